Context: an optimization exercise on an open-source flow, tuned for small area and a short achievable clock period. The choices shown serve that exercise and are no tape-out recipe. At most, simulation tests tie the RTL to the original design; equivalence was not proved. Runs are listed by start time; runs that overlapped did not see each other's results, and the first one shown may already differ from the original design. Some runs may be left out. An edit can pass the tests and still lose a function that they never use. Only the layout flow was run in runs 8, 10, 13, 16 and 20; the RTL was not checked for function there. Power and IR drop assume default switching activity.

--- config.mk ---
export PLATFORM = sky130hd
export DESIGN_NAME = adder
export DESIGN_NICKNAME = adder
export VERILOG_FILES = /design/flow/design.v
export SDC_FILE = /design/flow/constraint.sdc
export NUM_CORES = 4
export LEC_CHECK = 0
export CAP_MARGIN = 20
export CORE_AREA = 10 10 550 550
export DIE_AREA = 0 0 560 560
export SLEW_MARGIN = 20
--- constraint.sdc ---
create_clock -name core_clock -period 10.0 [get_ports {clk}]
set_input_delay 2.0000 -clock core_clock [delete_from_list [all_inputs] [get_ports {clk}]]
set_output_delay 2.0000 -clock core_clock [all_outputs]
set_load 0.01 [all_outputs]
--- design.v ---
module adder #(
    parameter N = 512,                           
    parameter p = 512'h65b48e8f740f89bffc8ab0d15e3e4c4ab42d083aedc88c425afbfcc69322c9cda7aac6c567f35507516730cc1f0b4f25c2721bf457aca8351b81b90533c6c87b,  
    parameter word_size = 32,
    parameter chunks = N/word_size
    ) (
    input clk,
    input rst,
    input c_in,
    input wire [N-1:0] X, Y,
    output wire [N:0] Z,
    output reg done
);
reg state;
reg [N-1:0] sum;
integer i;
reg [word_size:0] sum_partials0 [0:chunks-1];
reg [word_size:0] sum_partials1 [0:chunks-1];
reg [chunks-1:0] carry;
assign Z[N-1:0] = sum[N-1:0];
assign Z[N] = carry[chunks-1];
always@ (posedge clk) begin
    if (rst) begin
        state <= 1'b0;
	done <= 1'b0;
    end
    else begin
        if (state) begin
            done <= 1'b1;
        end
        else begin
            for (i = 0; i < chunks; i = i + 1) begin
                sum_partials0[i] <= X[32*i + 31 -: 32] + Y[32*i + 31 -: 32];
		sum_partials1[i] <= X[32*i + 31 -: 32] + Y[32*i + 31 -: 32] + 1'b1;
            end
            state <= 1'b1;
        end
    end
end
always@(*) begin
    begin
            for (i = 0; i < chunks; i = i + 1) begin
                if (i==0) begin
			if (c_in) begin
				sum[31:0] = sum_partials1[0][31:0];
                    		carry [0] = sum_partials1[0][32];
			end
			else begin
                    		sum[31:0] = sum_partials0[0][31:0];
                    		carry [0] = sum_partials0[0][32];
			end
                end
                else begin
                    if (carry [i-1]) begin
                        carry [i] = sum_partials1[i][32];
                        sum[(i+1)*word_size-1 -: word_size] = sum_partials1[i][31:0];
                    end
                    else begin
                        carry [i] = sum_partials0[i][32];
                        sum[(i+1)*word_size-1 -: word_size] = sum_partials0[i][31:0];
                    end
                end
            end
    end
end
endmodule
--- run.sh ---
#!/bin/bash
# synth_recipe.tcl (not shown) runs the flow's synth.tcl, then flattens the netlist and writes it again
# the make line also repeats each setting of config.mk as NAME=value (left out here)
make -C /OpenROAD-flow-scripts/flow DESIGN_CONFIG=/design/flow/config.mk WORK_HOME=/design/flow/orfs CLKGATE_MAP_FILE= SYNTH_SCRIPT=/design/flow/synth_recipe.tcl finish
==> results of run 1 <==
## power groups by stage
| stage | clock network, W | logic (W) | registers [W] |
|---|---|---|---|
| floorplan | 0 | 0.00308 | 0.00577 |
| global placement | 0 | 0.00549 | 0.00583 |
| detailed placement | 0 | 0.00556 | 0.00582 |
| CTS | 0.00547 | 0.00559 | 0.00573 |
| global route | 0.00562 | 0.00600 | 0.00575 |
| finish | 0.00534 | 0.00559 | 0.00573 |
## metrics by stage
stage	setup WS [ns]	power, W	utilization [%]	instances
final	1.20	0.0167	34.6	12900
after global routing	0.909	0.0174	34.5	12900
after CTS	1.02	0.0168	34.5	12800
after global placement	1.08	0.0113	32.8	12600
after detailed placement	1.04	0.0114	32.8	12600
after floorplan	-7.99	0.00885	-	7216
## flip-flops by register name, indices dropped and copies added, names as in the netlist
name	cells
done	1
state	1
sum_partials0	528
sum_partials1	528
## routing by layer
metal | part of all wire, % | GRT usage, %
met2 | 48 | 37.0
met3 | 7.3 | 5.12
met4 | 6.2 | 11.9
met5 | 0.048 | 0
met1 | 38 | 25.0
## cells by family (layout without fill, tap and decap cells)
| group | Yosys count | in the layout | share of synthesized area [%] |
|---|---|---|---|
| muxes | 447 | 447 | 6.71 |
| AOI/OAI and AO/OA | 1641 | 1641 | 14.6 |
| adders and majority gates | 544 | 544 | 9.23 |
| DFF | 1058 | 1058 | 42.3 |
| and+or+nand+nor | 2163 | 2163 | 14.3 |
| buffers and inverters | 471 | 2157 | 2.40 |
| other | 0 | 118 | 0 |
| xor gates and xnor gates | 892 | 892 | 10.4 |
## worst reg2reg max path: cells and delay by family (launching register included)
kind / cells / cell delay, ns
DFF: 1 / 0.33
and+or+nand+nor: 1 / 0.48
buffers and inverters: 2 / 1.72
## cells in the final DEF, fill, tap and decap left out, types with 21 or more instances in the layout
master and instances:
a211oi_1 86, a21o_1 271, a21oi_1 443, a311o_1 38, a31oi_1 54, and2_1 67
and3_1 114, and4_1 34, buf_4 75, bufinv_16 21, clkbuf_16 143, clkdlybuf4s50_1 1518
diode_2 118, edfxtp_1 1056, ha_1 528, inv_1 306, mux2_1 64, mux2_2 359
nand2_1 662, nand2b_1 117, nand3_1 248, nand4_1 139, nor2_1 370, nor2b_1 62
nor3_1 150, nor4_1 42, o211ai_1 51, o21a_1 94, o21ai_0 231, o21bai_1 80
o31ai_1 27, or2_2 26, or3_1 26, xnor2_1 606, xor2_1 285
## final timing paths
kind,startpoint,endpoint,slack [ns],depth (start not counted)
setup / recovery,c_in,Z[434],1.20,16
hold / removal,done,done,0.49,2
setup reg to reg,state,sum_partials0[1][21],7.03,3
hold reg to reg,done,done,0.49,2
## cell type report
class	instances	area, µm²
fillers	29200	190000
multi-input cells	5687	41700
flip-flops and latches	1058	31800
repair buffers	1601	15900
well taps	3900	4880
clock buffers	162	3650
inverters	306	1150
clock inverters	88	1110
diodes	118	295
==> results.txt, run 1 <==
instance count of the mapped netlist=just over 7,000; number of storage elements in the synthesis netlist=1,058; total CTS buffers=140; Final TNS setup=0 ns; placement row count=198; worst-skew pair later-pin latency=0.84 ns; Hold Vio Cnt, Final=0; most instantiated cells after synthesis=edfxtp_1 (1,056), nand2_1 (663), xnor2_1 (606); top flip-flop cell by instance count after synthesis=edfxtp_1; switching share of power=33.3%; layout cells sized above 1=8.39%; run status=no timing/DRC/antenna violations; share of the clock period used by the worst path after layout=88.0%; count leader, synth=edfxtp_1; async set-reset flop share out of synthesis=0%; remaining routing DRC violations=0; warnings from Yosys=3; critical path endpoint category=output port; maximum operating frequency=about 110 MHz; Crit Path Max Fanout=34; core area=291,000 µm²; highest cell delay on the worst timing path=approximately 0.51 ns; startpoint-to-endpoint class of the critical path=in -> out; highest ir drop seen on vdd=0.123 mV; cell area after synthesis=75,100 µm²; half-perimeter wire length after detailed placement=305,000 µm; setup repair after global routing missed its margin=no; Hold Worst Slack=around 0.49 ns; die extent in x=560 µm; Pins Over Slew Limit=0; class of the most critical hold timing path=reg -> reg; Required @ worst endpoint=8.00 ns; ratio of total power to cell area=roughly 170 nW/µm²; effective utilization at floorplan=around 26%; Post-synth EDFFs=1,056; worst path buffer plus inverter count=4; clock-pin slew on the worst setup and hold paths=~0.060 ns; largest net degree at the start of global routing=~150; sequential element share of the synthesized area=42.3%; clock tree from TritonCTS=done; minimum period implied by the final worst setup slack=8.80 ns; Via-to-Cell Ratio=5.09; internal power summed over all cells=0.0111 W; post-synthesis to final-layout area growth=33.7%; DIE AREA=314,000 µm²; global-route wire length before repair=496,000 µm; number of port buffers=1,540; highest-delay cell along the critical path=clkdlybuf4s50_1; global router's overall resource usage=21.7%; total of endpoints with negative setup slack in the final report=0; total routed wirelength=between 300,000 and 400,000 µm; max-cap viol count=0; post-detailed-route count of antenna-violating nets=0; number of top-level pins=1,541; share of total power in the clock network=32.0%; Flop pwr share=34.4%; ordered cell list for the critical path=buf_2 > mux2i_4 > buf_4 > nand4_1 > nand3_1 > o221a_1 > nor2_1 > nand2_2 > mux2i_4 > mux2_2 > nor2_4 > mux2i_4 > mux2i_4 > buf_4 > mux2_1 > clkdlybuf4s50_1; Slew @ Worst Pin=~1.2 ns; kind of launch point of the worst setup path=input pin; Sink Count=1,058; area share of the leading cell type in the synthesized netlist=a little over two fifths; number of iterations in the first detailed-routing pass=7; arrival time reported for the critical path endpoint=6.80 ns; count of routing violations after the opening detailed-route iteration=5,636; routed wirelength normalized by instance count=28.0 µm; number of antenna violations at the first check in global routing=between 100 and 150; via count of the first global-routing pass=64,600; post-route cell area=100,000 µm²; dominant cell type by area after synthesis=edfxtp_1; worst clock skew=0.0402 ns; # resized after CTS=0; Post-CTS Setup Repair Bufs=0; area post-placement=around 95,000 µm²; cell type with the highest occurrence count on the critical path=mux2i_4; total congestion overflow=0; root cell of the clock tree=clkbuf_16; Unique masters post-synth=102; layout net count=10,400; leakage dissipation=37.6 nW; leading post-synthesis cells by cell area=edfxtp_1 (42%), ha_1 (8.8%), xnor2_1 (7.1%); crit-path leading delay family=multiplexers; routability cong.=0.990; Psw=about 0.0056 W; maximum level of the CTS H-tree=4; number of hold-repair buffers added at the cts stage=0; Mapped Nets=8,787; Comb pwr share=between 30% and 40%; Chip Height=560 µm; post-synthesis average cell area=10.4 µm²; maximum clock insertion buffer count=4; via count=65,700; normalized max-slew margin=20.3%
==> run 2, diff against run 1 <==
==> design.v (replaced) <==
module adder #(
    parameter N = 512,
    parameter p = 512'h65b48e8f740f89bffc8ab0d15e3e4c4ab42d083aedc88c425afbfcc69322c9cda7aac6c567f35507516730cc1f0b4f25c2721bf457aca8351b81b90533c6c87b,
    parameter word_size = 32,
    parameter chunks = N/word_size
    ) (
    input clk,
    input rst,
    input c_in,
    input wire [N-1:0] X, Y,
    output wire [N:0] Z,
    output reg done
);
reg state;
reg [511:0] bs;    
reg [255:0] bg;    
reg cr;           
reg [512:0] zr;
assign Z = zr;
always @(posedge clk) begin
    if (rst) begin
        state <= 1'b0;
        done <= 1'b0;
    end else begin
        state <= 1'b1;
        done <= state;
    end
end
integer i;
always @(posedge clk) begin
    cr <= c_in;
    for (i = 0; i < 256; i = i + 1)
        {bg[i], bs[2*i +: 2]} <= {1'b0, X[2*i +: 2]} + {1'b0, Y[2*i +: 2]};
end
wire [255:0] bp;
genvar j;
generate for (j = 0; j < 256; j = j + 1) begin : gp
    assign bp[j] = &bs[2*j +: 2];
end endgenerate
wire g0c = bg[0] | (bp[0] & cr);
wire pg1;
wire pg2;
wire pp2;
wire pg3;
wire pp3;
wire pg4;
wire pp4;
wire pg5;
wire pp5;
wire pg6;
wire pp6;
wire pg7;
wire pp7;
wire pg8;
wire pp8;
wire pg9;
wire pp9;
wire pg10;
wire pp10;
wire pg11;
wire pp11;
wire pg12;
wire pp12;
wire pg13;
wire pp13;
wire pg14;
wire pp14;
wire pg15;
wire pp15;
wire pg16;
wire pp16;
wire pg17;
wire pp17;
wire pg18;
wire pp18;
wire pg19;
wire pp19;
wire pg20;
wire pp20;
wire pg21;
wire pp21;
wire pg22;
wire pp22;
wire pg23;
wire pp23;
wire pg24;
wire pp24;
wire pg25;
wire pp25;
wire pg26;
wire pp26;
wire pg27;
wire pp27;
wire pg28;
wire pp28;
wire pg29;
wire pp29;
wire pg30;
wire pp30;
wire pg31;
wire pp31;
wire pg32;
wire pp32;
wire pg33;
wire pp33;
wire pg34;
wire pp34;
wire pg35;
wire pp35;
wire pg36;
wire pp36;
wire pg37;
wire pp37;
wire pg38;
wire pp38;
wire pg39;
wire pp39;
wire pg40;
wire pp40;
wire pg41;
wire pp41;
wire pg42;
wire pp42;
wire pg43;
wire pp43;
wire pg44;
wire pp44;
wire pg45;
wire pp45;
wire pg46;
wire pp46;
wire pg47;
wire pp47;
wire pg48;
wire pp48;
wire pg49;
wire pp49;
wire pg50;
wire pp50;
wire pg51;
wire pp51;
wire pg52;
wire pp52;
wire pg53;
wire pp53;
wire pg54;
wire pp54;
wire pg55;
wire pp55;
wire pg56;
wire pp56;
wire pg57;
wire pp57;
wire pg58;
wire pp58;
wire pg59;
wire pp59;
wire pg60;
wire pp60;
wire pg61;
wire pp61;
wire pg62;
wire pp62;
wire pg63;
wire pp63;
wire pg64;
wire pp64;
wire pg65;
wire pp65;
wire pg66;
wire pp66;
wire pg67;
wire pp67;
wire pg68;
wire pp68;
wire pg69;
wire pp69;
wire pg70;
wire pp70;
wire pg71;
wire pp71;
wire pg72;
wire pp72;
wire pg73;
wire pp73;
wire pg74;
wire pp74;
wire pg75;
wire pp75;
wire pg76;
wire pp76;
wire pg77;
wire pp77;
wire pg78;
wire pp78;
wire pg79;
wire pp79;
wire pg80;
wire pp80;
wire pg81;
wire pp81;
wire pg82;
wire pp82;
wire pg83;
wire pp83;
wire pg84;
wire pp84;
wire pg85;
wire pp85;
wire pg86;
wire pp86;
wire pg87;
wire pp87;
wire pg88;
wire pp88;
wire pg89;
wire pp89;
wire pg90;
wire pp90;
wire pg91;
wire pp91;
wire pg92;
wire pp92;
wire pg93;
wire pp93;
wire pg94;
wire pp94;
wire pg95;
wire pp95;
wire pg96;
wire pp96;
wire pg97;
wire pp97;
wire pg98;
wire pp98;
wire pg99;
wire pp99;
wire pg100;
wire pp100;
wire pg101;
wire pp101;
wire pg102;
wire pp102;
wire pg103;
wire pp103;
wire pg104;
wire pp104;
wire pg105;
wire pp105;
wire pg106;
wire pp106;
wire pg107;
wire pp107;
wire pg108;
wire pp108;
wire pg109;
wire pp109;
wire pg110;
wire pp110;
wire pg111;
wire pp111;
wire pg112;
wire pp112;
wire pg113;
wire pp113;
wire pg114;
wire pp114;
wire pg115;
wire pp115;
wire pg116;
wire pp116;
wire pg117;
wire pp117;
wire pg118;
wire pp118;
wire pg119;
wire pp119;
wire pg120;
wire pp120;
wire pg121;
wire pp121;
wire pg122;
wire pp122;
wire pg123;
wire pp123;
wire pg124;
wire pp124;
wire pg125;
wire pp125;
wire pg126;
wire pp126;
wire pg127;
wire pp127;
wire pg128;
wire pp128;
wire pg129;
wire pg130;
wire pp130;
wire pg131;
wire pp131;
wire pg132;
wire pp132;
wire pg133;
wire pp133;
wire pg134;
wire pp134;
wire pg135;
wire pp135;
wire pg136;
wire pp136;
wire pg137;
wire pp137;
wire pg138;
wire pp138;
wire pg139;
wire pp139;
wire pg140;
wire pp140;
wire pg141;
wire pp141;
wire pg142;
wire pp142;
wire pg143;
wire pp143;
wire pg144;
wire pp144;
wire pg145;
wire pp145;
wire pg146;
wire pp146;
wire pg147;
wire pp147;
wire pg148;
wire pp148;
wire pg149;
wire pp149;
wire pg150;
wire pp150;
wire pg151;
wire pp151;
wire pg152;
wire pp152;
wire pg153;
wire pp153;
wire pg154;
wire pp154;
wire pg155;
wire pp155;
wire pg156;
wire pp156;
wire pg157;
wire pp157;
wire pg158;
wire pp158;
wire pg159;
wire pp159;
wire pg160;
wire pp160;
wire pg161;
wire pp161;
wire pg162;
wire pp162;
wire pg163;
wire pp163;
wire pg164;
wire pp164;
wire pg165;
wire pp165;
wire pg166;
wire pp166;
wire pg167;
wire pp167;
wire pg168;
wire pp168;
wire pg169;
wire pp169;
wire pg170;
wire pp170;
wire pg171;
wire pp171;
wire pg172;
wire pp172;
wire pg173;
wire pp173;
wire pg174;
wire pp174;
wire pg175;
wire pp175;
wire pg176;
wire pp176;
wire pg177;
wire pp177;
wire pg178;
wire pp178;
wire pg179;
wire pp179;
wire pg180;
wire pp180;
wire pg181;
wire pp181;
wire pg182;
wire pp182;
wire pg183;
wire pp183;
wire pg184;
wire pp184;
wire pg185;
wire pp185;
wire pg186;
wire pp186;
wire pg187;
wire pp187;
wire pg188;
wire pp188;
wire pg189;
wire pp189;
wire pg190;
wire pp190;
wire pg191;
wire pp191;
wire pg192;
wire pp192;
wire pg193;
wire pg194;
wire pp194;
wire pg195;
wire pp195;
wire pg196;
wire pp196;
wire pg197;
wire pp197;
wire pg198;
wire pp198;
wire pg199;
wire pp199;
wire pg200;
wire pp200;
wire pg201;
wire pp201;
wire pg202;
wire pp202;
wire pg203;
wire pp203;
wire pg204;
wire pp204;
wire pg205;
wire pp205;
wire pg206;
wire pp206;
wire pg207;
wire pp207;
wire pg208;
wire pp208;
wire pg209;
wire pp209;
wire pg210;
wire pp210;
wire pg211;
wire pp211;
wire pg212;
wire pp212;
wire pg213;
wire pp213;
wire pg214;
wire pp214;
wire pg215;
wire pp215;
wire pg216;
wire pp216;
wire pg217;
wire pp217;
wire pg218;
wire pp218;
wire pg219;
wire pp219;
wire pg220;
wire pp220;
wire pg221;
wire pp221;
wire pg222;
wire pp222;
wire pg223;
wire pp223;
wire pg224;
wire pp224;
wire pg225;
wire pg226;
wire pp226;
wire pg227;
wire pp227;
wire pg228;
wire pp228;
wire pg229;
wire pp229;
wire pg230;
wire pp230;
wire pg231;
wire pp231;
wire pg232;
wire pp232;
wire pg233;
wire pp233;
wire pg234;
wire pp234;
wire pg235;
wire pp235;
wire pg236;
wire pp236;
wire pg237;
wire pp237;
wire pg238;
wire pp238;
wire pg239;
wire pp239;
wire pg240;
wire pp240;
wire pg241;
wire pg242;
wire pp242;
wire pg243;
wire pp243;
wire pg244;
wire pp244;
wire pg245;
wire pp245;
wire pg246;
wire pp246;
wire pg247;
wire pp247;
wire pg248;
wire pp248;
wire pg249;
wire pg250;
wire pp250;
wire pg251;
wire pp251;
wire pg252;
wire pp252;
wire pg253;
wire pg254;
wire pp254;
wire pg255;
wire pg256;
wire pg257;
wire pg258;
wire pg259;
wire pg260;
wire pg261;
wire pg262;
wire pg263;
wire pg264;
wire pg265;
wire pg266;
wire pg267;
wire pg268;
wire pg269;
wire pg270;
wire pg271;
wire pg272;
wire pg273;
wire pg274;
wire pg275;
wire pg276;
wire pg277;
wire pg278;
wire pg279;
wire pg280;
wire pg281;
wire pg282;
wire pg283;
wire pg284;
wire pg285;
wire pg286;
wire pg287;
wire pg288;
wire pg289;
wire pg290;
wire pg291;
wire pg292;
wire pg293;
wire pg294;
wire pg295;
wire pg296;
wire pg297;
wire pg298;
wire pg299;
wire pg300;
wire pg301;
wire pg302;
wire pg303;
wire pg304;
wire pg305;
wire pg306;
wire pg307;
wire pg308;
wire pg309;
wire pg310;
wire pg311;
wire pg312;
wire pg313;
wire pg314;
wire pg315;
wire pg316;
wire pg317;
wire pg318;
wire pg319;
wire pg320;
wire pg321;
wire pg322;
wire pg323;
wire pg324;
wire pg325;
wire pg326;
wire pg327;
wire pg328;
wire pg329;
wire pg330;
wire pg331;
wire pg332;
wire pg333;
wire pg334;
wire pg335;
wire pg336;
wire pg337;
wire pg338;
wire pg339;
wire pg340;
wire pg341;
wire pg342;
wire pg343;
wire pg344;
wire pg345;
wire pg346;
wire pg347;
wire pg348;
wire pg349;
wire pg350;
wire pg351;
wire pg352;
wire pg353;
wire pg354;
wire pg355;
wire pg356;
wire pg357;
wire pg358;
wire pg359;
wire pg360;
wire pg361;
wire pg362;
wire pg363;
wire pg364;
wire pg365;
wire pg366;
wire pg367;
wire pg368;
wire pg369;
wire pg370;
wire pg371;
wire pg372;
wire pg373;
wire pg374;
wire pg375;
wire pg376;
wire pg377;
wire pg378;
wire pg379;
wire pg380;
wire pg381;
wire pg382;
wire pg383;
wire pg384;
wire pg385;
wire pg386;
wire pg387;
wire pg388;
wire pg389;
wire pg390;
wire pg391;
wire pg392;
wire pg393;
wire pg394;
wire pg395;
wire pg396;
wire pg397;
wire pg398;
wire pg399;
wire pg400;
wire pg401;
wire pg402;
wire pg403;
wire pg404;
wire pg405;
wire pg406;
wire pg407;
wire pg408;
wire pg409;
wire pg410;
wire pg411;
wire pg412;
wire pg413;
wire pg414;
wire pg415;
wire pg416;
wire pg417;
wire pg418;
wire pg419;
wire pg420;
wire pg421;
wire pg422;
wire pg423;
wire pg424;
wire pg425;
wire pg426;
wire pg427;
wire pg428;
wire pg429;
wire pg430;
wire pg431;
wire pg432;
wire pg433;
wire pg434;
wire pg435;
wire pg436;
wire pg437;
wire pg438;
wire pg439;
wire pg440;
wire pg441;
wire pg442;
wire pg443;
wire pg444;
wire pg445;
wire pg446;
wire pg447;
wire pg448;
wire pg449;
wire pg450;
wire pg451;
wire pg452;
wire pg453;
wire pg454;
wire pg455;
wire pg456;
wire pg457;
wire pg458;
wire pg459;
wire pg460;
wire pg461;
wire pg462;
wire pg463;
wire pg464;
wire pg465;
wire pg466;
wire pg467;
wire pg468;
wire pg469;
wire pg470;
wire pg471;
wire pg472;
wire pg473;
wire pg474;
wire pg475;
wire pg476;
wire pg477;
wire pg478;
wire pg479;
wire pg480;
wire pg481;
wire pg482;
wire pg483;
wire pg484;
wire pg485;
wire pg486;
wire pg487;
wire pg488;
wire pg489;
wire pg490;
wire pg491;
wire pg492;
wire pg493;
wire pg494;
wire pg495;
wire pg496;
wire pg497;
wire pg498;
wire pg499;
wire pg500;
wire pg501;
wire pg502;
assign pg1 = bg[1] | (bp[1] & g0c);
assign pg2 = bg[3] | (bp[3] & bg[2]);
assign pp2 = bp[3] & bp[2];
assign pg3 = bg[5] | (bp[5] & bg[4]);
assign pp3 = bp[5] & bp[4];
assign pg4 = bg[7] | (bp[7] & bg[6]);
assign pp4 = bp[7] & bp[6];
assign pg5 = bg[9] | (bp[9] & bg[8]);
assign pp5 = bp[9] & bp[8];
assign pg6 = bg[11] | (bp[11] & bg[10]);
assign pp6 = bp[11] & bp[10];
assign pg7 = bg[13] | (bp[13] & bg[12]);
assign pp7 = bp[13] & bp[12];
assign pg8 = bg[15] | (bp[15] & bg[14]);
assign pp8 = bp[15] & bp[14];
assign pg9 = bg[17] | (bp[17] & bg[16]);
assign pp9 = bp[17] & bp[16];
assign pg10 = bg[19] | (bp[19] & bg[18]);
assign pp10 = bp[19] & bp[18];
assign pg11 = bg[21] | (bp[21] & bg[20]);
assign pp11 = bp[21] & bp[20];
assign pg12 = bg[23] | (bp[23] & bg[22]);
assign pp12 = bp[23] & bp[22];
assign pg13 = bg[25] | (bp[25] & bg[24]);
assign pp13 = bp[25] & bp[24];
assign pg14 = bg[27] | (bp[27] & bg[26]);
assign pp14 = bp[27] & bp[26];
assign pg15 = bg[29] | (bp[29] & bg[28]);
assign pp15 = bp[29] & bp[28];
assign pg16 = bg[31] | (bp[31] & bg[30]);
assign pp16 = bp[31] & bp[30];
assign pg17 = bg[33] | (bp[33] & bg[32]);
assign pp17 = bp[33] & bp[32];
assign pg18 = bg[35] | (bp[35] & bg[34]);
assign pp18 = bp[35] & bp[34];
assign pg19 = bg[37] | (bp[37] & bg[36]);
assign pp19 = bp[37] & bp[36];
assign pg20 = bg[39] | (bp[39] & bg[38]);
assign pp20 = bp[39] & bp[38];
assign pg21 = bg[41] | (bp[41] & bg[40]);
assign pp21 = bp[41] & bp[40];
assign pg22 = bg[43] | (bp[43] & bg[42]);
assign pp22 = bp[43] & bp[42];
assign pg23 = bg[45] | (bp[45] & bg[44]);
assign pp23 = bp[45] & bp[44];
assign pg24 = bg[47] | (bp[47] & bg[46]);
assign pp24 = bp[47] & bp[46];
assign pg25 = bg[49] | (bp[49] & bg[48]);
assign pp25 = bp[49] & bp[48];
assign pg26 = bg[51] | (bp[51] & bg[50]);
assign pp26 = bp[51] & bp[50];
assign pg27 = bg[53] | (bp[53] & bg[52]);
assign pp27 = bp[53] & bp[52];
assign pg28 = bg[55] | (bp[55] & bg[54]);
assign pp28 = bp[55] & bp[54];
assign pg29 = bg[57] | (bp[57] & bg[56]);
assign pp29 = bp[57] & bp[56];
assign pg30 = bg[59] | (bp[59] & bg[58]);
assign pp30 = bp[59] & bp[58];
assign pg31 = bg[61] | (bp[61] & bg[60]);
assign pp31 = bp[61] & bp[60];
assign pg32 = bg[63] | (bp[63] & bg[62]);
assign pp32 = bp[63] & bp[62];
assign pg33 = bg[65] | (bp[65] & bg[64]);
assign pp33 = bp[65] & bp[64];
assign pg34 = bg[67] | (bp[67] & bg[66]);
assign pp34 = bp[67] & bp[66];
assign pg35 = bg[69] | (bp[69] & bg[68]);
assign pp35 = bp[69] & bp[68];
assign pg36 = bg[71] | (bp[71] & bg[70]);
assign pp36 = bp[71] & bp[70];
assign pg37 = bg[73] | (bp[73] & bg[72]);
assign pp37 = bp[73] & bp[72];
assign pg38 = bg[75] | (bp[75] & bg[74]);
assign pp38 = bp[75] & bp[74];
assign pg39 = bg[77] | (bp[77] & bg[76]);
assign pp39 = bp[77] & bp[76];
assign pg40 = bg[79] | (bp[79] & bg[78]);
assign pp40 = bp[79] & bp[78];
assign pg41 = bg[81] | (bp[81] & bg[80]);
assign pp41 = bp[81] & bp[80];
assign pg42 = bg[83] | (bp[83] & bg[82]);
assign pp42 = bp[83] & bp[82];
assign pg43 = bg[85] | (bp[85] & bg[84]);
assign pp43 = bp[85] & bp[84];
assign pg44 = bg[87] | (bp[87] & bg[86]);
assign pp44 = bp[87] & bp[86];
assign pg45 = bg[89] | (bp[89] & bg[88]);
assign pp45 = bp[89] & bp[88];
assign pg46 = bg[91] | (bp[91] & bg[90]);
assign pp46 = bp[91] & bp[90];
assign pg47 = bg[93] | (bp[93] & bg[92]);
assign pp47 = bp[93] & bp[92];
assign pg48 = bg[95] | (bp[95] & bg[94]);
assign pp48 = bp[95] & bp[94];
assign pg49 = bg[97] | (bp[97] & bg[96]);
assign pp49 = bp[97] & bp[96];
assign pg50 = bg[99] | (bp[99] & bg[98]);
assign pp50 = bp[99] & bp[98];
assign pg51 = bg[101] | (bp[101] & bg[100]);
assign pp51 = bp[101] & bp[100];
assign pg52 = bg[103] | (bp[103] & bg[102]);
assign pp52 = bp[103] & bp[102];
assign pg53 = bg[105] | (bp[105] & bg[104]);
assign pp53 = bp[105] & bp[104];
assign pg54 = bg[107] | (bp[107] & bg[106]);
assign pp54 = bp[107] & bp[106];
assign pg55 = bg[109] | (bp[109] & bg[108]);
assign pp55 = bp[109] & bp[108];
assign pg56 = bg[111] | (bp[111] & bg[110]);
assign pp56 = bp[111] & bp[110];
assign pg57 = bg[113] | (bp[113] & bg[112]);
assign pp57 = bp[113] & bp[112];
assign pg58 = bg[115] | (bp[115] & bg[114]);
assign pp58 = bp[115] & bp[114];
assign pg59 = bg[117] | (bp[117] & bg[116]);
assign pp59 = bp[117] & bp[116];
assign pg60 = bg[119] | (bp[119] & bg[118]);
assign pp60 = bp[119] & bp[118];
assign pg61 = bg[121] | (bp[121] & bg[120]);
assign pp61 = bp[121] & bp[120];
assign pg62 = bg[123] | (bp[123] & bg[122]);
assign pp62 = bp[123] & bp[122];
assign pg63 = bg[125] | (bp[125] & bg[124]);
assign pp63 = bp[125] & bp[124];
assign pg64 = bg[127] | (bp[127] & bg[126]);
assign pp64 = bp[127] & bp[126];
assign pg65 = bg[129] | (bp[129] & bg[128]);
assign pp65 = bp[129] & bp[128];
assign pg66 = bg[131] | (bp[131] & bg[130]);
assign pp66 = bp[131] & bp[130];
assign pg67 = bg[133] | (bp[133] & bg[132]);
assign pp67 = bp[133] & bp[132];
assign pg68 = bg[135] | (bp[135] & bg[134]);
assign pp68 = bp[135] & bp[134];
assign pg69 = bg[137] | (bp[137] & bg[136]);
assign pp69 = bp[137] & bp[136];
assign pg70 = bg[139] | (bp[139] & bg[138]);
assign pp70 = bp[139] & bp[138];
assign pg71 = bg[141] | (bp[141] & bg[140]);
assign pp71 = bp[141] & bp[140];
assign pg72 = bg[143] | (bp[143] & bg[142]);
assign pp72 = bp[143] & bp[142];
assign pg73 = bg[145] | (bp[145] & bg[144]);
assign pp73 = bp[145] & bp[144];
assign pg74 = bg[147] | (bp[147] & bg[146]);
assign pp74 = bp[147] & bp[146];
assign pg75 = bg[149] | (bp[149] & bg[148]);
assign pp75 = bp[149] & bp[148];
assign pg76 = bg[151] | (bp[151] & bg[150]);
assign pp76 = bp[151] & bp[150];
assign pg77 = bg[153] | (bp[153] & bg[152]);
assign pp77 = bp[153] & bp[152];
assign pg78 = bg[155] | (bp[155] & bg[154]);
assign pp78 = bp[155] & bp[154];
assign pg79 = bg[157] | (bp[157] & bg[156]);
assign pp79 = bp[157] & bp[156];
assign pg80 = bg[159] | (bp[159] & bg[158]);
assign pp80 = bp[159] & bp[158];
assign pg81 = bg[161] | (bp[161] & bg[160]);
assign pp81 = bp[161] & bp[160];
assign pg82 = bg[163] | (bp[163] & bg[162]);
assign pp82 = bp[163] & bp[162];
assign pg83 = bg[165] | (bp[165] & bg[164]);
assign pp83 = bp[165] & bp[164];
assign pg84 = bg[167] | (bp[167] & bg[166]);
assign pp84 = bp[167] & bp[166];
assign pg85 = bg[169] | (bp[169] & bg[168]);
assign pp85 = bp[169] & bp[168];
assign pg86 = bg[171] | (bp[171] & bg[170]);
assign pp86 = bp[171] & bp[170];
assign pg87 = bg[173] | (bp[173] & bg[172]);
assign pp87 = bp[173] & bp[172];
assign pg88 = bg[175] | (bp[175] & bg[174]);
assign pp88 = bp[175] & bp[174];
assign pg89 = bg[177] | (bp[177] & bg[176]);
assign pp89 = bp[177] & bp[176];
assign pg90 = bg[179] | (bp[179] & bg[178]);
assign pp90 = bp[179] & bp[178];
assign pg91 = bg[181] | (bp[181] & bg[180]);
assign pp91 = bp[181] & bp[180];
assign pg92 = bg[183] | (bp[183] & bg[182]);
assign pp92 = bp[183] & bp[182];
assign pg93 = bg[185] | (bp[185] & bg[184]);
assign pp93 = bp[185] & bp[184];
assign pg94 = bg[187] | (bp[187] & bg[186]);
assign pp94 = bp[187] & bp[186];
assign pg95 = bg[189] | (bp[189] & bg[188]);
assign pp95 = bp[189] & bp[188];
assign pg96 = bg[191] | (bp[191] & bg[190]);
assign pp96 = bp[191] & bp[190];
assign pg97 = bg[193] | (bp[193] & bg[192]);
assign pp97 = bp[193] & bp[192];
assign pg98 = bg[195] | (bp[195] & bg[194]);
assign pp98 = bp[195] & bp[194];
assign pg99 = bg[197] | (bp[197] & bg[196]);
assign pp99 = bp[197] & bp[196];
assign pg100 = bg[199] | (bp[199] & bg[198]);
assign pp100 = bp[199] & bp[198];
assign pg101 = bg[201] | (bp[201] & bg[200]);
assign pp101 = bp[201] & bp[200];
assign pg102 = bg[203] | (bp[203] & bg[202]);
assign pp102 = bp[203] & bp[202];
assign pg103 = bg[205] | (bp[205] & bg[204]);
assign pp103 = bp[205] & bp[204];
assign pg104 = bg[207] | (bp[207] & bg[206]);
assign pp104 = bp[207] & bp[206];
assign pg105 = bg[209] | (bp[209] & bg[208]);
assign pp105 = bp[209] & bp[208];
assign pg106 = bg[211] | (bp[211] & bg[210]);
assign pp106 = bp[211] & bp[210];
assign pg107 = bg[213] | (bp[213] & bg[212]);
assign pp107 = bp[213] & bp[212];
assign pg108 = bg[215] | (bp[215] & bg[214]);
assign pp108 = bp[215] & bp[214];
assign pg109 = bg[217] | (bp[217] & bg[216]);
assign pp109 = bp[217] & bp[216];
assign pg110 = bg[219] | (bp[219] & bg[218]);
assign pp110 = bp[219] & bp[218];
assign pg111 = bg[221] | (bp[221] & bg[220]);
assign pp111 = bp[221] & bp[220];
assign pg112 = bg[223] | (bp[223] & bg[222]);
assign pp112 = bp[223] & bp[222];
assign pg113 = bg[225] | (bp[225] & bg[224]);
assign pp113 = bp[225] & bp[224];
assign pg114 = bg[227] | (bp[227] & bg[226]);
assign pp114 = bp[227] & bp[226];
assign pg115 = bg[229] | (bp[229] & bg[228]);
assign pp115 = bp[229] & bp[228];
assign pg116 = bg[231] | (bp[231] & bg[230]);
assign pp116 = bp[231] & bp[230];
assign pg117 = bg[233] | (bp[233] & bg[232]);
assign pp117 = bp[233] & bp[232];
assign pg118 = bg[235] | (bp[235] & bg[234]);
assign pp118 = bp[235] & bp[234];
assign pg119 = bg[237] | (bp[237] & bg[236]);
assign pp119 = bp[237] & bp[236];
assign pg120 = bg[239] | (bp[239] & bg[238]);
assign pp120 = bp[239] & bp[238];
assign pg121 = bg[241] | (bp[241] & bg[240]);
assign pp121 = bp[241] & bp[240];
assign pg122 = bg[243] | (bp[243] & bg[242]);
assign pp122 = bp[243] & bp[242];
assign pg123 = bg[245] | (bp[245] & bg[244]);
assign pp123 = bp[245] & bp[244];
assign pg124 = bg[247] | (bp[247] & bg[246]);
assign pp124 = bp[247] & bp[246];
assign pg125 = bg[249] | (bp[249] & bg[248]);
assign pp125 = bp[249] & bp[248];
assign pg126 = bg[251] | (bp[251] & bg[250]);
assign pp126 = bp[251] & bp[250];
assign pg127 = bg[253] | (bp[253] & bg[252]);
assign pp127 = bp[253] & bp[252];
assign pg128 = bg[255] | (bp[255] & bg[254]);
assign pp128 = bp[255] & bp[254];
assign pg129 = pg2 | (pp2 & pg1);
assign pg130 = pg4 | (pp4 & pg3);
assign pp130 = pp4 & pp3;
assign pg131 = pg6 | (pp6 & pg5);
assign pp131 = pp6 & pp5;
assign pg132 = pg8 | (pp8 & pg7);
assign pp132 = pp8 & pp7;
assign pg133 = pg10 | (pp10 & pg9);
assign pp133 = pp10 & pp9;
assign pg134 = pg12 | (pp12 & pg11);
assign pp134 = pp12 & pp11;
assign pg135 = pg14 | (pp14 & pg13);
assign pp135 = pp14 & pp13;
assign pg136 = pg16 | (pp16 & pg15);
assign pp136 = pp16 & pp15;
assign pg137 = pg18 | (pp18 & pg17);
assign pp137 = pp18 & pp17;
assign pg138 = pg20 | (pp20 & pg19);
assign pp138 = pp20 & pp19;
assign pg139 = pg22 | (pp22 & pg21);
assign pp139 = pp22 & pp21;
assign pg140 = pg24 | (pp24 & pg23);
assign pp140 = pp24 & pp23;
assign pg141 = pg26 | (pp26 & pg25);
assign pp141 = pp26 & pp25;
assign pg142 = pg28 | (pp28 & pg27);
assign pp142 = pp28 & pp27;
assign pg143 = pg30 | (pp30 & pg29);
assign pp143 = pp30 & pp29;
assign pg144 = pg32 | (pp32 & pg31);
assign pp144 = pp32 & pp31;
assign pg145 = pg34 | (pp34 & pg33);
assign pp145 = pp34 & pp33;
assign pg146 = pg36 | (pp36 & pg35);
assign pp146 = pp36 & pp35;
assign pg147 = pg38 | (pp38 & pg37);
assign pp147 = pp38 & pp37;
assign pg148 = pg40 | (pp40 & pg39);
assign pp148 = pp40 & pp39;
assign pg149 = pg42 | (pp42 & pg41);
assign pp149 = pp42 & pp41;
assign pg150 = pg44 | (pp44 & pg43);
assign pp150 = pp44 & pp43;
assign pg151 = pg46 | (pp46 & pg45);
assign pp151 = pp46 & pp45;
assign pg152 = pg48 | (pp48 & pg47);
assign pp152 = pp48 & pp47;
assign pg153 = pg50 | (pp50 & pg49);
assign pp153 = pp50 & pp49;
assign pg154 = pg52 | (pp52 & pg51);
assign pp154 = pp52 & pp51;
assign pg155 = pg54 | (pp54 & pg53);
assign pp155 = pp54 & pp53;
assign pg156 = pg56 | (pp56 & pg55);
assign pp156 = pp56 & pp55;
assign pg157 = pg58 | (pp58 & pg57);
assign pp157 = pp58 & pp57;
assign pg158 = pg60 | (pp60 & pg59);
assign pp158 = pp60 & pp59;
assign pg159 = pg62 | (pp62 & pg61);
assign pp159 = pp62 & pp61;
assign pg160 = pg64 | (pp64 & pg63);
assign pp160 = pp64 & pp63;
assign pg161 = pg66 | (pp66 & pg65);
assign pp161 = pp66 & pp65;
assign pg162 = pg68 | (pp68 & pg67);
assign pp162 = pp68 & pp67;
assign pg163 = pg70 | (pp70 & pg69);
assign pp163 = pp70 & pp69;
assign pg164 = pg72 | (pp72 & pg71);
assign pp164 = pp72 & pp71;
assign pg165 = pg74 | (pp74 & pg73);
assign pp165 = pp74 & pp73;
assign pg166 = pg76 | (pp76 & pg75);
assign pp166 = pp76 & pp75;
assign pg167 = pg78 | (pp78 & pg77);
assign pp167 = pp78 & pp77;
assign pg168 = pg80 | (pp80 & pg79);
assign pp168 = pp80 & pp79;
assign pg169 = pg82 | (pp82 & pg81);
assign pp169 = pp82 & pp81;
assign pg170 = pg84 | (pp84 & pg83);
assign pp170 = pp84 & pp83;
assign pg171 = pg86 | (pp86 & pg85);
assign pp171 = pp86 & pp85;
assign pg172 = pg88 | (pp88 & pg87);
assign pp172 = pp88 & pp87;
assign pg173 = pg90 | (pp90 & pg89);
assign pp173 = pp90 & pp89;
assign pg174 = pg92 | (pp92 & pg91);
assign pp174 = pp92 & pp91;
assign pg175 = pg94 | (pp94 & pg93);
assign pp175 = pp94 & pp93;
assign pg176 = pg96 | (pp96 & pg95);
assign pp176 = pp96 & pp95;
assign pg177 = pg98 | (pp98 & pg97);
assign pp177 = pp98 & pp97;
assign pg178 = pg100 | (pp100 & pg99);
assign pp178 = pp100 & pp99;
assign pg179 = pg102 | (pp102 & pg101);
assign pp179 = pp102 & pp101;
assign pg180 = pg104 | (pp104 & pg103);
assign pp180 = pp104 & pp103;
assign pg181 = pg106 | (pp106 & pg105);
assign pp181 = pp106 & pp105;
assign pg182 = pg108 | (pp108 & pg107);
assign pp182 = pp108 & pp107;
assign pg183 = pg110 | (pp110 & pg109);
assign pp183 = pp110 & pp109;
assign pg184 = pg112 | (pp112 & pg111);
assign pp184 = pp112 & pp111;
assign pg185 = pg114 | (pp114 & pg113);
assign pp185 = pp114 & pp113;
assign pg186 = pg116 | (pp116 & pg115);
assign pp186 = pp116 & pp115;
assign pg187 = pg118 | (pp118 & pg117);
assign pp187 = pp118 & pp117;
assign pg188 = pg120 | (pp120 & pg119);
assign pp188 = pp120 & pp119;
assign pg189 = pg122 | (pp122 & pg121);
assign pp189 = pp122 & pp121;
assign pg190 = pg124 | (pp124 & pg123);
assign pp190 = pp124 & pp123;
assign pg191 = pg126 | (pp126 & pg125);
assign pp191 = pp126 & pp125;
assign pg192 = pg128 | (pp128 & pg127);
assign pp192 = pp128 & pp127;
assign pg193 = pg130 | (pp130 & pg129);
assign pg194 = pg132 | (pp132 & pg131);
assign pp194 = pp132 & pp131;
assign pg195 = pg134 | (pp134 & pg133);
assign pp195 = pp134 & pp133;
assign pg196 = pg136 | (pp136 & pg135);
assign pp196 = pp136 & pp135;
assign pg197 = pg138 | (pp138 & pg137);
assign pp197 = pp138 & pp137;
assign pg198 = pg140 | (pp140 & pg139);
assign pp198 = pp140 & pp139;
assign pg199 = pg142 | (pp142 & pg141);
assign pp199 = pp142 & pp141;
assign pg200 = pg144 | (pp144 & pg143);
assign pp200 = pp144 & pp143;
assign pg201 = pg146 | (pp146 & pg145);
assign pp201 = pp146 & pp145;
assign pg202 = pg148 | (pp148 & pg147);
assign pp202 = pp148 & pp147;
assign pg203 = pg150 | (pp150 & pg149);
assign pp203 = pp150 & pp149;
assign pg204 = pg152 | (pp152 & pg151);
assign pp204 = pp152 & pp151;
assign pg205 = pg154 | (pp154 & pg153);
assign pp205 = pp154 & pp153;
assign pg206 = pg156 | (pp156 & pg155);
assign pp206 = pp156 & pp155;
assign pg207 = pg158 | (pp158 & pg157);
assign pp207 = pp158 & pp157;
assign pg208 = pg160 | (pp160 & pg159);
assign pp208 = pp160 & pp159;
assign pg209 = pg162 | (pp162 & pg161);
assign pp209 = pp162 & pp161;
assign pg210 = pg164 | (pp164 & pg163);
assign pp210 = pp164 & pp163;
assign pg211 = pg166 | (pp166 & pg165);
assign pp211 = pp166 & pp165;
assign pg212 = pg168 | (pp168 & pg167);
assign pp212 = pp168 & pp167;
assign pg213 = pg170 | (pp170 & pg169);
assign pp213 = pp170 & pp169;
assign pg214 = pg172 | (pp172 & pg171);
assign pp214 = pp172 & pp171;
assign pg215 = pg174 | (pp174 & pg173);
assign pp215 = pp174 & pp173;
assign pg216 = pg176 | (pp176 & pg175);
assign pp216 = pp176 & pp175;
assign pg217 = pg178 | (pp178 & pg177);
assign pp217 = pp178 & pp177;
assign pg218 = pg180 | (pp180 & pg179);
assign pp218 = pp180 & pp179;
assign pg219 = pg182 | (pp182 & pg181);
assign pp219 = pp182 & pp181;
assign pg220 = pg184 | (pp184 & pg183);
assign pp220 = pp184 & pp183;
assign pg221 = pg186 | (pp186 & pg185);
assign pp221 = pp186 & pp185;
assign pg222 = pg188 | (pp188 & pg187);
assign pp222 = pp188 & pp187;
assign pg223 = pg190 | (pp190 & pg189);
assign pp223 = pp190 & pp189;
assign pg224 = pg192 | (pp192 & pg191);
assign pp224 = pp192 & pp191;
assign pg225 = pg194 | (pp194 & pg193);
assign pg226 = pg196 | (pp196 & pg195);
assign pp226 = pp196 & pp195;
assign pg227 = pg198 | (pp198 & pg197);
assign pp227 = pp198 & pp197;
assign pg228 = pg200 | (pp200 & pg199);
assign pp228 = pp200 & pp199;
assign pg229 = pg202 | (pp202 & pg201);
assign pp229 = pp202 & pp201;
assign pg230 = pg204 | (pp204 & pg203);
assign pp230 = pp204 & pp203;
assign pg231 = pg206 | (pp206 & pg205);
assign pp231 = pp206 & pp205;
assign pg232 = pg208 | (pp208 & pg207);
assign pp232 = pp208 & pp207;
assign pg233 = pg210 | (pp210 & pg209);
assign pp233 = pp210 & pp209;
assign pg234 = pg212 | (pp212 & pg211);
assign pp234 = pp212 & pp211;
assign pg235 = pg214 | (pp214 & pg213);
assign pp235 = pp214 & pp213;
assign pg236 = pg216 | (pp216 & pg215);
assign pp236 = pp216 & pp215;
assign pg237 = pg218 | (pp218 & pg217);
assign pp237 = pp218 & pp217;
assign pg238 = pg220 | (pp220 & pg219);
assign pp238 = pp220 & pp219;
assign pg239 = pg222 | (pp222 & pg221);
assign pp239 = pp222 & pp221;
assign pg240 = pg224 | (pp224 & pg223);
assign pp240 = pp224 & pp223;
assign pg241 = pg226 | (pp226 & pg225);
assign pg242 = pg228 | (pp228 & pg227);
assign pp242 = pp228 & pp227;
assign pg243 = pg230 | (pp230 & pg229);
assign pp243 = pp230 & pp229;
assign pg244 = pg232 | (pp232 & pg231);
assign pp244 = pp232 & pp231;
assign pg245 = pg234 | (pp234 & pg233);
assign pp245 = pp234 & pp233;
assign pg246 = pg236 | (pp236 & pg235);
assign pp246 = pp236 & pp235;
assign pg247 = pg238 | (pp238 & pg237);
assign pp247 = pp238 & pp237;
assign pg248 = pg240 | (pp240 & pg239);
assign pp248 = pp240 & pp239;
assign pg249 = pg242 | (pp242 & pg241);
assign pg250 = pg244 | (pp244 & pg243);
assign pp250 = pp244 & pp243;
assign pg251 = pg246 | (pp246 & pg245);
assign pp251 = pp246 & pp245;
assign pg252 = pg248 | (pp248 & pg247);
assign pp252 = pp248 & pp247;
assign pg253 = pg250 | (pp250 & pg249);
assign pg254 = pg252 | (pp252 & pg251);
assign pp254 = pp252 & pp251;
assign pg255 = pg254 | (pp254 & pg253);
assign pg256 = pg251 | (pp251 & pg253);
assign pg257 = pg243 | (pp243 & pg249);
assign pg258 = pg245 | (pp245 & pg253);
assign pg259 = pg247 | (pp247 & pg256);
assign pg260 = pg227 | (pp227 & pg241);
assign pg261 = pg229 | (pp229 & pg249);
assign pg262 = pg231 | (pp231 & pg257);
assign pg263 = pg233 | (pp233 & pg253);
assign pg264 = pg235 | (pp235 & pg258);
assign pg265 = pg237 | (pp237 & pg256);
assign pg266 = pg239 | (pp239 & pg259);
assign pg267 = pg195 | (pp195 & pg225);
assign pg268 = pg197 | (pp197 & pg241);
assign pg269 = pg199 | (pp199 & pg260);
assign pg270 = pg201 | (pp201 & pg249);
assign pg271 = pg203 | (pp203 & pg261);
assign pg272 = pg205 | (pp205 & pg257);
assign pg273 = pg207 | (pp207 & pg262);
assign pg274 = pg209 | (pp209 & pg253);
assign pg275 = pg211 | (pp211 & pg263);
assign pg276 = pg213 | (pp213 & pg258);
assign pg277 = pg215 | (pp215 & pg264);
assign pg278 = pg217 | (pp217 & pg256);
assign pg279 = pg219 | (pp219 & pg265);
assign pg280 = pg221 | (pp221 & pg259);
assign pg281 = pg223 | (pp223 & pg266);
assign pg282 = pg131 | (pp131 & pg193);
assign pg283 = pg133 | (pp133 & pg225);
assign pg284 = pg135 | (pp135 & pg267);
assign pg285 = pg137 | (pp137 & pg241);
assign pg286 = pg139 | (pp139 & pg268);
assign pg287 = pg141 | (pp141 & pg260);
assign pg288 = pg143 | (pp143 & pg269);
assign pg289 = pg145 | (pp145 & pg249);
assign pg290 = pg147 | (pp147 & pg270);
assign pg291 = pg149 | (pp149 & pg261);
assign pg292 = pg151 | (pp151 & pg271);
assign pg293 = pg153 | (pp153 & pg257);
assign pg294 = pg155 | (pp155 & pg272);
assign pg295 = pg157 | (pp157 & pg262);
assign pg296 = pg159 | (pp159 & pg273);
assign pg297 = pg161 | (pp161 & pg253);
assign pg298 = pg163 | (pp163 & pg274);
assign pg299 = pg165 | (pp165 & pg263);
assign pg300 = pg167 | (pp167 & pg275);
assign pg301 = pg169 | (pp169 & pg258);
assign pg302 = pg171 | (pp171 & pg276);
assign pg303 = pg173 | (pp173 & pg264);
assign pg304 = pg175 | (pp175 & pg277);
assign pg305 = pg177 | (pp177 & pg256);
assign pg306 = pg179 | (pp179 & pg278);
assign pg307 = pg181 | (pp181 & pg265);
assign pg308 = pg183 | (pp183 & pg279);
assign pg309 = pg185 | (pp185 & pg259);
assign pg310 = pg187 | (pp187 & pg280);
assign pg311 = pg189 | (pp189 & pg266);
assign pg312 = pg191 | (pp191 & pg281);
assign pg313 = pg3 | (pp3 & pg129);
assign pg314 = pg5 | (pp5 & pg193);
assign pg315 = pg7 | (pp7 & pg282);
assign pg316 = pg9 | (pp9 & pg225);
assign pg317 = pg11 | (pp11 & pg283);
assign pg318 = pg13 | (pp13 & pg267);
assign pg319 = pg15 | (pp15 & pg284);
assign pg320 = pg17 | (pp17 & pg241);
assign pg321 = pg19 | (pp19 & pg285);
assign pg322 = pg21 | (pp21 & pg268);
assign pg323 = pg23 | (pp23 & pg286);
assign pg324 = pg25 | (pp25 & pg260);
assign pg325 = pg27 | (pp27 & pg287);
assign pg326 = pg29 | (pp29 & pg269);
assign pg327 = pg31 | (pp31 & pg288);
assign pg328 = pg33 | (pp33 & pg249);
assign pg329 = pg35 | (pp35 & pg289);
assign pg330 = pg37 | (pp37 & pg270);
assign pg331 = pg39 | (pp39 & pg290);
assign pg332 = pg41 | (pp41 & pg261);
assign pg333 = pg43 | (pp43 & pg291);
assign pg334 = pg45 | (pp45 & pg271);
assign pg335 = pg47 | (pp47 & pg292);
assign pg336 = pg49 | (pp49 & pg257);
assign pg337 = pg51 | (pp51 & pg293);
assign pg338 = pg53 | (pp53 & pg272);
assign pg339 = pg55 | (pp55 & pg294);
assign pg340 = pg57 | (pp57 & pg262);
assign pg341 = pg59 | (pp59 & pg295);
assign pg342 = pg61 | (pp61 & pg273);
assign pg343 = pg63 | (pp63 & pg296);
assign pg344 = pg65 | (pp65 & pg253);
assign pg345 = pg67 | (pp67 & pg297);
assign pg346 = pg69 | (pp69 & pg274);
assign pg347 = pg71 | (pp71 & pg298);
assign pg348 = pg73 | (pp73 & pg263);
assign pg349 = pg75 | (pp75 & pg299);
assign pg350 = pg77 | (pp77 & pg275);
assign pg351 = pg79 | (pp79 & pg300);
assign pg352 = pg81 | (pp81 & pg258);
assign pg353 = pg83 | (pp83 & pg301);
assign pg354 = pg85 | (pp85 & pg276);
assign pg355 = pg87 | (pp87 & pg302);
assign pg356 = pg89 | (pp89 & pg264);
assign pg357 = pg91 | (pp91 & pg303);
assign pg358 = pg93 | (pp93 & pg277);
assign pg359 = pg95 | (pp95 & pg304);
assign pg360 = pg97 | (pp97 & pg256);
assign pg361 = pg99 | (pp99 & pg305);
assign pg362 = pg101 | (pp101 & pg278);
assign pg363 = pg103 | (pp103 & pg306);
assign pg364 = pg105 | (pp105 & pg265);
assign pg365 = pg107 | (pp107 & pg307);
assign pg366 = pg109 | (pp109 & pg279);
assign pg367 = pg111 | (pp111 & pg308);
assign pg368 = pg113 | (pp113 & pg259);
assign pg369 = pg115 | (pp115 & pg309);
assign pg370 = pg117 | (pp117 & pg280);
assign pg371 = pg119 | (pp119 & pg310);
assign pg372 = pg121 | (pp121 & pg266);
assign pg373 = pg123 | (pp123 & pg311);
assign pg374 = pg125 | (pp125 & pg281);
assign pg375 = pg127 | (pp127 & pg312);
assign pg376 = bg[2] | (bp[2] & pg1);
assign pg377 = bg[4] | (bp[4] & pg129);
assign pg378 = bg[6] | (bp[6] & pg313);
assign pg379 = bg[8] | (bp[8] & pg193);
assign pg380 = bg[10] | (bp[10] & pg314);
assign pg381 = bg[12] | (bp[12] & pg282);
assign pg382 = bg[14] | (bp[14] & pg315);
assign pg383 = bg[16] | (bp[16] & pg225);
assign pg384 = bg[18] | (bp[18] & pg316);
assign pg385 = bg[20] | (bp[20] & pg283);
assign pg386 = bg[22] | (bp[22] & pg317);
assign pg387 = bg[24] | (bp[24] & pg267);
assign pg388 = bg[26] | (bp[26] & pg318);
assign pg389 = bg[28] | (bp[28] & pg284);
assign pg390 = bg[30] | (bp[30] & pg319);
assign pg391 = bg[32] | (bp[32] & pg241);
assign pg392 = bg[34] | (bp[34] & pg320);
assign pg393 = bg[36] | (bp[36] & pg285);
assign pg394 = bg[38] | (bp[38] & pg321);
assign pg395 = bg[40] | (bp[40] & pg268);
assign pg396 = bg[42] | (bp[42] & pg322);
assign pg397 = bg[44] | (bp[44] & pg286);
assign pg398 = bg[46] | (bp[46] & pg323);
assign pg399 = bg[48] | (bp[48] & pg260);
assign pg400 = bg[50] | (bp[50] & pg324);
assign pg401 = bg[52] | (bp[52] & pg287);
assign pg402 = bg[54] | (bp[54] & pg325);
assign pg403 = bg[56] | (bp[56] & pg269);
assign pg404 = bg[58] | (bp[58] & pg326);
assign pg405 = bg[60] | (bp[60] & pg288);
assign pg406 = bg[62] | (bp[62] & pg327);
assign pg407 = bg[64] | (bp[64] & pg249);
assign pg408 = bg[66] | (bp[66] & pg328);
assign pg409 = bg[68] | (bp[68] & pg289);
assign pg410 = bg[70] | (bp[70] & pg329);
assign pg411 = bg[72] | (bp[72] & pg270);
assign pg412 = bg[74] | (bp[74] & pg330);
assign pg413 = bg[76] | (bp[76] & pg290);
assign pg414 = bg[78] | (bp[78] & pg331);
assign pg415 = bg[80] | (bp[80] & pg261);
assign pg416 = bg[82] | (bp[82] & pg332);
assign pg417 = bg[84] | (bp[84] & pg291);
assign pg418 = bg[86] | (bp[86] & pg333);
assign pg419 = bg[88] | (bp[88] & pg271);
assign pg420 = bg[90] | (bp[90] & pg334);
assign pg421 = bg[92] | (bp[92] & pg292);
assign pg422 = bg[94] | (bp[94] & pg335);
assign pg423 = bg[96] | (bp[96] & pg257);
assign pg424 = bg[98] | (bp[98] & pg336);
assign pg425 = bg[100] | (bp[100] & pg293);
assign pg426 = bg[102] | (bp[102] & pg337);
assign pg427 = bg[104] | (bp[104] & pg272);
assign pg428 = bg[106] | (bp[106] & pg338);
assign pg429 = bg[108] | (bp[108] & pg294);
assign pg430 = bg[110] | (bp[110] & pg339);
assign pg431 = bg[112] | (bp[112] & pg262);
assign pg432 = bg[114] | (bp[114] & pg340);
assign pg433 = bg[116] | (bp[116] & pg295);
assign pg434 = bg[118] | (bp[118] & pg341);
assign pg435 = bg[120] | (bp[120] & pg273);
assign pg436 = bg[122] | (bp[122] & pg342);
assign pg437 = bg[124] | (bp[124] & pg296);
assign pg438 = bg[126] | (bp[126] & pg343);
assign pg439 = bg[128] | (bp[128] & pg253);
assign pg440 = bg[130] | (bp[130] & pg344);
assign pg441 = bg[132] | (bp[132] & pg297);
assign pg442 = bg[134] | (bp[134] & pg345);
assign pg443 = bg[136] | (bp[136] & pg274);
assign pg444 = bg[138] | (bp[138] & pg346);
assign pg445 = bg[140] | (bp[140] & pg298);
assign pg446 = bg[142] | (bp[142] & pg347);
assign pg447 = bg[144] | (bp[144] & pg263);
assign pg448 = bg[146] | (bp[146] & pg348);
assign pg449 = bg[148] | (bp[148] & pg299);
assign pg450 = bg[150] | (bp[150] & pg349);
assign pg451 = bg[152] | (bp[152] & pg275);
assign pg452 = bg[154] | (bp[154] & pg350);
assign pg453 = bg[156] | (bp[156] & pg300);
assign pg454 = bg[158] | (bp[158] & pg351);
assign pg455 = bg[160] | (bp[160] & pg258);
assign pg456 = bg[162] | (bp[162] & pg352);
assign pg457 = bg[164] | (bp[164] & pg301);
assign pg458 = bg[166] | (bp[166] & pg353);
assign pg459 = bg[168] | (bp[168] & pg276);
assign pg460 = bg[170] | (bp[170] & pg354);
assign pg461 = bg[172] | (bp[172] & pg302);
assign pg462 = bg[174] | (bp[174] & pg355);
assign pg463 = bg[176] | (bp[176] & pg264);
assign pg464 = bg[178] | (bp[178] & pg356);
assign pg465 = bg[180] | (bp[180] & pg303);
assign pg466 = bg[182] | (bp[182] & pg357);
assign pg467 = bg[184] | (bp[184] & pg277);
assign pg468 = bg[186] | (bp[186] & pg358);
assign pg469 = bg[188] | (bp[188] & pg304);
assign pg470 = bg[190] | (bp[190] & pg359);
assign pg471 = bg[192] | (bp[192] & pg256);
assign pg472 = bg[194] | (bp[194] & pg360);
assign pg473 = bg[196] | (bp[196] & pg305);
assign pg474 = bg[198] | (bp[198] & pg361);
assign pg475 = bg[200] | (bp[200] & pg278);
assign pg476 = bg[202] | (bp[202] & pg362);
assign pg477 = bg[204] | (bp[204] & pg306);
assign pg478 = bg[206] | (bp[206] & pg363);
assign pg479 = bg[208] | (bp[208] & pg265);
assign pg480 = bg[210] | (bp[210] & pg364);
assign pg481 = bg[212] | (bp[212] & pg307);
assign pg482 = bg[214] | (bp[214] & pg365);
assign pg483 = bg[216] | (bp[216] & pg279);
assign pg484 = bg[218] | (bp[218] & pg366);
assign pg485 = bg[220] | (bp[220] & pg308);
assign pg486 = bg[222] | (bp[222] & pg367);
assign pg487 = bg[224] | (bp[224] & pg259);
assign pg488 = bg[226] | (bp[226] & pg368);
assign pg489 = bg[228] | (bp[228] & pg309);
assign pg490 = bg[230] | (bp[230] & pg369);
assign pg491 = bg[232] | (bp[232] & pg280);
assign pg492 = bg[234] | (bp[234] & pg370);
assign pg493 = bg[236] | (bp[236] & pg310);
assign pg494 = bg[238] | (bp[238] & pg371);
assign pg495 = bg[240] | (bp[240] & pg266);
assign pg496 = bg[242] | (bp[242] & pg372);
assign pg497 = bg[244] | (bp[244] & pg311);
assign pg498 = bg[246] | (bp[246] & pg373);
assign pg499 = bg[248] | (bp[248] & pg281);
assign pg500 = bg[250] | (bp[250] & pg374);
assign pg501 = bg[252] | (bp[252] & pg312);
assign pg502 = bg[254] | (bp[254] & pg375);
wire [256:0] bc;
assign bc[0] = cr;
assign bc[1] = g0c;
assign bc[2] = pg1;
assign bc[3] = pg376;
assign bc[4] = pg129;
assign bc[5] = pg377;
assign bc[6] = pg313;
assign bc[7] = pg378;
assign bc[8] = pg193;
assign bc[9] = pg379;
assign bc[10] = pg314;
assign bc[11] = pg380;
assign bc[12] = pg282;
assign bc[13] = pg381;
assign bc[14] = pg315;
assign bc[15] = pg382;
assign bc[16] = pg225;
assign bc[17] = pg383;
assign bc[18] = pg316;
assign bc[19] = pg384;
assign bc[20] = pg283;
assign bc[21] = pg385;
assign bc[22] = pg317;
assign bc[23] = pg386;
assign bc[24] = pg267;
assign bc[25] = pg387;
assign bc[26] = pg318;
assign bc[27] = pg388;
assign bc[28] = pg284;
assign bc[29] = pg389;
assign bc[30] = pg319;
assign bc[31] = pg390;
assign bc[32] = pg241;
assign bc[33] = pg391;
assign bc[34] = pg320;
assign bc[35] = pg392;
assign bc[36] = pg285;
assign bc[37] = pg393;
assign bc[38] = pg321;
assign bc[39] = pg394;
assign bc[40] = pg268;
assign bc[41] = pg395;
assign bc[42] = pg322;
assign bc[43] = pg396;
assign bc[44] = pg286;
assign bc[45] = pg397;
assign bc[46] = pg323;
assign bc[47] = pg398;
assign bc[48] = pg260;
assign bc[49] = pg399;
assign bc[50] = pg324;
assign bc[51] = pg400;
assign bc[52] = pg287;
assign bc[53] = pg401;
assign bc[54] = pg325;
assign bc[55] = pg402;
assign bc[56] = pg269;
assign bc[57] = pg403;
assign bc[58] = pg326;
assign bc[59] = pg404;
assign bc[60] = pg288;
assign bc[61] = pg405;
assign bc[62] = pg327;
assign bc[63] = pg406;
assign bc[64] = pg249;
assign bc[65] = pg407;
assign bc[66] = pg328;
assign bc[67] = pg408;
assign bc[68] = pg289;
assign bc[69] = pg409;
assign bc[70] = pg329;
assign bc[71] = pg410;
assign bc[72] = pg270;
assign bc[73] = pg411;
assign bc[74] = pg330;
assign bc[75] = pg412;
assign bc[76] = pg290;
assign bc[77] = pg413;
assign bc[78] = pg331;
assign bc[79] = pg414;
assign bc[80] = pg261;
assign bc[81] = pg415;
assign bc[82] = pg332;
assign bc[83] = pg416;
assign bc[84] = pg291;
assign bc[85] = pg417;
assign bc[86] = pg333;
assign bc[87] = pg418;
assign bc[88] = pg271;
assign bc[89] = pg419;
assign bc[90] = pg334;
assign bc[91] = pg420;
assign bc[92] = pg292;
assign bc[93] = pg421;
assign bc[94] = pg335;
assign bc[95] = pg422;
assign bc[96] = pg257;
assign bc[97] = pg423;
assign bc[98] = pg336;
assign bc[99] = pg424;
assign bc[100] = pg293;
assign bc[101] = pg425;
assign bc[102] = pg337;
assign bc[103] = pg426;
assign bc[104] = pg272;
assign bc[105] = pg427;
assign bc[106] = pg338;
assign bc[107] = pg428;
assign bc[108] = pg294;
assign bc[109] = pg429;
assign bc[110] = pg339;
assign bc[111] = pg430;
assign bc[112] = pg262;
assign bc[113] = pg431;
assign bc[114] = pg340;
assign bc[115] = pg432;
assign bc[116] = pg295;
assign bc[117] = pg433;
assign bc[118] = pg341;
assign bc[119] = pg434;
assign bc[120] = pg273;
assign bc[121] = pg435;
assign bc[122] = pg342;
assign bc[123] = pg436;
assign bc[124] = pg296;
assign bc[125] = pg437;
assign bc[126] = pg343;
assign bc[127] = pg438;
assign bc[128] = pg253;
assign bc[129] = pg439;
assign bc[130] = pg344;
assign bc[131] = pg440;
assign bc[132] = pg297;
assign bc[133] = pg441;
assign bc[134] = pg345;
assign bc[135] = pg442;
assign bc[136] = pg274;
assign bc[137] = pg443;
assign bc[138] = pg346;
assign bc[139] = pg444;
assign bc[140] = pg298;
assign bc[141] = pg445;
assign bc[142] = pg347;
assign bc[143] = pg446;
assign bc[144] = pg263;
assign bc[145] = pg447;
assign bc[146] = pg348;
assign bc[147] = pg448;
assign bc[148] = pg299;
assign bc[149] = pg449;
assign bc[150] = pg349;
assign bc[151] = pg450;
assign bc[152] = pg275;
assign bc[153] = pg451;
assign bc[154] = pg350;
assign bc[155] = pg452;
assign bc[156] = pg300;
assign bc[157] = pg453;
assign bc[158] = pg351;
assign bc[159] = pg454;
assign bc[160] = pg258;
assign bc[161] = pg455;
assign bc[162] = pg352;
assign bc[163] = pg456;
assign bc[164] = pg301;
assign bc[165] = pg457;
assign bc[166] = pg353;
assign bc[167] = pg458;
assign bc[168] = pg276;
assign bc[169] = pg459;
assign bc[170] = pg354;
assign bc[171] = pg460;
assign bc[172] = pg302;
assign bc[173] = pg461;
assign bc[174] = pg355;
assign bc[175] = pg462;
assign bc[176] = pg264;
assign bc[177] = pg463;
assign bc[178] = pg356;
assign bc[179] = pg464;
assign bc[180] = pg303;
assign bc[181] = pg465;
assign bc[182] = pg357;
assign bc[183] = pg466;
assign bc[184] = pg277;
assign bc[185] = pg467;
assign bc[186] = pg358;
assign bc[187] = pg468;
assign bc[188] = pg304;
assign bc[189] = pg469;
assign bc[190] = pg359;
assign bc[191] = pg470;
assign bc[192] = pg256;
assign bc[193] = pg471;
assign bc[194] = pg360;
assign bc[195] = pg472;
assign bc[196] = pg305;
assign bc[197] = pg473;
assign bc[198] = pg361;
assign bc[199] = pg474;
assign bc[200] = pg278;
assign bc[201] = pg475;
assign bc[202] = pg362;
assign bc[203] = pg476;
assign bc[204] = pg306;
assign bc[205] = pg477;
assign bc[206] = pg363;
assign bc[207] = pg478;
assign bc[208] = pg265;
assign bc[209] = pg479;
assign bc[210] = pg364;
assign bc[211] = pg480;
assign bc[212] = pg307;
assign bc[213] = pg481;
assign bc[214] = pg365;
assign bc[215] = pg482;
assign bc[216] = pg279;
assign bc[217] = pg483;
assign bc[218] = pg366;
assign bc[219] = pg484;
assign bc[220] = pg308;
assign bc[221] = pg485;
assign bc[222] = pg367;
assign bc[223] = pg486;
assign bc[224] = pg259;
assign bc[225] = pg487;
assign bc[226] = pg368;
assign bc[227] = pg488;
assign bc[228] = pg309;
assign bc[229] = pg489;
assign bc[230] = pg369;
assign bc[231] = pg490;
assign bc[232] = pg280;
assign bc[233] = pg491;
assign bc[234] = pg370;
assign bc[235] = pg492;
assign bc[236] = pg310;
assign bc[237] = pg493;
assign bc[238] = pg371;
assign bc[239] = pg494;
assign bc[240] = pg266;
assign bc[241] = pg495;
assign bc[242] = pg372;
assign bc[243] = pg496;
assign bc[244] = pg311;
assign bc[245] = pg497;
assign bc[246] = pg373;
assign bc[247] = pg498;
assign bc[248] = pg281;
assign bc[249] = pg499;
assign bc[250] = pg374;
assign bc[251] = pg500;
assign bc[252] = pg312;
assign bc[253] = pg501;
assign bc[254] = pg375;
assign bc[255] = pg502;
assign bc[256] = pg255;
always @(posedge clk) begin
    if (!done) begin
        for (i = 0; i < 256; i = i + 1)
            zr[2*i +: 2] <= bs[2*i +: 2] + bc[i];
        zr[512] <= bc[256];
    end
end
endmodule
--- a/config.mk
+++ b/config.mk
@@ -8,4 +8,4 @@
 export CAP_MARGIN = 20
-export CORE_AREA = 10 10 550 550
-export DIE_AREA = 0 0 560 560
+export CORE_MARGIN = 2
+export CORE_UTILIZATION = 50
 export SLEW_MARGIN = 20
==> run 2 against run 1 <==
Effect of this change:
- the flow now stops in I/O pin placement (3_2_place_iop)
- synthesized area shrank 32%
- synthesized cell count shrank 54%
==> results.txt, run 2 <==
Unique masters post-synth=76 (-25%); placement row count=116 (-41%); warnings from Yosys=1 (-2); Post-synth EDFFs=513 (-51%); Mapped Nets=5,110 (-42%); die extent in x=323 µm (-42%); run status=did not finish; async set-reset flop share out of synthesis=0% (unchanged); top flip-flop cell by instance count after synthesis=dfxtp_1; area share of the leading cell type in the synthesized netlist=30.4% (-12 points); most instantiated cells after synthesis=dfxtp_1 (771), edfxtp_1 (513), ha_1 (512); Stop Error=[ERROR PPL-0024] Number of IO pins (1541) exceeds maximum number of available positions (1164). Increase the die perimeter from 1290.36um to 2095.76um.; number of storage elements in the synthesis netlist=1,284 (+21%); dominant cell type by area after synthesis=dfxtp_1; post-synthesis average cell area=15.3 µm² (+47%); count leader, synth=dfxtp_1; cell area after synthesis=50,700 µm² (-32%); leading post-synthesis cells by cell area=dfxtp_1 (30%), edfxtp_1 (30%), ha_1 (13%); effective utilization at floorplan=50.6% (+25 points); last flow stage reached=I/O pin placement (3_2_place_iop); sequential element share of the synthesized area=60.8% (+18 points); Chip Height=323 µm (-42%); instance count of the mapped netlist=3,315 (-54%)
[run 2: cell count changes after synthesis, sizes merged, moves of 245 or more]
cell | before | now
xnor2 | 606 | 0
a21oi | 443 | 59
dfxtp | 2 | 771
inv | 306 | 61
nand2 | 664 | 150
a21o | 271 | 14
nor2 | 374 | 69
edfxtp | 1056 | 513
mux2 | 424 | 0
[run 2: kinds of logic after synthesis]
| family | after synthesis | synth area share (%) |
|---|---|---|
| AOI/OAI and AO/OA | 491 | 7.15 |
| buffers and inverters | 61 | 0.451 |
| adders and majority gates | 768 | 22.7 |
| xor gates and xnor gates | 256 | 4.42 |
| DFF | 1284 | 60.8 |
| and+or+nand+nor | 455 | 4.49 |
==> run 3, diff against run 2 <==
--- a/config.mk
+++ b/config.mk
@@ -7,2 +7,3 @@
 export LEC_CHECK = 0
+export ABC_CLOCK_PERIOD_IN_PS = 3000
 export CAP_MARGIN = 20
==> run 3 against run 2 <==
Effect of this change:
- synthesized area unchanged
- the run again fails in I/O pin placement (3_2_place_iop)
- synthesized cell count unchanged
==> results.txt, run 3 <==
run status=did not finish; last flow stage reached=I/O pin placement (3_2_place_iop); Stop Error=[ERROR PPL-0024] Number of IO pins (1541) exceeds maximum number of available positions (1164). Increase the die perimeter from 1290.36um to 2095.76um.; area share of the leading cell type in the synthesized netlist=30.4% (unchanged); portion of netlist area occupied by mux cells=0% (unchanged); compound-gate portion of the synthesized area=7.15% (unchanged); top flip-flop cell by instance count after synthesis=dfxtp_1; number of storage elements in the synthesis netlist=1,284 (unchanged); die extent in x=323 µm (unchanged); async set-reset flop share out of synthesis=0% (unchanged); effective utilization at floorplan=50.6% (unchanged); warnings from Yosys=1 (unchanged); Mapped Nets=5,110 (unchanged); Post-synth EDFFs=513 (unchanged); cell area after synthesis=50,700 µm² (unchanged); instance count of the mapped netlist=3,315 (unchanged); post-synthesis average cell area=15.3 µm² (unchanged); count leader, synth=dfxtp_1; sequential element share of the synthesized area=60.8% (unchanged); dominant cell type by area after synthesis=dfxtp_1; largest family of logic cells by synthesized area=adder cells; xor/xnor cell area share of the yosys netlist=4.42% (unchanged); most instantiated cells after synthesis=dfxtp_1 (771), edfxtp_1 (513), ha_1 (512); leading post-synthesis cells by cell area=dfxtp_1 (30%), edfxtp_1 (30%), ha_1 (13%); placement row count=116 (unchanged); post-synthesis adder-cell area fraction=22.7% (unchanged); area share of and/or/nand/nor cells after synthesis=4.49% (unchanged); Unique masters post-synth=76 (unchanged); Chip Height=323 µm (unchanged)
## run 3: cell counts after synthesis
No cell type changed its count.
## run 3: cell families after synthesis
family	count (synthesis)
buffers and inverters	61
xor gates and xnor gates	256
adders and majority gates	768
DFF	1284
AOI/OAI and AO/OA	491
and+or+nand+nor	455
==> run 4, diff against run 3 <==
--- a/config.mk
+++ b/config.mk
@@ -7,6 +7,5 @@
 export LEC_CHECK = 0
-export ABC_CLOCK_PERIOD_IN_PS = 3000
 export CAP_MARGIN = 20
-export CORE_MARGIN = 2
-export CORE_UTILIZATION = 50
+export CORE_AREA = 10 10 530 530
+export DIE_AREA = 0 0 540 540
 export SLEW_MARGIN = 20
==> run 4 against run 3 <==
Effect of this change:
- now clean on timing, DRC and antenna
- synthesized cell count stayed put
- synthesized area stayed put
==> results.txt, run 4 <==
core area=269,000 µm²; placement row count=190 (+64%); post-synthesis to final-layout area growth=49.9%; startpoint-to-endpoint class of the critical path=reg -> reg; Final Power=0.0165 W; Slew @ Worst Pin=~1.1 ns; Pins Over Slew Limit=0; normalized max-slew margin=27.6%; async set-reset flop share out of synthesis=0% (unchanged); setup repair after global routing missed its margin=no; maximum operating frequency=194 MHz; highest ir drop seen on vdd=0.116 mV; half-perimeter wire length after detailed placement=251,000 µm; flip-flop count of the largest register after layout=513; Crit Path Max Fanout=4; Flop pwr share=42.8%; remaining routing DRC violations=0; Sink Count=1,284; Setup WS pre-CTS=4.76 ns; DIE AREA=292,000 µm²; number of port buffers=1,540; area post-placement=70,800 µm²; max-cap viol count=0; total congestion overflow=0; register with the most flip-flops=zr; number of top-level pins=1,541; kind of launch point of the worst setup path=register; # resized after CTS=0; class of the most critical hold timing path=reg -> reg; most instantiated cells after synthesis=dfxtp_1 (771), edfxtp_1 (513), ha_1 (512); number of iterations in the first detailed-routing pass=5; layout net count=6,829; post-detailed-route count of antenna-violating nets=0; switching share of power=30.2%; top flip-flop cell by instance count after synthesis=dfxtp_1; Chip Height=540 µm (+67%); clock-pin slew on the worst setup and hold paths=0.07 ns; post-synthesis average cell area=15.3 µm² (unchanged); internal power summed over all cells=about 0.011 W; Final TNS setup=0 ns; Mapped Nets=5,110 (unchanged); share of total power in the clock network=35.2%; routability cong.=~0.99; Post-CTS Setup Repair Bufs=0; leading post-synthesis cells by cell area=dfxtp_1 (30%), edfxtp_1 (30%), ha_1 (13%); Comb pwr share=22.0%; Required @ worst endpoint=10.56 ns; routed wirelength normalized by instance count=32.6 µm; Unique masters post-synth=76 (unchanged); global-route wire length before repair=about 370,000 µm; number of antenna violations at the first check in global routing=125; effective utilization at floorplan=18.9% (-32 points); layout cells sized above 1=under 10%; Post-synth EDFFs=513 (unchanged); commonest non-fill, non-tap cell in the layout=clkdlybuf4s50_1; area share of the leading cell type in the synthesized netlist=30.4% (unchanged); number of cells on the worst reg-to-reg path=13; root cell of the clock tree=clkbuf_16; via count of the first global-routing pass=38,200; minimum period implied by the final worst setup slack=approximately 5.2 ns; total CTS buffers=159; via count=35,400; maximum level of the CTS H-tree=4; worst clock skew=around 0.07 ns; hold path cells=1; instance count of the mapped netlist=3,315 (unchanged); cell area after synthesis=50,700 µm² (unchanged); leakage dissipation=30.0 nW; number of storage elements in the synthesis netlist=1,284 (unchanged); count leader, synth=dfxtp_1; number of hold-repair buffers added at the cts stage=0; ratio of total power to cell area=216 nW/µm²; total of endpoints with negative setup slack in the final report=0; minimum setup slack in the final design=4.83 ns; Psw=roughly 0.0050 W; sequential element share of the synthesized area=60.8% (unchanged); warnings from Yosys=1 (unchanged); critical path endpoint category=register; maximum clock insertion buffer count=4; clock tree from TritonCTS=done; global router's overall resource usage=a little under a fifth; Via-to-Cell Ratio=4.06; share of the clock period used by the worst path after layout=51.7%; post-route cell area=76,100 µm²; most frequent cells in the layout=clkdlybuf4s50_1 (1,540), dfxtp_1 (771), edfxtp_1 (513); die extent in x=540 µm (+67%); arrival time reported for the critical path endpoint=5.72 ns; count of routing violations after the opening detailed-route iteration=2,475; Hold Worst Slack=~0.45 ns; worst-skew pair later-pin latency=between 0.8 and 0.9 ns; dominant cell type by area after synthesis=dfxtp_1; Hold Vio Cnt, Final=0; total routed wirelength=285,000 µm; run status=no timing/DRC/antenna violations; largest net degree at the start of global routing=148
run 4: cell counts after synthesis:
No cell type changed its count.
run 4: cell families (layout without fill, tap and decap cells):
| group | Yosys count | in the layout | share of synthesized area (%) |
|---|---|---|---|
| flops | 1284 | 1284 | 60.8 |
| fa+ha+maj | 768 | 768 | 22.7 |
| compound gates | 491 | 491 | 7.15 |
| simple gates | 455 | 455 | 4.49 |
| xor+xnor | 256 | 256 | 4.42 |
| buf+inv | 61 | 1901 | 0.451 |
| other cells | 0 | 25 | 0 |
run 4: worst paths after layout:
check | startpoint | to | slack, ns
worst max-delay path | bs[69] | zr[174] | 4.83
worst min-delay path | state | done | 0.45
worst max register to register | bs[69] | zr[174] | 4.83
worst min register to register | state | done | 0.45
run 4: worst max-delay path: stages, from the launching register on:
cell and delay (ns):
dfxtp_1 0.44, nand2_1 0.13, nor3_1 0.72, nand3_1 0.37, nor4_1 0.36, nand4_1 0.31, a211oi_2 0.79, nor2_1 0.21
o21bai_2 0.48, a21oi_1 0.24, o21bai_1 0.25, a31o_2 0.21, a31o_2 0.16, ha_1 0.22
run 4: area by class of cell:
| class | count | area [µm²] |
|---|---|---|
| Inverter | 61 | 233 |
| Clock inverter | 72 | 654 |
| Antenna cell | 25 | 62.6 |
| Multi-Input combinational cell | 1970 | 19700 |
| Tap cell | 3552 | 4440 |
| Fill cell | 27100 | 193000 |
| Sequential cell | 1284 | 30800 |
| Timing Repair Buffer | 1558 | 15600 |
| Clock buffer | 210 | 4550 |
run 4: stage by stage:
step                      utilization [%]  std cells
after CTS                            28.3       8707
after detailed placement             26.4       8425
after floorplan                         -       3315
final                                28.3       8732
after global routing                 28.3       8718
after global placement               26.4       8425
run 4: metal layers:
layer | track usage [%] | vias up | part of all wire (%)
met5 | 0 | - | 0.072
met4 | 4.91 | 34 | 3.1
met3 | 6.91 | 378 | 8.9
met2 | 32.4 | 1660 | 48
met1 | 21.8 | 17600 | 40
li1 | - | 15800 | -
run 4: power by group through the flow:
stage / logic (W) / registers (W) / clock network, W
2_1_floorplan: 0.000766 / 0.00714 / 0
3_5_place_dp: 0.00371 / 0.00713 / 0
6_report: 0.00362 / 0.00704 / 0.00579
4_1_cts: 0.00374 / 0.00704 / 0.00596
5_1_grt: 0.00386 / 0.00711 / 0.00615
3_3_place_gp: 0.00372 / 0.00713 / 0
==> run 5, diff against run 4 <==
--- a/config.mk
+++ b/config.mk
@@ -7,2 +7,3 @@
 export LEC_CHECK = 0
+export ABC_CLOCK_PERIOD_IN_PS = 3000
 export CAP_MARGIN = 20
==> run 5 against run 4 <==
Effect of this change:
- still clean
- setup slack unchanged
- die area unchanged
- register-to-register slack about the same
- final area unchanged
- global-route usage unchanged
- count of clock-buffer cells in the layout unchanged
- first-iteration DRC count unchanged
- power unchanged
- utilization unchanged
- clock skew unchanged
- critical path type unchanged
- critical endpoint unchanged
==> results.txt, run 5 <==
layout net count=6,829 (unchanged); setup repair after global routing missed its margin=no; launch instance of the worst min-delay path=state; maximum operating frequency=194 MHz (unchanged); startpoint-to-endpoint class of the critical path=reg -> reg; effective utilization at floorplan=18.9% (unchanged); run status=no timing/DRC/antenna violations; worst clock skew=0.0702 ns (unchanged); placement row count=190 (unchanged); highest-delay cell along the critical path=a211oi_2; Hold Worst Slack=0.455 ns (unchanged); Crit Reg-Reg Startpoint=bs[69]; number of port buffers=1,540 (unchanged); root cell of the clock tree=clkbuf_16; crit-path leading delay family=compound AO/OA/AOI/OAI gates; share of the clock period used by the worst path after layout=51.7% (unchanged); highest ir drop seen on vdd=0.116 mV (unchanged); DIE AREA=292,000 µm² (unchanged); leading post-synthesis cells by cell area=dfxtp_1 (30%), edfxtp_1 (30%), ha_1 (13%); critical path endpoint category=register; Post-synth EDFFs=513 (unchanged); routed wirelength normalized by instance count=32.6 µm (unchanged); layout cells sized above 1=8.23% (unchanged); routability cong.=0.987 (unchanged); count of routing violations after the opening detailed-route iteration=2,475 (unchanged); via count of the first global-routing pass=38,200 (unchanged); normalized max-slew margin=27.6% (unchanged); max-cap viol count=0 (unchanged); count leader, synth=dfxtp_1; Via-to-Cell Ratio=4.06 (unchanged); total of endpoints with negative setup slack in the final report=0 (unchanged); minimum period implied by the final worst setup slack=5.17 ns (unchanged); number of antenna violations at the first check in global routing=125 (unchanged); largest net degree at the start of global routing=148 (unchanged); Pins Over Slew Limit=0 (unchanged); worst path buffer plus inverter count=0 (unchanged); Mapped Nets=5,110 (unchanged); kind of launch point of the worst setup path=register; cell area after synthesis=50,700 µm² (unchanged); total CTS buffers=159 (unchanged); commonest non-fill, non-tap cell in the layout=clkdlybuf4s50_1; Crit Path Max Fanout=4 (unchanged); warnings from Yosys=1 (unchanged); number of hold-repair buffers added at the cts stage=0 (unchanged); post-synthesis average cell area=15.3 µm² (unchanged); post-synthesis to final-layout area growth=49.9% (unchanged); worst setup path startpoint=bs[69]; ordered cell list for the critical path=nand2_1 > nor3_1 > nand3_1 > nor4_1 > nand4_1 > a211oi_2 > nor2_1 > o21bai_2 > a21oi_1 > o21bai_1 > a31o_2 > a31o_2 > ha_1; global-route wire length before repair=369,000 µm (unchanged); post-detailed-route count of antenna-violating nets=0 (unchanged); number of top-level pins=1,541 (unchanged); cell type with the highest occurrence count on the critical path=a31o_2; flip-flop count of the largest register after layout=513 (unchanged); core area=269,000 µm² (unchanged); register with the most flip-flops=zr; Unique masters post-synth=76 (unchanged); area share of the leading cell type in the synthesized netlist=30.4% (unchanged); most instantiated cells after synthesis=dfxtp_1 (771), edfxtp_1 (513), ha_1 (512); maximum level of the CTS H-tree=4 (unchanged); async set-reset flop share out of synthesis=0% (unchanged); remaining routing DRC violations=0 (unchanged); class of the most critical hold timing path=reg -> reg; Final TNS setup=0 ns (unchanged); number of iterations in the first detailed-routing pass=5 (unchanged); leakage dissipation=30.0 nW (unchanged); sequential element share of the synthesized area=60.8% (unchanged); # resized after CTS=0 (unchanged); most frequent cells in the layout=clkdlybuf4s50_1 (1,540), dfxtp_1 (771), edfxtp_1 (513); Slew @ Worst Pin=1.09 ns (unchanged); Setup WS pre-CTS=4.76 ns (unchanged); half-perimeter wire length after detailed placement=251,000 µm (unchanged); clock tree from TritonCTS=done; Hold Vio Cnt, Final=0 (unchanged); dominant cell type by area after synthesis=dfxtp_1; instance count of the mapped netlist=3,315 (unchanged); Final Power=0.0165 W (unchanged); top flip-flop cell by instance count after synthesis=dfxtp_1; maximum clock insertion buffer count=4 (unchanged); Sink Count=1,284 (unchanged); arrival time reported for the critical path endpoint=5.72 ns (about the same); minimum setup slack in the final design=4.83 ns (unchanged); total congestion overflow=0 (unchanged); Chip Height=540 µm (unchanged); clock-pin slew on the worst setup and hold paths=0.07 ns (about the same); global router's overall resource usage=18.7% (unchanged); via count=35,400 (unchanged); worst-skew pair later-pin latency=0.83 ns (about the same); Layout Utilization=28.3% (unchanged); die extent in x=540 µm (unchanged); highest cell delay on the worst timing path=0.79 ns (about the same); number of storage elements in the synthesis netlist=1,284 (unchanged); Required @ worst endpoint=10.56 ns (about the same); total routed wirelength=285,000 µm (unchanged); Post-CTS Setup Repair Bufs=0 (unchanged); ratio of total power to cell area=216 nW/µm² (unchanged)
-- run 5: kinds of logic (layout without fill, tap and decap cells) --
| kind of cell | Yosys count | after routing | synth area share, % |
|---|---|---|---|
| AOI/OAI and AO/OA | 491 | 491 | 7.15 |
| other | 0 | 25 | 0 |
| DFF | 1284 | 1284 | 60.8 |
| xor gates and xnor gates | 256 | 256 | 4.42 |
| adders and majority gates | 768 | 768 | 22.7 |
| and+or+nand+nor | 455 | 455 | 4.49 |
| buffers and inverters | 61 | 1901 | 0.451 |
-- run 5: worst paths after layout --
check	slack, ns	endpoint	cells past startpoint
max	4.83	zr[174]	13
min	0.45	done	1
max reg2reg	4.83	zr[174]	13
min reg2reg	0.45	done	1
-- run 5: area by class of cell --
type / instances / area (µm²)
fill: 27100 / 193000
sequential: 1284 / 30800
multi-input combinational: 1970 / 19700
timing repair buffer: 1558 / 15600
clock buffer: 210 / 4550
tap: 3552 / 4440
clock inverter: 72 / 654
inverter: 61 / 233
antenna: 25 / 62.6
-- run 5: worst reg2reg max path, stage by stage, from the launching register on --
cell and delay [ns]:
dfxtp_1 0.44, nand2_1 0.13, nor3_1 0.72, nand3_1 0.37
nor4_1 0.36, nand4_1 0.31, a211oi_2 0.79, nor2_1 0.22
o21bai_2 0.48, a21oi_1 0.25, o21bai_1 0.25, a31o_2 0.21
a31o_2 0.16, ha_1 0.22
-- run 5: metrics by stage --
step | area [µm²] | cells
floorplan | 50800 | 3315
finish | 76100 | 8732
detailed placement | 70800 | 8425
CTS | 76000 | 8707
global placement | 70800 | 8425
global route | 76000 | 8718
-- run 5: metal layers --
metal	vias to the layer above	share of wire (%)	GRT usage, %
met1	17600	40	21.8
met5	-	0.072	0
li1	15800	-	-
met2	1660	48	32.4
met4	34	3.1	4.91
met3	378	8.9	6.91
-- run 5: where the power goes --
group,internal (W),switching (W),total (W)
combinational,0.00165,0.00198,0.00362
sequential,0.00643,0.000613,0.00704
clock,0.00340,0.00239,0.00579
==> run 6, diff against run 5 <==
==> flow/run.sh (new file) <==
#!/bin/bash
set -euo pipefail
MARGIN=${MARGIN:-6.5}
bash standard.sh \
  "BUFFER_PORTS_ARGS=-buffer_cell sky130_fd_sc_hd__buf_2" \
  "SETUP_SLACK_MARGIN=$MARGIN" \
  finish > standard.log 2>&1
==> standard.sh (new file) <==
#!/bin/bash
# synth_recipe.tcl (not shown) runs the flow's synth.tcl, then flattens the netlist and writes it again
# the make line also repeats each setting of config.mk as NAME=value (left out here)
make -C /OpenROAD-flow-scripts/flow DESIGN_CONFIG=/design/flow/config.mk WORK_HOME=/design/flow/orfs CLKGATE_MAP_FILE= SYNTH_SCRIPT=/design/flow/synth_recipe.tcl "${@:-finish}"
--- a/config.mk
+++ b/config.mk
@@ -7,3 +7,2 @@
 export LEC_CHECK = 0
-export ABC_CLOCK_PERIOD_IN_PS = 3000
 export CAP_MARGIN = 20
removed: run.sh
==> run 6 against run 5 <==
Effect of this change:
- still clean
- die area unchanged
- setup slack better by 1.0 ns
- clock skew increased by 0.012 ns
- power rose by 2.2%
- count of clock-buffer cells in the layout grew 11
- routed wire length up 2.1%
- sequential power is 1% higher
- first-iteration DRC count grew 1.3%
- final area down 0.16%
- clock power is 3.6% higher
- highest routed layer unchanged
==> results.txt, run 6 <==
post-synthesis to final-layout area growth=49.6%; kind of launch point of the worst setup path=register; number of hold-repair buffers added at the cts stage=0 (unchanged); commonest non-fill, non-tap cell in the layout=buf_2; normalized max-slew margin=26.8% (-0.82 points); total routed wirelength=291,000 µm (+2.1%); area share of the leading cell type in the synthesized netlist=30.4% (unchanged); number of iterations in the first detailed-routing pass=5 (unchanged); cell type with the highest occurrence count on the critical path=buf_12; minimum setup slack in the final design=5.84 ns (+1.01 ns); area of combinational cells with multiple inputs=24,300 µm² (+23%); share of total power in the clock network=35.7% (+0.5 points); Flop pwr share=42.5% (-0.3 points); DIE AREA=292,000 µm² (unchanged); met2 Resource Use GR=32.2% (-0.12 points); maximum clock insertion buffer count=4 (unchanged); switching share of power=31.5% (+1.3 points); half-perimeter wire length after detailed placement=251,000 µm (about the same); highest-delay cell along the critical path=a221o_2; warnings from Yosys=1 (unchanged); Slew @ Worst Pin=1.09 ns (+0.00387 ns); minimum period implied by the final worst setup slack=4.16 ns (-1.01 ns); number of cells on the worst reg-to-reg path=19 (+6); effective utilization at floorplan=18.9% (unchanged); highest ir drop seen on vdd=0.112 mV (-4.1%); total CTS buffers=160 (+0.63%); register with the most flip-flops=zr; most frequent cells in the layout=buf_2 (1,379), dfxtp_1 (740), edfxtp_1 (513); worst reg2reg endpoint=zr[383]; share of the clock period used by the worst path after layout=41.6% (-10 points); gr busiest metal=met2; Psw=0.00530 W (+6.6%); setup slack of the worst register-to-register path=5.84 ns (+1.01 ns); worst clock skew=0.0824 ns (+0.0122 ns); Final Power=0.0168 W (+2.2%); met1 Usage GRT=22.2% (+0.33 points); via count=37,000 (+4.3%); internal power summed over all cells=0.0115 W (+0.25%); flip-flop count of the largest register after layout=513 (unchanged); count leader, synth=dfxtp_1; total congestion overflow=0 (unchanged); worst setup path startpoint=bg[80]; placement row count=190 (unchanged); dominant cell type by area after synthesis=dfxtp_1; post-synthesis average cell area=15.3 µm² (unchanged); leading post-synthesis cells by cell area=dfxtp_1 (30%), edfxtp_1 (30%), ha_1 (13%); number of top-level pins=1,541 (unchanged); async set-reset flop share out of synthesis=0% (unchanged); Via-to-Cell Ratio=4.14 (+2.0%); instance count of the mapped netlist=3,315 (unchanged); Mapped Nets=5,110 (unchanged); worst-skew pair later-pin latency=0.84 ns (about the same); arrival time reported for the critical path endpoint=4.67 ns (-1.05 ns); Hold Vio Cnt, Final=0 (unchanged); Unique masters post-synth=76 (unchanged); ratio of total power to cell area=221 nW/µm² (+2.3%); Comb pwr share=21.8% (-0.2 points); capturing element of the worst setup path=zr[383]; leakage dissipation=32.0 nW (+6.8%); Final TNS setup=0 ns (unchanged); largest net degree at the start of global routing=104 (-30%); routed wirelength normalized by instance count=32.6 µm (-0.20%); count of routing violations after the opening detailed-route iteration=2,507 (+1.3%); global-route wire length before repair=375,000 µm (+1.7%); setup repair after global routing missed its margin=yes; Sink Count=1,284 (unchanged); number of port buffers=1,540 (unchanged); clock tree from TritonCTS=done; maximum operating frequency=241 MHz (+24%); die extent in x=540 µm (unchanged); highest cell delay on the worst timing path=0.39 ns (-0.40 ns); cell area after synthesis=50,700 µm² (unchanged); routability cong.=1.03 (+4.2%); maximum level of the CTS H-tree=4 (unchanged); core area=269,000 µm² (unchanged); ordered cell list for the critical path=a311oi_4 > o31ai_4 > a21oi_2 > o21ai_2 > a2111oi_4 > buf_6 > o21ai_2 > a221o_2 > buf_12 > o21ai_4 > buf_12 > and2_4 > buf_12 > inv_12 > a31oi_4 > o211ai_1 > a41o_1 > ha_4 > xor2_1; layout cells sized above 1=48.8% (+41 points); Post-synth EDFFs=513 (unchanged); root cell of the clock tree=clkbuf_16; post-detailed-route count of antenna-violating nets=0 (unchanged); Crit Path Max Fanout=5 (+1); total of endpoints with negative setup slack in the final report=0 (unchanged); run status=no timing/DRC/antenna violations; met3 GRT Util=6.76% (-0.15 points); max-cap viol count=0 (unchanged); startpoint-to-endpoint class of the critical path=reg -> reg; number of storage elements in the synthesis netlist=1,284 (unchanged); total of fill cells in the finished design=27,400 (+0.78%); Chip Height=540 µm (unchanged); class of the most critical hold timing path=reg -> reg; Setup WS pre-CTS=4.75 ns (-0.00588 ns); layout net count=7,008 (+2.6%); register area=30,900 µm² (+0.16%); sequential element share of the synthesized area=60.8% (unchanged); Required @ worst endpoint=10.52 ns (-0.04 ns); Pins Over Slew Limit=0 (unchanged); clock-pin slew on the worst setup and hold paths=0.06 ns (about the same); via count of the first global-routing pass=39,500 (+3.4%); top flip-flop cell by instance count after synthesis=dfxtp_1; remaining routing DRC violations=0 (unchanged); Crit Reg-Reg Startpoint=bg[80]; most instantiated cells after synthesis=dfxtp_1 (771), edfxtp_1 (513), ha_1 (512); number of antenna violations at the first check in global routing=130 (+4.0%); global router's overall resource usage=18.9% (+0.20 points); critical path endpoint category=register
[run 6: cell count changes in the layout (fill, tap and decap cells not counted), sizes merged]
| cell | before | now |
|---|---|---|
| buf | 18 | 1733 |
| clkdlybuf4s50 | 1540 | 0 |
| diode | 25 | 49 |
| clkinv | 49 | 34 |
| clkbuf | 210 | 224 |
| bufinv | 7 | 10 |
| inv | 75 | 78 |
| clkinvlp | 2 | 3 |
[run 6: worst min path at each step]
stage / startpoint / endpoint / slack [ns] / cells past startpoint
CTS: state / done / 0.44 / 1
global route: state / done / 0.46 / 1
global placement: state / done / 0.42 / 1
detailed placement: state / done / 0.42 / 1
floorplan: state / done / 0.41 / 1
finish: state / done / 0.44 / 1
[run 6: area by class of cell]
| cell class | count | area share (%) |
|---|---|---|
| antenna | 49 | 0.161 |
| timing repair buffer | 1736 | 13.9 |
| clock inverter | 64 | 0.936 |
| multi-input combinational | 1970 | 32.0 |
| sequential | 1284 | 40.7 |
| inverter | 61 | 0.349 |
| tap | 3552 | 5.85 |
| clock buffer | 221 | 6.17 |
[run 6: per-stage QoR]
step	util, %	hold WS (ns)	area, µm²	cells
2_1_floorplan	-	0.414	50800	3315
3_3_place_gp	23.5	0.421	63100	8425
3_5_place_dp	23.5	0.424	63100	8425
4_1_cts	27.1	0.435	72900	8811
5_1_grt	28.3	0.457	75900	8918
6_report	28.3	0.435	75900	8937
[run 6: power groups by stage]
stage / logic (W) / registers [W] / clock network [W]
floorplan: 0.000766 / 0.00714 / 0
detailed placement: 0.00309 / 0.00713 / 0
global route: 0.00393 / 0.00723 / 0.00637
finish: 0.00367 / 0.00714 / 0.00600
CTS: 0.00352 / 0.00711 / 0.00616
global placement: 0.00309 / 0.00714 / 0
[run 6: cells by family after synthesis]
| logic type | Yosys count | synth area share [%] |
|---|---|---|
| AO/OA/AOI/OAI | 491 | 7.15 |
| XOR/XNOR | 256 | 4.42 |
| adder cells (fa/ha/maj) | 768 | 22.7 |
| buffers and inverters | 61 | 0.451 |
| flip-flops | 1284 | 60.8 |
| AND/OR/NAND/NOR | 455 | 4.49 |
[run 6: worst max-delay path: cells and delay by family, from the launching register on]
kind	cells	cell delay, ns
AO/OA/AOI/OAI	11	2.43
buffers and inverters	5	0.63
flip-flops	1	0.33
AND/OR/NAND/NOR	1	0.19
adder cells (fa/ha/maj)	1	0.16
XOR/XNOR	1	0.14
[run 6: routing by layer]
metal / share of wire [%] / wire length [µm]
met3: 9.0 / 26200
met1: 39 / 114000
met2: 48 / 140000
met4: 3.8 / 11000
met5: 0.11 / 307
[run 6: what timing repair did]
| item | 4_1_cts | 5_1_grt |
|---|---|---|
| setup endpoints to repair | 604 | 493 |
| pin swaps | 157 | 164 |
| endpoints found under the hold margin | 0 | 0 |
| setup buffers | 101 | 77 |
| resized for setup | 722 | 409 |
==> run 7, diff against run 6 <==
==> run.sh (new file) <==
#!/bin/bash
# synth_recipe.tcl (not shown) runs the flow's synth.tcl, then flattens the netlist and writes it again
# the make line also repeats each setting of config.mk as NAME=value (left out here)
make -C /OpenROAD-flow-scripts/flow DESIGN_CONFIG=/design/flow/config.mk WORK_HOME=/design/flow/orfs CLKGATE_MAP_FILE= SYNTH_SCRIPT=/design/flow/synth_recipe.tcl finish
--- a/config.mk
+++ b/config.mk
@@ -10,2 +10,3 @@
 export DIE_AREA = 0 0 540 540
+export SETUP_SLACK_MARGIN = 5
 export SLEW_MARGIN = 20
removed: flow/run.sh
removed: standard.sh
==> run 7 against run 6 <==
Effect of this change:
- sequential power fell by 2%
- register-to-register slack lost 0.49 ns
- sequential cell count is the same
- setup slack got worse by 0.49 ns
- final area rose by 0.24%
- cell count down 2.3%
- fmax is 11% lower
- combinational power barely moved
- count of clock-buffer cells in the layout decreased by 13
- largest cell class unchanged
- still clean on timing, DRC and antenna
- worst hold slack better by 0.0058 ns
==> results.txt, run 7 <==
layout cells sized above 1=8.33% (-40 points); total CTS buffers=160 (unchanged); setup repair after global routing missed its margin=no; Required @ worst endpoint=10.57 ns (+0.05 ns); cell area after synthesis=50,700 µm² (unchanged); critical path endpoint category=register; DIE AREA=292,000 µm² (unchanged); dominant cell type by area after synthesis=dfxtp_1; Final TNS setup=0 ns (unchanged); count leader, synth=dfxtp_1; register with the most flip-flops=zr; startpoint-to-endpoint class of the critical path=reg -> reg; leading post-synthesis cells by cell area=dfxtp_1 (30%), edfxtp_1 (30%), ha_1 (13%); post-detailed-route count of antenna-violating nets=0 (unchanged); Sink Count=1,284 (unchanged); most frequent cells in the layout=clkdlybuf4s50_1 (1,540), dfxtp_1 (770), edfxtp_1 (513); flip-flop count of the largest register after layout=513 (unchanged); Slew @ Worst Pin=1.25 ns (+0.161 ns); clock tree from TritonCTS=done; launch instance of the worst min-delay path=state; worst clock skew=0.0624 ns (-0.0200 ns); number of storage elements in the synthesis netlist=1,284 (unchanged); layout net count=6,830 (-2.5%); hold path cells=1 (unchanged); via count of the first global-routing pass=38,300 (-2.9%); commonest non-fill, non-tap cell in the layout=clkdlybuf4s50_1; clock-pin slew on the worst setup and hold paths=0.06 ns (about the same); remaining routing DRC violations=0 (unchanged); maximum clock insertion buffer count=4 (unchanged); Mapped Nets=5,110 (unchanged); total routed wirelength=287,000 µm (-1.3%); total of fill cells in the finished design=27,100 (-1.0%); Via-to-Cell Ratio=4.07 (-1.7%); half-perimeter wire length after detailed placement=252,000 µm (+0.55%); number of top-level pins=1,541 (unchanged); effective utilization at floorplan=18.9% (unchanged); routed wirelength normalized by instance count=32.9 µm (+0.97%); async set-reset flop share out of synthesis=0% (unchanged); share of the clock period used by the worst path after layout=46.5% (+4.9 points); register area=30,800 µm² (-0.15%); top flip-flop cell by instance count after synthesis=dfxtp_1; Hold Vio Cnt, Final=0 (unchanged); number of cells on the worst reg-to-reg path=12 (-7); instance count of the mapped netlist=3,315 (unchanged); area of combinational cells with multiple inputs=19,800 µm² (-19%); total of endpoints with negative setup slack in the final report=0 (unchanged); via count=35,500 (-3.9%); total congestion overflow=0 (unchanged); Hold Path End=done; root cell of the clock tree=clkbuf_16; maximum operating frequency=215 MHz (-11%); Hold Worst Slack=0.441 ns (+0.00581 ns); run status=no timing/DRC/antenna violations; Crit Path Max Fanout=7 (+2); number of port buffers=1,540 (unchanged); worst-skew pair later-pin latency=0.83 ns (about the same); number of iterations in the first detailed-routing pass=5 (unchanged); number of hold-repair buffers added at the cts stage=0 (unchanged); ordered cell list for the critical path=nand4_1 > nor4_1 > inv_1 > o21bai_1 > a41oi_2 > or2_1 > a21o_1 > o31ai_4 > a21o_2 > a21oi_1 > o311ai_1 > ha_1; warnings from Yosys=1 (unchanged); post-synthesis to final-layout area growth=50.0%; class of the most critical hold timing path=reg -> reg; highest ir drop seen on vdd=0.0979 mV (-12%); core area=269,000 µm² (unchanged); setup slack of the worst register-to-register path=5.35 ns (-0.49 ns); normalized max-slew margin=16.6% (-10 points); max-cap viol count=0 (unchanged); Chip Height=540 µm (unchanged); count of routing violations after the opening detailed-route iteration=2,295 (-8.5%); global-route wire length before repair=372,000 µm (-0.83%); Unique masters post-synth=76 (unchanged); largest net degree at the start of global routing=137 (+32%); sequential element share of the synthesized area=60.8% (unchanged); highest-delay cell along the critical path=nor4_1; kind of launch point of the worst setup path=register; highest cell delay on the worst timing path=0.79 ns (+0.40 ns); Pins Over Slew Limit=0 (unchanged); worst reg2reg endpoint=zr[494]; most instantiated cells after synthesis=dfxtp_1 (771), edfxtp_1 (513), ha_1 (512); global router's overall resource usage=18.9% (-0.043 points); die extent in x=540 µm (unchanged); post-synthesis average cell area=15.3 µm² (unchanged); routability cong.=0.945 (-8.1%); ratio of total power to cell area=217 nW/µm² (-2.2%); Crit Reg-Reg Startpoint=bs[279]; leakage dissipation=30.0 nW (-6.4%); minimum period implied by the final worst setup slack=4.65 ns (+0.490 ns); number of antenna violations at the first check in global routing=118 (-9.2%); placement row count=190 (unchanged); Post-synth EDFFs=513 (unchanged); arrival time reported for the critical path endpoint=5.22 ns (+0.55 ns); maximum level of the CTS H-tree=4 (unchanged); area share of the leading cell type in the synthesized netlist=30.4% (unchanged)
run 7: cell counts after synthesis:
Identical to the previous run, type by type.
run 7: per-layer routing:
metal	part of all wire (%)	global-route usage, %	up-vias
li1	-	-	15800
met1	40	22.4	17700
met2	48	32.4	1657
met3	8.2	6.08	415
met4	3.7	5.97	48
met5	0.12	0	-
run 7: report_power, final:
| group | switching, W | total [W] | internal, W |
|---|---|---|---|
| combinational | 0.00199 | 0.00364 | 0.00165 |
| sequential | 0.000602 | 0.00703 | 0.00643 |
| clock | 0.00242 | 0.00581 | 0.00339 |
run 7: worst max-delay path by stage:
stage	startpoint	to	slack, ns	cells after the start
2_1_floorplan	done	zr[0]	1.56	1
5_1_grt	bs[107]	zr[429]	5.06	14
3_3_place_gp	bs[91]	zr[429]	4.79	14
4_1_cts	bs[181]	zr[429]	5.00	12
6_report	bs[279]	zr[494]	5.35	12
3_5_place_dp	bs[90]	zr[429]	4.77	14
run 7: through the flow:
| step | total power, W | instance area [µm²] | util (%) | std cells | worst slack, ns |
|---|---|---|---|---|---|
| 3_3_place_gp | 0.0109 | 70800 | 26.3 | 8421 | 4.79 |
| 6_report | 0.0165 | 76100 | 28.3 | 8734 | 5.35 |
| 2_1_floorplan | 0.00791 | 50800 | - | 3315 | 1.56 |
| 5_1_grt | 0.0172 | 76100 | 28.3 | 8717 | 5.06 |
| 4_1_cts | 0.0168 | 76000 | 28.3 | 8709 | 5.00 |
| 3_5_place_dp | 0.0109 | 70800 | 26.3 | 8421 | 4.77 |
run 7: logic make-up (layout without fill, tap and decap cells):
group	Yosys count	in the layout	share of synthesized area [%]
XOR/XNOR	256	256	4.42
AND/OR/NAND/NOR	455	455	4.49
flip-flops	1284	1284	60.8
buffers and inverters	61	1905	0.451
AO/OA/AOI/OAI	491	491	7.15
other	0	23	0
adder cells (fa/ha/maj)	768	768	22.7
run 7: worst max-delay path, delay by kind of cell (launching register included):
| kind | cells | cell delay, ns |
|---|---|---|
| buffers and inverters | 1 | 0.29 |
| AOI/OAI and AO/OA | 7 | 1.98 |
| adders and majority gates | 1 | 0.29 |
| DFF | 1 | 0.38 |
| and+or+nand+nor | 3 | 1.46 |
run 7: repair_timing:
action,in CTS,in global routing
hold endpoints to repair,0,0
setup endpoints to repair,42,18
resized for setup,6,5
setup buffers,2,2
pin swaps,0,1
run 7: final cells by class:
type,instances,area share [%]
Clock buffer,208,5.89
Multi-Input combinational cell,1970,26.0
Antenna cell,23,0.0756
Clock inverter,78,0.948
Tap cell,3552,5.84
Sequential cell,1284,40.5
Timing Repair Buffer,1558,20.5
Inverter,61,0.306
==> run 8: too many edits to list; what changed since run 7 <==
design.v: 1804 -> 1737 lines; modules unchanged: 0
  adder: edited, 1804 -> 1737 lines, shown in part
==> module adder, changes in run 8, first 92 of 1964 lines <==
@@ -15,3 +15,3 @@
 reg [511:0] bs;    
-reg [255:0] bg;    
+reg [127:0] bg;    
 reg cr;           
@@ -29,11 +29,25 @@
 integer i;
+wire [511:0] ic;    
+wire [511:0] isum;
+wire [127:0] icout;
+genvar b;
+generate for (b = 0; b < 512; b = b + 1) begin : ib
+    if (b % 4 == 0) begin
+        assign isum[b] = X[b] ^ Y[b];
+        assign ic[b] = X[b] & Y[b];
+    end else begin
+        assign isum[b] = X[b] ^ Y[b] ^ ic[b-1];
+        assign ic[b] = (X[b] & Y[b]) | (ic[b-1] & (X[b] ^ Y[b]));
+    end
+    if (b % 4 == 3) assign icout[b/4] = ic[b];
+end endgenerate
 always @(posedge clk) begin
     cr <= c_in;
-    for (i = 0; i < 256; i = i + 1)
-        {bg[i], bs[2*i +: 2]} <= {1'b0, X[2*i +: 2]} + {1'b0, Y[2*i +: 2]};
+    bs <= isum;
+    bg <= icout;
 end
-wire [255:0] bp;
+wire [127:0] bp;
 genvar j;
-generate for (j = 0; j < 256; j = j + 1) begin : gp
-    assign bp[j] = &bs[2*j +: 2];
+generate for (j = 0; j < 128; j = j + 1) begin : gp
+    assign bp[j] = &bs[4*j +: 4];
 end endgenerate
@@ -168,3 +182,2 @@
 wire pg65;
-wire pp65;
 wire pg66;
@@ -294,3 +307,2 @@
 wire pg128;
-wire pp128;
 wire pg129;
@@ -417,7 +429,4 @@
 wire pg190;
-wire pp190;
 wire pg191;
-wire pp191;
 wire pg192;
-wire pp192;
 wire pg193;
@@ -486,2 +495,3 @@
 wire pg225;
+wire pp225;
 wire pg226;
@@ -517,2 +527,3 @@
 wire pg241;
+wire pp241;
 wire pg242;
@@ -532,11 +543,8 @@
 wire pg249;
+wire pp249;
 wire pg250;
-wire pp250;
 wire pg251;
-wire pp251;
 wire pg252;
-wire pp252;
 wire pg253;
 wire pg254;
-wire pp254;
 wire pg255;
@@ -545,49 +553,97 @@
 wire pg258;
+wire pp258;
 wire pg259;
+wire pp259;
 wire pg260;
+wire pp260;
 wire pg261;
+wire pp261;
 wire pg262;
+wire pp262;
 wire pg263;
+wire pp263;
 wire pg264;
+wire pp264;
 wire pg265;
+wire pp265;
 wire pg266;
+wire pp266;
removed: run.sh
==> flow/run.sh (new file) <==
#!/bin/bash
set -euo pipefail
MARGIN=${MARGIN:-6.3}
bash standard.sh \
  "BUFFER_PORTS_ARGS=-buffer_cell sky130_fd_sc_hd__buf_2" \
  "SETUP_SLACK_MARGIN=$MARGIN" \
  finish > standard.log 2>&1
==> standard.sh (new file) <==
#!/bin/bash
# synth_recipe.tcl (not shown) runs the flow's synth.tcl, then flattens the netlist and writes it again
# the make line also repeats each setting of config.mk as NAME=value (left out here)
make -C /OpenROAD-flow-scripts/flow DESIGN_CONFIG=/design/flow/config.mk WORK_HOME=/design/flow/orfs CLKGATE_MAP_FILE= SYNTH_SCRIPT=/design/flow/synth_recipe.tcl "${@:-finish}"
--- a/config.mk
+++ b/config.mk
@@ -7,2 +7,3 @@
 export LEC_CHECK = 0
+export ABC_AREA = 1
 export CAP_MARGIN = 20
@@ -10,3 +11,2 @@
 export DIE_AREA = 0 0 540 540
-export SETUP_SLACK_MARGIN = 5
 export SLEW_MARGIN = 20
==> run 8 against run 7 <==
Effect of this change:
- largest cell class unchanged
- non-clock buffer count down 12
- worst hold slack worse by 0.042 ns
- synthesized cell count up 60%
- sequential share of layout area down 2.1 points
- first-iteration DRC count down 7.3%
==> results.txt, run 8 <==
Layout Utilization=27.4% (-0.93 points); worst-skew pair later-pin latency=0.84 ns (about the same); via count=40,400 (+14%); Mapped Nets=7,230 (+41%); number of top-level pins=1,541 (unchanged); dominant cell type by area after synthesis=edfxtp_1; critical path endpoint category=output port; routability cong.=0.976 (+3.3%); total of fill cells in the finished design=28,600 (+5.7%); share of the clock period used by the worst path after layout=35.3% (-11 points); normalized max-slew margin=31.6% (+15 points); routed wirelength normalized by instance count=26.8 µm (-18%); Via-to-Cell Ratio=3.77 (-7.4%); placement row count=190 (unchanged); layout net count=8,925 (+31%); minimum period implied by the final worst setup slack=3.53 ns (-1.12 ns); startpoint-to-endpoint class of the critical path=reg -> out; total of endpoints with negative setup slack in the final report=0 (unchanged); Unique masters post-synth=38 (-50%); post-detailed-route count of antenna-violating nets=0 (unchanged); count leader, synth=inv_1; max-cap viol count=0 (unchanged); flip-flop count of the largest register after layout=513 (unchanged); Chip Height=540 µm (unchanged); post-synthesis to final-layout area growth=30.7%; total CTS buffers=147 (-8.1%); ratio of total power to cell area=204 nW/µm² (-5.9%); highest ir drop seen on vdd=0.109 mV (+11%); post-route cell area=73,600 µm² (-3.3%); arrival time reported for the critical path endpoint=1.53 ns (-3.69 ns); cell area after synthesis=56,300 µm² (+11%); Pins Over Slew Limit=0 (unchanged); global-route wire length before repair=376,000 µm (+0.94%); async set-reset flop share out of synthesis=0% (unchanged); run status=no timing/DRC/antenna violations; remaining routing DRC violations=0 (unchanged); post-synthesis average cell area=10.6 µm² (-31%); total routed wirelength=288,000 µm (+0.13%); highest cell delay on the worst timing path=0.42 ns (-0.37 ns); Crit Path Max Fanout=1 (-6); maximum clock insertion buffer count=4 (unchanged); Hold Vio Cnt, Final=0 (unchanged); setup repair after global routing missed its margin=yes; count of routing violations after the opening detailed-route iteration=2,127 (-7.3%); area post-placement=68,600 µm² (-3.1%); clock-pin slew on the worst setup and hold paths=0.06 ns (about the same); number of antenna violations at the first check in global routing=121 (+2.5%); number of port buffers=1,540 (unchanged); half-perimeter wire length after detailed placement=259,000 µm (+2.6%); die extent in x=540 µm (unchanged); layout cells sized above 1=29.0% (+21 points); setup slack of the worst register-to-register path=6.52 ns (+1.17 ns); maximum operating frequency=283 MHz (+32%); root cell of the clock tree=clkbuf_16; sequential element share of the synthesized area=50.2% (-11 points); register with the most flip-flops=zr; ordered cell list for the critical path=buf_2; Post-synth EDFFs=513 (unchanged); number of iterations in the first detailed-routing pass=5 (unchanged); Final TNS setup=0 ns (unchanged); leakage dissipation=38.6 nW (+29%); maximum level of the CTS H-tree=4 (unchanged); effective utilization at floorplan=21.0% (+2.1 points); number of hold-repair buffers added at the cts stage=0 (unchanged); Required @ worst endpoint=8.00 ns (-2.57 ns); leading post-synthesis cells by cell area=edfxtp_1 (27%), dfxtp_1 (23%), fa_1 (14%); clock tree from TritonCTS=done; number of storage elements in the synthesis netlist=1,156 (-10%); most frequent cells in the layout=inv_1 (1,649), buf_2 (1,540), nand2_1 (883); Sink Count=1,156 (-10%); Slew @ Worst Pin=1.03 ns (-0.225 ns); highest-delay cell along the critical path=edfxtp_1; top flip-flop cell by instance count after synthesis=dfxtp_1; kind of launch point of the worst setup path=register; largest net degree at the start of global routing=137 (unchanged); total congestion overflow=0 (unchanged); warnings from Yosys=1 (unchanged); DIE AREA=292,000 µm² (unchanged); instance count of the mapped netlist=5,307 (+60%); core area=269,000 µm² (unchanged); class of the most critical hold timing path=reg -> reg; worst path buffer plus inverter count=1 (unchanged); most instantiated cells after synthesis=inv_1 (1,650), nand2_1 (900), dfxtp_1 (643); commonest non-fill, non-tap cell in the layout=inv_1; Final Power=0.0150 W (-8.9%); via count of the first global-routing pass=42,800 (+12%); crit-path leading delay family=flip-flops; area share of the leading cell type in the synthesized netlist=27.3% (-3.1 points); worst clock skew=0.116 ns (+0.0533 ns); global router's overall resource usage=19.0% (+0.12 points)
## run 8: what timing repair did
item / in CTS / in global routing
buffers inserted: 0 / 1
resized for setup: 15 / 25
pin swaps: 0 / 1
endpoints found under the setup margin: 25 / 43
## run 8: path summary, 6_finish.rpt
path / end / depth (start not counted) / startpoint
hold reg to reg: done / 2 / state
setup / recovery: Z[174] / 1 / zr[174]
setup reg to reg: zr[435] / 18 / bs[212]
hold / removal: done / 2 / state
## run 8: layout make-up
type | instances | area (µm²) | share of cell area, %
diodes | 53 | 133 | 0.180
clock buffers | 195 | 4160 | 5.64
clock inverters | 65 | 636 | 0.863
inverters | 1717 | 6450 | 8.76
multi-input cells | 2434 | 21800 | 29.5
flip-flops and latches | 1156 | 28300 | 38.4
well taps | 3552 | 4440 | 6.03
repair buffers | 1546 | 7790 | 10.6
## run 8: cell families after synthesis
kind of cell	Yosys count	synth area share, %
flops	1156	50.2
buf+inv	1717	11.4
simple gates	1309	10.2
xor+xnor	128	1.99
compound gates	101	1.12
fa+ha+maj	896	25.0
## run 8: metal layers
metal  up-vias  track usage (%)  wire length [µm]
met5         -                0               165
met4        26             5.28              9330
met3       392             6.42             23900
met2      1493             33.2            139000
met1     19400             22.1            115000
li1      19100                -                 -
## run 8: power breakdown
part	internal, W	switching [W]	leakage (nW)
clock	0.00315	0.00217	2.37
sequential	0.00596	0.000436	10.7
combinational	0.00108	0.00222	25.6
## run 8: per-stage QoR
| step | worst slack (ns) | hold WS (ns) | instances |
|---|---|---|---|
| after floorplan | 1.56 | 0.381 | 5307 |
| after global placement | 5.88 | 0.387 | 10400 |
| after detailed placement | 5.90 | 0.394 | 10400 |
| after CTS | 6.32 | 0.403 | 10700 |
| after global routing | 6.29 | 0.429 | 10700 |
| final | 6.47 | 0.399 | 10700 |
==> run 9, diff against run 8 <==
==> design.v: back to that of run 2 <==
==> run 9 against run 8 <==
Effect of this change:
- still clean on timing, DRC and antenna
- cell count decreased by 15%
- final area decreased by 5.8%
- clock skew decreased by 0.063 ns
- power increased by 3.4%
- non-clock buffer count increased by 31
- worst hold slack got worse by 0.0015 ns
- synthesized cell count decreased by 32%
- clock power increased by 8.5%
- critical path type is now reg -> reg
==> results.txt, run 9 <==
Required @ worst endpoint=10.47 ns (+2.47 ns); count leader, synth=dfxtp_1; top sig layer=met5; maximum clock insertion buffer count=4 (unchanged); routability cong.=1.02 (+4.2%); global-route wire length before repair=345,000 µm (-8.1%); max-cap viol count=0 (unchanged); Sink Count=1,284 (+11%); maximum operating frequency=274 MHz (-3.4%); area post-placement=63,300 µm² (-7.6%); die extent in x=540 µm (unchanged); clock tree from TritonCTS=done; highest ir drop seen on vdd=0.108 mV (-0.77%); cell type with the highest occurrence count on the critical path=nand2_4; instance count of the mapped netlist=3,588 (-32%); Crit Reg-Reg Startpoint=bs[0]; leading post-synthesis cells by cell area=dfxtp_1 (30%), edfxtp_1 (30%), ha_1 (13%); capturing element of the worst setup path=zr[259]; maximum level of the CTS H-tree=4 (unchanged); routed wirelength normalized by instance count=29.2 µm (+8.8%); effective utilization at floorplan=19.0% (-2.0 points); total congestion overflow=0 (unchanged); area share of the leading cell type in the synthesized netlist=30.2% (+2.9 points); startpoint-to-endpoint class of the critical path=reg -> reg; via count=36,300 (-10%); number of cells on the worst reg-to-reg path=22 (+4); top flip-flop cell by instance count after synthesis=dfxtp_1; Slew @ Worst Pin=1.07 ns (+0.0437 ns); setup slack of the worst register-to-register path=6.35 ns (-0.17 ns); total CTS buffers=155 (+5.4%); most frequent cells in the layout=buf_2 (1,536), dfxtp_1 (766), edfxtp_1 (513); placement row count=190 (unchanged); ratio of total power to cell area=224 nW/µm² (+9.7%); Via-to-Cell Ratio=4.00 (+6.2%); share of the clock period used by the worst path after layout=36.5% (+1.3 points); arrival time reported for the critical path endpoint=4.12 ns (+2.59 ns); worst-skew pair later-pin latency=0.82 ns (-0.02 ns); commonest non-fill, non-tap cell in the layout=buf_2; Mapped Nets=5,383 (-26%); Post-synth EDFFs=513 (unchanged); clock-pin slew on the worst setup and hold paths=0.06 ns (about the same); layout net count=7,117 (-20%); DIE AREA=292,000 µm² (unchanged); Final TNS setup=0 ns (unchanged); number of antenna violations at the first check in global routing=209 (+73%); warnings from Yosys=1 (unchanged); number of iterations in the first detailed-routing pass=5 (unchanged); worst reg2reg endpoint=zr[259]; Pins Over Slew Limit=0 (unchanged); worst clock skew=0.0527 ns (-0.0630 ns); critical path endpoint category=register; sequential element share of the synthesized area=60.4% (+10 points); ordered cell list for the critical path=nand3_2 > nand2_2 > nand2_2 > nand2_4 > nand2_4 > nand2_4 > nand2_4 > nand2_8 > nand2_4 > nand2_8 > nand2_4 > nand2_8 > nand2_4 > nand2_8 > nand2_4 > nand2_8 > buf_4 > buf_4 > nand3_1 > nand2_1 > ha_1 > xor2_1; number of hold-repair buffers added at the cts stage=0 (unchanged); highest-delay cell along the critical path=xor2_1; Hold Vio Cnt, Final=0 (unchanged); root cell of the clock tree=clkbuf_16; highest cell delay on the worst timing path=0.78 ns (+0.36 ns); number of top-level pins=1,541 (unchanged); cell area after synthesis=51,100 µm² (-9.3%); via count of the first global-routing pass=37,900 (-12%); post-synthesis average cell area=14.2 µm² (+34%); layout cells sized above 1=37.2% (+8.2 points); met1 wire length=107,000 µm (-6.5%); largest net degree at the start of global routing=128 (-6.6%); global router's overall resource usage=17.3% (-1.7 points); number of port buffers=1,540 (unchanged); total of endpoints with negative setup slack in the final report=0 (unchanged); wire length on met3=29,500 µm (+23%); setup repair after global routing missed its margin=yes; post-detailed-route count of antenna-violating nets=0 (unchanged); half-perimeter wire length after detailed placement=232,000 µm (-10%); dominant cell type by area after synthesis=dfxtp_1; Chip Height=540 µm (unchanged); metal2 WL=121,000 µm (-13%); leakage dissipation=31.8 nW (-18%); post-synthesis to final-layout area growth=35.8%; count of routing violations after the opening detailed-route iteration=2,661 (+25%); kind of launch point of the worst setup path=register; normalized max-slew margin=28.4% (-3.2 points); remaining routing DRC violations=0 (unchanged); worst setup path startpoint=bs[0]; post-route cell area=69,400 µm² (-5.8%); Final Power=0.0155 W (+3.4%); async set-reset flop share out of synthesis=0% (unchanged); flip-flop count of the largest register after layout=513 (unchanged); total routed wirelength=265,000 µm (-7.9%); run status=no timing/DRC/antenna violations; most instantiated cells after synthesis=dfxtp_1 (771), edfxtp_1 (513), ha_1 (512); Crit Path Max Fanout=5 (+4); register with the most flip-flops=zr; minimum period implied by the final worst setup slack=3.65 ns (+0.125 ns); core area=269,000 µm² (unchanged); Unique masters post-synth=43 (+13%); number of storage elements in the synthesis netlist=1,284 (+11%); class of the most critical hold timing path=reg -> reg
[run 9: cell count changes after synthesis, moves of 57 or more]
| cell | before | now |
|---|---|---|
| nor2_1 | 188 | 88 |
| nand3_1 | 10 | 106 |
| nor2_2 | 57 | 0 |
| a31o_2 | 0 | 86 |
| nand4_1 | 17 | 74 |
| inv_1 | 1650 | 256 |
| dfxtp_1 | 643 | 771 |
| inv_2 | 65 | 5 |
| fa_1 | 384 | 256 |
| xor2_1 | 128 | 256 |
| nand2_1 | 900 | 365 |
[run 9: how the worst min path moves through the flow]
stage	start	to	slack, ns	cells after the start
final	state	done	0.40	2
after CTS	state	done	0.40	2
after detailed placement	state	done	0.39	2
after global routing	state	done	0.40	2
after floorplan	state	done	0.38	2
after global placement	state	done	0.39	2
[run 9: metal layers]
layer / GRT usage [%] / vias to the layer above
met5: 0 / -
met4: 3.88 / 76
met3: 7.11 / 434
met2: 28.2 / 1918
met1: 21.5 / 17800
li1: - / 16000
[run 9: cell type report]
cell class,instances,area [µm²]
sequential,1284,30800
timing repair buffer,1577,8060
fill,28100,199000
multi-input combinational,2043,19800
clock buffer,227,4580
tap,3552,4440
clock inverter,53,547
antenna,76,190
inverter,261,983
[run 9: repair_timing]
item | CTS | global route
setup buffers | 13 | 17
setup endpoints to repair | 310 | 144
pin swaps | 11 | 28
gates cloned | 0 | 0
resized for setup | 49 | 63
[run 9: logic make-up (layout without fill, tap and decap cells)]
| logic type | count (synthesis) | after routing | synth area share, % |
|---|---|---|---|
| adders and majority gates | 768 | 768 | 22.6 |
| AOI/OAI and AO/OA | 312 | 312 | 4.34 |
| other | 0 | 76 | 0 |
| DFF | 1284 | 1284 | 60.4 |
| buffers and inverters | 261 | 2118 | 1.92 |
| and+or+nand+nor | 707 | 707 | 6.43 |
| xor gates and xnor gates | 256 | 256 | 4.39 |
[run 9: per-stage QoR]
step           hold slack (ns)  std cells  utilization, %  setup WS [ns]
6_report                 0.397       9073            25.8           6.35
5_1_grt                  0.401       9024            25.8           6.23
4_1_cts                  0.397       8980            25.6           6.25
3_5_place_dp             0.388       8687            23.6           5.16
3_3_place_gp             0.385       8687            23.6           4.79
2_1_floorplan            0.381       3588               -           1.56
[run 9: report_power, final]
part / internal [W] / total [W] / switching [W] / leakage (nW)
logic: 0.00101 / 0.00277 / 0.00177 / 17.5
clock network: 0.00336 / 0.00576 / 0.00240 / 2.51
registers: 0.00643 / 0.00700 / 0.000572 / 11.7
[run 9: critical path, delay by kind of cell, from the launching register on]
family        cells  cell delay, ns
xor+xnor          1            0.78
buf+inv           2            0.31
simple gates     18            1.62
fa+ha+maj         1            0.15
flops             1            0.34
==> run 10, diff against run 9 <==
==> design.v: back to that of run 8 <==
==> flow/run.sh (replaced) <==
#!/bin/bash
set -euo pipefail
MARGIN=${MARGIN:-6.5}
bash standard.sh \
  "BUFFER_PORTS_ARGS=-buffer_cell sky130_fd_sc_hd__buf_1" \
  "SETUP_SLACK_MARGIN=$MARGIN" \
  finish > standard.log 2>&1
--- a/config.mk
+++ b/config.mk
@@ -10,2 +10,4 @@
 export CORE_AREA = 10 10 530 530
+export CTS_CLUSTER_DIAMETER = 80
+export CTS_CLUSTER_SIZE = 30
 export DIE_AREA = 0 0 540 540
==> run 10 against run 9 <==
Effect of this change:
- utilization grew 0.48 points
- sequential share of layout area shrank 4.4 points
- global-route usage grew 1.4 points
- largest power group unchanged
- combinational power grew 16%
- setup slack gained 0.17 ns
- highest routed layer unchanged
- synthesized area grew 10%
- critical path depth shrank 21
- critical path type is now reg -> out
==> results.txt, run 10 <==
clock-pin slew on the worst setup and hold paths=0.12 ns (+0.06 ns); most frequent cells in the layout=inv_1 (1,648), buf_1 (1,331), nand2_1 (861); Sink Count=1,156 (-10%); routability cong.=0.972 (-4.5%); kind of launch point of the worst setup path=register; Slew @ Worst Pin=1.07 ns (-0.000560 ns); Final TNS setup=0 ns (unchanged); core area=269,000 µm² (unchanged); Post-synth EDFFs=513 (unchanged); dominant cell type by area after synthesis=edfxtp_1; Setup WS pre-CTS=5.96 ns (+0.806 ns); via count=39,900 (+9.9%); maximum operating frequency=287 MHz (+4.8%); minimum period implied by the final worst setup slack=3.49 ns (-0.169 ns); max-cap viol count=0 (unchanged); die extent in x=540 µm (unchanged); setup repair after global routing missed its margin=yes; number of iterations in the first detailed-routing pass=5 (unchanged); worst clock skew=0.0685 ns (+0.0158 ns); class of the most critical hold timing path=reg -> reg; post-detailed-route count of antenna-violating nets=0 (unchanged); total routed wirelength=284,000 µm (+7.3%); commonest non-fill, non-tap cell in the layout=inv_1; layout cells sized above 1=10.0% (-27 points); effective utilization at floorplan=21.0% (+2.0 points); highest-delay cell along the critical path=edfxtp_1; layout net count=8,865 (+25%); run status=no timing/DRC/antenna violations; highest ir drop seen on vdd=0.120 mV (+11%); Via-to-Cell Ratio=3.76 (-6.0%); Crit Reg-Reg Startpoint=bs[122]; number of antenna violations at the first check in global routing=102 (-51%); leakage dissipation=34.2 nW (+7.6%); top flip-flop cell by instance count after synthesis=dfxtp_1; Crit Path Max Fanout=1 (-4); Pins Over Slew Limit=0 (unchanged); total CTS buffers=83 (-46%); placement row count=190 (unchanged); worst path buffer plus inverter count=1 (-1); number of port buffers=1,540 (unchanged); leading post-synthesis cells by cell area=edfxtp_1 (27%), dfxtp_1 (23%), fa_1 (14%); ordered cell list for the critical path=clkbuf_2; area share of the leading cell type in the synthesized netlist=27.3% (-2.9 points); clock tree from TritonCTS=done; Chip Height=540 µm (unchanged); Mapped Nets=7,230 (+34%); post-synthesis average cell area=10.6 µm² (-25%); async set-reset flop share out of synthesis=0% (unchanged); most instantiated cells after synthesis=inv_1 (1,650), nand2_1 (900), dfxtp_1 (643); startpoint-to-endpoint class of the critical path=reg -> out; maximum clock insertion buffer count=3 (-1); global router's overall resource usage=18.8% (+1.4 points); number of top-level pins=1,541 (unchanged); total congestion overflow=0 (unchanged); worst-skew pair later-pin latency=0.77 ns (-0.05 ns); cell area after synthesis=56,300 µm² (+10%); number of hold-repair buffers added at the cts stage=0 (unchanged); total of endpoints with negative setup slack in the final report=0 (unchanged); Hold Vio Cnt, Final=0 (unchanged); DIE AREA=292,000 µm² (unchanged); half-perimeter wire length after detailed placement=257,000 µm (+11%); global-route wire length before repair=369,000 µm (+7.0%); minimum setup slack in the final design=6.51 ns (+0.169 ns); arrival time reported for the critical path endpoint=1.49 ns (-2.63 ns); via count of the first global-routing pass=41,800 (+10%); flip-flop count of the largest register after layout=513 (unchanged); instance count of the mapped netlist=5,307 (+48%); remaining routing DRC violations=0 (unchanged); highest cell delay on the worst timing path=0.52 ns (-0.26 ns); Required @ worst endpoint=8.00 ns (-2.47 ns); maximum level of the CTS H-tree=3 (-1); number of storage elements in the synthesis netlist=1,156 (-10%); worst setup path startpoint=zr[91]; share of the clock period used by the worst path after layout=34.9% (-1.7 points); count leader, synth=inv_1; register with the most flip-flops=zr; warnings from Yosys=1 (unchanged); normalized max-slew margin=28.7% (+0.28 points); largest net degree at the start of global routing=121 (-5.5%); launch instance of the worst min-delay path=state; routed wirelength normalized by instance count=26.8 µm (-8.2%); ratio of total power to cell area=192 nW/µm² (-14%); Unique masters post-synth=38 (-12%); count of routing violations after the opening detailed-route iteration=2,606 (-2.1%); post-synthesis to final-layout area growth=25.4%; root cell of the clock tree=clkbuf_16; sequential element share of the synthesized area=50.2% (-10 points); critical path endpoint category=output port; crit-path leading delay family=flip-flops
-- run 10: layout make-up --
class,instances,area [µm²]
repair buffers,1550,6220
clock inverters,63,1010
fillers,29000,198000
flip-flops and latches,1156,28300
multi-input cells,2434,22000
clock buffers,91,2190
well taps,3552,4440
diodes,46,115
inverters,1717,6450
-- run 10: worst paths after layout --
check / slack (ns) / to / depth (start not counted)
max: 6.51 / Z[91] / 1
min: 0.40 / done / 2
max reg2reg: 6.68 / zr[310] / 15
min reg2reg: 0.40 / done / 2
-- run 10: cell families (layout without fill, tap and decap cells) --
logic type | count (synthesis) | in the layout | synth area share, %
buffers and inverters | 1717 | 3421 | 11.4
and+or+nand+nor | 1309 | 1309 | 10.2
DFF | 1156 | 1156 | 50.2
adders and majority gates | 896 | 896 | 25.0
xor gates and xnor gates | 128 | 128 | 1.99
AOI/OAI and AO/OA | 101 | 101 | 1.12
other | 0 | 46 | 0
-- run 10: stage by stage --
stage                     cells  cell area (µm²)  utilization [%]  hold WS (ns)  total power (W)
after floorplan            5307            56300                -         0.381          0.00759
after detailed placement  10400            66700             24.8         0.396          0.00973
after global placement    10400            66700             24.8         0.385          0.00973
after global routing      10600            70600             26.3         0.432           0.0143
after CTS                 10600            70400             26.2         0.409           0.0138
final                     10600            70700             26.3         0.404           0.0136
-- run 10: repair_timing --
action                                  4_1_cts  5_1_grt
setup buffers                                 3        1
endpoints found under the setup margin      295       59
pin swaps                                     2        2
gates resized for setup                     267       60
-- run 10: metal layers --
layer | vias up | global-route usage (%) | part of all wire, %
met3 | 305 | 7.09 | 9.5
met4 | 20 | 5.66 | 3.4
met1 | 19100 | 21.6 | 39
met5 | - | 0 | 0.049
met2 | 1515 | 32.4 | 48
li1 | 18900 | - | -
-- run 10: power by group --
group	total, W	leakage (nW)	internal [W]	switching [W]
clock	0.00397	1.53	0.00181	0.00216
sequential	0.00641	10.7	0.00595	0.000454
combinational	0.00320	22.0	0.000968	0.00223
total	0.0136	34.2	0.00873	0.00484
==> run 11, diff against run 10 <==
==> design.v: back to that of run 2 <==
==> run 11 against run 10 <==
Effect of this change:
- clock power rose by 3%
- sequential power rose by 9.8%
- critical path depth rose by 25
- sequential cell count rose by 128
- largest power group unchanged
- highest routed layer unchanged
==> results.txt, run 11 <==
leakage dissipation=27.7 nW (-19%); total routed wirelength=263,000 µm (-7.4%); async set-reset flop share out of synthesis=0% (unchanged); cell area after synthesis=51,100 µm² (-9.3%); dominant cell type by area after synthesis=dfxtp_1; top flip-flop cell by instance count after synthesis=dfxtp_1; worst-skew pair later-pin latency=0.76 ns (about the same); post-route cell area=68,400 µm² (-3.2%); total congestion overflow=0 (unchanged); Required @ worst endpoint=10.49 ns (+2.49 ns); Crit Path Max Fanout=4 (+3); run status=no timing/DRC/antenna violations; placement row count=190 (unchanged); DIE AREA=292,000 µm² (unchanged); class of the most critical hold timing path=reg -> reg; met1 wire length=107,000 µm (-3.1%); core area=269,000 µm² (unchanged); clock-pin slew on the worst setup and hold paths=0.11 ns (about the same); number of iterations in the first detailed-routing pass=5 (unchanged); normalized max-slew margin=36.3% (+7.5 points); Post-synth EDFFs=513 (unchanged); warnings from Yosys=1 (unchanged); half-perimeter wire length after detailed placement=231,000 µm (-10%); register with the most flip-flops=zr; remaining routing DRC violations=0 (unchanged); routed wirelength normalized by instance count=29.3 µm (+9.3%); highest ir drop seen on vdd=0.110 mV (-8.2%); count of routing violations after the opening detailed-route iteration=2,784 (+6.8%); most frequent cells in the layout=buf_1 (1,363), dfxtp_1 (758), edfxtp_1 (513); number of antenna violations at the first check in global routing=156 (+53%); Slew @ Worst Pin=0.956 ns (-0.113 ns); worst clock skew=0.0825 ns (+0.0140 ns); count leader, synth=dfxtp_1; layout cells sized above 1=15.4% (+5.4 points); commonest non-fill, non-tap cell in the layout=buf_1; metal2 WL=119,000 µm (-13%); layout net count=7,110 (-20%); global-route wire length before repair=342,000 µm (-7.3%); post-synthesis average cell area=14.2 µm² (+34%); post-detailed-route count of antenna-violating nets=0 (unchanged); total CTS buffers=82 (-1.2%); maximum level of the CTS H-tree=3 (unchanged); routability cong.=0.998 (+2.7%); number of port buffers=1,540 (unchanged); number of storage elements in the synthesis netlist=1,284 (+11%); effective utilization at floorplan=19.0% (-2.0 points); post-synthesis to final-layout area growth=33.8%; Layout Utilization=25.5% (-0.85 points); critical path endpoint category=register; Hold Vio Cnt, Final=0 (unchanged); flip-flop count of the largest register after layout=513 (unchanged); startpoint-to-endpoint class of the critical path=reg -> reg; kind of launch point of the worst setup path=register; Pins Over Slew Limit=0 (unchanged); area share of the leading cell type in the synthesized netlist=30.2% (+2.9 points); via count of the first global-routing pass=37,300 (-11%); Mapped Nets=5,383 (-26%); wire length on met3=28,100 µm (+4.2%); minimum period implied by the final worst setup slack=3.72 ns (+0.231 ns); total of endpoints with negative setup slack in the final report=0 (unchanged); Final TNS setup=0 ns (unchanged); maximum operating frequency=269 MHz (-6.2%); Chip Height=540 µm (unchanged); top sig layer=met5; sequential element share of the synthesized area=60.4% (+10 points); Via-to-Cell Ratio=4.03 (+7.1%); most instantiated cells after synthesis=dfxtp_1 (771), edfxtp_1 (513), ha_1 (512); number of hold-repair buffers added at the cts stage=0 (unchanged); arrival time reported for the critical path endpoint=4.20 ns (+2.71 ns); setup repair after global routing missed its margin=yes; Unique masters post-synth=43 (+13%); share of the clock period used by the worst path after layout=37.2% (+2.3 points); global router's overall resource usage=17.2% (-1.6 points); instance count of the mapped netlist=3,588 (-32%); Sink Count=1,284 (+11%); clock tree from TritonCTS=done; max-cap viol count=0 (unchanged); via count=36,200 (-9.2%); leading post-synthesis cells by cell area=dfxtp_1 (30%), edfxtp_1 (30%), ha_1 (13%); root cell of the clock tree=clkbuf_16; area post-placement=61,400 µm² (-7.9%); largest net degree at the start of global routing=119 (-1.7%); maximum clock insertion buffer count=3 (unchanged); number of top-level pins=1,541 (unchanged); ratio of total power to cell area=205 nW/µm² (+6.7%); die extent in x=540 µm (unchanged)
-- run 11: cell type report --
type,count,area [µm²]
multi-input cells,2043,21300
diodes,51,128
well taps,3552,4440
clock inverters,64,1040
flip-flops and latches,1284,30900
repair buffers,1643,7420
clock buffers,90,2180
inverters,261,996
fillers,28200,200000
-- run 11: worst paths after layout --
| kind | start | end | slack (ns) | cells after the start |
|---|---|---|---|---|
| worst max-delay path | bs[150] | zr[503] | 6.28 | 26 |
| worst min-delay path | state | done | 0.40 | 2 |
| worst max register to register | bs[150] | zr[503] | 6.28 | 26 |
| worst min register to register | state | done | 0.40 | 2 |
-- run 11: what timing repair did --
action | CTS | global route
setup buffers | 58 | 36
pin swaps | 45 | 67
gates resized for setup | 471 | 281
endpoints found under the setup margin | 511 | 303
-- run 11: power breakdown --
group          internal (W)  leakage [nW]  switching, W
Clock               0.00181          1.53       0.00229
Combinational       0.00105          14.4       0.00181
Sequential          0.00642          11.7      0.000623
Total               0.00928          27.7       0.00472
-- run 11: critical path, stage by stage (launching register included) --
cell and delay (ns):
dfxtp_2 0.35, nand2_2 0.08, nor2_1 0.04, or2_1 0.22
a21oi_2 0.14, nor2_1 0.07, nor3_2 0.26, nand2_1 0.11
nand2_2 0.12, nand2_8 0.12, a21oi_4 0.22, nand2_8 0.11
nand2_4 0.10, nand2_8 0.11, nand2_4 0.13, nand2_8 0.07
nand2_4 0.12, nand2_8 0.07, nand2_4 0.09, nand2_4 0.08
buf_6 0.17, inv_4 0.06, o21bai_4 0.07, nand3_2 0.07
nand2_2 0.07, ha_4 0.15, xor2_1 0.14
-- run 11: logic make-up after synthesis --
group | after synthesis | share of synthesized area (%)
AOI/OAI and AO/OA | 312 | 4.34
xor gates and xnor gates | 256 | 4.39
adders and majority gates | 768 | 22.6
buffers and inverters | 261 | 1.92
DFF | 1284 | 60.4
and+or+nand+nor | 707 | 6.43
-- run 11: through the flow --
stage	power, W	setup slack [ns]	instances	hold slack [ns]
floorplan	0.00789	1.56	3588	0.381
global placement	0.00966	4.83	8689	0.387
detailed placement	0.00968	5.20	8689	0.386
CTS	0.0140	6.25	8901	0.400
global route	0.0146	6.07	8945	0.424
finish	0.0140	6.28	8988	0.402
-- run 11: metal layers --
metal | track usage, % | vias to the layer above
met5 | 0 | -
li1 | - | 15900
met4 | 4.53 | 78
met3 | 7.14 | 351
met1 | 21.2 | 18000
met2 | 27.5 | 1859
==> run 12, diff against run 11 <==
==> design.v (replaced) <==
module adder #(
    parameter N = 512,
    parameter p = 512'h65b48e8f740f89bffc8ab0d15e3e4c4ab42d083aedc88c425afbfcc69322c9cda7aac6c567f35507516730cc1f0b4f25c2721bf457aca8351b81b90533c6c87b,
    parameter word_size = 32,
    parameter chunks = N/word_size
    ) (
    input clk,
    input rst,
    input c_in,
    input wire [N-1:0] X, Y,
    output wire [N:0] Z,
    output reg done
);
reg state;
reg [511:0] bs;    
reg [127:0] bg;    
reg cr;           
reg [512:0] zr;
assign Z = zr;
always @(posedge clk) begin
    if (rst) begin
        state <= 1'b0;
        done <= 1'b0;
    end else begin
        state <= 1'b1;
        done <= state;
    end
end
integer i;
wire [511:0] ic;    
wire [511:0] isum;
wire [127:0] icout;
genvar b;
generate for (b = 0; b < 512; b = b + 1) begin : ib
    if (b % 4 == 0) begin
        assign isum[b] = X[b] ^ Y[b];
        assign ic[b] = X[b] & Y[b];
    end else begin
        adder_fa fa (.a(X[b]), .b(Y[b]), .ci(ic[b-1]), .s(isum[b]), .co(ic[b]));
    end
    if (b % 4 == 3) assign icout[b/4] = ic[b];
end endgenerate
always @(posedge clk) begin
    cr <= c_in;
    bs <= isum;
    bg <= icout;
end
wire [127:0] bp;
genvar j;
generate for (j = 0; j < 128; j = j + 1) begin : gp
    assign bp[j] = &bs[4*j +: 4];
end endgenerate
wire g0c = bg[0] | (bp[0] & cr);
wire pg1;
wire pg2;
wire pp2;
wire pg3;
wire pp3;
wire pg4;
wire pp4;
wire pg5;
wire pp5;
wire pg6;
wire pp6;
wire pg7;
wire pp7;
wire pg8;
wire pp8;
wire pg9;
wire pp9;
wire pg10;
wire pp10;
wire pg11;
wire pp11;
wire pg12;
wire pp12;
wire pg13;
wire pp13;
wire pg14;
wire pp14;
wire pg15;
wire pp15;
wire pg16;
wire pp16;
wire pg17;
wire pp17;
wire pg18;
wire pp18;
wire pg19;
wire pp19;
wire pg20;
wire pp20;
wire pg21;
wire pp21;
wire pg22;
wire pp22;
wire pg23;
wire pp23;
wire pg24;
wire pp24;
wire pg25;
wire pp25;
wire pg26;
wire pp26;
wire pg27;
wire pp27;
wire pg28;
wire pp28;
wire pg29;
wire pp29;
wire pg30;
wire pp30;
wire pg31;
wire pp31;
wire pg32;
wire pp32;
wire pg33;
wire pp33;
wire pg34;
wire pp34;
wire pg35;
wire pp35;
wire pg36;
wire pp36;
wire pg37;
wire pp37;
wire pg38;
wire pp38;
wire pg39;
wire pp39;
wire pg40;
wire pp40;
wire pg41;
wire pp41;
wire pg42;
wire pp42;
wire pg43;
wire pp43;
wire pg44;
wire pp44;
wire pg45;
wire pp45;
wire pg46;
wire pp46;
wire pg47;
wire pp47;
wire pg48;
wire pp48;
wire pg49;
wire pp49;
wire pg50;
wire pp50;
wire pg51;
wire pp51;
wire pg52;
wire pp52;
wire pg53;
wire pp53;
wire pg54;
wire pp54;
wire pg55;
wire pp55;
wire pg56;
wire pp56;
wire pg57;
wire pp57;
wire pg58;
wire pp58;
wire pg59;
wire pp59;
wire pg60;
wire pp60;
wire pg61;
wire pp61;
wire pg62;
wire pp62;
wire pg63;
wire pp63;
wire pg64;
wire pp64;
wire pg65;
wire pg66;
wire pp66;
wire pg67;
wire pp67;
wire pg68;
wire pp68;
wire pg69;
wire pp69;
wire pg70;
wire pp70;
wire pg71;
wire pp71;
wire pg72;
wire pp72;
wire pg73;
wire pp73;
wire pg74;
wire pp74;
wire pg75;
wire pp75;
wire pg76;
wire pp76;
wire pg77;
wire pp77;
wire pg78;
wire pp78;
wire pg79;
wire pp79;
wire pg80;
wire pp80;
wire pg81;
wire pp81;
wire pg82;
wire pp82;
wire pg83;
wire pp83;
wire pg84;
wire pp84;
wire pg85;
wire pp85;
wire pg86;
wire pp86;
wire pg87;
wire pp87;
wire pg88;
wire pp88;
wire pg89;
wire pp89;
wire pg90;
wire pp90;
wire pg91;
wire pp91;
wire pg92;
wire pp92;
wire pg93;
wire pp93;
wire pg94;
wire pp94;
wire pg95;
wire pp95;
wire pg96;
wire pp96;
wire pg97;
wire pp97;
wire pg98;
wire pp98;
wire pg99;
wire pp99;
wire pg100;
wire pp100;
wire pg101;
wire pp101;
wire pg102;
wire pp102;
wire pg103;
wire pp103;
wire pg104;
wire pp104;
wire pg105;
wire pp105;
wire pg106;
wire pp106;
wire pg107;
wire pp107;
wire pg108;
wire pp108;
wire pg109;
wire pp109;
wire pg110;
wire pp110;
wire pg111;
wire pp111;
wire pg112;
wire pp112;
wire pg113;
wire pp113;
wire pg114;
wire pp114;
wire pg115;
wire pp115;
wire pg116;
wire pp116;
wire pg117;
wire pp117;
wire pg118;
wire pp118;
wire pg119;
wire pp119;
wire pg120;
wire pp120;
wire pg121;
wire pp121;
wire pg122;
wire pp122;
wire pg123;
wire pp123;
wire pg124;
wire pp124;
wire pg125;
wire pp125;
wire pg126;
wire pp126;
wire pg127;
wire pp127;
wire pg128;
wire pg129;
wire pg130;
wire pp130;
wire pg131;
wire pp131;
wire pg132;
wire pp132;
wire pg133;
wire pp133;
wire pg134;
wire pp134;
wire pg135;
wire pp135;
wire pg136;
wire pp136;
wire pg137;
wire pp137;
wire pg138;
wire pp138;
wire pg139;
wire pp139;
wire pg140;
wire pp140;
wire pg141;
wire pp141;
wire pg142;
wire pp142;
wire pg143;
wire pp143;
wire pg144;
wire pp144;
wire pg145;
wire pp145;
wire pg146;
wire pp146;
wire pg147;
wire pp147;
wire pg148;
wire pp148;
wire pg149;
wire pp149;
wire pg150;
wire pp150;
wire pg151;
wire pp151;
wire pg152;
wire pp152;
wire pg153;
wire pp153;
wire pg154;
wire pp154;
wire pg155;
wire pp155;
wire pg156;
wire pp156;
wire pg157;
wire pp157;
wire pg158;
wire pp158;
wire pg159;
wire pp159;
wire pg160;
wire pp160;
wire pg161;
wire pp161;
wire pg162;
wire pp162;
wire pg163;
wire pp163;
wire pg164;
wire pp164;
wire pg165;
wire pp165;
wire pg166;
wire pp166;
wire pg167;
wire pp167;
wire pg168;
wire pp168;
wire pg169;
wire pp169;
wire pg170;
wire pp170;
wire pg171;
wire pp171;
wire pg172;
wire pp172;
wire pg173;
wire pp173;
wire pg174;
wire pp174;
wire pg175;
wire pp175;
wire pg176;
wire pp176;
wire pg177;
wire pp177;
wire pg178;
wire pp178;
wire pg179;
wire pp179;
wire pg180;
wire pp180;
wire pg181;
wire pp181;
wire pg182;
wire pp182;
wire pg183;
wire pp183;
wire pg184;
wire pp184;
wire pg185;
wire pp185;
wire pg186;
wire pp186;
wire pg187;
wire pp187;
wire pg188;
wire pp188;
wire pg189;
wire pp189;
wire pg190;
wire pg191;
wire pg192;
wire pg193;
wire pg194;
wire pp194;
wire pg195;
wire pp195;
wire pg196;
wire pp196;
wire pg197;
wire pp197;
wire pg198;
wire pp198;
wire pg199;
wire pp199;
wire pg200;
wire pp200;
wire pg201;
wire pp201;
wire pg202;
wire pp202;
wire pg203;
wire pp203;
wire pg204;
wire pp204;
wire pg205;
wire pp205;
wire pg206;
wire pp206;
wire pg207;
wire pp207;
wire pg208;
wire pp208;
wire pg209;
wire pp209;
wire pg210;
wire pp210;
wire pg211;
wire pp211;
wire pg212;
wire pp212;
wire pg213;
wire pp213;
wire pg214;
wire pp214;
wire pg215;
wire pp215;
wire pg216;
wire pp216;
wire pg217;
wire pp217;
wire pg218;
wire pp218;
wire pg219;
wire pp219;
wire pg220;
wire pp220;
wire pg221;
wire pp221;
wire pg222;
wire pp222;
wire pg223;
wire pp223;
wire pg224;
wire pp224;
wire pg225;
wire pp225;
wire pg226;
wire pp226;
wire pg227;
wire pp227;
wire pg228;
wire pp228;
wire pg229;
wire pp229;
wire pg230;
wire pp230;
wire pg231;
wire pp231;
wire pg232;
wire pp232;
wire pg233;
wire pp233;
wire pg234;
wire pp234;
wire pg235;
wire pp235;
wire pg236;
wire pp236;
wire pg237;
wire pp237;
wire pg238;
wire pp238;
wire pg239;
wire pp239;
wire pg240;
wire pp240;
wire pg241;
wire pp241;
wire pg242;
wire pp242;
wire pg243;
wire pp243;
wire pg244;
wire pp244;
wire pg245;
wire pp245;
wire pg246;
wire pp246;
wire pg247;
wire pp247;
wire pg248;
wire pp248;
wire pg249;
wire pp249;
wire pg250;
wire pg251;
wire pg252;
wire pg253;
wire pg254;
wire pg255;
wire pg256;
wire pg257;
wire pg258;
wire pp258;
wire pg259;
wire pp259;
wire pg260;
wire pp260;
wire pg261;
wire pp261;
wire pg262;
wire pp262;
wire pg263;
wire pp263;
wire pg264;
wire pp264;
wire pg265;
wire pp265;
wire pg266;
wire pp266;
wire pg267;
wire pp267;
wire pg268;
wire pp268;
wire pg269;
wire pp269;
wire pg270;
wire pp270;
wire pg271;
wire pp271;
wire pg272;
wire pp272;
wire pg273;
wire pp273;
wire pg274;
wire pp274;
wire pg275;
wire pp275;
wire pg276;
wire pp276;
wire pg277;
wire pp277;
wire pg278;
wire pp278;
wire pg279;
wire pp279;
wire pg280;
wire pp280;
wire pg281;
wire pp281;
wire pg282;
wire pp282;
wire pg283;
wire pp283;
wire pg284;
wire pp284;
wire pg285;
wire pp285;
wire pg286;
wire pp286;
wire pg287;
wire pp287;
wire pg288;
wire pp288;
wire pg289;
wire pp289;
wire pg290;
wire pp290;
wire pg291;
wire pp291;
wire pg292;
wire pp292;
wire pg293;
wire pp293;
wire pg294;
wire pp294;
wire pg295;
wire pp295;
wire pg296;
wire pp296;
wire pg297;
wire pp297;
wire pg298;
wire pp298;
wire pg299;
wire pp299;
wire pg300;
wire pp300;
wire pg301;
wire pp301;
wire pg302;
wire pp302;
wire pg303;
wire pp303;
wire pg304;
wire pp304;
wire pg305;
wire pp305;
wire pg306;
wire pg307;
wire pg308;
wire pg309;
wire pg310;
wire pg311;
wire pg312;
wire pg313;
wire pg314;
wire pg315;
wire pg316;
wire pg317;
wire pg318;
wire pg319;
wire pg320;
wire pg321;
wire pg322;
wire pp322;
wire pg323;
wire pp323;
wire pg324;
wire pp324;
wire pg325;
wire pp325;
wire pg326;
wire pp326;
wire pg327;
wire pp327;
wire pg328;
wire pp328;
wire pg329;
wire pp329;
wire pg330;
wire pp330;
wire pg331;
wire pp331;
wire pg332;
wire pp332;
wire pg333;
wire pp333;
wire pg334;
wire pp334;
wire pg335;
wire pp335;
wire pg336;
wire pp336;
wire pg337;
wire pp337;
wire pg338;
wire pp338;
wire pg339;
wire pp339;
wire pg340;
wire pp340;
wire pg341;
wire pp341;
wire pg342;
wire pp342;
wire pg343;
wire pp343;
wire pg344;
wire pp344;
wire pg345;
wire pp345;
wire pg346;
wire pp346;
wire pg347;
wire pp347;
wire pg348;
wire pp348;
wire pg349;
wire pp349;
wire pg350;
wire pp350;
wire pg351;
wire pp351;
wire pg352;
wire pp352;
wire pg353;
wire pp353;
wire pg354;
wire pg355;
wire pg356;
wire pg357;
wire pg358;
wire pg359;
wire pg360;
wire pg361;
wire pg362;
wire pg363;
wire pg364;
wire pg365;
wire pg366;
wire pg367;
wire pg368;
wire pg369;
wire pg370;
wire pg371;
wire pg372;
wire pg373;
wire pg374;
wire pg375;
wire pg376;
wire pg377;
wire pg378;
wire pg379;
wire pg380;
wire pg381;
wire pg382;
wire pg383;
wire pg384;
wire pg385;
wire pg386;
wire pg387;
wire pg388;
wire pg389;
wire pg390;
wire pg391;
wire pg392;
wire pg393;
wire pg394;
wire pg395;
wire pg396;
wire pg397;
wire pg398;
wire pg399;
wire pg400;
wire pg401;
wire pg402;
wire pg403;
wire pg404;
wire pg405;
wire pg406;
wire pg407;
wire pg408;
wire pg409;
wire pg410;
wire pg411;
wire pg412;
wire pg413;
wire pg414;
wire pg415;
wire pg416;
wire pg417;
wire pg418;
wire pg419;
wire pg420;
wire pg421;
wire pg422;
wire pg423;
wire pg424;
wire pg425;
wire pg426;
wire pg427;
wire pg428;
wire pg429;
wire pg430;
wire pg431;
wire pg432;
wire pg433;
wire pg434;
wire pg435;
wire pg436;
wire pg437;
wire pg438;
wire pg439;
wire pg440;
wire pg441;
wire pg442;
wire pg443;
wire pg444;
wire pg445;
wire pg446;
wire pg447;
wire pg448;
assign pg1 = bg[1] | (bp[1] & g0c);
assign pg2 = bg[3] | (bp[3] & bg[2]);
assign pp2 = bp[3] & bp[2];
assign pg3 = bg[5] | (bp[5] & bg[4]);
assign pp3 = bp[5] & bp[4];
assign pg4 = bg[7] | (bp[7] & bg[6]);
assign pp4 = bp[7] & bp[6];
assign pg5 = bg[9] | (bp[9] & bg[8]);
assign pp5 = bp[9] & bp[8];
assign pg6 = bg[11] | (bp[11] & bg[10]);
assign pp6 = bp[11] & bp[10];
assign pg7 = bg[13] | (bp[13] & bg[12]);
assign pp7 = bp[13] & bp[12];
assign pg8 = bg[15] | (bp[15] & bg[14]);
assign pp8 = bp[15] & bp[14];
assign pg9 = bg[17] | (bp[17] & bg[16]);
assign pp9 = bp[17] & bp[16];
assign pg10 = bg[19] | (bp[19] & bg[18]);
assign pp10 = bp[19] & bp[18];
assign pg11 = bg[21] | (bp[21] & bg[20]);
assign pp11 = bp[21] & bp[20];
assign pg12 = bg[23] | (bp[23] & bg[22]);
assign pp12 = bp[23] & bp[22];
assign pg13 = bg[25] | (bp[25] & bg[24]);
assign pp13 = bp[25] & bp[24];
assign pg14 = bg[27] | (bp[27] & bg[26]);
assign pp14 = bp[27] & bp[26];
assign pg15 = bg[29] | (bp[29] & bg[28]);
assign pp15 = bp[29] & bp[28];
assign pg16 = bg[31] | (bp[31] & bg[30]);
assign pp16 = bp[31] & bp[30];
assign pg17 = bg[33] | (bp[33] & bg[32]);
assign pp17 = bp[33] & bp[32];
assign pg18 = bg[35] | (bp[35] & bg[34]);
assign pp18 = bp[35] & bp[34];
assign pg19 = bg[37] | (bp[37] & bg[36]);
assign pp19 = bp[37] & bp[36];
assign pg20 = bg[39] | (bp[39] & bg[38]);
assign pp20 = bp[39] & bp[38];
assign pg21 = bg[41] | (bp[41] & bg[40]);
assign pp21 = bp[41] & bp[40];
assign pg22 = bg[43] | (bp[43] & bg[42]);
assign pp22 = bp[43] & bp[42];
assign pg23 = bg[45] | (bp[45] & bg[44]);
assign pp23 = bp[45] & bp[44];
assign pg24 = bg[47] | (bp[47] & bg[46]);
assign pp24 = bp[47] & bp[46];
assign pg25 = bg[49] | (bp[49] & bg[48]);
assign pp25 = bp[49] & bp[48];
assign pg26 = bg[51] | (bp[51] & bg[50]);
assign pp26 = bp[51] & bp[50];
assign pg27 = bg[53] | (bp[53] & bg[52]);
assign pp27 = bp[53] & bp[52];
assign pg28 = bg[55] | (bp[55] & bg[54]);
assign pp28 = bp[55] & bp[54];
assign pg29 = bg[57] | (bp[57] & bg[56]);
assign pp29 = bp[57] & bp[56];
assign pg30 = bg[59] | (bp[59] & bg[58]);
assign pp30 = bp[59] & bp[58];
assign pg31 = bg[61] | (bp[61] & bg[60]);
assign pp31 = bp[61] & bp[60];
assign pg32 = bg[63] | (bp[63] & bg[62]);
assign pp32 = bp[63] & bp[62];
assign pg33 = bg[65] | (bp[65] & bg[64]);
assign pp33 = bp[65] & bp[64];
assign pg34 = bg[67] | (bp[67] & bg[66]);
assign pp34 = bp[67] & bp[66];
assign pg35 = bg[69] | (bp[69] & bg[68]);
assign pp35 = bp[69] & bp[68];
assign pg36 = bg[71] | (bp[71] & bg[70]);
assign pp36 = bp[71] & bp[70];
assign pg37 = bg[73] | (bp[73] & bg[72]);
assign pp37 = bp[73] & bp[72];
assign pg38 = bg[75] | (bp[75] & bg[74]);
assign pp38 = bp[75] & bp[74];
assign pg39 = bg[77] | (bp[77] & bg[76]);
assign pp39 = bp[77] & bp[76];
assign pg40 = bg[79] | (bp[79] & bg[78]);
assign pp40 = bp[79] & bp[78];
assign pg41 = bg[81] | (bp[81] & bg[80]);
assign pp41 = bp[81] & bp[80];
assign pg42 = bg[83] | (bp[83] & bg[82]);
assign pp42 = bp[83] & bp[82];
assign pg43 = bg[85] | (bp[85] & bg[84]);
assign pp43 = bp[85] & bp[84];
assign pg44 = bg[87] | (bp[87] & bg[86]);
assign pp44 = bp[87] & bp[86];
assign pg45 = bg[89] | (bp[89] & bg[88]);
assign pp45 = bp[89] & bp[88];
assign pg46 = bg[91] | (bp[91] & bg[90]);
assign pp46 = bp[91] & bp[90];
assign pg47 = bg[93] | (bp[93] & bg[92]);
assign pp47 = bp[93] & bp[92];
assign pg48 = bg[95] | (bp[95] & bg[94]);
assign pp48 = bp[95] & bp[94];
assign pg49 = bg[97] | (bp[97] & bg[96]);
assign pp49 = bp[97] & bp[96];
assign pg50 = bg[99] | (bp[99] & bg[98]);
assign pp50 = bp[99] & bp[98];
assign pg51 = bg[101] | (bp[101] & bg[100]);
assign pp51 = bp[101] & bp[100];
assign pg52 = bg[103] | (bp[103] & bg[102]);
assign pp52 = bp[103] & bp[102];
assign pg53 = bg[105] | (bp[105] & bg[104]);
assign pp53 = bp[105] & bp[104];
assign pg54 = bg[107] | (bp[107] & bg[106]);
assign pp54 = bp[107] & bp[106];
assign pg55 = bg[109] | (bp[109] & bg[108]);
assign pp55 = bp[109] & bp[108];
assign pg56 = bg[111] | (bp[111] & bg[110]);
assign pp56 = bp[111] & bp[110];
assign pg57 = bg[113] | (bp[113] & bg[112]);
assign pp57 = bp[113] & bp[112];
assign pg58 = bg[115] | (bp[115] & bg[114]);
assign pp58 = bp[115] & bp[114];
assign pg59 = bg[117] | (bp[117] & bg[116]);
assign pp59 = bp[117] & bp[116];
assign pg60 = bg[119] | (bp[119] & bg[118]);
assign pp60 = bp[119] & bp[118];
assign pg61 = bg[121] | (bp[121] & bg[120]);
assign pp61 = bp[121] & bp[120];
assign pg62 = bg[123] | (bp[123] & bg[122]);
assign pp62 = bp[123] & bp[122];
assign pg63 = bg[125] | (bp[125] & bg[124]);
assign pp63 = bp[125] & bp[124];
assign pg64 = bg[127] | (bp[127] & bg[126]);
assign pp64 = bp[127] & bp[126];
assign pg65 = pg2 | (pp2 & pg1);
assign pg66 = pg3 | (pp3 & pg2);
assign pp66 = pp3 & pp2;
assign pg67 = pg4 | (pp4 & pg3);
assign pp67 = pp4 & pp3;
assign pg68 = pg5 | (pp5 & pg4);
assign pp68 = pp5 & pp4;
assign pg69 = pg6 | (pp6 & pg5);
assign pp69 = pp6 & pp5;
assign pg70 = pg7 | (pp7 & pg6);
assign pp70 = pp7 & pp6;
assign pg71 = pg8 | (pp8 & pg7);
assign pp71 = pp8 & pp7;
assign pg72 = pg9 | (pp9 & pg8);
assign pp72 = pp9 & pp8;
assign pg73 = pg10 | (pp10 & pg9);
assign pp73 = pp10 & pp9;
assign pg74 = pg11 | (pp11 & pg10);
assign pp74 = pp11 & pp10;
assign pg75 = pg12 | (pp12 & pg11);
assign pp75 = pp12 & pp11;
assign pg76 = pg13 | (pp13 & pg12);
assign pp76 = pp13 & pp12;
assign pg77 = pg14 | (pp14 & pg13);
assign pp77 = pp14 & pp13;
assign pg78 = pg15 | (pp15 & pg14);
assign pp78 = pp15 & pp14;
assign pg79 = pg16 | (pp16 & pg15);
assign pp79 = pp16 & pp15;
assign pg80 = pg17 | (pp17 & pg16);
assign pp80 = pp17 & pp16;
assign pg81 = pg18 | (pp18 & pg17);
assign pp81 = pp18 & pp17;
assign pg82 = pg19 | (pp19 & pg18);
assign pp82 = pp19 & pp18;
assign pg83 = pg20 | (pp20 & pg19);
assign pp83 = pp20 & pp19;
assign pg84 = pg21 | (pp21 & pg20);
assign pp84 = pp21 & pp20;
assign pg85 = pg22 | (pp22 & pg21);
assign pp85 = pp22 & pp21;
assign pg86 = pg23 | (pp23 & pg22);
assign pp86 = pp23 & pp22;
assign pg87 = pg24 | (pp24 & pg23);
assign pp87 = pp24 & pp23;
assign pg88 = pg25 | (pp25 & pg24);
assign pp88 = pp25 & pp24;
assign pg89 = pg26 | (pp26 & pg25);
assign pp89 = pp26 & pp25;
assign pg90 = pg27 | (pp27 & pg26);
assign pp90 = pp27 & pp26;
assign pg91 = pg28 | (pp28 & pg27);
assign pp91 = pp28 & pp27;
assign pg92 = pg29 | (pp29 & pg28);
assign pp92 = pp29 & pp28;
assign pg93 = pg30 | (pp30 & pg29);
assign pp93 = pp30 & pp29;
assign pg94 = pg31 | (pp31 & pg30);
assign pp94 = pp31 & pp30;
assign pg95 = pg32 | (pp32 & pg31);
assign pp95 = pp32 & pp31;
assign pg96 = pg33 | (pp33 & pg32);
assign pp96 = pp33 & pp32;
assign pg97 = pg34 | (pp34 & pg33);
assign pp97 = pp34 & pp33;
assign pg98 = pg35 | (pp35 & pg34);
assign pp98 = pp35 & pp34;
assign pg99 = pg36 | (pp36 & pg35);
assign pp99 = pp36 & pp35;
assign pg100 = pg37 | (pp37 & pg36);
assign pp100 = pp37 & pp36;
assign pg101 = pg38 | (pp38 & pg37);
assign pp101 = pp38 & pp37;
assign pg102 = pg39 | (pp39 & pg38);
assign pp102 = pp39 & pp38;
assign pg103 = pg40 | (pp40 & pg39);
assign pp103 = pp40 & pp39;
assign pg104 = pg41 | (pp41 & pg40);
assign pp104 = pp41 & pp40;
assign pg105 = pg42 | (pp42 & pg41);
assign pp105 = pp42 & pp41;
assign pg106 = pg43 | (pp43 & pg42);
assign pp106 = pp43 & pp42;
assign pg107 = pg44 | (pp44 & pg43);
assign pp107 = pp44 & pp43;
assign pg108 = pg45 | (pp45 & pg44);
assign pp108 = pp45 & pp44;
assign pg109 = pg46 | (pp46 & pg45);
assign pp109 = pp46 & pp45;
assign pg110 = pg47 | (pp47 & pg46);
assign pp110 = pp47 & pp46;
assign pg111 = pg48 | (pp48 & pg47);
assign pp111 = pp48 & pp47;
assign pg112 = pg49 | (pp49 & pg48);
assign pp112 = pp49 & pp48;
assign pg113 = pg50 | (pp50 & pg49);
assign pp113 = pp50 & pp49;
assign pg114 = pg51 | (pp51 & pg50);
assign pp114 = pp51 & pp50;
assign pg115 = pg52 | (pp52 & pg51);
assign pp115 = pp52 & pp51;
assign pg116 = pg53 | (pp53 & pg52);
assign pp116 = pp53 & pp52;
assign pg117 = pg54 | (pp54 & pg53);
assign pp117 = pp54 & pp53;
assign pg118 = pg55 | (pp55 & pg54);
assign pp118 = pp55 & pp54;
assign pg119 = pg56 | (pp56 & pg55);
assign pp119 = pp56 & pp55;
assign pg120 = pg57 | (pp57 & pg56);
assign pp120 = pp57 & pp56;
assign pg121 = pg58 | (pp58 & pg57);
assign pp121 = pp58 & pp57;
assign pg122 = pg59 | (pp59 & pg58);
assign pp122 = pp59 & pp58;
assign pg123 = pg60 | (pp60 & pg59);
assign pp123 = pp60 & pp59;
assign pg124 = pg61 | (pp61 & pg60);
assign pp124 = pp61 & pp60;
assign pg125 = pg62 | (pp62 & pg61);
assign pp125 = pp62 & pp61;
assign pg126 = pg63 | (pp63 & pg62);
assign pp126 = pp63 & pp62;
assign pg127 = pg64 | (pp64 & pg63);
assign pp127 = pp64 & pp63;
assign pg128 = pg66 | (pp66 & pg1);
assign pg129 = pg67 | (pp67 & pg65);
assign pg130 = pg68 | (pp68 & pg66);
assign pp130 = pp68 & pp66;
assign pg131 = pg69 | (pp69 & pg67);
assign pp131 = pp69 & pp67;
assign pg132 = pg70 | (pp70 & pg68);
assign pp132 = pp70 & pp68;
assign pg133 = pg71 | (pp71 & pg69);
assign pp133 = pp71 & pp69;
assign pg134 = pg72 | (pp72 & pg70);
assign pp134 = pp72 & pp70;
assign pg135 = pg73 | (pp73 & pg71);
assign pp135 = pp73 & pp71;
assign pg136 = pg74 | (pp74 & pg72);
assign pp136 = pp74 & pp72;
assign pg137 = pg75 | (pp75 & pg73);
assign pp137 = pp75 & pp73;
assign pg138 = pg76 | (pp76 & pg74);
assign pp138 = pp76 & pp74;
assign pg139 = pg77 | (pp77 & pg75);
assign pp139 = pp77 & pp75;
assign pg140 = pg78 | (pp78 & pg76);
assign pp140 = pp78 & pp76;
assign pg141 = pg79 | (pp79 & pg77);
assign pp141 = pp79 & pp77;
assign pg142 = pg80 | (pp80 & pg78);
assign pp142 = pp80 & pp78;
assign pg143 = pg81 | (pp81 & pg79);
assign pp143 = pp81 & pp79;
assign pg144 = pg82 | (pp82 & pg80);
assign pp144 = pp82 & pp80;
assign pg145 = pg83 | (pp83 & pg81);
assign pp145 = pp83 & pp81;
assign pg146 = pg84 | (pp84 & pg82);
assign pp146 = pp84 & pp82;
assign pg147 = pg85 | (pp85 & pg83);
assign pp147 = pp85 & pp83;
assign pg148 = pg86 | (pp86 & pg84);
assign pp148 = pp86 & pp84;
assign pg149 = pg87 | (pp87 & pg85);
assign pp149 = pp87 & pp85;
assign pg150 = pg88 | (pp88 & pg86);
assign pp150 = pp88 & pp86;
assign pg151 = pg89 | (pp89 & pg87);
assign pp151 = pp89 & pp87;
assign pg152 = pg90 | (pp90 & pg88);
assign pp152 = pp90 & pp88;
assign pg153 = pg91 | (pp91 & pg89);
assign pp153 = pp91 & pp89;
assign pg154 = pg92 | (pp92 & pg90);
assign pp154 = pp92 & pp90;
assign pg155 = pg93 | (pp93 & pg91);
assign pp155 = pp93 & pp91;
assign pg156 = pg94 | (pp94 & pg92);
assign pp156 = pp94 & pp92;
assign pg157 = pg95 | (pp95 & pg93);
assign pp157 = pp95 & pp93;
assign pg158 = pg96 | (pp96 & pg94);
assign pp158 = pp96 & pp94;
assign pg159 = pg97 | (pp97 & pg95);
assign pp159 = pp97 & pp95;
assign pg160 = pg98 | (pp98 & pg96);
assign pp160 = pp98 & pp96;
assign pg161 = pg99 | (pp99 & pg97);
assign pp161 = pp99 & pp97;
assign pg162 = pg100 | (pp100 & pg98);
assign pp162 = pp100 & pp98;
assign pg163 = pg101 | (pp101 & pg99);
assign pp163 = pp101 & pp99;
assign pg164 = pg102 | (pp102 & pg100);
assign pp164 = pp102 & pp100;
assign pg165 = pg103 | (pp103 & pg101);
assign pp165 = pp103 & pp101;
assign pg166 = pg104 | (pp104 & pg102);
assign pp166 = pp104 & pp102;
assign pg167 = pg105 | (pp105 & pg103);
assign pp167 = pp105 & pp103;
assign pg168 = pg106 | (pp106 & pg104);
assign pp168 = pp106 & pp104;
assign pg169 = pg107 | (pp107 & pg105);
assign pp169 = pp107 & pp105;
assign pg170 = pg108 | (pp108 & pg106);
assign pp170 = pp108 & pp106;
assign pg171 = pg109 | (pp109 & pg107);
assign pp171 = pp109 & pp107;
assign pg172 = pg110 | (pp110 & pg108);
assign pp172 = pp110 & pp108;
assign pg173 = pg111 | (pp111 & pg109);
assign pp173 = pp111 & pp109;
assign pg174 = pg112 | (pp112 & pg110);
assign pp174 = pp112 & pp110;
assign pg175 = pg113 | (pp113 & pg111);
assign pp175 = pp113 & pp111;
assign pg176 = pg114 | (pp114 & pg112);
assign pp176 = pp114 & pp112;
assign pg177 = pg115 | (pp115 & pg113);
assign pp177 = pp115 & pp113;
assign pg178 = pg116 | (pp116 & pg114);
assign pp178 = pp116 & pp114;
assign pg179 = pg117 | (pp117 & pg115);
assign pp179 = pp117 & pp115;
assign pg180 = pg118 | (pp118 & pg116);
assign pp180 = pp118 & pp116;
assign pg181 = pg119 | (pp119 & pg117);
assign pp181 = pp119 & pp117;
assign pg182 = pg120 | (pp120 & pg118);
assign pp182 = pp120 & pp118;
assign pg183 = pg121 | (pp121 & pg119);
assign pp183 = pp121 & pp119;
assign pg184 = pg122 | (pp122 & pg120);
assign pp184 = pp122 & pp120;
assign pg185 = pg123 | (pp123 & pg121);
assign pp185 = pp123 & pp121;
assign pg186 = pg124 | (pp124 & pg122);
assign pp186 = pp124 & pp122;
assign pg187 = pg125 | (pp125 & pg123);
assign pp187 = pp125 & pp123;
assign pg188 = pg126 | (pp126 & pg124);
assign pp188 = pp126 & pp124;
assign pg189 = pg127 | (pp127 & pg125);
assign pp189 = pp127 & pp125;
assign pg190 = pg130 | (pp130 & pg1);
assign pg191 = pg131 | (pp131 & pg65);
assign pg192 = pg132 | (pp132 & pg128);
assign pg193 = pg133 | (pp133 & pg129);
assign pg194 = pg134 | (pp134 & pg130);
assign pp194 = pp134 & pp130;
assign pg195 = pg135 | (pp135 & pg131);
assign pp195 = pp135 & pp131;
assign pg196 = pg136 | (pp136 & pg132);
assign pp196 = pp136 & pp132;
assign pg197 = pg137 | (pp137 & pg133);
assign pp197 = pp137 & pp133;
assign pg198 = pg138 | (pp138 & pg134);
assign pp198 = pp138 & pp134;
assign pg199 = pg139 | (pp139 & pg135);
assign pp199 = pp139 & pp135;
assign pg200 = pg140 | (pp140 & pg136);
assign pp200 = pp140 & pp136;
assign pg201 = pg141 | (pp141 & pg137);
assign pp201 = pp141 & pp137;
assign pg202 = pg142 | (pp142 & pg138);
assign pp202 = pp142 & pp138;
assign pg203 = pg143 | (pp143 & pg139);
assign pp203 = pp143 & pp139;
assign pg204 = pg144 | (pp144 & pg140);
assign pp204 = pp144 & pp140;
assign pg205 = pg145 | (pp145 & pg141);
assign pp205 = pp145 & pp141;
assign pg206 = pg146 | (pp146 & pg142);
assign pp206 = pp146 & pp142;
assign pg207 = pg147 | (pp147 & pg143);
assign pp207 = pp147 & pp143;
assign pg208 = pg148 | (pp148 & pg144);
assign pp208 = pp148 & pp144;
assign pg209 = pg149 | (pp149 & pg145);
assign pp209 = pp149 & pp145;
assign pg210 = pg150 | (pp150 & pg146);
assign pp210 = pp150 & pp146;
assign pg211 = pg151 | (pp151 & pg147);
assign pp211 = pp151 & pp147;
assign pg212 = pg152 | (pp152 & pg148);
assign pp212 = pp152 & pp148;
assign pg213 = pg153 | (pp153 & pg149);
assign pp213 = pp153 & pp149;
assign pg214 = pg154 | (pp154 & pg150);
assign pp214 = pp154 & pp150;
assign pg215 = pg155 | (pp155 & pg151);
assign pp215 = pp155 & pp151;
assign pg216 = pg156 | (pp156 & pg152);
assign pp216 = pp156 & pp152;
assign pg217 = pg157 | (pp157 & pg153);
assign pp217 = pp157 & pp153;
assign pg218 = pg158 | (pp158 & pg154);
assign pp218 = pp158 & pp154;
assign pg219 = pg159 | (pp159 & pg155);
assign pp219 = pp159 & pp155;
assign pg220 = pg160 | (pp160 & pg156);
assign pp220 = pp160 & pp156;
assign pg221 = pg161 | (pp161 & pg157);
assign pp221 = pp161 & pp157;
assign pg222 = pg162 | (pp162 & pg158);
assign pp222 = pp162 & pp158;
assign pg223 = pg163 | (pp163 & pg159);
assign pp223 = pp163 & pp159;
assign pg224 = pg164 | (pp164 & pg160);
assign pp224 = pp164 & pp160;
assign pg225 = pg165 | (pp165 & pg161);
assign pp225 = pp165 & pp161;
assign pg226 = pg166 | (pp166 & pg162);
assign pp226 = pp166 & pp162;
assign pg227 = pg167 | (pp167 & pg163);
assign pp227 = pp167 & pp163;
assign pg228 = pg168 | (pp168 & pg164);
assign pp228 = pp168 & pp164;
assign pg229 = pg169 | (pp169 & pg165);
assign pp229 = pp169 & pp165;
assign pg230 = pg170 | (pp170 & pg166);
assign pp230 = pp170 & pp166;
assign pg231 = pg171 | (pp171 & pg167);
assign pp231 = pp171 & pp167;
assign pg232 = pg172 | (pp172 & pg168);
assign pp232 = pp172 & pp168;
assign pg233 = pg173 | (pp173 & pg169);
assign pp233 = pp173 & pp169;
assign pg234 = pg174 | (pp174 & pg170);
assign pp234 = pp174 & pp170;
assign pg235 = pg175 | (pp175 & pg171);
assign pp235 = pp175 & pp171;
assign pg236 = pg176 | (pp176 & pg172);
assign pp236 = pp176 & pp172;
assign pg237 = pg177 | (pp177 & pg173);
assign pp237 = pp177 & pp173;
assign pg238 = pg178 | (pp178 & pg174);
assign pp238 = pp178 & pp174;
assign pg239 = pg179 | (pp179 & pg175);
assign pp239 = pp179 & pp175;
assign pg240 = pg180 | (pp180 & pg176);
assign pp240 = pp180 & pp176;
assign pg241 = pg181 | (pp181 & pg177);
assign pp241 = pp181 & pp177;
assign pg242 = pg182 | (pp182 & pg178);
assign pp242 = pp182 & pp178;
assign pg243 = pg183 | (pp183 & pg179);
assign pp243 = pp183 & pp179;
assign pg244 = pg184 | (pp184 & pg180);
assign pp244 = pp184 & pp180;
assign pg245 = pg185 | (pp185 & pg181);
assign pp245 = pp185 & pp181;
assign pg246 = pg186 | (pp186 & pg182);
assign pp246 = pp186 & pp182;
assign pg247 = pg187 | (pp187 & pg183);
assign pp247 = pp187 & pp183;
assign pg248 = pg188 | (pp188 & pg184);
assign pp248 = pp188 & pp184;
assign pg249 = pg189 | (pp189 & pg185);
assign pp249 = pp189 & pp185;
assign pg250 = pg194 | (pp194 & pg1);
assign pg251 = pg195 | (pp195 & pg65);
assign pg252 = pg196 | (pp196 & pg128);
assign pg253 = pg197 | (pp197 & pg129);
assign pg254 = pg198 | (pp198 & pg190);
assign pg255 = pg199 | (pp199 & pg191);
assign pg256 = pg200 | (pp200 & pg192);
assign pg257 = pg201 | (pp201 & pg193);
assign pg258 = pg202 | (pp202 & pg194);
assign pp258 = pp202 & pp194;
assign pg259 = pg203 | (pp203 & pg195);
assign pp259 = pp203 & pp195;
assign pg260 = pg204 | (pp204 & pg196);
assign pp260 = pp204 & pp196;
assign pg261 = pg205 | (pp205 & pg197);
assign pp261 = pp205 & pp197;
assign pg262 = pg206 | (pp206 & pg198);
assign pp262 = pp206 & pp198;
assign pg263 = pg207 | (pp207 & pg199);
assign pp263 = pp207 & pp199;
assign pg264 = pg208 | (pp208 & pg200);
assign pp264 = pp208 & pp200;
assign pg265 = pg209 | (pp209 & pg201);
assign pp265 = pp209 & pp201;
assign pg266 = pg210 | (pp210 & pg202);
assign pp266 = pp210 & pp202;
assign pg267 = pg211 | (pp211 & pg203);
assign pp267 = pp211 & pp203;
assign pg268 = pg212 | (pp212 & pg204);
assign pp268 = pp212 & pp204;
assign pg269 = pg213 | (pp213 & pg205);
assign pp269 = pp213 & pp205;
assign pg270 = pg214 | (pp214 & pg206);
assign pp270 = pp214 & pp206;
assign pg271 = pg215 | (pp215 & pg207);
assign pp271 = pp215 & pp207;
assign pg272 = pg216 | (pp216 & pg208);
assign pp272 = pp216 & pp208;
assign pg273 = pg217 | (pp217 & pg209);
assign pp273 = pp217 & pp209;
assign pg274 = pg218 | (pp218 & pg210);
assign pp274 = pp218 & pp210;
assign pg275 = pg219 | (pp219 & pg211);
assign pp275 = pp219 & pp211;
assign pg276 = pg220 | (pp220 & pg212);
assign pp276 = pp220 & pp212;
assign pg277 = pg221 | (pp221 & pg213);
assign pp277 = pp221 & pp213;
assign pg278 = pg222 | (pp222 & pg214);
assign pp278 = pp222 & pp214;
assign pg279 = pg223 | (pp223 & pg215);
assign pp279 = pp223 & pp215;
assign pg280 = pg224 | (pp224 & pg216);
assign pp280 = pp224 & pp216;
assign pg281 = pg225 | (pp225 & pg217);
assign pp281 = pp225 & pp217;
assign pg282 = pg226 | (pp226 & pg218);
assign pp282 = pp226 & pp218;
assign pg283 = pg227 | (pp227 & pg219);
assign pp283 = pp227 & pp219;
assign pg284 = pg228 | (pp228 & pg220);
assign pp284 = pp228 & pp220;
assign pg285 = pg229 | (pp229 & pg221);
assign pp285 = pp229 & pp221;
assign pg286 = pg230 | (pp230 & pg222);
assign pp286 = pp230 & pp222;
assign pg287 = pg231 | (pp231 & pg223);
assign pp287 = pp231 & pp223;
assign pg288 = pg232 | (pp232 & pg224);
assign pp288 = pp232 & pp224;
assign pg289 = pg233 | (pp233 & pg225);
assign pp289 = pp233 & pp225;
assign pg290 = pg234 | (pp234 & pg226);
assign pp290 = pp234 & pp226;
assign pg291 = pg235 | (pp235 & pg227);
assign pp291 = pp235 & pp227;
assign pg292 = pg236 | (pp236 & pg228);
assign pp292 = pp236 & pp228;
assign pg293 = pg237 | (pp237 & pg229);
assign pp293 = pp237 & pp229;
assign pg294 = pg238 | (pp238 & pg230);
assign pp294 = pp238 & pp230;
assign pg295 = pg239 | (pp239 & pg231);
assign pp295 = pp239 & pp231;
assign pg296 = pg240 | (pp240 & pg232);
assign pp296 = pp240 & pp232;
assign pg297 = pg241 | (pp241 & pg233);
assign pp297 = pp241 & pp233;
assign pg298 = pg242 | (pp242 & pg234);
assign pp298 = pp242 & pp234;
assign pg299 = pg243 | (pp243 & pg235);
assign pp299 = pp243 & pp235;
assign pg300 = pg244 | (pp244 & pg236);
assign pp300 = pp244 & pp236;
assign pg301 = pg245 | (pp245 & pg237);
assign pp301 = pp245 & pp237;
assign pg302 = pg246 | (pp246 & pg238);
assign pp302 = pp246 & pp238;
assign pg303 = pg247 | (pp247 & pg239);
assign pp303 = pp247 & pp239;
assign pg304 = pg248 | (pp248 & pg240);
assign pp304 = pp248 & pp240;
assign pg305 = pg249 | (pp249 & pg241);
assign pp305 = pp249 & pp241;
assign pg306 = pg258 | (pp258 & pg1);
assign pg307 = pg259 | (pp259 & pg65);
assign pg308 = pg260 | (pp260 & pg128);
assign pg309 = pg261 | (pp261 & pg129);
assign pg310 = pg262 | (pp262 & pg190);
assign pg311 = pg263 | (pp263 & pg191);
assign pg312 = pg264 | (pp264 & pg192);
assign pg313 = pg265 | (pp265 & pg193);
assign pg314 = pg266 | (pp266 & pg250);
assign pg315 = pg267 | (pp267 & pg251);
assign pg316 = pg268 | (pp268 & pg252);
assign pg317 = pg269 | (pp269 & pg253);
assign pg318 = pg270 | (pp270 & pg254);
assign pg319 = pg271 | (pp271 & pg255);
assign pg320 = pg272 | (pp272 & pg256);
assign pg321 = pg273 | (pp273 & pg257);
assign pg322 = pg274 | (pp274 & pg258);
assign pp322 = pp274 & pp258;
assign pg323 = pg275 | (pp275 & pg259);
assign pp323 = pp275 & pp259;
assign pg324 = pg276 | (pp276 & pg260);
assign pp324 = pp276 & pp260;
assign pg325 = pg277 | (pp277 & pg261);
assign pp325 = pp277 & pp261;
assign pg326 = pg278 | (pp278 & pg262);
assign pp326 = pp278 & pp262;
assign pg327 = pg279 | (pp279 & pg263);
assign pp327 = pp279 & pp263;
assign pg328 = pg280 | (pp280 & pg264);
assign pp328 = pp280 & pp264;
assign pg329 = pg281 | (pp281 & pg265);
assign pp329 = pp281 & pp265;
assign pg330 = pg282 | (pp282 & pg266);
assign pp330 = pp282 & pp266;
assign pg331 = pg283 | (pp283 & pg267);
assign pp331 = pp283 & pp267;
assign pg332 = pg284 | (pp284 & pg268);
assign pp332 = pp284 & pp268;
assign pg333 = pg285 | (pp285 & pg269);
assign pp333 = pp285 & pp269;
assign pg334 = pg286 | (pp286 & pg270);
assign pp334 = pp286 & pp270;
assign pg335 = pg287 | (pp287 & pg271);
assign pp335 = pp287 & pp271;
assign pg336 = pg288 | (pp288 & pg272);
assign pp336 = pp288 & pp272;
assign pg337 = pg289 | (pp289 & pg273);
assign pp337 = pp289 & pp273;
assign pg338 = pg290 | (pp290 & pg274);
assign pp338 = pp290 & pp274;
assign pg339 = pg291 | (pp291 & pg275);
assign pp339 = pp291 & pp275;
assign pg340 = pg292 | (pp292 & pg276);
assign pp340 = pp292 & pp276;
assign pg341 = pg293 | (pp293 & pg277);
assign pp341 = pp293 & pp277;
assign pg342 = pg294 | (pp294 & pg278);
assign pp342 = pp294 & pp278;
assign pg343 = pg295 | (pp295 & pg279);
assign pp343 = pp295 & pp279;
assign pg344 = pg296 | (pp296 & pg280);
assign pp344 = pp296 & pp280;
assign pg345 = pg297 | (pp297 & pg281);
assign pp345 = pp297 & pp281;
assign pg346 = pg298 | (pp298 & pg282);
assign pp346 = pp298 & pp282;
assign pg347 = pg299 | (pp299 & pg283);
assign pp347 = pp299 & pp283;
assign pg348 = pg300 | (pp300 & pg284);
assign pp348 = pp300 & pp284;
assign pg349 = pg301 | (pp301 & pg285);
assign pp349 = pp301 & pp285;
assign pg350 = pg302 | (pp302 & pg286);
assign pp350 = pp302 & pp286;
assign pg351 = pg303 | (pp303 & pg287);
assign pp351 = pp303 & pp287;
assign pg352 = pg304 | (pp304 & pg288);
assign pp352 = pp304 & pp288;
assign pg353 = pg305 | (pp305 & pg289);
assign pp353 = pp305 & pp289;
assign pg354 = pg322 | (pp322 & pg1);
assign pg355 = pg323 | (pp323 & pg65);
assign pg356 = pg324 | (pp324 & pg128);
assign pg357 = pg325 | (pp325 & pg129);
assign pg358 = pg326 | (pp326 & pg190);
assign pg359 = pg327 | (pp327 & pg191);
assign pg360 = pg328 | (pp328 & pg192);
assign pg361 = pg329 | (pp329 & pg193);
assign pg362 = pg330 | (pp330 & pg250);
assign pg363 = pg331 | (pp331 & pg251);
assign pg364 = pg332 | (pp332 & pg252);
assign pg365 = pg333 | (pp333 & pg253);
assign pg366 = pg334 | (pp334 & pg254);
assign pg367 = pg335 | (pp335 & pg255);
assign pg368 = pg336 | (pp336 & pg256);
assign pg369 = pg337 | (pp337 & pg257);
assign pg370 = pg338 | (pp338 & pg306);
assign pg371 = pg339 | (pp339 & pg307);
assign pg372 = pg340 | (pp340 & pg308);
assign pg373 = pg341 | (pp341 & pg309);
assign pg374 = pg342 | (pp342 & pg310);
assign pg375 = pg343 | (pp343 & pg311);
assign pg376 = pg344 | (pp344 & pg312);
assign pg377 = pg345 | (pp345 & pg313);
assign pg378 = pg346 | (pp346 & pg314);
assign pg379 = pg347 | (pp347 & pg315);
assign pg380 = pg348 | (pp348 & pg316);
assign pg381 = pg349 | (pp349 & pg317);
assign pg382 = pg350 | (pp350 & pg318);
assign pg383 = pg351 | (pp351 & pg319);
assign pg384 = pg352 | (pp352 & pg320);
assign pg385 = pg353 | (pp353 & pg321);
assign pg386 = bg[2] | (bp[2] & pg1);
assign pg387 = bg[4] | (bp[4] & pg65);
assign pg388 = bg[6] | (bp[6] & pg128);
assign pg389 = bg[8] | (bp[8] & pg129);
assign pg390 = bg[10] | (bp[10] & pg190);
assign pg391 = bg[12] | (bp[12] & pg191);
assign pg392 = bg[14] | (bp[14] & pg192);
assign pg393 = bg[16] | (bp[16] & pg193);
assign pg394 = bg[18] | (bp[18] & pg250);
assign pg395 = bg[20] | (bp[20] & pg251);
assign pg396 = bg[22] | (bp[22] & pg252);
assign pg397 = bg[24] | (bp[24] & pg253);
assign pg398 = bg[26] | (bp[26] & pg254);
assign pg399 = bg[28] | (bp[28] & pg255);
assign pg400 = bg[30] | (bp[30] & pg256);
assign pg401 = bg[32] | (bp[32] & pg257);
assign pg402 = bg[34] | (bp[34] & pg306);
assign pg403 = bg[36] | (bp[36] & pg307);
assign pg404 = bg[38] | (bp[38] & pg308);
assign pg405 = bg[40] | (bp[40] & pg309);
assign pg406 = bg[42] | (bp[42] & pg310);
assign pg407 = bg[44] | (bp[44] & pg311);
assign pg408 = bg[46] | (bp[46] & pg312);
assign pg409 = bg[48] | (bp[48] & pg313);
assign pg410 = bg[50] | (bp[50] & pg314);
assign pg411 = bg[52] | (bp[52] & pg315);
assign pg412 = bg[54] | (bp[54] & pg316);
assign pg413 = bg[56] | (bp[56] & pg317);
assign pg414 = bg[58] | (bp[58] & pg318);
assign pg415 = bg[60] | (bp[60] & pg319);
assign pg416 = bg[62] | (bp[62] & pg320);
assign pg417 = bg[64] | (bp[64] & pg321);
assign pg418 = bg[66] | (bp[66] & pg354);
assign pg419 = bg[68] | (bp[68] & pg355);
assign pg420 = bg[70] | (bp[70] & pg356);
assign pg421 = bg[72] | (bp[72] & pg357);
assign pg422 = bg[74] | (bp[74] & pg358);
assign pg423 = bg[76] | (bp[76] & pg359);
assign pg424 = bg[78] | (bp[78] & pg360);
assign pg425 = bg[80] | (bp[80] & pg361);
assign pg426 = bg[82] | (bp[82] & pg362);
assign pg427 = bg[84] | (bp[84] & pg363);
assign pg428 = bg[86] | (bp[86] & pg364);
assign pg429 = bg[88] | (bp[88] & pg365);
assign pg430 = bg[90] | (bp[90] & pg366);
assign pg431 = bg[92] | (bp[92] & pg367);
assign pg432 = bg[94] | (bp[94] & pg368);
assign pg433 = bg[96] | (bp[96] & pg369);
assign pg434 = bg[98] | (bp[98] & pg370);
assign pg435 = bg[100] | (bp[100] & pg371);
assign pg436 = bg[102] | (bp[102] & pg372);
assign pg437 = bg[104] | (bp[104] & pg373);
assign pg438 = bg[106] | (bp[106] & pg374);
assign pg439 = bg[108] | (bp[108] & pg375);
assign pg440 = bg[110] | (bp[110] & pg376);
assign pg441 = bg[112] | (bp[112] & pg377);
assign pg442 = bg[114] | (bp[114] & pg378);
assign pg443 = bg[116] | (bp[116] & pg379);
assign pg444 = bg[118] | (bp[118] & pg380);
assign pg445 = bg[120] | (bp[120] & pg381);
assign pg446 = bg[122] | (bp[122] & pg382);
assign pg447 = bg[124] | (bp[124] & pg383);
assign pg448 = bg[126] | (bp[126] & pg384);
wire [128:0] bc;
assign bc[0] = cr;
assign bc[1] = g0c;
assign bc[2] = pg1;
assign bc[3] = pg386;
assign bc[4] = pg65;
assign bc[5] = pg387;
assign bc[6] = pg128;
assign bc[7] = pg388;
assign bc[8] = pg129;
assign bc[9] = pg389;
assign bc[10] = pg190;
assign bc[11] = pg390;
assign bc[12] = pg191;
assign bc[13] = pg391;
assign bc[14] = pg192;
assign bc[15] = pg392;
assign bc[16] = pg193;
assign bc[17] = pg393;
assign bc[18] = pg250;
assign bc[19] = pg394;
assign bc[20] = pg251;
assign bc[21] = pg395;
assign bc[22] = pg252;
assign bc[23] = pg396;
assign bc[24] = pg253;
assign bc[25] = pg397;
assign bc[26] = pg254;
assign bc[27] = pg398;
assign bc[28] = pg255;
assign bc[29] = pg399;
assign bc[30] = pg256;
assign bc[31] = pg400;
assign bc[32] = pg257;
assign bc[33] = pg401;
assign bc[34] = pg306;
assign bc[35] = pg402;
assign bc[36] = pg307;
assign bc[37] = pg403;
assign bc[38] = pg308;
assign bc[39] = pg404;
assign bc[40] = pg309;
assign bc[41] = pg405;
assign bc[42] = pg310;
assign bc[43] = pg406;
assign bc[44] = pg311;
assign bc[45] = pg407;
assign bc[46] = pg312;
assign bc[47] = pg408;
assign bc[48] = pg313;
assign bc[49] = pg409;
assign bc[50] = pg314;
assign bc[51] = pg410;
assign bc[52] = pg315;
assign bc[53] = pg411;
assign bc[54] = pg316;
assign bc[55] = pg412;
assign bc[56] = pg317;
assign bc[57] = pg413;
assign bc[58] = pg318;
assign bc[59] = pg414;
assign bc[60] = pg319;
assign bc[61] = pg415;
assign bc[62] = pg320;
assign bc[63] = pg416;
assign bc[64] = pg321;
assign bc[65] = pg417;
assign bc[66] = pg354;
assign bc[67] = pg418;
assign bc[68] = pg355;
assign bc[69] = pg419;
assign bc[70] = pg356;
assign bc[71] = pg420;
assign bc[72] = pg357;
assign bc[73] = pg421;
assign bc[74] = pg358;
assign bc[75] = pg422;
assign bc[76] = pg359;
assign bc[77] = pg423;
assign bc[78] = pg360;
assign bc[79] = pg424;
assign bc[80] = pg361;
assign bc[81] = pg425;
assign bc[82] = pg362;
assign bc[83] = pg426;
assign bc[84] = pg363;
assign bc[85] = pg427;
assign bc[86] = pg364;
assign bc[87] = pg428;
assign bc[88] = pg365;
assign bc[89] = pg429;
assign bc[90] = pg366;
assign bc[91] = pg430;
assign bc[92] = pg367;
assign bc[93] = pg431;
assign bc[94] = pg368;
assign bc[95] = pg432;
assign bc[96] = pg369;
assign bc[97] = pg433;
assign bc[98] = pg370;
assign bc[99] = pg434;
assign bc[100] = pg371;
assign bc[101] = pg435;
assign bc[102] = pg372;
assign bc[103] = pg436;
assign bc[104] = pg373;
assign bc[105] = pg437;
assign bc[106] = pg374;
assign bc[107] = pg438;
assign bc[108] = pg375;
assign bc[109] = pg439;
assign bc[110] = pg376;
assign bc[111] = pg440;
assign bc[112] = pg377;
assign bc[113] = pg441;
assign bc[114] = pg378;
assign bc[115] = pg442;
assign bc[116] = pg379;
assign bc[117] = pg443;
assign bc[118] = pg380;
assign bc[119] = pg444;
assign bc[120] = pg381;
assign bc[121] = pg445;
assign bc[122] = pg382;
assign bc[123] = pg446;
assign bc[124] = pg383;
assign bc[125] = pg447;
assign bc[126] = pg384;
assign bc[127] = pg448;
assign bc[128] = pg385;
wire [511:0] zsum;
generate for (b = 0; b < 512; b = b + 1) begin : ob
    if (b % 4 == 0) assign zsum[b] = bs[b] ^ bc[b/4];
    else assign zsum[b] = bs[b] ^ (bc[b/4] & (&bs[b-1:b-(b%4)]));
end endgenerate
always @(posedge clk) begin
    if (!done) zr <= {bc[128], zsum};
end
endmodule
module adder_fa (input a, input b, input ci, output s, output co);
assign {co, s} = a + b + ci;
endmodule
--- a/config.mk
+++ b/config.mk
@@ -14 +14,3 @@
 export SLEW_MARGIN = 20
+export SYNTH_HIERARCHICAL = 1
+export SYNTH_MINIMUM_KEEP_SIZE = 0
==> run 12 against run 11 <==
Effect of this change:
- still clean on timing, DRC and antenna
- sequential share of layout area down 3.6 points
- global-route usage up 1.5 points
- combinational power rose by 9.4%
- cell count grew 13%
- setup slack better by 0.13 ns
- utilization fell by 0.11 points
- via count rose by 11%
- die area did not move
- register-to-register slack improved by 0.13 ns
- non-clock buffer count decreased by 96
- power decreased by 3.5%
- critical endpoint is now zr[386]
- largest cell class unchanged
==> results.txt, run 12 <==
run status=no timing/DRC/antenna violations; Unique masters post-synth=41 (-4.7%); via count=40,000 (+11%); async set-reset flop share out of synthesis=0% (unchanged); Required @ worst endpoint=10.48 ns (about the same); total routed wirelength=284,000 µm (+7.7%); crit-path leading delay family=simple AND/OR/NAND/NOR gates; number of port buffers=1,540 (unchanged); area share of the leading cell type in the synthesized netlist=28.5% (-1.7 points); Hold Vio Cnt, Final=0 (unchanged); ratio of total power to cell area=198 nW/µm² (-3.1%); global router's overall resource usage=18.7% (+1.5 points); arrival time reported for the critical path endpoint=4.06 ns (-0.14 ns); worst path buffer plus inverter count=0 (-2); number of iterations in the first detailed-routing pass=5 (unchanged); Setup WS pre-CTS=5.74 ns (+0.539 ns); kind of launch point of the worst setup path=register; number of storage elements in the synthesis netlist=1,156 (-10%); met1 Usage GRT=22.7% (+1.5 points); effective utilization at floorplan=20.1% (+1.1 points); cell area after synthesis=54,000 µm² (+5.6%); warnings from Yosys=7 (+6); routed wirelength normalized by instance count=27.9 µm (-4.6%); dominant cell type by area after synthesis=edfxtp_1; count leader, synth=nand2_1; most instantiated cells after synthesis=nand2_1 (1,146), dfxtp_1 (643), inv_1 (628); Final TNS setup=0 ns (unchanged); clock-pin slew on the worst setup and hold paths=0.10 ns (about the same); maximum operating frequency=279 MHz (+3.7%); normalized max-slew margin=30.9% (-5.4 points); Placed Instances=9,941 (+14%); post-route cell area=68,100 µm² (-0.44%); top flip-flop cell by instance count after synthesis=dfxtp_1; post-detailed-route count of antenna-violating nets=0 (unchanged); leading post-synthesis cells by cell area=edfxtp_1 (29%), dfxtp_1 (24%), fa_1 (14%); Slew @ Worst Pin=1.04 ns (+0.0811 ns); worst-skew pair later-pin latency=0.76 ns (about the same); met2 Resource Use GR=29.5% (+2.0 points); setup repair after global routing missed its margin=yes; worst clock skew=0.0676 ns (-0.0149 ns); die extent in x=540 µm (unchanged); Post-CTS Setup Repair Bufs=0 (-100%); cell type with the highest occurrence count on the critical path=nand2_1; highest ir drop seen on vdd=0.119 mV (+8.8%); total CTS buffers=82 (unchanged); most frequent cells in the layout=buf_1 (1,363), nand2_1 (1,136), dfxtp_1 (642); number of top-level pins=1,541 (unchanged); minimum period implied by the final worst setup slack=3.58 ns (-0.134 ns); area post-placement=64,300 µm² (+4.6%); maximum level of the CTS H-tree=3 (unchanged); total of fill cells in the finished design=28,800 (+2.0%); Post-synth EDFFs=513 (unchanged); core area=269,000 µm² (unchanged); largest net degree at the start of global routing=140 (+18%); ordered cell list for the critical path=nand2_1 > nor2_1 > nand2_1 > nor2_4 > nand2_2 > nor2_4 > nand2_1 > nor2_1 > nand2_2 > nand2_2 > nand2_1 > xnor2_1; count of routing violations after the opening detailed-route iteration=2,921 (+4.9%); share of the clock period used by the worst path after layout=35.8% (-1.3 points); remaining routing DRC violations=0 (unchanged); critical path endpoint category=register; class of the most critical hold timing path=reg -> reg; Chip Height=540 µm (unchanged); post-synthesis average cell area=11.1 µm² (-22%); flip-flop count of the largest register after layout=513 (unchanged); Crit Path Max Fanout=4 (unchanged); Pins Over Slew Limit=0 (unchanged); instance count of the mapped netlist=4,842 (+35%); total of endpoints with negative setup slack in the final report=0 (unchanged); DIE AREA=292,000 µm² (unchanged); routability cong.=0.979 (-1.9%); post-synthesis to final-layout area growth=26.2%; half-perimeter wire length after detailed placement=255,000 µm (+10%); minimum setup slack in the final design=6.42 ns (+0.134 ns); clock tree from TritonCTS=done; highest cell delay on the worst timing path=0.48 ns (+0.13 ns); layout cells sized above 1=12.4% (-3.0 points); met3 GRT Util=7.19% (+0.055 points); total congestion overflow=0 (unchanged); commonest non-fill, non-tap cell in the layout=buf_1; max-cap viol count=0 (unchanged); placement row count=190 (unchanged); root cell of the clock tree=clkbuf_16; Via-to-Cell Ratio=3.94 (-2.1%); Final Power=0.0135 W (-3.5%); number of antenna violations at the first check in global routing=142 (-9.0%); layout net count=8,140 (+14%); global-route wire length before repair=367,000 µm (+7.3%); highest-delay cell along the critical path=xnor2_1; Mapped Nets=6,509 (+21%); maximum clock insertion buffer count=3 (unchanged); sequential element share of the synthesized area=52.4% (-8.0 points); Sink Count=1,156 (-10%); leakage dissipation=28.8 nW (+4.1%); post-layout instance count excluding filler cells=10,100 (+13%); startpoint-to-endpoint class of the critical path=reg -> reg; setup slack of the worst register-to-register path=6.42 ns (+0.13 ns); register with the most flip-flops=zr; gr busiest metal=met2; via count of the first global-routing pass=41,000 (+9.7%)
## run 12: cell types whose count changed in the layout (fill, tap and decap cells not counted), moves of 74 or more
cell and delta:
nor2_1 +172, buf_2 +74, nand2_2 +95, ha_1 -171
dfxtp_1 -116, fa_1 +128, inv_2 +76, inv_1 +382
nand2_1 +814, a21oi_1 +81, buf_6 -105, nor2_2 +92
## run 12: final timing paths
kind | startpoint | to | cells after the start
hold reg to reg | state | done | 2
setup / recovery | bs[221] | zr[386] | 12
setup reg to reg | bs[221] | zr[386] | 12
hold / removal | state | done | 2
## run 12: tightest hold or removal path, cell delays in order (launching register included)
cell and delay [ns]:
dfxtp_1 0.30, inv_1 0.04, nor2_1 0.03
## run 12: cells by family (layout without fill, tap and decap cells)
group / Yosys count / count (layout) / share of synthesized area, %
adder cells (fa/ha/maj): 640 / 640 / 20.2
AO/OA/AOI/OAI: 168 / 168 / 1.94
AND/OR/NAND/NOR: 1931 / 1931 / 16.8
XOR/XNOR: 226 / 226 / 3.67
flip-flops: 1156 / 1156 / 52.4
other: 0 / 50 / 0
buffers and inverters: 721 / 2422 / 5.02
## run 12: per-layer routing
| metal | vias to the layer above | share of wire (%) |
|---|---|---|
| met5 | - | 0.11 |
| met2 | 1803 | 44 |
| met3 | 398 | 10 |
| li1 | 18500 | - |
| met4 | 50 | 4.6 |
| met1 | 19300 | 41 |
## run 12: repair_timing
item / 4_1_cts / 5_1_grt
hold buffers: 0 / 0
gates resized for setup: 208 / 18
pin swaps: 0 / 2
setup endpoints to repair: 354 / 42
hold endpoints to repair: 0 / 0
## run 12: through the flow
stage	utilization [%]	hold slack, ns
floorplan	-	0.381
global route	25.3	0.416
global placement	23.9	0.385
CTS	25.3	0.403
finish	25.3	0.399
detailed placement	23.9	0.391
## run 12: area by class of cell
| cell class | count | area [µm²] | share of cell area [%] |
|---|---|---|---|
| repair buffers | 1547 | 6100 | 8.97 |
| well taps | 3552 | 4440 | 6.53 |
| diodes | 50 | 125 | 0.184 |
| multi-input cells | 2965 | 23100 | 34.0 |
| clock buffers | 89 | 2110 | 3.10 |
| flip-flops and latches | 1156 | 28300 | 41.5 |
| clock inverters | 65 | 1180 | 1.74 |
| inverters | 721 | 2710 | 3.98 |
## run 12: report_power, final
group	switching [W]	internal (W)	total [W]
sequential	0.000485	0.00593	0.00641
combinational	0.00219	0.000937	0.00313
clock	0.00220	0.00177	0.00397
## run 12: per-module statistics from Yosys (local to each module, per instance)
| module | flops+latches | area [µm²] | cells inside | copies in the design |
|---|---|---|---|---|
| adder_fa | 0 | 20.0 | 1 | 384 |
| adder | 1156 | 46300 | 4458 | 1 |
==> run 13, diff against run 12 <==
--- a/design.v
+++ b/design.v
@@ -38,3 +38,4 @@
     end else begin
-        adder_fa fa (.a(X[b]), .b(Y[b]), .ci(ic[b-1]), .s(isum[b]), .co(ic[b]));
+        assign isum[b] = X[b] ^ Y[b] ^ ic[b-1];
+        assign ic[b] = (X[b] & Y[b]) | (ic[b-1] & (X[b] ^ Y[b]));
     end
@@ -1721,6 +1722,12 @@
 assign bc[128] = pg385;
+wire [511:0] oc;
 wire [511:0] zsum;
 generate for (b = 0; b < 512; b = b + 1) begin : ob
-    if (b % 4 == 0) assign zsum[b] = bs[b] ^ bc[b/4];
-    else assign zsum[b] = bs[b] ^ (bc[b/4] & (&bs[b-1:b-(b%4)]));
+    if (b % 4 == 0) begin
+        assign zsum[b] = bs[b] ^ bc[b/4];
+        assign oc[b] = bs[b] & bc[b/4];
+    end else begin
+        assign zsum[b] = bs[b] ^ oc[b-1];
+        assign oc[b] = bs[b] & oc[b-1];
+    end
 end endgenerate
@@ -1730,4 +1737 @@
 endmodule
-module adder_fa (input a, input b, input ci, output s, output co);
-assign {co, s} = a + b + ci;
-endmodule
==> flow/run.sh (replaced) <==
#!/bin/bash
# Own layout flow: the standard flow with the standard synthesis unchanged, and
#  - port buffers made from plain buffers (buf_1, resized later as timing needs) instead of the
#    default delay buffer,
#  - pins allowed on every routing track of the die's edge, so that the die can be small,
set -euo pipefail
MARGIN=${MARGIN:-6.5}
bash standard.sh \
  "BUFFER_PORTS_ARGS=-buffer_cell sky130_fd_sc_hd__buf_1" \
  "PLACE_PINS_ARGS=-min_distance 1 -min_distance_in_tracks" \
  "SETUP_SLACK_MARGIN=$MARGIN" \
  finish > standard.log 2>&1
--- a/config.mk
+++ b/config.mk
@@ -9,8 +9,6 @@
 export CAP_MARGIN = 20
-export CORE_AREA = 10 10 530 530
+export CORE_AREA = 10 10 370 370
 export CTS_CLUSTER_DIAMETER = 80
 export CTS_CLUSTER_SIZE = 30
-export DIE_AREA = 0 0 540 540
+export DIE_AREA = 0 0 380 380
 export SLEW_MARGIN = 20
-export SYNTH_HIERARCHICAL = 1
-export SYNTH_MINIMUM_KEEP_SIZE = 0
==> run 13 against run 12 <==
Effect of this change:
- still clean on timing, DRC and antenna
- synthesized cell count is 9.6% higher
- fmax increased by 3.0%
- non-clock buffer count fell by 2
- setup slack gained 0.10 ns
- routed wire length decreased by 31%
- final area is 2.2% lower
- synthesized area grew 4.4%
- utilization rose by 26 points
- highest routed layer unchanged
==> results.txt, run 13 <==
Crit Path Max Fanout=1 (-3); highest-delay cell along the critical path=edfxtp_1; register with the most flip-flops=zr; top sig layer=met5; Comb pwr share=22.4% (-0.8 points); worst-skew pair later-pin latency=0.71 ns (-0.05 ns); leakage dissipation=33.0 nW (+15%); maximum level of the CTS H-tree=2 (-1); normalized max-slew margin=32.6% (+1.7 points); post-synthesis average cell area=10.6 µm² (-4.7%); minimum period implied by the final worst setup slack=3.48 ns (-0.103 ns); met1 wire length=76,700 µm (-34%); metal2 WL=88,700 µm (-30%); setup repair after global routing missed its margin=yes; switching share of power=32.9% (-3.2 points); DIE AREA=144,000 µm² (-50%); largest net degree at the start of global routing=166 (+19%); commonest non-fill, non-tap cell in the layout=inv_1; core area=129,000 µm² (-52%); ratio of total power to cell area=182 nW/µm² (-8.3%); arrival time reported for the critical path endpoint=1.48 ns (-2.58 ns); highest cell delay on the worst timing path=0.47 ns (about the same); routability cong.=0.991 (+1.2%); clock-pin slew on the worst setup and hold paths=0.11 ns (about the same); share of total power in the clock network=25.0% (-4.4 points); number of iterations in the first detailed-routing pass=7 (+2); top flip-flop cell by instance count after synthesis=dfxtp_1; startpoint-to-endpoint class of the critical path=reg -> out; flip-flop count of the largest register after layout=513 (unchanged); highest ir drop seen on vdd=0.140 mV (+18%); global router's overall resource usage=26.5% (+7.8 points); effective utilization at floorplan=43.6% (+24 points); maximum clock insertion buffer count=3 (unchanged); class of the most critical hold timing path=reg -> reg; number of antenna violations at the first check in global routing=34 (-76%); dominant cell type by area after synthesis=edfxtp_1; total of endpoints with negative setup slack in the final report=0 (unchanged); clock tree from TritonCTS=done; internal power summed over all cells=0.00813 W (-5.8%); Chip Height=380 µm (-30%); die extent in x=380 µm (-30%); Mapped Nets=7,230 (+11%); # resized after CTS=0 (-100%); wire length on met3=16,800 µm (-41%); Required @ worst endpoint=8.00 ns (-2.48 ns); global-route wire length before repair=279,000 µm (-24%); routed wirelength normalized by instance count=22.6 µm (-19%); half-perimeter wire length after detailed placement=174,000 µm (-32%); remaining routing DRC violations=0 (unchanged); number of hold-repair buffers added at the cts stage=0 (unchanged); most frequent cells in the layout=inv_1 (1,649), buf_1 (1,538), nand2_1 (900); ordered cell list for the critical path=buf_1; setup slack of the worst register-to-register path=6.67 ns (+0.25 ns); leading post-synthesis cells by cell area=edfxtp_1 (27%), dfxtp_1 (23%), fa_1 (14%); most instantiated cells after synthesis=inv_1 (1,650), nand2_1 (900), dfxtp_1 (643); cell area after synthesis=56,300 µm² (+4.4%); Flop pwr share=52.6% (+5.1 points); Psw=0.00399 W (-18%); number of top-level pins=1,541 (unchanged); Hold Vio Cnt, Final=0 (unchanged); Slew @ Worst Pin=1.01 ns (-0.0260 ns); critical path endpoint category=output port; worst path buffer plus inverter count=1 (+1); total CTS buffers=58 (-29%); Via-to-Cell Ratio=4.55 (+15%); Final Power=0.0121 W (-10%); total routed wirelength=197,000 µm (-31%); warnings from Yosys=1 (-6); instance count of the mapped netlist=5,307 (+9.6%); Final TNS setup=0 ns (unchanged); share of the clock period used by the worst path after layout=34.8% (-1.0 points); number of storage elements in the synthesis netlist=1,156 (unchanged); Post-CTS Setup Repair Bufs=0 (unchanged); sequential element share of the synthesized area=50.2% (-2.2 points); total congestion overflow=0 (unchanged); async set-reset flop share out of synthesis=0% (unchanged); count leader, synth=inv_1; area share of the leading cell type in the synthesized netlist=27.3% (-1.2 points); via count of the first global-routing pass=41,900 (+2.2%); max-cap viol count=0 (unchanged); layout net count=8,835 (+8.5%); worst clock skew=0.0428 ns (-0.0248 ns); run status=no timing/DRC/antenna violations; number of port buffers=1,540 (unchanged); post-synthesis to final-layout area growth=18.2%; placement row count=132 (-31%); crit-path leading delay family=flip-flops; count of routing violations after the opening detailed-route iteration=2,226 (-24%); kind of launch point of the worst setup path=register; layout cells sized above 1=5.20% (-7.2 points); via count=39,700 (-0.78%); Unique masters post-synth=38 (-7.3%); root cell of the clock tree=clkbuf_16; post-detailed-route count of antenna-violating nets=0 (unchanged); Post-synth EDFFs=513 (unchanged); Sink Count=1,156 (unchanged); maximum operating frequency=287 MHz (+3.0%); Pins Over Slew Limit=0 (unchanged)
[run 13: cell types whose count changed after synthesis, sizes merged, moves of 63 or more]
cell	previous run	this run
nor2	389	273
a21oi	113	50
ha	256	512
xor2	191	128
nand2	1314	972
inv	714	1715
nand3	139	28
[run 13: layout make-up]
class / instances / area (µm²)
multi-input cells: 2434 / 21600
well taps: 1742 / 2180
diodes: 18 / 45.0
repair buffers: 1545 / 5850
flip-flops and latches: 1156 / 28300
clock buffers: 75 / 1640
fillers: 12100 / 62500
inverters: 1717 / 6450
clock inverters: 35 / 531
[run 13: worst min-delay path, cell delays in order (launching register included)]
cell,delay (ns)
dfxtp_1,0.30
inv_1,0.04
nor2_1,0.03
[run 13: per-layer routing]
metal / vias up / global-route usage [%]
met2: 1722 / 42.1
li1: 18800 / -
met4: 28 / 16.5
met3: 497 / 8.26
met1: 18700 / 31.1
met5: - / 0
[run 13: metrics by stage]
step | setup slack (ns) | cell area, µm² | util, % | instances | hold slack [ns]
6_report | 6.52 | 66600 | 51.6 | 8722 | 0.402
2_1_floorplan | 1.56 | 56300 | - | 5307 | 0.381
3_3_place_gp | 6.29 | 64400 | 49.8 | 8594 | 0.384
4_1_cts | 6.51 | 66500 | 51.5 | 8704 | 0.404
3_5_place_dp | 6.33 | 64400 | 49.8 | 8594 | 0.391
5_1_grt | 6.46 | 66600 | 51.6 | 8713 | 0.418
[run 13: path summary, 6_finish.rpt]
| path | startpoint | endpoint | cells past startpoint |
|---|---|---|---|
| setup reg to reg | done | zr[411] | 4 |
| setup / recovery | zr[311] | Z[311] | 1 |
| hold reg to reg | state | done | 2 |
| hold / removal | state | done | 2 |
[run 13: kinds of logic (layout without fill, tap and decap cells)]
kind of cell	Yosys count	count (layout)	synth area share, %
AOI/OAI and AO/OA	101	101	1.12
xor gates and xnor gates	128	128	1.99
adders and majority gates	896	896	25.0
buffers and inverters	1717	3372	11.4
DFF	1156	1156	50.2
other	0	18	0
and+or+nand+nor	1309	1309	10.2
[run 13: power groups by stage]
stage          Combinational (W)  Clock, W  Sequential (W)
5_1_grt                  0.00298   0.00326         0.00645
4_1_cts                  0.00273   0.00310         0.00637
3_3_place_gp             0.00268         0         0.00646
2_1_floorplan           0.000964         0         0.00663
3_5_place_dp             0.00271         0         0.00647
6_report                 0.00272   0.00303         0.00637
==> run 14, diff against run 13 <==
--- a/design.v
+++ b/design.v
@@ -38,4 +38,3 @@
     end else begin
-        assign isum[b] = X[b] ^ Y[b] ^ ic[b-1];
-        assign ic[b] = (X[b] & Y[b]) | (ic[b-1] & (X[b] ^ Y[b]));
+        adder_fa fa (.a(X[b]), .b(Y[b]), .ci(ic[b-1]), .s(isum[b]), .co(ic[b]));
     end
@@ -1722,12 +1721,6 @@
 assign bc[128] = pg385;
-wire [511:0] oc;
 wire [511:0] zsum;
 generate for (b = 0; b < 512; b = b + 1) begin : ob
-    if (b % 4 == 0) begin
-        assign zsum[b] = bs[b] ^ bc[b/4];
-        assign oc[b] = bs[b] & bc[b/4];
-    end else begin
-        assign zsum[b] = bs[b] ^ oc[b-1];
-        assign oc[b] = bs[b] & oc[b-1];
-    end
+    if (b % 4 == 0) assign zsum[b] = bs[b] ^ bc[b/4];
+    else assign zsum[b] = bs[b] ^ (bc[b/4] & (&bs[b-1:b-(b%4)]));
 end endgenerate
@@ -1737 +1730,4 @@
 endmodule
+module adder_fa (input a, input b, input ci, output s, output co);
+assign {co, s} = a + b + ci;
+endmodule
--- a/flow/run.sh
+++ b/flow/run.sh
@@ -6,3 +6,3 @@
 set -euo pipefail
-MARGIN=${MARGIN:-6.5}
+MARGIN=${MARGIN:-6.8}
 bash standard.sh \
--- a/config.mk
+++ b/config.mk
@@ -14 +14,3 @@
 export SLEW_MARGIN = 20
+export SYNTH_HIERARCHICAL = 1
+export SYNTH_MINIMUM_KEEP_SIZE = 0
==> run 14 against run 13 <==
Effect of this change:
- fmax grew 3.1%
- sequential cell count is the same
- critical path depth is the same
- sequential power is essentially flat
- routed wire length shrank 0.68%
- combinational power grew 19%
- via count shrank 0.79%
- cell count shrank 5.3%
- setup slack gained 0.10 ns
- power grew 6.8%
- synthesized cell count shrank 8.8%
- clock power grew 8.9%
- critical path type unchanged
- largest cell class unchanged
==> results.txt, run 14 <==
root cell of the clock tree=clkbuf_16; post-synthesis to final-layout area growth=24.3%; Crit Reg-Reg Startpoint=bs[65]; share of total power in the clock network=25.5% (+0.5 points); class of the most critical hold timing path=reg -> reg; max-cap viol count=0 (unchanged); layout net count=8,121 (-8.1%); routability cong.=0.957 (-3.4%); post-layout instance count excluding filler cells=8,260 (-5.3%); setup slack of the worst register-to-register path=6.97 ns (+0.30 ns); total congestion overflow=0 (unchanged); Setup WS pre-CTS=6.19 ns (-0.136 ns); setup repair after global routing missed its margin=yes; number of hold-repair buffers added at the cts stage=0 (unchanged); effective utilization at floorplan=41.8% (-1.8 points); count of routing violations after the opening detailed-route iteration=2,516 (+13%); minimum setup slack in the final design=6.63 ns (+0.104 ns); Hold Vio Cnt, Final=0 (unchanged); area post-placement=62,300 µm² (-3.2%); global router's overall resource usage=26.3% (-0.16 points); most frequent cells in the layout=nand2_1 (1,145), buf_1 (1,027), dfxtp_1 (642); core area=129,000 µm² (unchanged); Flop pwr share=49.5% (-3.1 points); capturing element of the worst setup path=Z[323]; Post-synth EDFFs=513 (unchanged); register with the most flip-flops=zr; half-perimeter wire length after detailed placement=169,000 µm (-2.8%); highest cell delay on the worst timing path=0.52 ns (+0.05 ns); critical path endpoint category=output port; Hold Worst Slack=0.402 ns (-0.000108 ns); post-detailed-route count of antenna-violating nets=0 (unchanged); global-route wire length before repair=276,000 µm (-0.89%); post-synthesis average cell area=11.1 µm² (+5.0%); highest ir drop seen on vdd=0.120 mV (-14%); flip-flop count of the largest register after layout=513 (unchanged); Chip Height=380 µm (unchanged); ordered cell list for the critical path=buf_6; leading post-synthesis cells by cell area=edfxtp_1 (29%), dfxtp_1 (24%), fa_1 (14%); arrival time reported for the critical path endpoint=1.37 ns (-0.11 ns); highest-delay cell along the critical path=edfxtp_1; worst clock skew=0.0427 ns (-0.000123 ns); ratio of total power to cell area=193 nW/µm² (+6.0%); total CTS buffers=66 (+14%); cell area after synthesis=54,000 µm² (-4.2%); instance count of the mapped netlist=4,842 (-8.8%); Crit Path Max Fanout=1 (unchanged); total of endpoints with negative setup slack in the final report=0 (unchanged); placement row count=132 (unchanged); maximum operating frequency=296 MHz (+3.1%); Mapped Nets=6,509 (-10%); dominant cell type by area after synthesis=edfxtp_1; leakage dissipation=29.8 nW (-9.7%); logic depth of the worst path, buffers included=1 (unchanged); count leader, synth=nand2_1; remaining routing DRC violations=0 (unchanged); clock tree from TritonCTS=done; area share of the leading cell type in the synthesized netlist=28.5% (+1.2 points); Sink Count=1,156 (unchanged); commonest non-fill, non-tap cell in the layout=nand2_1; maximum clock insertion buffer count=3 (unchanged); Via-to-Cell Ratio=4.77 (+4.8%); async set-reset flop share out of synthesis=0% (unchanged); worst path buffer plus inverter count=1 (unchanged); number of iterations in the first detailed-routing pass=6 (-1); top flip-flop cell by instance count after synthesis=dfxtp_1; run status=no timing/DRC/antenna violations; largest net degree at the start of global routing=166 (unchanged); startpoint-to-endpoint class of the critical path=reg -> out; total of fill cells in the finished design=11,700 (-3.0%); crit-path leading delay family=flip-flops; switching share of power=33.0% (+0.098 points); share of the clock period used by the worst path after layout=33.7% (-1.0 points); minimum period implied by the final worst setup slack=3.37 ns (-0.104 ns); Placed Instances=8,128 (-5.4%); worst-skew pair later-pin latency=0.68 ns (-0.03 ns); worst reg2reg endpoint=zr[333]; number of top-level pins=1,541 (unchanged); sequential element share of the synthesized area=52.4% (+2.2 points); total routed wirelength=195,000 µm (-0.68%); worst setup path startpoint=zr[323]; post-route cell area=67,100 µm² (+0.71%); Pins Over Slew Limit=0 (unchanged); die extent in x=380 µm (unchanged); Psw=0.00427 W (+7.1%); via count of the first global-routing pass=41,300 (-1.3%); area of combinational cells with multiple inputs=23,400 µm² (+8.0%); most instantiated cells after synthesis=nand2_1 (1,146), dfxtp_1 (643), inv_1 (628); Final TNS setup=0 ns (unchanged); number of port buffers=1,540 (unchanged); register area=28,300 µm² (unchanged); number of storage elements in the synthesis netlist=1,156 (unchanged); routed wirelength normalized by instance count=23.7 µm (+4.9%); number of antenna violations at the first check in global routing=23 (-32%); maximum level of the CTS H-tree=3 (+1); DIE AREA=144,000 µm² (unchanged); warnings from Yosys=7 (+6); via count=39,400 (-0.79%); normalized max-slew margin=30.3% (-2.3 points); number of cells on the worst reg-to-reg path=16 (+12); Unique masters post-synth=41 (+7.9%); Required @ worst endpoint=8.00 ns (about the same); internal power summed over all cells=0.00867 W (+6.6%); Comb pwr share=25.0% (+2.6 points); clock-pin slew on the worst setup and hold paths=0.11 ns (about the same); kind of launch point of the worst setup path=register; layout cells sized above 1=17.7% (+13 points); Slew @ Worst Pin=1.05 ns (+0.0346 ns)
run 14: cell types whose count changed after synthesis, moves of 65 or more:
cell	delta
nand3_1	+97
inv_1	-1022
nand2_2	+65
ha_1	-256
nand2_1	+246
nor2_1	+69
run 14: worst min-delay path, delay by kind of cell, from the launching register on:
| kind | cells | cell delay, ns |
|---|---|---|
| buf+inv | 1 | 0.04 |
| flops | 1 | 0.31 |
| simple gates | 1 | 0.03 |
run 14: cell type report:
class,count,area share (%)
Sequential cell,1156,42.2
Multi-Input combinational cell,2965,34.8
Timing Repair Buffer,1544,12.0
Inverter,721,4.04
Tap cell,1742,3.25
Clock buffer,69,2.51
Clock inverter,50,1.17
Antenna cell,13,0.0485
run 14: what timing repair did:
action / CTS / global route
gates cloned: 0 / 0
endpoints found under the hold margin: 0 / 0
gates resized for setup: 772 / 250
buffers inserted: 0 / 0
endpoints found under the setup margin: 656 / 523
run 14: modules after synthesis (local to each module, per instance):
module | cells | flops+latches | area (µm²) | copies in the design
adder_fa | 1 | 0 | 20.0 | 384
adder | 4458 | 1156 | 46300 | 1
run 14: cells by family (layout without fill, tap and decap cells):
| kind of cell | after synthesis | count (layout) | share of synthesized area (%) |
|---|---|---|---|
| DFF | 1156 | 1156 | 52.4 |
| xor gates and xnor gates | 226 | 226 | 3.67 |
| adders and majority gates | 640 | 640 | 20.2 |
| other | 0 | 13 | 0 |
| AOI/OAI and AO/OA | 168 | 168 | 1.94 |
| buffers and inverters | 721 | 2384 | 5.02 |
| and+or+nand+nor | 1931 | 1931 | 16.8 |
run 14: per-stage QoR:
stage          util, %  total power (W)
2_1_floorplan        -          0.00770
3_3_place_gp      48.3          0.00924
3_5_place_dp      48.3          0.00929
4_1_cts           51.4           0.0129
5_1_grt           51.9           0.0135
6_report          51.9           0.0129
run 14: worst min-delay path by stage:
stage               slack (ns)  endpoint  start  depth (start not counted)
finish                    0.40      done  state                          2
global route              0.44      done  state                          2
CTS                       0.41      done  state                          2
detailed placement        0.39      done  state                          2
global placement          0.39      done  state                          2
floorplan                 0.38      done  state                          2
run 14: routing by layer:
| metal | GRT usage [%] | vias to the layer above | share of wire [%] |
|---|---|---|---|
| li1 | - | 18400 | - |
| met1 | 30.7 | 18500 | 38 |
| met2 | 40.1 | 1875 | 44 |
| met3 | 8.92 | 570 | 9.2 |
| met4 | 19.6 | 14 | 8.6 |
| met5 | 0.0661 | - | 0.042 |
run 14: power groups by stage:
| stage | registers [W] | clock network [W] | logic [W] |
|---|---|---|---|
| detailed placement | 0.00646 | 0 | 0.00283 |
| finish | 0.00640 | 0.00330 | 0.00323 |
| global route | 0.00649 | 0.00355 | 0.00347 |
| CTS | 0.00638 | 0.00338 | 0.00312 |
| global placement | 0.00644 | 0 | 0.00280 |
| floorplan | 0.00661 | 0 | 0.00109 |
==> run 15, diff against run 14 <==
--- a/flow/run.sh
+++ b/flow/run.sh
@@ -6,3 +6,3 @@
 set -euo pipefail
-MARGIN=${MARGIN:-6.8}
+MARGIN=${MARGIN:-7.0}
 bash standard.sh \
@@ -11,2 +11,3 @@
   "SETUP_SLACK_MARGIN=$MARGIN" \
+  "CTS_ARGS=-sink_clustering_enable -repair_clock_nets -sink_clustering_size 30 -sink_clustering_max_diameter 80 -dont_use_dummy_load" \
   finish > standard.log 2>&1
==> run 15 against run 14 <==
Effect of this change:
- global-route usage increased by 0.12 points
- critical endpoint is now Z[325]
- first-iteration DRC count increased by 4.4%
- register-to-register slack improved by 0.19 ns
- highest routed layer unchanged
- cell count decreased by 0.62%
- utilization decreased by 0.30 points
==> results.txt, run 15 <==
run status=no timing/DRC/antenna violations; post-synthesis average cell area=11.1 µm² (unchanged); Layout Utilization=51.6% (-0.30 points); core area=129,000 µm² (unchanged); highest-delay cell along the critical path=edfxtp_1; clock tree from TritonCTS=done; number of antenna violations at the first check in global routing=25 (+8.7%); post-synthesis to final-layout area growth=23.6%; DIE AREA=144,000 µm² (unchanged); Hold Worst Slack=0.396 ns (-0.00634 ns); Via-to-Cell Ratio=4.77 (about the same); minimum period implied by the final worst setup slack=3.35 ns (-0.0257 ns); count of routing violations after the opening detailed-route iteration=2,627 (+4.4%); count leader, synth=nand2_1; share of the clock period used by the worst path after layout=33.5% (-0.26 points); via count of the first global-routing pass=41,100 (-0.52%); leakage dissipation=29.5 nW (-1.3%); crit-path leading delay family=flip-flops; largest net degree at the start of global routing=166 (unchanged); highest ir drop seen on vdd=0.105 mV (-13%); Pins Over Slew Limit=0 (unchanged); top flip-flop cell by instance count after synthesis=dfxtp_1; root cell of the clock tree=clkbuf_16; flip-flop count of the largest register after layout=513 (unchanged); kind of launch point of the worst setup path=register; internal power summed over all cells=0.00841 W (-2.9%); register with the most flip-flops=zr; switching share of power=31.9% (-1.1 points); async set-reset flop share out of synthesis=0% (unchanged); via count=39,200 (-0.54%); Crit Path Max Fanout=1 (unchanged); global router's overall resource usage=26.4% (+0.12 points); worst path buffer plus inverter count=1 (unchanged); total of endpoints with negative setup slack in the final report=0 (unchanged); maximum operating frequency=299 MHz (+0.77%); Chip Height=380 µm (unchanged); Slew @ Worst Pin=1.02 ns (-0.0221 ns); global-route wire length before repair=277,000 µm (+0.14%); sequential element share of the synthesized area=52.4% (unchanged); max-cap viol count=0 (unchanged); Post-synth EDFFs=513 (unchanged); setup repair after global routing missed its margin=yes; Final Power=0.0124 W (-4.5%); maximum level of the CTS H-tree=3 (unchanged); Hold Vio Cnt, Final=0 (unchanged); warnings from Yosys=7 (unchanged); total congestion overflow=0 (unchanged); commonest non-fill, non-tap cell in the layout=nand2_1; die extent in x=380 µm (unchanged); ratio of total power to cell area=185 nW/µm² (-4.0%); post-detailed-route count of antenna-violating nets=0 (unchanged); routability cong.=0.957 (unchanged); Unique masters post-synth=41 (unchanged); class of the most critical hold timing path=reg -> reg; cell area after synthesis=54,000 µm² (unchanged); number of top-level pins=1,541 (unchanged); half-perimeter wire length after detailed placement=169,000 µm (unchanged); most frequent cells in the layout=nand2_1 (1,136), buf_1 (1,026), dfxtp_1 (641); number of port buffers=1,540 (unchanged); instance count of the mapped netlist=4,842 (unchanged); ordered cell list for the critical path=clkbuf_2; highest cell delay on the worst timing path=0.52 ns (about the same); startpoint-to-endpoint class of the critical path=reg -> out; normalized max-slew margin=31.8% (+1.5 points); routed wirelength normalized by instance count=24.0 µm (+1.3%); number of storage elements in the synthesis netlist=1,156 (unchanged); clock-pin slew on the worst setup and hold paths=0.11 ns (about the same); leading post-synthesis cells by cell area=edfxtp_1 (29%), dfxtp_1 (24%), fa_1 (14%); Sink Count=1,156 (unchanged); share of total power in the clock network=21.7% (-3.8 points); Required @ worst endpoint=8.00 ns (about the same); total CTS buffers=66 (unchanged); worst-skew pair later-pin latency=0.67 ns (about the same); Final TNS setup=0 ns (unchanged); dominant cell type by area after synthesis=edfxtp_1; effective utilization at floorplan=41.8% (unchanged); Psw=0.00394 W (-7.8%); arrival time reported for the critical path endpoint=1.35 ns (-0.02 ns); placement row count=132 (unchanged); area share of the leading cell type in the synthesized netlist=28.5% (unchanged); worst clock skew=0.0809 ns (+0.0382 ns); remaining routing DRC violations=0 (unchanged); Flop pwr share=51.8% (+2.3 points); layout cells sized above 1=18.7% (+1.0 points); number of iterations in the first detailed-routing pass=5 (-1); critical path endpoint category=output port; Mapped Nets=6,509 (unchanged); Comb pwr share=26.5% (+1.5 points); most instantiated cells after synthesis=nand2_1 (1,146), dfxtp_1 (643), inv_1 (628); maximum clock insertion buffer count=3 (unchanged); total routed wirelength=197,000 µm (+0.64%); layout net count=8,126 (+0.062%)
run 15: metal layers:
metal	wire (µm)	global-route usage, %	vias up
met5	210	0.430	-
met4	16700	19.1	20
met3	18300	8.65	552
met2	85800	40.4	1878
met1	75600	31.1	18400
li1	-	-	18400
run 15: timing repair:
action / 4_1_cts / 5_1_grt
endpoints found under the setup margin: 696 / 658
gates cloned: 1 / 0
pin swaps: 11 / 31
setup buffers: 0 / 4
hold buffers: 0 / 0
resized for setup: 809 / 332
run 15: final timing paths:
check / startpoint / end / slack (ns) / depth (start not counted)
worst max-delay path: zr[325] / Z[325] / 6.65 / 1
worst min register to register: state / done / 0.40 / 2
worst max register to register: bs[213] / zr[380] / 7.16 / 16
worst min-delay path: state / done / 0.40 / 2
run 15: Yosys stat by module (local to each module, per instance):
module | cells | flops+latches | cell area, µm² | times used
adder_fa | 1 | 0 | 20.0 | 384
adder | 4458 | 1156 | 46300 | 1
run 15: kinds of logic after synthesis:
group | after synthesis | share of synthesized area, %
adders and majority gates | 640 | 20.2
and+or+nand+nor | 1931 | 16.8
AOI/OAI and AO/OA | 168 | 1.94
DFF | 1156 | 52.4
buffers and inverters | 721 | 5.02
xor gates and xnor gates | 226 | 3.67
run 15: area by class of cell:
class                           instances  area, µm²
Timing Repair Buffer                 1549       8100
Fill cell                           11800      62500
Multi-Input combinational cell       2965      23700
Antenna cell                           10       25.0
Clock buffer                           66       1650
Tap cell                             1742       2180
Inverter                              721       2710
Sequential cell                      1156      28300
run 15: power by group through the flow:
stage                     clock network [W]  registers (W)  logic, W
after CTS                           0.00276        0.00639   0.00313
after global routing                0.00291        0.00649   0.00350
after floorplan                           0        0.00661   0.00109
after global placement                    0        0.00644   0.00280
final                               0.00268        0.00640   0.00327
after detailed placement                  0        0.00646   0.00283
run 15: through the flow:
step	cells	setup WS (ns)	area [µm²]
after CTS	8195	6.58	65700
after floorplan	4842	1.56	54300
after global routing	8206	6.61	66700
after detailed placement	8128	6.19	62300
after global placement	8128	6.22	62300
final	8209	6.65	66700
==> run 16, diff against run 15 <==
==> design.v (replaced) <==
module adder #(
    parameter N = 512,
    parameter p = 512'h65b48e8f740f89bffc8ab0d15e3e4c4ab42d083aedc88c425afbfcc69322c9cda7aac6c567f35507516730cc1f0b4f25c2721bf457aca8351b81b90533c6c87b,
    parameter word_size = 32,
    parameter chunks = N/word_size
    ) (
    input clk,
    input rst,
    input c_in,
    input wire [N-1:0] X, Y,
    output wire [N:0] Z,
    output reg done
);
reg state;
reg [511:0] bs;    
reg [127:0] bg;    
reg cr;           
reg [512:0] zr;
assign Z = zr;
always @(posedge clk) begin
    if (rst) begin
        state <= 1'b0;
        done <= 1'b0;
    end else begin
        state <= 1'b1;
        done <= state;
    end
end
integer i;
wire [511:0] ic;    
wire [511:0] isum;
wire [127:0] icout;
genvar b;
generate for (b = 0; b < 512; b = b + 1) begin : ib
    if (b % 4 == 0) begin
        assign isum[b] = X[b] ^ Y[b];
        assign ic[b] = X[b] & Y[b];
    end else begin
        adder_fa fa (.a(X[b]), .b(Y[b]), .ci(ic[b-1]), .s(isum[b]), .co(ic[b]));
    end
    if (b % 4 == 3) assign icout[b/4] = ic[b];
end endgenerate
always @(posedge clk) begin
    cr <= c_in;
    bs <= isum;
    bg <= icout;
end
wire [127:0] bp;
genvar j;
generate for (j = 0; j < 128; j = j + 1) begin : gp
    assign bp[j] = &bs[4*j +: 4];
end endgenerate
wire g0c = bg[0] | (bp[0] & cr);
wire pg1;
wire pg2;
wire pp2;
wire pg3;
wire pp3;
wire pg4;
wire pp4;
wire pg5;
wire pp5;
wire pg6;
wire pp6;
wire pg7;
wire pp7;
wire pg8;
wire pp8;
wire pg9;
wire pp9;
wire pg10;
wire pp10;
wire pg11;
wire pp11;
wire pg12;
wire pp12;
wire pg13;
wire pp13;
wire pg14;
wire pp14;
wire pg15;
wire pp15;
wire pg16;
wire pp16;
wire pg17;
wire pp17;
wire pg18;
wire pp18;
wire pg19;
wire pp19;
wire pg20;
wire pp20;
wire pg21;
wire pp21;
wire pg22;
wire pp22;
wire pg23;
wire pp23;
wire pg24;
wire pp24;
wire pg25;
wire pp25;
wire pg26;
wire pp26;
wire pg27;
wire pp27;
wire pg28;
wire pp28;
wire pg29;
wire pp29;
wire pg30;
wire pp30;
wire pg31;
wire pp31;
wire pg32;
wire pp32;
wire pg33;
wire pp33;
wire pg34;
wire pp34;
wire pg35;
wire pp35;
wire pg36;
wire pp36;
wire pg37;
wire pp37;
wire pg38;
wire pp38;
wire pg39;
wire pp39;
wire pg40;
wire pp40;
wire pg41;
wire pp41;
wire pg42;
wire pp42;
wire pg43;
wire pp43;
wire pg44;
wire pp44;
wire pg45;
wire pp45;
wire pg46;
wire pp46;
wire pg47;
wire pp47;
wire pg48;
wire pp48;
wire pg49;
wire pp49;
wire pg50;
wire pp50;
wire pg51;
wire pp51;
wire pg52;
wire pp52;
wire pg53;
wire pp53;
wire pg54;
wire pp54;
wire pg55;
wire pp55;
wire pg56;
wire pp56;
wire pg57;
wire pp57;
wire pg58;
wire pp58;
wire pg59;
wire pp59;
wire pg60;
wire pp60;
wire pg61;
wire pp61;
wire pg62;
wire pp62;
wire pg63;
wire pp63;
wire pg64;
wire pp64;
wire pg65;
wire pg66;
wire pg67;
wire pp67;
wire pg68;
wire pp68;
wire pg69;
wire pp69;
wire pg70;
wire pp70;
wire pg71;
wire pp71;
wire pg72;
wire pp72;
wire pg73;
wire pp73;
wire pg74;
wire pp74;
wire pg75;
wire pp75;
wire pg76;
wire pp76;
wire pg77;
wire pp77;
wire pg78;
wire pp78;
wire pg79;
wire pp79;
wire pg80;
wire pp80;
wire pg81;
wire pp81;
wire pg82;
wire pp82;
wire pg83;
wire pp83;
wire pg84;
wire pp84;
wire pg85;
wire pp85;
wire pg86;
wire pp86;
wire pg87;
wire pp87;
wire pg88;
wire pp88;
wire pg89;
wire pp89;
wire pg90;
wire pp90;
wire pg91;
wire pp91;
wire pg92;
wire pp92;
wire pg93;
wire pp93;
wire pg94;
wire pp94;
wire pg95;
wire pp95;
wire pg96;
wire pp96;
wire pg97;
wire pp97;
wire pg98;
wire pp98;
wire pg99;
wire pp99;
wire pg100;
wire pp100;
wire pg101;
wire pp101;
wire pg102;
wire pp102;
wire pg103;
wire pp103;
wire pg104;
wire pp104;
wire pg105;
wire pp105;
wire pg106;
wire pp106;
wire pg107;
wire pp107;
wire pg108;
wire pp108;
wire pg109;
wire pp109;
wire pg110;
wire pp110;
wire pg111;
wire pp111;
wire pg112;
wire pp112;
wire pg113;
wire pp113;
wire pg114;
wire pp114;
wire pg115;
wire pp115;
wire pg116;
wire pp116;
wire pg117;
wire pp117;
wire pg118;
wire pp118;
wire pg119;
wire pp119;
wire pg120;
wire pp120;
wire pg121;
wire pp121;
wire pg122;
wire pp122;
wire pg123;
wire pp123;
wire pg124;
wire pp124;
wire pg125;
wire pp125;
wire pg126;
wire pp126;
wire pg127;
wire pp127;
wire pg128;
wire pp128;
wire pg129;
wire pg130;
wire pg131;
wire pg132;
wire pg133;
wire pp133;
wire pg134;
wire pp134;
wire pg135;
wire pp135;
wire pg136;
wire pp136;
wire pg137;
wire pp137;
wire pg138;
wire pp138;
wire pg139;
wire pp139;
wire pg140;
wire pp140;
wire pg141;
wire pp141;
wire pg142;
wire pp142;
wire pg143;
wire pp143;
wire pg144;
wire pp144;
wire pg145;
wire pp145;
wire pg146;
wire pp146;
wire pg147;
wire pp147;
wire pg148;
wire pp148;
wire pg149;
wire pp149;
wire pg150;
wire pp150;
wire pg151;
wire pp151;
wire pg152;
wire pp152;
wire pg153;
wire pp153;
wire pg154;
wire pp154;
wire pg155;
wire pp155;
wire pg156;
wire pp156;
wire pg157;
wire pp157;
wire pg158;
wire pp158;
wire pg159;
wire pp159;
wire pg160;
wire pp160;
wire pg161;
wire pp161;
wire pg162;
wire pp162;
wire pg163;
wire pp163;
wire pg164;
wire pp164;
wire pg165;
wire pp165;
wire pg166;
wire pp166;
wire pg167;
wire pp167;
wire pg168;
wire pp168;
wire pg169;
wire pp169;
wire pg170;
wire pp170;
wire pg171;
wire pp171;
wire pg172;
wire pp172;
wire pg173;
wire pp173;
wire pg174;
wire pp174;
wire pg175;
wire pp175;
wire pg176;
wire pp176;
wire pg177;
wire pp177;
wire pg178;
wire pp178;
wire pg179;
wire pp179;
wire pg180;
wire pp180;
wire pg181;
wire pp181;
wire pg182;
wire pp182;
wire pg183;
wire pp183;
wire pg184;
wire pp184;
wire pg185;
wire pp185;
wire pg186;
wire pp186;
wire pg187;
wire pp187;
wire pg188;
wire pp188;
wire pg189;
wire pp189;
wire pg190;
wire pp190;
wire pg191;
wire pp191;
wire pg192;
wire pp192;
wire pg193;
wire pg194;
wire pg195;
wire pg196;
wire pg197;
wire pg198;
wire pg199;
wire pg200;
wire pg201;
wire pp201;
wire pg202;
wire pp202;
wire pg203;
wire pp203;
wire pg204;
wire pp204;
wire pg205;
wire pp205;
wire pg206;
wire pp206;
wire pg207;
wire pp207;
wire pg208;
wire pp208;
wire pg209;
wire pp209;
wire pg210;
wire pp210;
wire pg211;
wire pp211;
wire pg212;
wire pp212;
wire pg213;
wire pp213;
wire pg214;
wire pp214;
wire pg215;
wire pp215;
wire pg216;
wire pp216;
wire pg217;
wire pp217;
wire pg218;
wire pp218;
wire pg219;
wire pp219;
wire pg220;
wire pp220;
wire pg221;
wire pp221;
wire pg222;
wire pp222;
wire pg223;
wire pp223;
wire pg224;
wire pp224;
wire pg225;
wire pp225;
wire pg226;
wire pp226;
wire pg227;
wire pp227;
wire pg228;
wire pp228;
wire pg229;
wire pp229;
wire pg230;
wire pp230;
wire pg231;
wire pp231;
wire pg232;
wire pp232;
wire pg233;
wire pp233;
wire pg234;
wire pp234;
wire pg235;
wire pp235;
wire pg236;
wire pp236;
wire pg237;
wire pp237;
wire pg238;
wire pp238;
wire pg239;
wire pp239;
wire pg240;
wire pp240;
wire pg241;
wire pp241;
wire pg242;
wire pp242;
wire pg243;
wire pp243;
wire pg244;
wire pp244;
wire pg245;
wire pp245;
wire pg246;
wire pp246;
wire pg247;
wire pp247;
wire pg248;
wire pp248;
wire pg249;
wire pp249;
wire pg250;
wire pp250;
wire pg251;
wire pp251;
wire pg252;
wire pp252;
wire pg253;
wire pp253;
wire pg254;
wire pp254;
wire pg255;
wire pp255;
wire pg256;
wire pp256;
wire pg257;
wire pg258;
wire pg259;
wire pg260;
wire pg261;
wire pg262;
wire pg263;
wire pg264;
wire pg265;
wire pg266;
wire pg267;
wire pg268;
wire pg269;
wire pg270;
wire pg271;
wire pg272;
wire pg273;
wire pp273;
wire pg274;
wire pp274;
wire pg275;
wire pp275;
wire pg276;
wire pp276;
wire pg277;
wire pp277;
wire pg278;
wire pp278;
wire pg279;
wire pp279;
wire pg280;
wire pp280;
wire pg281;
wire pp281;
wire pg282;
wire pp282;
wire pg283;
wire pp283;
wire pg284;
wire pp284;
wire pg285;
wire pp285;
wire pg286;
wire pp286;
wire pg287;
wire pp287;
wire pg288;
wire pp288;
wire pg289;
wire pp289;
wire pg290;
wire pp290;
wire pg291;
wire pp291;
wire pg292;
wire pp292;
wire pg293;
wire pp293;
wire pg294;
wire pp294;
wire pg295;
wire pp295;
wire pg296;
wire pp296;
wire pg297;
wire pp297;
wire pg298;
wire pp298;
wire pg299;
wire pp299;
wire pg300;
wire pp300;
wire pg301;
wire pp301;
wire pg302;
wire pp302;
wire pg303;
wire pp303;
wire pg304;
wire pp304;
wire pg305;
wire pp305;
wire pg306;
wire pp306;
wire pg307;
wire pp307;
wire pg308;
wire pp308;
wire pg309;
wire pp309;
wire pg310;
wire pp310;
wire pg311;
wire pp311;
wire pg312;
wire pp312;
wire pg313;
wire pp313;
wire pg314;
wire pp314;
wire pg315;
wire pp315;
wire pg316;
wire pp316;
wire pg317;
wire pp317;
wire pg318;
wire pp318;
wire pg319;
wire pp319;
wire pg320;
wire pp320;
wire pg321;
wire pg322;
wire pg323;
wire pg324;
wire pg325;
wire pg326;
wire pg327;
wire pg328;
wire pg329;
wire pg330;
wire pg331;
wire pg332;
wire pg333;
wire pg334;
wire pg335;
wire pg336;
wire pg337;
wire pg338;
wire pg339;
wire pg340;
wire pg341;
wire pg342;
wire pg343;
wire pg344;
wire pg345;
wire pg346;
wire pg347;
wire pg348;
wire pg349;
wire pg350;
wire pg351;
wire pg352;
wire pg353;
wire pp353;
wire pg354;
wire pp354;
wire pg355;
wire pp355;
wire pg356;
wire pp356;
wire pg357;
wire pp357;
wire pg358;
wire pp358;
wire pg359;
wire pp359;
wire pg360;
wire pp360;
wire pg361;
wire pp361;
wire pg362;
wire pp362;
wire pg363;
wire pp363;
wire pg364;
wire pp364;
wire pg365;
wire pp365;
wire pg366;
wire pp366;
wire pg367;
wire pp367;
wire pg368;
wire pp368;
wire pg369;
wire pp369;
wire pg370;
wire pp370;
wire pg371;
wire pp371;
wire pg372;
wire pp372;
wire pg373;
wire pp373;
wire pg374;
wire pp374;
wire pg375;
wire pp375;
wire pg376;
wire pp376;
wire pg377;
wire pp377;
wire pg378;
wire pp378;
wire pg379;
wire pp379;
wire pg380;
wire pp380;
wire pg381;
wire pp381;
wire pg382;
wire pp382;
wire pg383;
wire pp383;
wire pg384;
wire pp384;
wire pg385;
wire pg386;
wire pg387;
wire pg388;
wire pg389;
wire pg390;
wire pg391;
wire pg392;
wire pg393;
wire pg394;
wire pg395;
wire pg396;
wire pg397;
wire pg398;
wire pg399;
wire pg400;
wire pg401;
wire pg402;
wire pg403;
wire pg404;
wire pg405;
wire pg406;
wire pg407;
wire pg408;
wire pg409;
wire pg410;
wire pg411;
wire pg412;
wire pg413;
wire pg414;
wire pg415;
wire pg416;
wire pg417;
wire pg418;
wire pg419;
wire pg420;
wire pg421;
wire pg422;
wire pg423;
wire pg424;
wire pg425;
wire pg426;
wire pg427;
wire pg428;
wire pg429;
wire pg430;
wire pg431;
wire pg432;
wire pg433;
wire pg434;
wire pg435;
wire pg436;
wire pg437;
wire pg438;
wire pg439;
wire pg440;
wire pg441;
wire pg442;
wire pg443;
wire pg444;
wire pg445;
wire pg446;
wire pg447;
wire pg448;
assign pg1 = bg[1] | (bp[1] & g0c);
assign pg2 = bg[3] | (bp[3] & bg[2]);
assign pp2 = bp[3] & bp[2];
assign pg3 = bg[5] | (bp[5] & bg[4]);
assign pp3 = bp[5] & bp[4];
assign pg4 = bg[7] | (bp[7] & bg[6]);
assign pp4 = bp[7] & bp[6];
assign pg5 = bg[9] | (bp[9] & bg[8]);
assign pp5 = bp[9] & bp[8];
assign pg6 = bg[11] | (bp[11] & bg[10]);
assign pp6 = bp[11] & bp[10];
assign pg7 = bg[13] | (bp[13] & bg[12]);
assign pp7 = bp[13] & bp[12];
assign pg8 = bg[15] | (bp[15] & bg[14]);
assign pp8 = bp[15] & bp[14];
assign pg9 = bg[17] | (bp[17] & bg[16]);
assign pp9 = bp[17] & bp[16];
assign pg10 = bg[19] | (bp[19] & bg[18]);
assign pp10 = bp[19] & bp[18];
assign pg11 = bg[21] | (bp[21] & bg[20]);
assign pp11 = bp[21] & bp[20];
assign pg12 = bg[23] | (bp[23] & bg[22]);
assign pp12 = bp[23] & bp[22];
assign pg13 = bg[25] | (bp[25] & bg[24]);
assign pp13 = bp[25] & bp[24];
assign pg14 = bg[27] | (bp[27] & bg[26]);
assign pp14 = bp[27] & bp[26];
assign pg15 = bg[29] | (bp[29] & bg[28]);
assign pp15 = bp[29] & bp[28];
assign pg16 = bg[31] | (bp[31] & bg[30]);
assign pp16 = bp[31] & bp[30];
assign pg17 = bg[33] | (bp[33] & bg[32]);
assign pp17 = bp[33] & bp[32];
assign pg18 = bg[35] | (bp[35] & bg[34]);
assign pp18 = bp[35] & bp[34];
assign pg19 = bg[37] | (bp[37] & bg[36]);
assign pp19 = bp[37] & bp[36];
assign pg20 = bg[39] | (bp[39] & bg[38]);
assign pp20 = bp[39] & bp[38];
assign pg21 = bg[41] | (bp[41] & bg[40]);
assign pp21 = bp[41] & bp[40];
assign pg22 = bg[43] | (bp[43] & bg[42]);
assign pp22 = bp[43] & bp[42];
assign pg23 = bg[45] | (bp[45] & bg[44]);
assign pp23 = bp[45] & bp[44];
assign pg24 = bg[47] | (bp[47] & bg[46]);
assign pp24 = bp[47] & bp[46];
assign pg25 = bg[49] | (bp[49] & bg[48]);
assign pp25 = bp[49] & bp[48];
assign pg26 = bg[51] | (bp[51] & bg[50]);
assign pp26 = bp[51] & bp[50];
assign pg27 = bg[53] | (bp[53] & bg[52]);
assign pp27 = bp[53] & bp[52];
assign pg28 = bg[55] | (bp[55] & bg[54]);
assign pp28 = bp[55] & bp[54];
assign pg29 = bg[57] | (bp[57] & bg[56]);
assign pp29 = bp[57] & bp[56];
assign pg30 = bg[59] | (bp[59] & bg[58]);
assign pp30 = bp[59] & bp[58];
assign pg31 = bg[61] | (bp[61] & bg[60]);
assign pp31 = bp[61] & bp[60];
assign pg32 = bg[63] | (bp[63] & bg[62]);
assign pp32 = bp[63] & bp[62];
assign pg33 = bg[65] | (bp[65] & bg[64]);
assign pp33 = bp[65] & bp[64];
assign pg34 = bg[67] | (bp[67] & bg[66]);
assign pp34 = bp[67] & bp[66];
assign pg35 = bg[69] | (bp[69] & bg[68]);
assign pp35 = bp[69] & bp[68];
assign pg36 = bg[71] | (bp[71] & bg[70]);
assign pp36 = bp[71] & bp[70];
assign pg37 = bg[73] | (bp[73] & bg[72]);
assign pp37 = bp[73] & bp[72];
assign pg38 = bg[75] | (bp[75] & bg[74]);
assign pp38 = bp[75] & bp[74];
assign pg39 = bg[77] | (bp[77] & bg[76]);
assign pp39 = bp[77] & bp[76];
assign pg40 = bg[79] | (bp[79] & bg[78]);
assign pp40 = bp[79] & bp[78];
assign pg41 = bg[81] | (bp[81] & bg[80]);
assign pp41 = bp[81] & bp[80];
assign pg42 = bg[83] | (bp[83] & bg[82]);
assign pp42 = bp[83] & bp[82];
assign pg43 = bg[85] | (bp[85] & bg[84]);
assign pp43 = bp[85] & bp[84];
assign pg44 = bg[87] | (bp[87] & bg[86]);
assign pp44 = bp[87] & bp[86];
assign pg45 = bg[89] | (bp[89] & bg[88]);
assign pp45 = bp[89] & bp[88];
assign pg46 = bg[91] | (bp[91] & bg[90]);
assign pp46 = bp[91] & bp[90];
assign pg47 = bg[93] | (bp[93] & bg[92]);
assign pp47 = bp[93] & bp[92];
assign pg48 = bg[95] | (bp[95] & bg[94]);
assign pp48 = bp[95] & bp[94];
assign pg49 = bg[97] | (bp[97] & bg[96]);
assign pp49 = bp[97] & bp[96];
assign pg50 = bg[99] | (bp[99] & bg[98]);
assign pp50 = bp[99] & bp[98];
assign pg51 = bg[101] | (bp[101] & bg[100]);
assign pp51 = bp[101] & bp[100];
assign pg52 = bg[103] | (bp[103] & bg[102]);
assign pp52 = bp[103] & bp[102];
assign pg53 = bg[105] | (bp[105] & bg[104]);
assign pp53 = bp[105] & bp[104];
assign pg54 = bg[107] | (bp[107] & bg[106]);
assign pp54 = bp[107] & bp[106];
assign pg55 = bg[109] | (bp[109] & bg[108]);
assign pp55 = bp[109] & bp[108];
assign pg56 = bg[111] | (bp[111] & bg[110]);
assign pp56 = bp[111] & bp[110];
assign pg57 = bg[113] | (bp[113] & bg[112]);
assign pp57 = bp[113] & bp[112];
assign pg58 = bg[115] | (bp[115] & bg[114]);
assign pp58 = bp[115] & bp[114];
assign pg59 = bg[117] | (bp[117] & bg[116]);
assign pp59 = bp[117] & bp[116];
assign pg60 = bg[119] | (bp[119] & bg[118]);
assign pp60 = bp[119] & bp[118];
assign pg61 = bg[121] | (bp[121] & bg[120]);
assign pp61 = bp[121] & bp[120];
assign pg62 = bg[123] | (bp[123] & bg[122]);
assign pp62 = bp[123] & bp[122];
assign pg63 = bg[125] | (bp[125] & bg[124]);
assign pp63 = bp[125] & bp[124];
assign pg64 = bg[127] | (bp[127] & bg[126]);
assign pp64 = bp[127] & bp[126];
assign pg65 = bg[2] | (bp[2] & pg1);
assign pg66 = pg2 | (pp2 & pg1);
assign pg67 = bg[6] | (bp[6] & pg3);
assign pp67 = bp[6] & pp3;
assign pg68 = pg4 | (pp4 & pg3);
assign pp68 = pp4 & pp3;
assign pg69 = bg[10] | (bp[10] & pg5);
assign pp69 = bp[10] & pp5;
assign pg70 = pg6 | (pp6 & pg5);
assign pp70 = pp6 & pp5;
assign pg71 = bg[14] | (bp[14] & pg7);
assign pp71 = bp[14] & pp7;
assign pg72 = pg8 | (pp8 & pg7);
assign pp72 = pp8 & pp7;
assign pg73 = bg[18] | (bp[18] & pg9);
assign pp73 = bp[18] & pp9;
assign pg74 = pg10 | (pp10 & pg9);
assign pp74 = pp10 & pp9;
assign pg75 = bg[22] | (bp[22] & pg11);
assign pp75 = bp[22] & pp11;
assign pg76 = pg12 | (pp12 & pg11);
assign pp76 = pp12 & pp11;
assign pg77 = bg[26] | (bp[26] & pg13);
assign pp77 = bp[26] & pp13;
assign pg78 = pg14 | (pp14 & pg13);
assign pp78 = pp14 & pp13;
assign pg79 = bg[30] | (bp[30] & pg15);
assign pp79 = bp[30] & pp15;
assign pg80 = pg16 | (pp16 & pg15);
assign pp80 = pp16 & pp15;
assign pg81 = bg[34] | (bp[34] & pg17);
assign pp81 = bp[34] & pp17;
assign pg82 = pg18 | (pp18 & pg17);
assign pp82 = pp18 & pp17;
assign pg83 = bg[38] | (bp[38] & pg19);
assign pp83 = bp[38] & pp19;
assign pg84 = pg20 | (pp20 & pg19);
assign pp84 = pp20 & pp19;
assign pg85 = bg[42] | (bp[42] & pg21);
assign pp85 = bp[42] & pp21;
assign pg86 = pg22 | (pp22 & pg21);
assign pp86 = pp22 & pp21;
assign pg87 = bg[46] | (bp[46] & pg23);
assign pp87 = bp[46] & pp23;
assign pg88 = pg24 | (pp24 & pg23);
assign pp88 = pp24 & pp23;
assign pg89 = bg[50] | (bp[50] & pg25);
assign pp89 = bp[50] & pp25;
assign pg90 = pg26 | (pp26 & pg25);
assign pp90 = pp26 & pp25;
assign pg91 = bg[54] | (bp[54] & pg27);
assign pp91 = bp[54] & pp27;
assign pg92 = pg28 | (pp28 & pg27);
assign pp92 = pp28 & pp27;
assign pg93 = bg[58] | (bp[58] & pg29);
assign pp93 = bp[58] & pp29;
assign pg94 = pg30 | (pp30 & pg29);
assign pp94 = pp30 & pp29;
assign pg95 = bg[62] | (bp[62] & pg31);
assign pp95 = bp[62] & pp31;
assign pg96 = pg32 | (pp32 & pg31);
assign pp96 = pp32 & pp31;
assign pg97 = bg[66] | (bp[66] & pg33);
assign pp97 = bp[66] & pp33;
assign pg98 = pg34 | (pp34 & pg33);
assign pp98 = pp34 & pp33;
assign pg99 = bg[70] | (bp[70] & pg35);
assign pp99 = bp[70] & pp35;
assign pg100 = pg36 | (pp36 & pg35);
assign pp100 = pp36 & pp35;
assign pg101 = bg[74] | (bp[74] & pg37);
assign pp101 = bp[74] & pp37;
assign pg102 = pg38 | (pp38 & pg37);
assign pp102 = pp38 & pp37;
assign pg103 = bg[78] | (bp[78] & pg39);
assign pp103 = bp[78] & pp39;
assign pg104 = pg40 | (pp40 & pg39);
assign pp104 = pp40 & pp39;
assign pg105 = bg[82] | (bp[82] & pg41);
assign pp105 = bp[82] & pp41;
assign pg106 = pg42 | (pp42 & pg41);
assign pp106 = pp42 & pp41;
assign pg107 = bg[86] | (bp[86] & pg43);
assign pp107 = bp[86] & pp43;
assign pg108 = pg44 | (pp44 & pg43);
assign pp108 = pp44 & pp43;
assign pg109 = bg[90] | (bp[90] & pg45);
assign pp109 = bp[90] & pp45;
assign pg110 = pg46 | (pp46 & pg45);
assign pp110 = pp46 & pp45;
assign pg111 = bg[94] | (bp[94] & pg47);
assign pp111 = bp[94] & pp47;
assign pg112 = pg48 | (pp48 & pg47);
assign pp112 = pp48 & pp47;
assign pg113 = bg[98] | (bp[98] & pg49);
assign pp113 = bp[98] & pp49;
assign pg114 = pg50 | (pp50 & pg49);
assign pp114 = pp50 & pp49;
assign pg115 = bg[102] | (bp[102] & pg51);
assign pp115 = bp[102] & pp51;
assign pg116 = pg52 | (pp52 & pg51);
assign pp116 = pp52 & pp51;
assign pg117 = bg[106] | (bp[106] & pg53);
assign pp117 = bp[106] & pp53;
assign pg118 = pg54 | (pp54 & pg53);
assign pp118 = pp54 & pp53;
assign pg119 = bg[110] | (bp[110] & pg55);
assign pp119 = bp[110] & pp55;
assign pg120 = pg56 | (pp56 & pg55);
assign pp120 = pp56 & pp55;
assign pg121 = bg[114] | (bp[114] & pg57);
assign pp121 = bp[114] & pp57;
assign pg122 = pg58 | (pp58 & pg57);
assign pp122 = pp58 & pp57;
assign pg123 = bg[118] | (bp[118] & pg59);
assign pp123 = bp[118] & pp59;
assign pg124 = pg60 | (pp60 & pg59);
assign pp124 = pp60 & pp59;
assign pg125 = bg[122] | (bp[122] & pg61);
assign pp125 = bp[122] & pp61;
assign pg126 = pg62 | (pp62 & pg61);
assign pp126 = pp62 & pp61;
assign pg127 = bg[126] | (bp[126] & pg63);
assign pp127 = bp[126] & pp63;
assign pg128 = pg64 | (pp64 & pg63);
assign pp128 = pp64 & pp63;
assign pg129 = bg[4] | (bp[4] & pg66);
assign pg130 = pg3 | (pp3 & pg66);
assign pg131 = pg67 | (pp67 & pg66);
assign pg132 = pg68 | (pp68 & pg66);
assign pg133 = bg[12] | (bp[12] & pg70);
assign pp133 = bp[12] & pp70;
assign pg134 = pg7 | (pp7 & pg70);
assign pp134 = pp7 & pp70;
assign pg135 = pg71 | (pp71 & pg70);
assign pp135 = pp71 & pp70;
assign pg136 = pg72 | (pp72 & pg70);
assign pp136 = pp72 & pp70;
assign pg137 = bg[20] | (bp[20] & pg74);
assign pp137 = bp[20] & pp74;
assign pg138 = pg11 | (pp11 & pg74);
assign pp138 = pp11 & pp74;
assign pg139 = pg75 | (pp75 & pg74);
assign pp139 = pp75 & pp74;
assign pg140 = pg76 | (pp76 & pg74);
assign pp140 = pp76 & pp74;
assign pg141 = bg[28] | (bp[28] & pg78);
assign pp141 = bp[28] & pp78;
assign pg142 = pg15 | (pp15 & pg78);
assign pp142 = pp15 & pp78;
assign pg143 = pg79 | (pp79 & pg78);
assign pp143 = pp79 & pp78;
assign pg144 = pg80 | (pp80 & pg78);
assign pp144 = pp80 & pp78;
assign pg145 = bg[36] | (bp[36] & pg82);
assign pp145 = bp[36] & pp82;
assign pg146 = pg19 | (pp19 & pg82);
assign pp146 = pp19 & pp82;
assign pg147 = pg83 | (pp83 & pg82);
assign pp147 = pp83 & pp82;
assign pg148 = pg84 | (pp84 & pg82);
assign pp148 = pp84 & pp82;
assign pg149 = bg[44] | (bp[44] & pg86);
assign pp149 = bp[44] & pp86;
assign pg150 = pg23 | (pp23 & pg86);
assign pp150 = pp23 & pp86;
assign pg151 = pg87 | (pp87 & pg86);
assign pp151 = pp87 & pp86;
assign pg152 = pg88 | (pp88 & pg86);
assign pp152 = pp88 & pp86;
assign pg153 = bg[52] | (bp[52] & pg90);
assign pp153 = bp[52] & pp90;
assign pg154 = pg27 | (pp27 & pg90);
assign pp154 = pp27 & pp90;
assign pg155 = pg91 | (pp91 & pg90);
assign pp155 = pp91 & pp90;
assign pg156 = pg92 | (pp92 & pg90);
assign pp156 = pp92 & pp90;
assign pg157 = bg[60] | (bp[60] & pg94);
assign pp157 = bp[60] & pp94;
assign pg158 = pg31 | (pp31 & pg94);
assign pp158 = pp31 & pp94;
assign pg159 = pg95 | (pp95 & pg94);
assign pp159 = pp95 & pp94;
assign pg160 = pg96 | (pp96 & pg94);
assign pp160 = pp96 & pp94;
assign pg161 = bg[68] | (bp[68] & pg98);
assign pp161 = bp[68] & pp98;
assign pg162 = pg35 | (pp35 & pg98);
assign pp162 = pp35 & pp98;
assign pg163 = pg99 | (pp99 & pg98);
assign pp163 = pp99 & pp98;
assign pg164 = pg100 | (pp100 & pg98);
assign pp164 = pp100 & pp98;
assign pg165 = bg[76] | (bp[76] & pg102);
assign pp165 = bp[76] & pp102;
assign pg166 = pg39 | (pp39 & pg102);
assign pp166 = pp39 & pp102;
assign pg167 = pg103 | (pp103 & pg102);
assign pp167 = pp103 & pp102;
assign pg168 = pg104 | (pp104 & pg102);
assign pp168 = pp104 & pp102;
assign pg169 = bg[84] | (bp[84] & pg106);
assign pp169 = bp[84] & pp106;
assign pg170 = pg43 | (pp43 & pg106);
assign pp170 = pp43 & pp106;
assign pg171 = pg107 | (pp107 & pg106);
assign pp171 = pp107 & pp106;
assign pg172 = pg108 | (pp108 & pg106);
assign pp172 = pp108 & pp106;
assign pg173 = bg[92] | (bp[92] & pg110);
assign pp173 = bp[92] & pp110;
assign pg174 = pg47 | (pp47 & pg110);
assign pp174 = pp47 & pp110;
assign pg175 = pg111 | (pp111 & pg110);
assign pp175 = pp111 & pp110;
assign pg176 = pg112 | (pp112 & pg110);
assign pp176 = pp112 & pp110;
assign pg177 = bg[100] | (bp[100] & pg114);
assign pp177 = bp[100] & pp114;
assign pg178 = pg51 | (pp51 & pg114);
assign pp178 = pp51 & pp114;
assign pg179 = pg115 | (pp115 & pg114);
assign pp179 = pp115 & pp114;
assign pg180 = pg116 | (pp116 & pg114);
assign pp180 = pp116 & pp114;
assign pg181 = bg[108] | (bp[108] & pg118);
assign pp181 = bp[108] & pp118;
assign pg182 = pg55 | (pp55 & pg118);
assign pp182 = pp55 & pp118;
assign pg183 = pg119 | (pp119 & pg118);
assign pp183 = pp119 & pp118;
assign pg184 = pg120 | (pp120 & pg118);
assign pp184 = pp120 & pp118;
assign pg185 = bg[116] | (bp[116] & pg122);
assign pp185 = bp[116] & pp122;
assign pg186 = pg59 | (pp59 & pg122);
assign pp186 = pp59 & pp122;
assign pg187 = pg123 | (pp123 & pg122);
assign pp187 = pp123 & pp122;
assign pg188 = pg124 | (pp124 & pg122);
assign pp188 = pp124 & pp122;
assign pg189 = bg[124] | (bp[124] & pg126);
assign pp189 = bp[124] & pp126;
assign pg190 = pg63 | (pp63 & pg126);
assign pp190 = pp63 & pp126;
assign pg191 = pg127 | (pp127 & pg126);
assign pp191 = pp127 & pp126;
assign pg192 = pg128 | (pp128 & pg126);
assign pp192 = pp128 & pp126;
assign pg193 = bg[8] | (bp[8] & pg132);
assign pg194 = pg5 | (pp5 & pg132);
assign pg195 = pg69 | (pp69 & pg132);
assign pg196 = pg70 | (pp70 & pg132);
assign pg197 = pg133 | (pp133 & pg132);
assign pg198 = pg134 | (pp134 & pg132);
assign pg199 = pg135 | (pp135 & pg132);
assign pg200 = pg136 | (pp136 & pg132);
assign pg201 = bg[24] | (bp[24] & pg140);
assign pp201 = bp[24] & pp140;
assign pg202 = pg13 | (pp13 & pg140);
assign pp202 = pp13 & pp140;
assign pg203 = pg77 | (pp77 & pg140);
assign pp203 = pp77 & pp140;
assign pg204 = pg78 | (pp78 & pg140);
assign pp204 = pp78 & pp140;
assign pg205 = pg141 | (pp141 & pg140);
assign pp205 = pp141 & pp140;
assign pg206 = pg142 | (pp142 & pg140);
assign pp206 = pp142 & pp140;
assign pg207 = pg143 | (pp143 & pg140);
assign pp207 = pp143 & pp140;
assign pg208 = pg144 | (pp144 & pg140);
assign pp208 = pp144 & pp140;
assign pg209 = bg[40] | (bp[40] & pg148);
assign pp209 = bp[40] & pp148;
assign pg210 = pg21 | (pp21 & pg148);
assign pp210 = pp21 & pp148;
assign pg211 = pg85 | (pp85 & pg148);
assign pp211 = pp85 & pp148;
assign pg212 = pg86 | (pp86 & pg148);
assign pp212 = pp86 & pp148;
assign pg213 = pg149 | (pp149 & pg148);
assign pp213 = pp149 & pp148;
assign pg214 = pg150 | (pp150 & pg148);
assign pp214 = pp150 & pp148;
assign pg215 = pg151 | (pp151 & pg148);
assign pp215 = pp151 & pp148;
assign pg216 = pg152 | (pp152 & pg148);
assign pp216 = pp152 & pp148;
assign pg217 = bg[56] | (bp[56] & pg156);
assign pp217 = bp[56] & pp156;
assign pg218 = pg29 | (pp29 & pg156);
assign pp218 = pp29 & pp156;
assign pg219 = pg93 | (pp93 & pg156);
assign pp219 = pp93 & pp156;
assign pg220 = pg94 | (pp94 & pg156);
assign pp220 = pp94 & pp156;
assign pg221 = pg157 | (pp157 & pg156);
assign pp221 = pp157 & pp156;
assign pg222 = pg158 | (pp158 & pg156);
assign pp222 = pp158 & pp156;
assign pg223 = pg159 | (pp159 & pg156);
assign pp223 = pp159 & pp156;
assign pg224 = pg160 | (pp160 & pg156);
assign pp224 = pp160 & pp156;
assign pg225 = bg[72] | (bp[72] & pg164);
assign pp225 = bp[72] & pp164;
assign pg226 = pg37 | (pp37 & pg164);
assign pp226 = pp37 & pp164;
assign pg227 = pg101 | (pp101 & pg164);
assign pp227 = pp101 & pp164;
assign pg228 = pg102 | (pp102 & pg164);
assign pp228 = pp102 & pp164;
assign pg229 = pg165 | (pp165 & pg164);
assign pp229 = pp165 & pp164;
assign pg230 = pg166 | (pp166 & pg164);
assign pp230 = pp166 & pp164;
assign pg231 = pg167 | (pp167 & pg164);
assign pp231 = pp167 & pp164;
assign pg232 = pg168 | (pp168 & pg164);
assign pp232 = pp168 & pp164;
assign pg233 = bg[88] | (bp[88] & pg172);
assign pp233 = bp[88] & pp172;
assign pg234 = pg45 | (pp45 & pg172);
assign pp234 = pp45 & pp172;
assign pg235 = pg109 | (pp109 & pg172);
assign pp235 = pp109 & pp172;
assign pg236 = pg110 | (pp110 & pg172);
assign pp236 = pp110 & pp172;
assign pg237 = pg173 | (pp173 & pg172);
assign pp237 = pp173 & pp172;
assign pg238 = pg174 | (pp174 & pg172);
assign pp238 = pp174 & pp172;
assign pg239 = pg175 | (pp175 & pg172);
assign pp239 = pp175 & pp172;
assign pg240 = pg176 | (pp176 & pg172);
assign pp240 = pp176 & pp172;
assign pg241 = bg[104] | (bp[104] & pg180);
assign pp241 = bp[104] & pp180;
assign pg242 = pg53 | (pp53 & pg180);
assign pp242 = pp53 & pp180;
assign pg243 = pg117 | (pp117 & pg180);
assign pp243 = pp117 & pp180;
assign pg244 = pg118 | (pp118 & pg180);
assign pp244 = pp118 & pp180;
assign pg245 = pg181 | (pp181 & pg180);
assign pp245 = pp181 & pp180;
assign pg246 = pg182 | (pp182 & pg180);
assign pp246 = pp182 & pp180;
assign pg247 = pg183 | (pp183 & pg180);
assign pp247 = pp183 & pp180;
assign pg248 = pg184 | (pp184 & pg180);
assign pp248 = pp184 & pp180;
assign pg249 = bg[120] | (bp[120] & pg188);
assign pp249 = bp[120] & pp188;
assign pg250 = pg61 | (pp61 & pg188);
assign pp250 = pp61 & pp188;
assign pg251 = pg125 | (pp125 & pg188);
assign pp251 = pp125 & pp188;
assign pg252 = pg126 | (pp126 & pg188);
assign pp252 = pp126 & pp188;
assign pg253 = pg189 | (pp189 & pg188);
assign pp253 = pp189 & pp188;
assign pg254 = pg190 | (pp190 & pg188);
assign pp254 = pp190 & pp188;
assign pg255 = pg191 | (pp191 & pg188);
assign pp255 = pp191 & pp188;
assign pg256 = pg192 | (pp192 & pg188);
assign pp256 = pp192 & pp188;
assign pg257 = bg[16] | (bp[16] & pg200);
assign pg258 = pg9 | (pp9 & pg200);
assign pg259 = pg73 | (pp73 & pg200);
assign pg260 = pg74 | (pp74 & pg200);
assign pg261 = pg137 | (pp137 & pg200);
assign pg262 = pg138 | (pp138 & pg200);
assign pg263 = pg139 | (pp139 & pg200);
assign pg264 = pg140 | (pp140 & pg200);
assign pg265 = pg201 | (pp201 & pg200);
assign pg266 = pg202 | (pp202 & pg200);
assign pg267 = pg203 | (pp203 & pg200);
assign pg268 = pg204 | (pp204 & pg200);
assign pg269 = pg205 | (pp205 & pg200);
assign pg270 = pg206 | (pp206 & pg200);
assign pg271 = pg207 | (pp207 & pg200);
assign pg272 = pg208 | (pp208 & pg200);
assign pg273 = bg[48] | (bp[48] & pg216);
assign pp273 = bp[48] & pp216;
assign pg274 = pg25 | (pp25 & pg216);
assign pp274 = pp25 & pp216;
assign pg275 = pg89 | (pp89 & pg216);
assign pp275 = pp89 & pp216;
assign pg276 = pg90 | (pp90 & pg216);
assign pp276 = pp90 & pp216;
assign pg277 = pg153 | (pp153 & pg216);
assign pp277 = pp153 & pp216;
assign pg278 = pg154 | (pp154 & pg216);
assign pp278 = pp154 & pp216;
assign pg279 = pg155 | (pp155 & pg216);
assign pp279 = pp155 & pp216;
assign pg280 = pg156 | (pp156 & pg216);
assign pp280 = pp156 & pp216;
assign pg281 = pg217 | (pp217 & pg216);
assign pp281 = pp217 & pp216;
assign pg282 = pg218 | (pp218 & pg216);
assign pp282 = pp218 & pp216;
assign pg283 = pg219 | (pp219 & pg216);
assign pp283 = pp219 & pp216;
assign pg284 = pg220 | (pp220 & pg216);
assign pp284 = pp220 & pp216;
assign pg285 = pg221 | (pp221 & pg216);
assign pp285 = pp221 & pp216;
assign pg286 = pg222 | (pp222 & pg216);
assign pp286 = pp222 & pp216;
assign pg287 = pg223 | (pp223 & pg216);
assign pp287 = pp223 & pp216;
assign pg288 = pg224 | (pp224 & pg216);
assign pp288 = pp224 & pp216;
assign pg289 = bg[80] | (bp[80] & pg232);
assign pp289 = bp[80] & pp232;
assign pg290 = pg41 | (pp41 & pg232);
assign pp290 = pp41 & pp232;
assign pg291 = pg105 | (pp105 & pg232);
assign pp291 = pp105 & pp232;
assign pg292 = pg106 | (pp106 & pg232);
assign pp292 = pp106 & pp232;
assign pg293 = pg169 | (pp169 & pg232);
assign pp293 = pp169 & pp232;
assign pg294 = pg170 | (pp170 & pg232);
assign pp294 = pp170 & pp232;
assign pg295 = pg171 | (pp171 & pg232);
assign pp295 = pp171 & pp232;
assign pg296 = pg172 | (pp172 & pg232);
assign pp296 = pp172 & pp232;
assign pg297 = pg233 | (pp233 & pg232);
assign pp297 = pp233 & pp232;
assign pg298 = pg234 | (pp234 & pg232);
assign pp298 = pp234 & pp232;
assign pg299 = pg235 | (pp235 & pg232);
assign pp299 = pp235 & pp232;
assign pg300 = pg236 | (pp236 & pg232);
assign pp300 = pp236 & pp232;
assign pg301 = pg237 | (pp237 & pg232);
assign pp301 = pp237 & pp232;
assign pg302 = pg238 | (pp238 & pg232);
assign pp302 = pp238 & pp232;
assign pg303 = pg239 | (pp239 & pg232);
assign pp303 = pp239 & pp232;
assign pg304 = pg240 | (pp240 & pg232);
assign pp304 = pp240 & pp232;
assign pg305 = bg[112] | (bp[112] & pg248);
assign pp305 = bp[112] & pp248;
assign pg306 = pg57 | (pp57 & pg248);
assign pp306 = pp57 & pp248;
assign pg307 = pg121 | (pp121 & pg248);
assign pp307 = pp121 & pp248;
assign pg308 = pg122 | (pp122 & pg248);
assign pp308 = pp122 & pp248;
assign pg309 = pg185 | (pp185 & pg248);
assign pp309 = pp185 & pp248;
assign pg310 = pg186 | (pp186 & pg248);
assign pp310 = pp186 & pp248;
assign pg311 = pg187 | (pp187 & pg248);
assign pp311 = pp187 & pp248;
assign pg312 = pg188 | (pp188 & pg248);
assign pp312 = pp188 & pp248;
assign pg313 = pg249 | (pp249 & pg248);
assign pp313 = pp249 & pp248;
assign pg314 = pg250 | (pp250 & pg248);
assign pp314 = pp250 & pp248;
assign pg315 = pg251 | (pp251 & pg248);
assign pp315 = pp251 & pp248;
assign pg316 = pg252 | (pp252 & pg248);
assign pp316 = pp252 & pp248;
assign pg317 = pg253 | (pp253 & pg248);
assign pp317 = pp253 & pp248;
assign pg318 = pg254 | (pp254 & pg248);
assign pp318 = pp254 & pp248;
assign pg319 = pg255 | (pp255 & pg248);
assign pp319 = pp255 & pp248;
assign pg320 = pg256 | (pp256 & pg248);
assign pp320 = pp256 & pp248;
assign pg321 = bg[32] | (bp[32] & pg272);
assign pg322 = pg17 | (pp17 & pg272);
assign pg323 = pg81 | (pp81 & pg272);
assign pg324 = pg82 | (pp82 & pg272);
assign pg325 = pg145 | (pp145 & pg272);
assign pg326 = pg146 | (pp146 & pg272);
assign pg327 = pg147 | (pp147 & pg272);
assign pg328 = pg148 | (pp148 & pg272);
assign pg329 = pg209 | (pp209 & pg272);
assign pg330 = pg210 | (pp210 & pg272);
assign pg331 = pg211 | (pp211 & pg272);
assign pg332 = pg212 | (pp212 & pg272);
assign pg333 = pg213 | (pp213 & pg272);
assign pg334 = pg214 | (pp214 & pg272);
assign pg335 = pg215 | (pp215 & pg272);
assign pg336 = pg216 | (pp216 & pg272);
assign pg337 = pg273 | (pp273 & pg272);
assign pg338 = pg274 | (pp274 & pg272);
assign pg339 = pg275 | (pp275 & pg272);
assign pg340 = pg276 | (pp276 & pg272);
assign pg341 = pg277 | (pp277 & pg272);
assign pg342 = pg278 | (pp278 & pg272);
assign pg343 = pg279 | (pp279 & pg272);
assign pg344 = pg280 | (pp280 & pg272);
assign pg345 = pg281 | (pp281 & pg272);
assign pg346 = pg282 | (pp282 & pg272);
assign pg347 = pg283 | (pp283 & pg272);
assign pg348 = pg284 | (pp284 & pg272);
assign pg349 = pg285 | (pp285 & pg272);
assign pg350 = pg286 | (pp286 & pg272);
assign pg351 = pg287 | (pp287 & pg272);
assign pg352 = pg288 | (pp288 & pg272);
assign pg353 = bg[96] | (bp[96] & pg304);
assign pp353 = bp[96] & pp304;
assign pg354 = pg49 | (pp49 & pg304);
assign pp354 = pp49 & pp304;
assign pg355 = pg113 | (pp113 & pg304);
assign pp355 = pp113 & pp304;
assign pg356 = pg114 | (pp114 & pg304);
assign pp356 = pp114 & pp304;
assign pg357 = pg177 | (pp177 & pg304);
assign pp357 = pp177 & pp304;
assign pg358 = pg178 | (pp178 & pg304);
assign pp358 = pp178 & pp304;
assign pg359 = pg179 | (pp179 & pg304);
assign pp359 = pp179 & pp304;
assign pg360 = pg180 | (pp180 & pg304);
assign pp360 = pp180 & pp304;
assign pg361 = pg241 | (pp241 & pg304);
assign pp361 = pp241 & pp304;
assign pg362 = pg242 | (pp242 & pg304);
assign pp362 = pp242 & pp304;
assign pg363 = pg243 | (pp243 & pg304);
assign pp363 = pp243 & pp304;
assign pg364 = pg244 | (pp244 & pg304);
assign pp364 = pp244 & pp304;
assign pg365 = pg245 | (pp245 & pg304);
assign pp365 = pp245 & pp304;
assign pg366 = pg246 | (pp246 & pg304);
assign pp366 = pp246 & pp304;
assign pg367 = pg247 | (pp247 & pg304);
assign pp367 = pp247 & pp304;
assign pg368 = pg248 | (pp248 & pg304);
assign pp368 = pp248 & pp304;
assign pg369 = pg305 | (pp305 & pg304);
assign pp369 = pp305 & pp304;
assign pg370 = pg306 | (pp306 & pg304);
assign pp370 = pp306 & pp304;
assign pg371 = pg307 | (pp307 & pg304);
assign pp371 = pp307 & pp304;
assign pg372 = pg308 | (pp308 & pg304);
assign pp372 = pp308 & pp304;
assign pg373 = pg309 | (pp309 & pg304);
assign pp373 = pp309 & pp304;
assign pg374 = pg310 | (pp310 & pg304);
assign pp374 = pp310 & pp304;
assign pg375 = pg311 | (pp311 & pg304);
assign pp375 = pp311 & pp304;
assign pg376 = pg312 | (pp312 & pg304);
assign pp376 = pp312 & pp304;
assign pg377 = pg313 | (pp313 & pg304);
assign pp377 = pp313 & pp304;
assign pg378 = pg314 | (pp314 & pg304);
assign pp378 = pp314 & pp304;
assign pg379 = pg315 | (pp315 & pg304);
assign pp379 = pp315 & pp304;
assign pg380 = pg316 | (pp316 & pg304);
assign pp380 = pp316 & pp304;
assign pg381 = pg317 | (pp317 & pg304);
assign pp381 = pp317 & pp304;
assign pg382 = pg318 | (pp318 & pg304);
assign pp382 = pp318 & pp304;
assign pg383 = pg319 | (pp319 & pg304);
assign pp383 = pp319 & pp304;
assign pg384 = pg320 | (pp320 & pg304);
assign pp384 = pp320 & pp304;
assign pg385 = bg[64] | (bp[64] & pg352);
assign pg386 = pg33 | (pp33 & pg352);
assign pg387 = pg97 | (pp97 & pg352);
assign pg388 = pg98 | (pp98 & pg352);
assign pg389 = pg161 | (pp161 & pg352);
assign pg390 = pg162 | (pp162 & pg352);
assign pg391 = pg163 | (pp163 & pg352);
assign pg392 = pg164 | (pp164 & pg352);
assign pg393 = pg225 | (pp225 & pg352);
assign pg394 = pg226 | (pp226 & pg352);
assign pg395 = pg227 | (pp227 & pg352);
assign pg396 = pg228 | (pp228 & pg352);
assign pg397 = pg229 | (pp229 & pg352);
assign pg398 = pg230 | (pp230 & pg352);
assign pg399 = pg231 | (pp231 & pg352);
assign pg400 = pg232 | (pp232 & pg352);
assign pg401 = pg289 | (pp289 & pg352);
assign pg402 = pg290 | (pp290 & pg352);
assign pg403 = pg291 | (pp291 & pg352);
assign pg404 = pg292 | (pp292 & pg352);
assign pg405 = pg293 | (pp293 & pg352);
assign pg406 = pg294 | (pp294 & pg352);
assign pg407 = pg295 | (pp295 & pg352);
assign pg408 = pg296 | (pp296 & pg352);
assign pg409 = pg297 | (pp297 & pg352);
assign pg410 = pg298 | (pp298 & pg352);
assign pg411 = pg299 | (pp299 & pg352);
assign pg412 = pg300 | (pp300 & pg352);
assign pg413 = pg301 | (pp301 & pg352);
assign pg414 = pg302 | (pp302 & pg352);
assign pg415 = pg303 | (pp303 & pg352);
assign pg416 = pg304 | (pp304 & pg352);
assign pg417 = pg353 | (pp353 & pg352);
assign pg418 = pg354 | (pp354 & pg352);
assign pg419 = pg355 | (pp355 & pg352);
assign pg420 = pg356 | (pp356 & pg352);
assign pg421 = pg357 | (pp357 & pg352);
assign pg422 = pg358 | (pp358 & pg352);
assign pg423 = pg359 | (pp359 & pg352);
assign pg424 = pg360 | (pp360 & pg352);
assign pg425 = pg361 | (pp361 & pg352);
assign pg426 = pg362 | (pp362 & pg352);
assign pg427 = pg363 | (pp363 & pg352);
assign pg428 = pg364 | (pp364 & pg352);
assign pg429 = pg365 | (pp365 & pg352);
assign pg430 = pg366 | (pp366 & pg352);
assign pg431 = pg367 | (pp367 & pg352);
assign pg432 = pg368 | (pp368 & pg352);
assign pg433 = pg369 | (pp369 & pg352);
assign pg434 = pg370 | (pp370 & pg352);
assign pg435 = pg371 | (pp371 & pg352);
assign pg436 = pg372 | (pp372 & pg352);
assign pg437 = pg373 | (pp373 & pg352);
assign pg438 = pg374 | (pp374 & pg352);
assign pg439 = pg375 | (pp375 & pg352);
assign pg440 = pg376 | (pp376 & pg352);
assign pg441 = pg377 | (pp377 & pg352);
assign pg442 = pg378 | (pp378 & pg352);
assign pg443 = pg379 | (pp379 & pg352);
assign pg444 = pg380 | (pp380 & pg352);
assign pg445 = pg381 | (pp381 & pg352);
assign pg446 = pg382 | (pp382 & pg352);
assign pg447 = pg383 | (pp383 & pg352);
assign pg448 = pg384 | (pp384 & pg352);
wire [128:0] bc;
assign bc[0] = cr;
assign bc[1] = g0c;
assign bc[2] = pg1;
assign bc[3] = pg65;
assign bc[4] = pg66;
assign bc[5] = pg129;
assign bc[6] = pg130;
assign bc[7] = pg131;
assign bc[8] = pg132;
assign bc[9] = pg193;
assign bc[10] = pg194;
assign bc[11] = pg195;
assign bc[12] = pg196;
assign bc[13] = pg197;
assign bc[14] = pg198;
assign bc[15] = pg199;
assign bc[16] = pg200;
assign bc[17] = pg257;
assign bc[18] = pg258;
assign bc[19] = pg259;
assign bc[20] = pg260;
assign bc[21] = pg261;
assign bc[22] = pg262;
assign bc[23] = pg263;
assign bc[24] = pg264;
assign bc[25] = pg265;
assign bc[26] = pg266;
assign bc[27] = pg267;
assign bc[28] = pg268;
assign bc[29] = pg269;
assign bc[30] = pg270;
assign bc[31] = pg271;
assign bc[32] = pg272;
assign bc[33] = pg321;
assign bc[34] = pg322;
assign bc[35] = pg323;
assign bc[36] = pg324;
assign bc[37] = pg325;
assign bc[38] = pg326;
assign bc[39] = pg327;
assign bc[40] = pg328;
assign bc[41] = pg329;
assign bc[42] = pg330;
assign bc[43] = pg331;
assign bc[44] = pg332;
assign bc[45] = pg333;
assign bc[46] = pg334;
assign bc[47] = pg335;
assign bc[48] = pg336;
assign bc[49] = pg337;
assign bc[50] = pg338;
assign bc[51] = pg339;
assign bc[52] = pg340;
assign bc[53] = pg341;
assign bc[54] = pg342;
assign bc[55] = pg343;
assign bc[56] = pg344;
assign bc[57] = pg345;
assign bc[58] = pg346;
assign bc[59] = pg347;
assign bc[60] = pg348;
assign bc[61] = pg349;
assign bc[62] = pg350;
assign bc[63] = pg351;
assign bc[64] = pg352;
assign bc[65] = pg385;
assign bc[66] = pg386;
assign bc[67] = pg387;
assign bc[68] = pg388;
assign bc[69] = pg389;
assign bc[70] = pg390;
assign bc[71] = pg391;
assign bc[72] = pg392;
assign bc[73] = pg393;
assign bc[74] = pg394;
assign bc[75] = pg395;
assign bc[76] = pg396;
assign bc[77] = pg397;
assign bc[78] = pg398;
assign bc[79] = pg399;
assign bc[80] = pg400;
assign bc[81] = pg401;
assign bc[82] = pg402;
assign bc[83] = pg403;
assign bc[84] = pg404;
assign bc[85] = pg405;
assign bc[86] = pg406;
assign bc[87] = pg407;
assign bc[88] = pg408;
assign bc[89] = pg409;
assign bc[90] = pg410;
assign bc[91] = pg411;
assign bc[92] = pg412;
assign bc[93] = pg413;
assign bc[94] = pg414;
assign bc[95] = pg415;
assign bc[96] = pg416;
assign bc[97] = pg417;
assign bc[98] = pg418;
assign bc[99] = pg419;
assign bc[100] = pg420;
assign bc[101] = pg421;
assign bc[102] = pg422;
assign bc[103] = pg423;
assign bc[104] = pg424;
assign bc[105] = pg425;
assign bc[106] = pg426;
assign bc[107] = pg427;
assign bc[108] = pg428;
assign bc[109] = pg429;
assign bc[110] = pg430;
assign bc[111] = pg431;
assign bc[112] = pg432;
assign bc[113] = pg433;
assign bc[114] = pg434;
assign bc[115] = pg435;
assign bc[116] = pg436;
assign bc[117] = pg437;
assign bc[118] = pg438;
assign bc[119] = pg439;
assign bc[120] = pg440;
assign bc[121] = pg441;
assign bc[122] = pg442;
assign bc[123] = pg443;
assign bc[124] = pg444;
assign bc[125] = pg445;
assign bc[126] = pg446;
assign bc[127] = pg447;
assign bc[128] = pg448;
wire [511:0] zsum;
generate for (b = 0; b < 512; b = b + 1) begin : ob
    if (b % 4 == 0) assign zsum[b] = bs[b] ^ bc[b/4];
    else assign zsum[b] = bs[b] ^ (bc[b/4] & (&bs[b-1:b-(b%4)]));
end endgenerate
always @(posedge clk) begin
    if (!done) zr <= {bc[128], zsum};
end
endmodule
module adder_fa (input a, input b, input ci, output s, output co);
assign {co, s} = a + b + ci;
endmodule
--- a/flow/run.sh
+++ b/flow/run.sh
@@ -6,3 +6,3 @@
 set -euo pipefail
-MARGIN=${MARGIN:-7.0}
+MARGIN=${MARGIN:-6.8}
 bash standard.sh \
@@ -11,3 +11,2 @@
   "SETUP_SLACK_MARGIN=$MARGIN" \
-  "CTS_ARGS=-sink_clustering_enable -repair_clock_nets -sink_clustering_size 30 -sink_clustering_max_diameter 80 -dont_use_dummy_load" \
   finish > standard.log 2>&1
--- a/config.mk
+++ b/config.mk
@@ -7,3 +7,2 @@
 export LEC_CHECK = 0
-export ABC_AREA = 1
 export CAP_MARGIN = 20
==> run 16 against run 15 <==
Effect of this change:
- count of clock-buffer cells in the layout is 8 higher
- sequential power rose by 2%
- routed wire length fell by 6.3%
- cell count fell by 17%
- critical path type is now reg -> reg
- utilization hardly changed
- power grew 5.6%
- largest cell class unchanged
- critical path depth up 17
- critical endpoint is now zr[493]
==> results.txt, run 16 <==
async set-reset flop share out of synthesis=0% (unchanged); layout cells sized above 1=27.3% (+8.5 points); die extent in x=380 µm (unchanged); commonest non-fill, non-tap cell in the layout=buf_1; via count=34,300 (-13%); Via-to-Cell Ratio=5.01 (+4.9%); count leader, synth=dfxtp_1; Slew @ Worst Pin=1.12 ns (+0.101 ns); via count of the first global-routing pass=36,600 (-11%); number of top-level pins=1,541 (unchanged); cell area after synthesis=48,300 µm² (-10%); worst-skew pair later-pin latency=0.70 ns (+0.03 ns); total of endpoints with negative setup slack in the final report=0 (unchanged); Required @ worst endpoint=10.46 ns (+2.46 ns); routed wirelength normalized by instance count=26.9 µm (+12%); core area=129,000 µm² (unchanged); minimum period implied by the final worst setup slack=3.88 ns (+0.533 ns); count of routing violations after the opening detailed-route iteration=2,399 (-8.7%); total congestion overflow=0 (unchanged); instance count of the mapped netlist=3,159 (-35%); root cell of the clock tree=clkbuf_16; highest ir drop seen on vdd=0.133 mV (+26%); total CTS buffers=58 (-12%); ordered cell list for the critical path=nand4_1 > buf_4 > nor2_1 > a221o_1 > a22o_1 > o311a_1 > a211oi_4 > buf_6 > a211oi_4 > buf_12 > nor2_8 > o22ai_4 > buf_12 > buf_6 > or4_4 > and2_4 > ha_4 > xor2_1; remaining routing DRC violations=0 (unchanged); register with the most flip-flops=zr; clock-pin slew on the worst setup and hold paths=0.11 ns (about the same); routability cong.=0.998 (+4.4%); Final Power=0.0130 W (+5.6%); Post-synth EDFFs=513 (unchanged); global router's overall resource usage=24.4% (-2.0 points); kind of launch point of the worst setup path=register; sequential element share of the synthesized area=58.5% (+6.1 points); effective utilization at floorplan=37.4% (-4.4 points); global-route wire length before repair=257,000 µm (-7.0%); warnings from Yosys=7 (unchanged); run status=no timing/DRC/antenna violations; flip-flop count of the largest register after layout=513 (unchanged); highest-delay cell along the critical path=or4_4; DIE AREA=144,000 µm² (unchanged); layout net count=6,685 (-18%); leakage dissipation=26.3 nW (-11%); Sink Count=1,156 (unchanged); Hold Vio Cnt, Final=0 (unchanged); maximum operating frequency=258 MHz (-14%); most frequent cells in the layout=buf_1 (1,030), dfxtp_1 (587), edfxtp_1 (513); post-detailed-route count of antenna-violating nets=0 (unchanged); number of storage elements in the synthesis netlist=1,156 (unchanged); Chip Height=380 µm (unchanged); Final TNS setup=0 ns (unchanged); normalized max-slew margin=25.1% (-6.7 points); Unique masters post-synth=81 (+98%); startpoint-to-endpoint class of the critical path=reg -> reg; ratio of total power to cell area=195 nW/µm² (+5.5%); total routed wirelength=184,000 µm (-6.3%); class of the most critical hold timing path=reg -> reg; setup repair after global routing missed its margin=yes; placement row count=132 (unchanged); Layout Utilization=51.7% (about the same); leading post-synthesis cells by cell area=edfxtp_1 (32%), dfxtp_1 (27%), fa_1 (16%); worst path buffer plus inverter count=5 (+4); critical path endpoint category=register; half-perimeter wire length after detailed placement=152,000 µm (-10%); post-layout instance count excluding filler cells=6,843 (-17%); maximum clock insertion buffer count=3 (unchanged); Pins Over Slew Limit=0 (unchanged); share of the clock period used by the worst path after layout=38.8% (+5.3 points); maximum level of the CTS H-tree=2 (-1); arrival time reported for the critical path endpoint=4.34 ns (+2.99 ns); crit-path leading delay family=compound AO/OA/AOI/OAI gates; clock tree from TritonCTS=done; top flip-flop cell by instance count after synthesis=dfxtp_1; number of antenna violations at the first check in global routing=52 (+110%); max-cap viol count=0 (unchanged); total of fill cells in the finished design=11,100 (-5.4%); number of hold-repair buffers added at the cts stage=0 (unchanged); worst clock skew=0.0388 ns (-0.0421 ns); post-synthesis to final-layout area growth=38.2%; Placed Instances=6,449 (-21%); post-synthesis average cell area=15.3 µm² (+37%); number of iterations in the first detailed-routing pass=8 (+3); dominant cell type by area after synthesis=edfxtp_1; number of port buffers=1,540 (unchanged); area share of the leading cell type in the synthesized netlist=31.9% (+3.3 points); highest cell delay on the worst timing path=0.42 ns (-0.10 ns); Mapped Nets=4,826 (-26%); most instantiated cells after synthesis=dfxtp_1 (643), edfxtp_1 (513), fa_1 (384); largest net degree at the start of global routing=167 (+0.60%); Crit Path Max Fanout=4 (+3)
[run 16: per-stage QoR]
stage	instance area [µm²]	hold WS (ns)	setup WS (ns)
after global routing	66700	0.459	6.00
after detailed placement	56700	0.438	5.23
after global placement	56700	0.420	5.28
after floorplan	48600	0.414	1.56
final	66700	0.448	6.12
after CTS	64300	0.453	6.01
[run 16: area by class of cell]
cell class                 instances  area, µm²  share of cell area [%]
timing repair buffer            1799      10800                    16.2
multi-input combinational       1910      22800                    34.2
antenna                           33       82.6                   0.124
tap                             1742       2180                    3.27
clock buffer                      74       1670                    2.50
clock inverter                    36        494                   0.741
sequential                      1156      28300                    42.5
inverter                          93        373                   0.559
[run 16: logic make-up after synthesis]
| kind of cell | synth area share [%] |
|---|---|
| xor+xnor | 6.84 |
| fa+ha+maj | 22.5 |
| flops | 58.5 |
| buf+inv | 0.728 |
| simple gates | 7.41 |
| mux | 0.0414 |
| compound gates | 3.89 |
[run 16: modules after synthesis, one instance, submodules excluded]
module    cells inside  flip-flops and latches  copies in the design  cell area (µm²)
adder_fa             1                       0                   384             20.0
adder             2775                    1156                     1            40600
[run 16: worst reg2reg max path, cell delays in order (launching register included)]
cell and delay [ns]:
dfxtp_2 0.34, nand4_1 0.18, buf_4 0.15, nor2_1 0.05
a221o_1 0.33, a22o_1 0.28, o311a_1 0.34, a211oi_4 0.22
buf_6 0.15, a211oi_4 0.06, buf_12 0.15, nor2_8 0.16
o22ai_4 0.10, buf_12 0.15, buf_6 0.13, or4_4 0.42
and2_4 0.16, ha_4 0.15, xor2_1 0.13
[run 16: layer usage]
| layer | vias to the layer above | GRT usage (%) | wire length [µm] |
|---|---|---|---|
| met5 | - | 0 | 185 |
| met4 | 20 | 19.2 | 17000 |
| met3 | 545 | 9.50 | 19200 |
| met2 | 1871 | 36.2 | 79300 |
| met1 | 16800 | 28.3 | 68700 |
| li1 | 15100 | - | - |
[run 16: repair_timing]
action	4_1_cts	5_1_grt
endpoints found under the setup margin	936	923
setup buffers	189	61
resized for setup	1295	515
pin swaps	177	154
[run 16: final timing paths]
kind                               from  endpoint  slack [ns]  depth (start not counted)
worst min-delay path              state      done        0.45                          1
worst max-delay path            bs[215]   zr[493]        6.12                         18
worst min register to register    state      done        0.45                          1
worst max register to register  bs[215]   zr[493]        6.12                         18
[run 16: report_power, final]
| group | leakage [nW] | internal [W] | switching [W] | total, W |
|---|---|---|---|---|
| logic | 14.6 | 0.00160 | 0.00185 | 0.00346 |
| clock network | 1.05 | 0.00129 | 0.00173 | 0.00302 |
| registers | 10.7 | 0.00596 | 0.000601 | 0.00656 |
| total | 26.3 | 0.00886 | 0.00418 | 0.0130 |
==> run 17, diff against run 16 <==
==> design.v: back to that of run 12 <==
--- a/config.mk
+++ b/config.mk
@@ -7,7 +7,9 @@
 export LEC_CHECK = 0
+export ABC_AREA = 1
 export CAP_MARGIN = 20
-export CORE_AREA = 10 10 370 370
+export CORE_AREA = 10 10 320 320
 export CTS_CLUSTER_DIAMETER = 80
 export CTS_CLUSTER_SIZE = 30
-export DIE_AREA = 0 0 380 380
+export DIE_AREA = 0 0 330 330
+export PLACE_DENSITY = 0.75
 export SLEW_MARGIN = 20
==> run 17 against run 16 <==
Effect of this change:
- sequential share of layout area up 0.62 points
- synthesized cell count up 53%
- final area fell by 1.7%
- sequential cell count unchanged
- critical path depth fell by 17
- power is 6.3% lower
- synthesized area rose by 12%
- fmax is 15% higher
- largest power group unchanged
- highest routed layer unchanged
==> results.txt, run 17 <==
most instantiated cells after synthesis=nand2_1 (1,146), dfxtp_1 (643), inv_1 (628); arrival time reported for the critical path endpoint=1.38 ns (-2.96 ns); Sink Count=1,156 (unchanged); top flip-flop cell by instance count after synthesis=dfxtp_1; instance count of the mapped netlist=4,842 (+53%); ratio of total power to cell area=186 nW/µm² (-4.7%); class of the most critical hold timing path=reg -> reg; worst path buffer plus inverter count=1 (-4); clock tree from TritonCTS=done; total of fill cells in the finished design=7,272 (-35%); dominant cell type by area after synthesis=edfxtp_1; maximum level of the CTS H-tree=2 (unchanged); root cell of the clock tree=clkbuf_16; number of antenna violations at the first check in global routing=45 (-13%); most frequent cells in the layout=nand2_1 (1,146), buf_1 (1,034), dfxtp_1 (642); count of routing violations after the opening detailed-route iteration=3,419 (+43%); number of top-level pins=1,541 (unchanged); highest cell delay on the worst timing path=0.52 ns (+0.10 ns); routed wirelength normalized by instance count=24.9 µm (-7.4%); minimum period implied by the final worst setup slack=3.38 ns (-0.505 ns); remaining routing DRC violations=0 (unchanged); warnings from Yosys=7 (unchanged); Setup WS pre-CTS=6.22 ns (+0.985 ns); highest ir drop seen on vdd=0.136 mV (+2.8%); ordered cell list for the critical path=clkbuf_2; layout net count=8,106 (+21%); flip-flop count of the largest register after layout=513 (unchanged); commonest non-fill, non-tap cell in the layout=nand2_1; area share of the leading cell type in the synthesized netlist=28.5% (-3.3 points); layout cells sized above 1=17.0% (-10 points); global router's overall resource usage=34.4% (+10 points); via count of the first global-routing pass=41,500 (+13%); startpoint-to-endpoint class of the critical path=reg -> out; global-route wire length before repair=269,000 µm (+4.6%); Post-CTS Setup Repair Bufs=0 (-100%); crit-path leading delay family=flip-flops; Hold Vio Cnt, Final=0 (unchanged); sequential element share of the synthesized area=52.4% (-6.1 points); maximum clock insertion buffer count=3 (unchanged); via count=40,100 (+17%); Required @ worst endpoint=8.00 ns (-2.46 ns); effective utilization at floorplan=56.7% (+19 points); cell area after synthesis=54,000 µm² (+12%); leading post-synthesis cells by cell area=edfxtp_1 (29%), dfxtp_1 (24%), fa_1 (14%); half-perimeter wire length after detailed placement=164,000 µm (+8.4%); normalized max-slew margin=31.2% (+6.1 points); Chip Height=330 µm (-13%); die extent in x=330 µm (-13%); number of storage elements in the synthesis netlist=1,156 (unchanged); Unique masters post-synth=41 (-49%); Via-to-Cell Ratio=5.16 (+3.0%); Mapped Nets=6,509 (+35%); post-synthesis average cell area=11.1 µm² (-27%); area of combinational cells with multiple inputs=23,300 µm² (+2.2%); Post-synth EDFFs=513 (unchanged); total of endpoints with negative setup slack in the final report=0 (unchanged); register with the most flip-flops=zr; critical path endpoint category=output port; setup repair after global routing missed its margin=yes; minimum setup slack in the final design=6.62 ns (+0.505 ns); number of port buffers=1,540 (unchanged); Pins Over Slew Limit=0 (unchanged); count leader, synth=nand2_1; post-detailed-route count of antenna-violating nets=0 (unchanged); post-synthesis to final-layout area growth=21.6%; Slew @ Worst Pin=1.03 ns (-0.0920 ns); run status=no timing/DRC/antenna violations; share of the clock period used by the worst path after layout=33.8% (-5.0 points); highest-delay cell along the critical path=edfxtp_1; number of hold-repair buffers added at the cts stage=0 (unchanged); register area=28,300 µm² (-0.25%); max-cap viol count=0 (unchanged); Crit Path Max Fanout=1 (-3); leakage dissipation=29.4 nW (+12%); total CTS buffers=50 (-14%); routability cong.=1.01 (+1.6%); placement row count=113 (-14%); core area=95,200 µm² (-26%); number of iterations in the first detailed-routing pass=6 (-2); kind of launch point of the worst setup path=register; async set-reset flop share out of synthesis=0% (unchanged); worst clock skew=0.0441 ns (+0.00532 ns); Final TNS setup=0 ns (unchanged); total congestion overflow=0 (unchanged); clock-pin slew on the worst setup and hold paths=0.11 ns (about the same); largest net degree at the start of global routing=183 (+9.6%); total routed wirelength=194,000 µm (+5.3%); DIE AREA=109,000 µm² (-25%); maximum operating frequency=296 MHz (+15%); worst-skew pair later-pin latency=0.68 ns (-0.02 ns)
run 17: cell count changes after synthesis, moves of 31 or more:
| cell | previous run | this run |
|---|---|---|
| nand2_4 | 0 | 43 |
| nand2_2 | 1 | 123 |
| nor2_2 | 0 | 101 |
| and3_1 | 54 | 4 |
| nor2_4 | 0 | 31 |
| and4_1 | 48 | 0 |
| inv_1 | 89 | 628 |
| xnor2_1 | 157 | 35 |
| nand2_1 | 114 | 1146 |
| inv_2 | 3 | 86 |
| a21oi_1 | 69 | 107 |
| nand4_1 | 139 | 14 |
| nor2_1 | 79 | 257 |
run 17: kinds of logic after synthesis:
kind of cell | Yosys count | synth area share [%]
fa+ha+maj | 640 | 20.2
compound gates | 168 | 1.94
simple gates | 1931 | 16.8
buf+inv | 721 | 5.02
xor+xnor | 226 | 3.67
flops | 1156 | 52.4
run 17: final cells by class:
type | instances | share of cell area (%)
multi-input combinational | 2965 | 35.5
tap | 1265 | 2.41
sequential | 1156 | 43.1
timing repair buffer | 1545 | 12.2
inverter | 721 | 4.13
clock inverter | 21 | 0.374
clock buffer | 72 | 2.15
antenna | 36 | 0.137
run 17: where the power goes:
part           leakage, nW  total [W]  switching (W)  internal (W)
logic                 18.0    0.00322        0.00195       0.00127
registers             10.7    0.00642       0.000497       0.00593
clock network        0.789    0.00258        0.00155       0.00104
run 17: modules after synthesis (local to each module, per instance):
module	flops+latches	times used	cells
adder	1156	1	4458
adder_fa	0	384	1
run 17: final timing paths:
path	start	end	slack, ns	depth (start not counted)
hold / removal	state	done	0.41	2
setup / recovery	zr[324]	Z[324]	6.62	1
setup reg to reg	bs[130]	zr[325]	6.91	16
hold reg to reg	state	done	0.41	2
run 17: per-stage QoR:
step | utilization, % | instance area, µm² | hold slack [ns] | instances | power (W)
floorplan | - | 54300 | 0.381 | 4842 | 0.00770
global placement | 64.9 | 61700 | 0.383 | 7652 | 0.00913
detailed placement | 64.9 | 61700 | 0.394 | 7652 | 0.00922
CTS | 68.2 | 64900 | 0.409 | 7745 | 0.0120
global route | 68.9 | 65600 | 0.419 | 7777 | 0.0127
finish | 69.0 | 65600 | 0.409 | 7781 | 0.0122
run 17: per-layer routing:
layer / part of all wire (%) / GRT usage [%] / wire (µm)
met3: 10 / 11.6 / 19500
met1: 34 / 37.2 / 66400
met4: 10 / 29.6 / 19300
met5: 0.073 / 0.310 / 142
met2: 46 / 54.1 / 88800
run 17: what timing repair did:
action / 4_1_cts / 5_1_grt
pin swaps: 0 / 0
endpoints found under the setup margin: 513 / 695
gates resized for setup: 718 / 279
==> run 18, diff against run 17 <==
--- a/flow/run.sh
+++ b/flow/run.sh
@@ -6,3 +6,3 @@
 set -euo pipefail
-MARGIN=${MARGIN:-6.8}
+MARGIN=${MARGIN:-6.5}
 bash standard.sh \
--- a/config.mk
+++ b/config.mk
@@ -9,7 +9,6 @@
 export CAP_MARGIN = 20
-export CORE_AREA = 10 10 320 320
+export CORE_AREA = 10 10 370 370
 export CTS_CLUSTER_DIAMETER = 80
 export CTS_CLUSTER_SIZE = 30
-export DIE_AREA = 0 0 330 330
-export PLACE_DENSITY = 0.75
+export DIE_AREA = 0 0 380 380
 export SLEW_MARGIN = 20
==> run 18 against run 17 <==
Effect of this change:
- critical path depth unchanged
- sequential cell count stayed put
- sequential share of layout area grew 0.84 points
- first-iteration DRC count decreased by 26%
- combinational power is 11% lower
- count of clock-buffer cells in the layout unchanged
- synthesized area did not move
- clock skew down 0.0013 ns
- global-route usage is 7.9 points lower
- critical endpoint is now Z[146]
- largest cell class unchanged
==> results.txt, run 18 <==
routability cong.=0.980 (-3.5%); instance count of the mapped netlist=4,842 (unchanged); Setup WS pre-CTS=6.20 ns (-0.0163 ns); layout net count=8,119 (+0.16%); leakage dissipation=27.9 nW (-5.1%); launch instance of the worst min-delay path=state; clock tree from TritonCTS=done; count leader, synth=nand2_1; most frequent cells in the layout=buf_1 (1,520), nand2_1 (1,146), dfxtp_1 (642); highest cell delay on the worst timing path=0.41 ns (-0.11 ns); Layout Utilization=49.8% (-19 points); core area=129,000 µm² (+36%); ordered cell list for the critical path=buf_1; placement row count=132 (+17%); maximum clock insertion buffer count=3 (unchanged); most instantiated cells after synthesis=nand2_1 (1,146), dfxtp_1 (643), inv_1 (628); area of combinational cells with multiple inputs=23,000 µm² (-1.4%); clock-pin slew on the worst setup and hold paths=0.11 ns (about the same); register area=28,300 µm² (unchanged); effective utilization at floorplan=41.8% (-15 points); root cell of the clock tree=clkbuf_16; minimum setup slack in the final design=6.54 ns (-0.0800 ns); layout cells sized above 1=9.07% (-7.9 points); warnings from Yosys=7 (unchanged); number of hold-repair buffers added at the cts stage=0 (unchanged); Unique masters post-synth=41 (unchanged); register with the most flip-flops=zr; Pins Over Slew Limit=0 (unchanged); total routed wirelength=197,000 µm (+1.4%); Crit Reg-Reg Startpoint=done; cell area after synthesis=54,000 µm² (unchanged); via count=39,200 (-2.5%); global router's overall resource usage=26.5% (-7.9 points); class of the most critical hold timing path=reg -> reg; worst setup path startpoint=zr[146]; half-perimeter wire length after detailed placement=171,000 µm (+4.2%); highest ir drop seen on vdd=0.175 mV (+28%); total of fill cells in the finished design=12,100 (+67%); Chip Height=380 µm (+15%); total congestion overflow=0 (unchanged); largest net degree at the start of global routing=140 (-23%); async set-reset flop share out of synthesis=0% (unchanged); highest-delay cell along the critical path=buf_1; worst-skew pair later-pin latency=0.72 ns (+0.04 ns); Crit Path Max Fanout=1 (unchanged); Via-to-Cell Ratio=4.74 (-8.1%); ratio of total power to cell area=193 nW/µm² (+3.6%); number of iterations in the first detailed-routing pass=6 (unchanged); kind of launch point of the worst setup path=register; number of storage elements in the synthesis netlist=1,156 (unchanged); worst clock skew=0.0428 ns (-0.00131 ns); maximum operating frequency=289 MHz (-2.3%); startpoint-to-endpoint class of the critical path=reg -> out; Final TNS setup=0 ns (unchanged); Mapped Nets=6,509 (unchanged); post-synthesis to final-layout area growth=19.3%; arrival time reported for the critical path endpoint=1.46 ns (+0.08 ns); Final Power=0.0124 W (+1.6%); Post-synth EDFFs=513 (unchanged); DIE AREA=144,000 µm² (+33%); run status=no timing/DRC/antenna violations; share of the clock period used by the worst path after layout=34.6% (+0.80 points); number of antenna violations at the first check in global routing=24 (-47%); Slew @ Worst Pin=1.02 ns (-0.0132 ns); critical path endpoint category=output port; global-route wire length before repair=277,000 µm (+3.1%); Hold Vio Cnt, Final=0 (unchanged); top flip-flop cell by instance count after synthesis=dfxtp_1; worst path buffer plus inverter count=1 (unchanged); remaining routing DRC violations=0 (unchanged); setup repair after global routing missed its margin=no; flip-flop count of the largest register after layout=513 (unchanged); max-cap viol count=0 (unchanged); sequential element share of the synthesized area=52.4% (unchanged); commonest non-fill, non-tap cell in the layout=buf_1; Required @ worst endpoint=8.00 ns (about the same); maximum level of the CTS H-tree=2 (unchanged); post-layout instance count excluding filler cells=8,255 (+6.1%); total of endpoints with negative setup slack in the final report=0 (unchanged); count of routing violations after the opening detailed-route iteration=2,516 (-26%); dominant cell type by area after synthesis=edfxtp_1; crit-path leading delay family=buffers and inverters; minimum period implied by the final worst setup slack=3.46 ns (+0.0800 ns); die extent in x=380 µm (+15%); via count of the first global-routing pass=40,900 (-1.6%); Placed Instances=8,131 (+6.3%); post-synthesis average cell area=11.1 µm² (unchanged); Sink Count=1,156 (unchanged); routed wirelength normalized by instance count=23.8 µm (-4.4%); total CTS buffers=61 (+22%); leading post-synthesis cells by cell area=edfxtp_1 (29%), dfxtp_1 (24%), fa_1 (14%); normalized max-slew margin=32.1% (+0.88 points); area share of the leading cell type in the synthesized netlist=28.5% (unchanged); number of port buffers=1,540 (unchanged); number of top-level pins=1,541 (unchanged); post-detailed-route count of antenna-violating nets=0 (unchanged)
-- run 18: area by class of cell --
cell class,count,share of cell area [%]
sequential,1156,43.9
inverter,721,4.21
antenna,8,0.0311
timing repair buffer,1547,9.12
clock buffer,72,2.50
tap,1742,3.39
clock inverter,44,1.10
multi-input combinational,2965,35.7
-- run 18: path summary, 6_finish.rpt --
| path | depth (start not counted) | slack, ns | endpoint |
|---|---|---|---|
| worst max-delay path | 1 | 6.54 | Z[146] |
| worst min-delay path | 2 | 0.40 | done |
| worst max register to register | 3 | 6.84 | zr[406] |
| worst min register to register | 2 | 0.40 | done |
-- run 18: report_power, final --
group	total, W	leakage, nW	switching (W)	internal (W)
sequential	0.00635	10.7	0.000434	0.00592
clock	0.00318	1.12	0.00180	0.00139
combinational	0.00288	16.1	0.00197	0.000910
total	0.0124	27.9	0.00420	0.00822
-- run 18: kinds of logic (layout without fill, tap and decap cells) --
| logic type | Yosys count | after routing | synth area share [%] |
|---|---|---|---|
| AOI/OAI and AO/OA | 168 | 168 | 1.94 |
| xor gates and xnor gates | 226 | 226 | 3.67 |
| adders and majority gates | 640 | 640 | 20.2 |
| buffers and inverters | 721 | 2384 | 5.02 |
| DFF | 1156 | 1156 | 52.4 |
| other | 0 | 8 | 0 |
| and+or+nand+nor | 1931 | 1931 | 16.8 |
-- run 18: per-stage QoR --
step | area [µm²] | hold slack [ns]
global route | 64300 | 0.427
floorplan | 54000 | 0.381
detailed placement | 62000 | 0.391
finish | 64400 | 0.403
CTS | 64300 | 0.405
global placement | 62000 | 0.387
-- run 18: repair_timing --
item	4_1_cts	5_1_grt
endpoints found under the setup margin	5	15
hold endpoints to repair	0	0
gates cloned	0	0
setup buffers	0	0
gates resized for setup	5	15
-- run 18: per-module statistics from Yosys (local to each module, per instance) --
module	cells inside	area [µm²]
adder_fa	1	20.0
adder	4458	46300
-- run 18: metal layers --
layer | GRT usage, % | vias to the layer above | share of wire (%)
li1 | - | 18400 | -
met1 | 30.5 | 18300 | 38
met2 | 40.2 | 1886 | 43
met3 | 9.13 | 579 | 9.8
met4 | 20.6 | 10 | 9.5
met5 | 1.95 | - | 0.065
==> run 19, diff against run 18 <==
==> design.v (replaced) <==
module adder #(
    parameter N = 512,
    parameter p = 512'h65b48e8f740f89bffc8ab0d15e3e4c4ab42d083aedc88c425afbfcc69322c9cda7aac6c567f35507516730cc1f0b4f25c2721bf457aca8351b81b90533c6c87b,
    parameter word_size = 32,
    parameter chunks = N/word_size
    ) (
    input clk,
    input rst,
    input c_in,
    input wire [N-1:0] X, Y,
    output wire [N:0] Z,
    output reg done
);
reg state;
reg [511:0] bs;    
reg [127:0] bg;    
reg cr;           
reg [512:0] zr;
assign Z = zr;
always @(posedge clk) begin
    if (rst) begin
        state <= 1'b0;
        done <= 1'b0;
    end else begin
        state <= 1'b1;
        done <= state;
    end
end
integer i;
wire [511:0] ic;    
wire [511:0] isum;
wire [127:0] icout;
genvar b;
generate for (b = 0; b < 512; b = b + 1) begin : ib
    if (b % 4 == 0) begin
        assign isum[b] = X[b] ^ Y[b];
        assign ic[b] = X[b] & Y[b];
    end else begin
        adder_fa fa (.a(X[b]), .b(Y[b]), .ci(ic[b-1]), .s(isum[b]), .co(ic[b]));
    end
    if (b % 4 == 3) assign icout[b/4] = ic[b];
end endgenerate
always @(posedge clk) begin
    cr <= c_in;
    bs <= isum;
    bg <= icout;
end
wire [127:0] bp;
genvar j;
generate for (j = 0; j < 128; j = j + 1) begin : gp
    assign bp[j] = &bs[4*j +: 4];
end endgenerate
wire g0c = bg[0] | (bp[0] & cr);
wire pg1;
wire pg2;
wire pp2;
wire pg3;
wire pp3;
wire pg4;
wire pp4;
wire pg5;
wire pp5;
wire pg6;
wire pp6;
wire pg7;
wire pp7;
wire pg8;
wire pp8;
wire pg9;
wire pp9;
wire pg10;
wire pp10;
wire pg11;
wire pp11;
wire pg12;
wire pp12;
wire pg13;
wire pp13;
wire pg14;
wire pp14;
wire pg15;
wire pp15;
wire pg16;
wire pp16;
wire pg17;
wire pp17;
wire pg18;
wire pp18;
wire pg19;
wire pp19;
wire pg20;
wire pp20;
wire pg21;
wire pp21;
wire pg22;
wire pp22;
wire pg23;
wire pp23;
wire pg24;
wire pp24;
wire pg25;
wire pp25;
wire pg26;
wire pp26;
wire pg27;
wire pp27;
wire pg28;
wire pp28;
wire pg29;
wire pp29;
wire pg30;
wire pp30;
wire pg31;
wire pp31;
wire pg32;
wire pp32;
wire pg33;
wire pp33;
wire pg34;
wire pp34;
wire pg35;
wire pp35;
wire pg36;
wire pp36;
wire pg37;
wire pp37;
wire pg38;
wire pp38;
wire pg39;
wire pp39;
wire pg40;
wire pp40;
wire pg41;
wire pp41;
wire pg42;
wire pp42;
wire pg43;
wire pp43;
wire pg44;
wire pp44;
wire pg45;
wire pp45;
wire pg46;
wire pp46;
wire pg47;
wire pp47;
wire pg48;
wire pp48;
wire pg49;
wire pp49;
wire pg50;
wire pp50;
wire pg51;
wire pp51;
wire pg52;
wire pp52;
wire pg53;
wire pp53;
wire pg54;
wire pp54;
wire pg55;
wire pp55;
wire pg56;
wire pp56;
wire pg57;
wire pp57;
wire pg58;
wire pp58;
wire pg59;
wire pp59;
wire pg60;
wire pp60;
wire pg61;
wire pp61;
wire pg62;
wire pp62;
wire pg63;
wire pp63;
wire pg64;
wire pp64;
wire pg65;
wire pg66;
wire pg67;
wire pp67;
wire pg68;
wire pp68;
wire pg69;
wire pp69;
wire pg70;
wire pp70;
wire pg71;
wire pp71;
wire pg72;
wire pp72;
wire pg73;
wire pp73;
wire pg74;
wire pp74;
wire pg75;
wire pp75;
wire pg76;
wire pp76;
wire pg77;
wire pp77;
wire pg78;
wire pp78;
wire pg79;
wire pp79;
wire pg80;
wire pp80;
wire pg81;
wire pp81;
wire pg82;
wire pp82;
wire pg83;
wire pp83;
wire pg84;
wire pp84;
wire pg85;
wire pp85;
wire pg86;
wire pp86;
wire pg87;
wire pp87;
wire pg88;
wire pp88;
wire pg89;
wire pp89;
wire pg90;
wire pp90;
wire pg91;
wire pp91;
wire pg92;
wire pp92;
wire pg93;
wire pp93;
wire pg94;
wire pp94;
wire pg95;
wire pp95;
wire pg96;
wire pp96;
wire pg97;
wire pp97;
wire pg98;
wire pp98;
wire pg99;
wire pp99;
wire pg100;
wire pp100;
wire pg101;
wire pp101;
wire pg102;
wire pp102;
wire pg103;
wire pp103;
wire pg104;
wire pp104;
wire pg105;
wire pp105;
wire pg106;
wire pp106;
wire pg107;
wire pp107;
wire pg108;
wire pp108;
wire pg109;
wire pp109;
wire pg110;
wire pp110;
wire pg111;
wire pp111;
wire pg112;
wire pp112;
wire pg113;
wire pp113;
wire pg114;
wire pp114;
wire pg115;
wire pp115;
wire pg116;
wire pp116;
wire pg117;
wire pp117;
wire pg118;
wire pp118;
wire pg119;
wire pp119;
wire pg120;
wire pp120;
wire pg121;
wire pp121;
wire pg122;
wire pp122;
wire pg123;
wire pp123;
wire pg124;
wire pp124;
wire pg125;
wire pp125;
wire pg126;
wire pp126;
wire pg127;
wire pp127;
wire pg128;
wire pp128;
wire pg129;
wire pg130;
wire pg131;
wire pg132;
wire pg133;
wire pp133;
wire pg134;
wire pp134;
wire pg135;
wire pp135;
wire pg136;
wire pp136;
wire pg137;
wire pp137;
wire pg138;
wire pp138;
wire pg139;
wire pp139;
wire pg140;
wire pp140;
wire pg141;
wire pp141;
wire pg142;
wire pp142;
wire pg143;
wire pp143;
wire pg144;
wire pp144;
wire pg145;
wire pp145;
wire pg146;
wire pp146;
wire pg147;
wire pp147;
wire pg148;
wire pp148;
wire pg149;
wire pp149;
wire pg150;
wire pp150;
wire pg151;
wire pp151;
wire pg152;
wire pp152;
wire pg153;
wire pp153;
wire pg154;
wire pp154;
wire pg155;
wire pp155;
wire pg156;
wire pp156;
wire pg157;
wire pp157;
wire pg158;
wire pp158;
wire pg159;
wire pp159;
wire pg160;
wire pp160;
wire pg161;
wire pp161;
wire pg162;
wire pp162;
wire pg163;
wire pp163;
wire pg164;
wire pp164;
wire pg165;
wire pp165;
wire pg166;
wire pp166;
wire pg167;
wire pp167;
wire pg168;
wire pp168;
wire pg169;
wire pp169;
wire pg170;
wire pp170;
wire pg171;
wire pp171;
wire pg172;
wire pp172;
wire pg173;
wire pp173;
wire pg174;
wire pp174;
wire pg175;
wire pp175;
wire pg176;
wire pp176;
wire pg177;
wire pp177;
wire pg178;
wire pp178;
wire pg179;
wire pp179;
wire pg180;
wire pp180;
wire pg181;
wire pp181;
wire pg182;
wire pp182;
wire pg183;
wire pp183;
wire pg184;
wire pp184;
wire pg185;
wire pp185;
wire pg186;
wire pp186;
wire pg187;
wire pp187;
wire pg188;
wire pp188;
wire pg189;
wire pp189;
wire pg190;
wire pp190;
wire pg191;
wire pp191;
wire pg192;
wire pp192;
wire pg193;
wire pg194;
wire pg195;
wire pg196;
wire pg197;
wire pg198;
wire pg199;
wire pg200;
wire pg201;
wire pp201;
wire pg202;
wire pp202;
wire pg203;
wire pp203;
wire pg204;
wire pp204;
wire pg205;
wire pp205;
wire pg206;
wire pp206;
wire pg207;
wire pp207;
wire pg208;
wire pp208;
wire pg209;
wire pp209;
wire pg210;
wire pp210;
wire pg211;
wire pp211;
wire pg212;
wire pp212;
wire pg213;
wire pp213;
wire pg214;
wire pp214;
wire pg215;
wire pp215;
wire pg216;
wire pp216;
wire pg217;
wire pp217;
wire pg218;
wire pp218;
wire pg219;
wire pp219;
wire pg220;
wire pp220;
wire pg221;
wire pp221;
wire pg222;
wire pp222;
wire pg223;
wire pp223;
wire pg224;
wire pp224;
wire pg225;
wire pp225;
wire pg226;
wire pp226;
wire pg227;
wire pp227;
wire pg228;
wire pp228;
wire pg229;
wire pp229;
wire pg230;
wire pp230;
wire pg231;
wire pp231;
wire pg232;
wire pp232;
wire pg233;
wire pp233;
wire pg234;
wire pp234;
wire pg235;
wire pp235;
wire pg236;
wire pp236;
wire pg237;
wire pp237;
wire pg238;
wire pp238;
wire pg239;
wire pp239;
wire pg240;
wire pp240;
wire pg241;
wire pp241;
wire pg242;
wire pp242;
wire pg243;
wire pp243;
wire pg244;
wire pp244;
wire pg245;
wire pp245;
wire pg246;
wire pp246;
wire pg247;
wire pp247;
wire pg248;
wire pp248;
wire pg249;
wire pp249;
wire pg250;
wire pp250;
wire pg251;
wire pp251;
wire pg252;
wire pp252;
wire pg253;
wire pp253;
wire pg254;
wire pp254;
wire pg255;
wire pp255;
wire pg256;
wire pp256;
wire pg257;
wire pg258;
wire pg259;
wire pg260;
wire pg261;
wire pg262;
wire pg263;
wire pg264;
wire pg265;
wire pg266;
wire pg267;
wire pg268;
wire pg269;
wire pg270;
wire pg271;
wire pg272;
wire pg273;
wire pp273;
wire pg274;
wire pp274;
wire pg275;
wire pp275;
wire pg276;
wire pp276;
wire pg277;
wire pp277;
wire pg278;
wire pp278;
wire pg279;
wire pp279;
wire pg280;
wire pp280;
wire pg281;
wire pp281;
wire pg282;
wire pp282;
wire pg283;
wire pp283;
wire pg284;
wire pp284;
wire pg285;
wire pp285;
wire pg286;
wire pp286;
wire pg287;
wire pp287;
wire pg288;
wire pp288;
wire pg289;
wire pp289;
wire pg290;
wire pp290;
wire pg291;
wire pp291;
wire pg292;
wire pp292;
wire pg293;
wire pp293;
wire pg294;
wire pp294;
wire pg295;
wire pp295;
wire pg296;
wire pp296;
wire pg297;
wire pp297;
wire pg298;
wire pp298;
wire pg299;
wire pp299;
wire pg300;
wire pp300;
wire pg301;
wire pp301;
wire pg302;
wire pp302;
wire pg303;
wire pp303;
wire pg304;
wire pp304;
wire pg305;
wire pp305;
wire pg306;
wire pp306;
wire pg307;
wire pp307;
wire pg308;
wire pp308;
wire pg309;
wire pp309;
wire pg310;
wire pp310;
wire pg311;
wire pp311;
wire pg312;
wire pp312;
wire pg313;
wire pp313;
wire pg314;
wire pp314;
wire pg315;
wire pp315;
wire pg316;
wire pp316;
wire pg317;
wire pp317;
wire pg318;
wire pp318;
wire pg319;
wire pp319;
wire pg320;
wire pp320;
wire pg321;
wire pg322;
wire pg323;
wire pg324;
wire pg325;
wire pg326;
wire pg327;
wire pg328;
wire pg329;
wire pg330;
wire pg331;
wire pg332;
wire pg333;
wire pg334;
wire pg335;
wire pg336;
wire pg337;
wire pg338;
wire pg339;
wire pg340;
wire pg341;
wire pg342;
wire pg343;
wire pg344;
wire pg345;
wire pg346;
wire pg347;
wire pg348;
wire pg349;
wire pg350;
wire pg351;
wire pg352;
wire pg353;
wire pp353;
wire pg354;
wire pp354;
wire pg355;
wire pp355;
wire pg356;
wire pp356;
wire pg357;
wire pp357;
wire pg358;
wire pp358;
wire pg359;
wire pp359;
wire pg360;
wire pp360;
wire pg361;
wire pp361;
wire pg362;
wire pp362;
wire pg363;
wire pp363;
wire pg364;
wire pp364;
wire pg365;
wire pp365;
wire pg366;
wire pp366;
wire pg367;
wire pp367;
wire pg368;
wire pp368;
wire pg369;
wire pp369;
wire pg370;
wire pp370;
wire pg371;
wire pp371;
wire pg372;
wire pp372;
wire pg373;
wire pp373;
wire pg374;
wire pp374;
wire pg375;
wire pp375;
wire pg376;
wire pp376;
wire pg377;
wire pp377;
wire pg378;
wire pp378;
wire pg379;
wire pp379;
wire pg380;
wire pp380;
wire pg381;
wire pp381;
wire pg382;
wire pp382;
wire pg383;
wire pp383;
wire pg384;
wire pp384;
wire pg385;
wire pg386;
wire pg387;
wire pg388;
wire pg389;
wire pg390;
wire pg391;
wire pg392;
wire pg393;
wire pg394;
wire pg395;
wire pg396;
wire pg397;
wire pg398;
wire pg399;
wire pg400;
wire pg401;
wire pg402;
wire pg403;
wire pg404;
wire pg405;
wire pg406;
wire pg407;
wire pg408;
wire pg409;
wire pg410;
wire pg411;
wire pg412;
wire pg413;
wire pg414;
wire pg415;
wire pg416;
wire pg417;
wire pg418;
wire pg419;
wire pg420;
wire pg421;
wire pg422;
wire pg423;
wire pg424;
wire pg425;
wire pg426;
wire pg427;
wire pg428;
wire pg429;
wire pg430;
wire pg431;
wire pg432;
wire pg433;
wire pg434;
wire pg435;
wire pg436;
wire pg437;
wire pg438;
wire pg439;
wire pg440;
wire pg441;
wire pg442;
wire pg443;
wire pg444;
wire pg445;
wire pg446;
wire pg447;
wire pg448;
assign pg1 = bg[1] | (bp[1] & g0c);
assign pg2 = bg[3] | (bp[3] & bg[2]);
assign pp2 = bp[3] & bp[2];
assign pg3 = bg[5] | (bp[5] & bg[4]);
assign pp3 = bp[5] & bp[4];
assign pg4 = bg[7] | (bp[7] & bg[6]);
assign pp4 = bp[7] & bp[6];
assign pg5 = bg[9] | (bp[9] & bg[8]);
assign pp5 = bp[9] & bp[8];
assign pg6 = bg[11] | (bp[11] & bg[10]);
assign pp6 = bp[11] & bp[10];
assign pg7 = bg[13] | (bp[13] & bg[12]);
assign pp7 = bp[13] & bp[12];
assign pg8 = bg[15] | (bp[15] & bg[14]);
assign pp8 = bp[15] & bp[14];
assign pg9 = bg[17] | (bp[17] & bg[16]);
assign pp9 = bp[17] & bp[16];
assign pg10 = bg[19] | (bp[19] & bg[18]);
assign pp10 = bp[19] & bp[18];
assign pg11 = bg[21] | (bp[21] & bg[20]);
assign pp11 = bp[21] & bp[20];
assign pg12 = bg[23] | (bp[23] & bg[22]);
assign pp12 = bp[23] & bp[22];
assign pg13 = bg[25] | (bp[25] & bg[24]);
assign pp13 = bp[25] & bp[24];
assign pg14 = bg[27] | (bp[27] & bg[26]);
assign pp14 = bp[27] & bp[26];
assign pg15 = bg[29] | (bp[29] & bg[28]);
assign pp15 = bp[29] & bp[28];
assign pg16 = bg[31] | (bp[31] & bg[30]);
assign pp16 = bp[31] & bp[30];
assign pg17 = bg[33] | (bp[33] & bg[32]);
assign pp17 = bp[33] & bp[32];
assign pg18 = bg[35] | (bp[35] & bg[34]);
assign pp18 = bp[35] & bp[34];
assign pg19 = bg[37] | (bp[37] & bg[36]);
assign pp19 = bp[37] & bp[36];
assign pg20 = bg[39] | (bp[39] & bg[38]);
assign pp20 = bp[39] & bp[38];
assign pg21 = bg[41] | (bp[41] & bg[40]);
assign pp21 = bp[41] & bp[40];
assign pg22 = bg[43] | (bp[43] & bg[42]);
assign pp22 = bp[43] & bp[42];
assign pg23 = bg[45] | (bp[45] & bg[44]);
assign pp23 = bp[45] & bp[44];
assign pg24 = bg[47] | (bp[47] & bg[46]);
assign pp24 = bp[47] & bp[46];
assign pg25 = bg[49] | (bp[49] & bg[48]);
assign pp25 = bp[49] & bp[48];
assign pg26 = bg[51] | (bp[51] & bg[50]);
assign pp26 = bp[51] & bp[50];
assign pg27 = bg[53] | (bp[53] & bg[52]);
assign pp27 = bp[53] & bp[52];
assign pg28 = bg[55] | (bp[55] & bg[54]);
assign pp28 = bp[55] & bp[54];
assign pg29 = bg[57] | (bp[57] & bg[56]);
assign pp29 = bp[57] & bp[56];
assign pg30 = bg[59] | (bp[59] & bg[58]);
assign pp30 = bp[59] & bp[58];
assign pg31 = bg[61] | (bp[61] & bg[60]);
assign pp31 = bp[61] & bp[60];
assign pg32 = bg[63] | (bp[63] & bg[62]);
assign pp32 = bp[63] & bp[62];
assign pg33 = bg[65] | (bp[65] & bg[64]);
assign pp33 = bp[65] & bp[64];
assign pg34 = bg[67] | (bp[67] & bg[66]);
assign pp34 = bp[67] & bp[66];
assign pg35 = bg[69] | (bp[69] & bg[68]);
assign pp35 = bp[69] & bp[68];
assign pg36 = bg[71] | (bp[71] & bg[70]);
assign pp36 = bp[71] & bp[70];
assign pg37 = bg[73] | (bp[73] & bg[72]);
assign pp37 = bp[73] & bp[72];
assign pg38 = bg[75] | (bp[75] & bg[74]);
assign pp38 = bp[75] & bp[74];
assign pg39 = bg[77] | (bp[77] & bg[76]);
assign pp39 = bp[77] & bp[76];
assign pg40 = bg[79] | (bp[79] & bg[78]);
assign pp40 = bp[79] & bp[78];
assign pg41 = bg[81] | (bp[81] & bg[80]);
assign pp41 = bp[81] & bp[80];
assign pg42 = bg[83] | (bp[83] & bg[82]);
assign pp42 = bp[83] & bp[82];
assign pg43 = bg[85] | (bp[85] & bg[84]);
assign pp43 = bp[85] & bp[84];
assign pg44 = bg[87] | (bp[87] & bg[86]);
assign pp44 = bp[87] & bp[86];
assign pg45 = bg[89] | (bp[89] & bg[88]);
assign pp45 = bp[89] & bp[88];
assign pg46 = bg[91] | (bp[91] & bg[90]);
assign pp46 = bp[91] & bp[90];
assign pg47 = bg[93] | (bp[93] & bg[92]);
assign pp47 = bp[93] & bp[92];
assign pg48 = bg[95] | (bp[95] & bg[94]);
assign pp48 = bp[95] & bp[94];
assign pg49 = bg[97] | (bp[97] & bg[96]);
assign pp49 = bp[97] & bp[96];
assign pg50 = bg[99] | (bp[99] & bg[98]);
assign pp50 = bp[99] & bp[98];
assign pg51 = bg[101] | (bp[101] & bg[100]);
assign pp51 = bp[101] & bp[100];
assign pg52 = bg[103] | (bp[103] & bg[102]);
assign pp52 = bp[103] & bp[102];
assign pg53 = bg[105] | (bp[105] & bg[104]);
assign pp53 = bp[105] & bp[104];
assign pg54 = bg[107] | (bp[107] & bg[106]);
assign pp54 = bp[107] & bp[106];
assign pg55 = bg[109] | (bp[109] & bg[108]);
assign pp55 = bp[109] & bp[108];
assign pg56 = bg[111] | (bp[111] & bg[110]);
assign pp56 = bp[111] & bp[110];
assign pg57 = bg[113] | (bp[113] & bg[112]);
assign pp57 = bp[113] & bp[112];
assign pg58 = bg[115] | (bp[115] & bg[114]);
assign pp58 = bp[115] & bp[114];
assign pg59 = bg[117] | (bp[117] & bg[116]);
assign pp59 = bp[117] & bp[116];
assign pg60 = bg[119] | (bp[119] & bg[118]);
assign pp60 = bp[119] & bp[118];
assign pg61 = bg[121] | (bp[121] & bg[120]);
assign pp61 = bp[121] & bp[120];
assign pg62 = bg[123] | (bp[123] & bg[122]);
assign pp62 = bp[123] & bp[122];
assign pg63 = bg[125] | (bp[125] & bg[124]);
assign pp63 = bp[125] & bp[124];
assign pg64 = bg[127] | (bp[127] & bg[126]);
assign pp64 = bp[127] & bp[126];
assign pg65 = bg[2] | (bp[2] & pg1);
assign pg66 = pg2 | (pp2 & pg1);
assign pg67 = bg[6] | (bp[6] & pg3);
assign pp67 = bp[6] & pp3;
assign pg68 = pg4 | (pp4 & pg3);
assign pp68 = pp4 & pp3;
assign pg69 = bg[10] | (bp[10] & pg5);
assign pp69 = bp[10] & pp5;
assign pg70 = pg6 | (pp6 & pg5);
assign pp70 = pp6 & pp5;
assign pg71 = bg[14] | (bp[14] & pg7);
assign pp71 = bp[14] & pp7;
assign pg72 = pg8 | (pp8 & pg7);
assign pp72 = pp8 & pp7;
assign pg73 = bg[18] | (bp[18] & pg9);
assign pp73 = bp[18] & pp9;
assign pg74 = pg10 | (pp10 & pg9);
assign pp74 = pp10 & pp9;
assign pg75 = bg[22] | (bp[22] & pg11);
assign pp75 = bp[22] & pp11;
assign pg76 = pg12 | (pp12 & pg11);
assign pp76 = pp12 & pp11;
assign pg77 = bg[26] | (bp[26] & pg13);
assign pp77 = bp[26] & pp13;
assign pg78 = pg14 | (pp14 & pg13);
assign pp78 = pp14 & pp13;
assign pg79 = bg[30] | (bp[30] & pg15);
assign pp79 = bp[30] & pp15;
assign pg80 = pg16 | (pp16 & pg15);
assign pp80 = pp16 & pp15;
assign pg81 = bg[34] | (bp[34] & pg17);
assign pp81 = bp[34] & pp17;
assign pg82 = pg18 | (pp18 & pg17);
assign pp82 = pp18 & pp17;
assign pg83 = bg[38] | (bp[38] & pg19);
assign pp83 = bp[38] & pp19;
assign pg84 = pg20 | (pp20 & pg19);
assign pp84 = pp20 & pp19;
assign pg85 = bg[42] | (bp[42] & pg21);
assign pp85 = bp[42] & pp21;
assign pg86 = pg22 | (pp22 & pg21);
assign pp86 = pp22 & pp21;
assign pg87 = bg[46] | (bp[46] & pg23);
assign pp87 = bp[46] & pp23;
assign pg88 = pg24 | (pp24 & pg23);
assign pp88 = pp24 & pp23;
assign pg89 = bg[50] | (bp[50] & pg25);
assign pp89 = bp[50] & pp25;
assign pg90 = pg26 | (pp26 & pg25);
assign pp90 = pp26 & pp25;
assign pg91 = bg[54] | (bp[54] & pg27);
assign pp91 = bp[54] & pp27;
assign pg92 = pg28 | (pp28 & pg27);
assign pp92 = pp28 & pp27;
assign pg93 = bg[58] | (bp[58] & pg29);
assign pp93 = bp[58] & pp29;
assign pg94 = pg30 | (pp30 & pg29);
assign pp94 = pp30 & pp29;
assign pg95 = bg[62] | (bp[62] & pg31);
assign pp95 = bp[62] & pp31;
assign pg96 = pg32 | (pp32 & pg31);
assign pp96 = pp32 & pp31;
assign pg97 = bg[66] | (bp[66] & pg33);
assign pp97 = bp[66] & pp33;
assign pg98 = pg34 | (pp34 & pg33);
assign pp98 = pp34 & pp33;
assign pg99 = bg[70] | (bp[70] & pg35);
assign pp99 = bp[70] & pp35;
assign pg100 = pg36 | (pp36 & pg35);
assign pp100 = pp36 & pp35;
assign pg101 = bg[74] | (bp[74] & pg37);
assign pp101 = bp[74] & pp37;
assign pg102 = pg38 | (pp38 & pg37);
assign pp102 = pp38 & pp37;
assign pg103 = bg[78] | (bp[78] & pg39);
assign pp103 = bp[78] & pp39;
assign pg104 = pg40 | (pp40 & pg39);
assign pp104 = pp40 & pp39;
assign pg105 = bg[82] | (bp[82] & pg41);
assign pp105 = bp[82] & pp41;
assign pg106 = pg42 | (pp42 & pg41);
assign pp106 = pp42 & pp41;
assign pg107 = bg[86] | (bp[86] & pg43);
assign pp107 = bp[86] & pp43;
assign pg108 = pg44 | (pp44 & pg43);
assign pp108 = pp44 & pp43;
assign pg109 = bg[90] | (bp[90] & pg45);
assign pp109 = bp[90] & pp45;
assign pg110 = pg46 | (pp46 & pg45);
assign pp110 = pp46 & pp45;
assign pg111 = bg[94] | (bp[94] & pg47);
assign pp111 = bp[94] & pp47;
assign pg112 = pg48 | (pp48 & pg47);
assign pp112 = pp48 & pp47;
assign pg113 = bg[98] | (bp[98] & pg49);
assign pp113 = bp[98] & pp49;
assign pg114 = pg50 | (pp50 & pg49);
assign pp114 = pp50 & pp49;
assign pg115 = bg[102] | (bp[102] & pg51);
assign pp115 = bp[102] & pp51;
assign pg116 = pg52 | (pp52 & pg51);
assign pp116 = pp52 & pp51;
assign pg117 = bg[106] | (bp[106] & pg53);
assign pp117 = bp[106] & pp53;
assign pg118 = pg54 | (pp54 & pg53);
assign pp118 = pp54 & pp53;
assign pg119 = bg[110] | (bp[110] & pg55);
assign pp119 = bp[110] & pp55;
assign pg120 = pg56 | (pp56 & pg55);
assign pp120 = pp56 & pp55;
assign pg121 = bg[114] | (bp[114] & pg57);
assign pp121 = bp[114] & pp57;
assign pg122 = pg58 | (pp58 & pg57);
assign pp122 = pp58 & pp57;
assign pg123 = bg[118] | (bp[118] & pg59);
assign pp123 = bp[118] & pp59;
assign pg124 = pg60 | (pp60 & pg59);
assign pp124 = pp60 & pp59;
assign pg125 = bg[122] | (bp[122] & pg61);
assign pp125 = bp[122] & pp61;
assign pg126 = pg62 | (pp62 & pg61);
assign pp126 = pp62 & pp61;
assign pg127 = bg[126] | (bp[126] & pg63);
assign pp127 = bp[126] & pp63;
assign pg128 = pg64 | (pp64 & pg63);
assign pp128 = pp64 & pp63;
assign pg129 = bg[4] | (bp[4] & pg66);
assign pg130 = pg3 | (pp3 & pg66);
assign pg131 = pg67 | (pp67 & pg66);
assign pg132 = pg68 | (pp68 & pg66);
assign pg133 = bg[12] | (bp[12] & pg70);
assign pp133 = bp[12] & pp70;
assign pg134 = pg7 | (pp7 & pg70);
assign pp134 = pp7 & pp70;
assign pg135 = pg71 | (pp71 & pg70);
assign pp135 = pp71 & pp70;
assign pg136 = pg72 | (pp72 & pg70);
assign pp136 = pp72 & pp70;
assign pg137 = bg[20] | (bp[20] & pg74);
assign pp137 = bp[20] & pp74;
assign pg138 = pg11 | (pp11 & pg74);
assign pp138 = pp11 & pp74;
assign pg139 = pg75 | (pp75 & pg74);
assign pp139 = pp75 & pp74;
assign pg140 = pg76 | (pp76 & pg74);
assign pp140 = pp76 & pp74;
assign pg141 = bg[28] | (bp[28] & pg78);
assign pp141 = bp[28] & pp78;
assign pg142 = pg15 | (pp15 & pg78);
assign pp142 = pp15 & pp78;
assign pg143 = pg79 | (pp79 & pg78);
assign pp143 = pp79 & pp78;
assign pg144 = pg80 | (pp80 & pg78);
assign pp144 = pp80 & pp78;
assign pg145 = bg[36] | (bp[36] & pg82);
assign pp145 = bp[36] & pp82;
assign pg146 = pg19 | (pp19 & pg82);
assign pp146 = pp19 & pp82;
assign pg147 = pg83 | (pp83 & pg82);
assign pp147 = pp83 & pp82;
assign pg148 = pg84 | (pp84 & pg82);
assign pp148 = pp84 & pp82;
assign pg149 = bg[44] | (bp[44] & pg86);
assign pp149 = bp[44] & pp86;
assign pg150 = pg23 | (pp23 & pg86);
assign pp150 = pp23 & pp86;
assign pg151 = pg87 | (pp87 & pg86);
assign pp151 = pp87 & pp86;
assign pg152 = pg88 | (pp88 & pg86);
assign pp152 = pp88 & pp86;
assign pg153 = bg[52] | (bp[52] & pg90);
assign pp153 = bp[52] & pp90;
assign pg154 = pg27 | (pp27 & pg90);
assign pp154 = pp27 & pp90;
assign pg155 = pg91 | (pp91 & pg90);
assign pp155 = pp91 & pp90;
assign pg156 = pg92 | (pp92 & pg90);
assign pp156 = pp92 & pp90;
assign pg157 = bg[60] | (bp[60] & pg94);
assign pp157 = bp[60] & pp94;
assign pg158 = pg31 | (pp31 & pg94);
assign pp158 = pp31 & pp94;
assign pg159 = pg95 | (pp95 & pg94);
assign pp159 = pp95 & pp94;
assign pg160 = pg96 | (pp96 & pg94);
assign pp160 = pp96 & pp94;
assign pg161 = bg[68] | (bp[68] & pg98);
assign pp161 = bp[68] & pp98;
assign pg162 = pg35 | (pp35 & pg98);
assign pp162 = pp35 & pp98;
assign pg163 = pg99 | (pp99 & pg98);
assign pp163 = pp99 & pp98;
assign pg164 = pg100 | (pp100 & pg98);
assign pp164 = pp100 & pp98;
assign pg165 = bg[76] | (bp[76] & pg102);
assign pp165 = bp[76] & pp102;
assign pg166 = pg39 | (pp39 & pg102);
assign pp166 = pp39 & pp102;
assign pg167 = pg103 | (pp103 & pg102);
assign pp167 = pp103 & pp102;
assign pg168 = pg104 | (pp104 & pg102);
assign pp168 = pp104 & pp102;
assign pg169 = bg[84] | (bp[84] & pg106);
assign pp169 = bp[84] & pp106;
assign pg170 = pg43 | (pp43 & pg106);
assign pp170 = pp43 & pp106;
assign pg171 = pg107 | (pp107 & pg106);
assign pp171 = pp107 & pp106;
assign pg172 = pg108 | (pp108 & pg106);
assign pp172 = pp108 & pp106;
assign pg173 = bg[92] | (bp[92] & pg110);
assign pp173 = bp[92] & pp110;
assign pg174 = pg47 | (pp47 & pg110);
assign pp174 = pp47 & pp110;
assign pg175 = pg111 | (pp111 & pg110);
assign pp175 = pp111 & pp110;
assign pg176 = pg112 | (pp112 & pg110);
assign pp176 = pp112 & pp110;
assign pg177 = bg[100] | (bp[100] & pg114);
assign pp177 = bp[100] & pp114;
assign pg178 = pg51 | (pp51 & pg114);
assign pp178 = pp51 & pp114;
assign pg179 = pg115 | (pp115 & pg114);
assign pp179 = pp115 & pp114;
assign pg180 = pg116 | (pp116 & pg114);
assign pp180 = pp116 & pp114;
assign pg181 = bg[108] | (bp[108] & pg118);
assign pp181 = bp[108] & pp118;
assign pg182 = pg55 | (pp55 & pg118);
assign pp182 = pp55 & pp118;
assign pg183 = pg119 | (pp119 & pg118);
assign pp183 = pp119 & pp118;
assign pg184 = pg120 | (pp120 & pg118);
assign pp184 = pp120 & pp118;
assign pg185 = bg[116] | (bp[116] & pg122);
assign pp185 = bp[116] & pp122;
assign pg186 = pg59 | (pp59 & pg122);
assign pp186 = pp59 & pp122;
assign pg187 = pg123 | (pp123 & pg122);
assign pp187 = pp123 & pp122;
assign pg188 = pg124 | (pp124 & pg122);
assign pp188 = pp124 & pp122;
assign pg189 = bg[124] | (bp[124] & pg126);
assign pp189 = bp[124] & pp126;
assign pg190 = pg63 | (pp63 & pg126);
assign pp190 = pp63 & pp126;
assign pg191 = pg127 | (pp127 & pg126);
assign pp191 = pp127 & pp126;
assign pg192 = pg128 | (pp128 & pg126);
assign pp192 = pp128 & pp126;
assign pg193 = bg[8] | (bp[8] & pg132);
assign pg194 = pg5 | (pp5 & pg132);
assign pg195 = pg69 | (pp69 & pg132);
assign pg196 = pg70 | (pp70 & pg132);
assign pg197 = pg133 | (pp133 & pg132);
assign pg198 = pg134 | (pp134 & pg132);
assign pg199 = pg135 | (pp135 & pg132);
assign pg200 = pg136 | (pp136 & pg132);
assign pg201 = bg[24] | (bp[24] & pg140);
assign pp201 = bp[24] & pp140;
assign pg202 = pg13 | (pp13 & pg140);
assign pp202 = pp13 & pp140;
assign pg203 = pg77 | (pp77 & pg140);
assign pp203 = pp77 & pp140;
assign pg204 = pg78 | (pp78 & pg140);
assign pp204 = pp78 & pp140;
assign pg205 = pg141 | (pp141 & pg140);
assign pp205 = pp141 & pp140;
assign pg206 = pg142 | (pp142 & pg140);
assign pp206 = pp142 & pp140;
assign pg207 = pg143 | (pp143 & pg140);
assign pp207 = pp143 & pp140;
assign pg208 = pg144 | (pp144 & pg140);
assign pp208 = pp144 & pp140;
assign pg209 = bg[40] | (bp[40] & pg148);
assign pp209 = bp[40] & pp148;
assign pg210 = pg21 | (pp21 & pg148);
assign pp210 = pp21 & pp148;
assign pg211 = pg85 | (pp85 & pg148);
assign pp211 = pp85 & pp148;
assign pg212 = pg86 | (pp86 & pg148);
assign pp212 = pp86 & pp148;
assign pg213 = pg149 | (pp149 & pg148);
assign pp213 = pp149 & pp148;
assign pg214 = pg150 | (pp150 & pg148);
assign pp214 = pp150 & pp148;
assign pg215 = pg151 | (pp151 & pg148);
assign pp215 = pp151 & pp148;
assign pg216 = pg152 | (pp152 & pg148);
assign pp216 = pp152 & pp148;
assign pg217 = bg[56] | (bp[56] & pg156);
assign pp217 = bp[56] & pp156;
assign pg218 = pg29 | (pp29 & pg156);
assign pp218 = pp29 & pp156;
assign pg219 = pg93 | (pp93 & pg156);
assign pp219 = pp93 & pp156;
assign pg220 = pg94 | (pp94 & pg156);
assign pp220 = pp94 & pp156;
assign pg221 = pg157 | (pp157 & pg156);
assign pp221 = pp157 & pp156;
assign pg222 = pg158 | (pp158 & pg156);
assign pp222 = pp158 & pp156;
assign pg223 = pg159 | (pp159 & pg156);
assign pp223 = pp159 & pp156;
assign pg224 = pg160 | (pp160 & pg156);
assign pp224 = pp160 & pp156;
assign pg225 = bg[72] | (bp[72] & pg164);
assign pp225 = bp[72] & pp164;
assign pg226 = pg37 | (pp37 & pg164);
assign pp226 = pp37 & pp164;
assign pg227 = pg101 | (pp101 & pg164);
assign pp227 = pp101 & pp164;
assign pg228 = pg102 | (pp102 & pg164);
assign pp228 = pp102 & pp164;
assign pg229 = pg165 | (pp165 & pg164);
assign pp229 = pp165 & pp164;
assign pg230 = pg166 | (pp166 & pg164);
assign pp230 = pp166 & pp164;
assign pg231 = pg167 | (pp167 & pg164);
assign pp231 = pp167 & pp164;
assign pg232 = pg168 | (pp168 & pg164);
assign pp232 = pp168 & pp164;
assign pg233 = bg[88] | (bp[88] & pg172);
assign pp233 = bp[88] & pp172;
assign pg234 = pg45 | (pp45 & pg172);
assign pp234 = pp45 & pp172;
assign pg235 = pg109 | (pp109 & pg172);
assign pp235 = pp109 & pp172;
assign pg236 = pg110 | (pp110 & pg172);
assign pp236 = pp110 & pp172;
assign pg237 = pg173 | (pp173 & pg172);
assign pp237 = pp173 & pp172;
assign pg238 = pg174 | (pp174 & pg172);
assign pp238 = pp174 & pp172;
assign pg239 = pg175 | (pp175 & pg172);
assign pp239 = pp175 & pp172;
assign pg240 = pg176 | (pp176 & pg172);
assign pp240 = pp176 & pp172;
assign pg241 = bg[104] | (bp[104] & pg180);
assign pp241 = bp[104] & pp180;
assign pg242 = pg53 | (pp53 & pg180);
assign pp242 = pp53 & pp180;
assign pg243 = pg117 | (pp117 & pg180);
assign pp243 = pp117 & pp180;
assign pg244 = pg118 | (pp118 & pg180);
assign pp244 = pp118 & pp180;
assign pg245 = pg181 | (pp181 & pg180);
assign pp245 = pp181 & pp180;
assign pg246 = pg182 | (pp182 & pg180);
assign pp246 = pp182 & pp180;
assign pg247 = pg183 | (pp183 & pg180);
assign pp247 = pp183 & pp180;
assign pg248 = pg184 | (pp184 & pg180);
assign pp248 = pp184 & pp180;
assign pg249 = bg[120] | (bp[120] & pg188);
assign pp249 = bp[120] & pp188;
assign pg250 = pg61 | (pp61 & pg188);
assign pp250 = pp61 & pp188;
assign pg251 = pg125 | (pp125 & pg188);
assign pp251 = pp125 & pp188;
assign pg252 = pg126 | (pp126 & pg188);
assign pp252 = pp126 & pp188;
assign pg253 = pg189 | (pp189 & pg188);
assign pp253 = pp189 & pp188;
assign pg254 = pg190 | (pp190 & pg188);
assign pp254 = pp190 & pp188;
assign pg255 = pg191 | (pp191 & pg188);
assign pp255 = pp191 & pp188;
assign pg256 = pg192 | (pp192 & pg188);
assign pp256 = pp192 & pp188;
assign pg257 = bg[16] | (bp[16] & pg200);
assign pg258 = pg9 | (pp9 & pg200);
assign pg259 = pg73 | (pp73 & pg200);
assign pg260 = pg74 | (pp74 & pg200);
assign pg261 = pg137 | (pp137 & pg200);
assign pg262 = pg138 | (pp138 & pg200);
assign pg263 = pg139 | (pp139 & pg200);
assign pg264 = pg140 | (pp140 & pg200);
assign pg265 = pg201 | (pp201 & pg200);
assign pg266 = pg202 | (pp202 & pg200);
assign pg267 = pg203 | (pp203 & pg200);
assign pg268 = pg204 | (pp204 & pg200);
assign pg269 = pg205 | (pp205 & pg200);
assign pg270 = pg206 | (pp206 & pg200);
assign pg271 = pg207 | (pp207 & pg200);
assign pg272 = pg208 | (pp208 & pg200);
assign pg273 = bg[48] | (bp[48] & pg216);
assign pp273 = bp[48] & pp216;
assign pg274 = pg25 | (pp25 & pg216);
assign pp274 = pp25 & pp216;
assign pg275 = pg89 | (pp89 & pg216);
assign pp275 = pp89 & pp216;
assign pg276 = pg90 | (pp90 & pg216);
assign pp276 = pp90 & pp216;
assign pg277 = pg153 | (pp153 & pg216);
assign pp277 = pp153 & pp216;
assign pg278 = pg154 | (pp154 & pg216);
assign pp278 = pp154 & pp216;
assign pg279 = pg155 | (pp155 & pg216);
assign pp279 = pp155 & pp216;
assign pg280 = pg156 | (pp156 & pg216);
assign pp280 = pp156 & pp216;
assign pg281 = pg217 | (pp217 & pg216);
assign pp281 = pp217 & pp216;
assign pg282 = pg218 | (pp218 & pg216);
assign pp282 = pp218 & pp216;
assign pg283 = pg219 | (pp219 & pg216);
assign pp283 = pp219 & pp216;
assign pg284 = pg220 | (pp220 & pg216);
assign pp284 = pp220 & pp216;
assign pg285 = pg221 | (pp221 & pg216);
assign pp285 = pp221 & pp216;
assign pg286 = pg222 | (pp222 & pg216);
assign pp286 = pp222 & pp216;
assign pg287 = pg223 | (pp223 & pg216);
assign pp287 = pp223 & pp216;
assign pg288 = pg224 | (pp224 & pg216);
assign pp288 = pp224 & pp216;
assign pg289 = bg[80] | (bp[80] & pg232);
assign pp289 = bp[80] & pp232;
assign pg290 = pg41 | (pp41 & pg232);
assign pp290 = pp41 & pp232;
assign pg291 = pg105 | (pp105 & pg232);
assign pp291 = pp105 & pp232;
assign pg292 = pg106 | (pp106 & pg232);
assign pp292 = pp106 & pp232;
assign pg293 = pg169 | (pp169 & pg232);
assign pp293 = pp169 & pp232;
assign pg294 = pg170 | (pp170 & pg232);
assign pp294 = pp170 & pp232;
assign pg295 = pg171 | (pp171 & pg232);
assign pp295 = pp171 & pp232;
assign pg296 = pg172 | (pp172 & pg232);
assign pp296 = pp172 & pp232;
assign pg297 = pg233 | (pp233 & pg232);
assign pp297 = pp233 & pp232;
assign pg298 = pg234 | (pp234 & pg232);
assign pp298 = pp234 & pp232;
assign pg299 = pg235 | (pp235 & pg232);
assign pp299 = pp235 & pp232;
assign pg300 = pg236 | (pp236 & pg232);
assign pp300 = pp236 & pp232;
assign pg301 = pg237 | (pp237 & pg232);
assign pp301 = pp237 & pp232;
assign pg302 = pg238 | (pp238 & pg232);
assign pp302 = pp238 & pp232;
assign pg303 = pg239 | (pp239 & pg232);
assign pp303 = pp239 & pp232;
assign pg304 = pg240 | (pp240 & pg232);
assign pp304 = pp240 & pp232;
assign pg305 = bg[112] | (bp[112] & pg248);
assign pp305 = bp[112] & pp248;
assign pg306 = pg57 | (pp57 & pg248);
assign pp306 = pp57 & pp248;
assign pg307 = pg121 | (pp121 & pg248);
assign pp307 = pp121 & pp248;
assign pg308 = pg122 | (pp122 & pg248);
assign pp308 = pp122 & pp248;
assign pg309 = pg185 | (pp185 & pg248);
assign pp309 = pp185 & pp248;
assign pg310 = pg186 | (pp186 & pg248);
assign pp310 = pp186 & pp248;
assign pg311 = pg187 | (pp187 & pg248);
assign pp311 = pp187 & pp248;
assign pg312 = pg188 | (pp188 & pg248);
assign pp312 = pp188 & pp248;
assign pg313 = pg249 | (pp249 & pg248);
assign pp313 = pp249 & pp248;
assign pg314 = pg250 | (pp250 & pg248);
assign pp314 = pp250 & pp248;
assign pg315 = pg251 | (pp251 & pg248);
assign pp315 = pp251 & pp248;
assign pg316 = pg252 | (pp252 & pg248);
assign pp316 = pp252 & pp248;
assign pg317 = pg253 | (pp253 & pg248);
assign pp317 = pp253 & pp248;
assign pg318 = pg254 | (pp254 & pg248);
assign pp318 = pp254 & pp248;
assign pg319 = pg255 | (pp255 & pg248);
assign pp319 = pp255 & pp248;
assign pg320 = pg256 | (pp256 & pg248);
assign pp320 = pp256 & pp248;
assign pg321 = bg[32] | (bp[32] & pg272);
assign pg322 = pg17 | (pp17 & pg272);
assign pg323 = pg81 | (pp81 & pg272);
assign pg324 = pg82 | (pp82 & pg272);
assign pg325 = pg145 | (pp145 & pg272);
assign pg326 = pg146 | (pp146 & pg272);
assign pg327 = pg147 | (pp147 & pg272);
assign pg328 = pg148 | (pp148 & pg272);
assign pg329 = pg209 | (pp209 & pg272);
assign pg330 = pg210 | (pp210 & pg272);
assign pg331 = pg211 | (pp211 & pg272);
assign pg332 = pg212 | (pp212 & pg272);
assign pg333 = pg213 | (pp213 & pg272);
assign pg334 = pg214 | (pp214 & pg272);
assign pg335 = pg215 | (pp215 & pg272);
assign pg336 = pg216 | (pp216 & pg272);
assign pg337 = pg273 | (pp273 & pg272);
assign pg338 = pg274 | (pp274 & pg272);
assign pg339 = pg275 | (pp275 & pg272);
assign pg340 = pg276 | (pp276 & pg272);
assign pg341 = pg277 | (pp277 & pg272);
assign pg342 = pg278 | (pp278 & pg272);
assign pg343 = pg279 | (pp279 & pg272);
assign pg344 = pg280 | (pp280 & pg272);
assign pg345 = pg281 | (pp281 & pg272);
assign pg346 = pg282 | (pp282 & pg272);
assign pg347 = pg283 | (pp283 & pg272);
assign pg348 = pg284 | (pp284 & pg272);
assign pg349 = pg285 | (pp285 & pg272);
assign pg350 = pg286 | (pp286 & pg272);
assign pg351 = pg287 | (pp287 & pg272);
assign pg352 = pg288 | (pp288 & pg272);
assign pg353 = bg[96] | (bp[96] & pg304);
assign pp353 = bp[96] & pp304;
assign pg354 = pg49 | (pp49 & pg304);
assign pp354 = pp49 & pp304;
assign pg355 = pg113 | (pp113 & pg304);
assign pp355 = pp113 & pp304;
assign pg356 = pg114 | (pp114 & pg304);
assign pp356 = pp114 & pp304;
assign pg357 = pg177 | (pp177 & pg304);
assign pp357 = pp177 & pp304;
assign pg358 = pg178 | (pp178 & pg304);
assign pp358 = pp178 & pp304;
assign pg359 = pg179 | (pp179 & pg304);
assign pp359 = pp179 & pp304;
assign pg360 = pg180 | (pp180 & pg304);
assign pp360 = pp180 & pp304;
assign pg361 = pg241 | (pp241 & pg304);
assign pp361 = pp241 & pp304;
assign pg362 = pg242 | (pp242 & pg304);
assign pp362 = pp242 & pp304;
assign pg363 = pg243 | (pp243 & pg304);
assign pp363 = pp243 & pp304;
assign pg364 = pg244 | (pp244 & pg304);
assign pp364 = pp244 & pp304;
assign pg365 = pg245 | (pp245 & pg304);
assign pp365 = pp245 & pp304;
assign pg366 = pg246 | (pp246 & pg304);
assign pp366 = pp246 & pp304;
assign pg367 = pg247 | (pp247 & pg304);
assign pp367 = pp247 & pp304;
assign pg368 = pg248 | (pp248 & pg304);
assign pp368 = pp248 & pp304;
assign pg369 = pg305 | (pp305 & pg304);
assign pp369 = pp305 & pp304;
assign pg370 = pg306 | (pp306 & pg304);
assign pp370 = pp306 & pp304;
assign pg371 = pg307 | (pp307 & pg304);
assign pp371 = pp307 & pp304;
assign pg372 = pg308 | (pp308 & pg304);
assign pp372 = pp308 & pp304;
assign pg373 = pg309 | (pp309 & pg304);
assign pp373 = pp309 & pp304;
assign pg374 = pg310 | (pp310 & pg304);
assign pp374 = pp310 & pp304;
assign pg375 = pg311 | (pp311 & pg304);
assign pp375 = pp311 & pp304;
assign pg376 = pg312 | (pp312 & pg304);
assign pp376 = pp312 & pp304;
assign pg377 = pg313 | (pp313 & pg304);
assign pp377 = pp313 & pp304;
assign pg378 = pg314 | (pp314 & pg304);
assign pp378 = pp314 & pp304;
assign pg379 = pg315 | (pp315 & pg304);
assign pp379 = pp315 & pp304;
assign pg380 = pg316 | (pp316 & pg304);
assign pp380 = pp316 & pp304;
assign pg381 = pg317 | (pp317 & pg304);
assign pp381 = pp317 & pp304;
assign pg382 = pg318 | (pp318 & pg304);
assign pp382 = pp318 & pp304;
assign pg383 = pg319 | (pp319 & pg304);
assign pp383 = pp319 & pp304;
assign pg384 = pg320 | (pp320 & pg304);
assign pp384 = pp320 & pp304;
assign pg385 = bg[64] | (bp[64] & pg352);
assign pg386 = pg33 | (pp33 & pg352);
assign pg387 = pg97 | (pp97 & pg352);
assign pg388 = pg98 | (pp98 & pg352);
assign pg389 = pg161 | (pp161 & pg352);
assign pg390 = pg162 | (pp162 & pg352);
assign pg391 = pg163 | (pp163 & pg352);
assign pg392 = pg164 | (pp164 & pg352);
assign pg393 = pg225 | (pp225 & pg352);
assign pg394 = pg226 | (pp226 & pg352);
assign pg395 = pg227 | (pp227 & pg352);
assign pg396 = pg228 | (pp228 & pg352);
assign pg397 = pg229 | (pp229 & pg352);
assign pg398 = pg230 | (pp230 & pg352);
assign pg399 = pg231 | (pp231 & pg352);
assign pg400 = pg232 | (pp232 & pg352);
assign pg401 = pg289 | (pp289 & pg352);
assign pg402 = pg290 | (pp290 & pg352);
assign pg403 = pg291 | (pp291 & pg352);
assign pg404 = pg292 | (pp292 & pg352);
assign pg405 = pg293 | (pp293 & pg352);
assign pg406 = pg294 | (pp294 & pg352);
assign pg407 = pg295 | (pp295 & pg352);
assign pg408 = pg296 | (pp296 & pg352);
assign pg409 = pg297 | (pp297 & pg352);
assign pg410 = pg298 | (pp298 & pg352);
assign pg411 = pg299 | (pp299 & pg352);
assign pg412 = pg300 | (pp300 & pg352);
assign pg413 = pg301 | (pp301 & pg352);
assign pg414 = pg302 | (pp302 & pg352);
assign pg415 = pg303 | (pp303 & pg352);
assign pg416 = pg304 | (pp304 & pg352);
assign pg417 = pg353 | (pp353 & pg352);
assign pg418 = pg354 | (pp354 & pg352);
assign pg419 = pg355 | (pp355 & pg352);
assign pg420 = pg356 | (pp356 & pg352);
assign pg421 = pg357 | (pp357 & pg352);
assign pg422 = pg358 | (pp358 & pg352);
assign pg423 = pg359 | (pp359 & pg352);
assign pg424 = pg360 | (pp360 & pg352);
assign pg425 = pg361 | (pp361 & pg352);
assign pg426 = pg362 | (pp362 & pg352);
assign pg427 = pg363 | (pp363 & pg352);
assign pg428 = pg364 | (pp364 & pg352);
assign pg429 = pg365 | (pp365 & pg352);
assign pg430 = pg366 | (pp366 & pg352);
assign pg431 = pg367 | (pp367 & pg352);
assign pg432 = pg368 | (pp368 & pg352);
assign pg433 = pg369 | (pp369 & pg352);
assign pg434 = pg370 | (pp370 & pg352);
assign pg435 = pg371 | (pp371 & pg352);
assign pg436 = pg372 | (pp372 & pg352);
assign pg437 = pg373 | (pp373 & pg352);
assign pg438 = pg374 | (pp374 & pg352);
assign pg439 = pg375 | (pp375 & pg352);
assign pg440 = pg376 | (pp376 & pg352);
assign pg441 = pg377 | (pp377 & pg352);
assign pg442 = pg378 | (pp378 & pg352);
assign pg443 = pg379 | (pp379 & pg352);
assign pg444 = pg380 | (pp380 & pg352);
assign pg445 = pg381 | (pp381 & pg352);
assign pg446 = pg382 | (pp382 & pg352);
assign pg447 = pg383 | (pp383 & pg352);
assign pg448 = pg384 | (pp384 & pg352);
wire [128:0] bc;
assign bc[0] = cr;
assign bc[1] = g0c;
assign bc[2] = pg1;
assign bc[3] = pg65;
assign bc[4] = pg66;
assign bc[5] = pg129;
assign bc[6] = pg130;
assign bc[7] = pg131;
assign bc[8] = pg132;
assign bc[9] = pg193;
assign bc[10] = pg194;
assign bc[11] = pg195;
assign bc[12] = pg196;
assign bc[13] = pg197;
assign bc[14] = pg198;
assign bc[15] = pg199;
assign bc[16] = pg200;
assign bc[17] = pg257;
assign bc[18] = pg258;
assign bc[19] = pg259;
assign bc[20] = pg260;
assign bc[21] = pg261;
assign bc[22] = pg262;
assign bc[23] = pg263;
assign bc[24] = pg264;
assign bc[25] = pg265;
assign bc[26] = pg266;
assign bc[27] = pg267;
assign bc[28] = pg268;
assign bc[29] = pg269;
assign bc[30] = pg270;
assign bc[31] = pg271;
assign bc[32] = pg272;
assign bc[33] = pg321;
assign bc[34] = pg322;
assign bc[35] = pg323;
assign bc[36] = pg324;
assign bc[37] = pg325;
assign bc[38] = pg326;
assign bc[39] = pg327;
assign bc[40] = pg328;
assign bc[41] = pg329;
assign bc[42] = pg330;
assign bc[43] = pg331;
assign bc[44] = pg332;
assign bc[45] = pg333;
assign bc[46] = pg334;
assign bc[47] = pg335;
assign bc[48] = pg336;
assign bc[49] = pg337;
assign bc[50] = pg338;
assign bc[51] = pg339;
assign bc[52] = pg340;
assign bc[53] = pg341;
assign bc[54] = pg342;
assign bc[55] = pg343;
assign bc[56] = pg344;
assign bc[57] = pg345;
assign bc[58] = pg346;
assign bc[59] = pg347;
assign bc[60] = pg348;
assign bc[61] = pg349;
assign bc[62] = pg350;
assign bc[63] = pg351;
assign bc[64] = pg352;
assign bc[65] = pg385;
assign bc[66] = pg386;
assign bc[67] = pg387;
assign bc[68] = pg388;
assign bc[69] = pg389;
assign bc[70] = pg390;
assign bc[71] = pg391;
assign bc[72] = pg392;
assign bc[73] = pg393;
assign bc[74] = pg394;
assign bc[75] = pg395;
assign bc[76] = pg396;
assign bc[77] = pg397;
assign bc[78] = pg398;
assign bc[79] = pg399;
assign bc[80] = pg400;
assign bc[81] = pg401;
assign bc[82] = pg402;
assign bc[83] = pg403;
assign bc[84] = pg404;
assign bc[85] = pg405;
assign bc[86] = pg406;
assign bc[87] = pg407;
assign bc[88] = pg408;
assign bc[89] = pg409;
assign bc[90] = pg410;
assign bc[91] = pg411;
assign bc[92] = pg412;
assign bc[93] = pg413;
assign bc[94] = pg414;
assign bc[95] = pg415;
assign bc[96] = pg416;
assign bc[97] = pg417;
assign bc[98] = pg418;
assign bc[99] = pg419;
assign bc[100] = pg420;
assign bc[101] = pg421;
assign bc[102] = pg422;
assign bc[103] = pg423;
assign bc[104] = pg424;
assign bc[105] = pg425;
assign bc[106] = pg426;
assign bc[107] = pg427;
assign bc[108] = pg428;
assign bc[109] = pg429;
assign bc[110] = pg430;
assign bc[111] = pg431;
assign bc[112] = pg432;
assign bc[113] = pg433;
assign bc[114] = pg434;
assign bc[115] = pg435;
assign bc[116] = pg436;
assign bc[117] = pg437;
assign bc[118] = pg438;
assign bc[119] = pg439;
assign bc[120] = pg440;
assign bc[121] = pg441;
assign bc[122] = pg442;
assign bc[123] = pg443;
assign bc[124] = pg444;
assign bc[125] = pg445;
assign bc[126] = pg446;
assign bc[127] = pg447;
assign bc[128] = pg448;
wire [511:0] oc;
wire [511:0] zsum;
generate for (b = 0; b < 512; b = b + 1) begin : ob
    if (b % 4 == 3) begin
        assign zsum[b] = bs[b] ^ oc[b-1];
    end else if (b % 4 == 0) begin
        adder_ha ha (.a(bs[b]), .b(bc[b/4]), .s(zsum[b]), .co(oc[b]));
    end else begin
        adder_ha ha (.a(bs[b]), .b(oc[b-1]), .s(zsum[b]), .co(oc[b]));
    end
end endgenerate
always @(posedge clk) begin
    if (!done) zr <= {bc[128], zsum};
end
endmodule
module adder_ha (input a, input b, output s, output co);
assign {co, s} = a + b;
endmodule
module adder_fa (input a, input b, input ci, output s, output co);
assign {co, s} = a + b + ci;
endmodule
==> run 19 against run 18 <==
Effect of this change:
- still clean on timing, DRC and antenna
- non-clock buffer count is 8 higher
- critical path depth did not move
- die area unchanged
- combinational power fell by 15%
- via count shrank 15%
- power shrank 5.5%
- cell count is 17% lower
- count of clock-buffer cells in the layout is 1 lower
- fmax rose by 0.80%
- critical path type unchanged
- utilization shrank 3.6 points
==> results.txt, run 19 <==
remaining routing DRC violations=0 (unchanged); Post-synth EDFFs=513 (unchanged); ordered cell list for the critical path=buf_1; highest cell delay on the worst timing path=0.39 ns (-0.02 ns); count of routing violations after the opening detailed-route iteration=2,414 (-4.1%); startpoint-to-endpoint class of the critical path=reg -> out; total routed wirelength=173,000 µm (-12%); layout cells sized above 1=3.65% (-5.4 points); Flop pwr share=54.0% (+2.8 points); DIE AREA=144,000 µm² (unchanged); most frequent cells in the layout=buf_1 (1,520), dfxtp_1 (642), edfxtp_1 (513); post-synthesis to final-layout area growth=21.0%; worst path buffer plus inverter count=1 (unchanged); total CTS buffers=57 (-6.6%); maximum operating frequency=292 MHz (+0.80%); normalized max-slew margin=33.3% (+1.2 points); async set-reset flop share out of synthesis=0% (unchanged); Setup WS pre-CTS=6.06 ns (-0.140 ns); number of iterations in the first detailed-routing pass=7 (+1); total of endpoints with negative setup slack in the final report=0 (unchanged); clock tree from TritonCTS=done; Via-to-Cell Ratio=4.86 (+2.5%); setup slack of the worst register-to-register path=6.72 ns (-0.12 ns); number of antenna violations at the first check in global routing=38 (+58%); Pins Over Slew Limit=0 (unchanged); count leader, synth=dfxtp_1; kind of launch point of the worst setup path=register; Mapped Nets=5,376 (-17%); die extent in x=380 µm (unchanged); via count=33,400 (-15%); highest-delay cell along the critical path=buf_1; post-synthesis average cell area=14.3 µm² (+28%); Layout Utilization=46.2% (-3.6 points); number of port buffers=1,540 (unchanged); Chip Height=380 µm (unchanged); worst-skew pair later-pin latency=0.71 ns (about the same); run status=no timing/DRC/antenna violations; leakage dissipation=24.3 nW (-13%); Hold Vio Cnt, Final=0 (unchanged); crit-path leading delay family=buffers and inverters; share of total power in the clock network=25.2% (-0.4 points); placement row count=132 (unchanged); worst clock skew=0.0543 ns (+0.0115 ns); area post-placement=57,200 µm² (-7.7%); most instantiated cells after synthesis=dfxtp_1 (643), edfxtp_1 (513), ha_1 (512); clock-pin slew on the worst setup and hold paths=0.11 ns (about the same); maximum level of the CTS H-tree=2 (unchanged); number of storage elements in the synthesis netlist=1,156 (unchanged); critical path endpoint category=output port; minimum period implied by the final worst setup slack=3.43 ns (-0.0274 ns); Crit Path Max Fanout=1 (unchanged); arrival time reported for the critical path endpoint=1.43 ns (-0.03 ns); dominant cell type by area after synthesis=edfxtp_1; Required @ worst endpoint=8.00 ns (about the same); share of the clock period used by the worst path after layout=34.3% (-0.27 points); Sink Count=1,156 (unchanged); post-route cell area=59,700 µm² (-7.2%); area share of the leading cell type in the synthesized netlist=31.2% (+2.7 points); half-perimeter wire length after detailed placement=146,000 µm (-15%); number of hold-repair buffers added at the cts stage=0 (unchanged); routability cong.=0.980 (about the same); core area=129,000 µm² (unchanged); maximum clock insertion buffer count=3 (unchanged); commonest non-fill, non-tap cell in the layout=buf_1; root cell of the clock tree=clkbuf_16; warnings from Yosys=7 (unchanged); leading post-synthesis cells by cell area=edfxtp_1 (31%), dfxtp_1 (26%), fa_1 (16%); top flip-flop cell by instance count after synthesis=dfxtp_1; routed wirelength normalized by instance count=25.3 µm (+6.0%); global router's overall resource usage=23.1% (-3.4 points); Comb pwr share=20.8% (-2.4 points); layout net count=6,974 (-14%); switching share of power=31.6% (-2.2 points); post-detailed-route count of antenna-violating nets=0 (unchanged); sequential element share of the synthesized area=57.3% (+4.9 points); minimum setup slack in the final design=6.57 ns (+0.0274 ns); ratio of total power to cell area=197 nW/µm² (+1.8%); via count of the first global-routing pass=35,900 (-12%); Psw=0.00371 W (-12%); internal power summed over all cells=0.00802 W (-2.4%); largest net degree at the start of global routing=159 (+14%); highest ir drop seen on vdd=0.153 mV (-12%); effective utilization at floorplan=38.2% (-3.6 points); instance count of the mapped netlist=3,453 (-29%); max-cap viol count=0 (unchanged); register with the most flip-flops=zr; number of top-level pins=1,541 (unchanged); Hold Worst Slack=0.409 ns (+0.00555 ns); global-route wire length before repair=244,000 µm (-12%); cell area after synthesis=49,300 µm² (-8.6%); Unique masters post-synth=44 (+7.3%); flip-flop count of the largest register after layout=513 (unchanged); total congestion overflow=0 (unchanged); class of the most critical hold timing path=reg -> reg; Slew @ Worst Pin=1.00 ns (-0.0180 ns); Final TNS setup=0 ns (unchanged); setup repair after global routing missed its margin=no
==> run 19: logic make-up (layout without fill, tap and decap cells) <==
group	Yosys count	count (layout)	share of synthesized area (%)
DFF	1156	1156	57.3
AOI/OAI and AO/OA	223	223	2.63
other	0	22	0
xor gates and xnor gates	128	128	2.27
and+or+nand+nor	815	819	7.27
adders and majority gates	896	896	28.6
buffers and inverters	235	1876	1.94
==> run 19: path summary, 6_finish.rpt <==
kind           start  endpoint  depth (start not counted)
max reg2reg  bs[166]   zr[427]                         17
max          zr[485]    Z[485]                          1
min reg2reg    state      done                          2
min            state      done                          2
==> run 19: what timing repair did <==
item                                    4_1_cts  5_1_grt
setup buffers                                 1        6
endpoints found under the setup margin      254      158
resized for setup                            18       29
pin swaps                                     3        4
cloned                                        3        1
==> run 19: power groups by stage <==
stage | sequential, W | clock [W] | combinational (W)
after global placement | 0.00643 | 0 | 0.00236
after global routing | 0.00643 | 0.00320 | 0.00264
after CTS | 0.00635 | 0.00305 | 0.00241
after detailed placement | 0.00644 | 0 | 0.00237
after floorplan | 0.00663 | 0 | 0.000706
final | 0.00634 | 0.00295 | 0.00244
==> run 19: layout make-up <==
cell class,instances,area [µm²]
clock inverters,35,629
repair buffers,1555,6000
inverters,215,811
flip-flops and latches,1156,28300
multi-input cells,2066,20300
fillers,11900,69500
clock buffers,71,1480
diodes,22,55.1
well taps,1742,2180
==> run 19: through the flow <==
step | cells | total power, W
after global routing | 6857 | 0.0123
after floorplan | 3453 | 0.00733
after global placement | 6722 | 0.00879
after detailed placement | 6723 | 0.00881
after CTS | 6833 | 0.0118
final | 6862 | 0.0117
==> run 19: per-module statistics from Yosys, one instance, submodules excluded <==
module | cells inside | flip-flops and latches | copies in the design
adder | 2685 | 1156 | 1
adder_ha | 1 | 0 | 384
adder_fa | 1 | 0 | 384
==> run 19: layer usage <==
| metal | track usage (%) | up-vias | wire (µm) |
|---|---|---|---|
| li1 | - | 15100 | - |
| met1 | 26.5 | 15900 | 63800 |
| met2 | 34.8 | 1797 | 75800 |
| met3 | 8.77 | 541 | 18000 |
| met4 | 17.9 | 26 | 15700 |
| met5 | 0.0330 | - | 158 |
==> run 20: too many edits to list; what changed since run 19 <==
design.v: 1742 -> 3987 lines; modules unchanged: 2
  adder: edited, 1736 -> 3981 lines, shown in part
==> module adder, changes in run 20, first 49 of 3987 lines <==
@@ -15,5 +15,5 @@
 reg [511:0] bs;    
-reg [127:0] bg;    
+reg [170:0] bg;    
 reg cr;           
-reg [512:0] zr;
+reg [512:0] zr;    
 assign Z = zr;
@@ -28,16 +28,859 @@
 end
-integer i;
 wire [511:0] ic;    
 wire [511:0] isum;
-wire [127:0] icout;
-genvar b;
-generate for (b = 0; b < 512; b = b + 1) begin : ib
-    if (b % 4 == 0) begin
-        assign isum[b] = X[b] ^ Y[b];
-        assign ic[b] = X[b] & Y[b];
-    end else begin
-        adder_fa fa (.a(X[b]), .b(Y[b]), .ci(ic[b-1]), .s(isum[b]), .co(ic[b]));
-    end
-    if (b % 4 == 3) assign icout[b/4] = ic[b];
-end endgenerate
+wire [170:0] icout;
+assign isum[0] = X[0] ^ Y[0];
+assign ic[0] = X[0] & Y[0];
+adder_fa fa1 (.a(X[1]), .b(Y[1]), .ci(ic[0]), .s(isum[1]), .co(ic[1]));
+adder_fa fa2 (.a(X[2]), .b(Y[2]), .ci(ic[1]), .s(isum[2]), .co(ic[2]));
+assign icout[0] = ic[2];
+assign isum[3] = X[3] ^ Y[3];
+assign ic[3] = X[3] & Y[3];
+adder_fa fa4 (.a(X[4]), .b(Y[4]), .ci(ic[3]), .s(isum[4]), .co(ic[4]));
+adder_fa fa5 (.a(X[5]), .b(Y[5]), .ci(ic[4]), .s(isum[5]), .co(ic[5]));
+assign icout[1] = ic[5];
+assign isum[6] = X[6] ^ Y[6];
+assign ic[6] = X[6] & Y[6];
+adder_fa fa7 (.a(X[7]), .b(Y[7]), .ci(ic[6]), .s(isum[7]), .co(ic[7]));
+adder_fa fa8 (.a(X[8]), .b(Y[8]), .ci(ic[7]), .s(isum[8]), .co(ic[8]));
+assign icout[2] = ic[8];
+assign isum[9] = X[9] ^ Y[9];
+assign ic[9] = X[9] & Y[9];
+adder_fa fa10 (.a(X[10]), .b(Y[10]), .ci(ic[9]), .s(isum[10]), .co(ic[10]));
+adder_fa fa11 (.a(X[11]), .b(Y[11]), .ci(ic[10]), .s(isum[11]), .co(ic[11]));
+assign icout[3] = ic[11];
+assign isum[12] = X[12] ^ Y[12];
+assign ic[12] = X[12] & Y[12];
+adder_fa fa13 (.a(X[13]), .b(Y[13]), .ci(ic[12]), .s(isum[13]), .co(ic[13]));
+adder_fa fa14 (.a(X[14]), .b(Y[14]), .ci(ic[13]), .s(isum[14]), .co(ic[14]));
==> run 20 against run 19 <==
Effect of this change:
- still clean on timing, DRC and antenna
- worst hold slack worse by 0.015 ns
- fmax down 1.1%
- largest cell class unchanged
- non-clock buffer count grew 1
- critical path type unchanged
- routed wire length decreased by 0.37%
- sequential power increased by 3%
- register-to-register slack barely moved
- sequential cell count up 43
- synthesized cell count grew 6.8%
- clock skew down 0.020 ns
- highest routed layer unchanged
==> results.txt, run 20 <==
max-cap viol count=0 (unchanged); class of the most critical hold timing path=reg -> reg; total CTS buffers=61 (+7.0%); share of total power in the clock network=26.0% (+0.8 points); count leader, synth=dfxtp_1; setup repair after global routing missed its margin=yes; Hold Vio Cnt, Final=0 (unchanged); async set-reset flop share out of synthesis=0% (unchanged); Layout Utilization=47.3% (+1.1 points); post-synthesis to final-layout area growth=20.9%; number of top-level pins=1,541 (unchanged); Mapped Nets=5,569 (+3.6%); placement row count=132 (unchanged); dominant cell type by area after synthesis=edfxtp_1; switching share of power=31.8% (+0.14 points); minimum period implied by the final worst setup slack=3.47 ns (+0.0396 ns); count of routing violations after the opening detailed-route iteration=2,349 (-2.7%); Required @ worst endpoint=8.00 ns (about the same); post-detailed-route count of antenna-violating nets=0 (unchanged); gr busiest metal=met2; die extent in x=380 µm (unchanged); clock tree from TritonCTS=done; Post-synth EDFFs=513 (unchanged); area share of the leading cell type in the synthesized netlist=30.5% (-0.75 points); via count of the first global-routing pass=36,900 (+2.6%); worst path buffer plus inverter count=1 (unchanged); Flop pwr share=53.7% (-0.3 points); core area=129,000 µm² (unchanged); internal power summed over all cells=0.00829 W (+3.4%); cell area after synthesis=50,500 µm² (+2.5%); total congestion overflow=0 (unchanged); number of iterations in the first detailed-routing pass=7 (unchanged); global router's overall resource usage=23.0% (-0.14 points); worst-skew pair later-pin latency=0.71 ns (about the same); run status=no timing/DRC/antenna violations; clock-pin slew on the worst setup and hold paths=0.11 ns (about the same); Unique masters post-synth=47 (+6.8%); routability cong.=0.967 (-1.3%); leakage dissipation=25.1 nW (+2.9%); Sink Count=1,199 (+3.7%); highest-delay cell along the critical path=edfxtp_1; Crit Path Max Fanout=1 (unchanged); number of storage elements in the synthesis netlist=1,199 (+3.7%); Chip Height=380 µm (unchanged); global-route wire length before repair=246,000 µm (+0.82%); most instantiated cells after synthesis=dfxtp_1 (686), edfxtp_1 (513), ha_1 (512); ordered cell list for the critical path=buf_6; flip-flop count of the largest register after layout=513 (unchanged); total routed wirelength=173,000 µm (-0.37%); DIE AREA=144,000 µm² (unchanged); number of port buffers=1,540 (unchanged); Via-to-Cell Ratio=4.86 (about the same); Slew @ Worst Pin=1.02 ns (+0.0162 ns); half-perimeter wire length after detailed placement=146,000 µm (-0.29%); met3 GRT Util=8.36% (-0.42 points); Final TNS setup=0 ns (unchanged); effective utilization at floorplan=39.1% (+0.95 points); startpoint-to-endpoint class of the critical path=reg -> out; Psw=0.00386 W (+4.1%); most frequent cells in the layout=buf_1 (1,524), dfxtp_1 (685), edfxtp_1 (513); met1 Usage GRT=27.5% (+0.98 points); post-synthesis average cell area=13.7 µm² (-4.1%); remaining routing DRC violations=0 (unchanged); layout net count=7,173 (+2.9%); largest net degree at the start of global routing=152 (-4.4%); kind of launch point of the worst setup path=register; critical path endpoint category=output port; arrival time reported for the critical path endpoint=1.47 ns (+0.04 ns); total of fill cells in the finished design=12,000 (+0.28%); share of the clock period used by the worst path after layout=34.7% (+0.40 points); number of antenna violations at the first check in global routing=22 (-42%); ratio of total power to cell area=199 nW/µm² (+1.2%); Pins Over Slew Limit=0 (unchanged); top flip-flop cell by instance count after synthesis=dfxtp_1; layout cells sized above 1=3.74% (+0.093 points); via count=34,500 (+3.3%); total of endpoints with negative setup slack in the final report=0 (unchanged); met2 Resource Use GR=34.9% (+0.087 points); commonest non-fill, non-tap cell in the layout=buf_1; area post-placement=58,500 µm² (+2.1%); normalized max-slew margin=32.2% (-1.1 points); Comb pwr share=20.3% (-0.5 points); worst clock skew=0.0339 ns (-0.0204 ns); routed wirelength normalized by instance count=24.4 µm (-3.6%); instance count of the mapped netlist=3,689 (+6.8%); sequential element share of the synthesized area=57.6% (+0.32 points); warnings from Yosys=7 (unchanged); leading post-synthesis cells by cell area=edfxtp_1 (30%), dfxtp_1 (27%), fa_1 (14%); highest cell delay on the worst timing path=0.56 ns (+0.17 ns); post-route cell area=61,100 µm² (+2.4%); highest ir drop seen on vdd=0.133 mV (-13%); maximum clock insertion buffer count=3 (unchanged); crit-path leading delay family=flip-flops; maximum operating frequency=288 MHz (-1.1%); maximum level of the CTS H-tree=2 (unchanged); register with the most flip-flops=zr; root cell of the clock tree=clkbuf_16
==> run 20: changes by cell type in the layout (fill, tap and decap cells not counted), sizes merged, moves of 12 or more <==
cell / delta
nand2: -45
nor3: +12
nor2: +54
o21ai: +18
nand3: +187
dfxtp: +43
nand4: -98
inv: +64
diode: -14
xor2: +43
fa: -43
==> run 20: cell families (layout without fill, tap and decap cells) <==
family / count (synthesis) / after routing / share of synthesized area [%]
compound gates: 250 / 250 / 2.97
other cells: 0 / 8 / 0
xor+xnor: 171 / 171 / 2.96
flops: 1199 / 1199 / 57.6
buf+inv: 292 / 1943 / 2.29
simple gates: 924 / 929 / 7.95
fa+ha+maj: 853 / 853 / 26.2
==> run 20: path summary, 6_finish.rpt <==
| check | cells after the start | slack [ns] | from | to |
|---|---|---|---|---|
| setup / recovery | 1 | 6.53 | zr[307] | Z[307] |
| hold / removal | 2 | 0.39 | state | done |
| setup reg to reg | 15 | 6.73 | bs[86] | zr[488] |
| hold reg to reg | 2 | 0.39 | state | done |
==> run 20: what timing repair did <==
action	4_1_cts	5_1_grt
pin swaps	4	6
setup buffers	3	4
cloned	2	3
hold endpoints to repair	0	0
hold buffers	0	0
resized for setup	21	24
setup endpoints to repair	190	238
==> run 20: area by class of cell <==
type | instances | area [µm²] | area share [%]
clock buffer | 76 | 1700 | 2.78
timing repair buffer | 1556 | 5970 | 9.76
sequential | 1199 | 29100 | 47.7
tap | 1742 | 2180 | 3.57
clock inverter | 39 | 642 | 1.05
antenna | 8 | 20.0 | 0.0328
inverter | 272 | 1020 | 1.68
multi-input combinational | 2203 | 20400 | 33.4
==> run 20: worst reg2reg max path: cells and delay by family, from the launching register on <==
family / cells / cell delay (ns)
xor+xnor: 1 / 0.07
fa+ha+maj: 2 / 0.33
flops: 1 / 0.36
simple gates: 12 / 2.25
==> run 20: routing by layer <==
| layer | part of all wire (%) | wire, µm |
|---|---|---|
| met5 | 0.072 | 124 |
| met4 | 7.7 | 13300 |
| met3 | 10 | 18100 |
| met2 | 43 | 74400 |
| met1 | 39 | 66900 |
==> run 20: per-module statistics from Yosys, one instance, submodules excluded <==
module / flops+latches / copies in the design / cells
adder_fa: 0 / 341 / 1
adder_ha: 0 / 341 / 1
adder: 1199 / 1 / 3007
==> run 20: power groups by stage <==
stage / clock network, W / logic, W / registers (W)
2_1_floorplan: 0 / 0.000765 / 0.00679
3_3_place_gp: 0 / 0.00241 / 0.00662
3_5_place_dp: 0 / 0.00242 / 0.00663
4_1_cts: 0.00326 / 0.00246 / 0.00653
5_1_grt: 0.00343 / 0.00269 / 0.00661
6_report: 0.00316 / 0.00247 / 0.00652
==> run 20: stage by stage <==
step | setup slack, ns | hold WS, ns | std cells | power, W
after detailed placement | 6.00 | 0.389 | 6960 | 0.00906
after global placement | 6.08 | 0.387 | 6960 | 0.00903
after CTS | 6.46 | 0.395 | 7080 | 0.0123
after global routing | 6.48 | 0.426 | 7091 | 0.0127
after floorplan | 1.56 | 0.381 | 3689 | 0.00755
final | 6.53 | 0.394 | 7095 | 0.0122
==> run 21, diff against run 20 <==
==> design.v: back to that of run 19 <==
--- a/config.mk
+++ b/config.mk
@@ -9,6 +9,7 @@
 export CAP_MARGIN = 20
-export CORE_AREA = 10 10 370 370
+export CORE_AREA = 10 10 320 320
 export CTS_CLUSTER_DIAMETER = 80
 export CTS_CLUSTER_SIZE = 30
-export DIE_AREA = 0 0 380 380
+export DIE_AREA = 0 0 330 330
+export PLACE_DENSITY = 0.75
 export SLEW_MARGIN = 20
==> run 21 against run 20 <==
Effect of this change:
- still clean on timing, DRC and antenna
- register-to-register slack lost 0.08 ns
- combinational power hardly changed
- power decreased by 6.5%
- critical path depth did not move
- via count fell by 1.5%
- synthesized cell count shrank 6.4%
- final area fell by 4.3%
- sequential cell count down 43
- count of clock-buffer cells in the layout is 1 lower
- routed wire length shrank 1.3%
- sequential share of layout area is 0.65 points higher
- critical path type unchanged
- highest routed layer unchanged
==> results.txt, run 21 <==
Unique masters post-synth=44 (-6.4%); leading post-synthesis cells by cell area=edfxtp_1 (31%), dfxtp_1 (26%), fa_1 (16%); most frequent cells in the layout=buf_1 (1,522), dfxtp_1 (642), edfxtp_1 (513); post-detailed-route count of antenna-violating nets=0 (unchanged); commonest non-fill, non-tap cell in the layout=buf_1; total routed wirelength=170,000 µm (-1.3%); routed wirelength normalized by instance count=26.7 µm (+9.8%); total congestion overflow=0 (unchanged); minimum setup slack in the final design=6.55 ns (+0.0188 ns); maximum level of the CTS H-tree=2 (unchanged); flip-flop count of the largest register after layout=513 (unchanged); number of iterations in the first detailed-routing pass=8 (+1); Setup WS pre-CTS=6.15 ns (+0.150 ns); Final TNS setup=0 ns (unchanged); via count=34,000 (-1.5%); via count of the first global-routing pass=36,200 (-1.8%); share of the clock period used by the worst path after layout=34.5% (-0.19 points); run status=no timing/DRC/antenna violations; dominant cell type by area after synthesis=edfxtp_1; setup repair after global routing missed its margin=yes; async set-reset flop share out of synthesis=0% (unchanged); ordered cell list for the critical path=buf_1; warnings from Yosys=7 (unchanged); root cell of the clock tree=clkbuf_16; worst-skew pair later-pin latency=0.67 ns (-0.04 ns); global router's overall resource usage=30.3% (+7.4 points); highest ir drop seen on vdd=0.185 mV (+39%); layout net count=6,956 (-3.0%); Sink Count=1,156 (-3.6%); area of combinational cells with multiple inputs=20,100 µm² (-1.5%); clock-pin slew on the worst setup and hold paths=0.12 ns (about the same); total CTS buffers=50 (-18%); critical path endpoint category=output port; minimum period implied by the final worst setup slack=3.45 ns (-0.0188 ns); sequential element share of the synthesized area=57.3% (-0.32 points); effective utilization at floorplan=51.8% (+13 points); number of antenna violations at the first check in global routing=60 (+170%); register with the most flip-flops=zr; most instantiated cells after synthesis=dfxtp_1 (643), edfxtp_1 (513), ha_1 (512); startpoint-to-endpoint class of the critical path=reg -> out; leakage dissipation=24.1 nW (-3.8%); number of hold-repair buffers added at the cts stage=0 (unchanged); highest cell delay on the worst timing path=0.42 ns (-0.14 ns); post-synthesis average cell area=14.3 µm² (+4.3%); Pins Over Slew Limit=0 (unchanged); placement row count=113 (-14%); cell area after synthesis=49,300 µm² (-2.4%); Post-synth EDFFs=513 (unchanged); worst path buffer plus inverter count=1 (unchanged); maximum clock insertion buffer count=3 (unchanged); Mapped Nets=5,376 (-3.5%); Hold Vio Cnt, Final=0 (unchanged); largest net degree at the start of global routing=184 (+21%); class of the most critical hold timing path=reg -> reg; number of top-level pins=1,541 (unchanged); Chip Height=330 µm (-13%); total of endpoints with negative setup slack in the final report=0 (unchanged); layout cells sized above 1=2.92% (-0.82 points); clock tree from TritonCTS=done; instance count of the mapped netlist=3,453 (-6.4%); ratio of total power to cell area=194 nW/µm² (-2.3%); maximum operating frequency=290 MHz (+0.54%); Required @ worst endpoint=8.00 ns (about the same); max-cap viol count=0 (unchanged); remaining routing DRC violations=0 (unchanged); global-route wire length before repair=238,000 µm (-3.5%); kind of launch point of the worst setup path=register; die extent in x=330 µm (-13%); Hold Worst Slack=0.416 ns (+0.0223 ns); half-perimeter wire length after detailed placement=141,000 µm (-3.1%); Slew @ Worst Pin=1.13 ns (+0.114 ns); Final Power=0.0114 W (-6.5%); post-synthesis to final-layout area growth=18.6%; count of routing violations after the opening detailed-route iteration=2,861 (+22%); area share of the leading cell type in the synthesized netlist=31.2% (+0.75 points); normalized max-slew margin=24.6% (-7.6 points); count leader, synth=dfxtp_1; DIE AREA=109,000 µm² (-25%); Crit Path Max Fanout=1 (unchanged); routability cong.=1.06 (+9.1%); Via-to-Cell Ratio=5.33 (+9.7%); core area=95,200 µm² (-26%); number of port buffers=1,540 (unchanged); number of storage elements in the synthesis netlist=1,156 (-3.6%); arrival time reported for the critical path endpoint=1.45 ns (-0.02 ns); highest-delay cell along the critical path=buf_1; worst clock skew=0.0463 ns (+0.0124 ns); register area=28,300 µm² (-3.0%); crit-path leading delay family=buffers and inverters; top flip-flop cell by instance count after synthesis=dfxtp_1; total of fill cells in the finished design=7,528 (-37%)
run 21: final timing paths:
path / from / endpoint / slack, ns / cells past startpoint
min: state / done / 0.42 / 2
max reg2reg: bs[3] / zr[403] / 6.65 / 22
max: zr[65] / Z[65] / 6.55 / 1
min reg2reg: state / done / 0.42 / 2
run 21: per-layer routing:
metal  wire length (µm)  global-route usage [%]  share of wire [%]
met1              56100                    31.5                 33
met2              75700                    45.5                 44
met3              19300                    13.1                 11
met4              19100                    29.4                 11
met5                267                   0.443               0.16
run 21: per-module statistics from Yosys, one instance, submodules excluded:
module,flip-flops and latches,cells,cell area (µm²),times used
adder_ha,0,1,12.5,384
adder,1156,2685,36800,1
adder_fa,0,1,20.0,384
run 21: final cells by class:
class                           count  area share, %
Sequential cell                  1156           48.3
Multi-Input combinational cell   2062           34.4
Timing Repair Buffer             1548           10.1
Tap cell                         1265           2.71
Clock buffer                       75           2.44
Inverter                          215           1.39
Clock inverter                     17          0.411
Antenna cell                       36          0.154
run 21: cells by family after synthesis:
group,Yosys count,synth area share [%]
buf+inv,235,1.94
xor+xnor,128,2.27
simple gates,815,7.27
compound gates,223,2.63
fa+ha+maj,896,28.6
flops,1156,57.3
run 21: what timing repair did:
action,4_1_cts,5_1_grt
setup buffers,0,0
setup endpoints to repair,237,176
gates cloned,0,1
gates resized for setup,9,24
pin swaps,0,0
run 21: power by group:
part	internal [W]	leakage, nW	switching, W
sequential	0.00595	10.7	0.000393
clock	0.00106	0.809	0.00153
combinational	0.000808	12.6	0.00164
total	0.00781	24.1	0.00356
run 21: metrics by stage:
step | util (%) | instance area [µm²] | std cells
after floorplan | - | 49300 | 3453
after global placement | 59.5 | 56600 | 6245
after detailed placement | 59.5 | 56600 | 6245
after CTS | 61.3 | 58300 | 6337
after global routing | 61.5 | 58500 | 6366
final | 61.5 | 58500 | 6374
--- run 22: outline of the changes from run 21 ---
design.v: 1742 -> 3989 lines; modules unchanged: 2
  adder: edited, 1736 -> 3983 lines, shown in part
==> module adder, changes in run 22, first 50 of 3994 lines <==
@@ -15,6 +15,6 @@
 reg [511:0] bs;    
-reg [127:0] bg;    
+reg [170:0] bg;    
 reg cr;           
-reg [512:0] zr;
-assign Z = zr;
+reg zc;           
+assign Z = {zc, bs};    
 always @(posedge clk) begin
@@ -28,26 +28,1035 @@
 end
-integer i;
 wire [511:0] ic;    
 wire [511:0] isum;
-wire [127:0] icout;
-genvar b;
-generate for (b = 0; b < 512; b = b + 1) begin : ib
-    if (b % 4 == 0) begin
-        assign isum[b] = X[b] ^ Y[b];
-        assign ic[b] = X[b] & Y[b];
-    end else begin
-        adder_fa fa (.a(X[b]), .b(Y[b]), .ci(ic[b-1]), .s(isum[b]), .co(ic[b]));
-    end
-    if (b % 4 == 3) assign icout[b/4] = ic[b];
-end endgenerate
+wire [170:0] icout;
+assign isum[0] = X[0] ^ Y[0];
+assign ic[0] = X[0] & Y[0];
+adder_fa fa1 (.a(X[1]), .b(Y[1]), .ci(ic[0]), .s(isum[1]), .co(ic[1]));
+adder_fa fa2 (.a(X[2]), .b(Y[2]), .ci(ic[1]), .s(isum[2]), .co(ic[2]));
+assign icout[0] = ic[2];
+assign isum[3] = X[3] ^ Y[3];
+assign ic[3] = X[3] & Y[3];
+adder_fa fa4 (.a(X[4]), .b(Y[4]), .ci(ic[3]), .s(isum[4]), .co(ic[4]));
+adder_fa fa5 (.a(X[5]), .b(Y[5]), .ci(ic[4]), .s(isum[5]), .co(ic[5]));
+assign icout[1] = ic[5];
+assign isum[6] = X[6] ^ Y[6];
+assign ic[6] = X[6] & Y[6];
+adder_fa fa7 (.a(X[7]), .b(Y[7]), .ci(ic[6]), .s(isum[7]), .co(ic[7]));
+adder_fa fa8 (.a(X[8]), .b(Y[8]), .ci(ic[7]), .s(isum[8]), .co(ic[8]));
+assign icout[2] = ic[8];
+assign isum[9] = X[9] ^ Y[9];
+assign ic[9] = X[9] & Y[9];
+adder_fa fa10 (.a(X[10]), .b(Y[10]), .ci(ic[9]), .s(isum[10]), .co(ic[10]));
+adder_fa fa11 (.a(X[11]), .b(Y[11]), .ci(ic[10]), .s(isum[11]), .co(ic[11]));
+assign icout[3] = ic[11];
+assign isum[12] = X[12] ^ Y[12];
+assign ic[12] = X[12] & Y[12];
+adder_fa fa13 (.a(X[13]), .b(Y[13]), .ci(ic[12]), .s(isum[13]), .co(ic[13]));
--- a/flow/run.sh
+++ b/flow/run.sh
@@ -11,2 +11,3 @@
   "SETUP_SLACK_MARGIN=$MARGIN" \
+  "CTS_ARGS=-sink_clustering_enable -repair_clock_nets -sink_clustering_size 30 -sink_clustering_max_diameter 80 -dont_use_dummy_load" \
   finish > standard.log 2>&1
--- a/config.mk
+++ b/config.mk
@@ -9,7 +9,6 @@
 export CAP_MARGIN = 20
-export CORE_AREA = 10 10 320 320
+export CORE_AREA = 10 10 370 370
 export CTS_CLUSTER_DIAMETER = 80
 export CTS_CLUSTER_SIZE = 30
-export DIE_AREA = 0 0 330 330
-export PLACE_DENSITY = 0.75
+export DIE_AREA = 0 0 380 380
 export SLEW_MARGIN = 20
==> run 22 against run 21 <==
Effect of this change:
- worst hold slack better by 0.19 ns
- largest power group unchanged
- sequential cell count is 469 lower
- die area is 33% higher
- critical endpoint is now Z[225]
- register-to-register slack barely moved
- fmax decreased by 2.3%
- clock skew rose by 0.032 ns
- final area down 4.1%
- combinational power is 26% higher
==> results.txt, run 22 <==
commonest non-fill, non-tap cell in the layout=nand2_1; Psw=0.00343 W (-3.6%); largest net degree at the start of global routing=162 (-12%); number of storage elements in the synthesis netlist=687 (-41%); met1 wire length=76,100 µm (+36%); arrival time reported for the critical path endpoint=1.53 ns (+0.08 ns); most frequent cells in the layout=nand2_1 (1,508), buf_1 (1,475), edfxtp_1 (513); sequential element share of the synthesized area=41.0% (-16 points); number of iterations in the first detailed-routing pass=6 (-2); maximum level of the CTS H-tree=2 (unchanged); count of routing violations after the opening detailed-route iteration=3,250 (+14%); dominant cell type by area after synthesis=edfxtp_1; via count of the first global-routing pass=41,600 (+15%); root cell of the clock tree=clkbuf_16; Final TNS setup=0 ns (unchanged); post-synthesis to final-layout area growth=21.8%; flip-flop count of the largest register after layout=512 (-0.19%); cell area after synthesis=46,100 µm² (-6.6%); total of fill cells in the finished design=13,000 (+73%); minimum setup slack in the final design=6.47 ns (-0.0803 ns); placement row count=132 (+17%); number of port buffers=1,540 (unchanged); number of antenna violations at the first check in global routing=33 (-45%); wire length on met3=21,400 µm (+11%); worst clock skew=0.0786 ns (+0.0322 ns); max-cap viol count=0 (unchanged); Mapped Nets=6,533 (+22%); Pins Over Slew Limit=0 (unchanged); leakage dissipation=23.9 nW (-0.70%); global router's overall resource usage=26.4% (-3.9 points); area share of the leading cell type in the synthesized netlist=33.4% (+2.2 points); switching share of power=37.5% (+6.2 points); post-route cell area=56,100 µm² (-4.1%); warnings from Yosys=7 (unchanged); async set-reset flop share out of synthesis=0% (unchanged); number of cells on the worst reg-to-reg path=21 (-4.5%); setup repair after global routing missed its margin=yes; via count=40,600 (+19%); total CTS buffers=53 (+6.0%); Final Power=0.00914 W (-20%); core area=129,000 µm² (+36%); Via-to-Cell Ratio=5.10 (-4.2%); global-route wire length before repair=285,000 µm (+20%); total of endpoints with negative setup slack in the final report=0 (unchanged); clock tree from TritonCTS=done; Flop pwr share=44.6% (-11 points); register with the most flip-flops=bs; Sink Count=687 (-41%); ratio of total power to cell area=163 nW/µm² (-16%); internal power summed over all cells=0.00571 W (-27%); leading post-synthesis cells by cell area=edfxtp_1 (33%), fa_1 (15%), ha_1 (14%); Crit Path Max Fanout=3 (+2); Post-synth EDFFs=513 (unchanged); Unique masters post-synth=49 (+11%); metal2 WL=88,400 µm (+17%); number of top-level pins=1,541 (unchanged); total congestion overflow=0 (unchanged); minimum period implied by the final worst setup slack=3.53 ns (+0.0803 ns); Slew @ Worst Pin=1.13 ns (-0.00552 ns); crit-path leading delay family=buffers and inverters; total routed wirelength=201,000 µm (+18%); top sig layer=met5; most instantiated cells after synthesis=nand2_1 (1,521), edfxtp_1 (513), ha_1 (512); maximum clock insertion buffer count=3 (unchanged); run status=no timing/DRC/antenna violations; instance count of the mapped netlist=4,653 (+35%); routed wirelength normalized by instance count=25.3 µm (-5.2%); highest-delay cell along the critical path=edfxtp_1; number of hold-repair buffers added at the cts stage=0 (unchanged); highest ir drop seen on vdd=0.112 mV (-40%); logic depth of the worst path, buffers included=2 (+1); normalized max-slew margin=25.0% (+0.37 points); Layout Utilization=43.5% (-18 points); maximum operating frequency=283 MHz (-2.3%); Comb pwr share=33.6% (+12 points); clock-pin slew on the worst setup and hold paths=0.11 ns (about the same); area post-placement=53,700 µm² (-5.3%); hold path cells=4 (+2); highest cell delay on the worst timing path=0.41 ns (about the same); DIE AREA=144,000 µm² (+33%); half-perimeter wire length after detailed placement=163,000 µm (+15%); ordered cell list for the critical path=buf_4 > buf_1; area of combinational cells with multiple inputs=26,100 µm² (+29%); die extent in x=380 µm (+15%); register area=18,900 µm² (-33%); top flip-flop cell by instance count after synthesis=edfxtp_1; post-detailed-route count of antenna-violating nets=0 (unchanged); class of the most critical hold timing path=reg -> reg; worst-skew pair later-pin latency=0.68 ns (about the same); post-synthesis average cell area=9.90 µm² (-31%); share of the clock period used by the worst path after layout=35.3% (+0.80 points); worst path buffer plus inverter count=2 (+1); Setup WS pre-CTS=5.74 ns (-0.409 ns); routability cong.=0.970 (-8.0%); kind of launch point of the worst setup path=register; layout cells sized above 1=5.02% (+2.1 points); effective utilization at floorplan=35.7% (-16 points); share of total power in the clock network=21.7% (-1.0 points); count leader, synth=nand2_1; remaining routing DRC violations=0 (unchanged); Hold Vio Cnt, Final=0 (unchanged); Required @ worst endpoint=8.00 ns (about the same); layout net count=8,079 (+16%); startpoint-to-endpoint class of the critical path=reg -> out; Chip Height=380 µm (+15%); critical path endpoint category=output port
## run 22: changes by cell type after synthesis, sizes merged, moves of 43 or more
cell	change
clkbuf	+85
dfxtp	-469
fa	-43
inv	+56
nand2	+1148
nand3	+183
nand4	-95
nor2	+46
o21ai	+189
xnor2	+171
xor2	-128
## run 22: metrics by stage
step | hold slack, ns | instances
6_report | 0.601 | 7949
5_1_grt | 0.679 | 7944
4_1_cts | 0.604 | 7883
3_5_place_dp | 0.579 | 7822
3_3_place_gp | 0.565 | 7822
2_1_floorplan | 0.543 | 4653
## run 22: what timing repair did
item                                    in CTS  in global routing
setup buffers                                4                 52
gates resized for setup                     59                111
cloned                                       4                  4
endpoints found under the setup margin     259                379
pin swaps                                    3                 14
## run 22: cell families (layout without fill, tap and decap cells)
| family | Yosys count | in the layout | share of synthesized area [%] |
|---|---|---|---|
| buf+inv | 404 | 1942 | 3.49 |
| compound gates | 420 | 420 | 5.10 |
| other cells | 0 | 10 | 0 |
| simple gates | 2118 | 2124 | 18.4 |
| flops | 687 | 687 | 41.0 |
| xor+xnor | 171 | 171 | 3.25 |
| fa+ha+maj | 853 | 853 | 28.7 |
## run 22: power groups by stage
stage	Combinational (W)	Sequential (W)	Clock [W]
after floorplan	0.00127	0.00426	0
after global placement	0.00287	0.00411	0
after detailed placement	0.00288	0.00414	0
after CTS	0.00293	0.00408	0.00205
after global routing	0.00336	0.00414	0.00213
final	0.00307	0.00408	0.00198
## run 22: per-module statistics from Yosys, one instance, submodules excluded
module / cell area [µm²] / copies in the design / cells inside / flip-flops and latches
adder: 35000 / 1 / 3971 / 687
adder_fa: 20.0 / 341 / 1 / 0
adder_ha: 12.5 / 341 / 1 / 0
## run 22: worst min-delay path, delay by kind of cell (launching register included)
kind / cells / cell delay [ns]
simple gates: 2 / 0.10
buf+inv: 1 / 0.04
compound gates: 1 / 0.03
flops: 1 / 0.32
## run 22: layout make-up
| type | count | area share (%) |
|---|---|---|
| Antenna cell | 10 | 0.0446 |
| Sequential cell | 687 | 33.7 |
| Clock buffer | 53 | 2.36 |
| Inverter | 271 | 1.83 |
| Timing Repair Buffer | 1618 | 11.8 |
| Tap cell | 1742 | 3.88 |
| Multi-Input combinational cell | 3568 | 46.4 |
## run 22: final timing paths
kind,startpoint,end,slack (ns)
min,bg[170],zc,0.60
max,bs[225],Z[225],6.47
max reg2reg,bs[220],bs[434],6.66
min reg2reg,bg[170],zc,0.60
## run 22: routing by layer
layer  up-vias  global-route usage, %
li1      18500                      -
met1     19300                   31.0
met2      2169                   40.5
met3       543                   9.98
met4        46                   16.8
met5         -                   1.16
## Run 23: large edit since run 22, in outline
design.v: 3989 -> 3256 lines; modules unchanged: 2
  adder: edited, 3983 -> 3250 lines, shown in part
==> module adder, changes in run 23, first 45 of 4935 lines <==
@@ -15,3 +15,3 @@
 reg [511:0] bs;    
-reg [170:0] bg;    
+reg [127:0] bg;    
 reg cr;           
@@ -30,3 +30,3 @@
 wire [511:0] isum;
-wire [170:0] icout;
+wire [127:0] icout;
 assign isum[0] = X[0] ^ Y[0];
@@ -35,18 +35,16 @@
 adder_fa fa2 (.a(X[2]), .b(Y[2]), .ci(ic[1]), .s(isum[2]), .co(ic[2]));
-assign icout[0] = ic[2];
-assign isum[3] = X[3] ^ Y[3];
-assign ic[3] = X[3] & Y[3];
-adder_fa fa4 (.a(X[4]), .b(Y[4]), .ci(ic[3]), .s(isum[4]), .co(ic[4]));
+adder_fa fa3 (.a(X[3]), .b(Y[3]), .ci(ic[2]), .s(isum[3]), .co(ic[3]));
+assign icout[0] = ic[3];
+assign isum[4] = X[4] ^ Y[4];
+assign ic[4] = X[4] & Y[4];
 adder_fa fa5 (.a(X[5]), .b(Y[5]), .ci(ic[4]), .s(isum[5]), .co(ic[5]));
-assign icout[1] = ic[5];
-assign isum[6] = X[6] ^ Y[6];
-assign ic[6] = X[6] & Y[6];
+adder_fa fa6 (.a(X[6]), .b(Y[6]), .ci(ic[5]), .s(isum[6]), .co(ic[6]));
 adder_fa fa7 (.a(X[7]), .b(Y[7]), .ci(ic[6]), .s(isum[7]), .co(ic[7]));
-adder_fa fa8 (.a(X[8]), .b(Y[8]), .ci(ic[7]), .s(isum[8]), .co(ic[8]));
-assign icout[2] = ic[8];
-assign isum[9] = X[9] ^ Y[9];
-assign ic[9] = X[9] & Y[9];
+assign icout[1] = ic[7];
+assign isum[8] = X[8] ^ Y[8];
+assign ic[8] = X[8] & Y[8];
+adder_fa fa9 (.a(X[9]), .b(Y[9]), .ci(ic[8]), .s(isum[9]), .co(ic[9]));
 adder_fa fa10 (.a(X[10]), .b(Y[10]), .ci(ic[9]), .s(isum[10]), .co(ic[10]));
 adder_fa fa11 (.a(X[11]), .b(Y[11]), .ci(ic[10]), .s(isum[11]), .co(ic[11]));
-assign icout[3] = ic[11];
+assign icout[2] = ic[11];
 assign isum[12] = X[12] ^ Y[12];
@@ -55,18 +53,16 @@
 adder_fa fa14 (.a(X[14]), .b(Y[14]), .ci(ic[13]), .s(isum[14]), .co(ic[14]));
-assign icout[4] = ic[14];
-assign isum[15] = X[15] ^ Y[15];
-assign ic[15] = X[15] & Y[15];
-adder_fa fa16 (.a(X[16]), .b(Y[16]), .ci(ic[15]), .s(isum[16]), .co(ic[16]));
--- a/flow/run.sh
+++ b/flow/run.sh
@@ -11,3 +11,2 @@
   "SETUP_SLACK_MARGIN=$MARGIN" \
-  "CTS_ARGS=-sink_clustering_enable -repair_clock_nets -sink_clustering_size 30 -sink_clustering_max_diameter 80 -dont_use_dummy_load" \
   finish > standard.log 2>&1
==> run 23 against run 22 <==
Effect of this change:
- critical endpoint is now bs[431]
- count of clock-buffer cells in the layout shrank 2
- clock power grew 18%
- combinational power decreased by 5%
- largest power group unchanged
- non-clock buffer count increased by 5
- critical path depth rose by 5
- still clean
- register-to-register slack got worse by 0.04 ns
- setup slack improved by 0.039 ns
- final area down 0.57%
- clock skew decreased by 0.037 ns
==> results.txt, run 23 <==
register area=18,000 µm² (-4.6%); number of storage elements in the synthesis netlist=644 (-6.3%); area of combinational cells with multiple inputs=26,200 µm² (+0.60%); total congestion overflow=0 (unchanged); setup repair after global routing missed its margin=yes; total of endpoints with negative setup slack in the final report=0 (unchanged); normalized max-slew margin=18.5% (-6.5 points); sequential element share of the synthesized area=40.1% (-0.92 points); remaining routing DRC violations=0 (unchanged); most frequent cells in the layout=nand2_1 (1,640), buf_1 (1,496), edfxtp_1 (513); Via-to-Cell Ratio=5.06 (-0.94%); worst clock skew=0.0418 ns (-0.0368 ns); run status=no timing/DRC/antenna violations; arrival time reported for the critical path endpoint=3.86 ns (+2.33 ns); minimum period implied by the final worst setup slack=3.49 ns (-0.0391 ns); number of iterations in the first detailed-routing pass=6 (unchanged); number of port buffers=1,540 (unchanged); Post-synth EDFFs=513 (unchanged); area share of the leading cell type in the synthesized netlist=34.2% (+0.81 points); placement row count=132 (unchanged); Final Power=0.00913 W (about the same); Mapped Nets=6,387 (-2.2%); layout cells sized above 1=6.25% (+1.2 points); via count=39,500 (-2.6%); highest ir drop seen on vdd=0.117 mV (+5.0%); count leader, synth=nand2_1; post-synthesis average cell area=10.1 µm² (+1.8%); root cell of the clock tree=clkbuf_16; total routed wirelength=198,000 µm (-1.6%); async set-reset flop share out of synthesis=0% (unchanged); commonest non-fill, non-tap cell in the layout=nand2_1; Pins Over Slew Limit=0 (unchanged); startpoint-to-endpoint class of the critical path=in -> reg; via count of the first global-routing pass=40,900 (-1.7%); clock-pin slew on the worst setup and hold paths=0.09 ns (-0.02 ns); Hold Vio Cnt, Final=0 (unchanged); core area=129,000 µm² (unchanged); routed wirelength normalized by instance count=25.4 µm (+0.13%); effective utilization at floorplan=34.8% (-0.84 points); number of top-level pins=1,541 (unchanged); top flip-flop cell by instance count after synthesis=edfxtp_1; Unique masters post-synth=44 (-10%); kind of launch point of the worst setup path=input pin; register with the most flip-flops=bs; hold path cells=2 (-2); die extent in x=380 µm (unchanged); critical path endpoint category=register; post-route cell area=55,800 µm² (-0.57%); dominant cell type by area after synthesis=edfxtp_1; post-detailed-route count of antenna-violating nets=0 (unchanged); clock tree from TritonCTS=done; maximum level of the CTS H-tree=2 (unchanged); number of antenna violations at the first check in global routing=34 (+3.0%); DIE AREA=144,000 µm² (unchanged); worst-skew pair later-pin latency=0.69 ns (about the same); Slew @ Worst Pin=1.22 ns (+0.0975 ns); Chip Height=380 µm (unchanged); capturing element of the worst setup path=bs[431]; count of routing violations after the opening detailed-route iteration=2,944 (-9.4%); Hold Worst Slack=0.693 ns (+0.0916 ns); Crit Path Max Fanout=1 (-2); class of the most critical hold timing path=reg -> reg; leakage dissipation=23.9 nW (-0.27%); Required @ worst endpoint=10.36 ns (+2.36 ns); area post-placement=52,600 µm² (-1.9%); post-synthesis to final-layout area growth=24.1%; flip-flop count of the largest register after layout=512 (unchanged); ratio of total power to cell area=164 nW/µm² (+0.48%); post-layout instance count excluding filler cells=7,813 (-1.7%); instance count of the mapped netlist=4,464 (-4.1%); maximum clock insertion buffer count=3 (unchanged); Sink Count=644 (-6.3%); Placed Instances=7,627 (-2.5%); setup slack of the worst register-to-register path=6.62 ns (-0.04 ns); worst reg2reg endpoint=bs[483]; number of cells on the worst reg-to-reg path=17 (-19%); worst setup path startpoint=X[428]; total of fill cells in the finished design=13,000 (+0.37%); maximum operating frequency=286 MHz (+1.1%); global router's overall resource usage=26.2% (-0.27 points); Final TNS setup=0 ns (unchanged); leading post-synthesis cells by cell area=edfxtp_1 (34%), fa_1 (17%), ha_1 (14%); routability cong.=1.03 (+6.0%); largest net degree at the start of global routing=209 (+29%); layout net count=7,931 (-1.8%); Crit Reg-Reg Startpoint=bs[434]; warnings from Yosys=7 (unchanged); global-route wire length before repair=282,000 µm (-1.3%); most instantiated cells after synthesis=nand2_1 (1,658), edfxtp_1 (513), ha_1 (512); max-cap viol count=0 (unchanged); cell area after synthesis=45,000 µm² (-2.4%); share of the clock period used by the worst path after layout=34.9% (-0.39 points); total CTS buffers=48 (-9.4%); half-perimeter wire length after detailed placement=161,000 µm (-0.89%)
run 23: cell types whose count changed after synthesis, moves of 50 or more:
cell / before / now
inv_1: 266 / 207
o21ai_0: 217 / 154
nor2_1: 259 / 209
nand3_1: 237 / 52
nand2_1: 1521 / 1658
nand4_1: 13 / 104
run 23: how the worst min path moves through the flow:
stage | from | endpoint | slack, ns
2_1_floorplan | cr | bs[0] | 0.61
3_3_place_gp | cr | bs[0] | 0.65
3_5_place_dp | cr | bs[0] | 0.67
4_1_cts | cr | bs[0] | 0.69
5_1_grt | bs[363] | bs[363] | 0.73
6_report | bs[279] | bs[279] | 0.69
run 23: modules after synthesis, one instance, submodules excluded:
module,cell area [µm²],copies in the design,cells inside,flip-flops and latches
adder,32500,1,3696,644
adder_fa,20.0,384,1,0
adder_ha,12.5,384,1,0
run 23: timing repair:
item | 4_1_cts | 5_1_grt
cloned | 5 | 3
setup endpoints to repair | 289 | 264
buffers inserted | 15 | 50
resized for setup | 73 | 98
pin swaps | 5 | 37
hold buffers | 0 | 0
run 23: power breakdown:
group / internal [W] / total, W / leakage (nW) / switching, W
combinational: 0.00105 / 0.00291 / 16.5 / 0.00186
clock: 0.00103 / 0.00233 / 0.883 / 0.00130
sequential: 0.00348 / 0.00388 / 6.45 / 0.000406
total: 0.00556 / 0.00913 / 23.9 / 0.00357
run 23: cell families after synthesis:
family                     count (synthesis)  share of synthesized area, %
and+or+nand+nor                         2099                          18.7
adders and majority gates                896                          31.3
xor gates and xnor gates                 128                          2.49
DFF                                      644                          40.1
AOI/OAI and AO/OA                        351                          4.31
buffers and inverters                    346                          3.06
run 23: cell type report:
class | count | area share, %
Antenna cell | 23 | 0.103
Clock buffer | 51 | 2.25
Clock inverter | 39 | 1.08
Inverter | 211 | 1.46
Multi-Input combinational cell | 3480 | 47.0
Sequential cell | 644 | 32.3
Tap cell | 1742 | 3.91
Timing Repair Buffer | 1623 | 11.9
run 23: through the flow:
step	setup slack, ns	util [%]
after floorplan	1.56	-
after global placement	5.82	40.7
after detailed placement	5.80	40.7
after CTS	6.39	42.5
after global routing	6.37	43.2
final	6.51	43.2
run 23: layer usage:
metal / GRT usage [%] / routed length [µm]
met1: 30.4 / 74900
met2: 39.2 / 85200
met3: 9.11 / 19500
met4: 20.8 / 18500
met5: 0.231 / 148
run 23: worst max-delay path, cell delays in order:
cell	delay, ns
buf_1	0.08
ha_1	0.21
fa_1	0.51
fa_1	0.45
fa_1	0.44
nand2_1	0.07
o21ai_0	0.09
==> run 24, diff against run 23 <==
==> design.v: back to that of run 22 <==
==> flow/run.sh (replaced) <==
#!/bin/bash
# Own layout flow: the standard flow with the standard synthesis unchanged, and
#  - port buffers made from plain buffers (buf_1, resized later as timing needs) instead of the
#    default delay buffer,
#  - pins allowed on every routing track of the die's edge, so that the die can be small,
#  - after global placement, each output buffer moved next to the register that drives it
#    (move_outbufs.tcl); detailed placement legalizes it,
#  - clock tree sinks clustered in groups of up to 30 within 80 um, without dummy loads.
# Each tool's full output stays in orfs/logs/; make's output goes to standard.log and
# move_outbufs.log here.
set -euo pipefail
MARGIN=${MARGIN:-6.65}
HERE=$(pwd)
ARGS=(
  "BUFFER_PORTS_ARGS=-buffer_cell sky130_fd_sc_hd__buf_1"
  "PLACE_PINS_ARGS=-min_distance 1 -min_distance_in_tracks"
  "SETUP_SLACK_MARGIN=$MARGIN"
  "CTS_ARGS=-sink_clustering_enable -repair_clock_nets -sink_clustering_size 30 -sink_clustering_max_diameter 80 -dont_use_dummy_load"
)
RES=$HERE/orfs/results/sky130hd/adder/base
bash standard.sh "${ARGS[@]}" "$RES/3_3_place_gp.odb" > standard.log 2>&1
ODB_FILE=$RES/3_3_place_gp.odb openroad -no_init -exit "$HERE/flow/move_outbufs.tcl" > move_outbufs.log 2>&1
bash standard.sh "${ARGS[@]}" finish >> standard.log 2>&1
==> flow/move_outbufs.tcl (new file) <==
# Moves each output port's buffer next to the register that drives it, so that the register
# drives a short wire and the (resizable) buffer drives the wire to the pin.
read_db $::env(ODB_FILE)
set block [ord::get_db_block]
set moved 0
foreach bterm [$block getBTerms] {
  if {[$bterm getIoType] ne "OUTPUT"} continue
  set net [$bterm getNet]
  if {$net eq "NULL"} continue
  set buf ""
  foreach it [$net getITerms] { if {[$it isOutputSignal]} { set buf [$it getInst] } }
  if {$buf eq ""} continue
  set drv ""
  foreach it [$buf getITerms] {
    if {[$it isInputSignal]} {
      set innet [$it getNet]
      if {$innet eq "NULL"} continue
      foreach jt [$innet getITerms] { if {[$jt isOutputSignal]} { set drv [$jt getInst] } }
    }
  }
  if {$drv eq ""} continue
  set loc [$drv getLocation]
  $buf setLocation [lindex $loc 0] [lindex $loc 1]
  incr moved
}
puts "moved $moved output buffers"
write_db $::env(ODB_FILE)
==> run 24 against run 23 <==
Effect of this change:
- still clean
- fmax increased by 2.1%
- worst hold slack got worse by 0.097 ns
- register-to-register slack gained 0.12 ns
- combinational power grew 19%
- highest routed layer unchanged
==> results.txt, run 24 <==
run status=no timing/DRC/antenna violations; met3 GRT Util=10.7% (+1.6 points); leading post-synthesis cells by cell area=edfxtp_1 (33%), fa_1 (15%), ha_1 (14%); area of combinational cells with multiple inputs=26,500 µm² (+1.2%); met2 Resource Use GR=41.6% (+2.4 points); routability cong.=1.02 (-0.74%); Hold Vio Cnt, Final=0 (unchanged); dominant cell type by area after synthesis=edfxtp_1; area share of the leading cell type in the synthesized netlist=33.4% (-0.81 points); effective utilization at floorplan=35.7% (+0.84 points); clock-pin slew on the worst setup and hold paths=0.12 ns (+0.03 ns); layout net count=8,219 (+3.6%); async set-reset flop share out of synthesis=0% (unchanged); global router's overall resource usage=27.4% (+1.2 points); Required @ worst endpoint=8.00 ns (-2.36 ns); minimum setup slack in the final design=6.58 ns (+0.0711 ns); ratio of total power to cell area=161 nW/µm² (-1.6%); register area=18,900 µm² (+4.8%); commonest non-fill, non-tap cell in the layout=nand2_1; critical path endpoint category=output port; placement row count=132 (unchanged); number of hold-repair buffers added at the cts stage=0 (unchanged); total of endpoints with negative setup slack in the final report=0 (unchanged); die extent in x=380 µm (unchanged); flip-flop count of the largest register after layout=512 (unchanged); class of the most critical hold timing path=reg -> reg; leakage dissipation=25.6 nW (+7.2%); Pins Over Slew Limit=0 (unchanged); startpoint-to-endpoint class of the critical path=reg -> out; cell type with the highest occurrence count on the critical path=buf_6; number of antenna violations at the first check in global routing=43 (+26%); Sink Count=687 (+6.7%); setup repair after global routing missed its margin=yes; total CTS buffers=49 (+2.1%); met1 Usage GRT=31.5% (+1.1 points); normalized max-slew margin=28.9% (+10 points); minimum period implied by the final worst setup slack=3.42 ns (-0.0711 ns); largest net degree at the start of global routing=163 (-22%); global-route wire length before repair=292,000 µm (+3.6%); count of routing violations after the opening detailed-route iteration=3,383 (+15%); post-synthesis average cell area=9.90 µm² (-1.7%); highest ir drop seen on vdd=0.126 mV (+7.1%); instance count of the mapped netlist=4,653 (+4.2%); number of storage elements in the synthesis netlist=687 (+6.7%); count leader, synth=nand2_1; Crit Path Max Fanout=3 (+2); post-synthesis to final-layout area growth=26.7%; Mapped Nets=6,533 (+2.3%); most instantiated cells after synthesis=nand2_1 (1,521), edfxtp_1 (513), ha_1 (512); Unique masters post-synth=49 (+11%); via count=41,100 (+4.0%); number of top-level pins=1,541 (unchanged); Slew @ Worst Pin=1.07 ns (-0.155 ns); maximum operating frequency=292 MHz (+2.1%); total congestion overflow=0 (unchanged); total routed wirelength=209,000 µm (+5.4%); routed wirelength normalized by instance count=25.8 µm (+1.7%); worst path buffer plus inverter count=2 (+1); Chip Height=380 µm (unchanged); number of port buffers=1,540 (unchanged); Setup WS pre-CTS=5.68 ns (-0.122 ns); clock tree from TritonCTS=done; Final TNS setup=0 ns (unchanged); worst clock skew=0.0708 ns (+0.0290 ns); cell area after synthesis=46,100 µm² (+2.4%); root cell of the clock tree=clkbuf_16; register with the most flip-flops=bs; top flip-flop cell by instance count after synthesis=edfxtp_1; number of iterations in the first detailed-routing pass=6 (unchanged); share of the clock period used by the worst path after layout=34.2% (-0.71 points); max-cap viol count=0 (unchanged); total of fill cells in the finished design=12,700 (-2.3%); crit-path leading delay family=flip-flops; remaining routing DRC violations=0 (unchanged); sequential element share of the synthesized area=41.0% (+0.92 points); Via-to-Cell Ratio=5.08 (+0.40%); gr busiest metal=met2; maximum level of the CTS H-tree=2 (unchanged); kind of launch point of the worst setup path=register; warnings from Yosys=7 (unchanged); half-perimeter wire length after detailed placement=168,000 µm (+4.3%); maximum clock insertion buffer count=3 (unchanged); post-detailed-route count of antenna-violating nets=0 (unchanged); highest cell delay on the worst timing path=0.46 ns (-0.05 ns); ordered cell list for the critical path=buf_6 > buf_6; arrival time reported for the critical path endpoint=1.42 ns (-2.44 ns); most frequent cells in the layout=nand2_1 (1,494), buf_1 (1,175), edfxtp_1 (513); via count of the first global-routing pass=41,700 (+2.0%); worst-skew pair later-pin latency=0.69 ns (about the same); Post-synth EDFFs=513 (unchanged); highest-delay cell along the critical path=edfxtp_1; core area=129,000 µm² (unchanged); DIE AREA=144,000 µm² (unchanged); layout cells sized above 1=13.8% (+7.6 points)
[run 24: changes by cell type in the layout (fill, tap and decap cells not counted), sizes merged, moves of 45 or more]
cell | before | now
nand3 | 53 | 239
nand2 | 1680 | 1544
buf | 1610 | 1715
nand4 | 106 | 13
o21ai | 158 | 222
nor2 | 221 | 266
[run 24: repair_timing]
item	in CTS	in global routing
gates resized for setup	451	256
buffers inserted	132	66
gates cloned	4	4
pin swaps	3	33
endpoints found under the setup margin	680	581
[run 24: Yosys stat by module (local to each module, per instance)]
module | cells inside | area [µm²]
adder | 3971 | 35000
adder_fa | 1 | 20.0
adder_ha | 1 | 12.5
[run 24: path summary, 6_finish.rpt]
kind	depth (start not counted)	startpoint	end	slack, ns
worst max-delay path	2	bs[223]	Z[223]	6.58
worst min-delay path	4	bg[170]	zc	0.60
worst max register to register	20	bs[305]	bs[425]	6.74
worst min register to register	4	bg[170]	zc	0.60
[run 24: cells by family (layout without fill, tap and decap cells)]
family | count (synthesis) | count (layout) | share of synthesized area [%]
DFF | 687 | 687 | 41.0
and+or+nand+nor | 2118 | 2125 | 18.4
buffers and inverters | 404 | 2081 | 3.49
xor gates and xnor gates | 171 | 171 | 3.25
adders and majority gates | 853 | 853 | 28.7
other | 0 | 14 | 0
AOI/OAI and AO/OA | 420 | 420 | 5.10
[run 24: cell type report]
cell class	instances	area share, %
Antenna cell	14	0.0600
Clock buffer	49	2.10
Timing Repair Buffer	1761	14.5
Multi-Input combinational cell	3569	45.5
Sequential cell	687	32.4
Tap cell	1742	3.73
Inverter	271	1.77
[run 24: routing by layer]
layer / part of all wire (%) / vias to the layer above
met1: 37 / 19400
met3: 11 / 597
met5: 0.16 / -
met4: 8.5 / 56
met2: 43 / 2151
li1: - / 18800
[run 24: power breakdown]
part / internal [W] / switching (W) / total [W]
registers: 0.00366 / 0.000358 / 0.00402
logic: 0.00136 / 0.00209 / 0.00345
clock network: 0.000864 / 0.00105 / 0.00192
[run 24: per-stage QoR]
stage	area, µm²	hold slack [ns]	power [W]	util, %	instances
2_1_floorplan	46300	0.543	0.00554	-	4653
3_3_place_gp	53900	0.568	0.00700	41.7	7824
3_5_place_dp	53900	0.562	0.00706	41.7	7824
4_1_cts	57100	0.593	0.00925	44.2	8009
5_1_grt	58400	0.669	0.00987	45.2	8087
6_report	58400	0.596	0.00939	45.2	8093
[run 24: worst reg2reg max path: cells and delay by family (launching register included)]
kind	cells	cell delay, ns
AND/OR/NAND/NOR	13	1.43
flip-flops	1	0.46
adder cells (fa/ha/maj)	2	0.39
buffers and inverters	2	0.31
AO/OA/AOI/OAI	2	0.22
XOR/XNOR	1	0.15
==> run 25, diff against run 24 <==
--- a/flow/run.sh
+++ b/flow/run.sh
@@ -11,3 +11,3 @@
 set -euo pipefail
-MARGIN=${MARGIN:-6.65}
+MARGIN=${MARGIN:-6.5}
 HERE=$(pwd)
==> run 25 against run 24 <==
Effect of this change:
- largest power group unchanged
- first-iteration DRC count is 2.6% lower
- clock power about the same
- sequential power barely moved
- critical path type unchanged
- setup slack got worse by 0.073 ns
- via count decreased by 1.7%
- critical path depth stayed put
- die area unchanged
- worst hold slack better by 0.052 ns
- global-route usage down 0.77 points
==> results.txt, run 25 <==
count of routing violations after the opening detailed-route iteration=3,296 (-2.6%); most instantiated cells after synthesis=nand2_1 (1,521), edfxtp_1 (513), ha_1 (512); via count of the first global-routing pass=41,200 (-1.1%); minimum period implied by the final worst setup slack=3.49 ns (+0.0728 ns); register area=18,900 µm² (unchanged); Final TNS setup=0 ns (unchanged); instance count of the mapped netlist=4,653 (unchanged); Unique masters post-synth=49 (unchanged); critical path endpoint category=output port; via count=40,400 (-1.7%); half-perimeter wire length after detailed placement=165,000 µm (-2.1%); metal2 WL=87,200 µm (-3.7%); post-detailed-route count of antenna-violating nets=0 (unchanged); maximum operating frequency=286 MHz (-2.1%); Flop pwr share=44.6% (+1.8 points); Pins Over Slew Limit=0 (unchanged); share of total power in the clock network=21.4% (+1.0 points); post-synthesis average cell area=9.90 µm² (unchanged); minimum setup slack in the final design=6.51 ns (-0.0728 ns); total CTS buffers=51 (+4.1%); share of the clock period used by the worst path after layout=34.9% (+0.73 points); total congestion overflow=0 (unchanged); Hold Vio Cnt, Final=0 (unchanged); routed wirelength normalized by instance count=25.5 µm (-1.2%); number of storage elements in the synthesis netlist=687 (unchanged); Post-synth EDFFs=513 (unchanged); Via-to-Cell Ratio=5.10 (+0.50%); worst clock skew=0.0800 ns (+0.00916 ns); Crit Path Max Fanout=3 (unchanged); routability cong.=0.970 (-5.0%); max-cap viol count=0 (unchanged); clock tree from TritonCTS=done; async set-reset flop share out of synthesis=0% (unchanged); normalized max-slew margin=23.3% (-5.6 points); effective utilization at floorplan=35.7% (unchanged); commonest non-fill, non-tap cell in the layout=nand2_1; root cell of the clock tree=clkbuf_16; Required @ worst endpoint=8.00 ns (about the same); sequential element share of the synthesized area=41.0% (unchanged); wire length on met3=21,500 µm (-5.0%); area share of the leading cell type in the synthesized netlist=33.4% (unchanged); cell area after synthesis=46,100 µm² (unchanged); number of top-level pins=1,541 (unchanged); class of the most critical hold timing path=reg -> reg; highest cell delay on the worst timing path=0.39 ns (-0.07 ns); flip-flop count of the largest register after layout=512 (unchanged); Psw=0.00342 W (-2.2%); number of hold-repair buffers added at the cts stage=0 (unchanged); kind of launch point of the worst setup path=register; global-route wire length before repair=286,000 µm (-2.1%); Chip Height=380 µm (unchanged); core area=129,000 µm² (unchanged); ratio of total power to cell area=162 nW/µm² (+0.89%); remaining routing DRC violations=0 (unchanged); Setup WS pre-CTS=5.70 ns (+0.0213 ns); setup repair after global routing missed its margin=yes; most frequent cells in the layout=nand2_1 (1,507), buf_1 (1,488), edfxtp_1 (513); total routed wirelength=202,000 µm (-3.3%); Sink Count=687 (unchanged); placement row count=132 (unchanged); highest ir drop seen on vdd=0.116 mV (-7.6%); total of fill cells in the finished design=13,000 (+1.6%); ordered cell list for the critical path=buf_4 > buf_1; area of combinational cells with multiple inputs=26,100 µm² (-1.8%); arrival time reported for the critical path endpoint=1.49 ns (+0.07 ns); leading post-synthesis cells by cell area=edfxtp_1 (33%), fa_1 (15%), ha_1 (14%); area post-placement=53,700 µm² (-0.39%); top sig layer=met5; warnings from Yosys=7 (unchanged); top flip-flop cell by instance count after synthesis=edfxtp_1; Comb pwr share=34.0% (-2.8 points); maximum level of the CTS H-tree=2 (unchanged); total of endpoints with negative setup slack in the final report=0 (unchanged); number of iterations in the first detailed-routing pass=6 (unchanged); number of port buffers=1,540 (unchanged); switching share of power=37.7% (+0.42 points); worst-skew pair later-pin latency=0.68 ns (about the same); run status=no timing/DRC/antenna violations; maximum clock insertion buffer count=3 (unchanged); layout net count=8,052 (-2.0%); count leader, synth=nand2_1; largest net degree at the start of global routing=162 (-0.61%); highest-delay cell along the critical path=edfxtp_1; number of antenna violations at the first check in global routing=33 (-23%); DIE AREA=144,000 µm² (unchanged); Hold Worst Slack=0.648 ns (+0.0521 ns); die extent in x=380 µm (unchanged); Slew @ Worst Pin=1.15 ns (+0.0833 ns); global router's overall resource usage=26.6% (-0.77 points); post-route cell area=55,900 µm² (-4.2%); Mapped Nets=6,533 (unchanged); met1 wire length=76,100 µm (-2.0%); dominant cell type by area after synthesis=edfxtp_1; leakage dissipation=23.8 nW (-7.1%); post-synthesis to final-layout area growth=21.4%; layout cells sized above 1=4.26% (-9.6 points); clock-pin slew on the worst setup and hold paths=0.10 ns (-0.02 ns); internal power summed over all cells=0.00566 W (-4.0%); register with the most flip-flops=bs; startpoint-to-endpoint class of the critical path=reg -> out
## run 25: cell counts after synthesis
No cell type changed its count.
## run 25: layout make-up
cell class	instances	area share [%]
multi-input cells	3567	46.6
flip-flops and latches	687	33.8
repair buffers	1594	11.6
well taps	1742	3.90
clock buffers	51	2.28
inverters	271	1.84
diodes	6	0.0268
## run 25: power groups by stage
stage	clock, W	sequential, W	combinational (W)
global route	0.00210	0.00412	0.00337
CTS	0.00200	0.00405	0.00298
detailed placement	0	0.00411	0.00293
global placement	0	0.00411	0.00287
floorplan	0	0.00426	0.00127
finish	0.00194	0.00405	0.00308
## run 25: metal layers
| layer | GRT usage (%) | vias to the layer above |
|---|---|---|
| met1 | 31.1 | 19100 |
| met4 | 18.6 | 42 |
| met5 | 1.09 | - |
| met2 | 40.0 | 2163 |
| li1 | - | 18500 |
| met3 | 10.2 | 558 |
## run 25: kinds of logic after synthesis
kind of cell	after synthesis	share of synthesized area [%]
AO/OA/AOI/OAI	420	5.10
buffers and inverters	404	3.49
XOR/XNOR	171	3.25
adder cells (fa/ha/maj)	853	28.7
AND/OR/NAND/NOR	2118	18.4
flip-flops	687	41.0
## run 25: critical path: cells and delay by family (launching register included)
family / cells / cell delay, ns
buffers and inverters: 2 / 0.45
flip-flops: 1 / 0.39
## run 25: repair_timing
action / CTS / global route
cloned: 2 / 6
setup buffers: 3 / 28
endpoints found under the setup margin: 273 / 241
gates resized for setup: 58 / 94
pin swaps: 3 / 12
## run 25: worst paths after layout
path / from / slack [ns] / depth (start not counted) / to
max: bs[99] / 6.51 / 2 / Z[99]
min: bg[170] / 0.65 / 4 / zc
max reg2reg: bs[78] / 6.67 / 20 / bs[491]
min reg2reg: bg[170] / 0.65 / 4 / zc
## run 25: modules after synthesis (local to each module, per instance)
module / cells / times used
adder_fa: 1 / 341
adder: 3971 / 1
adder_ha: 1 / 341
## run 25: stage by stage
step                util (%)  cells  total power, W
floorplan                  -   4653         0.00553
global placement        41.5   7822         0.00698
detailed placement      41.5   7822         0.00704
CTS                     42.7   7878         0.00902
global route            43.3   7916         0.00959
finish                  43.3   7918         0.00908
==> run 26, diff against run 25 <==
--- a/flow/run.sh
+++ b/flow/run.sh
@@ -7,3 +7,3 @@
 #    (move_outbufs.tcl); detailed placement legalizes it,
-#  - clock tree sinks clustered in groups of up to 30 within 80 um, without dummy loads.
+#  - clock tree sinks clustered in groups of up to 20 within 50 um, without dummy loads.
 # Each tool's full output stays in orfs/logs/; make's output goes to standard.log and
@@ -17,3 +17,3 @@
   "SETUP_SLACK_MARGIN=$MARGIN"
-  "CTS_ARGS=-sink_clustering_enable -repair_clock_nets -sink_clustering_size 30 -sink_clustering_max_diameter 80 -dont_use_dummy_load"
+  "CTS_ARGS=-sink_clustering_enable -repair_clock_nets -sink_clustering_size 20 -sink_clustering_max_diameter 50 -dont_use_dummy_load"
 )
==> run 26 against run 25 <==
Effect of this change:
- via count is 0.63% higher
- first-iteration DRC count is 1.4% lower
- sequential share of layout area is 0.81 points lower
- highest routed layer unchanged
==> results.txt, run 26 <==
Placed Instances=7,822 (unchanged); area of combinational cells with multiple inputs=26,000 µm² (-0.22%); core area=129,000 µm² (unchanged); startpoint-to-endpoint class of the critical path=reg -> out; worst-skew pair later-pin latency=0.70 ns (+0.02 ns); Psw=0.00363 W (+6.0%); setup repair after global routing missed its margin=no; internal power summed over all cells=0.00664 W (+17%); compound-gate portion of the synthesized area=5.10% (unchanged); Pins Over Slew Limit=0 (unchanged); clock tree from TritonCTS=done; layout net count=8,104 (+0.65%); Post-synth EDFFs=513 (unchanged); leakage dissipation=24.5 nW (+3.0%); normalized max-slew margin=25.1% (+1.8 points); critical path endpoint category=output port; maximum clock insertion buffer count=3 (unchanged); share of the clock period used by the worst path after layout=34.6% (-0.28 points); DIE AREA=144,000 µm² (unchanged); logic depth of the worst path, buffers included=1 (-1); routability cong.=0.970 (unchanged); total CTS buffers=109 (+110%); worst path buffer plus inverter count=1 (-1); portion of netlist area occupied by mux cells=0% (unchanged); Flop pwr share=39.6% (-5.0 points); Comb pwr share=30.0% (-4.0 points); remaining routing DRC violations=0 (unchanged); post-detailed-route count of antenna-violating nets=0 (unchanged); async set-reset flop share out of synthesis=0% (unchanged); instance count of the mapped netlist=4,653 (unchanged); Unique masters post-synth=49 (unchanged); count leader, synth=nand2_1; Mapped Nets=6,533 (unchanged); via count of the first global-routing pass=41,700 (+1.1%); arrival time reported for the critical path endpoint=1.46 ns (-0.03 ns); Slew @ Worst Pin=1.12 ns (-0.0270 ns); share of total power in the clock network=30.4% (+9.0 points); cell area after synthesis=46,100 µm² (unchanged); area share of and/or/nand/nor cells after synthesis=18.4% (unchanged); post-layout instance count excluding filler cells=7,973 (+0.69%); worst clock skew=0.0731 ns (-0.00690 ns); highest cell delay on the worst timing path=0.39 ns (about the same); ratio of total power to cell area=179 nW/µm² (+10%); total congestion overflow=0 (unchanged); register with the most flip-flops=bs; flip-flop count of the largest register after layout=512 (unchanged); largest net degree at the start of global routing=162 (unchanged); Sink Count=687 (unchanged); Chip Height=380 µm (unchanged); xor/xnor cell area share of the yosys netlist=3.25% (unchanged); total of endpoints with negative setup slack in the final report=0 (unchanged); register area=18,900 µm² (unchanged); number of top-level pins=1,541 (unchanged); post-synthesis adder-cell area fraction=28.7% (unchanged); switching share of power=35.3% (-2.4 points); root cell of the clock tree=clkbuf_16; area share of the leading cell type in the synthesized netlist=33.4% (unchanged); highest ir drop seen on vdd=0.148 mV (+28%); post-synthesis to final-layout area growth=24.4%; minimum period implied by the final worst setup slack=3.46 ns (-0.0281 ns); highest-delay cell along the critical path=buf_1; Crit Path Max Fanout=3 (unchanged); kind of launch point of the worst setup path=register; leading post-synthesis cells by cell area=edfxtp_1 (33%), fa_1 (15%), ha_1 (14%); dominant cell type by area after synthesis=edfxtp_1; hold path cells=4 (unchanged); via count=40,600 (+0.63%); class of the most critical hold timing path=reg -> reg; most frequent cells in the layout=nand2_1 (1,507), buf_1 (1,463), edfxtp_1 (513); warnings from Yosys=7 (unchanged); Hold Vio Cnt, Final=0 (unchanged); half-perimeter wire length after detailed placement=165,000 µm (unchanged); global router's overall resource usage=26.9% (+0.30 points); commonest non-fill, non-tap cell in the layout=nand2_1; Final TNS setup=0 ns (unchanged); effective utilization at floorplan=35.7% (unchanged); count of routing violations after the opening detailed-route iteration=3,251 (-1.4%); largest family of logic cells by synthesized area=adder cells; Via-to-Cell Ratio=5.10 (about the same); run status=no timing/DRC/antenna violations; number of iterations in the first detailed-routing pass=5 (-1); top flip-flop cell by instance count after synthesis=edfxtp_1; number of antenna violations at the first check in global routing=30 (-9.1%); maximum level of the CTS H-tree=3 (+1); clock-pin slew on the worst setup and hold paths=0.06 ns (-0.04 ns); number of cells on the worst reg-to-reg path=18 (-10%); die extent in x=380 µm (unchanged); sequential element share of the synthesized area=41.0% (unchanged); Required @ worst endpoint=8.00 ns (about the same); most instantiated cells after synthesis=nand2_1 (1,521), edfxtp_1 (513), ha_1 (512); total routed wirelength=204,000 µm (+0.82%); number of port buffers=1,540 (unchanged); layout cells sized above 1=5.46% (+1.2 points); maximum operating frequency=289 MHz (+0.81%); crit-path leading delay family=buffers and inverters; number of storage elements in the synthesis netlist=687 (unchanged); post-synthesis average cell area=9.90 µm² (unchanged); total of fill cells in the finished design=12,800 (-1.1%); routed wirelength normalized by instance count=25.6 µm (+0.12%); global-route wire length before repair=288,000 µm (+0.97%); max-cap viol count=0 (unchanged); placement row count=132 (unchanged); ordered cell list for the critical path=buf_1
[run 26: cell counts after synthesis]
No cell type changed its count.
[run 26: per-stage QoR]
| step | power, W | hold slack [ns] | util [%] | area (µm²) | setup slack (ns) |
|---|---|---|---|---|---|
| floorplan | 0.00553 | 0.543 | - | 46100 | 1.56 |
| global placement | 0.00698 | 0.565 | 41.5 | 53600 | 5.80 |
| detailed placement | 0.00704 | 0.588 | 41.5 | 53700 | 5.70 |
| CTS | 0.0102 | 0.620 | 43.8 | 56600 | 6.46 |
| global route | 0.0108 | 0.693 | 44.4 | 57300 | 6.47 |
| finish | 0.0103 | 0.617 | 44.4 | 57300 | 6.54 |
[run 26: Yosys stat by module (local to each module, per instance)]
module | cells | copies in the design | area [µm²]
adder_ha | 1 | 341 | 12.5
adder_fa | 1 | 341 | 20.0
adder | 3971 | 1 | 35000
[run 26: power groups by stage]
stage / Clock [W] / Combinational (W) / Sequential (W)
3_3_place_gp: 0 / 0.00287 / 0.00411
6_report: 0.00312 / 0.00308 / 0.00406
4_1_cts: 0.00319 / 0.00298 / 0.00406
3_5_place_dp: 0 / 0.00293 / 0.00411
2_1_floorplan: 0 / 0.00127 / 0.00426
5_1_grt: 0.00330 / 0.00337 / 0.00413
[run 26: cells by family (layout without fill, tap and decap cells)]
group | after synthesis | count (layout)
compound gates | 420 | 420
xor+xnor | 171 | 171
fa+ha+maj | 853 | 853
buf+inv | 404 | 1968
flops | 687 | 687
other cells | 0 | 9
simple gates | 2118 | 2123
[run 26: what timing repair did]
| item | in CTS | in global routing |
|---|---|---|
| hold buffers | 0 | 0 |
| resized for setup | 80 | 91 |
| buffers inserted | 2 | 23 |
| cloned | 3 | 5 |
| pin swaps | 3 | 11 |
| endpoints found under the setup margin | 275 | 201 |
[run 26: area by class of cell]
| class | count | share of cell area (%) |
|---|---|---|
| repair buffers | 1588 | 11.2 |
| inverters | 271 | 1.79 |
| diodes | 9 | 0.0393 |
| multi-input cells | 3567 | 45.4 |
| clock buffers | 109 | 4.76 |
| well taps | 1742 | 3.80 |
| flip-flops and latches | 687 | 33.0 |
[run 26: worst paths after layout]
path	from	to	slack [ns]
max	bs[174]	Z[174]	6.54
min	bg[170]	zc	0.62
max reg2reg	bs[279]	bs[446]	6.65
min reg2reg	bg[170]	zc	0.62
[run 26: per-layer routing]
layer  part of all wire [%]  routed length [µm]  vias to the layer above  GRT usage [%]
met3                     11               22800                      603           10.5
li1                       -                   -                    18600              -
met1                     37               75500                    19100           31.1
met5                   0.12                 247                        -          0.661
met2                     43               88300                     2276           40.6
met4                    8.3               16900                       36           19.1
==> run 27, diff against run 26 <==
--- a/flow/run.sh
+++ b/flow/run.sh
@@ -6,4 +6,4 @@
 #  - after global placement, each output buffer moved next to the register that drives it
-#    (move_outbufs.tcl); detailed placement legalizes it,
-#  - clock tree sinks clustered in groups of up to 20 within 50 um, without dummy loads.
+#    and made a buf_2 (move_outbufs.tcl); detailed placement legalizes it,
+#  - clock tree sinks clustered in groups of up to 30 within 80 um, without dummy loads.
 # Each tool's full output stays in orfs/logs/; make's output goes to standard.log and
@@ -17,3 +17,3 @@
   "SETUP_SLACK_MARGIN=$MARGIN"
-  "CTS_ARGS=-sink_clustering_enable -repair_clock_nets -sink_clustering_size 20 -sink_clustering_max_diameter 50 -dont_use_dummy_load"
+  "CTS_ARGS=-sink_clustering_enable -repair_clock_nets -sink_clustering_size 30 -sink_clustering_max_diameter 80 -dont_use_dummy_load"
 )
--- a/flow/move_outbufs.tcl
+++ b/flow/move_outbufs.tcl
@@ -1,3 +1,3 @@
 # Moves each output port's buffer next to the register that drives it, so that the register
-# drives a short wire and the (resizable) buffer drives the wire to the pin.
+# drives a short wire and the (resizable) buffer, made a buf_2, drives the wire to the pin.
 read_db $::env(ODB_FILE)
@@ -5,2 +5,3 @@
 set moved 0
+set buf2 [[ord::get_db] findMaster sky130_fd_sc_hd__buf_2]
 foreach bterm [$block getBTerms] {
@@ -23,2 +24,3 @@
   $buf setLocation [lindex $loc 0] [lindex $loc 1]
+  if {[[$buf getMaster] getName] eq "sky130_fd_sc_hd__buf_1"} { $buf swapMaster $buf2 }
   incr moved
==> run 27 against run 26 <==
Effect of this change:
- final area fell by 1.6%
- utilization shrank 0.72 points
- worst hold slack got worse by 0.017 ns
- power decreased by 11%
- routed wire length is 0.67% lower
- cell count fell by 0.77%
- critical path type unchanged
- largest cell class unchanged
- largest power group unchanged
==> results.txt, run 27 <==
warnings from Yosys=7 (unchanged); total congestion overflow=0 (unchanged); post-detailed-route count of antenna-violating nets=0 (unchanged); number of hold-repair buffers added at the cts stage=0 (unchanged); Sink Count=687 (unchanged); clock tree from TritonCTS=done; max-cap viol count=0 (unchanged); highest-delay cell along the critical path=edfxtp_1; register with the most flip-flops=bs; number of iterations in the first detailed-routing pass=5 (unchanged); flip-flop count of the largest register after layout=512 (unchanged); routability cong.=0.970 (unchanged); count leader, synth=nand2_1; layout net count=8,040 (-0.79%); DIE AREA=144,000 µm² (unchanged); Post-synth EDFFs=513 (unchanged); launch instance of the worst min-delay path=bg[170]; clock-pin slew on the worst setup and hold paths=0.09 ns (+0.03 ns); post-route cell area=56,400 µm² (-1.6%); Required @ worst endpoint=8.00 ns (about the same); class of the most critical hold timing path=reg -> reg; instance count of the mapped netlist=4,653 (unchanged); Crit Path Max Fanout=2 (-1); Crit Reg-Reg Startpoint=bs[178]; most frequent cells in the layout=nand2_1 (1,508), buf_1 (1,026), buf_2 (514); switching share of power=37.3% (+2.0 points); effective utilization at floorplan=35.7% (unchanged); count of routing violations after the opening detailed-route iteration=3,268 (+0.52%); routed wirelength normalized by instance count=25.6 µm (about the same); post-synthesis average cell area=9.90 µm² (unchanged); remaining routing DRC violations=0 (unchanged); largest net degree at the start of global routing=162 (unchanged); async set-reset flop share out of synthesis=0% (unchanged); kind of launch point of the worst setup path=register; number of storage elements in the synthesis netlist=687 (unchanged); minimum period implied by the final worst setup slack=3.40 ns (-0.0671 ns); Pins Over Slew Limit=0 (unchanged); post-synthesis to final-layout area growth=22.4%; most instantiated cells after synthesis=nand2_1 (1,521), edfxtp_1 (513), ha_1 (512); Chip Height=380 µm (unchanged); leakage dissipation=25.1 nW (+2.4%); highest cell delay on the worst timing path=0.44 ns (+0.05 ns); Slew @ Worst Pin=1.11 ns (-0.00904 ns); area share of the leading cell type in the synthesized netlist=33.4% (unchanged); worst-skew pair later-pin latency=0.68 ns (-0.02 ns); number of antenna violations at the first check in global routing=34 (+13%); Psw=0.00342 W (-5.8%); ordered cell list for the critical path=buf_4 > buf_2; ratio of total power to cell area=163 nW/µm² (-9.3%); Via-to-Cell Ratio=5.10 (about the same); sequential element share of the synthesized area=41.0% (unchanged); worst clock skew=0.0837 ns (+0.0106 ns); startpoint-to-endpoint class of the critical path=reg -> out; Comb pwr share=34.5% (+4.5 points); highest ir drop seen on vdd=0.113 mV (-24%); cell area after synthesis=46,100 µm² (unchanged); total routed wirelength=202,000 µm (-0.67%); arrival time reported for the critical path endpoint=1.40 ns (-0.06 ns); core area=129,000 µm² (unchanged); number of top-level pins=1,541 (unchanged); critical path endpoint category=output port; via count of the first global-routing pass=41,400 (-0.70%); layout cells sized above 1=11.4% (+6.0 points); half-perimeter wire length after detailed placement=165,000 µm (+0.24%); Final TNS setup=0 ns (unchanged); leading post-synthesis cells by cell area=edfxtp_1 (33%), fa_1 (15%), ha_1 (14%); die extent in x=380 µm (unchanged); maximum level of the CTS H-tree=2 (-1); worst setup path startpoint=bs[196]; number of port buffers=1,540 (unchanged); global-route wire length before repair=285,000 µm (-1.1%); root cell of the clock tree=clkbuf_16; via count=40,400 (-0.71%); commonest non-fill, non-tap cell in the layout=nand2_1; maximum clock insertion buffer count=3 (unchanged); global router's overall resource usage=26.5% (-0.41 points); total CTS buffers=52 (-52%); run status=no timing/DRC/antenna violations; setup repair after global routing missed its margin=yes; crit-path leading delay family=flip-flops; Final Power=0.00917 W (-11%); placement row count=132 (unchanged); share of total power in the clock network=21.4% (-9.0 points); area post-placement=54,300 µm² (+1.2%); Mapped Nets=6,533 (unchanged); top flip-flop cell by instance count after synthesis=edfxtp_1; Hold Vio Cnt, Final=0 (unchanged); normalized max-slew margin=25.7% (+0.60 points); Unique masters post-synth=49 (unchanged); worst path buffer plus inverter count=2 (+1); total of endpoints with negative setup slack in the final report=0 (unchanged); dominant cell type by area after synthesis=edfxtp_1; maximum operating frequency=294 MHz (+2.0%); share of the clock period used by the worst path after layout=34.0% (-0.67 points); internal power summed over all cells=0.00575 W (-13%); Flop pwr share=44.1% (+4.5 points)
-- run 27: cell counts after synthesis --
No cell type changed its count.
-- run 27: cell type report --
class	count	area [µm²]
Tap cell	1742	2180
Inverter	271	1030
Clock buffer	52	1300
Timing Repair Buffer	1580	6890
Sequential cell	687	18900
Antenna cell	12	30.0
Multi-Input combinational cell	3568	26100
Fill cell	12800	72800
-- run 27: cell families (layout without fill, tap and decap cells) --
group | Yosys count | in the layout | share of synthesized area [%]
other | 0 | 12 | 0
adders and majority gates | 853 | 853 | 28.7
DFF | 687 | 687 | 41.0
buffers and inverters | 404 | 1903 | 3.49
xor gates and xnor gates | 171 | 171 | 3.25
and+or+nand+nor | 2118 | 2124 | 18.4
AOI/OAI and AO/OA | 420 | 420 | 5.10
-- run 27: through the flow --
| step | cells | util [%] | hold WS (ns) | worst slack [ns] |
|---|---|---|---|---|
| after floorplan | 4653 | - | 0.543 | 1.56 |
| after global placement | 7822 | 41.5 | 0.565 | 5.80 |
| after detailed placement | 7822 | 42.0 | 0.588 | 5.73 |
| after CTS | 7878 | 43.1 | 0.614 | 6.43 |
| after global routing | 7904 | 43.6 | 0.685 | 6.46 |
| final | 7912 | 43.6 | 0.600 | 6.60 |
-- run 27: power by group through the flow --
stage                     Combinational (W)  Clock [W]  Sequential, W
after floorplan                     0.00127          0        0.00426
final                               0.00316    0.00196        0.00404
after detailed placement            0.00303          0        0.00409
after global placement              0.00287          0        0.00411
after CTS                           0.00307    0.00202        0.00404
after global routing                0.00344    0.00211        0.00411
-- run 27: repair_timing --
item / in CTS / in global routing
hold endpoints to repair: 0 / 0
pin swaps: 2 / 13
buffers inserted: 2 / 15
gates resized for setup: 19 / 81
gates cloned: 2 / 7
setup endpoints to repair: 235 / 310
-- run 27: worst paths after layout --
check / endpoint / slack (ns) / cells past startpoint
min reg2reg: zc / 0.60 / 4
max reg2reg: bs[485] / 6.67 / 18
max: Z[196] / 6.60 / 2
min: zc / 0.60 / 4
-- run 27: worst register-to-register path, cell delays in order, from the launching register on --
cell and delay (ns):
edfxtp_1 0.43, nand3_1 0.13, inv_1 0.06, a21oi_1 0.11, o21ai_0 0.21, a21oi_2 0.28
nand2_1 0.14, a21oi_4 0.19, nand2_8 0.08, buf_16 0.16, nand2_8 0.27, nand2_8 0.14
buf_6 0.17, nand2_1 0.05, nand2_1 0.06, ha_1 0.19, ha_1 0.19, xnor2_1 0.14
o21ai_0 0.08
-- run 27: routing by layer --
layer / up-vias / routed length, µm / GRT usage (%) / part of all wire, %
li1: 18500 / - / - / -
met1: 19100 / 75400 / 30.6 / 37
met2: 2161 / 88500 / 40.6 / 44
met3: 573 / 21900 / 10.1 / 11
met4: 50 / 16200 / 17.9 / 8.0
met5: - / 401 / 0.793 / 0.20
-- run 27: per-module statistics from Yosys, one instance, submodules excluded --
module	area, µm²	flip-flops and latches	cells inside	times used
adder	35000	687	3971	1
adder_fa	20.0	0	1	341
adder_ha	12.5	0	1	341
==> run 28, diff against run 27 <==
--- a/config.mk
+++ b/config.mk
@@ -13,2 +13,3 @@
 export DIE_AREA = 0 0 380 380
+export PLACE_DENSITY = 0.7
 export SLEW_MARGIN = 20
==> run 28 against run 27 <==
Effect of this change:
- still clean
- power fell by 0.23%
- fmax fell by 0.45%
- register-to-register slack improved by 0.02 ns
- final area barely moved
- worst hold slack got worse by 0.0026 ns
- sequential cell count did not move
- synthesized area did not move
- utilization barely moved
- clock power barely moved
- critical path type unchanged
- critical endpoint is now Z[207]
==> results.txt, run 28 <==
area of combinational cells with multiple inputs=26,000 µm² (about the same); count leader, synth=nand2_1; kind of launch point of the worst setup path=register; arrival time reported for the critical path endpoint=1.41 ns (about the same); number of top-level pins=1,541 (unchanged); largest net degree at the start of global routing=241 (+49%); Crit Path Max Fanout=2 (unchanged); leading post-synthesis cells by cell area=edfxtp_1 (33%), fa_1 (15%), ha_1 (14%); remaining routing DRC violations=0 (unchanged); sequential element share of the synthesized area=41.0% (unchanged); count of routing violations after the opening detailed-route iteration=3,553 (+8.7%); leakage dissipation=25.0 nW (-0.27%); Final TNS setup=0 ns (unchanged); share of the clock period used by the worst path after layout=34.1% (+0.15 points); normalized max-slew margin=29.8% (+4.1 points); Layout Utilization=43.7% (about the same); most instantiated cells after synthesis=nand2_1 (1,521), edfxtp_1 (513), ha_1 (512); maximum clock insertion buffer count=3 (unchanged); Crit Reg-Reg Startpoint=bs[224]; core area=129,000 µm² (unchanged); via count=40,900 (+1.2%); switching share of power=37.4% (+0.11 points); highest-delay cell along the critical path=edfxtp_1; run status=no timing/DRC/antenna violations; clock tree from TritonCTS=done; class of the most critical hold timing path=reg -> reg; launch instance of the worst min-delay path=bg[170]; post-layout instance count excluding filler cells=7,936 (+0.30%); Psw=0.00342 W (about the same); Setup WS pre-CTS=5.61 ns (-0.124 ns); area share of the leading cell type in the synthesized netlist=33.4% (unchanged); effective utilization at floorplan=35.7% (unchanged); global router's overall resource usage=27.1% (+0.58 points); Flop pwr share=44.2% (about the same); ratio of total power to cell area=162 nW/µm² (-0.27%); layout cells sized above 1=11.6% (+0.17 points); commonest non-fill, non-tap cell in the layout=nand2_1; register area=18,900 µm² (unchanged); internal power summed over all cells=0.00573 W (-0.40%); worst setup path startpoint=bs[207]; Comb pwr share=34.6% (about the same); worst clock skew=0.0855 ns (+0.00174 ns); flip-flop count of the largest register after layout=512 (unchanged); dominant cell type by area after synthesis=edfxtp_1; placement row count=132 (unchanged); root cell of the clock tree=clkbuf_16; total routed wirelength=207,000 µm (+2.2%); max-cap viol count=0 (unchanged); number of hold-repair buffers added at the cts stage=0 (unchanged); global-route wire length before repair=289,000 µm (+1.5%); maximum operating frequency=293 MHz (-0.45%); startpoint-to-endpoint class of the critical path=reg -> out; Via-to-Cell Ratio=5.15 (+0.92%); minimum period implied by the final worst setup slack=3.41 ns (+0.0152 ns); post-synthesis average cell area=9.90 µm² (unchanged); Mapped Nets=6,533 (unchanged); number of iterations in the first detailed-routing pass=6 (+1); post-detailed-route count of antenna-violating nets=0 (unchanged); warnings from Yosys=7 (unchanged); number of antenna violations at the first check in global routing=49 (+44%); maximum level of the CTS H-tree=2 (unchanged); share of total power in the clock network=21.2% (-0.2 points); routed wirelength normalized by instance count=26.1 µm (+1.9%); cell area after synthesis=46,100 µm² (unchanged); die extent in x=380 µm (unchanged); instance count of the mapped netlist=4,653 (unchanged); DIE AREA=144,000 µm² (unchanged); total congestion overflow=0 (unchanged); Pins Over Slew Limit=0 (unchanged); minimum setup slack in the final design=6.59 ns (-0.0152 ns); most frequent cells in the layout=nand2_1 (1,506), buf_1 (1,026), buf_2 (514); total of endpoints with negative setup slack in the final report=0 (unchanged); number of port buffers=1,540 (unchanged); critical path endpoint category=output port; clock-pin slew on the worst setup and hold paths=0.10 ns (about the same); ordered cell list for the critical path=buf_4 > buf_2; Hold Worst Slack=0.597 ns (-0.00257 ns); half-perimeter wire length after detailed placement=168,000 µm (+1.5%); top flip-flop cell by instance count after synthesis=edfxtp_1; Hold Vio Cnt, Final=0 (unchanged); Post-synth EDFFs=513 (unchanged); worst path buffer plus inverter count=2 (unchanged); Required @ worst endpoint=8.00 ns (about the same); crit-path leading delay family=flip-flops; setup repair after global routing missed its margin=yes; highest ir drop seen on vdd=0.120 mV (+6.0%); post-synthesis to final-layout area growth=22.4% (about the same); total of fill cells in the finished design=12,900 (+0.37%); layout net count=8,043 (+0.037%); routability cong.=1.01 (+4.4%); Sink Count=687 (unchanged); Placed Instances=7,819 (-0.038%); Unique masters post-synth=49 (unchanged); highest cell delay on the worst timing path=0.40 ns (-0.04 ns); Slew @ Worst Pin=1.05 ns (-0.0613 ns); number of storage elements in the synthesis netlist=687 (unchanged); total CTS buffers=51 (-1.9%); worst-skew pair later-pin latency=0.68 ns (about the same); register with the most flip-flops=bs; async set-reset flop share out of synthesis=0% (unchanged); Chip Height=380 µm (unchanged); via count of the first global-routing pass=41,900 (+1.1%)
-- run 28: logic make-up (layout without fill, tap and decap cells) --
logic type,after synthesis,after routing,share of synthesized area [%]
AOI/OAI and AO/OA,420,420,5.10
xor gates and xnor gates,171,171,3.25
adders and majority gates,853,853,28.7
buffers and inverters,404,1905,3.49
DFF,687,687,41.0
other,0,33,0
and+or+nand+nor,2118,2125,18.4
-- run 28: path summary, 6_finish.rpt --
path | end | slack, ns | depth (start not counted)
min | zc | 0.60 | 4
max reg2reg | bs[461] | 6.69 | 21
min reg2reg | zc | 0.60 | 4
max | Z[207] | 6.59 | 2
-- run 28: power by group through the flow --
stage | clock network [W] | registers [W] | logic, W
finish | 0.00194 | 0.00405 | 0.00316
global placement | 0 | 0.00410 | 0.00286
CTS | 0.00200 | 0.00404 | 0.00308
floorplan | 0 | 0.00426 | 0.00127
detailed placement | 0 | 0.00410 | 0.00303
global route | 0.00208 | 0.00411 | 0.00343
-- run 28: area by class of cell --
class                      count  share of cell area, %
multi-input combinational   3569                   46.2
sequential                   687                   33.5
timing repair buffer        1583                   12.2
tap                         1742                   3.86
clock buffer                  51                   2.26
inverter                     271                   1.84
antenna                       33                  0.146
-- run 28: metal layers --
layer  track usage, %  routed length [µm]  part of all wire [%]
met1             30.4               74600                    36
met2             41.5               91000                    44
met3             9.66               22000                    11
met4             21.2               19000                   9.2
met5             2.21                 228                  0.11
-- run 28: repair_timing --
item,in CTS,in global routing
cloned,5,4
gates resized for setup,37,61
setup buffers,6,17
hold endpoints to repair,0,0
setup endpoints to repair,367,276
pin swaps,8,9
-- run 28: worst reg2reg max path: stages, from the launching register on --
cell,delay (ns)
edfxtp_1,0.46
nand3_1,0.15
nor2_1,0.06
inv_1,0.15
o21ai_4,0.11
nand2_1,0.07
nand3_1,0.06
nand2_1,0.11
nand2_4,0.10
nand2_2,0.11
nand2_4,0.09
buf_12,0.17
a21oi_4,0.18
buf_4,0.14
buf_12,0.13
nand2_8,0.14
nand2_1,0.10
nand2_1,0.05
ha_1,0.18
ha_1,0.19
xnor2_1,0.18
o21ai_0,0.09
-- run 28: through the flow --
stage | total power [W] | cell area, µm²
global placement | 0.00696 | 53600
detailed placement | 0.00713 | 54300
CTS | 0.00912 | 55900
global route | 0.00962 | 56400
floorplan | 0.00553 | 46100
finish | 0.00915 | 56400
-- run 28: Yosys stat by module (local to each module, per instance) --
module / area, µm² / flip-flops and latches / cells inside
adder_ha: 12.5 / 0 / 1
adder_fa: 20.0 / 0 / 1
adder: 35000 / 687 / 3971

## static timing again, ports no longer ideal
How much do the figures lean on ideal ports? The routed layouts below were timed once more, with nothing changed but the port constraints. Step 1 (the two cells are an assumption about what drives the block):
set clk [get_ports {clk}]
set_driving_cell -lib_cell sky130_fd_sc_hd__clkbuf_16 $clk
set_driving_cell -lib_cell sky130_fd_sc_hd__buf_2 [delete_from_list [all_inputs] $clk]
Step 2 adds t to the input delays and takes it off the output delays; t is the mean of the earliest and latest rising clock arrival at the registers after step 1. Input paths then give back, and output paths get back, about the clock's delay inside the block. Three values: ideal ports, drivers, drivers and shift; two values: the first two.
run | t (ns) | setup WS [ns] | worst setup path after step 2 | worst data-port slew with drivers (ns) | cell pins on the clock port's net
run 1 | 0.904 | 1.202 / 1.022 / 1.022 | input to output | 0.42 | 1
run 4 | 0.884 | 4.833 / 4.833 / 4.833 | register to register | 0.33 | 1
run 5 | 0.884 | 4.833 / 4.833 / 4.833 | register to register | 0.33 | 1
run 6 | 0.891 | 5.845 / 5.845 / 5.845 | register to register | 0.36 | 1
run 7 | 0.891 | 5.355 / 5.355 / 5.355 | register to register | 0.34 | 1
run 8 | 0.886 | 6.471 / 6.371 / 6.165 | input to register | 0.24 | 1
run 9 | 0.881 | 6.346 / 6.294 / 6.346 | register to register | 0.45 | 1
run 10 | 0.845 | 6.515 / 6.411 / 6.110 | input to register | 0.25 | 1
run 11 | 0.808 | 6.284 / 6.284 / 6.284 | register to register | 0.40 | 1
run 12 | 0.823 | 6.418 / 6.418 / 6.115 | input to register | 0.29 | 1
run 13 | 0.774 | 6.521 / 6.438 / 6.256 | input to register | 0.18 | 1
run 14 | 0.733 | 6.626 / 6.548 / 6.198 | input to register | 0.21 | 1
run 15 | 0.706 | 6.651 / 6.574 / 6.297 | input to register | 0.23 | 1
run 16 | 0.752 | 6.118 / 6.118 / 6.118 | register to register | 0.20 | 1
run 17 | 0.733 | 6.623 / 6.548 / 6.161 | input to register | 0.25 | 1
run 18 | 0.772 | 6.543 / 6.468 / 6.209 | input to register | 0.17 | 1
run 19 | 0.760 | 6.571 / 6.496 / 6.154 | input to register | 0.20 | 1
run 20 | 0.769 | 6.531 / 6.460 / 6.566 | input to register | 0.13 | 1
run 21 | 0.722 | 6.550 / 6.479 / 6.129 | input to register | 0.33 | 1
run 22 | 0.721 | 6.470 / 6.394 / 6.198 | input to register | 0.23 | 1
run 23 | 0.739 | 6.509 / 6.444 / 5.815 | input to register | 0.21 | 1
run 24 | 0.727 | 6.580 / 6.504 / 6.071 | input to register | 0.27 | 1
run 25 | 0.708 | 6.507 / 6.434 / 6.195 | input to register | 0.25 | 1
run 26 | 0.742 | 6.535 / 6.460 / 6.188 | input to register | 0.23 | 1
run 27 | 0.711 | 6.602 / 6.530 / 6.197 | input to register | 0.18 | 1
run 28 | 0.710 | 6.587 / 6.515 / 6.203 | input to register | 0.22 | 1
After both steps every run listed still meets setup and hold. The setup slack of run 23, which loses most, moves by -0.065 ns with the drivers and by -0.694 ns with both steps.
